From an optimization exercise on the open Yosys and OpenROAD flow, aimed at a short achievable clock period and few clock cycles; shortcuts taken in it are not production practice. RTL that was checked went through simulation tests only; none was proved equivalent to the original. The runs stand in the order in which they began. Some may have run side by side, so a run need not build on the results above it, and the first need not be the original design. Some runs may be left out. An edit can pass the tests and still lose a function that they never use. For runs 5 to 8, 11 to 31, 33, 34, 37 to 39, 43, 44, 46 and 47, only the layout was checked, not whether the RTL still works. Power figures rest on the tool's default switching activity, not on a simulated workload.

File: config.mk
export PLATFORM = sky130hd
export DESIGN_NAME = cpu
export DESIGN_NICKNAME = cpu
export VERILOG_FILES = /design/flow/design.v
export SDC_FILE = /design/flow/constraint.sdc
export NUM_CORES = 4
export LEC_CHECK = 0
export CAP_MARGIN = 20
export CORE_MARGIN = 2
export CORE_UTILIZATION = 40
export PLACE_DENSITY = 0.6
export SLEW_MARGIN = 20
File: constraint.sdc
create_clock -name core_clock -period 13.0 [get_ports {clk}]
set_input_delay 2.6000 -clock core_clock [delete_from_list [all_inputs] [get_ports {clk}]]
set_output_delay 2.6000 -clock core_clock [all_outputs]
set_load 0.01 [all_outputs]
File: design.v
module alu(input	[15:0] a, b, 
		   input	[1:0]  alucont,
           output reg [15:0] result);
  always@(*)
    case(alucont[1:0])
      2'b00: result <= a + b;
      2'b01: result <= a & b;
      2'b10: result <= a - b; 
      default: result <= 16'b0000000000000000;
    endcase
endmodule
module regfile(input         clk, 
               input         RegWr, 
               input  [2:0]  Rs1, Rs2, Rd, 
               input  [15:0] WBus, 
               output reg [15:0] Bus1, Bus2);
	reg [15:0] rf[7:0];
	always @(negedge clk)
		if (RegWr && Rd != 0)
			rf[Rd] <= WBus ;
  	assign Bus1 = (Rs1 != 0) ? rf[Rs1] : 0 ;
  	assign Bus2 = (Rs2 != 0) ? rf[Rs2] : 0 ;
endmodule
module adder(input  [15:0] a, b,
             output [15:0] y);
  assign y = a + b;
endmodule
module subtractor(input  [15:0] a, b,
				output	Z, N, V, 
             	output [15:0] y);
	assign y = a - b;
	assign N = y[15];
	assign V = (a[15] ^ b[15]) & (a[15] ^ y[15]);
	assign Z = ~|y;
endmodule
module signext #(parameter WIDTH = 8)  
				(input  [WIDTH-1:0] a,
				input	extendcont,
				output [15:0] y);
  assign y = extendcont ? {{(16-WIDTH){a[WIDTH-1]}}, a} : {{(16-WIDTH){1'b0}}, a};
endmodule
module flopr #(parameter WIDTH = 16)  
              (input                  clk, reset,
               input      [WIDTH-1:0] d, 
               output reg [WIDTH-1:0] q);
  always @(posedge clk, posedge reset)
    if (reset) q <= 0;
    else       q <= d;
endmodule
module flopenr #(parameter WIDTH = 16)
                (input                  clk, reset,
                 input                  en,
                 input      [WIDTH-1:0] d, 
                 output reg [WIDTH-1:0] q);
  always @(posedge clk, posedge reset)
    if      (reset) q <= 0;
    else if (en)    q <= d;
endmodule
module mux2 #(parameter WIDTH = 16)
             (input  [WIDTH-1:0] d0, d1, 
              input              s, 
              output [WIDTH-1:0] y);
  assign y = s ? d1 : d0; 
endmodule
module mux4 #(parameter WIDTH = 16)
             (input  [WIDTH-1:0] d0, d1, d2, d3,
              input  [1:0]       s, 
              output [WIDTH-1:0] y);
  assign y = s[1] ? (s[0] ? d3 : d2) : (s[0] ? d1 : d0); 
endmodule
module controller(input        clk, reset,
                input  [3:0] opcode,
                input        M, N, V, Z, stall,
				output  [1:0] RegSrc1, RegSrc2, RegDest, MEMWBdata, EXALUOp, PCSrc,
				output sign_extend_imm, MEMMemRd, MEMMemWr, MEMSignExtendMemData, EXALUSrc, EXMemDataIn, 
    			output WBRegWr, EXRegWr, MEMRegWr, EXMemRd, EXMemWr, DMemWr, killF
				);
	wire  DRegWr, DALUSrc, DMemDataIn, DMemRd, DSignExtendMemData, selectedRegWr, selectedMemWr;
	wire  EXSignExtendMemData;
	wire [1:0] DALUOp, DWBdata, EXWBdata;
	mainControlUnit mcu(opcode, M,
	RegSrc1, RegSrc2, RegDest, DWBdata,
	sign_extend_imm, DRegWr, DALUSrc, DMemDataIn, DMemRd, DMemWr, DSignExtendMemData);
	alucontrol ac(opcode, DALUOp);
	pccontrol pc(opcode, Z, N, V, PCSrc, killF);
	mux2 #(2) ctrlSignalSelector({DRegWr, DMemWr}, 2'b00, stall, {selectedRegWr, selectedMemWr});
	flopr #(4) EX_IDEXBuffer(clk, reset, {DALUSrc, DALUOp, DMemDataIn}, {EXALUSrc, EXALUOp, EXMemDataIn});
	flopr #(5) MEM_IDEXBuffer(clk, reset, {DMemRd, selectedMemWr, DSignExtendMemData, DWBdata}, {EXMemRd, EXMemWr, EXSignExtendMemData, EXWBdata});
	flopr #(1) WB_IDEXBuffer(clk, reset, {selectedRegWr}, {EXRegWr}); 
	flopr #(5) MEM_EXMEMBuffer(clk, reset, {EXMemRd, EXMemWr, EXSignExtendMemData, EXWBdata}, {MEMMemRd, MEMMemWr, MEMSignExtendMemData, MEMWBdata});
	flopr #(1) WB_EXMEMBuffer(clk, reset, {EXRegWr}, {MEMRegWr});
	flopr #(1) WB_MEMWBBuffer(clk, reset, {MEMRegWr}, {WBRegWr});
endmodule
module mainControlUnit(input  [3:0] op, input mode,
               output       [1:0] RegSrc1, RegSrc2,
               output       [1:0] RegDest, WBdata,
               output       sign_extend_imm, RegWr,
               output       ALUsrc, MemDataIn,
               output 		MemRd, MemWr, 
			   output		Sign_Extend_Data);
  reg [14:0] controls;
  assign {RegSrc1, RegSrc2, RegDest,
          sign_extend_imm, RegWr,
          ALUsrc, MemDataIn, MemRd,
		  MemWr, Sign_Extend_Data, WBdata} = controls;
  always @(*)
    casez({op, mode})
      {4'b0000,   1'b?}: controls <= 15'b000000010000000;  
	  {4'b0001,   1'b?}: controls <= 15'b000000010000000;  
	  {4'b0010,   1'b?}: controls <= 15'b000000010000000;  
	  {4'b0011,  1'b?}: controls <= 15'b010101111000000;  
	  {4'b0100,  1'b?}: controls <= 15'b010101011000000;  
	  {4'b0101,    1'b?}: controls <= 15'b010101111010001;  
	  {4'b0110,   1'b0}: controls <= 15'b010101111010010;  
	  {4'b0110,   1'b1}: controls <= 15'b010101111010110;  
	  {4'b0111,    1'b?}: controls <= 15'b010100101001000;  
	  {4'b1000,   1'b0}: controls <= 15'b010100100000000;  
	  {4'b1000,  1'b1}: controls <= 15'b110100100000000;  
	  {4'b1001,   1'b0}: controls <= 15'b010100100000000;  
	  {4'b1001,  1'b1}: controls <= 15'b110100100000000;  
	  {4'b1010,   1'b0}: controls <= 15'b010100100000000;  
	  {4'b1010,  1'b1}: controls <= 15'b110100100000000;  
	  {4'b1011,   1'b0}: controls <= 15'b010100100000000;  
	  {4'b1011,  1'b1}: controls <= 15'b110100100000000;  
	  {4'b1100,   1'b?}: controls <= 15'b000000000000000;  
	  {4'b1101,  1'b?}: controls <= 15'b000010010000011;  
	  {4'b1110,   1'b?}: controls <= 15'b100000000000000;  
	  {4'b1111,   1'b?}: controls <= 15'b111100000101000;  
	  default: controls <= 15'b111111111111111;  
    endcase
endmodule
module alucontrol(input	[3:0] opcode,
				output reg	[1:0] ALUop);
  always @(*)
    case(opcode)
		4'b0000: ALUop <= 2'b01; 
     	4'b0001: ALUop <= 2'b00;
		4'b0010: ALUop <= 2'b10;
		4'b0011: ALUop <= 2'b00;
		4'b0100: ALUop <= 2'b01;
		4'b0101: ALUop <= 2'b00;
		4'b0110: ALUop <= 2'b00;
		4'b0111: ALUop <= 2'b00;
		4'b1000: ALUop <= 2'b00;
		4'b1001: ALUop <= 2'b00;
		4'b1010: ALUop <= 2'b00;
		4'b1011: ALUop <= 2'b00;
		4'b1100: ALUop <= 2'b00;
		4'b1101: ALUop <= 2'b00;
		4'b1110: ALUop <= 2'b00;
		4'b1111: ALUop <= 2'b00;
    endcase
endmodule
module pccontrol(input	[3:0] IDOpcode,
	input Z, N, V,
	output [1:0] PCsrc,
	output killF);
	reg branchTaken, jump, rtrn;
	assign branchTaken = ((IDOpcode == 4'b1000) && ((Z == 1) || (N != V))) ||
	((IDOpcode == 4'b1001) && (N == V)) ||
	((IDOpcode == 4'b1010) && (Z == 1)) ||
	((IDOpcode == 4'b1011) && (Z == 0));
	assign jump = (IDOpcode == 4'b1100) || (IDOpcode == 4'b1101);
	assign rtrn = IDOpcode == 4'b1110;
	assign PCsrc = branchTaken ? 2'b01 : 
	(jump ? 2'b10 : 
	(rtrn ?	2'b11 : 2'b00));
	assign killF = (IDOpcode[3:2] == 2'b10) || (IDOpcode == 4'b1100) || (IDOpcode == 4'b1101) || (IDOpcode == 4'b1110);
endmodule
module datapath(input         clk, reset,
				input  [1:0] RegSrc1, RegSrc2, RegDest, MEMWBdata, EXALUOp, PCSrc,
				input sign_extend_imm, MEMSignExtendMemData, EXALUSrc, EXMemDataIn,
    			input WBRegWr, EXRegWr, MEMRegWr, DMemWr, EXMemRd, EXMemWr, killF,
                output	Z, N, V, mode, stall,
                output [15:0] instrAddrF,
                input  [15:0] instrF,
                output [15:0] DataInM, ALUOutM,
                input  [15:0] DataOut, 
                output [3:0]  Opcode);
	wire [15:0] PCPlus2F, branchAddr, selectedInstruction;
	wire [15:0] untakenBranchPC;
	wire [15:0] PCNext;
	wire [1:0] ForwardBus1, ForwardBus2;
	wire ForwardME;
	wire [2:0] RegSrc1D, RegSrc2D, RegDestD;
	wire [15:0] Bus1D, Bus2D, SubOut, instrAddrD, PCPlus2D;
	wire [15:0] ForwardedData1, ForwardedData2, extendedImmediateD, extendedImmediateS, instrD;
	wire EXForwardME;
	wire [2:0] RegDestE;
	wire [15:0] ALUOutE, ALUIn2, SelectedDataIn, DataInE, extendedImmediateE, instrAddrE,
	Bus1E, Bus2E, PCPlus2E;
	wire [15:0] PCPlus2M, extendedDataOut, WrittenDataM;
	wire [2:0] RegDestM;
	wire [15:0] WrittenDataW;
	wire [2:0] RegDestW;
	hazard    h(RegDestE, RegDestM, RegSrc1D, RegSrc2D,
	EXRegWr, MEMRegWr, EXMemRd, DMemWr,
	ForwardME,
	ForwardBus1, ForwardBus2, 
	stall);
	mux2 #(16) untakenBranchMUX(PCPlus2F, instrAddrF, killF, untakenBranchPC);
	mux4 PCinput(untakenBranchPC, branchAddr, {instrAddrF[15:13], instrD[11:0], 1'b0}, ForwardedData1, PCSrc, PCNext);
	flopenr #(16) PC(clk, reset, ~stall, PCNext, instrAddrF);	 
	adder       pcadd1(instrAddrF, 16'b10, PCPlus2F);	 
	mux2 #(16) fetchedInstructionSelector(instrF, 16'b0000000000000000, killF, selectedInstruction);
	flopenr #(16) PCBufferF(clk, reset, ~stall, instrAddrF, instrAddrD);	 
	flopenr #(16) PCPlusBufferF(clk, reset, ~stall, PCPlus2F, PCPlus2D);	 
	flopenr #(16) FetchedInstrBufferF(clk, reset, ~stall, selectedInstruction, instrD);	 
	assign Opcode = instrD[15:12];
	assign mode = instrD[11];
	mux4 #(3) regSrc1Selector(instrD[8:6], instrD[7:5], 3'b111, 3'b000, RegSrc1, RegSrc1D);			
	mux4 #(3) regSrc2Selector(instrD[5:3], instrD[10:8], instrD[10:8], instrD[11:9], RegSrc2, RegSrc2D);
	mux4 #(3) regDestSelector(instrD[11:9], instrD[10:8], 3'b111, 3'b000, RegDest, RegDestD);
	regfile rf(clk, WBRegWr, RegSrc1D, RegSrc2D, RegDestW, WrittenDataW, Bus1D, Bus2D);
	mux4 #(16) ForwardBus1Selector(Bus1D, ALUOutE, WrittenDataM, WrittenDataW, ForwardBus1, ForwardedData1);
	mux4 #(16) ForwardBus2Selector(Bus2D, ALUOutE, WrittenDataM, WrittenDataW, ForwardBus2, ForwardedData2);
	signext #(5) itype_extender(instrD[4:0], sign_extend_imm, extendedImmediateD);
	adder branchAdder(extendedImmediateD, instrAddrD, branchAddr);
	subtractor sb(ForwardedData1, ForwardedData2, Z, N, V, SubOut);
	flopr #(16) ImmBufferE(clk, reset, extendedImmediateD, extendedImmediateE);
	flopr #(16) PCBufferE(clk, reset, instrAddrD, instrAddrE);
	flopr #(16) Bus1BufferE(clk, reset, ForwardedData1, Bus1E);
	flopr #(16) Bus2BufferE(clk, reset, ForwardedData2, Bus2E);
	flopr #(3) RdE(clk, reset, RegDestD, RegDestE);
	flopr #(16) PCPlusBufferE(clk, reset, PCPlus2D, PCPlus2E);
	flopr #(16) ExtendedSTypeImmediate(clk, reset, {{(7){instrD[8]}} ,instrD[8:0]}, extendedImmediateS);
	flopr #(1)  ForwardMEBuffer(clk, reset, ForwardME, EXForwardME);
	mux2 #(16) ALUInputSelector(Bus2E, extendedImmediateE, EXALUSrc, ALUIn2);
	alu ALU(Bus1E, ALUIn2, EXALUOp, ALUOutE);
	mux2 #(16) ForwardedMemDataSelector(Bus2E, DataOut, EXForwardME, DataInE);
	mux2 #(16) DataInSelector(DataInE, extendedImmediateS, EXMemDataIn, SelectedDataIn);
	flopr #(16) ALUOutBuffer(clk, reset, ALUOutE, ALUOutM);
	flopr #(16)	DataInBuffer(clk, reset, SelectedDataIn, DataInM);
	flopr #(16)	NextPCBuffer(clk, reset, PCPlus2E, PCPlus2M);
	flopr #(3)	RdMBuffer(clk, reset, RegDestE, RegDestM);
	signext #(8) MemDataExtender(DataOut[7:0], MEMSignExtendMemData, extendedDataOut);
	mux4 #(16) WBDataSelector(ALUOutM, DataOut, extendedDataOut, PCPlus2M, MEMWBdata, WrittenDataM);
	flopr #(16) WBDataBuffer(clk, reset, WrittenDataM, WrittenDataW);
	flopr #(3) RdWBuffer(clk, reset, RegDestM, RegDestW);	  
endmodule
module hazard(input [2:0] Rd2, Rd3, Rs1, Rs2, 
              input ExRegWr, MemRegWr, ExMemRd, DMemWr,
              output reg ForwardMemEx,
              output reg [1:0] ForwardBus1, ForwardBus2,
              output reg stall);
 	always @(*)
		begin
			ForwardBus1 = 2'b00; ForwardBus2 = 2'b00;
      		if (Rs1 != 0)
        		if (Rs1 == Rd2 & ExRegWr)
					ForwardBus1 = 2'b01 ;
        		else if (Rs1 == Rd3 & MemRegWr)
					ForwardBus1 = 2'b10 ;
      		if (Rs2 != 0)
        		if (Rs2 == Rd2 & ExRegWr)
					ForwardBus2 = 2'b01 ;
        		else if (Rs2 == Rd3 & MemRegWr)
					ForwardBus2 = 2'b10 ;
			ForwardMemEx = 1'b0 ;
			stall = ExMemRd && (ForwardBus1 == 1 || ForwardBus2 == 1) && !ForwardMemEx ;  
		end
endmodule
module cpu(input         clk, reset,
	input [15:0] dataout, instruction,
	output  MemRd, MemWr,
	output [15:0] datain, instrAddr, dataAddr);
  wire [3:0] opcode;
  wire M, Z, N, V, stall;
  wire [1:0] RegSrc1, RegSrc2, RegDest, MEMWBdata, EXALUOp, PCSrc;
  wire sign_extend_imm, MEMSignExtendMemData, EXALUSrc,
  WBRegWr, EXRegWr, MEMRegWr, EXMemRd, EXMemWr, killF, EXMemDataIn, DMemWr;
  controller c(clk, reset, opcode, M, N, V, Z, stall,
  RegSrc1, RegSrc2, RegDest, MEMWBdata, EXALUOp, PCSrc,
  sign_extend_imm, MemRd, MemWr, MEMSignExtendMemData, EXALUSrc, EXMemDataIn,
  WBRegWr, EXRegWr, MEMRegWr, EXMemRd, EXMemWr, DMemWr, killF);
  datapath dp(clk, reset, RegSrc1, RegSrc2, RegDest, MEMWBdata, EXALUOp, PCSrc,
  sign_extend_imm, MEMSignExtendMemData, EXALUSrc, EXMemDataIn,
  WBRegWr, EXRegWr, MEMRegWr, DMemWr, EXMemRd, EXMemWr, killF, Z, N, V, M, stall,
  instrAddr, instruction, datain, dataAddr, dataout, opcode);
endmodule
File: run.sh
#!/bin/bash
# synth_recipe.tcl (not shown) runs the flow's synth.tcl, then flattens the netlist and writes it again
# the make line also repeats each setting of config.mk as NAME=value (left out here)
make -C /OpenROAD-flow-scripts/flow DESIGN_CONFIG=/design/flow/config.mk WORK_HOME=/design/flow/orfs CLKGATE_MAP_FILE= SYNTH_SCRIPT=/design/flow/synth_recipe.tcl finish
==> flow_summary.json, run 1 <==
{
  "chipHeight_um": 215.4,
  "cts_tree": "yes",
  "cp.arrival_ps": 12970,
  "grt.met2_usage_pct": 39.32,
  "hpwl_um": 40150,
  "peakVddDrop_v": 0.0001390,
  "drive_gt1_share_pct": 10.81,
  "synth_ff_type": "dfrtp_1",
  "vias": 14620,
  "cts_sinks": 339,
  "grt_usage_pct": 24.43,
  "wl_um": 56960,
  "dp_cells": 2311,
  "netlist.area_leader.share_pct": 29.54,
  "synth.ff_latch_count": 339,
  "rows": 77,
  "synth_enable_flop_cells": 128,
  "rsz0062_at_grt": "false",
  "busiest_layer": "met2",
  "mappedNetlistArea_mm2": 0.01788,
  "crit_type": "reg2reg",
  "slew_violations": 0,
  "hold_class": "reg2reg",
  "ys_types": 91,
  "async_reset_ff_share_pct": 62.24,
  "overflow": 0,
  "status": "finished clean",
  "stdcell_area_mm2": 0.02147,
  "chipWidth_um": 215.4,
  "numCtsBuffers": 40,
  "core_area_mm2": 0.04412,
  "ant_nets": 0,
  "tightest_slew_ps": 1229,
  "place_congestion": 0.9514,
  "clk_latency_ps": 630,
  "areaGrowthSynthToFinish_pct": 20.08,
  "cp_max_fo": 5,
  "clkTransAtPathRegs_ps": 60,
  "dieArea_mm2": 0.04640,
  "synth_top_area_cell": "dfrtp_1",
  "synth_area_leaders": "dfrtp_1 (30%), edfxtp_1 (22%), mux2i_1 (4.9%)",
  "setup_tns_ps": 0,
  "slew_headroom_pct": 17.35,
  "avgSynthCellArea_um2": 10.67,
  "power.density_mw_per_mm2": 305.4,
  "place_area_mm2": 0.01945,
  "drt_iter0_drc": 1361,
  "fin_skew_ps": 65.02,
  "fillers": 4199,
  "syn_inst": 1676,
  "num-nets-final": 1978,
  "grt_antenna_before_repair": 0,
  "worst_setup_path_end_kind": "register",
  "yosys_warnings": 16,
  "grt_max_degree": 74,
  "met1_usage_pct": 33.32,
  "routed_via_density": 5.810,
  "pin_count": 84,
  "met3_usage_pct": 3.185,
  "n_antenna_cell": 0,
  "finalHoldViolCount": 0,
  "drc": 0,
  "crit_required_ps": 13460,
  "grt_pass1_vias": 14500,
  "power.leakage_uw": 0.009377,
  "max_cap_violations": 0,
  "setup_viol": 0,
  "cp-start-kind": "register",
  "yosysSeqAreaShare_pct": 51.04,
  "grt_first_pass_wirelength_um": 86420,
  "cts_max_level": 2,
  "initial_utilization_pct": 40.51,
  "wire_per_inst_um": 22.63,
  "finalNonFillerCells": 2517,
  "hold_buffers": 0,
  "drtPass1Iterations": 5,
  "cts_root_buf": "clkbuf_16",
  "cts_buffer_depth": 3,
  "io_buffers": 83
}
-- area by class of cell --
type	count	area (um^2)	share of cell area, %
flip-flops and latches	339	9124	42.50
multi-input cells	1201	8302	38.67
repair buffers	128	1172	5.461
clock buffers	49	1077	5.018
clock inverters	153	837.1	3.899
well taps	592	740.7	3.450
inverters	55	214.0	0.9967
-- worst max-delay path: stages, from the launching register on --
cell,delay (ps)
edfxtp_1,390
mux2_2,280
a222oi_1,250
mux2i_1,180
mux2i_1,330
a211oi_4,160
inv_1,100
ha_1,150
nand2b_1,140
a21oi_2,100
o41ai_4,430
o31ai_2,160
a21oi_1,170
nor2_1,50
o21ai_1,110
nand2b_1,80
fa_1,420
nand3b_1,160
a221o_1,270
nor4_2,130
o2111ai_1,130
and4bb_2,360
nand4_1,180
a21oi_4,230
buf_4,140
mux4_2,470
mux2_2,260
-- registers in the layout (all words and copies together), names as in the netlist, 6 cells and up --
| register | flops |
|---|---|
| dp.ImmBufferE.q | 6 |
| dp.PCPlusBufferF.q | 16 |
| dp.ALUOutBuffer.q | 16 |
| dp.Bus1BufferE.q | 16 |
| dp.PCPlusBufferE.q | 16 |
| dp.PC.q | 16 |
| dp.NextPCBuffer.q | 16 |
| dp.DataInBuffer.q | 16 |
| dp.WBDataBuffer.q | 16 |
| dp.FetchedInstrBufferF.q | 16 |
| dp.rf.rf | 128 |
| dp.PCBufferF.q | 15 |
| dp.Bus2BufferE.q | 16 |
-- synthesized netlist by cell type, drive strengths merged, types with 16 or more instances --
cell type and instances:
nand2 158, o22ai 21, o211ai 21, mux2i 87, buf 43, mux2 65
dfrtp 211, a211oi 44, edfxtp 128, a221oi 20, nor3 29, nand2b 25
nor2 134, o21ai 106, nand3 34, xor2 25, clkbuf 52, inv 56
nor2b 22, ha 48, a21oi 85, xnor2 36, and2 16
-- placed cells by master, fill, tap and decap left out, types with 24 or more instances in the layout --
cell / count
dfrtp_1: 211
inv_1: 184
nand2_1: 157
nor2_1: 134
edfxtp_1: 128
o21ai_0: 102
mux2i_1: 86
clkdlybuf4s50_1: 83
a21oi_1: 81
mux2_2: 65
ha_1: 48
buf_4: 44
clkbuf_16: 42
a211oi_1: 38
xnor2_1: 36
nand3_1: 33
nor3_1: 28
xor2_1: 25
nand2b_1: 24
-- report_power, final --
group,switching [uW],internal [uW],total [uW]
sequential,325,1530,1860
combinational,2020,1310,3330
clock,577,792,1370
total,2920,3630,6560
-- through the flow --
| step | hold slack [ps] | util (%) | total power, uW | worst slack (ps) |
|---|---|---|---|---|
| 2_1_floorplan | 331.2 | - | 3925 | 1062 |
| 3_3_place_gp | 334.1 | 44.09 | 5104 | 171.0 |
| 3_5_place_dp | 334.7 | 44.09 | 5127 | 44.68 |
| 4_1_cts | 347.8 | 48.43 | 6472 | 173.0 |
| 5_1_grt | 352.4 | 48.65 | 6958 | 48.24 |
| 6_report | 346.3 | 48.65 | 6556 | 487.5 |
-- cell families after synthesis --
group / after synthesis / synth area share, %
buffers and inverters: 151 / 3.478
other: 1 / 0.02098
AOI/OAI and AO/OA: 450 / 17.34
xor gates and xnor gates: 61 / 2.989
DFF: 339 / 51.04
adders and majority gates: 51 / 3.695
muxes: 153 / 9.092
and+or+nand+nor: 470 / 12.35
-- metal layers --
layer,share of wire (%),vias up
met3,6.7,115
li1,-,6634
met5,0,-
met4,3.8,0
met2,46,577
met1,43,7298
-- final timing paths --
kind / from / cells after the start / end / slack [ps]
worst max-delay path: dp.rf.rf[6][0]$_DFFE_NP_ / 26 / dp.PC.q[7]$_DFFE_PP0P_ / 490
worst min-delay path: dp.PCPlusBufferE.q[13]$_DFF_PP0_ / 0 / dp.NextPCBuffer.q[13]$_DFF_PP0_ / 350
worst max register to register: dp.rf.rf[6][0]$_DFFE_NP_ / 26 / dp.PC.q[7]$_DFFE_PP0P_ / 490
worst min register to register: dp.PCPlusBufferE.q[13]$_DFF_PP0_ / 0 / dp.NextPCBuffer.q[13]$_DFF_PP0_ / 350
max in group asynchronous: reset / 3 / dp.Bus1BufferE.q[6]$_DFF_PP0_ / 9160
min in group asynchronous: reset / 2 / dp.WBDataBuffer.q[4]$_DFF_PP0_ / 2490
-- what timing repair did --
item                                    CTS  global route
pin swaps                                 0             2
buffers inserted                          0             5
endpoints found under the setup margin    4            16
gates cloned                              0             0
gates resized for setup                   1            11
Testbench counts, summed over its fixed seeds: cycles 11,599.
--- run 2: outline of the changes from run 1 ---
design.v: 280 -> 143 lines; modules unchanged: 0
  cpu: edited, 18 -> 143 lines, shown in part
  removed: alu, regfile, adder, subtractor, signext, flopr, flopenr, mux2, mux4, controller, mainControlUnit, alucontrol, pccontrol, datapath, hazard
==> module cpu, changes in run 2, first 20 of 160 lines <==
@@ -1,18 +1,143 @@
 module cpu(input         clk, reset,
-	input [15:0] dataout, instruction,
-	output  MemRd, MemWr,
-	output [15:0] datain, instrAddr, dataAddr);
-  wire [3:0] opcode;
-  wire M, Z, N, V, stall;
-  wire [1:0] RegSrc1, RegSrc2, RegDest, MEMWBdata, EXALUOp, PCSrc;
-  wire sign_extend_imm, MEMSignExtendMemData, EXALUSrc,
-  WBRegWr, EXRegWr, MEMRegWr, EXMemRd, EXMemWr, killF, EXMemDataIn, DMemWr;
-  controller c(clk, reset, opcode, M, N, V, Z, stall,
-  RegSrc1, RegSrc2, RegDest, MEMWBdata, EXALUOp, PCSrc,
-  sign_extend_imm, MemRd, MemWr, MEMSignExtendMemData, EXALUSrc, EXMemDataIn,
-  WBRegWr, EXRegWr, MEMRegWr, EXMemRd, EXMemWr, DMemWr, killF);
-  datapath dp(clk, reset, RegSrc1, RegSrc2, RegDest, MEMWBdata, EXALUOp, PCSrc,
-  sign_extend_imm, MEMSignExtendMemData, EXALUSrc, EXMemDataIn,
-  WBRegWr, EXRegWr, MEMRegWr, DMemWr, EXMemRd, EXMemWr, killF, Z, N, V, M, stall,
-  instrAddr, instruction, datain, dataAddr, dataout, opcode);
+           input  [15:0] dataout, instruction,
+           output        MemRd, MemWr,
==> run 2 against run 1 <==
Against the previous run:
- clock power decreased by 42%
- sequential share of layout area decreased by 0.95 points
- clock skew decreased by 47 ps
- critical endpoint is now pc[5]$_DFFE_PP0P_
==> flow_summary.json, run 2 <==
{
  "initial_utilization_pct": 40.90,
  "timing.hold.ws_ps": 343.8,
  "finalHoldViolCount": 0,
  "slew_headroom_pct": 31.98,
  "grt_pass1_vias": 10870,
  "synth_top_family_by_area": "compound AO/OA/AOI/OAI gates",
  "drive_gt1_share_pct": 11.43,
  "cp.arrival_ps": 6030,
  "ys_top_cells_by_count": "edfxtp_1 (182), nand2_1 (107), nor2_1 (104)",
  "place_congestion": 0.9583,
  "cts_resized": 0,
  "ys_types": 86,
  "synth.mux.area_fraction_pct": 9.307,
  "status": "finished clean",
  "finalNonFillerCells": 1872,
  "cp_max_fo": 38,
  "drc": 0,
  "clk_latency_ps": 570,
  "final_common_cell": "edfxtp_1",
  "grt_max_degree": 59,
  "cp-start-kind": "register",
  "mappedNetlistArea_mm2": 0.01420,
  "setup_tns_ps": 0,
  "drt_iter0_drc": 1418,
  "cts_tree": "yes",
  "num-nets-final": 1469,
  "fin_skew_ps": 17.65,
  "routed_via_density": 6.048,
  "n_antenna_cell": 0,
  "crit_required_ps": 13440,
  "finalCriticalPeriod_ps": 5587,
  "core_area_mm2": 0.03471,
  "fmaxAchievable_mhz": 179.0,
  "dp_cells": 1822,
  "mostFrequentLayoutCells": "edfxtp_1 (182), nand2_1 (107), nor2_1 (103)",
  "async_reset_ff_share_pct": 8.230,
  "synth_fa_ha_area_share_pct": 3.543,
  "cts_root_buf": "clkbuf_16",
  "final.period_utilization_pct": 42.98,
  "synth_ff_type": "edfxtp_1",
  "chipWidth_um": 192.4,
  "hold_buffers": 0,
  "ant_nets": 0,
  "wire_per_inst_um": 24.52,
  "chipHeight_um": 192.4,
  "crit_type": "reg2reg",
  "synth_enable_flop_cells": 182,
  "worst_setup_path_end_kind": "register",
  "synth_area_leaders": "edfxtp_1 (38%), dfxtp_1 (5.8%), dfrtp_1 (3.5%)",
  "syn_inst": 1349,
  "cts_buffer_depth": 3,
  "yosysSeqAreaShare_pct": 47.81,
  "largest_register_ffs": 112,
  "cts_max_level": 1,
  "clkTransAtPathRegs_ps": 60,
  "overflow": 0,
  "pin_count": 84,
  "slew_violations": 0,
  "numCtsBuffers": 27,
  "vias": 11320,
  "yosysMostFrequentCell": "edfxtp_1",
  "tightest_slew_ps": 1013,
  "cts_sinks": 243,
  "hold_class": "reg2reg",
  "wl_um": 45900,
  "netlist.area_leader.share_pct": 38.50,
  "yosys_warnings": 1,
  "areaGrowthSynthToFinish_pct": 15.04,
  "fin_util_pct": 47.05,
  "top_register": "rf",
  "synth_xor_area_share_pct": 4.442,
  "hpwl_um": 33100,
  "power.leakage_uw": 0.005870,
  "dieArea_mm2": 0.03701,
  "power.density_mw_per_mm2": 196.8,
  "grt_antenna_before_repair": 4,
  "rsz0062_at_grt": "false",
  "setup_viol": 0,
  "synth_simple_gate_area_share_pct": 12.31,
  "max_cap_violations": 0,
  "io_buffers": 83,
  "rows": 68,
  "grt_first_pass_wirelength_um": 68800,
  "postCtsSetupBuffers": 0,
  "drtPass1Iterations": 6,
  "synth_top_area_cell": "edfxtp_1",
  "peakVddDrop_v": 0.00009871,
  "synth_compound_area_share_pct": 18.19,
  "avgSynthCellArea_um2": 10.52,
  "grt_usage_pct": 24.95,
  "fillers": 3228,
  "synth.ff_latch_count": 243
}
-- run 2: changes by cell type after synthesis, moves of 17 or more --
cell and delta:
nor2_1 -30, nand2_1 -51, mux2i_1 -51, dfrtp_1 -191
mux2_2 -23, dfxtp_1 +41, mux4_2 +18, buf_2 -18
edfxtp_1 +54, a211oi_1 -22, o21ai_0 -44, nand3_1 -17
-- run 2: per-stage QoR --
step           total power [uW]  cell area (um^2)  setup slack [ps]
6_report                   3214             16330              7413
5_1_grt                    3370             16330              7041
4_1_cts                    3202             16330              7551
3_5_place_dp               2402             15390              7138
3_3_place_gp               2399             15390              7140
2_1_floorplan              1916             14200              8067
-- run 2: power by group --
group / leakage (uW) / internal [uW] / switching [uW]
logic: 0.00308 / 495 / 673
clock network: 0.000467 / 473 / 324
registers: 0.00232 / 1030 / 216
total: 0.00587 / 2000 / 1210
-- run 2: final timing paths --
kind	cells after the start	slack [ps]	startpoint	to
setup / recovery	16	7410	xa[0]$_DFFE_PN_	pc[5]$_DFFE_PP0P_
hold reg to reg	0	340	xsx$_DFFE_PN_	msx$_DFF_P_
setup reg to reg	16	7410	xa[0]$_DFFE_PN_	pc[5]$_DFFE_PP0P_
max in group asynchronous	2	9860	reset	pc[15]$_DFFE_PP0P_
min in group asynchronous	2	2540	reset	mwr$_DFF_PP0_
hold / removal	0	340	xsx$_DFFE_PN_	msx$_DFF_P_
-- run 2: critical path, cell delays in order, from the launching register on --
cell,delay [ps]
edfxtp_1,330
buf_4,460
nor2b_1,710
a22oi_1,210
o21ai_1,210
a22o_1,380
ha_1,320
a21oi_1,160
a21oi_1,80
a2111oi_0,430
o211ai_1,240
a21o_1,200
a221oi_1,460
o21ai_1,230
a31oi_4,530
nor3_1,120
a311o_1,340
-- run 2: layout make-up --
cell class	count	area (um^2)	share of cell area (%)
clock buffers	40	847.1	5.187
flip-flops and latches	243	6787	41.55
well taps	455	569.3	3.486
clock inverters	10	96.34	0.5899
repair buffers	107	1011	6.190
inverters	61	229.0	1.402
multi-input cells	956	6793	41.59
-- run 2: per-layer routing --
layer  track usage [%]  part of all wire, %
met5                 0                0.028
met2             37.71                   43
met1             36.84                   46
met3             3.983                  8.4
met4             7.134                  2.7
Testbench counts for the RTL of run 2, summed over its fixed seeds: cycles 9,878.
==> run 3: changes to the inputs <==
--- a/config.mk
+++ b/config.mk
@@ -5,8 +5,10 @@
 export SDC_FILE = /design/flow/constraint.sdc
 export NUM_CORES = 4
 export LEC_CHECK = 0
+export ABC_CLOCK_PERIOD_IN_PS = 2000
 export CAP_MARGIN = 20
 export CORE_MARGIN = 2
-export CORE_UTILIZATION = 40
-export PLACE_DENSITY = 0.6
+export CORE_UTILIZATION = 60
+export PLACE_DENSITY = 0.75
+export SETUP_SLACK_MARGIN = 5
 export SLEW_MARGIN = 20
==> run 3 against run 2 <==
Against the previous run:
- worst hold slack improved by 11 ps
- via count rose by 1.2%
- sequential cell count did not move
- fmax decreased by 3.2%
- routed wire length decreased by 6.7%
- first-iteration DRC count rose by 5.5%
- non-clock buffer count down 3
- synthesized cell count is the same
- largest cell class unchanged
==> flow_summary.json, run 3 <==
{
  "status": "finished clean",
  "syn_inst": 1349,
  "ys_types": 86,
  "drtPass1Iterations": 6,
  "crit_family": "compound AO/OA/AOI/OAI gates",
  "fmaxAchievable_mhz": 173.3,
  "num-nets-final": 1466,
  "synth_area_leaders": "edfxtp_1 (38%), dfxtp_1 (5.8%), dfrtp_1 (3.5%)",
  "synth.ff_latch_count": 243,
  "synth_top_area_cell": "edfxtp_1",
  "power_uw": 3213,
  "mostFrequentLayoutCells": "edfxtp_1 (182), nand2_1 (107), nor2_1 (104)",
  "yosys_warnings": 1,
  "yosysSeqAreaShare_pct": 47.81,
  "avgSynthCellArea_um2": 10.52,
  "largest_register_ffs": 112,
  "fillers": 1762,
  "wire_per_inst_um": 24.70,
  "yosysMostFrequentCell": "edfxtp_1",
  "mappedNetlistArea_mm2": 0.01420,
  "cp.arrival_ps": 6220,
  "worst_setup_path_end_kind": "register",
  "rsz0062_at_grt": "false",
  "place_area_mm2": 0.01519,
  "hold_class": "reg2reg",
  "setup_tns_ps": 0,
  "cts_tree": "yes",
  "synth.mux.area_fraction_pct": 9.307,
  "cts_buffer_depth": 3,
  "place_congestion": 1.008,
  "stdcell_area_mm2": 0.01615,
  "rows": 56,
  "cts_resized": 0,
  "finalCriticalPeriod_ps": 5771,
  "overflow": 0,
  "drc": 0,
  "synth_fa_ha_area_share_pct": 3.543,
  "chipWidth_um": 157.8,
  "areaGrowthSynthToFinish_pct": 13.73,
  "wl_um": 42810,
  "power.leakage_uw": 0.005842,
  "async_reset_ff_share_pct": 8.230,
  "finalHoldViolCount": 0,
  "hpwl_um": 30610,
  "clk_latency_ps": 560,
  "synth_top_family_by_area": "compound AO/OA/AOI/OAI gates",
  "timing.hold.ws_ps": 354.6,
  "cp-start-kind": "register",
  "critical-path-max-stage-delay_ps": 950,
  "power.density_mw_per_mm2": 199.0,
  "cts_root_buf": "clkbuf_16",
  "tightest_slew_ps": 1158,
  "hold_buffers": 0,
  "final_common_cell": "edfxtp_1",
  "cts_max_level": 1,
  "path_buf_inv": 2,
  "crit_required_ps": 13450,
  "drive_gt1_share_pct": 11.53,
  "io_buffers": 83,
  "cts_sinks": 243,
  "core_area_mm2": 0.02333,
  "clkTransAtPathRegs_ps": 60,
  "crit_type": "reg2reg",
  "numCtsBuffers": 27,
  "routed_via_density": 6.613,
  "setup_viol": 0,
  "synth_xor_area_share_pct": 4.442,
  "crit_chain": "buf_4, nor3_1, or2_2, o21ai_0, inv_1, ha_1, a21oi_1, a21oi_1, a2111oi_0, o211ai_1, or2_2, o2111a_1, or3_4, a31oi_4, nor3_1, a311o_1",
  "max_cap_violations": 0,
  "vias": 11460,
  "drt_iter0_drc": 1496,
  "slowest_stage": "o21ai_0",
  "final.period_utilization_pct": 44.39,
  "fin_skew_ps": 19.08,
  "slew_violations": 0,
  "grt_max_degree": 58,
  "grt_antenna_before_repair": 1,
  "synth_simple_gate_area_share_pct": 12.31,
  "n_antenna_cell": 0,
  "dieArea_mm2": 0.02491,
  "fin_util_pct": 69.20,
  "synth_enable_flop_cells": 182,
  "peakVddDrop_v": 0.0001445,
  "chipHeight_um": 157.8,
  "synth_compound_area_share_pct": 18.19,
  "synth_ff_type": "edfxtp_1",
  "reg2reg_slack_ps": 7230,
  "ant_nets": 0,
  "postCtsSetupBuffers": 0,
  "cp_max_fo": 48,
  "ys_top_cells_by_count": "edfxtp_1 (182), nand2_1 (107), nor2_1 (104)",
  "grt_first_pass_wirelength_um": 64570,
  "pin_count": 84,
  "netlist.area_leader.share_pct": 38.50,
  "top_register": "rf",
  "grt_pass1_vias": 10820,
  "grt_usage_pct": 34.65,
  "initial_utilization_pct": 60.84,
  "slew_headroom_pct": 21.96
}
## run 3: cell counts after synthesis
No cell type changed its count.
## run 3: worst paths after layout
| check | start | end | depth (start not counted) |
|---|---|---|---|
| worst max-delay path | xb[1]$_DFFE_PN_ | pc[5]$_DFFE_PP0P_ | 16 |
| worst min-delay path | xbyte$_DFFE_PN_ | mbyte$_DFF_P_ | 0 |
| worst max register to register | xb[1]$_DFFE_PN_ | pc[5]$_DFFE_PP0P_ | 16 |
| worst min register to register | xbyte$_DFFE_PN_ | mbyte$_DFF_P_ | 0 |
| max in group asynchronous | reset | pc[6]$_DFFE_PP0P_ | 2 |
| min in group asynchronous | reset | xv$_DFFE_PP0P_ | 2 |
## run 3: cell type report
| type | instances | area (um^2) | share of cell area (%) |
|---|---|---|---|
| clock buffer | 29 | 703.2 | 4.355 |
| multi-input combinational | 956 | 6790 | 42.06 |
| inverter | 61 | 229.0 | 1.418 |
| timing repair buffer | 104 | 988.4 | 6.122 |
| sequential | 243 | 6787 | 42.03 |
| tap | 319 | 399.1 | 2.472 |
| clock inverter | 21 | 249.0 | 1.542 |
## run 3: stage by stage
step / worst slack (ps) / instances
after floorplan: 8067 / 1349
final: 7229 / 1733
after detailed placement: 7401 / 1683
after global routing: 6910 / 1733
after global placement: 7481 / 1683
after CTS: 7458 / 1733
## run 3: routing by layer
metal / GRT usage, % / up-vias / wire length [um]
li1: - / 5138 / -
met1: 50.37 / 5465 / 17520
met2: 51.95 / 747 / 18480
met3: 7.446 / 108 / 5331
met4: 11.26 / 2 / 1463
met5: 0 / - / 12
## run 3: cell families after synthesis
group                      Yosys count
DFF                                243
AOI/OAI and AO/OA                  380
and+or+nand+nor                    363
adders and majority gates           39
muxes                              102
buffers and inverters              150
xor gates and xnor gates            72
## run 3: worst register-to-register path, cell delays in order (launching register included)
cell	delay [ps]
edfxtp_1	320
buf_4	540
nor3_1	160
or2_2	440
o21ai_0	950
inv_1	110
ha_1	350
a21oi_1	160
a21oi_1	80
a2111oi_0	420
o211ai_1	260
or2_2	350
o2111a_1	140
or3_4	400
a31oi_4	500
nor3_1	140
a311o_1	350
## run 3: power by group
group	internal [uW]	switching, uW
clock	477	337
combinational	494	665
sequential	1030	208
==> run 4: changes to the inputs <==
--- a/config.mk
+++ b/config.mk
@@ -8,7 +8,6 @@
 export ABC_CLOCK_PERIOD_IN_PS = 2000
 export CAP_MARGIN = 20
 export CORE_MARGIN = 2
-export CORE_UTILIZATION = 60
-export PLACE_DENSITY = 0.75
-export SETUP_SLACK_MARGIN = 5
+export CORE_UTILIZATION = 40
+export PLACE_DENSITY = 0.6
 export SLEW_MARGIN = 20
==> run 4 against run 3 <==
Against the previous run:
- cell count rose by 8.0%
- critical path depth did not move
- worst setup slack improved by 180 ps
- sequential cell count did not move
- clock-buffer cell count rose by 11
- core utilization fell by 22 points
- first-iteration DRC count fell by 5.2%
- final area rose by 1.2%
- critical path type unchanged
- critical endpoint unchanged
==> flow_summary.json, run 4 <==
{
  "status": "finished clean",
  "drtPass1Iterations": 6,
  "grt_antenna_before_repair": 4,
  "cts_root_buf": "clkbuf_16",
  "final_common_cell": "edfxtp_1",
  "numCtsBuffers": 27,
  "clkTransAtPathRegs_ps": 60,
  "cp.arrival_ps": 6030,
  "finalCriticalPeriod_ps": 5587,
  "cp-start-kind": "register",
  "cts_sinks": 243,
  "grt_usage_pct": 24.95,
  "async_reset_ff_share_pct": 8.230,
  "power.density_mw_per_mm2": 196.8,
  "finalNonFillerCells": 1872,
  "postLayoutSetupSlackWorst_ps": 7413,
  "chipHeight_um": 192.4,
  "io_buffers": 83,
  "vias": 11320,
  "ys_types": 86,
  "dp_cells": 1822,
  "largest_register_ffs": 112,
  "fin_skew_ps": 17.65,
  "hpwl_um": 33100,
  "postCtsSetupBuffers": 0,
  "rsz0062_at_grt": "false",
  "grt_pass1_vias": 10870,
  "hold_buffers": 0,
  "hold_class": "reg2reg",
  "synth_area_leaders": "edfxtp_1 (38%), dfxtp_1 (5.8%), dfrtp_1 (3.5%)",
  "ys_top_cells_by_count": "edfxtp_1 (182), nand2_1 (107), nor2_1 (104)",
  "rows": 68,
  "setup_tns_ps": 0,
  "num-nets-final": 1469,
  "slowest_stage": "nor2b_1",
  "place_ws_ps": 7138,
  "yosysSeqAreaShare_pct": 47.81,
  "fillers": 3228,
  "overflow": 0,
  "critical-path-max-stage-delay_ps": 710,
  "yosysMostFrequentCell": "edfxtp_1",
  "drt_iter0_drc": 1418,
  "place_area_mm2": 0.01539,
  "syn_inst": 1349,
  "dieArea_mm2": 0.03701,
  "cts_tree": "yes",
  "timing.hold.ws_ps": 343.8,
  "max_cap_violations": 0,
  "synth_top_area_cell": "edfxtp_1",
  "cts_max_level": 1,
  "setup_viol": 0,
  "clk_latency_ps": 570,
  "n_antenna_cell": 0,
  "wire_per_inst_um": 24.52,
  "grt_max_degree": 59,
  "power.leakage_uw": 0.005870,
  "grt_first_pass_wirelength_um": 68800,
  "chipWidth_um": 192.4,
  "cts_buffer_depth": 3,
  "crit_family": "compound AO/OA/AOI/OAI gates",
  "final.period_utilization_pct": 42.98,
  "crit_required_ps": 13440,
  "stdcell_area_mm2": 0.01633,
  "path_buf_inv": 1,
  "drive_gt1_share_pct": 11.43,
  "fmaxAchievable_mhz": 179.0,
  "wl_um": 45900,
  "core_area_mm2": 0.03471,
  "slew_headroom_pct": 31.98,
  "slew_violations": 0,
  "cp_max_fo": 38,
  "synth_enable_flop_cells": 182,
  "netlist.area_leader.share_pct": 38.50,
  "crit_chain": "buf_4, nor2b_1, a22oi_1, o21ai_1, a22o_1, ha_1, a21oi_1, a21oi_1, a2111oi_0, o211ai_1, a21o_1, a221oi_1, o21ai_1, a31oi_4, nor3_1, a311o_1",
  "pin_count": 84,
  "areaGrowthSynthToFinish_pct": 15.04,
  "cts_resized": 0,
  "tightest_slew_ps": 1013,
  "finalHoldViolCount": 0,
  "worst_setup_path_end_kind": "register",
  "peakVddDrop_v": 0.00009871,
  "synth.ff_latch_count": 243,
  "place_congestion": 0.9583,
  "avgSynthCellArea_um2": 10.52,
  "synth_ff_type": "edfxtp_1",
  "routed_via_density": 6.048,
  "crit_type": "reg2reg",
  "yosys_warnings": 1,
  "mostFrequentLayoutCells": "edfxtp_1 (182), nand2_1 (107), nor2_1 (103)",
  "mappedNetlistArea_mm2": 0.01420,
  "drc": 0,
  "initial_utilization_pct": 40.90,
  "top_register": "rf",
  "ant_nets": 0,
  "reg2reg_slack_ps": 7410
}
[run 4: where the power goes]
group	switching (uW)	total [uW]	leakage, uW	internal [uW]
Combinational	673	1170	0.00308	495
Clock	324	797	0.000467	473
Sequential	216	1250	0.00232	1030
Total	1210	3210	0.00587	2000
[run 4: kinds of logic after synthesis]
kind of cell / Yosys count / share of synthesized area (%)
xor gates and xnor gates: 72 / 4.442
muxes: 102 / 9.307
DFF: 243 / 47.81
AOI/OAI and AO/OA: 380 / 18.19
buffers and inverters: 150 / 4.398
adders and majority gates: 39 / 3.543
and+or+nand+nor: 363 / 12.31
[run 4: final cells by class]
| cell class | count | area (um^2) | share of cell area [%] |
|---|---|---|---|
| timing repair buffer | 107 | 1011 | 6.190 |
| clock buffer | 40 | 847.1 | 5.187 |
| tap | 455 | 569.3 | 3.486 |
| inverter | 61 | 229.0 | 1.402 |
| clock inverter | 10 | 96.34 | 0.5899 |
| sequential | 243 | 6787 | 41.55 |
| multi-input combinational | 956 | 6793 | 41.59 |
[run 4: through the flow]
stage | total power [uW] | utilization (%)
after floorplan | 1916 | -
after global placement | 2399 | 44.32
after detailed placement | 2402 | 44.32
after CTS | 3202 | 47.04
after global routing | 3370 | 47.05
final | 3214 | 47.05
[run 4: final timing paths]
check / from / endpoint / cells past startpoint
max in group asynchronous: reset / pc[15]$_DFFE_PP0P_ / 2
min in group asynchronous: reset / mwr$_DFF_PP0_ / 2
setup / recovery: xa[0]$_DFFE_PN_ / pc[5]$_DFFE_PP0P_ / 16
setup reg to reg: xa[0]$_DFFE_PN_ / pc[5]$_DFFE_PP0P_ / 16
hold reg to reg: xsx$_DFFE_PN_ / msx$_DFF_P_ / 0
hold / removal: xsx$_DFFE_PN_ / msx$_DFF_P_ / 0
[run 4: per-layer routing]
| metal | track usage [%] | vias up | wire length (um) |
|---|---|---|---|
| li1 | - | 5156 | - |
| met5 | 0 | - | 13 |
| met2 | 37.71 | 543 | 19840 |
| met4 | 7.134 | 2 | 1234 |
| met1 | 36.84 | 5534 | 20960 |
| met3 | 3.983 | 87 | 3853 |
--- run 5: outline of the changes from run 4 ---
design.v: 143 -> 151 lines; modules unchanged: 0
  cpu: edited, 143 -> 151 lines, shown in part
==> module cpu, changes in run 5, first 29 of 180 lines <==
@@ -5,52 +5,38 @@
   reg [15:0] pc;           
   reg [15:0] ras;          
   reg        xv;           
-  reg [2:0]  xa, xb, xd;   
+  reg [7:1]  xao, xbo;     
+  reg [7:0]  xsa, xsb;     
+  reg [2:0]  xd;           
   reg        xwe;          
-  reg [1:0]  xop;          
+  reg        xand, xcall, xsub;  
   reg        ximm;         
   reg [15:0] xi;           
   reg        xld, xbyte, xsx, xst, xsv;
   reg [8:0]  xs9;          
-  reg        xbr, xpt, xret;
-  reg [1:0]  xbt;          
+  reg [2:0]  xm;           
+  reg        xret;
   reg [15:0] xalt;         
-  reg        xfa, xfb;     
   reg        xla, xlb;     
   reg [15:0] mres, mdata;
-  reg [2:0]  md;
-  reg        mwe, mld, mbyte, msx, mwr;
-  reg [15:0] rf [1:7];
-  reg [15:0] rfa, rfb;
-  always @(*) begin
-    case (xa)
--- a/config.mk
+++ b/config.mk
@@ -5,7 +5,6 @@
 export SDC_FILE = /design/flow/constraint.sdc
 export NUM_CORES = 4
 export LEC_CHECK = 0
-export ABC_CLOCK_PERIOD_IN_PS = 2000
 export CAP_MARGIN = 20
 export CORE_MARGIN = 2
 export CORE_UTILIZATION = 40
==> run 5 against run 4 <==
Against the previous run:
- clock power grew 13%
- core utilization shrank 0.069 points
- sequential power grew 7%
- via count shrank 1.3%
- non-clock buffer count shrank 10
- sequential share of layout area grew 3.9 points
- register-to-register slack gained 970 ps
- synthesized area shrank 0.67%
- clock-buffer cell count shrank 4
- highest routed layer is now met4
==> flow_summary.json, run 5 <==
{
  "status": "finished clean",
  "synth_area_leaders": "edfxtp_1 (40%), dfxtp_1 (7.4%), a22oi_1 (6.4%)",
  "cts_sinks": 268,
  "yosysSeqAreaShare_pct": 52.46,
  "rsz0062_at_grt": "false",
  "cp_common_cell": "nand3_1",
  "initial_utilization_pct": 40.72,
  "drc": 0,
  "synth.ff_latch_count": 268,
  "wl_met2_um": 19880,
  "chipHeight_um": 191.8,
  "num-nets-final": 1409,
  "worst_setup_path_end_kind": "register",
  "avgSynthCellArea_um2": 10.87,
  "vias": 11180,
  "mappedNetlistArea_mm2": 0.01410,
  "drt_iter0_drc": 1324,
  "met3_length_um": 3878,
  "cp.arrival_ps": 5870,
  "overflow": 0,
  "fin_skew_ps": 19.11,
  "syn_inst": 1297,
  "critical-path-max-stage-delay_ps": 610,
  "cts_tree": "yes",
  "finalHoldViolCount": 0,
  "crit_cells": 13,
  "slew_violations": 0,
  "r2r_end": "mres[14]$_DFF_P_",
  "crit_type": "in2reg",
  "synth_enable_flop_cells": 190,
  "wl_um": 45100,
  "slew_headroom_pct": 24.52,
  "drtPass1Iterations": 6,
  "pin_count": 84,
  "place_congestion": 0.8900,
  "crit_required_ps": 13430,
  "crit_family": "buffers and inverters",
  "hold_class": "reg2reg",
  "max_cap_violations": 0,
  "fmaxAchievable_mhz": 184.1,
  "cts_root_buf": "clkbuf_16",
  "crit_chain": "clkdlybuf4s50_1, inv_1, ha_1, nand3_1, buf_4, inv_1, a21oi_1, nand3_1, o21ai_1, xnor2_1, or4_1, nand3_1, o21ai_0",
  "grt_antenna_before_repair": 0,
  "grt_max_degree": 65,
  "synth_ff_type": "edfxtp_1",
  "reg2reg_slack_ps": 8380,
  "final.period_utilization_pct": 41.79,
  "finalCriticalPeriod_ps": 5433,
  "grt_first_pass_wirelength_um": 67210,
  "async_reset_ff_share_pct": 9.701,
  "areaGrowthSynthToFinish_pct": 15.37,
  "postLayoutSetupSlackWorst_ps": 7567,
  "min_delay_path_depth": 0,
  "power.leakage_uw": 0.005804,
  "hold_start": "xsx$_DFFE_PN_",
  "power.density_mw_per_mm2": 205.3,
  "routed_via_density": 6.160,
  "grt_usage_pct": 24.55,
  "wire_per_inst_um": 24.85,
  "clkTransAtPathRegs_ps": 60,
  "final_common_cell": "edfxtp_1",
  "ys_top_cells_by_count": "edfxtp_1 (190), a22oi_1 (121), nand2_1 (97)",
  "yosysMostFrequentCell": "edfxtp_1",
  "grt_pass1_vias": 10690,
  "setup_viol": 0,
  "chipWidth_um": 191.8,
  "cts_resized": 0,
  "ant_nets": 0,
  "drt-met1-wl_um": 19670,
  "timing.hold.ws_ps": 340.6,
  "cp_max_fo": 19,
  "yosys_warnings": 1,
  "cp-start-kind": "input pin",
  "dieArea_mm2": 0.03677,
  "n_antenna_cell": 0,
  "fillers": 3143,
  "path_buf_inv": 4,
  "cts_max_level": 1,
  "place_ws_ps": 7061,
  "clk_latency_ps": 570,
  "drive_gt1_share_pct": 9.412,
  "mostFrequentLayoutCells": "edfxtp_1 (190), a22oi_1 (121), nand2_1 (97)",
  "cts_buffer_depth": 3,
  "slowest_stage": "or4_1",
  "rows": 68,
  "tightest_slew_ps": 1132,
  "hpwl_um": 30760,
  "hold_buffers": 0,
  "top_layer_used": "met4",
  "hold-path-endpoint": "msx$_DFF_P_",
  "setup_tns_ps": 0,
  "timing.rr.start": "xsb[0]$_SDFF_PP0_",
  "peakVddDrop_v": 0.0001048,
  "postCtsSetupBuffers": 0,
  "r2r_cells": 16,
  "netlist.area_leader.share_pct": 40.46,
  "io_buffers": 83,
  "numCtsBuffers": 30,
  "synth_top_area_cell": "edfxtp_1",
  "ys_types": 79,
  "core_area_mm2": 0.03463
}
[run 5: cell count changes in the layout (fill, tap and decap cells not counted), moves of 17 or more]
cell      previous run  this run
nor2_1             103        83
a21oi_1             98        63
inv_1               58        41
a22oi_1             15       121
mux4_2              19         0
nand4_1              7        32
o211ai_1            14        31
mux2i_1             36        13
[run 5: per-stage QoR]
stage	total power, uW	utilization (%)	instances	area [um^2]
finish	3340	46.98	1815	16270
global route	3499	46.98	1815	16270
CTS	3330	46.98	1815	16270
detailed placement	2438	43.96	1759	15220
global placement	2421	43.96	1759	15220
floorplan	1993	-	1297	14100
[run 5: layout make-up]
cell class | instances | area (um^2) | area share, %
multi-input combinational | 894 | 6151 | 37.81
inverter | 45 | 170.2 | 1.046
clock inverter | 20 | 240.2 | 1.477
sequential | 268 | 7397 | 45.47
clock buffer | 36 | 804.5 | 4.945
timing repair buffer | 97 | 935.9 | 5.753
tap | 455 | 569.3 | 3.499
[run 5: cells by family (layout without fill, tap and decap cells)]
family,after synthesis,in the layout,share of synthesized area [%]
mux,52,52,4.037
fa+ha+maj,41,41,3.780
simple gates,333,333,11.62
buf+inv,135,198,3.957
flops,268,268,52.46
xor+xnor,86,86,5.342
compound gates,382,382,18.80
[run 5: per-layer routing]
metal,up-vias,track usage [%]
met4,0,8.757
met2,626,37.59
met3,108,3.252
met5,-,0
met1,5452,35.60
li1,4994,-
[run 5: worst max-delay path by stage]
stage | slack [ps] | endpoint | startpoint
finish | 7570 | xsa[3]$_DFF_P_ | instruction[12]
global route | 7350 | xsa[3]$_DFF_P_ | instruction[12]
CTS | 7640 | xsa[3]$_DFF_P_ | instruction[12]
detailed placement | 7060 | xsa[3]$_DFF_P_ | instruction[12]
global placement | 7180 | xsa[3]$_DFF_P_ | instruction[12]
floorplan | 8030 | xsa[2]$_DFF_P_ | instruction[12]
[run 5: power breakdown]
group	internal, uW	switching, uW	total [uW]	leakage [uW]
clock network	540	357	897	0.000504
registers	1120	223	1340	0.00261
logic	485	615	1100	0.00269
total	2150	1190	3340	0.00580
==> run 6: changes to the inputs <==
==> flow/run.sh (new file) <==
#!/bin/bash
# Own flow: the standard layout, with repair_timing aiming for more setup slack
# than the default (the clock period and constraints are unchanged).
set -euo pipefail
bash standard.sh SETUP_SLACK_MARGIN=9 finish > flow_standard.log 2>&1
==> standard.sh (new file) <==
#!/bin/bash
# synth_recipe.tcl (not shown) runs the flow's synth.tcl, then flattens the netlist and writes it again
# the make line also repeats each setting of config.mk as NAME=value (left out here)
make -C /OpenROAD-flow-scripts/flow DESIGN_CONFIG=/design/flow/config.mk WORK_HOME=/design/flow/orfs CLKGATE_MAP_FILE= SYNTH_SCRIPT=/design/flow/synth_recipe.tcl "${@:-finish}"
removed: run.sh
==> run 6 against run 5 <==
Against the previous run:
- still clean
- first-iteration DRC count increased by 6.4%
- sequential cell count unchanged
- total power increased by 3.3%
- final area increased by 7.8%
- synthesized area unchanged
- global-route usage increased by 0.49 points
- cell count increased by 3.7%
- clock power decreased by 8.4%
- fmax increased by 24%
- critical endpoint is now pc[10]$_DFFE_PP0P_
- largest cell class unchanged
==> flow_summary.json, run 6 <==
{
  "status": "finished clean",
  "crit_type": "in2reg",
  "cts_root_buf": "clkbuf_16",
  "cts_max_level": 1,
  "fillers": 3033,
  "slowest_stage": "o311a_1",
  "slew_violations": 0,
  "mappedNetlistArea_mm2": 0.01410,
  "chipHeight_um": 191.8,
  "setup_tns_ps": 0,
  "wl_um": 46830,
  "synth.ff_latch_count": 268,
  "chipWidth_um": 191.8,
  "place_congestion": 0.8778,
  "mostFrequentLayoutCells": "edfxtp_1 (190), a22oi_1 (119), nand2_1 (95)",
  "rsz0062_at_grt": "true",
  "synth_area_leaders": "edfxtp_1 (40%), dfxtp_1 (7.4%), a22oi_1 (6.4%)",
  "ff_latch_area_mm2": 0.007448,
  "power.density_mw_per_mm2": 196.9,
  "cp.arrival_ps": 4790,
  "slew_headroom_pct": 28.73,
  "numCtsBuffers": 29,
  "peakVddDrop_v": 0.0001030,
  "multiInputGateArea_mm2": 0.006853,
  "yosysMostFrequentCell": "edfxtp_1",
  "num-nets-final": 1477,
  "netlist.area_leader.share_pct": 40.46,
  "power.leakage_uw": 0.006404,
  "grt_usage_pct": 25.04,
  "final.period_utilization_pct": 33.58,
  "drtPass1Iterations": 8,
  "hold_buffers": 0,
  "pin_count": 84,
  "dieArea_mm2": 0.03677,
  "ys_types": 79,
  "cts_sinks": 268,
  "ant_nets": 0,
  "crit_required_ps": 13420,
  "core_area_mm2": 0.03463,
  "grt_max_degree": 66,
  "initial_utilization_pct": 40.72,
  "tightest_slew_ps": 1069,
  "avgSynthCellArea_um2": 10.87,
  "fmaxAchievable_mhz": 229.1,
  "hpwl_um": 30730,
  "areaGrowthSynthToFinish_pct": 24.31,
  "drive_gt1_share_pct": 24.46,
  "synth_ff_type": "edfxtp_1",
  "n_antenna_cell": 0,
  "crit_family": "compound AO/OA/AOI/OAI gates",
  "dp_cells": 1763,
  "drt_iter0_drc": 1409,
  "clkTransAtPathRegs_ps": 60,
  "synth_enable_flop_cells": 190,
  "async_reset_ff_share_pct": 9.701,
  "wire_per_inst_um": 24.88,
  "grt_antenna_before_repair": 0,
  "io_buffers": 83,
  "final_common_cell": "edfxtp_1",
  "cp_max_fo": 5,
  "finalNonFillerCells": 1882,
  "rows": 68,
  "grt_pass1_vias": 10960,
  "synth_top_area_cell": "edfxtp_1",
  "cts_buffer_depth": 3,
  "yosys_warnings": 1,
  "reg2reg_slack_ps": 9010,
  "clk_latency_ps": 570,
  "drc": 0,
  "cp-start-kind": "input pin",
  "routed_via_density": 6.113,
  "finalCriticalPeriod_ps": 4366,
  "worst_setup_path_end_kind": "register",
  "ys_top_cells_by_count": "edfxtp_1 (190), a22oi_1 (121), nand2_1 (97)",
  "cts_tree": "yes",
  "max_cap_violations": 0,
  "syn_inst": 1297,
  "overflow": 0,
  "hold_class": "reg2reg",
  "fin_skew_ps": 34.98,
  "vias": 11500,
  "path_buf_inv": 2,
  "crit_chain": "buf_2, ha_4, o21a_4, a21oi_2, buf_4, o2111ai_4, a21boi_4, nor2_2, o31ai_1, a31oi_1, o311a_1",
  "grt_first_pass_wirelength_um": 68590,
  "setup_viol": 0,
  "finalHoldViolCount": 0,
  "critical-path-max-stage-delay_ps": 320,
  "yosysSeqAreaShare_pct": 52.46
}
run 6: cell counts after synthesis:
No cell type changed its count.
run 6: final timing paths:
path,from,to,cells after the start
worst max-delay path,instruction[3],pc[10]$_DFFE_PP0P_,11
worst min-delay path,xsx$_DFFE_PN_,msx$_DFF_P_,0
worst max register to register,xsa[5]$_DFF_P_,pc[6]$_DFFE_PP0P_,12
worst min register to register,xsx$_DFFE_PN_,msx$_DFF_P_,0
max in group asynchronous,reset,pc[14]$_DFFE_PP0P_,3
min in group asynchronous,reset,mwe[7]$_DFF_PP0_,3
run 6: through the flow:
stage	hold WS (ps)	total power (uW)	area, um^2	setup WS (ps)	utilization, %
global placement	336.2	2460	15470	7163	44.68
finish	368.5	3451	17530	8634	50.62
floorplan	323.3	2020	14390	8246	-
detailed placement	336.9	2478	15470	7109	44.68
global route	376.2	3606	17530	8575	50.62
CTS	368.3	3392	17150	8673	49.53
run 6: repair_timing:
item / in CTS / in global routing
endpoints found under the setup margin: 143 / 89
gates cloned: 1 / 0
setup buffers: 47 / 17
resized for setup: 207 / 56
pin swaps: 57 / 44
run 6: metal layers:
| layer | wire [um] | global-route usage [%] | vias up |
|---|---|---|---|
| li1 | - | - | 5135 |
| met1 | 19880 | 35.86 | 5658 |
| met2 | 21190 | 38.96 | 622 |
| met3 | 4324 | 3.709 | 89 |
| met4 | 1428 | 8.166 | 0 |
| met5 | 0 | 0 | - |
run 6: power breakdown:
part | internal [uW] | switching [uW]
combinational | 567 | 781
sequential | 1130 | 149
clock | 476 | 346
run 6: kinds of logic after synthesis:
group	share of synthesized area, %
flops	52.46
xor+xnor	5.342
compound gates	18.80
mux	4.037
simple gates	11.62
buf+inv	3.957
fa+ha+maj	3.780
run 6: final cells by class:
cell class | instances | share of cell area, %
clock inverter | 14 | 0.6495
tap | 455 | 3.248
timing repair buffer | 166 | 8.594
clock buffer | 40 | 4.818
inverter | 45 | 1.106
multi-input combinational | 894 | 39.09
sequential | 268 | 42.49
==> run 7: changes to the inputs <==
==> flow/run.sh (replaced) <==
#!/bin/bash
# Own flow: the standard layout, with two changes to how it is made (the clock period
# and constraints are unchanged):
#  - the port buffers that buffer_ports inserts are plain buffers (buf_2), not whatever cell
#    it picks by default (a delay cell on this platform);
#  - repair_timing aims for more setup slack than the default.
set -euo pipefail
bash standard.sh SETUP_SLACK_MARGIN=9.2 'BUFFER_PORTS_ARGS=-buffer_cell sky130_fd_sc_hd__buf_2' finish > flow_standard.log 2>&1
==> run 7 against run 6 <==
Against the previous run:
- final area increased by 2.4%
- register-to-register slack improved by 100 ps
- via count increased by 2.0%
- still clean on timing, DRC and antenna
- synthesized area unchanged
- sequential share of layout area decreased by 1.0 points
- critical path type unchanged
==> flow_summary.json, run 7 <==
{
  "status": "finished clean",
  "grt_usage_pct": 25.21,
  "syn_inst": 1297,
  "grt_antenna_before_repair": 0,
  "fin_skew_ps": 46.30,
  "power_frac_clock_pct": 25.2,
  "synth.ff_latch_count": 268,
  "power.density_mw_per_mm2": 200.3,
  "fillers": 2999,
  "wire_per_inst_um": 24.78,
  "power_leader": "combinational logic",
  "wl_um": 47830,
  "timing.rr.start": "xsa[1]$_DFF_P_",
  "io_buffers": 83,
  "stdcell_area_mm2": 0.01795,
  "finalHoldViolCount": 0,
  "mappedNetlistArea_mm2": 0.01410,
  "power_uw": 3596,
  "core_area_mm2": 0.03463,
  "grt_first_pass_wirelength_um": 69140,
  "setup_viol": 0,
  "mostFrequentLayoutCells": "edfxtp_1 (190), a22oi_1 (114), buf_4 (99)",
  "drive_gt1_share_pct": 33.49,
  "r2r_end": "pc[6]$_DFFE_PP0P_",
  "place_area_mm2": 0.01504,
  "yosysMostFrequentCell": "edfxtp_1",
  "place_ws_ps": 7598,
  "p_switching_uw": 1325,
  "routed_via_density": 6.082,
  "synth_ff_type": "edfxtp_1",
  "drtPass1Iterations": 6,
  "tightest_slew_ps": 1035,
  "fmaxAchievable_mhz": 226.6,
  "num-nets-final": 1524,
  "dp_cells": 1761,
  "finalCriticalPeriod_ps": 4412,
  "postLayoutSetupSlackWorst_ps": 8588,
  "yosys_warnings": 1,
  "grt_max_degree": 73,
  "power.leakage_uw": 0.006625,
  "hold-path-endpoint": "msx$_DFF_P_",
  "numCtsBuffers": 30,
  "pin_count": 84,
  "hold_class": "reg2reg",
  "slowest_stage": "or4_4",
  "clk_latency_ps": 590,
  "seq_power_uw": 1280,
  "netlist.area_leader.share_pct": 40.46,
  "cts_buffer_depth": 3,
  "cts_sinks": 268,
  "place_congestion": 0.8749,
  "crit_required_ps": 13490,
  "grt_pass1_vias": 11000,
  "hpwl_um": 30730,
  "fin_util_pct": 51.85,
  "crit_type": "in2reg",
  "clkTransAtPathRegs_ps": 60,
  "cts_max_level": 1,
  "rsz0062_at_grt": "true",
  "dieArea_mm2": 0.03677,
  "final_common_cell": "edfxtp_1",
  "chipWidth_um": 191.8,
  "async_reset_ff_share_pct": 9.701,
  "crit_start": "instruction[13]",
  "reg2reg_slack_ps": 9110,
  "ys_top_cells_by_count": "edfxtp_1 (190), a22oi_1 (121), nand2_1 (97)",
  "setup_tns_ps": 0,
  "p_clk_uw": 907,
  "p_int_uw": 2271,
  "cts_root_buf": "clkbuf_16",
  "initial_utilization_pct": 40.72,
  "yosysSeqAreaShare_pct": 52.46,
  "timing.hold.ws_ps": 317.7,
  "min_delay_path_depth": 0,
  "drc": 0,
  "hold_buffers": 0,
  "cp-start-kind": "input pin",
  "ant_nets": 0,
  "synth_top_area_cell": "edfxtp_1",
  "slew_violations": 0,
  "r2r_cells": 13,
  "chipHeight_um": 191.8,
  "power_frac_seq_pct": 35.6,
  "finalNonFillerCells": 1930,
  "comb_power_share_pct": 39.2,
  "critical-path-max-stage-delay_ps": 600,
  "cp.arrival_ps": 4900,
  "crit_family": "simple AND/OR/NAND/NOR gates",
  "cp_common_cell": "buf_12",
  "hold_start": "xsx$_DFFE_PN_",
  "max_cap_violations": 0,
  "vias": 11740,
  "swShare_pct": 36.86,
  "rows": 68,
  "cts_tree": "yes",
  "path_buf_inv": 3,
  "met3_length_um": 4564,
  "avgSynthCellArea_um2": 10.87,
  "final.period_utilization_pct": 33.94,
  "top_layer_used": "met4",
  "n_antenna_cell": 0,
  "crit_chain": "buf_12, inv_12, ha_4, nor3_4, nor2_1, o21a_1, a221oi_2, a21oi_2, xor2_1, or4_4, buf_12, nand3_2, nand2_1",
  "powerComb_uw": 1410,
  "wl_met2_um": 21370,
  "peakVddDrop_v": 0.0001253,
  "worst_setup_path_end_kind": "register",
  "synth_area_leaders": "edfxtp_1 (40%), dfxtp_1 (7.4%), a22oi_1 (6.4%)",
  "cp_max_fo": 3,
  "areaGrowthSynthToFinish_pct": 27.33,
  "ys_types": 79,
  "overflow": 0,
  "slew_headroom_pct": 30.98,
  "synth_enable_flop_cells": 190,
  "drt_iter0_drc": 1329,
  "drt-met1-wl_um": 20320
}
==> run 7: cell count changes in the layout (fill, tap and decap cells not counted), moves of 5 or more <==
| cell | previous run | this run |
|---|---|---|
| buf_2 | 3 | 75 |
| dlygate4sd2_1 | 42 | 0 |
| buf_4 | 72 | 99 |
| clkdlybuf4s50_1 | 24 | 0 |
| o21ai_0 | 47 | 38 |
| buf_6 | 10 | 18 |
| nand2_1 | 95 | 88 |
| o21ai_1 | 8 | 15 |
| dlymetal6s2s_1 | 6 | 0 |
| nand2_2 | 2 | 8 |
| a22oi_1 | 119 | 114 |
| a22oi_2 | 6 | 11 |
| buf_8 | 1 | 6 |
| clkbuf_2 | 5 | 0 |
==> run 7: layout make-up <==
type	instances	area, um^2	area share (%)
Clock inverter	13	143.9	0.8014
Sequential cell	268	7443	41.46
Clock buffer	43	944.7	5.261
Tap cell	455	569.3	3.171
Timing Repair Buffer	208	1612	8.976
Multi-Input combinational cell	898	7047	39.25
Inverter	45	195.2	1.087
==> run 7: repair_timing <==
item	4_1_cts	5_1_grt
pin swaps	63	70
endpoints found under the setup margin	104	92
buffers inserted	60	48
gates cloned	1	4
resized for setup	128	104
==> run 7: how the worst max path moves through the flow <==
stage | end | slack, ps | depth (start not counted)
6_report | xsa[1]$_DFF_P_ | 8590 | 13
5_1_grt | xsa[3]$_DFF_P_ | 8520 | 12
4_1_cts | xsa[3]$_DFF_P_ | 8710 | 12
3_5_place_dp | xsa[2]$_DFF_P_ | 7600 | 11
3_3_place_gp | xsa[2]$_DFF_P_ | 7700 | 11
2_1_floorplan | xsb[2]$_DFF_P_ | 8250 | 11
==> run 7: worst register-to-register path, delay by kind of cell, from the launching register on <==
family / cells / cell delay, ps
multiplexers: 1 / 160
adder cells (fa/ha/maj): 1 / 430
AND/OR/NAND/NOR: 7 / 1770
AO/OA/AOI/OAI: 3 / 830
flip-flops: 1 / 300
buffers and inverters: 1 / 230
==> run 7: cell families after synthesis <==
group / after synthesis / share of synthesized area, %
muxes: 52 / 4.037
AOI/OAI and AO/OA: 382 / 18.80
adders and majority gates: 41 / 3.780
xor gates and xnor gates: 86 / 5.342
buffers and inverters: 135 / 3.957
and+or+nand+nor: 333 / 11.62
DFF: 268 / 52.46
==> run 7: metal layers <==
layer,up-vias,GRT usage (%)
li1,5236,-
met1,5710,36.51
met2,703,38.78
met3,89,3.691
met4,0,8.195
met5,-,0
==> run 8: changes to the inputs <==
--- a/design.v
+++ b/design.v
@@ -16,7 +16,8 @@
   reg [8:0]  xs9;          
   reg [2:0]  xm;           
   reg        xret;
-  reg [15:0] xalt;         
+  reg [15:0] xpc2, xbt;    
+  reg        xpt;          
   reg        xla, xlb;     
   reg [15:0] mres, mdata;
   reg [7:1]  mwe;          
@@ -32,12 +33,12 @@
   wire        go = xv & ~st;                   
   wire [15:0] bop = ximm ? xi : xsub ? ~bv : bv;
   wire [15:0] sum = av + bop + {15'd0, xsub};
-  wire [15:0] res = xcall ? xalt : xand ? (av & bop) : sum;
+  wire [15:0] res = xcall ? xpc2 : xand ? (av & bop) : sum;
   wire        eq = (av == bv);
   wire        lt = (av[15] ^ bv[15]) ? av[15] : (av[14:0] < bv[14:0]);   
   wire        mbr = eq ? xm[2] : lt ? xm[1] : xm[0];
   wire        mis = go & (mbr | (xret & (av != pc)));
-  wire [15:0] redir = xret ? av : xalt;
+  wire [15:0] redir = xret ? av : xpt ? xpc2 : xbt;
   wire [15:0] i   = instruction;
   wire [3:0]  op  = i[15:12];
   wire [15:0] pc2 = pc + 16'd2;
@@ -60,36 +61,31 @@
       2'd2: ftk = 3'b100;    
       default: ftk = 3'b011;  
     endcase
-  reg [2:0]  fa, fb, fd;
-  reg        fwe, fimm, fld, fst, fsv, fand, fsub;
-  reg [15:0] fi;
-  always @(*) begin
-    fa = i[7:5]; fb = 3'd0; fd = i[10:8]; fwe = 1'b0; fimm = 1'b1; fld = 1'b0;
-    fst = 1'b0; fsv = 1'b0; fand = 1'b0; fsub = 1'b0; fi = {{11{i[4]}}, i[4:0]};
-    case (op)
-      4'd0, 4'd1, 4'd2: begin
-        fa = i[8:6]; fb = i[5:3]; fd = i[11:9]; fwe = 1'b1; fimm = 1'b0;
-        fand = (op == 4'd0); fsub = (op == 4'd2);
-      end
-      4'd3: fwe = 1'b1;
-      4'd4: begin fwe = 1'b1; fand = 1'b1; fi = {11'd0, i[4:0]}; end
-      4'd5, 4'd6: begin fwe = 1'b1; fld = 1'b1; end
-      4'd7: begin fb = i[10:8]; fst = 1'b1; end
-      4'd8, 4'd9, 4'd10, 4'd11: begin
-        fa = i[11] ? 3'd0 : i[7:5]; fb = i[10:8];
-      end
-      4'd12: fa = 3'd0;
-      4'd13: begin fa = 3'd0; fd = 3'd7; fwe = 1'b1; end
-      4'd14: fa = 3'd7;
-      default: begin fa = i[11:9]; fst = 1'b1; fsv = 1'b1; fi = 16'd0; end
-    endcase
-    if (fd == 3'd0) fwe = 1'b0;
-  end
-  wire [7:0] fao = 8'd1 << fa;
-  wire [7:0] fbo = 8'd1 << fb;
+  wire fR   = ~op[3] & ~op[2] & ~(op[1] & op[0]);           
+  wire fA75 = (~op[3] & (op[2] | (op[1] & op[0]))) | (fbr & ~i[11]);
+  wire fA7  = fret;
+  wire fA119 = (op == 4'd15);
+  wire fB108 = (op == 4'd7) | fbr;
+  wire [7:0] d86  = 8'd1 << i[8:6];
+  wire [7:0] d75  = 8'd1 << i[7:5];
+  wire [7:0] d119 = 8'd1 << i[11:9];
+  wire [7:0] d53  = 8'd1 << i[5:3];
+  wire [7:0] d108 = 8'd1 << i[10:8];
+  wire [7:0] fao = ({8{fR}} & d86) | ({8{fA75}} & d75) | ({8{fA119}} & d119) | ({8{fA7}} & 8'h80);
+  wire [7:0] fbo = ({8{fR}} & d53) | ({8{fB108}} & d108);
+  wire [7:0] xdo = 8'd1 << xd;
   wire       xw  = xv & xwe;    
-  wire       ffa = xw & (fa == xd);
-  wire       ffb = xw & (fb == xd);
+  wire       ffa = xw & |(fao & xdo);
+  wire       ffb = xw & |(fbo & xdo);
+  wire [2:0] fd  = fR ? i[11:9] : (op == 4'd13) ? 3'd7 : i[10:8];
+  wire       fwe = (fR | (~op[3] & (op[2] ^ (op[1] & op[0]))) | (op == 4'd3) | (op == 4'd13)) & (fd != 3'd0);
+  wire       fimm = ~fR;
+  wire       fld  = (op == 4'd5) | (op == 4'd6);
+  wire       fst  = (op == 4'd7) | (op == 4'd15);
+  wire       fsv  = (op == 4'd15);
+  wire       fand = (op == 4'd0) | (op == 4'd4);
+  wire       fsub = (op == 4'd2);
+  wire [15:0] fi  = (op == 4'd15) ? 16'd0 : {{11{i[4] & (op != 4'd4)}}, i[4:0]};
   always @(posedge clk or posedge reset)
     if (reset) begin
       pc <= 16'd0;
@@ -117,9 +113,8 @@
       xs9 <= i[8:0];
       xm <= fbr ? (ftk ^ {3{fpt}}) : 3'b000;
       xret <= fret;
-      xalt <= (fbr & ~fpt) ? bt : pc2;
+      xpc2 <= pc2; xbt <= bt; xpt <= fpt;
     end
-  wire [7:0] xdo = 8'd1 << xd;
   always @(posedge clk or posedge reset)
     if (reset) begin
       mwe <= 7'd0; mld <= 1'b0; mwr <= 1'b0;
==> run 8 against run 7 <==
Against the previous run:
- die area grew 5.3%
- cell count increased by 1.4%
- first-iteration DRC count fell by 1.1%
- total power up 3.3%
- combinational power is 5% lower
- global-route usage grew 0.34 points
- synthesized area grew 5.4%
- sequential cell count rose by 17
- clock-buffer cell count increased by 5
- clock power rose by 4.4%
- critical endpoint is now pc[12]$_DFFE_PP0P_
- largest cell class unchanged
- highest routed layer unchanged
==> flow_summary.json, run 8 <==
{
  "rsz0062_at_grt": "true",
  "finalCriticalPeriod_ps": 4454,
  "synth_enable_flop_cells": 207,
  "grt_pass1_vias": 11600,
  "chipWidth_um": 196.8,
  "stdcell_area_mm2": 0.01834,
  "cts_buffer_depth": 3,
  "fillers": 3217,
  "synth_xor_area_share_pct": 4.637,
  "n_antenna_cell": 0,
  "grt_usage_pct": 25.55,
  "ys_top_cells_by_count": "edfxtp_1 (207), a22oi_1 (124), nor2_1 (108)",
  "num-nets-final": 1538,
  "clkTransAtPathRegs_ps": 60,
  "max_cap_violations": 0,
  "dp_cells": 1810,
  "crit_type": "in2reg",
  "power.density_mw_per_mm2": 202.7,
  "grt_first_pass_wirelength_um": 73860,
  "pin_count": 84,
  "place_ws_ps": 7480,
  "core_area_mm2": 0.03661,
  "hold_class": "reg2reg",
  "mappedNetlistArea_mm2": 0.01487,
  "dieArea_mm2": 0.03873,
  "synth_top_area_cell": "edfxtp_1",
  "final.period_utilization_pct": 34.26,
  "vias": 12010,
  "grt_max_degree": 84,
  "overflow": 0,
  "io_buffers": 83,
  "areaGrowthSynthToFinish_pct": 23.32,
  "grt_antenna_before_repair": 0,
  "status": "finished clean",
  "place_area_mm2": 0.01570,
  "synth_fa_ha_area_share_pct": 3.518,
  "hpwl_um": 32550,
  "synth_simple_gate_area_share_pct": 11.99,
  "cp_max_fo": 7,
  "cts_max_level": 2,
  "setup_viol": 0,
  "initial_utilization_pct": 40.61,
  "place_congestion": 0.9013,
  "postLayoutSetupSlackWorst_ps": 8546,
  "wl_um": 50280,
  "synth_area_leaders": "edfxtp_1 (42%), dfxtp_1 (7.0%), a22oi_1 (6.3%)",
  "finalNonFillerCells": 1957,
  "tightest_slew_ps": 1144,
  "chipHeight_um": 196.8,
  "synth_ff_type": "edfxtp_1",
  "ys_types": 82,
  "cp-start-kind": "input pin",
  "avgSynthCellArea_um2": 11.15,
  "routed_via_density": 6.138,
  "slew_headroom_pct": 23.74,
  "cts_root_buf": "clkbuf_16",
  "wire_per_inst_um": 25.69,
  "synth.mux.area_fraction_pct": 3.913,
  "synth_top_family_by_area": "compound AO/OA/AOI/OAI gates",
  "fmaxAchievable_mhz": 224.5,
  "drc": 0,
  "worst_setup_path_end_kind": "register",
  "min_delay_path_depth": 0,
  "cts_sinks": 285,
  "setup_tns_ps": 0,
  "power_uw": 3716,
  "power.leakage_uw": 0.006872,
  "final_common_cell": "edfxtp_1",
  "yosysMostFrequentCell": "edfxtp_1",
  "fin_skew_ps": 31.39,
  "peakVddDrop_v": 0.0001037,
  "synth_compound_area_share_pct": 17.66,
  "drtPass1Iterations": 5,
  "yosys_warnings": 1,
  "numCtsBuffers": 34,
  "rows": 70,
  "finalHoldViolCount": 0,
  "async_reset_ff_share_pct": 9.123,
  "ant_nets": 0,
  "drive_gt1_share_pct": 30.96,
  "drt_iter0_drc": 1315,
  "netlist.area_leader.share_pct": 41.81,
  "yosysSeqAreaShare_pct": 53.19,
  "crit_required_ps": 13410,
  "synth.ff_latch_count": 285,
  "syn_inst": 1333,
  "hold_buffers": 0,
  "slew_violations": 0,
  "clk_latency_ps": 520,
  "cts_tree": "yes",
  "r2r_cells": 13,
  "cp.arrival_ps": 4870,
  "mostFrequentLayoutCells": "edfxtp_1 (207), a22oi_1 (116), nor2_1 (101)"
}
==> run 8: worst max-delay path, cell delays in order <==
cell and delay (ps):
buf_8 100, ha_4 200, a21o_1 190, a2111oi_4 370, buf_6 160, and4b_4 310, buf_4 140, a31oi_4 90
xnor2_2 180, nor2_1 60, o21ai_1 150, a21oi_1 80, o31ai_1 220
==> run 8: timing repair <==
item	in CTS	in global routing
pin swaps	66	62
endpoints found under the setup margin	94	61
resized for setup	136	70
cloned	3	1
buffers inserted	52	30
==> run 8: path summary, 6_finish.rpt <==
check	start	to	slack, ps
setup reg to reg	xsb[5]$_DFF_P_	pc[15]$_DFFE_PP0P_	9240
hold / removal	xbyte$_DFFE_PN_	mbyte$_DFF_P_	360
max in group asynchronous	reset	pc[13]$_DFFE_PP0P_	10440
hold reg to reg	xbyte$_DFFE_PN_	mbyte$_DFF_P_	360
min in group asynchronous	reset	mwe[1]$_DFF_PP0_	2190
setup / recovery	instruction[1]	pc[12]$_DFFE_PP0P_	8550
==> run 8: logic make-up after synthesis <==
| kind of cell | count (synthesis) |
|---|---|
| AND/OR/NAND/NOR | 352 |
| multiplexers | 52 |
| adder cells (fa/ha/maj) | 40 |
| buffers and inverters | 143 |
| flip-flops | 285 |
| XOR/XNOR | 77 |
| AO/OA/AOI/OAI | 384 |
==> run 8: cell type report <==
cell class	count	area (um^2)	area share, %
multi-input combinational	907	7103	38.74
inverter	47	191.4	1.044
clock buffer	48	984.7	5.371
clock inverter	13	118.9	0.6483
sequential	285	7941	43.31
tap	468	585.6	3.194
timing repair buffer	189	1410	7.691
==> run 8: metal layers <==
layer	vias to the layer above	GRT usage (%)	wire, um
met1	5904	37.07	21750
li1	5292	-	-
met3	112	4.090	4834
met5	-	0	0
met2	704	38.31	21810
met4	0	9.942	1884
==> run 8: through the flow <==
step                util, %  hold WS [ps]
finish                50.08         357.0
global route          50.08         370.4
CTS                   48.54         363.7
detailed placement    42.89         343.0
global placement      42.89         365.6
floorplan                 -         323.3
==> run 8: report_power, final <==
| group | switching [uW] | internal [uW] |
|---|---|---|
| clock network | 379 | 568 |
| registers | 193 | 1240 |
| logic | 768 | 571 |
| total | 1340 | 2380 |
--- run 9: outline of the changes from run 8 ---
design.v: 146 -> 158 lines; modules unchanged: 0
  pcinc: new, 7 lines
  cpu: edited, 146 -> 151 lines, shown in part
==> module pcinc as of run 9 <==
module pcinc(input  [15:0] pc,
             output [15:0] pc2,
             output [10:0] hip, him);
  assign pc2 = pc + 16'd2;
  assign hip = pc[15:5] + 11'd1;
  assign him = pc[15:5] - 11'd1;
endmodule
==> module cpu, changes in run 9, first 23 of 105 lines <==
@@ -15,9 +15,9 @@
   reg        xld, xbyte, xsx, xst, xsv;
   reg [8:0]  xs9;          
   reg [2:0]  xm;           
-  reg        xret;
+  reg        xret, xpt;    
   reg [15:0] xpc2, xbt;    
-  reg        xpt;          
+  reg [15:0] xrt;          
   reg        xla, xlb;     
   reg [15:0] mres, mdata;
   reg [7:1]  mwe;          
@@ -37,22 +37,25 @@
   wire        eq = (av == bv);
   wire        lt = (av[15] ^ bv[15]) ? av[15] : (av[14:0] < bv[14:0]);   
   wire        mbr = eq ? xm[2] : lt ? xm[1] : xm[0];
-  wire        mis = go & (mbr | (xret & (av != pc)));
+  wire        mis = go & (mbr | (xret & (av != xrt)));
   wire [15:0] redir = xret ? av : xpt ? xpc2 : xbt;
-  wire [15:0] i   = instruction;
-  wire [3:0]  op  = i[15:12];
-  wire [15:0] pc2 = pc + 16'd2;
-  wire [5:0]  lo  = {1'b0, pc[4:0]} + {1'b0, i[4:0]};
==> run 9 against run 8 <==
Against the previous run:
- still clean
- sequential cell count rose by 16
- cell count increased by 3.5%
- critical path depth down 1
- final area up 4.1%
- clock power is 0.7% lower
- register-to-register slack worse by 200 ps
- clock skew rose by 4.9 ps
- first-iteration DRC count increased by 22%
- critical endpoint is now pc[15]$_DFFE_PP0P_
==> flow_summary.json, run 9 <==
{
  "peakVddDrop_v": 0.00007599,
  "grt_antenna_before_repair": 0,
  "overflow": 0,
  "drive_gt1_share_pct": 31.70,
  "crit_family": "compound AO/OA/AOI/OAI gates",
  "drtPass1Iterations": 6,
  "synth_compound_area_share_pct": 16.76,
  "max_cap_violations": 0,
  "drt_iter0_drc": 1601,
  "areaGrowthSynthToFinish_pct": 24.45,
  "cp.arrival_ps": 4710,
  "synth_xor_area_share_pct": 5.406,
  "routed_via_density": 5.998,
  "async_reset_ff_share_pct": 8.638,
  "core_area_mm2": 0.03776,
  "rows": 71,
  "setup_tns_ps": 0,
  "wire_per_inst_um": 25.43,
  "vias": 12150,
  "fin_skew_ps": 36.30,
  "cp_max_fo": 3,
  "mappedNetlistArea_mm2": 0.01534,
  "numCtsBuffers": 35,
  "clk_latency_ps": 550,
  "syn_inst": 1313,
  "crit_required_ps": 13350,
  "worst_setup_path_end_kind": "register",
  "finalHoldViolCount": 0,
  "synth_top_area_cell": "edfxtp_1",
  "io_buffers": 83,
  "power_uw": 3494,
  "hold_buffers": 0,
  "grt_pass1_vias": 11480,
  "ys_types": 86,
  "power.density_mw_per_mm2": 183.0,
  "tightest_slew_ps": 1076,
  "synth_area_leaders": "edfxtp_1 (44%), dfxtp_1 (6.8%), a22oi_1 (6.0%)",
  "synth_enable_flop_cells": 223,
  "avgSynthCellArea_um2": 11.69,
  "cts_sinks": 301,
  "synth_fa_ha_area_share_pct": 3.474,
  "chipWidth_um": 199.9,
  "grt_first_pass_wirelength_um": 74870,
  "place_congestion": 0.8855,
  "pin_count": 84,
  "fin_util_pct": 50.58,
  "postLayoutSetupSlackWorst_ps": 8644,
  "power.leakage_uw": 0.007192,
  "stdcell_area_mm2": 0.01910,
  "setup_viol": 0,
  "min_delay_path_depth": 0,
  "yosysSeqAreaShare_pct": 54.66,
  "rsz0062_at_grt": "true",
  "chipHeight_um": 199.9,
  "finalCriticalPeriod_ps": 4356,
  "clkTransAtPathRegs_ps": 60,
  "ys_top_cells_by_count": "edfxtp_1 (223), a22oi_1 (123), nor2_1 (92)",
  "crit_type": "in2reg",
  "slew_headroom_pct": 28.26,
  "initial_utilization_pct": 40.64,
  "yosys_warnings": 1,
  "final.period_utilization_pct": 33.51,
  "dieArea_mm2": 0.03994,
  "num-nets-final": 1561,
  "dp_cells": 1840,
  "wl_um": 51490,
  "cts_root_buf": "clkbuf_16",
  "hpwl_um": 32760,
  "hold_class": "reg2reg",
  "slowest_stage": "a222oi_1",
  "slew_violations": 0,
  "timing.hold.ws_ps": 344.6,
  "final_common_cell": "edfxtp_1",
  "synth.mux.area_fraction_pct": 3.669,
  "drc": 0,
  "r2r_cells": 18,
  "cts_buffer_depth": 3,
  "synth_top_family_by_area": "compound AO/OA/AOI/OAI gates",
  "synth.ff_latch_count": 301,
  "synth_ff_type": "edfxtp_1",
  "netlist.area_leader.share_pct": 43.64,
  "crit_chain": "buf_8, ha_4, a21o_1, a21oi_2, o21a_2, nor3_4, nor4b_4, buf_4, a32oi_4, xnor2_2, a222oi_1, a31oi_1",
  "crit_cells": 12,
  "synth_simple_gate_area_share_pct": 11.46,
  "grt_usage_pct": 25.52,
  "grt_max_degree": 75,
  "critical-path-max-stage-delay_ps": 330,
  "mostFrequentLayoutCells": "edfxtp_1 (223), buf_4 (125), a22oi_1 (117)",
  "status": "finished clean",
  "yosysMostFrequentCell": "edfxtp_1",
  "cp-start-kind": "input pin",
  "path_buf_inv": 2,
  "n_antenna_cell": 0,
  "cts_tree": "yes",
  "place_ws_ps": 7856,
  "ant_nets": 0,
  "place_area_mm2": 0.01626,
  "fmaxAchievable_mhz": 229.5,
  "finalNonFillerCells": 2025,
  "cts_max_level": 2
}
## run 9: cell count changes after synthesis, sizes merged, moves of 10 or more
cell	before	now
nand3	16	27
o31ai	16	5
edfxtp	207	223
nor2	108	93
nand2	87	77
a21oi	82	56
## run 9: final cells by class
| cell class | count | area (um^2) |
|---|---|---|
| fillers | 3276 | 18660 |
| inverters | 43 | 183.9 |
| repair buffers | 227 | 1737 |
| flip-flops and latches | 301 | 8427 |
| clock buffers | 44 | 959.7 |
| clock inverters | 20 | 140.1 |
| well taps | 511 | 639.4 |
| repair inverters | 1 | 7.507 |
| multi-input cells | 878 | 7002 |
## run 9: worst register-to-register path, cell delays in order, from the launching register on
cell and delay, ps:
dfxtp_2 330, buf_12 130, a22oi_2 190, nand4_1 110, buf_6 160, xnor2_4 160
o21ai_2 100, fa_2 400, fa_2 350, a21o_1 170, a21oi_2 200, o21bai_2 100
a211oi_2 330, o31ai_2 150, o41ai_2 290, buf_4 170, xor2_1 140, o21ai_1 70
mux2_4 290
## run 9: final timing paths
kind | from | to | slack (ps)
min in group asynchronous | reset | mwr$_DFF_PP0_ | 2140
max reg2reg | xsb[4]$_DFF_P_ | mres[12]$_DFF_P_ | 9040
min reg2reg | xsx$_DFFE_PN_ | msx$_DFF_P_ | 340
min | xsx$_DFFE_PN_ | msx$_DFF_P_ | 340
max in group asynchronous | reset | pc[15]$_DFFE_PP0P_ | 10520
max | instruction[1] | pc[15]$_DFFE_PP0P_ | 8640
## run 9: cells by family after synthesis
kind of cell	Yosys count
xor gates and xnor gates	93
muxes	52
adders and majority gates	41
AOI/OAI and AO/OA	358
DFF	301
and+or+nand+nor	334
buffers and inverters	134
## run 9: per-layer routing
| layer | GRT usage [%] | vias to the layer above | share of wire [%] |
|---|---|---|---|
| met3 | 3.663 | 109 | 9.1 |
| met4 | 9.246 | 0 | 3.5 |
| met2 | 39.70 | 687 | 45 |
| met1 | 36.42 | 5997 | 42 |
| li1 | - | 5352 | - |
| met5 | 0 | - | 0 |
## run 9: repair_timing
action,4_1_cts,5_1_grt
endpoints found under the setup margin,75,59
cloned,2,0
endpoints found under the hold margin,0,0
pin swaps,53,56
buffers inserted,73,46
resized for setup,125,69
## run 9: where the power goes
group	internal [uW]	leakage, uW	total (uW)	switching (uW)
clock network	529	0.000538	940	411
logic	490	0.00371	1110	623
registers	1270	0.00295	1440	168
Testbench counts for the RTL of run 9, summed over its fixed seeds: cycles 9,878.
==> run 10: changes to the inputs <==
--- a/config.mk
+++ b/config.mk
@@ -10,3 +10,4 @@
 export CORE_UTILIZATION = 40
 export PLACE_DENSITY = 0.6
 export SLEW_MARGIN = 20
+export SYNTH_HIERARCHICAL = 1
==> run 10 against run 9 <==
Against the previous run:
- still clean on timing, DRC and antenna
- global-route usage decreased by 1.5 points
- die area increased by 2.6%
- sequential power about the same
- synthesized cell count increased by 0.69%
- core utilization decreased by 1.0 points
- critical endpoint is now pc[7]$_DFFE_PP0P_
- largest power group unchanged
==> flow_summary.json, run 10 <==
{
  "wl_um": 50380,
  "setup_viol": 0,
  "synth_area_leaders": "edfxtp_1 (42%), dfxtp_1 (6.6%), a22oi_1 (4.6%)",
  "rows": 72,
  "wire_per_inst_um": 25.25,
  "grt_first_pass_wirelength_um": 74080,
  "chipWidth_um": 202.5,
  "areaGrowthSynthToFinish_pct": 21.79,
  "drtPass1Iterations": 8,
  "grt_max_degree": 61,
  "fin_util_pct": 49.55,
  "drt_iter0_drc": 1377,
  "crit_required_ps": 13470,
  "slew_violations": 0,
  "finalHoldViolCount": 0,
  "place_ws_ps": 7679,
  "synth_simple_gate_area_share_pct": 12.04,
  "fillers": 3440,
  "hpwl_um": 31740,
  "cts_tree": "yes",
  "synth_xor_area_share_pct": 5.780,
  "reg2reg_slack_ps": 9280,
  "numCtsBuffers": 35,
  "clkTransAtPathRegs_ps": 60,
  "overflow": 0,
  "synth.mux.area_fraction_pct": 3.882,
  "yosysMostFrequentCell": "edfxtp_1",
  "synth_top_area_cell": "edfxtp_1",
  "drc": 0,
  "place_congestion": 0.8520,
  "cts_root_buf": "clkbuf_16",
  "max_cap_violations": 0,
  "synth_ff_type": "edfxtp_1",
  "yosys_warnings": 7,
  "r2r_end": "pc[2]$_DFFE_PP0P_",
  "syn_inst": 1322,
  "finalCriticalPeriod_ps": 4019,
  "grt_pass1_vias": 11560,
  "n_antenna_cell": 0,
  "clk_latency_ps": 560,
  "cp_max_fo": 5,
  "fin_skew_ps": 24.27,
  "io_buffers": 83,
  "ant_nets": 0,
  "synth_top_family_by_area": "compound AO/OA/AOI/OAI gates",
  "netlist.area_leader.share_pct": 42.49,
  "fmaxAchievable_mhz": 248.8,
  "cp.arrival_ps": 4490,
  "drive_gt1_share_pct": 32.36,
  "hold_buffers": 0,
  "chipHeight_um": 202.5,
  "async_reset_ff_share_pct": 8.638,
  "power.density_mw_per_mm2": 188.6,
  "ys_types": 84,
  "power.leakage_uw": 0.007173,
  "slew_headroom_pct": 25.47,
  "cts_max_level": 2,
  "mappedNetlistArea_mm2": 0.01576,
  "mostFrequentLayoutCells": "edfxtp_1 (223), nand2_1 (96), a22oi_1 (88), buf_4 (88), buf_2 (73)",
  "timing.rr.start": "xsa[1]$_DFF_P_",
  "cts_buffer_depth": 3,
  "hold_class": "reg2reg",
  "critPathCapture": "pc[7]$_DFFE_PP0P_",
  "rsz0062_at_grt": "true",
  "crit_start": "instruction[1]",
  "synth_compound_area_share_pct": 16.79,
  "routed_via_density": 5.998,
  "initial_utilization_pct": 40.68,
  "final.period_utilization_pct": 30.92,
  "r2r_cells": 12,
  "num-nets-final": 1524,
  "synth.ff_latch_count": 301,
  "status": "finished clean",
  "worst_setup_path_end_kind": "register",
  "hold_start": "xsx$_DFFE_PN_",
  "postLayoutSetupSlackWorst_ps": 8981,
  "vias": 11970,
  "synth_fa_ha_area_share_pct": 3.390,
  "dieArea_mm2": 0.04100,
  "cp-start-kind": "input pin",
  "ys_top_cells_by_count": "edfxtp_1 (223), nand2_1 (101), a22oi_1 (96)",
  "cts_sinks": 301,
  "grt_antenna_before_repair": 0,
  "peakVddDrop_v": 0.0001505,
  "pin_count": 84,
  "avgSynthCellArea_um2": 11.92,
  "yosysSeqAreaShare_pct": 53.23,
  "tightest_slew_ps": 1118,
  "setup_tns_ps": 0,
  "final_common_cell": "edfxtp_1",
  "synth_enable_flop_cells": 223,
  "grt_usage_pct": 24.01,
  "core_area_mm2": 0.03874,
  "crit_type": "in2reg"
}
[run 10: cell types whose count changed after synthesis, sizes merged, moves of 7 or more]
cell	change
a21oi	+8
inv	-10
nand2	+26
nor2	-20
and4	+7
xor2	+11
a222oi	+7
buf	+8
a22o	+7
o21ai	-10
[run 10: stage by stage]
stage	std cells	hold WS, ps	instance area, um^2	total power, uW
final	1995	357.8	19190	3620
after global routing	1995	370.4	19190	3773
after CTS	1949	355.5	18480	3534
after detailed placement	1846	341.4	16520	2370
after global placement	1846	338.4	16520	2353
after floorplan	1322	323.3	16010	2071
[run 10: routing by layer]
layer | GRT usage [%] | part of all wire (%) | vias to the layer above
met2 | 38.15 | 46 | 612
li1 | - | - | 5309
met4 | 8.342 | 3.0 | 0
met1 | 33.41 | 43 | 5932
met5 | 0 | 0 | -
met3 | 3.852 | 8.2 | 113
[run 10: what timing repair did]
item / CTS / global route
pin swaps: 31 / 55
setup buffers: 34 / 45
endpoints found under the setup margin: 75 / 55
resized for setup: 120 / 75
hold endpoints to repair: 0 / 0
gates cloned: 5 / 1
[run 10: worst min path at each step]
stage / to / depth (start not counted)
final: msx$_DFF_P_ / 0
after global routing: msx$_DFF_P_ / 0
after CTS: msx$_DFF_P_ / 0
after detailed placement: msx$_DFF_P_ / 0
after global placement: msx$_DFF_P_ / 0
after floorplan: mbyte$_DFF_P_ / 0
[run 10: area by class of cell]
class	instances	area [um^2]	area share (%)
Clock buffer	42	933.4	4.863
Clock inverter	22	201.4	1.050
Inverter	34	147.6	0.7692
Multi-Input combinational cell	891	7323	38.16
Sequential cell	301	8442	43.98
Tap cell	518	648.1	3.377
Timing Repair Buffer	187	1498	7.803
[run 10: worst max-delay path: stages]
cell,delay [ps]
buf_12,100
ha_4,190
a21o_1,200
a21oi_4,170
o21ai_4,80
buf_6,140
buf_12,120
buf_16,130
o22ai_2,180
a21o_2,120
nand2_1,50
a221o_1,320
nand3_1,60
[run 10: modules after synthesis (local to each module, per instance)]
module / cell area, um^2 / flip-flops and latches / cells inside / times used
cpu: 15090 / 301 / 1233 / 1
pcinc: 668.1 / 0 / 89 / 1
[run 10: logic make-up after synthesis]
family | Yosys count
compound gates | 351
simple gates | 336
flops | 301
buf+inv | 132
xor+xnor | 104
mux | 57
fa+ha+maj | 41
[run 10: power by group]
part	switching [uW]	internal [uW]	total [uW]
logic	671	538	1210
registers	165	1270	1440
clock network	416	560	976
==> run 11: changes to the inputs <==
--- a/design.v
+++ b/design.v
@@ -4,6 +4,12 @@
   assign pc2 = pc + 16'd2;
   assign hip = pc[15:5] + 11'd1;
   assign him = pc[15:5] - 11'd1;
+endmodule
+module cmux #(parameter WIDTH = 11)
+             (input              s,
+              input  [WIDTH-1:0] d1, d0,
+              output [WIDTH-1:0] y);
+  assign y = s ? d1 : d0;
 endmodule
 module cpu(input         clk, reset,
            input  [15:0] dataout, instruction,
@@ -30,6 +36,7 @@
   reg [7:1]  mwe;          
   reg        mld, mbyte, msx, mwr;
   reg [15:0] r1, r2, r3, r4, r5, r6, r7;
+  wire [7:0]  xdo = 8'd1 << xd;
   wire [15:0] av = ({16{xsa[0]}} & mres) | ({16{xsa[1]}} & r1) | ({16{xsa[2]}} & r2) |
                    ({16{xsa[3]}} & r3)   | ({16{xsa[4]}} & r4) | ({16{xsa[5]}} & r5) |
                    ({16{xsa[6]}} & r6)   | ({16{xsa[7]}} & r7);
@@ -52,7 +59,7 @@
   wire [10:0] hip, him;
   pcinc pci(pc, pc2, hip, him);
   wire [5:0]  lo = {1'b0, pc[4:0]} + {1'b0, i[4:0]};
-  wire [15:0] bt = {i[4] ? (lo[5] ? pc[15:5] : him) : (lo[5] ? hip : pc[15:5]), lo[4:0]};
+  wire        c5 = lo[5];    
   wire [15:0] jt = {pc2[15:13], i[11:0], 1'b0};
   wire fbr  = (op[3:2] == 2'b10);
   wire fj   = (op[3:1] == 3'b110);
@@ -62,7 +69,19 @@
   wire sr   = fret;
   wire sb   = fbr & fpt;
   wire ss   = ~(sj | sr | sb);
-  wire [15:0] fnext = ({16{sj}} & jt) | ({16{sr}} & ras) | ({16{sb}} & bt) | ({16{ss}} & pc2);
+  wire [10:0] bt1 = i[4] ? pc[15:5] : hip;
+  wire [10:0] bt0 = i[4] ? him : pc[15:5];
+  wire [10:0] bth;
+  cmux #(11) btm(c5, bt1, bt0, bth);
+  wire [15:0] bt = {bth, lo[4:0]};
+  wire [15:0] keep = mis ? redir : pc;
+  wire        usek = mis | st;
+  wire [15:0] nb  = ({16{sj}} & jt) | ({16{sr}} & ras) | ({16{ss}} & pc2);
+  wire [15:0] n1  = usek ? keep : nb | {{11{sb}} & bt1, {5{sb}} & lo[4:0]};
+  wire [15:0] n0  = usek ? keep : nb | {{11{sb}} & bt0, {5{sb}} & lo[4:0]};
+  wire [15:0] pcd;
+  cmux #(11) pcm(c5, n1[15:5], n0[15:5], pcd[15:5]);
+  assign pcd[4:0] = n0[4:0];
   reg [2:0] ftk;
   always @(*)
     case (op[1:0])
@@ -83,11 +102,9 @@
   wire [7:0] d108 = 8'd1 << i[10:8];
   wire [7:0] fao = ({8{fR}} & d86) | ({8{fA75}} & d75) | ({8{fA119}} & d119) | ({8{fA7}} & 8'h80);
   wire [7:0] fbo = ({8{fR}} & d53) | ({8{fB108}} & d108);
-  wire       xw  = xv & xwe;    
-  wire       e86 = (i[8:6] == xd), e75 = (i[7:5] == xd), e119 = (i[11:9] == xd);
-  wire       e53 = (i[5:3] == xd), e108 = (i[10:8] == xd), e7 = (xd == 3'd7);
-  wire       ffa = xw & ((fR & e86) | (fA75 & e75) | (fA119 & e119) | (fA7 & e7));
-  wire       ffb = xw & ((fR & e53) | (fB108 & e108));
+  wire [7:1] xwd = {7{xv & xwe}} & xdo[7:1];
+  wire       ffa = |(fao[7:1] & xwd);
+  wire       ffb = |(fbo[7:1] & xwd);
   wire [2:0] fd  = fR ? i[11:9] : (op == 4'd13) ? 3'd7 : i[10:8];
   wire       fwe = (fR | (~op[3] & (op[2] ^ (op[1] & op[0]))) | (op == 4'd13)) & (fd != 3'd0);
   wire       fimm = ~fR;
@@ -101,12 +118,9 @@
     if (reset) begin
       pc <= 16'd0;
       xv <= 1'b0;
-    end else if (mis) begin
-      pc <= redir;
-      xv <= 1'b0;
-    end else if (!st) begin
-      pc <= fnext;
-      xv <= 1'b1;
+    end else begin
+      pc <= pcd;
+      xv <= ~mis;       
     end
   always @(posedge clk)
     if (!st && op == 4'd13) ras <= pc2;
@@ -115,8 +129,8 @@
       xsa <= {xao, 1'b0}; xsb <= {xbo, 1'b0}; xla <= 1'b0; xlb <= 1'b0;
     end else begin
       xao <= fao[7:1]; xbo <= fbo[7:1];
-      xsa <= {fao[7:1] & {7{~ffa}}, ffa};
-      xsb <= {fbo[7:1] & {7{~ffb}}, ffb};
+      xsa <= {fao[7:1] & ~xwd, ffa};
+      xsb <= {fbo[7:1] & ~xwd, ffb};
       xla <= ffa & xld; xlb <= ffb & xld;
       xd <= fd; xwe <= fwe; xand <= fand; xsub <= fsub; xcall <= (op == 4'd13);
       ximm <= fimm; xi <= fi;
@@ -126,7 +140,6 @@
       xret <= fret; xpt <= fpt;
       xpc2 <= pc2; xbt <= bt; xrt <= ras;
     end
-  wire [7:0] xdo = 8'd1 << xd;
   always @(posedge clk or posedge reset)
     if (reset) begin
       mwe <= 7'd0; mld <= 1'b0; mwr <= 1'b0;
==> run 11 against run 10 <==
Against the previous run:
- still clean
- clock-buffer cell count rose by 7
- final area rose by 0.98%
- total power rose by 2.6%
- clock power rose by 0.9%
- global-route usage rose by 0.92 points
- non-clock buffer count rose by 16
- clock skew fell by 9.1 ps
- fmax fell by 0.11%
- critical path depth fell by 3
- critical endpoint is now pc[5]$_DFF_PP0_
- largest cell class unchanged
- highest routed layer is now met5
==> flow_summary.json, run 11 <==
{
  "fillers": 3448,
  "netlist.area_leader.share_pct": 42.50,
  "max_cap_violations": 0,
  "num-nets-final": 1572,
  "grt_max_degree": 67,
  "vias": 12450,
  "fmaxAchievable_mhz": 248.5,
  "mostFrequentLayoutCells": "edfxtp_1 (223), a22oi_1 (121), buf_4 (103)",
  "avgSynthCellArea_um2": 11.72,
  "rows": 72,
  "final.period_utilization_pct": 30.95,
  "yosysMostFrequentCell": "edfxtp_1",
  "status": "finished clean",
  "drc": 0,
  "synth_ff_type": "edfxtp_1",
  "core_area_mm2": 0.03874,
  "overflow": 0,
  "routed_via_density": 6.101,
  "slew_violations": 0,
  "hpwl_um": 33830,
  "setup_tns_ps": 0,
  "grt_usage_pct": 24.94,
  "cp_max_fo": 8,
  "ant_nets": 0,
  "synth_area_leaders": "edfxtp_1 (42%), dfxtp_1 (6.6%), a22oi_1 (5.9%)",
  "fin_skew_ps": 15.16,
  "reg2reg_slack_ps": 9200,
  "drive_gt1_share_pct": 31.89,
  "busiest_layer": "met2",
  "peakVddDrop_v": 0.00009634,
  "wl_um": 52890,
  "slew_headroom_pct": 24.20,
  "io_buffers": 83,
  "ys_types": 77,
  "clkTransAtPathRegs_ps": 60,
  "place_congestion": 0.8773,
  "yosys_warnings": 7,
  "hold_buffers": 0,
  "numCtsBuffers": 35,
  "cts_root_buf": "clkbuf_16",
  "grt_antenna_before_repair": 1,
  "synth.ff_latch_count": 301,
  "power.leakage_uw": 0.007387,
  "critical-path-max-stage-delay_ps": 360,
  "chipHeight_um": 202.5,
  "dp_cells": 1867,
  "p_int_uw": 2438,
  "syn_inst": 1345,
  "worst_setup_path_end_kind": "register",
  "finalCriticalPeriod_ps": 4024,
  "grt_pass1_vias": 11830,
  "crit_chain": "buf_12, nor2b_4, or3_4, nor2b_4, nor3_4, buf_12, a222oi_1, a21boi_2, o221ai_1, mux2_4",
  "finalHoldViolCount": 0,
  "drt_iter0_drc": 1495,
  "cts_max_level": 2,
  "dieArea_mm2": 0.04100,
  "met3_usage_pct": 4.735,
  "finalNonFillerCells": 2040,
  "cp-start-kind": "input pin",
  "setup_viol": 0,
  "cp.arrival_ps": 4440,
  "async_reset_ff_share_pct": 8.638,
  "clk_latency_ps": 530,
  "chipWidth_um": 202.5,
  "wire_per_inst_um": 25.92,
  "drtPass1Iterations": 6,
  "ys_top_cells_by_count": "edfxtp_1 (223), a22oi_1 (124), nor2_1 (97)",
  "cts_sinks": 301,
  "hold_class": "reg2reg",
  "pin_count": 84,
  "crit_type": "in2reg",
  "grt_first_pass_wirelength_um": 76650,
  "yosysSeqAreaShare_pct": 53.23,
  "cts_tree": "yes",
  "tightest_slew_ps": 1137,
  "p_switching_uw": 1278,
  "grt.met2_usage_pct": 37.05,
  "hold_start": "xsx$_DFFE_PN_",
  "crit_start": "instruction[13]",
  "initial_utilization_pct": 40.68,
  "final_common_cell": "edfxtp_1",
  "cts_buffer_depth": 3,
  "slowest_stage": "a222oi_1",
  "timing.hold.ws_ps": 366.1,
  "areaGrowthSynthToFinish_pct": 23.00,
  "comb_power_share_pct": 34.7,
  "power.density_mw_per_mm2": 191.7,
  "synth_top_area_cell": "edfxtp_1",
  "met1_usage_pct": 36.03,
  "power_frac_clock_pct": 26.5,
  "power_frac_seq_pct": 38.8,
  "crit_required_ps": 13420,
  "synth_enable_flop_cells": 223,
  "rsz0062_at_grt": "true",
  "swShare_pct": 34.40,
  "mappedNetlistArea_mm2": 0.01576,
  "timing.rr.start": "xsb[5]$_DFF_P_"
}
## run 11: layout make-up
type / count / area (um^2) / area share, %
clock inverter: 15 / 175.2 / 0.9038
antenna: 1 / 2.502 / 0.01291
multi-input combinational: 908 / 7316 / 37.74
sequential: 301 / 8453 / 43.61
tap: 518 / 648.1 / 3.344
timing repair buffer: 203 / 1617 / 8.340
clock buffer: 49 / 989.7 / 5.106
inverter: 45 / 181.4 / 0.9360
## run 11: Yosys stat by module, one instance, submodules excluded, a selection
| module | flip-flops and latches | area [um^2] | copies in the design |
|---|---|---|---|
| cpu | 301 | 14740 | 1 |
| pcinc | 0 | 668.1 | 1 |
## run 11: per-layer routing
layer  vias to the layer above  share of wire, %
met5                         -             0.013
met4                         2               3.9
met3                       131                11
met2                       771                43
met1                      6078                42
li1                       5464                 -
## run 11: timing repair
action | CTS | global route
setup buffers | 56 | 45
resized for setup | 123 | 59
pin swaps | 40 | 55
cloned | 4 | 2
setup endpoints to repair | 89 | 65
hold endpoints to repair | 0 | 0
## run 11: cells by family after synthesis
| kind of cell | Yosys count | synth area share (%) |
|---|---|---|
| compound gates | 372 | 16.80 |
| simple gates | 316 | 10.62 |
| flops | 301 | 53.23 |
| buf+inv | 140 | 4.335 |
| mux | 89 | 6.694 |
| xor+xnor | 82 | 4.605 |
| fa+ha+maj | 45 | 3.708 |
## run 11: metrics by stage
stage,util (%),area [um^2],worst slack (ps),power (uW)
global placement,42.94,16630,7391,2502
detailed placement,42.94,16630,7263,2525
CTS,48.22,18680,8997,3598
floorplan,-,16060,8566,2183
global route,50.03,19380,8932,3862
finish,50.04,19380,8976,3716
## run 11: worst max-delay path: cells and delay by family
family	cells	cell delay, ps
AOI/OAI and AO/OA	3	720
and+or+nand+nor	4	570
muxes	1	280
buffers and inverters	2	260
## run 11: path summary, 6_finish.rpt
check	end	depth (start not counted)
worst max-delay path	pc[5]$_DFF_PP0_	10
worst min-delay path	msx$_DFF_P_	0
worst max register to register	pc[10]$_DFF_PP0_	17
worst min register to register	msx$_DFF_P_	0
max in group asynchronous	pc[9]$_DFF_PP0_	3
min in group asynchronous	mwr$_DFF_PP0_	3
## run 11: power groups by stage
stage / clock [uW] / combinational, uW / sequential (uW)
floorplan: 0 / 788 / 1390
global placement: 0 / 1010 / 1490
detailed placement: 0 / 1030 / 1490
CTS: 993 / 1160 / 1440
global route: 1030 / 1380 / 1450
finish: 985 / 1290 / 1440
==> run 12: changes to the inputs <==
--- a/flow/run.sh
+++ b/flow/run.sh
@@ -5,4 +5,4 @@
 #    it picks by default (a delay cell on this platform);
 #  - repair_timing aims for more setup slack than the default.
 set -euo pipefail
-bash standard.sh SETUP_SLACK_MARGIN=9.2 'BUFFER_PORTS_ARGS=-buffer_cell sky130_fd_sc_hd__buf_2' finish > flow_standard.log 2>&1
+bash standard.sh SETUP_SLACK_MARGIN=9.2 MATCH_CELL_FOOTPRINT=0 'BUFFER_PORTS_ARGS=-buffer_cell sky130_fd_sc_hd__buf_2' finish > flow_standard.log 2>&1
==> run 12 against run 11 <==
Against the previous run:
- synthesized cell count stayed put
- non-clock buffer count increased by 10
- combinational power is 6% higher
- die area stayed put
- final area increased by 0.69%
- sequential share of layout area is 0.33 points lower
- global-route usage is 0.20 points higher
- sequential cell count did not move
- total power grew 1.1%
- first-iteration DRC count increased by 1.3%
- still clean on timing, DRC and antenna
- fmax is essentially flat
- clock power fell by 5.3%
==> flow_summary.json, run 12 <==
{
  "netlist.area_leader.share_pct": 42.50,
  "power_frac_clock_pct": 24.8,
  "wire_per_inst_um": 26.21,
  "grt_first_pass_wirelength_um": 76800,
  "cts_sinks": 301,
  "chipHeight_um": 202.5,
  "multiInputGateArea_mm2": 0.007447,
  "postLayoutSetupSlackWorst_ps": 8979,
  "synth_area_leaders": "edfxtp_1 (42%), dfxtp_1 (6.6%), a22oi_1 (5.9%)",
  "yosys_warnings": 7,
  "drt_iter0_drc": 1515,
  "finalCriticalPeriod_ps": 4021,
  "swShare_pct": 35.26,
  "cts_buffer_depth": 3,
  "power.density_mw_per_mm2": 192.4,
  "crit_required_ps": 13470,
  "mostFrequentLayoutCells": "edfxtp_1 (223), a22oi_1 (118), buf_4 (107)",
  "final_common_cell": "edfxtp_1",
  "cp-start-kind": "input pin",
  "grt_pass1_vias": 11750,
  "ys_types": 77,
  "synth_ff_type": "edfxtp_1",
  "cp_max_fo": 5,
  "ys_top_cells_by_count": "edfxtp_1 (223), a22oi_1 (124), nor2_1 (97)",
  "fmaxAchievable_mhz": 248.7,
  "synth_simple_gate_area_share_pct": 10.62,
  "setup_tns_ps": 0,
  "grt_antenna_before_repair": 1,
  "timing.rr.start": "xsb[1]$_DFF_P_",
  "min_delay_path_depth": 0,
  "synth.mux.area_fraction_pct": 6.694,
  "crit_chain": "buf_12, ha_4, inv_4, ha_4, nor2b_4, or3b_4, o21ai_2, a21o_1, nor2b_1, a21oi_1, a31oi_2, and2_1",
  "slew_violations": 0,
  "crit_type": "in2reg",
  "fin_util_pct": 50.38,
  "hold_buffers": 0,
  "rsz0062_at_grt": "true",
  "timing.hold.ws_ps": 410.6,
  "n_antenna_cell": 0,
  "drc": 0,
  "r2r_cells": 17,
  "grt_max_degree": 59,
  "hold-path-endpoint": "msx$_DFF_P_",
  "place_congestion": 0.9105,
  "cts_root_buf": "clkbuf_16",
  "worst_setup_path_end_kind": "register",
  "hold_class": "reg2reg",
  "grt_usage_pct": 25.14,
  "areaGrowthSynthToFinish_pct": 23.85,
  "comb_power_share_pct": 36.5,
  "chipWidth_um": 202.5,
  "dieArea_mm2": 0.04100,
  "synth_xor_area_share_pct": 4.605,
  "status": "finished clean",
  "tightest_slew_ps": 1155,
  "yosysMostFrequentCell": "edfxtp_1",
  "finalNonFillerCells": 2047,
  "crit_family": "simple AND/OR/NAND/NOR gates",
  "synth.ff_latch_count": 301,
  "drtPass1Iterations": 6,
  "r2r_end": "pc[15]$_DFF_PP0_",
  "setup_viol": 0,
  "ant_nets": 0,
  "critical-path-max-stage-delay_ps": 410,
  "stdcell_area_mm2": 0.01952,
  "slowest_stage": "or3b_4",
  "syn_inst": 1345,
  "fillers": 3432,
  "initial_utilization_pct": 40.68,
  "synth_fa_ha_area_share_pct": 3.708,
  "io_buffers": 83,
  "ff_latch_area_mm2": 0.008447,
  "power_uw": 3756,
  "power.leakage_uw": 0.007469,
  "async_reset_ff_share_pct": 8.638,
  "pin_count": 84,
  "cts_max_level": 2,
  "cp_common_cell": "ha_4",
  "clkTransAtPathRegs_ps": 60,
  "mappedNetlistArea_mm2": 0.01576,
  "max_cap_violations": 0,
  "power_frac_seq_pct": 38.7,
  "hpwl_um": 33950,
  "fin_skew_ps": 30.60,
  "reg2reg_slack_ps": 9220,
  "rows": 72,
  "synth_top_family_by_area": "compound AO/OA/AOI/OAI gates",
  "clk_latency_ps": 540,
  "routed_via_density": 6.110,
  "yosysSeqAreaShare_pct": 53.23,
  "path_buf_inv": 2,
  "synth_enable_flop_cells": 223,
  "finalHoldViolCount": 0,
  "cp.arrival_ps": 4490,
  "synth_top_area_cell": "edfxtp_1",
  "vias": 12510,
  "num-nets-final": 1581,
  "synth_compound_area_share_pct": 16.80,
  "place_ws_ps": 7280,
  "place_area_mm2": 0.01659,
  "p_switching_uw": 1324,
  "dp_cells": 1867,
  "hold_start": "xsx$_DFFE_PN_",
  "peakVddDrop_v": 0.0001112,
  "p_int_uw": 2432,
  "cts_tree": "yes",
  "numCtsBuffers": 34,
  "drive_gt1_share_pct": 33.81,
  "overflow": 0,
  "avgSynthCellArea_um2": 11.72,
  "slew_headroom_pct": 22.99,
  "wl_um": 53660,
  "core_area_mm2": 0.03874,
  "final.period_utilization_pct": 30.93
}
run 12: cell counts after synthesis:
Identical to the previous run, type by type.
run 12: worst max path at each step:
stage	from	to	slack [ps]	cells after the start
detailed placement	instruction[4]	pc[9]$_DFF_PP0_	7280	8
global placement	instruction[4]	pc[5]$_DFF_PP0_	7460	8
CTS	instruction[13]	xla$_SDFF_PP0_	9030	12
finish	instruction[13]	xla$_SDFF_PP0_	8980	12
global route	instruction[13]	xla$_SDFF_PP0_	8940	12
floorplan	instruction[11]	pc[14]$_DFF_PP0_	8640	9
run 12: modules after synthesis (local to each module, per instance), a selection:
module  flops+latches  times used
cpu               301           1
pcinc               0           1
run 12: logic make-up (layout without fill, tap and decap cells):
| family | Yosys count | count (layout) |
|---|---|---|
| AOI/OAI and AO/OA | 372 | 372 |
| xor gates and xnor gates | 82 | 82 |
| adders and majority gates | 45 | 45 |
| buffers and inverters | 140 | 320 |
| DFF | 301 | 301 |
| muxes | 89 | 89 |
| and+or+nand+nor | 316 | 320 |
run 12: power groups by stage:
stage,clock (uW),sequential (uW),combinational (uW)
after CTS,938,1460,1190
after detailed placement,0,1490,1040
after floorplan,0,1390,781
after global routing,978,1460,1460
after global placement,0,1490,1020
final,933,1450,1370
run 12: what timing repair did:
item | in CTS | in global routing
buffers inserted | 40 | 70
pin swaps | 42 | 59
setup endpoints to repair | 85 | 66
resized for setup | 124 | 103
gates cloned | 7 | 1
run 12: worst register-to-register path: cells and delay by family, from the launching register on:
family / cells / cell delay, ps
and+or+nand+nor: 2 / 560
muxes: 1 / 300
AOI/OAI and AO/OA: 9 / 1580
DFF: 1 / 330
buffers and inverters: 4 / 630
adders and majority gates: 1 / 270
run 12: layout make-up:
class	count	share of cell area, %
sequential	301	43.28
multi-input combinational	908	38.16
timing repair buffer	213	8.834
clock buffer	40	4.578
tap	518	3.321
clock inverter	22	0.9232
inverter	45	0.9040
run 12: routing by layer:
| layer | track usage (%) | wire length (um) | up-vias |
|---|---|---|---|
| met5 | 0 | 0 | - |
| met4 | 7.873 | 1488 | 0 |
| met3 | 5.088 | 5694 | 105 |
| met2 | 37.37 | 24030 | 743 |
| met1 | 36.83 | 22440 | 6179 |
| li1 | - | - | 5480 |
==> run 13: changes to the inputs <==
--- a/flow/run.sh
+++ b/flow/run.sh
@@ -5,4 +5,4 @@
 #    it picks by default (a delay cell on this platform);
 #  - repair_timing aims for more setup slack than the default.
 set -euo pipefail
-bash standard.sh SETUP_SLACK_MARGIN=9.2 MATCH_CELL_FOOTPRINT=0 'BUFFER_PORTS_ARGS=-buffer_cell sky130_fd_sc_hd__buf_2' finish > flow_standard.log 2>&1
+bash standard.sh SETUP_SLACK_MARGIN=9.5 MATCH_CELL_FOOTPRINT=0 'BUFFER_PORTS_ARGS=-buffer_cell sky130_fd_sc_hd__buf_2' finish > flow_standard.log 2>&1
==> run 13 against run 12 <==
Against the previous run:
- still clean
- sequential share of layout area is 1.3 points lower
- final area is 3.8% higher
- clock-buffer cell count is 9 higher
- synthesized area stayed put
- synthesized cell count stayed put
- cell count is 2.2% higher
- fmax is 0.67% lower
- sequential cell count stayed put
- die area stayed put
==> flow_summary.json, run 13 <==
{
  "io_buffers": 83,
  "chipHeight_um": 202.5,
  "p_clk_uw": 940,
  "power_leader": "combinational logic",
  "rsz0062_at_grt": "true",
  "rows": 72,
  "cts_max_level": 2,
  "yosysMostFrequentCell": "edfxtp_1",
  "setup_tns_ps": 0,
  "cp-start-kind": "input pin",
  "power_frac_seq_pct": 37.1,
  "powerComb_uw": 1500,
  "overflow": 0,
  "syn_inst": 1345,
  "vias": 12830,
  "yosysSeqAreaShare_pct": 53.23,
  "hold_class": "reg2reg",
  "power.leakage_uw": 0.007745,
  "yosys_warnings": 7,
  "grt_antenna_before_repair": 1,
  "slowest_stage": "a222oi_1",
  "postCtsSetupBuffers": 114,
  "cp.arrival_ps": 4440,
  "power.density_mw_per_mm2": 191.3,
  "grt_usage_pct": 25.52,
  "avgSynthCellArea_um2": 11.72,
  "clk_latency_ps": 530,
  "wire_per_inst_um": 25.92,
  "final_common_cell": "edfxtp_1",
  "seq_power_uw": 1440,
  "crit_chain": "buf_12, nor2b_4, or3_4, nor2b_4, nor3_4, buf_6, a222oi_1, a21boi_2, o221ai_2, mux2_4",
  "slew_violations": 0,
  "ant_nets": 0,
  "place_congestion": 0.9093,
  "ys_types": 77,
  "cp_common_cell": "nor2b_4",
  "peakVddDrop_v": 0.0001364,
  "routed_via_density": 6.131,
  "wl_um": 54230,
  "power_frac_clock_pct": 24.2,
  "crit_required_ps": 13390,
  "numCtsBuffers": 35,
  "postLayoutSetupSlackWorst_ps": 8952,
  "cts_resized": 218,
  "chipWidth_um": 202.5,
  "mappedNetlistArea_mm2": 0.01576,
  "comb_power_share_pct": 38.7,
  "p_int_uw": 2542,
  "cts_tree": "yes",
  "synth_enable_flop_cells": 223,
  "cp_max_fo": 5,
  "worst_setup_path_end_kind": "register",
  "critical-path-max-stage-delay_ps": 340,
  "dieArea_mm2": 0.04100,
  "swShare_pct": 34.43,
  "fillers": 3337,
  "slew_headroom_pct": 24.49,
  "crit_type": "in2reg",
  "finalHoldViolCount": 0,
  "core_area_mm2": 0.03874,
  "tightest_slew_ps": 1133,
  "initial_utilization_pct": 40.68,
  "areaGrowthSynthToFinish_pct": 28.59,
  "place_ws_ps": 7330,
  "stdcell_area_mm2": 0.02026,
  "grt_first_pass_wirelength_um": 78010,
  "place_area_mm2": 0.01673,
  "mostFrequentLayoutCells": "edfxtp_1 (223), buf_4 (138), a22oi_1 (120)",
  "drt_iter0_drc": 1768,
  "cts_sinks": 301,
  "clkTransAtPathRegs_ps": 60,
  "synth_ff_type": "edfxtp_1",
  "async_reset_ff_share_pct": 8.638,
  "fin_util_pct": 52.31,
  "status": "finished clean",
  "cts_root_buf": "clkbuf_16",
  "num-nets-final": 1624,
  "synth_area_leaders": "edfxtp_1 (42%), dfxtp_1 (6.6%), a22oi_1 (5.9%)",
  "setup_viol": 0,
  "hpwl_um": 33890,
  "grt_max_degree": 61,
  "netlist.area_leader.share_pct": 42.50,
  "synth.ff_latch_count": 301,
  "drtPass1Iterations": 9,
  "cts_buffer_depth": 3,
  "synth_top_area_cell": "edfxtp_1",
  "max_cap_violations": 0,
  "drive_gt1_share_pct": 36.81,
  "drc": 0,
  "power_uw": 3876,
  "grt_pass1_vias": 11850,
  "fin_skew_ps": 25.31,
  "ys_top_cells_by_count": "edfxtp_1 (223), a22oi_1 (124), nor2_1 (97)",
  "final.period_utilization_pct": 31.14,
  "hold_buffers": 0,
  "fmaxAchievable_mhz": 247.1,
  "finalCriticalPeriod_ps": 4048,
  "p_switching_uw": 1335,
  "pin_count": 84
}
## run 13: stage by stage
step	cells	hold slack, ps
floorplan	1345	323.3
global placement	1867	380.8
detailed placement	1867	369.0
CTS	2051	378.7
global route	2092	388.1
finish	2092	375.8
## run 13: path summary, 6_finish.rpt
path / from / endpoint / slack [ps] / cells past startpoint
min in group asynchronous: reset / mwr$_DFF_PP0_ / 2150 / 3
worst min register to register: xsx$_DFFE_PN_ / msx$_DFF_P_ / 380 / 0
worst max-delay path: instruction[13] / pc[11]$_DFF_PP0_ / 8950 / 10
max in group asynchronous: reset / pc[4]$_DFFE_PP0P_ / 10490 / 3
worst min-delay path: xsx$_DFFE_PN_ / msx$_DFF_P_ / 380 / 0
worst max register to register: xsb[1]$_DFF_P_ / pc[10]$_DFF_PP0_ / 9250 / 13
## run 13: logic make-up (layout without fill, tap and decap cells)
group / after synthesis / in the layout / share of synthesized area, %
xor gates and xnor gates: 82 / 82 / 4.605
and+or+nand+nor: 316 / 322 / 10.62
adders and majority gates: 45 / 45 / 3.708
muxes: 89 / 89 / 6.694
buffers and inverters: 140 / 362 / 4.335
other: 0 / 1 / 0
DFF: 301 / 301 / 53.23
AOI/OAI and AO/OA: 372 / 372 / 16.80
## run 13: area by class of cell
| cell class | instances | area (um^2) | share of cell area, % |
|---|---|---|---|
| Sequential cell | 301 | 8507 | 41.98 |
| Clock buffer | 49 | 969.7 | 4.785 |
| Inverter | 45 | 186.4 | 0.9200 |
| Tap cell | 518 | 648.1 | 3.199 |
| Antenna cell | 1 | 2.502 | 0.01235 |
| Clock inverter | 15 | 125.1 | 0.6175 |
| Multi-Input combinational cell | 910 | 7512 | 37.07 |
| Timing Repair Buffer | 253 | 2312 | 11.41 |
## run 13: per-module statistics from Yosys (local to each module, per instance), excerpt
module  times used  cells  area, um^2
cpu              1   1232       14740
pcinc            1     89       668.1
## run 13: per-layer routing
layer	global-route usage, %	share of wire [%]	up-vias
li1	-	-	5570
met1	35.75	41	6308
met2	37.78	43	809
met3	6.244	11	140
met4	10.71	4.5	0
met5	0	0	-
## run 13: worst max-delay path, delay by kind of cell
family | cells | cell delay (ps)
and+or+nand+nor | 4 | 570
AOI/OAI and AO/OA | 3 | 760
buffers and inverters | 2 | 240
muxes | 1 | 280
==> run 14: changes to the inputs <==
--- a/design.v
+++ b/design.v
@@ -36,6 +36,10 @@
   reg [7:1]  mwe;          
   reg        mld, mbyte, msx, mwr;
   reg [15:0] r1, r2, r3, r4, r5, r6, r7;
+  reg [7:1]  zf, nf;       
+  reg [15:0] xni;          
+  reg        xaddi;        
+  reg        xzk;          
   wire [7:0]  xdo = 8'd1 << xd;
   wire [15:0] av = ({16{xsa[0]}} & mres) | ({16{xsa[1]}} & r1) | ({16{xsa[2]}} & r2) |
                    ({16{xsa[3]}} & r3)   | ({16{xsa[4]}} & r4) | ({16{xsa[5]}} & r5) |
@@ -53,6 +57,13 @@
   wire        mbr = eq ? xm[2] : lt ? xm[1] : xm[0];
   wire        mis = go & (mbr | (xret & (av != xrt)));
   wire [15:0] redir = xret ? av : xpt ? xpc2 : xbt;
+  wire        xz  = xaddi ? (av == xni) : xand ? ((av & bop) == 16'd0) : eq;
+  wire        mz  = (mres == 16'd0);
+  wire [7:1]  mw  = mwe & {7{~mld}};
+  wire [7:1]  ez  = (xwd & {7{xz}}) | (~xwd & mw & {7{mz}}) | (~xwd & ~mwe & zf);
+  wire [7:1]  en  = (~xwd & mw & {7{mres[15]}}) | (~xwd & ~mwe & nf);
+  wire [7:1]  ekz = (xwd & {7{xzk}}) | (~xwd & ~(mwe & {7{mld}}));    
+  wire [7:1]  ekn = ~xwd & ~(mwe & {7{mld}});                           
   wire [15:0] i  = instruction;
   wire [3:0]  op = i[15:12];
   wire [15:0] pc2;
@@ -64,7 +75,16 @@
   wire fbr  = (op[3:2] == 2'b10);
   wire fj   = (op[3:1] == 3'b110);
   wire fret = (op == 4'd14);
-  wire fpt  = i[4] | op[0] | (~op[1] & i[11]);    
+  wire fps  = i[4] | op[0] | (~op[1] & i[11]);    
+  wire [7:0] rdo = 8'd1 << i[10:8];
+  wire       rz  = rdo[0] | |(rdo[7:1] & ez);
+  wire       rn  = |(rdo[7:1] & en);
+  wire       rkz = rdo[0] | |(rdo[7:1] & ekz);
+  wire       rkn = rdo[0] | |(rdo[7:1] & ekn);
+  wire       fzc = i[11] | (i[7:5] == 3'd0);       
+  wire       rtk = op[1] ? (op[0] ^ rz) : op[0] ? (rn | rz) : ~rn;
+  wire       rkn2 = op[1] ? rkz : (rkz & rkn);
+  wire fpt  = (fzc & rkn2) ? rtk : fps;
   wire sj   = fj;
   wire sr   = fret;
   wire sb   = fbr & fpt;
@@ -138,6 +158,8 @@
       xs9 <= i[8:0];
       xm <= fbr ? (ftk ^ {3{fpt}}) : 3'b000;
       xret <= fret; xpt <= fpt;
+      xni <= 16'd0 - fi; xaddi <= (op == 4'd3);
+      xzk <= (op == 4'd3) | (op == 4'd2) | (op == 4'd0) | (op == 4'd4);
       xpc2 <= pc2; xbt <= bt; xrt <= ras;
     end
   always @(posedge clk or posedge reset)
@@ -163,6 +185,16 @@
     if (mwe[6]) r6 <= wv;
     if (mwe[7]) r7 <= wv;
   end
+  wire wz = (wv == 16'd0);
+  always @(posedge clk) begin
+    if (mwe[1]) begin zf[1] <= wz; nf[1] <= wv[15]; end
+    if (mwe[2]) begin zf[2] <= wz; nf[2] <= wv[15]; end
+    if (mwe[3]) begin zf[3] <= wz; nf[3] <= wv[15]; end
+    if (mwe[4]) begin zf[4] <= wz; nf[4] <= wv[15]; end
+    if (mwe[5]) begin zf[5] <= wz; nf[5] <= wv[15]; end
+    if (mwe[6]) begin zf[6] <= wz; nf[6] <= wv[15]; end
+    if (mwe[7]) begin zf[7] <= wz; nf[7] <= wv[15]; end
+  end
   assign instrAddr = pc;
   assign dataAddr  = mres;
   assign datain    = mdata;
--- a/flow/run.sh
+++ b/flow/run.sh
@@ -5,4 +5,4 @@
 #    it picks by default (a delay cell on this platform);
 #  - repair_timing aims for more setup slack than the default.
 set -euo pipefail
-bash standard.sh SETUP_SLACK_MARGIN=9.5 MATCH_CELL_FOOTPRINT=0 'BUFFER_PORTS_ARGS=-buffer_cell sky130_fd_sc_hd__buf_2' finish > flow_standard.log 2>&1
+bash standard.sh SETUP_SLACK_MARGIN=9.2 'BUFFER_PORTS_ARGS=-buffer_cell sky130_fd_sc_hd__buf_2' finish > flow_standard.log 2>&1
==> run 14 against run 13 <==
Against the previous run:
- routed wire length rose by 9.6%
- combinational power down 8%
- cell count increased by 11%
- final area is 5.1% higher
- first-iteration DRC count shrank 4.4%
- register-to-register slack worse by 830 ps
- critical path type unchanged
- critical endpoint is now pc[6]$_DFF_PP0_
==> flow_summary.json, run 14 <==
{
  "synth.ff_latch_count": 323,
  "grt_pass1_vias": 13290,
  "overflow": 0,
  "worst_setup_path_end_kind": "register",
  "vias": 13930,
  "power_uw": 3883,
  "rsz0062_at_grt": "true",
  "fmaxAchievable_mhz": 210.3,
  "slew_headroom_pct": 27.96,
  "finalCriticalPeriod_ps": 4755,
  "peakVddDrop_v": 0.00009738,
  "r2r_cells": 15,
  "finalNonFillerCells": 2312,
  "netlist.area_leader.share_pct": 42.28,
  "drive_gt1_share_pct": 29.49,
  "power.density_mw_per_mm2": 182.3,
  "avgSynthCellArea_um2": 11.23,
  "drtPass1Iterations": 6,
  "synth_ff_type": "edfxtp_1",
  "synth_area_leaders": "edfxtp_1 (42%), a22oi_1 (6.0%), dfxtp_1 (6.0%)",
  "timing.rr.start": "xsa[0]$_SDFF_PP0_",
  "async_reset_ff_share_pct": 8.050,
  "dp_cells": 2133,
  "final.period_utilization_pct": 36.58,
  "slew_violations": 0,
  "stdcell_area_mm2": 0.02129,
  "finalHoldViolCount": 0,
  "ant_nets": 0,
  "clk_latency_ps": 530,
  "mappedNetlistArea_mm2": 0.01740,
  "crit_type": "in2reg",
  "rows": 76,
  "fin_util_pct": 49.54,
  "grt_antenna_before_repair": 2,
  "fin_skew_ps": 17.53,
  "yosysSeqAreaShare_pct": 52.00,
  "core_area_mm2": 0.04298,
  "cp.arrival_ps": 5160,
  "numCtsBuffers": 34,
  "drc": 0,
  "min_delay_path_depth": 0,
  "hpwl_um": 39710,
  "initial_utilization_pct": 40.49,
  "crit_required_ps": 13400,
  "cts_sinks": 323,
  "fillers": 3865,
  "synth_enable_flop_cells": 245,
  "cts_root_buf": "clkbuf_16",
  "mostFrequentLayoutCells": "edfxtp_1 (245), a22oi_1 (139), buf_4 (111)",
  "hold_start": "xbyte$_DFFE_PN_",
  "wire_per_inst_um": 25.70,
  "cp_max_fo": 7,
  "crit_start": "instruction[10]",
  "grt_first_pass_wirelength_um": 86310,
  "areaGrowthSynthToFinish_pct": 22.36,
  "hold_class": "reg2reg",
  "grt_usage_pct": 25.89,
  "num-nets-final": 1786,
  "final_common_cell": "edfxtp_1",
  "clkTransAtPathRegs_ps": 60,
  "wl_um": 59410,
  "chipHeight_um": 212.6,
  "r2r_end": "pc[9]$_DFF_PP0_",
  "ys_top_cells_by_count": "edfxtp_1 (245), a22oi_1 (140), nor2_1 (105)",
  "pin_count": 84,
  "status": "finished clean",
  "yosysMostFrequentCell": "edfxtp_1",
  "grt_max_degree": 65,
  "place_congestion": 0.9155,
  "cts_max_level": 2,
  "hold_buffers": 0,
  "drt_iter0_drc": 1691,
  "chipWidth_um": 212.6,
  "setup_viol": 0,
  "synth_top_area_cell": "edfxtp_1",
  "place_area_mm2": 0.01843,
  "cts_tree": "yes",
  "cp-start-kind": "input pin",
  "yosys_warnings": 7,
  "io_buffers": 83,
  "routed_via_density": 6.025,
  "power.leakage_uw": 0.008161,
  "hold-path-endpoint": "mbyte$_DFF_P_",
  "max_cap_violations": 0,
  "reg2reg_slack_ps": 8420,
  "ys_types": 87,
  "setup_tns_ps": 0,
  "dieArea_mm2": 0.04519,
  "syn_inst": 1550,
  "cts_buffer_depth": 3,
  "tightest_slew_ps": 1081
}
run 14: stage by stage:
stage                     worst slack, ps  hold WS [ps]
after detailed placement             6722         328.6
after global routing                 8151         351.1
after global placement               6842         326.8
after CTS                            8268         342.8
after floorplan                      7834         323.3
final                                8245         342.8
run 14: cell families (layout without fill, tap and decap cells):
logic type               count (synthesis)  in the layout  share of synthesized area (%)
other                                    0              1                              0
buffers and inverters                  185            357                          4.501
AO/OA/AOI/OAI                          389            389                          15.77
XOR/XNOR                                97             97                          4.882
adder cells (fa/ha/maj)                 51             51                          3.796
AND/OR/NAND/NOR                        399            403                          12.15
flip-flops                             323            323                          52.00
multiplexers                           106            106                          6.903
run 14: worst max-delay path by stage:
stage | to | slack, ps | depth (start not counted)
3_3_place_gp | pc[13]$_DFF_PP0_ | 6840 | 11
4_1_cts | pc[8]$_DFF_PP0_ | 8270 | 13
3_5_place_dp | pc[13]$_DFF_PP0_ | 6720 | 11
2_1_floorplan | pc[14]$_DFF_PP0_ | 7830 | 13
6_report | pc[6]$_DFF_PP0_ | 8240 | 13
5_1_grt | pc[6]$_DFF_PP0_ | 8150 | 13
run 14: layout make-up:
class	instances	area [um^2]	share of cell area [%]
tap	585	732.0	3.438
timing repair buffer	212	1615	7.586
clock buffer	49	973.4	4.572
multi-input combinational	1046	8437	39.62
sequential	323	9133	42.89
inverter	84	336.6	1.581
antenna	1	2.502	0.01175
clock inverter	12	63.81	0.2997
run 14: repair_timing:
action | 4_1_cts | 5_1_grt
buffers inserted | 62 | 49
endpoints found under the setup margin | 102 | 67
cloned | 5 | 1
pin swaps | 52 | 50
endpoints found under the hold margin | 0 | 0
resized for setup | 168 | 75
run 14: modules after synthesis, one instance, submodules excluded, a selection:
module / times used / area (um^2)
pcinc: 1 / 680.7
cpu: 1 / 16380
run 14: per-layer routing:
metal	global-route usage [%]	vias up	part of all wire [%]
met3	3.456	150	6.9
li1	-	6202	-
met4	10.71	2	4.3
met5	0	-	0.012
met2	41.29	693	46
met1	35.59	6883	43
run 14: power by group:
group | internal, uW | switching, uW
Clock | 523 | 406
Combinational | 616 | 766
Sequential | 1360 | 212
run 14: worst max-delay path: stages:
cell and delay (ps):
buf_12 120, xnor2_4 120, nand4b_1 160, o311ai_4 130, a222oi_1 380, a41oi_2 230
and3_1 230, and3_4 190, o311ai_4 220, buf_6 190, nand2b_4 200, o211ai_1 110
mux2_4 280
==> run 15: changes to the inputs <==
--- a/design.v
+++ b/design.v
@@ -10,6 +10,12 @@
               input  [WIDTH-1:0] d1, d0,
               output [WIDTH-1:0] y);
   assign y = s ? d1 : d0;
+endmodule
+module nsel #(parameter WIDTH = 11)
+             (input              pt, c,
+              input  [WIDTH-1:0] t1, t0, n,
+              output [WIDTH-1:0] y);
+  assign y = pt ? (c ? t1 : t0) : n;
 endmodule
 module cpu(input         clk, reset,
            input  [15:0] dataout, instruction,
@@ -87,8 +93,6 @@
   wire fpt  = (fzc & rkn2) ? rtk : fps;
   wire sj   = fj;
   wire sr   = fret;
-  wire sb   = fbr & fpt;
-  wire ss   = ~(sj | sr | sb);
   wire [10:0] bt1 = i[4] ? pc[15:5] : hip;
   wire [10:0] bt0 = i[4] ? him : pc[15:5];
   wire [10:0] bth;
@@ -96,12 +100,12 @@
   wire [15:0] bt = {bth, lo[4:0]};
   wire [15:0] keep = mis ? redir : pc;
   wire        usek = mis | st;
-  wire [15:0] nb  = ({16{sj}} & jt) | ({16{sr}} & ras) | ({16{ss}} & pc2);
-  wire [15:0] n1  = usek ? keep : nb | {{11{sb}} & bt1, {5{sb}} & lo[4:0]};
-  wire [15:0] n0  = usek ? keep : nb | {{11{sb}} & bt0, {5{sb}} & lo[4:0]};
+  wire [15:0] nb  = ({16{sj}} & jt) | ({16{sr}} & ras) | ({16{~fbr & ~sj & ~sr}} & pc2);
+  wire [15:0] tn  = usek ? keep : nb | ({16{fbr}} & pc2);             
+  wire [15:0] t1  = usek ? keep : nb | ({16{fbr}} & {bt1, lo[4:0]});  
+  wire [15:0] t0  = usek ? keep : nb | ({16{fbr}} & {bt0, lo[4:0]});  
   wire [15:0] pcd;
-  cmux #(11) pcm(c5, n1[15:5], n0[15:5], pcd[15:5]);
-  assign pcd[4:0] = n0[4:0];
+  nsel #(16) pcm(fpt & fbr, c5, t1, t0, tn, pcd);
   reg [2:0] ftk;
   always @(*)
     case (op[1:0])
==> run 15 against run 14 <==
Against the previous run:
- sequential share of layout area down 1.1 points
- via count up 4.8%
- clock-buffer cell count up 6
- cell count up 3.2%
- synthesized area up 1.6%
- clock power up 11%
- sequential cell count unchanged
- routed wire length up 2.1%
- worst hold slack better by 28 ps
- first-iteration DRC count down 2.0%
- fmax up 7.4%
- critical path type unchanged
- largest power group unchanged
==> flow_summary.json, run 15 <==
{
  "n_antenna_cell": 0,
  "ys_top_cells_by_count": "edfxtp_1 (245), a22oi_1 (142), nor2_1 (135)",
  "max_cap_violations": 0,
  "async_reset_ff_share_pct": 8.050,
  "final.period_utilization_pct": 34.06,
  "ff_latch_area_mm2": 0.009125,
  "cp-start-kind": "input pin",
  "dp_cells": 2200,
  "wl_um": 60660,
  "avgSynthCellArea_um2": 10.98,
  "finalNonFillerCells": 2386,
  "grt.met2_usage_pct": 41.28,
  "yosysMostFrequentCell": "edfxtp_1",
  "grt_antenna_before_repair": 0,
  "power_frac_clock_pct": 24.8,
  "slowest_stage": "or2_4",
  "slew_violations": 0,
  "grt_usage_pct": 25.62,
  "overflow": 0,
  "peakVddDrop_v": 0.0001077,
  "syn_inst": 1611,
  "crit_chain": "buf_16, xor2_4, nor3_2, nor2_1, a211o_1, a41o_1, o31ai_1, o31ai_1, a41o_1, or2_4, and2_4, nor2_2, a21oi_2",
  "numCtsBuffers": 36,
  "chipWidth_um": 214.3,
  "drive_gt1_share_pct": 30.49,
  "synth.ff_latch_count": 323,
  "num-nets-final": 1854,
  "cp.arrival_ps": 4830,
  "hold-path-endpoint": "msx$_DFF_P_",
  "routed_via_density": 6.117,
  "hpwl_um": 39180,
  "grt_max_degree": 66,
  "synth_simple_gate_area_share_pct": 11.68,
  "synth_top_family_by_area": "compound AO/OA/AOI/OAI gates",
  "grt_first_pass_wirelength_um": 89630,
  "p_int_uw": 2657,
  "hold_buffers": 0,
  "grt_pass1_vias": 14380,
  "cts_max_level": 2,
  "fin_skew_ps": 21.28,
  "areaGrowthSynthToFinish_pct": 23.39,
  "fillers": 3931,
  "worst_setup_path_end_kind": "register",
  "timing.rr.start": "xsb[0]$_SDFF_PP0_",
  "r2r_end": "pc[15]$_DFF_PP0_",
  "setup_viol": 0,
  "clk_latency_ps": 530,
  "met3_usage_pct": 4.638,
  "critical-path-max-stage-delay_ps": 290,
  "crit_type": "in2reg",
  "drtPass1Iterations": 5,
  "cts_root_buf": "clkbuf_16",
  "synth_fa_ha_area_share_pct": 3.807,
  "synth_ff_type": "edfxtp_1",
  "mappedNetlistArea_mm2": 0.01768,
  "cp_max_fo": 8,
  "met1_usage_pct": 34.08,
  "wire_per_inst_um": 25.42,
  "finalCriticalPeriod_ps": 4428,
  "final_common_cell": "edfxtp_1",
  "drt_iter0_drc": 1658,
  "core_area_mm2": 0.04393,
  "vias": 14590,
  "setup_tns_ps": 0,
  "fmaxAchievable_mhz": 225.8,
  "rsz0062_at_grt": "true",
  "clkTransAtPathRegs_ps": 60,
  "synth.mux.area_fraction_pct": 6.836,
  "yosys_warnings": 7,
  "synth_xor_area_share_pct": 4.755,
  "initial_utilization_pct": 40.25,
  "r2r_cells": 17,
  "drc": 0,
  "synth_top_area_cell": "edfxtp_1",
  "hold_start": "xsx$_DFFE_PN_",
  "p_switching_uw": 1503,
  "swShare_pct": 36.12,
  "power_frac_seq_pct": 37.7,
  "comb_power_share_pct": 37.5,
  "multiInputGateArea_mm2": 0.008737,
  "chipHeight_um": 214.3,
  "netlist.area_leader.share_pct": 41.61,
  "cts_buffer_depth": 3,
  "dieArea_mm2": 0.04590,
  "ant_nets": 0,
  "status": "finished clean",
  "hold_class": "reg2reg",
  "cts_sinks": 323,
  "crit_required_ps": 13400,
  "tightest_slew_ps": 1066,
  "synth_enable_flop_cells": 245,
  "synth_compound_area_share_pct": 17.46,
  "io_buffers": 83,
  "mostFrequentLayoutCells": "edfxtp_1 (245), a22oi_1 (138), buf_4 (127)",
  "synth_area_leaders": "edfxtp_1 (42%), a22oi_1 (6.0%), dfxtp_1 (5.9%)",
  "timing.hold.ws_ps": 370.7,
  "cts_tree": "yes",
  "min_delay_path_depth": 0,
  "yosysSeqAreaShare_pct": 51.17,
  "slew_headroom_pct": 28.92,
  "power.density_mw_per_mm2": 190.7,
  "reg2reg_slack_ps": 8670,
  "ys_types": 72,
  "pin_count": 84,
  "place_congestion": 0.9144,
  "finalHoldViolCount": 0,
  "busiest_layer": "met2",
  "power.leakage_uw": 0.008156,
  "rows": 77
}
run 15: power groups by stage:
stage                     Sequential (uW)  Clock (uW)  Combinational [uW]
after global routing                 1580        1080                1680
after detailed placement             1620           0                1240
final                                1570        1030                1560
after CTS                            1570        1040                1440
after global placement               1610           0                1210
after floorplan                      1500           0                 949
run 15: critical path: cells and delay by family:
kind	cells	cell delay [ps]
xor+xnor	1	160
simple gates	5	960
compound gates	6	1000
buf+inv	1	110
run 15: stage by stage:
stage | util (%) | total power, uW | worst slack [ps] | area (um^2)
2_1_floorplan | - | 2448 | 8234 | 17960
3_3_place_gp | 42.49 | 2823 | 7744 | 18670
3_5_place_dp | 42.49 | 2855 | 7616 | 18670
4_1_cts | 48.37 | 4053 | 8659 | 21250
5_1_grt | 49.66 | 4345 | 8539 | 21820
6_report | 49.66 | 4160 | 8572 | 21820
run 15: metal layers:
metal	up-vias	share of wire [%]
li1	6452	-
met1	7093	40
met5	-	0
met3	184	9.2
met2	865	46
met4	0	4.4
run 15: worst max path at each step:
stage	slack (ps)	to	depth (start not counted)	startpoint
final	8570	pc[15]$_DFF_PP0_	13	instruction[8]
after global routing	8540	pc[15]$_DFF_PP0_	13	instruction[8]
after CTS	8660	pc[13]$_DFF_PP0_	13	instruction[8]
after detailed placement	7620	pc[11]$_DFF_PP0_	13	instruction[8]
after global placement	7740	pc[1]$_DFF_PP0_	12	instruction[8]
after floorplan	8230	pc[10]$_DFF_PP0_	14	instruction[8]
run 15: area by class of cell:
cell class | count | area share, %
inverter | 52 | 0.9806
tap | 592 | 3.395
multi-input combinational | 1128 | 40.04
clock buffer | 55 | 4.926
timing repair buffer | 227 | 8.327
sequential | 323 | 41.82
clock inverter | 9 | 0.5046
run 15: per-module statistics from Yosys (local to each module, per instance), a selection:
module,cell area [um^2],copies in the design,flops+latches
pcinc,680.7,1,0
cpu,16480,1,323
run 15: repair_timing:
item | in CTS | in global routing
setup endpoints to repair | 117 | 64
endpoints found under the hold margin | 0 | 0
gates resized for setup | 195 | 74
pin swaps | 49 | 35
cloned | 7 | 0
setup buffers | 79 | 36
run 15: logic make-up after synthesis:
group,Yosys count
muxes,109
adders and majority gates,52
DFF,323
AOI/OAI and AO/OA,456
xor gates and xnor gates,96
and+or+nand+nor,412
buffers and inverters,163
==> run 16: changes to the inputs <==
--- a/design.v
+++ b/design.v
@@ -127,8 +127,11 @@
   wire [7:0] fao = ({8{fR}} & d86) | ({8{fA75}} & d75) | ({8{fA119}} & d119) | ({8{fA7}} & 8'h80);
   wire [7:0] fbo = ({8{fR}} & d53) | ({8{fB108}} & d108);
   wire [7:1] xwd = {7{xv & xwe}} & xdo[7:1];
-  wire       ffa = |(fao[7:1] & xwd);
-  wire       ffb = |(fbo[7:1] & xwd);
+  wire       xw  = xv & xwe;
+  wire       e86 = (i[8:6] == xd), e75 = (i[7:5] == xd), e119 = (i[11:9] == xd);
+  wire       e53 = (i[5:3] == xd), e108 = (i[10:8] == xd), e7 = (xd == 3'd7);
+  wire       ffa = xw & ((fR & e86) | (fA75 & e75) | (fA119 & e119) | (fA7 & e7));
+  wire       ffb = xw & ((fR & e53) | (fB108 & e108));
   wire [2:0] fd  = fR ? i[11:9] : (op == 4'd13) ? 3'd7 : i[10:8];
   wire       fwe = (fR | (~op[3] & (op[2] ^ (op[1] & op[0]))) | (op == 4'd13)) & (fd != 3'd0);
   wire       fimm = ~fR;
==> run 16 against run 15 <==
Against the previous run:
- still clean
- core utilization up 0.39 points
- clock-buffer cell count down 2
- synthesized area about the same
- routed wire length down 0.34%
- cell count up 0.54%
- sequential cell count unchanged
- sequential power about the same
- via count down 0.12%
- critical endpoint is now xm[0]$_SDFFCE_PN0N_
- largest cell class unchanged
- largest power group is now combinational logic
==> flow_summary.json, run 16 <==
{
  "async_reset_ff_share_pct": 8.050,
  "grt_max_degree": 84,
  "synth.mux.area_fraction_pct": 6.839,
  "clk_latency_ps": 550,
  "power.density_mw_per_mm2": 194.7,
  "drive_gt1_share_pct": 31.14,
  "cts_sinks": 323,
  "synth_top_family_by_area": "compound AO/OA/AOI/OAI gates",
  "vias": 14580,
  "initial_utilization_pct": 40.23,
  "synth_xor_area_share_pct": 5.353,
  "crit_type": "in2reg",
  "grt_pass1_vias": 14210,
  "hpwl_um": 39310,
  "areaGrowthSynthToFinish_pct": 24.43,
  "fillers": 3852,
  "overflow": 0,
  "fin_skew_ps": 21.12,
  "drc": 0,
  "power_frac_seq_pct": 37.1,
  "cts_buffer_depth": 3,
  "grt_usage_pct": 25.59,
  "postLayoutSetupSlackWorst_ps": 8340,
  "grt_first_pass_wirelength_um": 89670,
  "power.leakage_uw": 0.008259,
  "worst_setup_path_end_kind": "register",
  "pin_count": 84,
  "avgSynthCellArea_um2": 10.84,
  "finalNonFillerCells": 2399,
  "slew_headroom_pct": 31.50,
  "num-nets-final": 1863,
  "mappedNetlistArea_mm2": 0.01767,
  "synth_enable_flop_cells": 245,
  "p_int_uw": 2727,
  "synth_compound_area_share_pct": 16.26,
  "cp_max_fo": 5,
  "wire_per_inst_um": 25.20,
  "p_switching_uw": 1555,
  "crit_required_ps": 13380,
  "hold_class": "reg2reg",
  "fmaxAchievable_mhz": 214.6,
  "status": "finished clean",
  "cts_tree": "yes",
  "core_area_mm2": 0.04393,
  "setup_viol": 0,
  "cp.arrival_ps": 5040,
  "finalHoldViolCount": 0,
  "rows": 77,
  "place_congestion": 0.9270,
  "mostFrequentLayoutCells": "edfxtp_1 (245), a22oi_1 (152), nor2_1 (109)",
  "numCtsBuffers": 36,
  "yosys_warnings": 7,
  "chipHeight_um": 214.2,
  "drtPass1Iterations": 8,
  "syn_inst": 1630,
  "ys_top_cells_by_count": "edfxtp_1 (245), a22oi_1 (153), a21oi_1 (122)",
  "final_common_cell": "edfxtp_1",
  "finalCriticalPeriod_ps": 4660,
  "synth_fa_ha_area_share_pct": 3.866,
  "postCtsSetupBuffers": 71,
  "power_uw": 4282,
  "routed_via_density": 6.076,
  "place_ws_ps": 7385,
  "swShare_pct": 36.32,
  "yosysSeqAreaShare_pct": 51.20,
  "stdcell_area_mm2": 0.02199,
  "setup_tns_ps": 0,
  "grt_antenna_before_repair": 3,
  "synth_area_leaders": "edfxtp_1 (42%), a22oi_1 (6.5%), dfxtp_1 (5.9%)",
  "power_frac_clock_pct": 25.1,
  "drt_iter0_drc": 1662,
  "slew_violations": 0,
  "final.period_utilization_pct": 35.85,
  "ys_types": 80,
  "wl_um": 60460,
  "hold_buffers": 0,
  "synth_simple_gate_area_share_pct": 12.13,
  "tightest_slew_ps": 1028,
  "cp-start-kind": "input pin",
  "cts_resized": 182,
  "max_cap_violations": 0,
  "rsz0062_at_grt": "true",
  "timing.hold.ws_ps": 361.7,
  "chipWidth_um": 214.2,
  "peakVddDrop_v": 0.0001127,
  "cts_root_buf": "clkbuf_16",
  "dp_cells": 2217,
  "fin_util_pct": 50.05,
  "yosysMostFrequentCell": "edfxtp_1",
  "io_buffers": 83,
  "comb_power_share_pct": 37.8,
  "clkTransAtPathRegs_ps": 60,
  "synth_ff_type": "edfxtp_1",
  "synth_top_area_cell": "edfxtp_1",
  "synth.ff_latch_count": 323,
  "dieArea_mm2": 0.04588,
  "ant_nets": 0,
  "cts_max_level": 2,
  "place_area_mm2": 0.01868,
  "netlist.area_leader.share_pct": 41.63
}
[run 16: cell types whose count changed after synthesis, sizes merged, moves of 11 or more]
cell,before,now
a22oi,142,153
buf,48,28
clkbuf,63,81
nor2,135,121
o21ai,54,105
o221ai,43,2
xor2,42,57
[run 16: cell families after synthesis]
| family | count (synthesis) |
|---|---|
| AO/OA/AOI/OAI | 455 |
| XOR/XNOR | 108 |
| adder cells (fa/ha/maj) | 53 |
| buffers and inverters | 163 |
| flip-flops | 323 |
| multiplexers | 108 |
| AND/OR/NAND/NOR | 420 |
[run 16: modules after synthesis, one instance, submodules excluded, a selection]
module | flip-flops and latches | area [um^2]
cpu | 323 | 16470
pcinc | 0 | 680.7
[run 16: final timing paths]
path,startpoint,endpoint,cells after the start,slack (ps)
min in group asynchronous,reset,mwe[3]$_DFF_PP0_,3,2140
max,instruction[13],xm[0]$_SDFFCE_PN0N_,10,8340
min reg2reg,xsx$_DFFE_PN_,msx$_DFF_P_,0,360
max reg2reg,xsa[3]$_DFF_P_,pc[7]$_DFF_PP0_,19,8480
min,xsx$_DFFE_PN_,msx$_DFF_P_,0,360
max in group asynchronous,reset,pc[8]$_DFF_PP0_,3,10500
[run 16: critical path, stage by stage]
cell and delay (ps):
buf_12 100, and2_4 140, mux2_4 260, a2111o_1 370, a2111o_1 430, o21ai_4 110, nor3b_2 70, mux2_4 310
or4_4 500, a21oi_4 150
[run 16: power groups by stage]
stage | sequential, uW | combinational, uW | clock [uW]
after floorplan | 1520 | 974 | 0
after global placement | 1650 | 1260 | 0
after detailed placement | 1650 | 1280 | 0
after CTS | 1580 | 1520 | 1090
after global routing | 1600 | 1750 | 1130
final | 1590 | 1620 | 1080
[run 16: cell type report]
type | instances | area (um^2) | area share (%)
well taps | 592 | 740.7 | 3.369
clock inverters | 13 | 181.4 | 0.8251
flip-flops and latches | 323 | 9144 | 41.58
repair buffers | 218 | 1848 | 8.404
multi-input cells | 1144 | 8782 | 39.94
diodes | 2 | 5.005 | 0.02276
clock buffers | 53 | 1067 | 4.854
inverters | 54 | 220.2 | 1.001
[run 16: layer usage]
layer	wire length, um	share of wire, %	up-vias	global-route usage [%]
li1	-	-	6405	-
met1	24530	41	7110	34.28
met2	27990	46	877	40.81
met3	5551	9.2	182	5.177
met4	2382	3.9	2	10.09
met5	13	0.022	-	0
==> run 17: changes to the inputs <==
--- a/design.v
+++ b/design.v
@@ -42,7 +42,7 @@
   reg [7:1]  mwe;          
   reg        mld, mbyte, msx, mwr;
   reg [15:0] r1, r2, r3, r4, r5, r6, r7;
-  reg [7:1]  zf, nf;       
+  reg [7:1]  zf;           
   reg [15:0] xni;          
   reg        xaddi;        
   reg        xzk;          
@@ -67,9 +67,7 @@
   wire        mz  = (mres == 16'd0);
   wire [7:1]  mw  = mwe & {7{~mld}};
   wire [7:1]  ez  = (xwd & {7{xz}}) | (~xwd & mw & {7{mz}}) | (~xwd & ~mwe & zf);
-  wire [7:1]  en  = (~xwd & mw & {7{mres[15]}}) | (~xwd & ~mwe & nf);
   wire [7:1]  ekz = (xwd & {7{xzk}}) | (~xwd & ~(mwe & {7{mld}}));    
-  wire [7:1]  ekn = ~xwd & ~(mwe & {7{mld}});                           
   wire [15:0] i  = instruction;
   wire [3:0]  op = i[15:12];
   wire [15:0] pc2;
@@ -82,15 +80,11 @@
   wire fj   = (op[3:1] == 3'b110);
   wire fret = (op == 4'd14);
   wire fps  = i[4] | op[0] | (~op[1] & i[11]);    
-  wire [7:0] rdo = 8'd1 << i[10:8];
-  wire       rz  = rdo[0] | |(rdo[7:1] & ez);
-  wire       rn  = |(rdo[7:1] & en);
-  wire       rkz = rdo[0] | |(rdo[7:1] & ekz);
-  wire       rkn = rdo[0] | |(rdo[7:1] & ekn);
+  wire [7:0] pne = {~(ekz & ez), 1'b0};                           
+  wire [7:0] peq = {(ekz & ez) | (~ekz & {7{i[4]}}), 1'b1};       
   wire       fzc = i[11] | (i[7:5] == 3'd0);       
-  wire       rtk = op[1] ? (op[0] ^ rz) : op[0] ? (rn | rz) : ~rn;
-  wire       rkn2 = op[1] ? rkz : (rkz & rkn);
-  wire fpt  = (fzc & rkn2) ? rtk : fps;
+  wire       rne = pne[i[10:8]], req = peq[i[10:8]];
+  wire fpt  = (op[1] & fzc) ? (op[0] ? rne : req) : fps;
   wire sj   = fj;
   wire sr   = fret;
   wire [10:0] bt1 = i[4] ? pc[15:5] : hip;
@@ -194,13 +188,13 @@
   end
   wire wz = (wv == 16'd0);
   always @(posedge clk) begin
-    if (mwe[1]) begin zf[1] <= wz; nf[1] <= wv[15]; end
-    if (mwe[2]) begin zf[2] <= wz; nf[2] <= wv[15]; end
-    if (mwe[3]) begin zf[3] <= wz; nf[3] <= wv[15]; end
-    if (mwe[4]) begin zf[4] <= wz; nf[4] <= wv[15]; end
-    if (mwe[5]) begin zf[5] <= wz; nf[5] <= wv[15]; end
-    if (mwe[6]) begin zf[6] <= wz; nf[6] <= wv[15]; end
-    if (mwe[7]) begin zf[7] <= wz; nf[7] <= wv[15]; end
+    if (mwe[1]) zf[1] <= wz;
+    if (mwe[2]) zf[2] <= wz;
+    if (mwe[3]) zf[3] <= wz;
+    if (mwe[4]) zf[4] <= wz;
+    if (mwe[5]) zf[5] <= wz;
+    if (mwe[6]) zf[6] <= wz;
+    if (mwe[7]) zf[7] <= wz;
   end
   assign instrAddr = pc;
   assign dataAddr  = mres;
==> run 17 against run 16 <==
Against the previous run:
- critical path depth increased by 5
- sequential share of layout area decreased by 2.1 points
- synthesized cell count rose by 2.1%
- clock power about the same
- first-iteration DRC count up 39%
- worst setup slack better by 420 ps
- routed wire length up 9.5%
- core utilization grew 2.1 points
- largest cell class is now multi-input gates
- worst hold slack worse by 7.2 ps
- register-to-register slack improved by 280 ps
- sequential power is essentially flat
- critical path type is now reg2reg
==> flow_summary.json, run 17 <==
{
  "cts_sinks": 323,
  "buffers": 265,
  "met3_length_um": 7159,
  "r2r_end": "xm[1]$_SDFFCE_PN0N_",
  "syn_inst": 1664,
  "hpwl_um": 40670,
  "cts_resized": 229,
  "busiest_layer": "met2",
  "setup_viol": 0,
  "top_layer_used": "met5",
  "synth_enable_flop_cells": 245,
  "chipWidth_um": 216.6,
  "cts_buffer_depth": 3,
  "fmaxAchievable_mhz": 235.9,
  "pin_count": 84,
  "finalHoldViolCount": 0,
  "setup_tns_ps": 0,
  "drc": 0,
  "ff_latch_area_mm2": 0.009131,
  "synth_area_leaders": "edfxtp_1 (41%), dfxtp_1 (5.8%), a22oi_1 (5.4%)",
  "core_area_mm2": 0.04441,
  "final_common_cell": "edfxtp_1",
  "slew_headroom_pct": 24.32,
  "cts_tree": "yes",
  "seq_area_share_pct": 39.45,
  "peakVddDrop_v": 0.0001148,
  "multi_input_gates": 1158,
  "timing.rr.start": "xsa[1]$_DFF_P_",
  "drt_iter0_drc": 2309,
  "place_congestion": 0.9164,
  "wl_met2_um": 29610,
  "hold_start": "xsx$_DFFE_PN_",
  "grt_max_degree": 87,
  "dieArea_mm2": 0.04694,
  "inv_count": 60,
  "largest_cell_class": "multi-input gates",
  "vias": 15410,
  "finalCriticalPeriod_ps": 4239,
  "yosysMostFrequentCell": "edfxtp_1",
  "grt.met2_usage_pct": 41.29,
  "drt-met1-wl_um": 26690,
  "synth_top_area_cell": "edfxtp_1",
  "wire_per_inst_um": 26.84,
  "crit_required_ps": 13400,
  "status": "finished clean",
  "overflow": 0,
  "hold-path-endpoint": "msx$_DFF_P_",
  "wl_um": 66210,
  "numCtsBuffers": 38,
  "clkbuf_count": 54,
  "grt_pass1_vias": 14630,
  "fillers": 3773,
  "async_reset_ff_share_pct": 8.050,
  "chipHeight_um": 216.6,
  "rsz0062_at_grt": "true",
  "crit_type": "reg2reg",
  "initial_utilization_pct": 40.72,
  "fin_skew_ps": 30.02,
  "drtPass1Iterations": 7,
  "nFlopsAndLatches": 323,
  "tightest_slew_ps": 1135,
  "num-nets-final": 1931,
  "power.leakage_uw": 0.008750,
  "avgSynthCellArea_um2": 10.87,
  "postLayoutSetupSlackWorst_ps": 8761,
  "hold_class": "reg2reg",
  "synth_ff_type": "edfxtp_1",
  "grt_antenna_before_repair": 3,
  "clk_latency_ps": 570,
  "ys_top_cells_by_count": "edfxtp_1 (245), a21oi_1 (140), nor2_1 (138)",
  "cp_max_fo": 16,
  "grt_usage_pct": 27.20,
  "hold_buffers": 0,
  "final-clk-cell-share_pct": 5.184,
  "multiInputGateArea_mm2": 0.009425,
  "cp-start-kind": "register",
  "power.density_mw_per_mm2": 186.1,
  "cts_max_level": 2,
  "r2r_cells": 15,
  "grt_first_pass_wirelength_um": 94840,
  "mappedNetlistArea_mm2": 0.01809,
  "met3_usage_pct": 7.972,
  "bufAreaShareNonClock_pct": 10.42,
  "ys_types": 75,
  "drive_gt1_share_pct": 34.63,
  "netlist.area_leader.share_pct": 40.68,
  "yosys_warnings": 7,
  "cp.arrival_ps": 4640,
  "nWellTaps": 592,
  "postCtsSetupBuffers": 112,
  "io_buffers": 83,
  "final.period_utilization_pct": 32.61,
  "reg2reg_slack_ps": 8760,
  "ant_nets": 0,
  "min_delay_path_depth": 0,
  "clkTransAtPathRegs_ps": 60,
  "multi_input_area_share_pct": 40.72,
  "slew_violations": 0,
  "n_antenna_cell": 1,
  "met1_usage_pct": 36.37,
  "rows": 77,
  "routed_via_density": 6.244,
  "place_ws_ps": 7700,
  "mostFrequentLayoutCells": "edfxtp_1 (245), buf_4 (134), a21oi_1 (116)",
  "synth.ff_latch_count": 323,
  "cts_root_buf": "clkbuf_16",
  "yosysSeqAreaShare_pct": 50.03,
  "worst_setup_path_end_kind": "register",
  "areaGrowthSynthToFinish_pct": 27.97,
  "max_cap_violations": 0
}
==> run 17: cell types whose count changed after synthesis, moves of 7 or more <==
| cell | delta |
|---|---|
| o21ai_1 | -40 |
| nand4_2 | +7 |
| xnor2_1 | -10 |
| o21a_1 | +9 |
| a22oi_1 | -22 |
| nor2_1 | +17 |
| o21ai_0 | -23 |
| and3_1 | -7 |
| buf_6 | +12 |
| a21oi_1 | +18 |
| o221ai_1 | +42 |
| clkbuf_1 | +11 |
==> run 17: per-module statistics from Yosys (local to each module, per instance), excerpt <==
module,copies in the design,cell area (um^2),cells
pcinc,1,620.6,92
cpu,1,16950,1507
==> run 17: worst max-delay path by stage <==
| stage | startpoint | slack [ps] | to |
|---|---|---|---|
| 2_1_floorplan | instruction[12] | 8790 | xni[11]$_DFFE_PN_ |
| 3_3_place_gp | instruction[12] | 7810 | pc[11]$_DFF_PP0_ |
| 3_5_place_dp | xsa[0]$_SDFF_PP0_ | 7700 | pc[14]$_DFF_PP0_ |
| 4_1_cts | r1[0]$_DFFE_PP_ | 8930 | pc[14]$_DFF_PP0_ |
| 5_1_grt | xsa[1]$_DFF_P_ | 8690 | pc[3]$_DFF_PP0_ |
| 6_report | xsa[1]$_DFF_P_ | 8760 | xm[1]$_SDFFCE_PN0N_ |
==> run 17: cell families after synthesis <==
group / after synthesis / synth area share (%)
multiplexers: 114 / 7.104
AO/OA/AOI/OAI: 464 / 17.74
adder cells (fa/ha/maj): 51 / 3.652
XOR/XNOR: 102 / 4.939
flip-flops: 323 / 50.03
AND/OR/NAND/NOR: 426 / 11.82
buffers and inverters: 184 / 4.725
==> run 17: through the flow <==
stage	power, uW	cells	hold slack, ps	area, um^2	util [%]
final	4307	2467	354.5	23150	52.11
after floorplan	2440	1664	323.3	18600	-
after CTS	4172	2426	359.2	22390	50.40
after global placement	2849	2237	335.5	19120	43.05
after global routing	4471	2466	367.7	23140	52.11
after detailed placement	2872	2237	347.1	19120	43.05
==> run 17: worst max-delay path, stage by stage, from the launching register on <==
cell	delay [ps]
dfxtp_1	330
buf_4	230
a22oi_1	260
nand4_1	290
ha_1	430
nand4_1	230
nor3_4	360
a41oi_4	160
buf_12	180
a2111oi_4	340
nor3b_2	110
o32a_1	410
buf_4	160
buf_6	110
o41a_1	370
o211ai_1	90
==> run 17: power breakdown <==
group,switching [uW],internal (uW)
Sequential,188,1370
Combinational,976,727
Clock,439,607
==> run 18: changes to the inputs <==
--- a/design.v
+++ b/design.v
@@ -16,6 +16,19 @@
               input  [WIDTH-1:0] t1, t0, n,
               output [WIDTH-1:0] y);
   assign y = pt ? (c ? t1 : t0) : n;
+endmodule
+module bpred(input  [3:0] op,
+             input        i11, i4,
+             input  [2:0] rs, rd,
+             input  [7:1] kz, kn,
+             output       ptb);
+  wire fps = i4 | op[0] | (~op[1] & i11);
+  wire fzc = i11 | (rs == 3'd0);
+  wire [7:0] z = {kz, 1'b1};
+  wire [7:0] n = {kn, 1'b0};
+  wire rne = ~z[rd];
+  wire req = z[rd] | (~n[rd] & i4);
+  assign ptb = (op[3:2] == 2'b10) & ((op[1] & fzc) ? (op[0] ? rne : req) : fps);
 endmodule
 module cpu(input         clk, reset,
            input  [15:0] dataout, instruction,
@@ -33,7 +46,8 @@
   reg [15:0] xi;           
   reg        xld, xbyte, xsx, xst, xsv;
   reg [8:0]  xs9;          
-  reg [2:0]  xm;           
+  reg [2:0]  xtk;          
+  reg        xbr;          
   reg        xret, xpt;    
   reg [15:0] xpc2, xbt;    
   reg [15:0] xrt;          
@@ -44,7 +58,6 @@
   reg [15:0] r1, r2, r3, r4, r5, r6, r7;
   reg [7:1]  zf;           
   reg [15:0] xni;          
-  reg        xaddi;        
   reg        xzk;          
   wire [7:0]  xdo = 8'd1 << xd;
   wire [15:0] av = ({16{xsa[0]}} & mres) | ({16{xsa[1]}} & r1) | ({16{xsa[2]}} & r2) |
@@ -60,10 +73,11 @@
   wire [15:0] res = xcall ? xpc2 : xand ? (av & bop) : sum;
   wire        eq = (av == bv);
   wire        lt = (av[15] ^ bv[15]) ? av[15] : (av[14:0] < bv[14:0]);   
+  wire [2:0]  xm  = {3{xbr}} & (xtk ^ {3{xpt}});    
   wire        mbr = eq ? xm[2] : lt ? xm[1] : xm[0];
   wire        mis = go & (mbr | (xret & (av != xrt)));
   wire [15:0] redir = xret ? av : xpt ? xpc2 : xbt;
-  wire        xz  = xaddi ? (av == xni) : xand ? ((av & bop) == 16'd0) : eq;
+  wire        xz  = (av == xni);
   wire        mz  = (mres == 16'd0);
   wire [7:1]  mw  = mwe & {7{~mld}};
   wire [7:1]  ez  = (xwd & {7{xz}}) | (~xwd & mw & {7{mz}}) | (~xwd & ~mwe & zf);
@@ -79,12 +93,8 @@
   wire fbr  = (op[3:2] == 2'b10);
   wire fj   = (op[3:1] == 3'b110);
   wire fret = (op == 4'd14);
-  wire fps  = i[4] | op[0] | (~op[1] & i[11]);    
-  wire [7:0] pne = {~(ekz & ez), 1'b0};                           
-  wire [7:0] peq = {(ekz & ez) | (~ekz & {7{i[4]}}), 1'b1};       
-  wire       fzc = i[11] | (i[7:5] == 3'd0);       
-  wire       rne = pne[i[10:8]], req = peq[i[10:8]];
-  wire fpt  = (op[1] & fzc) ? (op[0] ? rne : req) : fps;
+  wire fpt;
+  bpred bp(op, i[11], i[4], i[7:5], i[10:8], ekz & ez, ekz & ~ez, fpt);
   wire sj   = fj;
   wire sr   = fret;
   wire [10:0] bt1 = i[4] ? pc[15:5] : hip;
@@ -99,7 +109,7 @@
   wire [15:0] t1  = usek ? keep : nb | ({16{fbr}} & {bt1, lo[4:0]});  
   wire [15:0] t0  = usek ? keep : nb | ({16{fbr}} & {bt0, lo[4:0]});  
   wire [15:0] pcd;
-  nsel #(16) pcm(fpt & fbr, c5, t1, t0, tn, pcd);
+  nsel #(16) pcm(fpt, c5, t1, t0, tn, pcd);
   reg [2:0] ftk;
   always @(*)
     case (op[1:0])
@@ -157,10 +167,10 @@
       ximm <= fimm; xi <= fi;
       xld <= fld; xbyte <= (op == 4'd6); xsx <= i[11]; xst <= fst; xsv <= fsv;
       xs9 <= i[8:0];
-      xm <= fbr ? (ftk ^ {3{fpt}}) : 3'b000;
+      xtk <= ftk; xbr <= fbr;
       xret <= fret; xpt <= fpt;
-      xni <= 16'd0 - fi; xaddi <= (op == 4'd3);
-      xzk <= (op == 4'd3) | (op == 4'd2) | (op == 4'd0) | (op == 4'd4);
+      xni <= 16'd0 - fi;
+      xzk <= (op == 4'd3);
       xpc2 <= pc2; xbt <= bt; xrt <= ras;
     end
   always @(posedge clk or posedge reset)
==> run 18 against run 17 <==
Against the previous run:
- worst setup slack worse by 92 ps
- die area is 2.2% lower
- core utilization is 3.0 points lower
- critical path depth is 1 higher
- clock skew is 10 ps lower
- critical endpoint is now pc[10]$_DFF_PP0_
- largest cell class is now sequential cells
==> flow_summary.json, run 18 <==
{
  "wire_per_inst_um": 26.29,
  "yosys_warnings": 7,
  "cts_root_buf": "clkbuf_16",
  "core_area_mm2": 0.04393,
  "top_layer_used": "met5",
  "rows": 77,
  "synth.ff_latch_count": 323,
  "crit_type": "reg2reg",
  "final.period_utilization_pct": 33.32,
  "ys_top_cells_by_count": "edfxtp_1 (245), a22oi_1 (137), a21oi_1 (135)",
  "hpwl_um": 40200,
  "postLayoutSetupSlackWorst_ps": 8669,
  "fmaxAchievable_mhz": 230.9,
  "avgSynthCellArea_um2": 10.99,
  "p_int_uw": 2689,
  "busiest_layer": "met2",
  "worst_setup_path_end_kind": "register",
  "mostFrequentLayoutCells": "edfxtp_1 (245), a22oi_1 (123), a21oi_1 (122)",
  "yosysMostFrequentCell": "edfxtp_1",
  "num-nets-final": 1816,
  "grt_first_pass_wirelength_um": 89500,
  "chipHeight_um": 214.2,
  "numCtsBuffers": 37,
  "synth_xor_area_share_pct": 5.399,
  "cts_tree": "yes",
  "synth_enable_flop_cells": 245,
  "synth_top_family_by_area": "compound AO/OA/AOI/OAI gates",
  "met3_usage_pct": 5.603,
  "synth_compound_area_share_pct": 16.97,
  "p_clk_uw": 1070,
  "hold_class": "reg2reg",
  "crit_required_ps": 13460,
  "dp_cells": 2200,
  "areaGrowthSynthToFinish_pct": 22.02,
  "slew_violations": 0,
  "finalCriticalPeriod_ps": 4331,
  "drtPass1Iterations": 6,
  "clk_latency_ps": 540,
  "cts_max_level": 2,
  "initial_utilization_pct": 40.25,
  "met1_usage_pct": 36.14,
  "async_reset_ff_share_pct": 8.050,
  "critical-path-max-stage-delay_ps": 500,
  "chipWidth_um": 214.2,
  "status": "finished clean",
  "cts_sinks": 323,
  "cp-start-kind": "register",
  "synth_fa_ha_area_share_pct": 3.659,
  "grt_pass1_vias": 13660,
  "netlist.area_leader.share_pct": 41.61,
  "vias": 14570,
  "pin_count": 84,
  "drc": 0,
  "final_common_cell": "edfxtp_1",
  "swShare_pct": 36.24,
  "finalNonFillerCells": 2353,
  "grt_usage_pct": 25.84,
  "dieArea_mm2": 0.04590,
  "fin_util_pct": 49.11,
  "place_ws_ps": 7591,
  "hold_buffers": 0,
  "synth_ff_type": "edfxtp_1",
  "synth_area_leaders": "edfxtp_1 (42%), dfxtp_1 (5.9%), a22oi_1 (5.8%)",
  "max_cap_violations": 0,
  "wl_um": 61870,
  "grt_antenna_before_repair": 3,
  "place_congestion": 0.9297,
  "setup_viol": 0,
  "power_frac_clock_pct": 25.5,
  "drive_gt1_share_pct": 28.05,
  "powerComb_uw": 1550,
  "place_area_mm2": 0.01874,
  "power.leakage_uw": 0.008043,
  "synth_top_area_cell": "edfxtp_1",
  "wl_met2_um": 27700,
  "slowest_stage": "mux4_2",
  "cp.arrival_ps": 4790,
  "synth_simple_gate_area_share_pct": 11.35,
  "fin_skew_ps": 19.86,
  "peakVddDrop_v": 0.0001450,
  "tightest_slew_ps": 1102,
  "cts_buffer_depth": 3,
  "setup_tns_ps": 0,
  "finalHoldViolCount": 0,
  "rsz0062_at_grt": "true",
  "slew_headroom_pct": 26.52,
  "power.density_mw_per_mm2": 195.5,
  "drt-met1-wl_um": 25810,
  "grt_max_degree": 83,
  "fillers": 3984,
  "crit_family": "compound AO/OA/AOI/OAI gates",
  "overflow": 0,
  "power_frac_seq_pct": 37.7,
  "path_buf_inv": 3,
  "crit_chain": "buf_6, a22oi_2, nand4_1, or3_4, a2111oi_4, o21ai_4, mux2_4, o211a_1, mux4_2, a211oi_4, o21ai_4, a2111oi_4, buf_6, clkbuf_16, nor2_1, a21oi_1",
  "drt_iter0_drc": 1829,
  "clkTransAtPathRegs_ps": 60,
  "mappedNetlistArea_mm2": 0.01768,
  "stdcell_area_mm2": 0.02157,
  "io_buffers": 83,
  "met3_length_um": 6009,
  "ys_types": 75,
  "routed_via_density": 6.191,
  "power_leader": "sequential cells",
  "cp_max_fo": 8,
  "synth.mux.area_fraction_pct": 7.112,
  "syn_inst": 1609,
  "comb_power_share_pct": 36.8,
  "ant_nets": 0,
  "grt.met2_usage_pct": 39.31,
  "n_antenna_cell": 0,
  "seq_power_uw": 1590,
  "p_switching_uw": 1528,
  "yosysSeqAreaShare_pct": 51.18
}
==> run 18: timing repair <==
item / 4_1_cts / 5_1_grt
setup buffers: 52 / 28
pin swaps: 25 / 49
gates resized for setup: 132 / 103
gates cloned: 3 / 3
endpoints found under the setup margin: 110 / 67
endpoints found under the hold margin: 0 / 0
==> run 18: per-stage QoR <==
| stage | total power (uW) | hold slack (ps) |
|---|---|---|
| detailed placement | 2856 | 330.4 |
| global route | 4387 | 361.1 |
| global placement | 2833 | 325.3 |
| floorplan | 2419 | 323.3 |
| finish | 4217 | 347.1 |
| CTS | 4095 | 344.1 |
==> run 18: cell families (layout without fill, tap and decap cells) <==
logic type,Yosys count,in the layout
adders and majority gates,50,50
AOI/OAI and AO/OA,441,441
and+or+nand+nor,411,412
muxes,111,111
buffers and inverters,164,315
xor gates and xnor gates,109,109
DFF,323,323
==> run 18: cell type report <==
| type | count | area (um^2) | share of cell area (%) |
|---|---|---|---|
| clock buffer | 48 | 998.5 | 4.628 |
| clock inverter | 19 | 234.0 | 1.084 |
| inverter | 52 | 210.2 | 0.9743 |
| multi-input combinational | 1123 | 8587 | 39.80 |
| sequential | 323 | 9131 | 42.32 |
| tap | 592 | 740.7 | 3.433 |
| timing repair buffer | 196 | 1673 | 7.754 |
==> run 18: final timing paths <==
kind | start | to | slack, ps | cells after the start
setup / recovery | xsa[2]$_DFF_P_ | pc[10]$_DFF_PP0_ | 8670 | 16
hold / removal | xsx$_DFFE_PN_ | msx$_DFF_P_ | 350 | 0
setup reg to reg | xsa[2]$_DFF_P_ | pc[10]$_DFF_PP0_ | 8670 | 16
hold reg to reg | xsx$_DFFE_PN_ | msx$_DFF_P_ | 350 | 0
max in group asynchronous | reset | mwe[5]$_DFF_PP0_ | 10490 | 3
min in group asynchronous | reset | pc[12]$_DFF_PP0_ | 2160 | 3
==> run 18: worst reg2reg max path: stages, from the launching register on <==
cell       delay, ps
dfxtp_4          390
buf_6            150
a22oi_2          150
nand4_1          240
or3_4            480
a2111oi_4        430
o21ai_4          170
mux2_4           310
o211a_1          120
mux4_2           500
a211oi_4         300
o21ai_4          110
a2111oi_4        300
buf_6            210
clkbuf_16        200
nor2_1            50
a21oi_1          130
==> run 18: per-module statistics from Yosys, one instance, submodules excluded, excerpt <==
module / times used / cells
bpred: 1 / 20
cpu: 1 / 1432
pcinc: 1 / 92
==> run 19: changes to the inputs <==
--- a/flow/run.sh
+++ b/flow/run.sh
@@ -5,4 +5,4 @@
 #    it picks by default (a delay cell on this platform);
 #  - repair_timing aims for more setup slack than the default.
 set -euo pipefail
-bash standard.sh SETUP_SLACK_MARGIN=9.2 'BUFFER_PORTS_ARGS=-buffer_cell sky130_fd_sc_hd__buf_2' finish > flow_standard.log 2>&1
+bash standard.sh SETUP_SLACK_MARGIN=9.2 ADDER_MAP_FILE= 'BUFFER_PORTS_ARGS=-buffer_cell sky130_fd_sc_hd__buf_2' finish > flow_standard.log 2>&1
==> run 19 against run 18 <==
Against the previous run:
- via count rose by 1.9%
- total power fell by 6.3%
- clock power barely moved
- sequential cell count did not move
- synthesized cell count rose by 2.2%
- sequential power fell by 4%
- routed wire length rose by 2.0%
- critical endpoint is now pc[11]$_DFF_PP0_
- sequential share of layout area fell by 0.11 points
- cell count rose by 2.7%
- first-iteration DRC count rose by 5.2%
==> flow_summary.json, run 19 <==
{
  "cts_max_level": 2,
  "setup_viol": 0,
  "async_reset_ff_share_pct": 8.050,
  "chipHeight_um": 214.2,
  "synth.mux.area_fraction_pct": 6.642,
  "p_switching_uw": 1412,
  "netlist.area_leader.share_pct": 41.64,
  "drive_gt1_share_pct": 29.93,
  "fmaxAchievable_mhz": 232.4,
  "grt.met2_usage_pct": 39.73,
  "drc": 0,
  "met1_usage_pct": 37.34,
  "grt_usage_pct": 26.39,
  "clk_latency_ps": 570,
  "power_frac_clock_pct": 27.0,
  "cp_max_fo": 21,
  "wl_um": 63090,
  "mostFrequentLayoutCells": "edfxtp_1 (245), nor2_1 (132), a22oi_1 (130), buf_4 (130), a21oi_1 (103)",
  "vias": 14840,
  "final_common_cell": "edfxtp_1",
  "slew_violations": 0,
  "cts_tree": "yes",
  "wire_per_inst_um": 26.11,
  "ys_top_cells_by_count": "edfxtp_1 (245), a22oi_1 (152), nor2_1 (139)",
  "yosysMostFrequentCell": "edfxtp_1",
  "overflow": 0,
  "grt_pass1_vias": 13900,
  "timing.rr.start": "xsa[1]$_DFF_P_",
  "cts_sinks": 323,
  "synth_top_area_cell": "edfxtp_1",
  "hpwl_um": 39340,
  "drtPass1Iterations": 6,
  "fin_skew_ps": 28.40,
  "initial_utilization_pct": 40.22,
  "power.density_mw_per_mm2": 181.9,
  "synth_enable_flop_cells": 245,
  "pin_count": 84,
  "num-nets-final": 1829,
  "ant_nets": 0,
  "cp-start-kind": "register",
  "core_area_mm2": 0.04393,
  "synth_area_leaders": "edfxtp_1 (42%), a22oi_1 (6.5%), dfxtp_1 (5.9%)",
  "place_ws_ps": 7453,
  "met3_usage_pct": 5.135,
  "grt_antenna_before_repair": 1,
  "yosys_warnings": 7,
  "synth_simple_gate_area_share_pct": 12.09,
  "comb_power_share_pct": 34.4,
  "io_buffers": 83,
  "cts_root_buf": "clkbuf_16",
  "power.leakage_uw": 0.007895,
  "tightest_slew_ps": 1084,
  "grt_first_pass_wirelength_um": 91510,
  "routed_via_density": 6.143,
  "setup_tns_ps": 0,
  "areaGrowthSynthToFinish_pct": 22.98,
  "slew_headroom_pct": 27.73,
  "hold_start": "xbyte$_DFFE_PN_",
  "crit_required_ps": 13440,
  "postLayoutSetupSlackWorst_ps": 8697,
  "crit_start": "xsa[1]$_DFF_P_",
  "synth_xor_area_share_pct": 6.047,
  "synth_top_family_by_area": "compound AO/OA/AOI/OAI gates",
  "grt_max_degree": 84,
  "busiest_layer": "met2",
  "numCtsBuffers": 37,
  "swShare_pct": 35.74,
  "synth_fa_ha_area_share_pct": 1.239,
  "finalCriticalPeriod_ps": 4303,
  "peakVddDrop_v": 0.0001518,
  "critPathCapture": "pc[11]$_DFF_PP0_",
  "synth.ff_latch_count": 323,
  "hold_buffers": 0,
  "worst_setup_path_end_kind": "register",
  "synth_ff_type": "edfxtp_1",
  "r2r_cells": 18,
  "clkTransAtPathRegs_ps": 60,
  "chipWidth_um": 214.2,
  "r2r_end": "pc[11]$_DFF_PP0_",
  "rows": 77,
  "drt_iter0_drc": 1924,
  "rsz0062_at_grt": "true",
  "yosysSeqAreaShare_pct": 51.21,
  "syn_inst": 1644,
  "crit_type": "reg2reg",
  "place_congestion": 0.9041,
  "cp.arrival_ps": 4740,
  "ys_types": 84,
  "final.period_utilization_pct": 33.10,
  "synth_compound_area_share_pct": 18.08,
  "dp_cells": 2214,
  "finalHoldViolCount": 0,
  "hold_class": "reg2reg",
  "status": "finished clean",
  "power_frac_seq_pct": 38.6,
  "mappedNetlistArea_mm2": 0.01767,
  "stdcell_area_mm2": 0.02173,
  "reg2reg_slack_ps": 8700,
  "n_antenna_cell": 0,
  "place_area_mm2": 0.01852,
  "avgSynthCellArea_um2": 10.75,
  "max_cap_violations": 0,
  "dieArea_mm2": 0.04587,
  "finalNonFillerCells": 2416,
  "p_int_uw": 2540,
  "cts_buffer_depth": 3
}
## run 19: area by class of cell
class | count | area, um^2
Clock inverter | 20 | 215.2
Inverter | 37 | 145.1
Fill cell | 3974 | 22200
Clock buffer | 48 | 1017
Multi-Input combinational cell | 1161 | 8536
Timing Repair Buffer | 235 | 1903
Sequential cell | 323 | 9173
Tap cell | 592 | 740.7
## run 19: kinds of logic (layout without fill, tap and decap cells)
kind of cell	Yosys count	after routing
AO/OA/AOI/OAI	483	483
XOR/XNOR	122	122
adder cells (fa/ha/maj)	21	22
buffers and inverters	161	340
flip-flops	323	323
multiplexers	104	104
AND/OR/NAND/NOR	430	430
## run 19: what timing repair did
item                                    4_1_cts  5_1_grt
resized for setup                           162       66
endpoints found under the setup margin      125       63
buffers inserted                             90       38
pin swaps                                    30       26
gates cloned                                  4        2
## run 19: Yosys stat by module (local to each module, per instance), a selection
module / area (um^2) / copies in the design
cpu: 16350 / 1
pcinc: 614.3 / 1
bpred: 183.9 / 1
## run 19: critical path, cell delays in order, from the launching register on
cell and delay [ps]:
dfxtp_4 520, a22oi_1 140, nand4_1 210, buf_4 150, nand2b_1 70, maj3_1 360, maj3_1 390, maj3_2 330
o21ai_1 160, nor3_2 100, mux2i_1 170, mux2_1 340, o211ai_1 170, and3_4 230, or2_4 150, bufbuf_16 300
o21ai_1 110, mux2i_1 190, a21oi_1 90
## run 19: worst min-delay path by stage
stage	to	slack (ps)	cells past startpoint
2_1_floorplan	mbyte$_DFF_P_	320	0
3_5_place_dp	mbyte$_DFF_P_	340	0
3_3_place_gp	msx$_DFF_P_	330	0
5_1_grt	mbyte$_DFF_P_	350	0
6_report	mbyte$_DFF_P_	340	0
4_1_cts	mbyte$_DFF_P_	340	0
## run 19: power groups by stage
stage	Combinational, uW	Sequential (uW)	Clock [uW]
after global placement	1010	1580	0
after CTS	1260	1520	1080
after floorplan	805	1460	0
final	1360	1520	1070
after global routing	1450	1530	1120
after detailed placement	1030	1580	0
## run 19: metal layers
metal	vias up	routed length (um)
li1	6508	-
met4	2	2690
met2	930	27760
met5	-	13
met1	7249	25640
met3	153	6983
## run 19: metrics by stage
stage          utilization (%)  hold WS, ps  total power [uW]
5_1_grt                  49.46        353.4              4105
3_3_place_gp             42.15        329.5              2590
4_1_cts                  48.07        343.4              3861
2_1_floorplan                -        323.3              2263
6_report                 49.46        338.8              3952
3_5_place_dp             42.15        335.3              2613
==> run 20: changes to the inputs <==
--- a/design.v
+++ b/design.v
@@ -68,16 +68,19 @@
                    ({16{xsb[6]}} & r6)   | ({16{xsb[7]}} & r7);
   wire        st = xv & (xla | xlb);           
   wire        go = xv & ~st;                   
-  wire [15:0] bop = ximm ? xi : xsub ? ~bv : bv;
-  wire [15:0] sum = av + bop + {15'd0, xsub};
-  wire [15:0] res = xcall ? xpc2 : xand ? (av & bop) : sum;
+  wire [15:0] bop = ximm ? xi : bv;
+  wire [15:0] sum = av + bop;
+  wire [15:0] dif = av - bv;
+  wire [15:0] res = xcall ? xpc2 : xand ? (av & bop) : xsub ? dif : sum;
   wire        eq = (av == bv);
   wire        lt = (av[15] ^ bv[15]) ? av[15] : (av[14:0] < bv[14:0]);   
   wire [2:0]  xm  = {3{xbr}} & (xtk ^ {3{xpt}});    
   wire        mbr = eq ? xm[2] : lt ? xm[1] : xm[0];
   wire        mis = go & (mbr | (xret & (av != xrt)));
   wire [15:0] redir = xret ? av : xpt ? xpc2 : xbt;
-  wire        xz  = (av == xni);
+  wire [7:0]  xe  = {r7 == xni, r6 == xni, r5 == xni, r4 == xni, r3 == xni, r2 == xni, r1 == xni,
+                     mres == xni};
+  wire        xz  = |(xsa & xe);
   wire        mz  = (mres == 16'd0);
   wire [7:1]  mw  = mwe & {7{~mld}};
   wire [7:1]  ez  = (xwd & {7{xz}}) | (~xwd & mw & {7{mz}}) | (~xwd & ~mwe & zf);
--- a/flow/run.sh
+++ b/flow/run.sh
@@ -5,4 +5,4 @@
 #    it picks by default (a delay cell on this platform);
 #  - repair_timing aims for more setup slack than the default.
 set -euo pipefail
-bash standard.sh SETUP_SLACK_MARGIN=9.2 ADDER_MAP_FILE= 'BUFFER_PORTS_ARGS=-buffer_cell sky130_fd_sc_hd__buf_2' finish > flow_standard.log 2>&1
+bash standard.sh SETUP_SLACK_MARGIN=9.2 'BUFFER_PORTS_ARGS=-buffer_cell sky130_fd_sc_hd__buf_2' finish > flow_standard.log 2>&1
==> run 20 against run 19 <==
Against the previous run:
- critical path depth shrank 8
- cell count grew 12%
- worst setup slack gained 180 ps
- total power grew 13%
- highest routed layer is now met4
- fmax grew 4.4%
- synthesized area grew 9.9%
- sequential cell count is the same
- combinational power grew 34%
- non-clock buffer count grew 20
==> flow_summary.json, run 20 <==
{
  "status": "finished clean",
  "rows": 80,
  "hpwl_um": 49040,
  "clkTransAtPathRegs_ps": 60,
  "dp_cells": 2495,
  "synth_top_family_by_area": "compound AO/OA/AOI/OAI gates",
  "cts_max_level": 2,
  "finalHoldViolCount": 0,
  "cp_max_fo": 8,
  "ys_top_cells_by_count": "edfxtp_1 (245), a22oi_1 (150), nand2_1 (138)",
  "setup_viol": 0,
  "cp_common_cell": "buf_16",
  "yosysMostFrequentCell": "edfxtp_1",
  "grt_antenna_before_repair": 0,
  "routed_via_density": 6.264,
  "cp-start-kind": "input pin",
  "grt_usage_pct": 28.43,
  "cts_root_buf": "clkbuf_16",
  "place_congestion": 0.9532,
  "reg2reg_slack_ps": 8900,
  "areaGrowthSynthToFinish_pct": 24.03,
  "min_delay_path_depth": 0,
  "io_buffers": 83,
  "stdcell_area_mm2": 0.02408,
  "crit_chain": "buf_16, mux4_2, and2_4, or3_4, o21ai_4, a2111oi_4, buf_6, buf_16, nor2_2, a21oi_1",
  "crit_required_ps": 13440,
  "synth_simple_gate_area_share_pct": 13.42,
  "final_common_cell": "edfxtp_1",
  "grt_first_pass_wirelength_um": 106000,
  "finalNonFillerCells": 2697,
  "synth_fa_ha_area_share_pct": 3.029,
  "clk_latency_ps": 560,
  "cts_tree": "yes",
  "drc": 0,
  "synth_enable_flop_cells": 245,
  "slew_violations": 0,
  "synth_ff_type": "edfxtp_1",
  "cts_buffer_depth": 3,
  "cts_sinks": 323,
  "mostFrequentLayoutCells": "edfxtp_1 (245), a22oi_1 (139), nand2_1 (135)",
  "async_reset_ff_share_pct": 8.050,
  "power.density_mw_per_mm2": 184.8,
  "mappedNetlistArea_mm2": 0.01941,
  "met3_length_um": 7511,
  "hold-path-endpoint": "msx$_DFF_P_",
  "tightest_slew_ps": 921.9,
  "chipWidth_um": 224.3,
  "path_buf_inv": 3,
  "drt-met1-wl_um": 31060,
  "worst_setup_path_end_kind": "register",
  "synth_xor_area_share_pct": 8.881,
  "setup_tns_ps": 0,
  "power.leakage_uw": 0.009036,
  "synth_top_area_cell": "edfxtp_1",
  "crit_type": "in2reg",
  "top_layer_used": "met4",
  "core_area_mm2": 0.04785,
  "crit_family": "simple AND/OR/NAND/NOR gates",
  "timing.rr.start": "xni[1]$_DFFE_PN_",
  "yosysSeqAreaShare_pct": 46.61,
  "yosys_warnings": 7,
  "wl_met2_um": 31940,
  "synth.ff_latch_count": 323,
  "wire_per_inst_um": 27.40,
  "num-nets-final": 2131,
  "synth.mux.area_fraction_pct": 6.109,
  "ys_types": 83,
  "final.period_utilization_pct": 31.69,
  "r2r_end": "pc[8]$_DFF_PP0_",
  "fin_skew_ps": 16.38,
  "slew_headroom_pct": 38.54,
  "vias": 16890,
  "grt_max_degree": 88,
  "max_cap_violations": 0,
  "dieArea_mm2": 0.05032,
  "n_antenna_cell": 0,
  "wl_um": 73890,
  "critical-path-max-stage-delay_ps": 490,
  "r2r_cells": 18,
  "syn_inst": 1892,
  "peakVddDrop_v": 0.0001459,
  "grt_pass1_vias": 15900,
  "fmaxAchievable_mhz": 242.7,
  "cp.arrival_ps": 4560,
  "drt_iter0_drc": 2405,
  "synth_compound_area_share_pct": 17.43,
  "chipHeight_um": 224.3,
  "hold_start": "xsx$_DFFE_PN_",
  "numCtsBuffers": 38,
  "ant_nets": 0,
  "rsz0062_at_grt": "true",
  "pin_count": 84,
  "initial_utilization_pct": 40.58,
  "drive_gt1_share_pct": 28.00,
  "place_area_mm2": 0.02046,
  "avgSynthCellArea_um2": 10.26,
  "drtPass1Iterations": 8,
  "finalCriticalPeriod_ps": 4120,
  "netlist.area_leader.share_pct": 37.89,
  "synth_area_leaders": "edfxtp_1 (38%), a22oi_1 (5.8%), xnor2_1 (5.4%)",
  "hold_class": "reg2reg",
  "overflow": 0,
  "slowest_stage": "mux4_2"
}
==> run 20: layout make-up <==
| class | count | area, um^2 |
|---|---|---|
| multi-input combinational | 1377 | 10450 |
| sequential | 323 | 9133 |
| inverter | 57 | 220.2 |
| clock inverter | 21 | 167.7 |
| timing repair buffer | 255 | 2263 |
| fill | 4298 | 23770 |
| tap | 615 | 769.5 |
| clock buffer | 49 | 1075 |
==> run 20: repair_timing <==
| item | CTS | global route |
|---|---|---|
| gates cloned | 6 | 6 |
| gates resized for setup | 152 | 136 |
| pin swaps | 39 | 74 |
| setup endpoints to repair | 122 | 60 |
| hold buffers | 0 | 0 |
| buffers inserted | 80 | 40 |
==> run 20: routing by layer <==
layer | vias to the layer above | global-route usage (%)
met5 | - | 0
met1 | 8255 | 39.66
met2 | 1048 | 43.15
met4 | 0 | 11.69
met3 | 199 | 5.879
li1 | 7392 | -
==> run 20: report_power, final <==
group | switching [uW] | leakage (uW) | internal [uW] | total [uW]
logic | 1050 | 0.00526 | 769 | 1820
registers | 199 | 0.00316 | 1370 | 1570
clock network | 453 | 0.000612 | 610 | 1060
==> run 20: modules after synthesis (local to each module, per instance), excerpt <==
module / cells / flops+latches / times used
bpred: 20 / 0 / 1
cpu: 1715 / 323 / 1
pcinc: 92 / 0 / 1
==> run 20: worst max path at each step <==
stage	start	endpoint	slack, ps	cells past startpoint
global route	xsb[2]$_DFF_P_	pc[1]$_DFF_PP0_	8760	17
CTS	instruction[9]	xpt$_DFFE_PN_	8930	8
finish	instruction[9]	pc[8]$_DFF_PP0_	8880	10
global placement	instruction[12]	pc[5]$_DFF_PP0_	7860	12
detailed placement	instruction[12]	pc[6]$_DFF_PP0_	7850	12
floorplan	instruction[9]	pc[6]$_DFF_PP0_	8600	9
==> run 20: metrics by stage <==
step | hold WS [ps] | total power (uW) | util (%) | setup slack (ps)
after floorplan | 323.3 | 2530 | - | 8604
after global placement | 325.7 | 2975 | 42.76 | 7856
after detailed placement | 344.3 | 2997 | 42.76 | 7853
after CTS | 359.7 | 4297 | 48.19 | 8932
after global routing | 361.3 | 4631 | 50.33 | 8763
final | 355.4 | 4449 | 50.33 | 8880
==> run 20: logic make-up after synthesis <==
| family | Yosys count |
|---|---|
| DFF | 323 |
| buffers and inverters | 192 |
| and+or+nand+nor | 527 |
| muxes | 105 |
| AOI/OAI and AO/OA | 503 |
| xor gates and xnor gates | 196 |
| adders and majority gates | 46 |
==> run 21: changes to the inputs <==
--- a/design.v
+++ b/design.v
@@ -29,6 +29,19 @@
   wire rne = ~z[rd];
   wire req = z[rd] | (~n[rd] & i4);
   assign ptb = (op[3:2] == 2'b10) & ((op[1] & fzc) ? (op[0] ? rne : req) : fps);
+endmodule
+module ao4 #(parameter WIDTH = 16)
+            (input              s0, s1, s2, s3,
+             input  [WIDTH-1:0] d0, d1, d2, d3,
+             output [WIDTH-1:0] y);
+  assign y = ({WIDTH{s0}} & d0) | ({WIDTH{s1}} & d1) | ({WIDTH{s2}} & d2) | ({WIDTH{s3}} & d3);
+endmodule
+module fdec(input  [3:0] op,
+            output       sj, sr, sb, ss);
+  assign sj = op[3] & op[2] & ~op[1];
+  assign sr = op[3] & op[2] & op[1] & ~op[0];
+  assign sb = op[3] & ~op[2];
+  assign ss = ~op[3] | (op[3] & op[2] & op[1] & op[0]);
 endmodule
 module cpu(input         clk, reset,
            input  [15:0] dataout, instruction,
@@ -98,20 +111,22 @@
   wire fret = (op == 4'd14);
   wire fpt;
   bpred bp(op, i[11], i[4], i[7:5], i[10:8], ekz & ez, ekz & ~ez, fpt);
-  wire sj   = fj;
-  wire sr   = fret;
   wire [10:0] bt1 = i[4] ? pc[15:5] : hip;
   wire [10:0] bt0 = i[4] ? him : pc[15:5];
   wire [10:0] bth;
   cmux #(11) btm(c5, bt1, bt0, bth);
   wire [15:0] bt = {bth, lo[4:0]};
+  wire        sj, sr, sb, ss;
+  fdec fd0(op, sj, sr, sb, ss);
   wire [15:0] keep = mis ? redir : pc;
   wire        usek = mis | st;
-  wire [15:0] nb  = ({16{sj}} & jt) | ({16{sr}} & ras) | ({16{~fbr & ~sj & ~sr}} & pc2);
-  wire [15:0] tn  = usek ? keep : nb | ({16{fbr}} & pc2);             
-  wire [15:0] t1  = usek ? keep : nb | ({16{fbr}} & {bt1, lo[4:0]});  
-  wire [15:0] t0  = usek ? keep : nb | ({16{fbr}} & {bt0, lo[4:0]});  
-  wire [15:0] pcd;
+  wire [15:0] p1, p0, pn, t1, t0, tn, pcd;
+  ao4 #(16) a1(sj, sr, ss, sb, jt, ras, pc2, {bt1, lo[4:0]}, p1);    
+  ao4 #(16) a0(sj, sr, ss, sb, jt, ras, pc2, {bt0, lo[4:0]}, p0);    
+  ao4 #(16) an(sj, sr, ss, sb, jt, ras, pc2, pc2, pn);               
+  cmux #(16) k1(usek, keep, p1, t1);
+  cmux #(16) k0(usek, keep, p0, t0);
+  cmux #(16) kn(usek, keep, pn, tn);
   nsel #(16) pcm(fpt, c5, t1, t0, tn, pcd);
   reg [2:0] ftk;
   always @(*)
==> run 21 against run 20 <==
Against the previous run:
- register-to-register slack worse by 60 ps
- core utilization down 1.8 points
- still clean
- critical path type is now reg2reg
- clock-buffer cell count down 5
- non-clock buffer count down 25
==> flow_summary.json, run 21 <==
{
  "status": "finished clean",
  "pin_count": 84,
  "fin_util_pct": 48.52,
  "netlist.area_leader.share_pct": 35.15,
  "wire_per_inst_um": 27.95,
  "fin_skew_ps": 19.81,
  "avgSynthCellArea_um2": 10.55,
  "finalHoldViolCount": 0,
  "crit_chain": "buf_6, and3_1, o2111ai_4, nor4_2, nor4_1, nand4_1, buf_6, nor2_1, a21oi_2, nor2b_1, mux4_2, and2_4, or3_4, o21ai_2, a2111oi_4, buf_6, clkbuf_16, nor2_1, a21oi_1",
  "slowest_stage": "edfxtp_1",
  "wl_um": 79020,
  "grt_usage_pct": 28.48,
  "finalNonFillerCells": 2827,
  "routed_via_density": 6.399,
  "rsz0062_at_grt": "true",
  "drt_iter0_drc": 2677,
  "mappedNetlistArea_mm2": 0.02093,
  "min_delay_path_depth": 0,
  "ys_types": 89,
  "initial_utilization_pct": 40.64,
  "cts_root_buf": "clkbuf_16",
  "cts_buffer_depth": 3,
  "hpwl_um": 52010,
  "synth_area_leaders": "edfxtp_1 (35%), a22oi_1 (6.2%), xnor2_1 (5.0%)",
  "reg2reg_slack_ps": 8840,
  "num-nets-final": 2193,
  "crit_start": "xni[12]$_DFFE_PN_",
  "vias": 18090,
  "path_buf_inv": 4,
  "critical-path-max-stage-delay_ps": 570,
  "synth_enable_flop_cells": 245,
  "synth_ff_type": "edfxtp_1",
  "crit_type": "reg2reg",
  "tightest_slew_ps": 1193,
  "core_area_mm2": 0.05151,
  "r2r_cells": 19,
  "power.leakage_uw": 0.009393,
  "drtPass1Iterations": 7,
  "mostFrequentLayoutCells": "edfxtp_1 (245), a22oi_1 (172), nand2_1 (144), nor2_1 (144), xnor2_1 (117)",
  "ys_top_cells_by_count": "edfxtp_1 (245), a22oi_1 (173), nor2_1 (154)",
  "chipWidth_um": 232.8,
  "numCtsBuffers": 39,
  "overflow": 0,
  "setup_tns_ps": 0,
  "worst_setup_path_end_kind": "register",
  "syn_inst": 1984,
  "areaGrowthSynthToFinish_pct": 19.40,
  "crit_family": "simple AND/OR/NAND/NOR gates",
  "final.period_utilization_pct": 31.98,
  "slew_violations": 0,
  "cp.arrival_ps": 4600,
  "r2r_end": "pc[10]$_DFF_PP0_",
  "synth.ff_latch_count": 323,
  "max_cap_violations": 0,
  "peakVddDrop_v": 0.0001028,
  "postCtsSetupBuffers": 74,
  "crit_required_ps": 13440,
  "hold_class": "reg2reg",
  "fmaxAchievable_mhz": 240.6,
  "finalCriticalPeriod_ps": 4157,
  "timing.rr.start": "xni[12]$_DFFE_PN_",
  "rows": 83,
  "ant_nets": 0,
  "dp_cells": 2638,
  "hold_start": "xsx$_DFFE_PN_",
  "drive_gt1_share_pct": 30.48,
  "hold-path-endpoint": "msx$_DFF_P_",
  "grt_antenna_before_repair": 3,
  "cp_common_cell": "buf_6",
  "yosys_warnings": 7,
  "slew_headroom_pct": 20.49,
  "dieArea_mm2": 0.05417,
  "crit_cells": 19,
  "grt_pass1_vias": 16990,
  "clk_latency_ps": 580,
  "cp_max_fo": 8,
  "power.density_mw_per_mm2": 192.8,
  "place_congestion": 0.9620,
  "io_buffers": 83,
  "final_common_cell": "edfxtp_1",
  "cts_sinks": 323,
  "critPathCapture": "pc[10]$_DFF_PP0_",
  "cts_max_level": 2,
  "yosysMostFrequentCell": "edfxtp_1",
  "setup_viol": 0,
  "cts_tree": "yes",
  "yosysSeqAreaShare_pct": 43.23,
  "chipHeight_um": 232.8,
  "grt_first_pass_wirelength_um": 113800,
  "synth_top_area_cell": "edfxtp_1",
  "clkTransAtPathRegs_ps": 60,
  "drc": 0,
  "cp-start-kind": "register",
  "power_uw": 4817,
  "hold_buffers": 0,
  "cts_resized": 154,
  "async_reset_ff_share_pct": 8.050,
  "grt_max_degree": 77
}
-- run 21: cell types whose count changed in the layout (fill, tap and decap cells not counted), moves of 17 or more --
cell	delta
nor2_1	+21
a22oi_2	+32
a21oi_1	-35
mux2_4	+35
a22oi_1	+33
mux2_2	+28
buf_4	-17
o21ai_1	-39
-- run 21: per-stage QoR --
stage	cell area, um^2	hold WS [ps]	setup slack, ps
floorplan	21230	323.3	8590
global placement	21720	327.7	7846
detailed placement	21770	328.8	7827
CTS	24340	343.2	8917
global route	24990	365.4	8745
finish	24990	344.0	8843
-- run 21: layout make-up --
cell class | instances | area (um^2)
Sequential cell | 323 | 9149
Fill cell | 4638 | 26520
Antenna cell | 1 | 2.502
Multi-Input combinational cell | 1460 | 11510
Tap cell | 680 | 850.8
Clock inverter | 28 | 285.3
Inverter | 61 | 231.5
Timing Repair Buffer | 230 | 1958
Clock buffer | 44 | 1005
-- run 21: routing by layer --
| metal | global-route usage [%] | part of all wire, % | routed length, um | up-vias |
|---|---|---|---|---|
| li1 | - | - | - | 7678 |
| met1 | 40.51 | 41 | 32790 | 8850 |
| met2 | 41.89 | 42 | 33500 | 1292 |
| met3 | 5.355 | 11 | 8637 | 268 |
| met4 | 12.82 | 5.2 | 4086 | 2 |
| met5 | 0 | 0.016 | 13 | - |
-- run 21: worst register-to-register path, cell delays in order, from the launching register on --
cell	delay, ps
edfxtp_1	570
buf_6	210
and3_1	190
o2111ai_4	240
nor4_2	80
nor4_1	240
nand4_1	140
buf_6	180
nor2_1	150
a21oi_2	60
nor2b_1	150
mux4_2	470
and2_4	190
or3_4	360
o21ai_2	160
a2111oi_4	90
buf_6	190
clkbuf_16	190
nor2_1	110
a21oi_1	50
-- run 21: power breakdown --
group	internal [uW]	switching, uW	total, uW	leakage, uW
Combinational	937	1150	2090	0.00559
Sequential	1380	224	1610	0.00317
Clock	644	480	1120	0.000631
-- run 21: kinds of logic after synthesis --
group                    Yosys count  share of synthesized area (%)
AO/OA/AOI/OAI                    485                          16.92
AND/OR/NAND/NOR                  564                          13.38
multiplexers                     167                          9.690
other                              1                        0.01792
XOR/XNOR                         194                          8.243
adder cells (fa/ha/maj)           46                          2.804
flip-flops                       323                          43.23
buffers and inverters            204                          5.721
==> run 22: changes to the inputs <==
--- a/design.v
+++ b/design.v
@@ -42,6 +42,34 @@
   assign sr = op[3] & op[2] & op[1] & ~op[0];
   assign sb = op[3] & ~op[2];
   assign ss = ~op[3] | (op[3] & op[2] & op[1] & op[0]);
+endmodule
+module kslvl #(parameter WIDTH = 16, parameter DIST = 1)
+              (input  [WIDTH-1:0] gi, pi,
+               output [WIDTH-1:0] go, po);
+  genvar k;
+  generate
+    for (k = 0; k < WIDTH; k = k + 1) begin : bitk
+      if (k >= DIST) begin : comb
+        assign go[k] = gi[k] | (pi[k] & gi[k-DIST]);
+        assign po[k] = pi[k] & pi[k-DIST];
+      end else begin : pass
+        assign go[k] = gi[k];
+        assign po[k] = pi[k];
+      end
+    end
+  endgenerate
+endmodule
+module ksadd(input  [15:0] a, b,
+             input         cin,
+             output [15:0] s);
+  wire [15:0] p = a ^ b;
+  wire [15:0] g0 = (a & b) | {15'd0, p[0] & cin};
+  wire [15:0] g1, p1, g2, p2, g3, p3, g4, p4;
+  kslvl #(16, 1) l1(g0, p, g1, p1);
+  kslvl #(16, 2) l2(g1, p1, g2, p2);
+  kslvl #(16, 4) l3(g2, p2, g3, p3);
+  kslvl #(16, 8) l4(g3, p3, g4, p4);
+  assign s = p ^ {g4[14:0], cin};
 endmodule
 module cpu(input         clk, reset,
            input  [15:0] dataout, instruction,
@@ -82,11 +110,12 @@
   wire        st = xv & (xla | xlb);           
   wire        go = xv & ~st;                   
   wire [15:0] bop = ximm ? xi : bv;
-  wire [15:0] sum = av + bop;
-  wire [15:0] dif = av - bv;
+  wire [15:0] sum, dif;
+  ksadd adda(av, bop, 1'b0, sum);
+  ksadd adds(av, ~bv, 1'b1, dif);
   wire [15:0] res = xcall ? xpc2 : xand ? (av & bop) : xsub ? dif : sum;
   wire        eq = (av == bv);
-  wire        lt = (av[15] ^ bv[15]) ? av[15] : (av[14:0] < bv[14:0]);   
+  wire        lt = dif[15] ^ ((av[15] ^ bv[15]) & (av[15] ^ dif[15]));   
   wire [2:0]  xm  = {3{xbr}} & (xtk ^ {3{xpt}});    
   wire        mbr = eq ? xm[2] : lt ? xm[1] : xm[0];
   wire        mis = go & (mbr | (xret & (av != xrt)));
==> run 22 against run 21 <==
Against the previous run:
- largest cell class unchanged
- core utilization up 0.14 points
- cell count is 2.5% higher
- non-clock buffer count up 55
- first-iteration DRC count shrank 8.6%
- fmax is 6.0% lower
- synthesized cell count rose by 1.0%
- clock-buffer cell count rose by 3
- die area is 2.7% higher
- register-to-register slack got worse by 260 ps
- critical path depth increased by 2
- sequential power hardly changed
- combinational power increased by 7%
==> flow_summary.json, run 22 <==
{
  "overflow": 0,
  "vias": 17780,
  "busiest_layer": "met2",
  "cp.arrival_ps": 4860,
  "setup_viol": 0,
  "hold_class": "reg2reg",
  "power.leakage_uw": 0.01045,
  "grt_max_degree": 65,
  "n_antenna_cell": 0,
  "max_cap_violations": 0,
  "areaGrowthSynthToFinish_pct": 20.99,
  "met1_usage_pct": 39.76,
  "io_buffers": 83,
  "finalCriticalPeriod_ps": 4422,
  "cts_buffer_depth": 3,
  "cp-start-kind": "register",
  "dieArea_mm2": 0.05566,
  "grt_antenna_before_repair": 2,
  "wire_per_inst_um": 27.41,
  "cts_root_buf": "clkbuf_16",
  "cp_max_fo": 8,
  "mappedNetlistArea_mm2": 0.02151,
  "drt-met1-wl_um": 34700,
  "chipWidth_um": 235.9,
  "setup_tns_ps": 0,
  "cts_tree": "yes",
  "worst_setup_path_end_kind": "register",
  "path_buf_inv": 4,
  "mostFrequentLayoutCells": "edfxtp_1 (245), buf_4 (174), xor2_1 (156)",
  "drtPass1Iterations": 6,
  "initial_utilization_pct": 40.22,
  "grt_usage_pct": 27.94,
  "status": "finished clean",
  "place_congestion": 0.9750,
  "grt_pass1_vias": 16900,
  "yosys_warnings": 7,
  "chipHeight_um": 235.9,
  "numCtsBuffers": 39,
  "syn_inst": 2004,
  "wl_um": 79440,
  "rsz0062_at_grt": "true",
  "drc": 0,
  "avgSynthCellArea_um2": 10.74,
  "rows": 85,
  "grt_first_pass_wirelength_um": 116000,
  "hpwl_um": 53530,
  "crit_family": "multiplexers",
  "crit_required_ps": 13440,
  "routed_via_density": 6.134,
  "critical-path-max-stage-delay_ps": 390,
  "cts_sinks": 323,
  "wl_met2_um": 34790,
  "timing.hold.ws_ps": 486.1,
  "grt.met2_usage_pct": 42.42,
  "crit_chain": "buf_4, a22oi_1, nand4_1, inv_2, ha_1, and2_4, and2_4, a21o_1, a21o_1, xor2_1, maj3_2, mux2i_2, xnor2_1, nand3_1, a31oi_4, buf_12, buf_12, mux2_4, mux2_4, mux2i_1, a21oi_1",
  "final_common_cell": "edfxtp_1",
  "slew_headroom_pct": 26.16,
  "drive_gt1_share_pct": 32.61,
  "slowest_stage": "dfxtp_4",
  "ant_nets": 0,
  "tightest_slew_ps": 1108,
  "met3_usage_pct": 4.669,
  "slew_violations": 0,
  "fin_skew_ps": 21.55,
  "fmaxAchievable_mhz": 226.2,
  "final.period_utilization_pct": 34.01,
  "peakVddDrop_v": 0.0001207,
  "pin_count": 84,
  "met3_length_um": 6647,
  "fillers": 4846,
  "cts_max_level": 2,
  "top_layer_used": "met4",
  "drt_iter0_drc": 2448,
  "crit_type": "reg2reg",
  "clk_latency_ps": 570,
  "core_area_mm2": 0.05350,
  "num-nets-final": 2258,
  "finalHoldViolCount": 0,
  "clkTransAtPathRegs_ps": 60,
  "power.density_mw_per_mm2": 192.9
}
==> run 22: changes by cell type in the layout (fill, tap and decap cells not counted), sizes merged, moves of 9 or more <==
cell | previous run | this run
nand3 | 47 | 38
o21ai | 49 | 31
xor2 | 72 | 159
a311oi | 3 | 16
nand2 | 151 | 110
mux2i | 47 | 59
nor2 | 154 | 119
a21o | 11 | 94
xnor2 | 122 | 50
and2 | 7 | 69
buf | 222 | 281
==> run 22: stage by stage <==
stage	std cells	util, %	total power (uW)	setup slack [ps]	cell area, um^2
2_1_floorplan	2007	-	2921	8599	21830
3_3_place_gp	2641	41.19	3408	6981	22030
3_5_place_dp	2641	41.19	3423	6942	22030
4_1_cts	2854	47.61	4916	8685	25470
5_1_grt	2898	48.66	5230	8428	26030
6_report	2898	48.66	5021	8578	26030
==> run 22: cell type report <==
cell class	count	area, um^2	share of cell area [%]
inverter	65	256.5	0.9854
clock inverter	23	297.8	1.144
tap	696	870.8	3.346
multi-input combinational	1459	12010	46.14
timing repair buffer	285	2370	9.104
sequential	323	9189	35.30
clock buffer	47	1037	3.985
==> run 22: path summary, 6_finish.rpt <==
path                                      from                to  slack [ps]  cells past startpoint
worst min register to register   xsx$_DFFE_PN_       msx$_DFF_P_         490                      0
worst max register to register  xsb[6]$_DFF_P_   pc[4]$_DFF_PP0_        8580                     21
worst max-delay path            xsb[6]$_DFF_P_   pc[4]$_DFF_PP0_        8580                     21
worst min-delay path             xsx$_DFFE_PN_       msx$_DFF_P_         490                      0
min in group asynchronous                reset     mwr$_DFF_PP0_        2150                      3
max in group asynchronous                reset  pc[12]$_DFF_PP0_       10470                      3
==> run 22: timing repair <==
| action | CTS | global route |
|---|---|---|
| gates resized for setup | 209 | 50 |
| pin swaps | 65 | 27 |
| setup buffers | 136 | 43 |
| gates cloned | 7 | 0 |
| hold buffers | 0 | 0 |
| setup endpoints to repair | 86 | 54 |
==> run 22: report_power, final <==
part | total (uW) | internal [uW] | switching (uW)
Clock | 1170 | 709 | 456
Sequential | 1630 | 1380 | 246
Combinational | 2230 | 1040 | 1190
==> run 23: changes to the inputs <==
--- a/design.v
+++ b/design.v
@@ -20,15 +20,24 @@
 module bpred(input  [3:0] op,
              input        i11, i4,
              input  [2:0] rs, rd,
-             input  [7:1] kz, kn,
-             output       ptb);
+             input  [7:1] kz, kn, xw,
+             output       p1, p0, pm, hx);
+  wire fbr = (op[3:2] == 2'b10);
   wire fps = i4 | op[0] | (~op[1] & i11);
-  wire fzc = i11 | (rs == 3'd0);
+  wire zc  = op[1] & (i11 | (rs == 3'd0));       
   wire [7:0] z = {kz, 1'b1};
   wire [7:0] n = {kn, 1'b0};
+  wire [7:0] x = {xw, 1'b0};
   wire rne = ~z[rd];
   wire req = z[rd] | (~n[rd] & i4);
-  assign ptb = (op[3:2] == 2'b10) & ((op[1] & fzc) ? (op[0] ? rne : req) : fps);
+  assign pm = fbr & (zc ? (op[0] ? rne : req) : fps);
+  assign p1 = fbr & (zc ? ~op[0] : fps);
+  assign p0 = fbr & (zc ? op[0] : fps);
+  assign hx = zc & x[rd];
+endmodule
+module psel(input hx, xz, p1, p0, pm,
+            output y);
+  assign y = hx ? (xz ? p1 : p0) : pm;
 endmodule
 module ao4 #(parameter WIDTH = 16)
             (input              s0, s1, s2, s3,
@@ -125,8 +134,8 @@
   wire        xz  = |(xsa & xe);
   wire        mz  = (mres == 16'd0);
   wire [7:1]  mw  = mwe & {7{~mld}};
-  wire [7:1]  ez  = (xwd & {7{xz}}) | (~xwd & mw & {7{mz}}) | (~xwd & ~mwe & zf);
-  wire [7:1]  ekz = (xwd & {7{xzk}}) | (~xwd & ~(mwe & {7{mld}}));    
+  wire [7:1]  kzm = ~xwd & ((mw & {7{mz}}) | (~mwe & zf));
+  wire [7:1]  knm = ~xwd & ((mw & {7{~mz}}) | (~mwe & ~zf));
   wire [15:0] i  = instruction;
   wire [3:0]  op = i[15:12];
   wire [15:0] pc2;
@@ -138,8 +147,9 @@
   wire fbr  = (op[3:2] == 2'b10);
   wire fj   = (op[3:1] == 3'b110);
   wire fret = (op == 4'd14);
-  wire fpt;
-  bpred bp(op, i[11], i[4], i[7:5], i[10:8], ekz & ez, ekz & ~ez, fpt);
+  wire fpt, fp1, fp0, fpm, fhx;
+  bpred bp(op, i[11], i[4], i[7:5], i[10:8], kzm, knm, xwd & {7{xzk}}, fp1, fp0, fpm, fhx);
+  psel ps(fhx, xz, fp1, fp0, fpm, fpt);
   wire [10:0] bt1 = i[4] ? pc[15:5] : hip;
   wire [10:0] bt0 = i[4] ? him : pc[15:5];
   wire [10:0] bth;
@@ -216,7 +226,6 @@
       xs9 <= i[8:0];
       xtk <= ftk; xbr <= fbr;
       xret <= fret; xpt <= fpt;
-      xni <= 16'd0 - fi;
       xzk <= (op == 4'd3);
       xpc2 <= pc2; xbt <= bt; xrt <= ras;
     end
@@ -226,6 +235,8 @@
     end else begin
       mwe <= (go & xwe) ? xdo[7:1] : 7'd0; mld <= go & xld; mwr <= go & xst;
     end
+  always @(posedge clk)
+    xni <= 16'd0 - fi;
   always @(posedge clk) begin
     mres  <= res;
     mdata <= xsv ? {{7{xs9[8]}}, xs9} : bv;
==> run 23 against run 22 <==
Against the previous run:
- clock skew decreased by 2.9 ps
- sequential cell count increased by 1
- global-route usage decreased by 0.30 points
- fmax decreased by 1.9%
- clock power about the same
- critical path type unchanged
- total power decreased by 0.70%
- largest power group unchanged
- via count decreased by 0.13%
- critical path depth unchanged
- synthesized cell count decreased by 0.50%
- first-iteration DRC count decreased by 14%
- routed wire length increased by 0.63%
==> flow_summary.json, run 23 <==
{
  "status": "finished clean",
  "grt_usage_pct": 27.64,
  "wire_per_inst_um": 27.76,
  "stdcell_area_mm2": 0.02616,
  "pin_count": 84,
  "finalCriticalPeriod_ps": 4505,
  "cts_buffer_depth": 3,
  "cp-start-kind": "register",
  "drive_gt1_share_pct": 34.28,
  "cp.arrival_ps": 4940,
  "crit_required_ps": 13440,
  "tightest_slew_ps": 1128,
  "hold-path-endpoint": "msx$_DFF_P_",
  "final_common_cell": "edfxtp_1",
  "place_congestion": 0.9881,
  "syn_inst": 1994,
  "dieArea_mm2": 0.05565,
  "max_cap_violations": 0,
  "fmaxAchievable_mhz": 222.0,
  "cp_max_fo": 16,
  "finalHoldViolCount": 0,
  "avgSynthCellArea_um2": 10.79,
  "core_area_mm2": 0.05287,
  "initial_utilization_pct": 40.69,
  "drtPass1Iterations": 6,
  "areaGrowthSynthToFinish_pct": 21.62,
  "place_area_mm2": 0.02211,
  "crit_type": "reg2reg",
  "wl_met2_um": 35180,
  "routed_via_density": 6.164,
  "ant_nets": 0,
  "reg2reg_slack_ps": 8490,
  "cts_root_buf": "clkbuf_16",
  "numCtsBuffers": 38,
  "cts_sinks": 324,
  "rsz0062_at_grt": "true",
  "io_buffers": 83,
  "num-nets-final": 2248,
  "grt_first_pass_wirelength_um": 114800,
  "setup_viol": 0,
  "met3_length_um": 6673,
  "final.period_utilization_pct": 34.66,
  "fin_skew_ps": 18.61,
  "hold_start": "xsx$_DFFE_PN_",
  "drt-met1-wl_um": 34500,
  "setup_tns_ps": 0,
  "hpwl_um": 53100,
  "drt_iter0_drc": 2110,
  "cts_max_level": 2,
  "slew_violations": 0,
  "power.leakage_uw": 0.01040,
  "cts_tree": "yes",
  "min_delay_path_depth": 0,
  "peakVddDrop_v": 0.0001163,
  "r2r_cells": 21,
  "chipHeight_um": 235.9,
  "yosys_warnings": 7,
  "grt_antenna_before_repair": 1,
  "clk_latency_ps": 560,
  "timing.rr.start": "xsb[6]$_DFF_P_",
  "wl_um": 79940,
  "mappedNetlistArea_mm2": 0.02151,
  "crit_start": "xsb[6]$_DFF_P_",
  "slew_headroom_pct": 24.79,
  "rows": 84,
  "mostFrequentLayoutCells": "edfxtp_1 (232), buf_4 (169), a22oi_1 (129)",
  "top_layer_used": "met5",
  "worst_setup_path_end_kind": "register",
  "vias": 17750,
  "chipWidth_um": 235.9,
  "drc": 0,
  "power.density_mw_per_mm2": 190.6,
  "grt_pass1_vias": 16760,
  "hold_class": "reg2reg",
  "clkTransAtPathRegs_ps": 60,
  "overflow": 0,
  "r2r_end": "pc[9]$_DFF_PP0_",
  "grt_max_degree": 61
}
run 23: per-stage QoR:
stage                     utilization (%)  worst slack [ps]  power [uW]  hold WS, ps  instances
final                               49.49              8495        4986        347.5       2880
after global routing                49.48              8340        5188        351.5       2879
after CTS                           47.21              8537        4800        350.0       2789
after detailed placement            41.82              6930        3403        329.4       2626
after global placement              41.76              6953        3380        328.6       2625
after floorplan                         -              8580        2912        323.3       1997
run 23: how the worst max path moves through the flow:
stage | slack (ps) | cells after the start | endpoint
after floorplan | 8580 | 8 | pc[10]$_DFF_PP0_
after global placement | 6950 | 17 | pc[13]$_DFF_PP0_
after detailed placement | 6930 | 17 | pc[15]$_DFF_PP0_
after CTS | 8540 | 20 | pc[4]$_DFF_PP0_
after global routing | 8340 | 21 | pc[6]$_DFF_PP0_
final | 8490 | 21 | pc[9]$_DFF_PP0_
run 23: worst max-delay path, cell delays in order, from the launching register on:
cell and delay (ps):
dfxtp_4 440, a22oi_2 240, nand4_1 280, inv_2 150, ha_4 210, a21o_1 170, a21o_1 180, a21o_1 200
a21o_1 180, xor2_2 160, maj3_2 370, mux2i_2 210, xnor2_1 90, nand3_1 130, a31oi_4 100, buf_12 160
buf_4 140, or2_4 260, buf_12 160, mux2_4 300, mux2i_1 160, a21oi_2 70
run 23: area by class of cell:
| type | instances | area, um^2 |
|---|---|---|
| fill | 4737 | 26700 |
| multi-input combinational | 1448 | 12240 |
| sequential | 324 | 9079 |
| timing repair buffer | 285 | 2400 |
| clock buffer | 51 | 1031 |
| tap | 688 | 860.8 |
| clock inverter | 17 | 294.0 |
| inverter | 66 | 256.5 |
| antenna | 1 | 2.502 |
run 23: timing repair:
action,in CTS,in global routing
resized for setup,186,113
hold endpoints to repair,0,0
gates cloned,9,0
setup endpoints to repair,90,72
setup buffers,86,90
hold buffers,0,0
pin swaps,40,34
run 23: report_power, final:
group	switching, uW	internal (uW)
logic	1180	1030
registers	244	1370
clock network	442	716
total	1860	3120
run 23: routing by layer:
layer / global-route usage (%) / vias up
li1: - / 7731
met1: 38.28 / 8802
met2: 43.19 / 1005
met3: 4.810 / 212
met4: 10.33 / 2
met5: 0 / -
==> run 24: changes to the inputs <==
--- a/design.v
+++ b/design.v
@@ -157,16 +157,15 @@
   wire [15:0] bt = {bth, lo[4:0]};
   wire        sj, sr, sb, ss;
   fdec fd0(op, sj, sr, sb, ss);
-  wire [15:0] keep = mis ? redir : pc;
-  wire        usek = mis | st;
-  wire [15:0] p1, p0, pn, t1, t0, tn, pcd;
+  wire [15:0] p1, p0, pn, t1, t0, tn, fn, pcd;
   ao4 #(16) a1(sj, sr, ss, sb, jt, ras, pc2, {bt1, lo[4:0]}, p1);    
   ao4 #(16) a0(sj, sr, ss, sb, jt, ras, pc2, {bt0, lo[4:0]}, p0);    
   ao4 #(16) an(sj, sr, ss, sb, jt, ras, pc2, pc2, pn);               
-  cmux #(16) k1(usek, keep, p1, t1);
-  cmux #(16) k0(usek, keep, p0, t0);
-  cmux #(16) kn(usek, keep, pn, tn);
-  nsel #(16) pcm(fpt, c5, t1, t0, tn, pcd);
+  cmux #(16) k1(st, pc, p1, t1);
+  cmux #(16) k0(st, pc, p0, t0);
+  cmux #(16) kn(st, pc, pn, tn);
+  nsel #(16) pcm(fpt, c5, t1, t0, tn, fn);
+  cmux #(16) km(mis, redir, fn, pcd);
   reg [2:0] ftk;
   always @(*)
     case (op[1:0])
==> run 24 against run 23 <==
Against the previous run:
- synthesized cell count is 1.1% higher
- sequential cell count did not move
- worst setup slack better by 57 ps
- global-route usage shrank 0.62 points
- critical path type is now in2reg
==> flow_summary.json, run 24 <==
{
  "status": "finished clean",
  "worst_setup_path_end_kind": "register",
  "num-nets-final": 2202,
  "mostFrequentLayoutCells": "edfxtp_1 (232), a22oi_1 (156), nor2_1 (131)",
  "fmaxAchievable_mhz": 224.8,
  "max_cap_violations": 0,
  "overflow": 0,
  "reg2reg_slack_ps": 8600,
  "numCtsBuffers": 38,
  "setup_viol": 0,
  "finalCriticalPeriod_ps": 4448,
  "grt_first_pass_wirelength_um": 112900,
  "slew_headroom_pct": 35.94,
  "rows": 85,
  "cts_tree": "yes",
  "power.density_mw_per_mm2": 188.6,
  "r2r_cells": 14,
  "cts_max_level": 2,
  "ant_nets": 0,
  "crit_required_ps": 13440,
  "mappedNetlistArea_mm2": 0.02160,
  "place_congestion": 0.9946,
  "tightest_slew_ps": 960.9,
  "clk_latency_ps": 570,
  "drtPass1Iterations": 6,
  "drive_gt1_share_pct": 29.73,
  "dieArea_mm2": 0.05586,
  "grt_pass1_vias": 16940,
  "power.leakage_uw": 0.01008,
  "grt_usage_pct": 27.02,
  "syn_inst": 2015,
  "setup_tns_ps": 0,
  "hold_buffers": 0,
  "core_area_mm2": 0.05360,
  "drc": 0,
  "yosys_warnings": 7,
  "finalNonFillerCells": 2842,
  "fin_util_pct": 47.17,
  "drt_iter0_drc": 2039,
  "final_common_cell": "edfxtp_1",
  "clkTransAtPathRegs_ps": 60,
  "finalHoldViolCount": 0,
  "min_delay_path_depth": 0,
  "cts_sinks": 324,
  "avgSynthCellArea_um2": 10.72,
  "slew_violations": 0,
  "rsz0062_at_grt": "true",
  "timing.hold.ws_ps": 339.8,
  "routed_via_density": 6.154,
  "hpwl_um": 51110,
  "grt_max_degree": 68,
  "wire_per_inst_um": 27.51,
  "pin_count": 84,
  "grt_antenna_before_repair": 1,
  "cp_max_fo": 7,
  "hold_class": "reg2reg",
  "areaGrowthSynthToFinish_pct": 17.07,
  "peakVddDrop_v": 0.0001704,
  "cts_buffer_depth": 3,
  "n_antenna_cell": 0,
  "initial_utilization_pct": 40.29,
  "chipWidth_um": 236.4,
  "final.period_utilization_pct": 34.21,
  "chipHeight_um": 236.4,
  "crit_type": "in2reg",
  "cp.arrival_ps": 4890,
  "cts_root_buf": "clkbuf_16",
  "fin_skew_ps": 31.07,
  "dp_cells": 2657,
  "wl_um": 78190,
  "cp-start-kind": "input pin",
  "io_buffers": 83,
  "vias": 17490
}
-- run 24: cell count changes in the layout (fill, tap and decap cells not counted), sizes merged, moves of 4 or more --
cell,before,now
nand2,99,105
nor2,111,148
xor2,114,96
xnor2,98,112
inv,64,69
bufinv,8,3
buf,282,214
a21oi,102,83
nor3,32,36
-- run 24: repair_timing --
| item | CTS | global route |
|---|---|---|
| buffers inserted | 80 | 26 |
| endpoints found under the setup margin | 84 | 67 |
| gates resized for setup | 173 | 52 |
| pin swaps | 42 | 8 |
| gates cloned | 8 | 1 |
-- run 24: critical path, cell delays in order --
cell	delay, ps
buf_16	120
mux2_4	300
mux4_2	510
a2111oi_4	260
a311oi_4	70
nor2_4	250
a21oi_4	90
buf_12	180
buf_6	110
nor2_4	70
a21oi_2	40
mux2_4	270
-- run 24: path summary, 6_finish.rpt --
kind	to	startpoint
worst max register to register	pc[5]$_DFF_PP0_	xsb[0]$_SDFF_PP0_
worst min-delay path	msx$_DFF_P_	xsx$_DFFE_PN_
max in group asynchronous	pc[0]$_DFF_PP0_	reset
min in group asynchronous	mwe[2]$_DFF_PP0_	reset
worst max-delay path	pc[1]$_DFF_PP0_	instruction[10]
worst min register to register	msx$_DFF_P_	xsx$_DFFE_PN_
-- run 24: area by class of cell --
type                            count  area, um^2
Clock buffer                       50        1110
Clock inverter                     19       185.2
Fill cell                        4963       28320
Inverter                           66       250.2
Multi-Input combinational cell   1467       11970
Sequential cell                   324        9066
Tap cell                          696       870.8
Timing Repair Buffer              220        1834
-- run 24: where the power goes --
part / switching (uW) / total [uW] / internal (uW)
Combinational: 1120 / 2030 / 914
Sequential: 237 / 1610 / 1370
Clock: 460 / 1120 / 663
Total: 1820 / 4770 / 2950
-- run 24: metal layers --
metal	GRT usage [%]	routed length, um	vias to the layer above
met5	0	13	-
met4	12.72	4144	2
met3	4.962	7001	236
met2	42.42	34610	1005
met1	36.07	32420	8601
li1	-	-	7645
-- run 24: per-stage QoR --
stage | cell area (um^2) | setup WS (ps) | power (uW)
floorplan | 21950 | 8346 | 2848
global route | 25280 | 8506 | 4955
finish | 25280 | 8552 | 4767
detailed placement | 22100 | 7188 | 3335
CTS | 24780 | 8599 | 4666
global placement | 22100 | 7195 | 3313
==> run 25: changes to the inputs <==
--- a/design.v
+++ b/design.v
@@ -79,6 +79,22 @@
   kslvl #(16, 4) l3(g2, p2, g3, p3);
   kslvl #(16, 8) l4(g3, p3, g4, p4);
   assign s = p ^ {g4[14:0], cin};
+endmodule
+module kscarry(input  [15:0] a, b,
+               input         cin,
+               output        cout);
+  wire [15:0] p = a ^ b;
+  wire [15:0] g0 = (a & b) | {15'd0, p[0] & cin};
+  wire [15:0] g1, p1, g2, p2, g3, p3, g4, p4;
+  kslvl #(16, 1) l1(g0, p, g1, p1);
+  kslvl #(16, 2) l2(g1, p1, g2, p2);
+  kslvl #(16, 4) l3(g2, p2, g3, p3);
+  kslvl #(16, 8) l4(g3, p3, g4, p4);
+  assign cout = g4[15];
+endmodule
+module misl(input  eq, lt, m2, m1, m0, rw,
+            output mis);
+  assign mis = (eq & m2) | (~eq & (lt ? m1 : m0)) | rw;
 endmodule
 module cpu(input         clk, reset,
            input  [15:0] dataout, instruction,
@@ -124,10 +140,13 @@
   ksadd adds(av, ~bv, 1'b1, dif);
   wire [15:0] res = xcall ? xpc2 : xand ? (av & bop) : xsub ? dif : sum;
   wire        eq = (av == bv);
-  wire        lt = dif[15] ^ ((av[15] ^ bv[15]) & (av[15] ^ dif[15]));   
+  wire        nlt;
+  kscarry cmpc({~av[15], av[14:0]}, {bv[15], ~bv[14:0]}, 1'b1, nlt);
+  wire        lt = ~nlt;
   wire [2:0]  xm  = {3{xbr}} & (xtk ^ {3{xpt}});    
-  wire        mbr = eq ? xm[2] : lt ? xm[1] : xm[0];
-  wire        mis = go & (mbr | (xret & (av != xrt)));
+  wire [2:0]  gm  = {3{go}} & xm;
+  wire        mis;
+  misl ml(eq, lt, gm[2], gm[1], gm[0], go & xret & (av != xrt), mis);
   wire [15:0] redir = xret ? av : xpt ? xpc2 : xbt;
   wire [7:0]  xe  = {r7 == xni, r6 == xni, r5 == xni, r4 == xni, r3 == xni, r2 == xni, r1 == xni,
                      mres == xni};
--- a/flow/run.sh
+++ b/flow/run.sh
@@ -5,4 +5,4 @@
 #    it picks by default (a delay cell on this platform);
 #  - repair_timing aims for more setup slack than the default.
 set -euo pipefail
-bash standard.sh SETUP_SLACK_MARGIN=9.2 'BUFFER_PORTS_ARGS=-buffer_cell sky130_fd_sc_hd__buf_2' finish > flow_standard.log 2>&1
+bash standard.sh SETUP_SLACK_MARGIN=9.45 'BUFFER_PORTS_ARGS=-buffer_cell sky130_fd_sc_hd__buf_2' finish > flow_standard.log 2>&1
==> run 25 against run 24 <==
Against the previous run:
- still clean
- cell count grew 0.88%
- sequential share of layout area decreased by 0.86 points
- sequential cell count is the same
- clock skew is 9.4 ps lower
- largest power group unchanged
==> flow_summary.json, run 25 <==
{
  "grt_antenna_before_repair": 2,
  "initial_utilization_pct": 40.22,
  "fin_skew_ps": 21.71,
  "crit_required_ps": 13450,
  "fin_util_pct": 47.17,
  "hpwl_um": 52850,
  "ant_nets": 0,
  "drive_gt1_share_pct": 30.28,
  "drt_iter0_drc": 2075,
  "cts_max_level": 2,
  "peakVddDrop_v": 0.0001339,
  "clk_latency_ps": 580,
  "power.leakage_uw": 0.01021,
  "cts_tree": "yes",
  "drc": 0,
  "mappedNetlistArea_mm2": 0.02207,
  "final.period_utilization_pct": 33.74,
  "crit_type": "in2reg",
  "multiInputGateArea_mm2": 0.01254,
  "yosys_warnings": 7,
  "max_cap_violations": 0,
  "drtPass1Iterations": 7,
  "chipHeight_um": 238.9,
  "overflow": 0,
  "num-nets-final": 2235,
  "routed_via_density": 6.205,
  "dp_cells": 2694,
  "core_area_mm2": 0.05488,
  "cts_buffer_depth": 3,
  "slew_headroom_pct": 27.74,
  "clkTransAtPathRegs_ps": 60,
  "grt_max_degree": 62,
  "setup_viol": 0,
  "n_antenna_cell": 0,
  "tightest_slew_ps": 1084,
  "cp_max_fo": 9,
  "ff_latch_area_mm2": 0.009060,
  "wl_um": 78990,
  "hold_class": "reg2reg",
  "hold_buffers": 0,
  "finalCriticalPeriod_ps": 4386,
  "rows": 86,
  "place_congestion": 0.9592,
  "numCtsBuffers": 37,
  "areaGrowthSynthToFinish_pct": 17.28,
  "vias": 17790,
  "cp-start-kind": "input pin",
  "fillers": 5005,
  "fmaxAchievable_mhz": 228.0,
  "mostFrequentLayoutCells": "edfxtp_1 (232), a22oi_1 (155), xnor2_1 (137)",
  "cts_root_buf": "clkbuf_16",
  "syn_inst": 2039,
  "chipWidth_um": 238.9,
  "rsz0062_at_grt": "true",
  "slew_violations": 0,
  "finalNonFillerCells": 2867,
  "cp.arrival_ps": 4840,
  "power.density_mw_per_mm2": 184.8,
  "finalHoldViolCount": 0,
  "final_common_cell": "edfxtp_1",
  "dieArea_mm2": 0.05707,
  "pin_count": 84,
  "avgSynthCellArea_um2": 10.82,
  "grt_first_pass_wirelength_um": 114900,
  "cts_sinks": 324,
  "wire_per_inst_um": 27.55,
  "grt_usage_pct": 27.31,
  "grt_pass1_vias": 17160,
  "setup_tns_ps": 0,
  "timing.hold.ws_ps": 347.1,
  "worst_setup_path_end_kind": "register",
  "io_buffers": 83,
  "status": "finished clean"
}
## run 25: changes by cell type in the layout (fill, tap and decap cells not counted), sizes merged, moves of 5 or more
cell,change
a21o,+15
a21oi,-31
a22o,+10
a311oi,-16
a31oi,+16
and2,+18
clkbuf,-5
ha,+16
inv,-15
nand2,+8
nor2,-12
o21ai,+15
xnor2,+27
xor2,-24
## run 25: cell type report
type	instances	share of cell area, %
multi-input combinational	1504	48.44
sequential	324	35.00
timing repair buffer	215	7.628
clock buffer	49	3.954
tap	704	3.403
clock inverter	19	0.7976
inverter	52	0.7734
## run 25: final timing paths
path | slack, ps | start | end | cells past startpoint
max | 8610 | instruction[10] | pc[6]$_DFF_PP0_ | 11
min | 350 | xbyte$_DFFE_PN_ | mbyte$_DFF_P_ | 0
max reg2reg | 9220 | mres[1]$_DFF_P_ | pc[6]$_DFF_PP0_ | 16
min reg2reg | 350 | xbyte$_DFFE_PN_ | mbyte$_DFF_P_ | 0
max in group asynchronous | 10470 | reset | pc[14]$_DFF_PP0_ | 3
min in group asynchronous | 2140 | reset | pc[10]$_DFF_PP0_ | 3
## run 25: power by group
| part | switching (uW) | internal, uW |
|---|---|---|
| combinational | 1140 | 963 |
| sequential | 228 | 1370 |
| clock | 448 | 636 |
## run 25: timing repair
item	CTS	global route
pin swaps	27	34
buffers inserted	74	24
endpoints found under the hold margin	0	0
resized for setup	205	59
cloned	7	0
endpoints found under the setup margin	138	122
## run 25: metal layers
| metal | routed length, um | global-route usage (%) |
|---|---|---|
| met3 | 7247 | 4.861 |
| met2 | 34710 | 42.19 |
| met4 | 3971 | 11.78 |
| met1 | 33040 | 37.54 |
| met5 | 16 | 0 |
## run 25: worst max-delay path: stages
cell,delay (ps)
buf_16,120
mux2_4,290
mux4_2,520
a311oi_2,260
nor2_2,80
a21oi_4,180
buf_6,150
buf_4,120
buf_12,140
a21oi_1,80
mux2_4,270
## run 25: stage by stage
| step | cell area (um^2) | total power (uW) | setup slack, ps |
|---|---|---|---|
| 5_1_grt | 25880 | 4975 | 8546 |
| 4_1_cts | 25450 | 4708 | 8642 |
| 2_1_floorplan | 22520 | 2849 | 8346 |
| 6_report | 25880 | 4784 | 8614 |
| 3_5_place_dp | 22750 | 3329 | 7548 |
| 3_3_place_gp | 22750 | 3293 | 7598 |
==> run 26: changes to the inputs <==
--- a/flow/run.sh
+++ b/flow/run.sh
@@ -5,4 +5,4 @@
 #    it picks by default (a delay cell on this platform);
 #  - repair_timing aims for more setup slack than the default.
 set -euo pipefail
-bash standard.sh SETUP_SLACK_MARGIN=9.45 'BUFFER_PORTS_ARGS=-buffer_cell sky130_fd_sc_hd__buf_2' finish > flow_standard.log 2>&1
+bash standard.sh SETUP_SLACK_MARGIN=9.2 'BUFFER_PORTS_ARGS=-buffer_cell sky130_fd_sc_hd__buf_2' finish > flow_standard.log 2>&1
==> run 26 against run 25 <==
Against the previous run:
- sequential power is essentially flat
- critical endpoint unchanged
- combinational power is 7% lower
- still clean on timing, DRC and antenna
- total power is 2.8% lower
==> flow_summary.json, run 26 <==
{
  "wl_um": 77520,
  "status": "finished clean",
  "cts_root_buf": "clkbuf_16",
  "grt_pass1_vias": 16950,
  "finalCriticalPeriod_ps": 4414,
  "hpwl_um": 52370,
  "met3_length_um": 7336,
  "critical-path-max-stage-delay_ps": 520,
  "wire_per_inst_um": 27.47,
  "cts_sinks": 324,
  "cts_tree": "yes",
  "cp.arrival_ps": 4850,
  "timing.hold.ws_ps": 364.3,
  "cts_buffer_depth": 3,
  "place_congestion": 0.9621,
  "pin_count": 84,
  "vias": 17430,
  "hold_class": "reg2reg",
  "dp_cells": 2694,
  "crit_required_ps": 13440,
  "yosys_warnings": 7,
  "postLayoutSetupSlackWorst_ps": 8586,
  "grt_first_pass_wirelength_um": 113600,
  "areaGrowthSynthToFinish_pct": 13.19,
  "setup_viol": 0,
  "fmaxAchievable_mhz": 226.5,
  "top_layer_used": "met4",
  "mostFrequentLayoutCells": "edfxtp_1 (232), a22oi_1 (158), xnor2_1 (138)",
  "routed_via_density": 6.175,
  "peakVddDrop_v": 0.0001816,
  "drive_gt1_share_pct": 26.64,
  "cts_max_level": 2,
  "rsz0062_at_grt": "true",
  "chipWidth_um": 238.9,
  "path_buf_inv": 3,
  "dieArea_mm2": 0.05707,
  "slew_violations": 0,
  "grt_usage_pct": 26.86,
  "cp-start-kind": "input pin",
  "power.leakage_uw": 0.009852,
  "power.density_mw_per_mm2": 186.1,
  "place_ws_ps": 7531,
  "cp_max_fo": 8,
  "max_cap_violations": 0,
  "crit_type": "in2reg",
  "avgSynthCellArea_um2": 10.82,
  "fillers": 5072,
  "drc": 0,
  "clk_latency_ps": 580,
  "crit_chain": "buf_16, mux2_4, mux4_2, a2111oi_4, a311oi_2, nor2_2, a21oi_4, buf_12, buf_16, nor2_4, a21oi_2, mux2_4",
  "setup_tns_ps": 0,
  "worst_setup_path_end_kind": "register",
  "crit_family": "multiplexers",
  "fin_skew_ps": 32.79,
  "drt_iter0_drc": 2141,
  "wl_met2_um": 33630,
  "slowest_stage": "mux4_2",
  "num-nets-final": 2188,
  "final.period_utilization_pct": 33.96,
  "io_buffers": 83,
  "rows": 86,
  "ant_nets": 0,
  "finalHoldViolCount": 0,
  "mappedNetlistArea_mm2": 0.02207,
  "overflow": 0,
  "grt_max_degree": 59,
  "grt_antenna_before_repair": 3,
  "final_common_cell": "edfxtp_1",
  "syn_inst": 2039,
  "slew_headroom_pct": 29.91,
  "tightest_slew_ps": 1051,
  "initial_utilization_pct": 40.22,
  "core_area_mm2": 0.05488,
  "reg2reg_slack_ps": 9170,
  "finalNonFillerCells": 2822,
  "chipHeight_um": 238.9,
  "drt-met1-wl_um": 33000,
  "clkTransAtPathRegs_ps": 60,
  "numCtsBuffers": 39,
  "drtPass1Iterations": 6
}
run 26: report_power, final:
part | switching [uW] | internal, uW
registers | 236 | 1370
logic | 1080 | 873
clock network | 463 | 618
total | 1780 | 2860
run 26: through the flow:
| stage | cell area (um^2) | utilization (%) | power, uW |
|---|---|---|---|
| CTS | 24780 | 45.15 | 4587 |
| detailed placement | 22620 | 41.22 | 3317 |
| global placement | 22620 | 41.22 | 3287 |
| global route | 24980 | 45.52 | 4852 |
| finish | 24980 | 45.52 | 4648 |
| floorplan | 22370 | - | 2842 |
run 26: final timing paths:
| check | from | endpoint | depth (start not counted) |
|---|---|---|---|
| worst max register to register | xsa[1]$_DFF_P_ | pc[1]$_DFF_PP0_ | 13 |
| worst min register to register | xsx$_DFFE_PN_ | msx$_DFF_P_ | 0 |
| max in group asynchronous | reset | pc[9]$_DFF_PP0_ | 3 |
| min in group asynchronous | reset | mwe[1]$_DFF_PP0_ | 3 |
| worst max-delay path | instruction[10] | pc[6]$_DFF_PP0_ | 12 |
| worst min-delay path | xsx$_DFFE_PN_ | msx$_DFF_P_ | 0 |
run 26: what timing repair did:
item,in CTS,in global routing
hold buffers,0,0
cloned,6,0
pin swaps,18,15
resized for setup,145,28
setup buffers,38,12
setup endpoints to repair,90,57
run 26: area by class of cell:
class,count,area [um^2],area share [%]
repair buffers,167,1359,5.439
well taps,704,880.8,3.526
clock buffers,56,1102,4.412
clock inverters,15,140.1,0.5609
flip-flops and latches,324,9031,36.15
multi-input cells,1503,12270,49.11
inverters,52,197.7,0.7913
diodes,1,2.502,0.01002
run 26: metal layers:
layer	track usage, %	up-vias
met5	0	-
met4	11.74	0
met3	5.012	203
met2	40.58	1011
met1	37.48	8552
li1	-	7660
==> run 27: changes to the inputs <==
--- a/design.v
+++ b/design.v
@@ -19,21 +19,25 @@
 endmodule
 module bpred(input  [3:0] op,
              input        i11, i4,
-             input  [2:0] rs, rd,
+             input  [2:0] rs,
+             input  [7:0] rdo,
              input  [7:1] kz, kn, xw,
              output       p1, p0, pm, hx);
   wire fbr = (op[3:2] == 2'b10);
   wire fps = i4 | op[0] | (~op[1] & i11);
   wire zc  = op[1] & (i11 | (rs == 3'd0));       
-  wire [7:0] z = {kz, 1'b1};
-  wire [7:0] n = {kn, 1'b0};
-  wire [7:0] x = {xw, 1'b0};
-  wire rne = ~z[rd];
-  wire req = z[rd] | (~n[rd] & i4);
+  wire zr  = rdo[0] | |(rdo[7:1] & kz);          
+  wire nr  = |(rdo[7:1] & kn);                   
+  wire rne = ~zr;
+  wire req = zr | (~nr & i4);
   assign pm = fbr & (zc ? (op[0] ? rne : req) : fps);
   assign p1 = fbr & (zc ? ~op[0] : fps);
   assign p0 = fbr & (zc ? op[0] : fps);
-  assign hx = zc & x[rd];
+  assign hx = zc & |(rdo[7:1] & xw);
+endmodule
+module dec8(input  [2:0] a,
+            output [7:0] y);
+  assign y = 8'd1 << a;
 endmodule
 module psel(input hx, xz, p1, p0, pm,
             output y);
@@ -167,7 +171,9 @@
   wire fj   = (op[3:1] == 3'b110);
   wire fret = (op == 4'd14);
   wire fpt, fp1, fp0, fpm, fhx;
-  bpred bp(op, i[11], i[4], i[7:5], i[10:8], kzm, knm, xwd & {7{xzk}}, fp1, fp0, fpm, fhx);
+  wire [7:0] rdo;
+  dec8 rdd(i[10:8], rdo);
+  bpred bp(op, i[11], i[4], i[7:5], rdo, kzm, knm, xwd & {7{xzk}}, fp1, fp0, fpm, fhx);
   psel ps(fhx, xz, fp1, fp0, fpm, fpt);
   wire [10:0] bt1 = i[4] ? pc[15:5] : hip;
   wire [10:0] bt0 = i[4] ? him : pc[15:5];
==> run 27 against run 26 <==
Against the previous run:
- still clean
- worst setup slack improved by 80 ps
- routed wire length fell by 1.3%
- sequential cell count did not move
- first-iteration DRC count rose by 16%
- critical path depth rose by 2
- via count rose by 0.23%
- final area rose by 0.86%
- sequential share of layout area fell by 0.33 points
- clock power rose by 4%
- sequential power barely moved
- register-to-register slack got worse by 280 ps
- fmax rose by 1.9%
- critical path type unchanged
- largest cell class unchanged
==> flow_summary.json, run 27 <==
{
  "fillers": 5077,
  "fmaxAchievable_mhz": 230.7,
  "crit_start": "instruction[10]",
  "vias": 17470,
  "grt_antenna_before_repair": 0,
  "chipWidth_um": 238.8,
  "dieArea_mm2": 0.05704,
  "ff_latch_area_mm2": 0.009026,
  "crit_type": "in2reg",
  "fin_util_pct": 46.00,
  "cp_max_fo": 8,
  "power.leakage_uw": 0.009998,
  "clkTransAtPathRegs_ps": 60,
  "stdcell_area_mm2": 0.02520,
  "cts_max_level": 2,
  "mappedNetlistArea_mm2": 0.02206,
  "hpwl_um": 51700,
  "dp_cells": 2698,
  "grt_pass1_vias": 16760,
  "overflow": 0,
  "yosys_warnings": 7,
  "chipHeight_um": 238.8,
  "cp_common_cell": "buf_16",
  "drtPass1Iterations": 6,
  "cts_buffer_depth": 3,
  "setup_tns_ps": 0,
  "multiInputGateArea_mm2": 0.01224,
  "initial_utilization_pct": 40.28,
  "mostFrequentLayoutCells": "edfxtp_1 (232), a22oi_1 (161), xnor2_1 (135)",
  "grt.met2_usage_pct": 40.87,
  "hold_class": "reg2reg",
  "final.period_utilization_pct": 33.34,
  "syn_inst": 2040,
  "cts_tree": "yes",
  "place_area_mm2": 0.02266,
  "timing.rr.start": "xsa[5]$_DFF_P_",
  "final_common_cell": "edfxtp_1",
  "finalNonFillerCells": 2838,
  "met1_usage_pct": 36.45,
  "path_buf_inv": 3,
  "met3_usage_pct": 4.192,
  "hold_buffers": 0,
  "slew_headroom_pct": 28.07,
  "numCtsBuffers": 38,
  "pin_count": 84,
  "slowest_stage": "mux2_4",
  "slew_violations": 0,
  "rows": 86,
  "ant_nets": 0,
  "finalCriticalPeriod_ps": 4334,
  "drc": 0,
  "grt_max_degree": 66,
  "grt_first_pass_wirelength_um": 111400,
  "tightest_slew_ps": 1069,
  "wl_um": 76540,
  "critical-path-max-stage-delay_ps": 260,
  "drive_gt1_share_pct": 27.33,
  "crit_chain": "buf_16, and3b_2, a22o_1, a221oi_2, nand3_1, a2111oi_2, a311oi_1, nor2_1, a21oi_4, buf_12, buf_16, nor2_4, a21oi_2, mux2_4",
  "finalHoldViolCount": 0,
  "cp-start-kind": "input pin",
  "peakVddDrop_v": 0.0001260,
  "areaGrowthSynthToFinish_pct": 14.22,
  "place_ws_ps": 7569,
  "status": "finished clean",
  "crit_family": "compound AO/OA/AOI/OAI gates",
  "max_cap_violations": 0,
  "clk_latency_ps": 570,
  "cp.arrival_ps": 4780,
  "worst_setup_path_end_kind": "register",
  "cts_sinks": 324,
  "num-nets-final": 2204,
  "wire_per_inst_um": 26.97,
  "grt_usage_pct": 26.23,
  "routed_via_density": 6.154,
  "postLayoutSetupSlackWorst_ps": 8666,
  "core_area_mm2": 0.05477,
  "cts_root_buf": "clkbuf_16",
  "avgSynthCellArea_um2": 10.81,
  "busiest_layer": "met2",
  "crit_required_ps": 13450,
  "hold_start": "xsx$_DFFE_PN_",
  "rsz0062_at_grt": "true",
  "fin_skew_ps": 25.82,
  "power.density_mw_per_mm2": 185.2,
  "setup_viol": 0,
  "place_congestion": 0.9533,
  "io_buffers": 83,
  "drt_iter0_drc": 2493
}
-- run 27: final cells by class --
type,count,area share (%)
timing repair buffer,181,6.262
clock buffer,53,4.236
clock inverter,17,0.8243
inverter,52,0.7846
sequential,324,35.82
multi-input combinational,1506,48.56
tap,704,3.496
antenna,1,0.009931
-- run 27: final timing paths --
kind                                          to  slack (ps)  cells past startpoint
worst max-delay path            pc[10]$_DFF_PP0_        8670                     14
worst min-delay path                 msx$_DFF_P_         350                      0
worst max register to register  pc[12]$_DFF_PP0_        8890                     11
worst min register to register       msx$_DFF_P_         350                      0
max in group asynchronous       pc[14]$_DFF_PP0_       10510                      3
min in group asynchronous          mwr$_DFF_PP0_        2120                      3
-- run 27: what timing repair did --
action | CTS | global route
hold endpoints to repair | 0 | 0
cloned | 6 | 4
setup buffers | 39 | 20
gates resized for setup | 114 | 39
endpoints found under the setup margin | 80 | 64
pin swaps | 16 | 20
-- run 27: metal layers --
| layer | wire (um) | vias to the layer above |
|---|---|---|
| met5 | 0 | - |
| met4 | 3403 | 0 |
| met3 | 6628 | 197 |
| met2 | 33820 | 986 |
| met1 | 32690 | 8581 |
| li1 | - | 7702 |
-- run 27: through the flow --
step | total power (uW) | hold WS (ps)
floorplan | 2851 | 323.3
global placement | 3283 | 330.9
detailed placement | 3311 | 340.4
CTS | 4583 | 352.0
global route | 4872 | 366.1
finish | 4667 | 354.4
-- run 27: where the power goes --
part	internal (uW)	total (uW)	switching [uW]	leakage, uW
combinational	879	1950	1070	0.00619
sequential	1370	1600	226	0.00317
clock	659	1120	458	0.000630
==> run 28: changes to the inputs <==
--- a/design.v
+++ b/design.v
@@ -21,27 +21,14 @@
              input        i11, i4,
              input  [2:0] rs,
              input  [7:0] rdo,
-             input  [7:1] kz, kn, xw,
-             output       p1, p0, pm, hx);
+             input  [7:0] pne, eqz, equ,
+             output       pt);
   wire fbr = (op[3:2] == 2'b10);
   wire fps = i4 | op[0] | (~op[1] & i11);
   wire zc  = op[1] & (i11 | (rs == 3'd0));       
-  wire zr  = rdo[0] | |(rdo[7:1] & kz);          
-  wire nr  = |(rdo[7:1] & kn);                   
-  wire rne = ~zr;
-  wire req = zr | (~nr & i4);
-  assign pm = fbr & (zc ? (op[0] ? rne : req) : fps);
-  assign p1 = fbr & (zc ? ~op[0] : fps);
-  assign p0 = fbr & (zc ? op[0] : fps);
-  assign hx = zc & |(rdo[7:1] & xw);
-endmodule
-module dec8(input  [2:0] a,
-            output [7:0] y);
-  assign y = 8'd1 << a;
-endmodule
-module psel(input hx, xz, p1, p0, pm,
-            output y);
-  assign y = hx ? (xz ? p1 : p0) : pm;
+  wire rne = |(rdo & pne);
+  wire req = |(rdo & eqz) | (|(rdo & equ) & i4);
+  assign pt = fbr & (zc ? (op[0] ? rne : req) : fps);
 endmodule
 module ao4 #(parameter WIDTH = 16)
             (input              s0, s1, s2, s3,
@@ -99,6 +86,22 @@
 module misl(input  eq, lt, m2, m1, m0, rw,
             output mis);
   assign mis = (eq & m2) | (~eq & (lt ? m1 : m0)) | rw;
+endmodule
+module dec8(input  [2:0] a,
+            output [7:0] y);
+  assign y = 8'd1 << a;
+endmodule
+module ksadd5(input  [4:0] a, b,
+              output [4:0] s,
+              output       co);
+  wire [4:0] p = a ^ b;
+  wire [4:0] g0 = a & b;
+  wire [4:0] g1, p1, g2, p2, g3, p3;
+  kslvl #(5, 1) l1(g0, p, g1, p1);
+  kslvl #(5, 2) l2(g1, p1, g2, p2);
+  kslvl #(5, 4) l3(g2, p2, g3, p3);
+  assign s  = p ^ {g3[3:0], 1'b0};
+  assign co = g3[4];
 endmodule
 module cpu(input         clk, reset,
            input  [15:0] dataout, instruction,
@@ -164,17 +167,20 @@
   wire [15:0] pc2;
   wire [10:0] hip, him;
   pcinc pci(pc, pc2, hip, him);
-  wire [5:0]  lo = {1'b0, pc[4:0]} + {1'b0, i[4:0]};
+  wire [5:0]  lo;
+  ksadd5 loa(pc[4:0], i[4:0], lo[4:0], lo[5]);
   wire        c5 = lo[5];    
   wire [15:0] jt = {pc2[15:13], i[11:0], 1'b0};
   wire fbr  = (op[3:2] == 2'b10);
   wire fj   = (op[3:1] == 3'b110);
   wire fret = (op == 4'd14);
-  wire fpt, fp1, fp0, fpm, fhx;
+  wire [7:1] xk  = xwd & {7{xzk}};
+  wire [7:1] ekz = (xk & {7{xz}}) | kzm;           
+  wire [7:1] ekn = (xk & {7{~xz}}) | knm;          
+  wire fpt;
   wire [7:0] rdo;
   dec8 rdd(i[10:8], rdo);
-  bpred bp(op, i[11], i[4], i[7:5], rdo, kzm, knm, xwd & {7{xzk}}, fp1, fp0, fpm, fhx);
-  psel ps(fhx, xz, fp1, fp0, fpm, fpt);
+  bpred bp(op, i[11], i[4], i[7:5], rdo, {~ekz, 1'b0}, {ekz, 1'b1}, {~ekn, 1'b0}, fpt);
   wire [10:0] bt1 = i[4] ? pc[15:5] : hip;
   wire [10:0] bt0 = i[4] ? him : pc[15:5];
   wire [10:0] bth;
==> run 28 against run 27 <==
Against the previous run:
- critical endpoint is now pc[7]$_DFF_PP0_
- highest routed layer is now met5
- total power is 1.9% higher
- core utilization up 0.32 points
- routed wire length rose by 3.4%
- clock-buffer cell count fell by 2
- combinational power rose by 3%
- largest power group unchanged
==> flow_summary.json, run 28 <==
{
  "cp.arrival_ps": 4630,
  "ant_nets": 0,
  "finalNonFillerCells": 2889,
  "place_ws_ps": 7812,
  "cts_max_level": 2,
  "grt_antenna_before_repair": 1,
  "hold_class": "reg2reg",
  "avgSynthCellArea_um2": 10.55,
  "worst_setup_path_end_kind": "register",
  "p_switching_uw": 1799,
  "rows": 86,
  "final_common_cell": "edfxtp_1",
  "num-nets-final": 2256,
  "crit_type": "in2reg",
  "rsz0062_at_grt": "true",
  "grt_first_pass_wirelength_um": 114800,
  "peakVddDrop_v": 0.0001478,
  "postLayoutSetupSlackWorst_ps": 8817,
  "crit_required_ps": 13440,
  "cp-start-kind": "input pin",
  "routed_via_density": 6.233,
  "power.leakage_uw": 0.01028,
  "slew_violations": 0,
  "drtPass1Iterations": 9,
  "grt_usage_pct": 27.04,
  "clk_latency_ps": 570,
  "cts_buffer_depth": 3,
  "grt_pass1_vias": 17510,
  "slew_headroom_pct": 21.68,
  "drt_iter0_drc": 2267,
  "setup_viol": 0,
  "vias": 18010,
  "n_antenna_cell": 0,
  "wire_per_inst_um": 27.40,
  "yosys_warnings": 7,
  "power_uw": 4755,
  "pin_count": 84,
  "hold_buffers": 0,
  "place_congestion": 0.9615,
  "hpwl_um": 52280,
  "drc": 0,
  "p_int_uw": 2956,
  "finalHoldViolCount": 0,
  "status": "finished clean",
  "drive_gt1_share_pct": 25.86,
  "grt_max_degree": 73,
  "core_area_mm2": 0.05488,
  "fillers": 5068,
  "setup_tns_ps": 0,
  "numCtsBuffers": 37,
  "chipWidth_um": 239.0,
  "cts_sinks": 324,
  "comb_power_share_pct": 42.3,
  "overflow": 0,
  "stdcell_area_mm2": 0.02542,
  "dieArea_mm2": 0.05711,
  "mappedNetlistArea_mm2": 0.02209,
  "max_cap_violations": 0,
  "syn_inst": 2094,
  "power.density_mw_per_mm2": 187.0,
  "chipHeight_um": 239.0,
  "dp_cells": 2727,
  "areaGrowthSynthToFinish_pct": 15.11,
  "power_frac_seq_pct": 33.9,
  "cp_max_fo": 8,
  "cts_tree": "yes",
  "reg2reg_slack_ps": 8890,
  "cts_root_buf": "clkbuf_16",
  "finalCriticalPeriod_ps": 4183,
  "mostFrequentLayoutCells": "edfxtp_1 (232), a22oi_1 (193), xor2_1 (166)",
  "place_area_mm2": 0.02246,
  "power_frac_clock_pct": 23.8,
  "wl_um": 79170,
  "final.period_utilization_pct": 32.17,
  "fmaxAchievable_mhz": 239.1,
  "io_buffers": 83,
  "swShare_pct": 37.84,
  "tightest_slew_ps": 1175,
  "fin_skew_ps": 19.37,
  "clkTransAtPathRegs_ps": 60,
  "initial_utilization_pct": 40.25
}
-- run 28: cell count changes in the layout (fill, tap and decap cells not counted), moves of 14 or more --
cell / delta
xor2_1: +93
xnor2_1: -90
a22oi_1: +32
a21oi_1: +29
nand3_1: +29
or3_1: +18
a22oi_2: -17
a311oi_1: +15
a21oi_2: -14
and3_1: -14
-- run 28: path summary, 6_finish.rpt --
kind | end | cells past startpoint | start
setup / recovery | pc[7]$_DFF_PP0_ | 11 | instruction[9]
hold / removal | mbyte$_DFF_P_ | 0 | xbyte$_DFFE_PN_
setup reg to reg | pc[14]$_DFF_PP0_ | 15 | xni[9]$_DFF_P_
hold reg to reg | mbyte$_DFF_P_ | 0 | xbyte$_DFFE_PN_
max in group asynchronous | pc[1]$_DFF_PP0_ | 3 | reset
min in group asynchronous | pc[11]$_DFF_PP0_ | 3 | reset
-- run 28: metal layers --
metal / track usage [%] / part of all wire, % / up-vias
li1: - / - / 7876
met2: 41.82 / 44 / 1049
met5: 0 / 0.016 / -
met4: 11.04 / 4.4 / 2
met1: 37.10 / 43 / 8863
met3: 5.208 / 8.6 / 217
-- run 28: final cells by class --
cell class	instances	area, um^2	area share [%]
inverter	62	235.2	0.9252
tap	704	880.8	3.465
sequential	324	9032	35.53
multi-input combinational	1535	12190	47.94
clock inverter	17	252.7	0.9941
timing repair buffer	196	1763	6.934
clock buffer	51	1071	4.213
-- run 28: worst max-delay path, cell delays in order --
cell and delay (ps):
buf_16 120, buf_6 130, nor3b_2 280, a22oi_1 130
a41oi_2 230, a2111oi_4 80, o31ai_4 320, buf_6 210
buf_16 170, a21oi_2 60, mux2_4 280
-- run 28: timing repair --
action | CTS | global route
buffers inserted | 62 | 21
hold endpoints to repair | 0 | 0
cloned | 10 | 1
gates resized for setup | 151 | 47
pin swaps | 22 | 17
setup endpoints to repair | 90 | 62
-- run 28: through the flow --
stage | hold WS (ps) | utilization (%)
3_5_place_dp | 329.6 | 40.93
2_1_floorplan | 323.3 | -
3_3_place_gp | 327.2 | 40.93
5_1_grt | 350.8 | 46.33
6_report | 338.8 | 46.33
4_1_cts | 342.5 | 45.66
-- run 28: power groups by stage --
stage               combinational, uW  sequential [uW]  clock [uW]
floorplan                        1340             1520           0
global placement                 1620             1670           0
detailed placement               1650             1670           0
CTS                              1920             1600        1150
global route                     2140             1620        1190
finish                           2010             1610        1130
==> run 29: changes to the inputs <==
--- a/config.mk
+++ b/config.mk
@@ -7,7 +7,7 @@
 export LEC_CHECK = 0
 export CAP_MARGIN = 20
 export CORE_MARGIN = 2
-export CORE_UTILIZATION = 40
-export PLACE_DENSITY = 0.6
+export CORE_UTILIZATION = 55
+export PLACE_DENSITY = 0.7
 export SLEW_MARGIN = 20
 export SYNTH_HIERARCHICAL = 1
==> run 29 against run 28 <==
Against the previous run:
- register-to-register slack improved by 70 ps
- total power down 2.3%
- synthesized area stayed put
- core utilization up 17 points
- still clean on timing, DRC and antenna
- critical path depth unchanged
- highest routed layer unchanged
- final area fell by 1.8%
- global-route usage rose by 8.2 points
- worst setup slack improved by 32 ps
- die area is 27% lower
- via count increased by 0.41%
- clock power fell by 4%
==> flow_summary.json, run 29 <==
{
  "finalCriticalPeriod_ps": 4150,
  "cts_max_level": 2,
  "power.leakage_uw": 0.01019,
  "setup_tns_ps": 0,
  "drtPass1Iterations": 8,
  "hpwl_um": 48940,
  "slew_violations": 0,
  "cts_root_buf": "clkbuf_16",
  "max_cap_violations": 0,
  "r2r_cells": 14,
  "cp_max_fo": 8,
  "comb_power_share_pct": 42.3,
  "slowest_stage": "o31ai_4",
  "rows": 73,
  "final_common_cell": "edfxtp_1",
  "finalNonFillerCells": 2704,
  "final.period_utilization_pct": 31.93,
  "overflow": 0,
  "finalHoldViolCount": 0,
  "drc": 0,
  "p_switching_uw": 1773,
  "vias": 18080,
  "rsz0062_at_grt": "true",
  "hold_buffers": 0,
  "initial_utilization_pct": 55.72,
  "core_area_mm2": 0.03964,
  "critical-path-max-stage-delay_ps": 310,
  "min_delay_path_depth": 0,
  "postLayoutSetupSlackWorst_ps": 8850,
  "mappedNetlistArea_mm2": 0.02209,
  "routed_via_density": 6.687,
  "mostFrequentLayoutCells": "edfxtp_1 (232), a22oi_1 (193), xor2_1 (167)",
  "fin_skew_ps": 20.45,
  "power.density_mw_per_mm2": 186.2,
  "power_uw": 4647,
  "areaGrowthSynthToFinish_pct": 12.99,
  "crit_type": "in2reg",
  "peakVddDrop_v": 0.0001713,
  "grt_usage_pct": 35.27,
  "chipHeight_um": 204.4,
  "cp-start-kind": "input pin",
  "drive_gt1_share_pct": 24.93,
  "fmaxAchievable_mhz": 240.9,
  "status": "finished clean",
  "chipWidth_um": 204.4,
  "clkTransAtPathRegs_ps": 70,
  "power_frac_seq_pct": 34.4,
  "drt_iter0_drc": 2471,
  "grt_antenna_before_repair": 2,
  "numCtsBuffers": 37,
  "yosys_warnings": 7,
  "fillers": 3215,
  "ant_nets": 0,
  "place_ws_ps": 7831,
  "slew_headroom_pct": 22.68,
  "clk_latency_ps": 580,
  "dp_cells": 2553,
  "crit_chain": "buf_16, buf_4, nor3b_4, a22oi_2, a41oi_2, a2111oi_4, o31ai_4, buf_6, buf_16, a21oi_1, mux2_4",
  "swShare_pct": 38.16,
  "avgSynthCellArea_um2": 10.55,
  "tightest_slew_ps": 1160,
  "reg2reg_slack_ps": 8960,
  "grt_first_pass_wirelength_um": 109100,
  "num-nets-final": 2249,
  "power_frac_clock_pct": 23.3,
  "syn_inst": 2094,
  "crit_required_ps": 13450,
  "cts_buffer_depth": 3,
  "grt_pass1_vias": 17270,
  "wire_per_inst_um": 27.59,
  "cts_sinks": 324,
  "pin_count": 84,
  "cts_tree": "yes",
  "worst_setup_path_end_kind": "register",
  "ff_latch_area_mm2": 0.009042,
  "multiInputGateArea_mm2": 0.01212,
  "io_buffers": 83,
  "dieArea_mm2": 0.04178,
  "setup_viol": 0,
  "grt_max_degree": 68,
  "place_congestion": 0.9851,
  "hold_class": "reg2reg",
  "cp.arrival_ps": 4600,
  "p_int_uw": 2873,
  "cp_common_cell": "buf_16",
  "wl_um": 74610
}
## run 29: cell count changes in the layout (fill, tap and decap cells not counted), moves of 4 or more
| cell | delta |
|---|---|
| dfxtp_4 | +5 |
| clkinv_1 | +6 |
| clkbuf_8 | -5 |
| buf_6 | -4 |
| clkbuf_1 | -4 |
| dfxtp_2 | -6 |
| dfrtp_2 | -4 |
## run 29: worst max-delay path, delay by kind of cell
family          cells  cell delay [ps]
simple gates        1              250
compound gates      5              850
mux                 1              270
buf+inv             4              620
## run 29: per-layer routing
metal  vias up  global-route usage [%]  part of all wire (%)
li1       7860                       -                     -
met1      8810                   47.40                    40
met2      1202                   54.76                    44
met3       207                   8.115                    11
met4         2                   14.96                   4.5
met5         -                       0                0.0094
## run 29: area by class of cell
| type | count | area share (%) |
|---|---|---|
| antenna | 1 | 0.01003 |
| clock buffer | 41 | 3.855 |
| clock inverter | 27 | 1.138 |
| inverter | 62 | 0.9425 |
| multi-input combinational | 1535 | 48.55 |
| sequential | 324 | 36.23 |
| tap | 525 | 2.632 |
| timing repair buffer | 189 | 6.643 |
## run 29: worst paths after layout
kind,startpoint,endpoint
hold / removal,xsx$_DFFE_PN_,msx$_DFF_P_
hold reg to reg,xsx$_DFFE_PN_,msx$_DFF_P_
setup reg to reg,xsa[7]$_DFF_P_,pc[13]$_DFF_PP0_
min in group asynchronous,reset,mld$_DFF_PP0_
max in group asynchronous,reset,pc[7]$_DFF_PP0_
setup / recovery,instruction[9],pc[14]$_DFF_PP0_
## run 29: power by group through the flow
| stage | sequential [uW] | clock, uW | combinational [uW] |
|---|---|---|---|
| 2_1_floorplan | 1520 | 0 | 1340 |
| 3_3_place_gp | 1650 | 0 | 1610 |
| 3_5_place_dp | 1660 | 0 | 1640 |
| 4_1_cts | 1580 | 1090 | 1880 |
| 5_1_grt | 1600 | 1130 | 2090 |
| 6_report | 1600 | 1080 | 1970 |
## run 29: what timing repair did
action / CTS / global route
gates cloned: 9 / 2
gates resized for setup: 133 / 45
buffers inserted: 50 / 21
endpoints found under the setup margin: 86 / 59
pin swaps: 17 / 11
## run 29: stage by stage
step,instance area (um^2),utilization [%],hold WS (ps)
finish,24960,62.96,336.2
global route,24950,62.95,366.2
CTS,24600,62.05,350.7
detailed placement,22270,56.19,340.4
global placement,22270,56.19,327.0
floorplan,22400,-,323.3
--- run 30: outline of the changes from run 29 ---
design.v: 302 -> 301 lines; modules unchanged: 12
  cpu: edited, 197 -> 196 lines, shown in part
==> module cpu, changes in run 30, first 28 of 114 lines <==
@@ -21,10 +21,11 @@
   reg [15:0] xrt;          
   reg        xla, xlb;     
   reg [15:0] mres, mdata;
+  reg [15:0] maddr;        
   reg [7:1]  mwe;          
+  reg [7:1]  mwl;          
   reg        mld, mbyte, msx, mwr;
   reg [15:0] r1, r2, r3, r4, r5, r6, r7;
-  reg [7:1]  zf;           
   reg [15:0] xni;          
   reg        xzk;          
   wire [7:0]  xdo = 8'd1 << xd;
@@ -47,14 +48,18 @@
   wire        lt = ~nlt;
   wire [2:0]  xm  = {3{xbr}} & (xtk ^ {3{xpt}});    
   wire [2:0]  gm  = {3{go}} & xm;
-  wire        mis;
-  misl ml(eq, lt, gm[2], gm[1], gm[0], go & xret & (av != xrt), mis);
+  wire        mis, mis2;    
+  wire        rw = go & xret & (av != xrt);
+  misl ml(eq, lt, gm[2], gm[1], gm[0], rw, mis);
+  misl ml2(eq, lt, gm[2], gm[1], gm[0], rw, mis2);
   wire [15:0] redir = xret ? av : xpt ? xpc2 : xbt;
   wire [7:0]  xe  = {r7 == xni, r6 == xni, r5 == xni, r4 == xni, r3 == xni, r2 == xni, r1 == xni,
                      mres == xni};
   wire        xz  = |(xsa & xe);
   wire        mz  = (mres == 16'd0);
==> run 30 against run 29 <==
Against the previous run:
- critical path depth increased by 2
- sequential power increased by 7%
- core utilization decreased by 0.97 points
- sequential share of layout area decreased by 1.5 points
- global-route usage increased by 2.9 points
- largest power group unchanged
==> flow_summary.json, run 30 <==
{
  "stdcell_area_mm2": 0.02670,
  "crit_required_ps": 13440,
  "grt_antenna_before_repair": 2,
  "place_area_mm2": 0.02429,
  "grt_usage_pct": 38.21,
  "chipWidth_um": 212.7,
  "rsz0062_at_grt": "true",
  "wl_um": 86390,
  "worst_setup_path_end_kind": "register",
  "crit_type": "reg2reg",
  "tightest_slew_ps": 1086,
  "grt_pass1_vias": 19350,
  "drc": 0,
  "setup_tns_ps": 0,
  "p_switching_uw": 1858,
  "rows": 76,
  "slew_headroom_pct": 27.63,
  "power.leakage_uw": 0.01067,
  "clkTransAtPathRegs_ps": 60,
  "avgSynthCellArea_um2": 10.06,
  "cts_sinks": 340,
  "vias": 20420,
  "mostFrequentLayoutCells": "edfxtp_1 (225), nor2_1 (203), a22oi_1 (195)",
  "initial_utilization_pct": 55.63,
  "dieArea_mm2": 0.04526,
  "cts_root_buf": "clkbuf_16",
  "drt_iter0_drc": 2926,
  "power_uw": 4899,
  "p_int_uw": 3041,
  "io_buffers": 83,
  "final_common_cell": "edfxtp_1",
  "yosys_warnings": 7,
  "place_congestion": 0.9725,
  "numCtsBuffers": 39,
  "overflow": 0,
  "routed_via_density": 6.737,
  "drive_gt1_share_pct": 24.38,
  "max_cap_violations": 0,
  "grt_max_degree": 71,
  "hold_class": "reg2reg",
  "areaGrowthSynthToFinish_pct": 11.42,
  "hold_buffers": 0,
  "clk_latency_ps": 580,
  "cts_max_level": 2,
  "cts_buffer_depth": 3,
  "swShare_pct": 37.92,
  "power.density_mw_per_mm2": 183.5,
  "fmaxAchievable_mhz": 241.9,
  "wire_per_inst_um": 28.50,
  "status": "finished clean",
  "timing.hold.ws_ps": 338.6,
  "fin_skew_ps": 26.53,
  "mappedNetlistArea_mm2": 0.02396,
  "final.period_utilization_pct": 31.80,
  "finalCriticalPeriod_ps": 4134,
  "setup_viol": 0,
  "finalHoldViolCount": 0,
  "power_frac_clock_pct": 22.8,
  "drtPass1Iterations": 6,
  "hpwl_um": 58820,
  "peakVddDrop_v": 0.0001800,
  "syn_inst": 2381,
  "chipHeight_um": 212.7,
  "cp.arrival_ps": 4570,
  "cp-start-kind": "register",
  "cts_tree": "yes",
  "comb_power_share_pct": 42.2,
  "cp_max_fo": 8,
  "power_frac_seq_pct": 34.9,
  "slew_violations": 0,
  "core_area_mm2": 0.04308,
  "pin_count": 84,
  "ant_nets": 0,
  "num-nets-final": 2514,
  "grt_first_pass_wirelength_um": 127000
}
[run 30: metrics by stage]
stage | utilization [%] | cells | setup slack [ps]
6_report | 61.99 | 3031 | 8866
5_1_grt | 61.98 | 3030 | 8804
4_1_cts | 61.34 | 3009 | 8926
3_5_place_dp | 56.38 | 2886 | 7765
3_3_place_gp | 56.34 | 2885 | 7838
2_1_floorplan | - | 2391 | 8575
[run 30: metal layers]
metal	vias to the layer above	global-route usage [%]	share of wire [%]
met4	0	15.51	4.2
met2	1342	58.73	44
met1	10020	53.29	41
met3	223	7.016	11
met5	-	0	0
li1	8832	-	-
[run 30: worst max-delay path, stage by stage (launching register included)]
cell,delay (ps)
edfxtp_1,540
nor4_1,650
nand4_1,390
nor4_1,690
a31oi_1,90
nor2_1,180
a31oi_1,100
a221oi_2,310
and4_1,300
o31ai_4,120
buf_6,210
nor2_1,100
a21oi_1,50
mux2_4,270
[run 30: layout make-up]
| cell class | count | area, um^2 |
|---|---|---|
| fillers | 3465 | 16370 |
| multi-input cells | 1760 | 13480 |
| flip-flops and latches | 340 | 9275 |
| repair buffers | 200 | 1668 |
| clock buffers | 53 | 1132 |
| well taps | 585 | 732.0 |
| inverters | 73 | 276.5 |
| clock inverters | 19 | 140.1 |
| diodes | 1 | 2.502 |
[run 30: power groups by stage]
stage	sequential, uW	combinational (uW)	clock (uW)
after global placement	1790	1740	0
after CTS	1700	2000	1120
final	1710	2070	1120
after detailed placement	1790	1790	0
after global routing	1720	2220	1160
after floorplan	1580	1550	0
[run 30: repair_timing]
item,4_1_cts,5_1_grt
gates cloned,9,0
endpoints found under the setup margin,65,59
setup buffers,42,21
hold endpoints to repair,0,0
pin swaps,14,13
resized for setup,88,45
[run 30: path summary, 6_finish.rpt]
path | startpoint | to | slack [ps] | depth (start not counted)
hold / removal | xsx$_DFFE_PN_ | msx$_DFF_P_ | 340 | 0
hold reg to reg | xsx$_DFFE_PN_ | msx$_DFF_P_ | 340 | 0
setup / recovery | r4[3]$_DFFE_PP_ | pc[5]$_DFF_PP0_ | 8870 | 13
setup reg to reg | r4[3]$_DFFE_PP_ | pc[5]$_DFF_PP0_ | 8870 | 13
min in group asynchronous | reset | mwr$_DFF_PP0_ | 2160 | 3
max in group asynchronous | reset | pc[5]$_DFF_PP0_ | 10370 | 3
==> run 31: changes to the inputs <==
--- a/flow/run.sh
+++ b/flow/run.sh
@@ -5,4 +5,4 @@
 #    it picks by default (a delay cell on this platform);
 #  - repair_timing aims for more setup slack than the default.
 set -euo pipefail
-bash standard.sh SETUP_SLACK_MARGIN=9.2 'BUFFER_PORTS_ARGS=-buffer_cell sky130_fd_sc_hd__buf_2' finish > flow_standard.log 2>&1
+bash standard.sh SETUP_SLACK_MARGIN=9.5 'BUFFER_PORTS_ARGS=-buffer_cell sky130_fd_sc_hd__buf_2' finish > flow_standard.log 2>&1
==> run 31 against run 30 <==
Against the previous run:
- synthesized cell count did not move
- total power up 6.6%
- fmax fell by 0.81%
- sequential share of layout area fell by 2.0 points
- sequential cell count unchanged
- routed wire length grew 2.6%
==> flow_summary.json, run 31 <==
{
  "drc": 0,
  "cp-start-kind": "input pin",
  "fin_util_pct": 66.14,
  "critPathCapture": "pc[2]$_DFF_PP0_",
  "rows": 76,
  "path_buf_inv": 3,
  "crit_type": "in2reg",
  "chipWidth_um": 212.7,
  "multiInputGateArea_mm2": 0.01411,
  "clkTransAtPathRegs_ps": 60,
  "cts_buffer_depth": 3,
  "wire_per_inst_um": 28.51,
  "overflow": 0,
  "grt_antenna_before_repair": 1,
  "cp_max_fo": 14,
  "crit_cells": 11,
  "critical-path-max-stage-delay_ps": 280,
  "grt_first_pass_wirelength_um": 127600,
  "numCtsBuffers": 39,
  "io_buffers": 83,
  "peakVddDrop_v": 0.0002184,
  "routed_via_density": 6.679,
  "stdcell_area_mm2": 0.02849,
  "cts_root_buf": "clkbuf_16",
  "place_congestion": 0.9819,
  "crit_required_ps": 13450,
  "yosys_warnings": 7,
  "avgSynthCellArea_um2": 10.06,
  "chipHeight_um": 212.7,
  "crit_start": "instruction[9]",
  "fmaxAchievable_mhz": 239.9,
  "cts_sinks": 340,
  "fillers": 3278,
  "power.leakage_uw": 0.01133,
  "num-nets-final": 2591,
  "vias": 20760,
  "place_area_mm2": 0.02444,
  "worst_setup_path_end_kind": "register",
  "crit_family": "compound AO/OA/AOI/OAI gates",
  "final_common_cell": "edfxtp_1",
  "slowest_stage": "a2111oi_4",
  "timing.rr.start": "r2[4]$_DFFE_PP_",
  "fin_skew_ps": 17.72,
  "drtPass1Iterations": 7,
  "reg2reg_slack_ps": 8870,
  "grt_max_degree": 80,
  "hpwl_um": 58040,
  "drive_gt1_share_pct": 31.09,
  "wl_um": 88620,
  "cp.arrival_ps": 4620,
  "rsz0062_at_grt": "true",
  "slew_violations": 0,
  "setup_tns_ps": 0,
  "syn_inst": 2381,
  "grt_usage_pct": 38.39,
  "final.period_utilization_pct": 32.06,
  "pin_count": 84,
  "cts_tree": "yes",
  "slew_headroom_pct": 24.64,
  "timing.hold.ws_ps": 341.2,
  "ff_latch_area_mm2": 0.009324,
  "cts_max_level": 2,
  "power_uw": 5221,
  "power.density_mw_per_mm2": 183.3,
  "dieArea_mm2": 0.04526,
  "hold_class": "reg2reg",
  "r2r_end": "pc[11]$_DFF_PP0_",
  "initial_utilization_pct": 55.63,
  "finalHoldViolCount": 0,
  "hold_buffers": 0,
  "tightest_slew_ps": 1130,
  "finalCriticalPeriod_ps": 4168,
  "grt_pass1_vias": 19600,
  "areaGrowthSynthToFinish_pct": 18.88,
  "core_area_mm2": 0.04308,
  "status": "finished clean",
  "clk_latency_ps": 580,
  "max_cap_violations": 0,
  "setup_viol": 0,
  "mostFrequentLayoutCells": "edfxtp_1 (225), nor2_1 (199), a22oi_1 (193)",
  "mappedNetlistArea_mm2": 0.02396,
  "drt_iter0_drc": 2740,
  "r2r_cells": 12,
  "crit_chain": "buf_16, and3b_2, buf_4, a222oi_1, nand3_1, a2111oi_4, o31ai_2, buf_6, nor2_1, a21oi_1, mux2_4",
  "ant_nets": 0
}
[run 31: power by group]
group          leakage, uW  internal, uW  switching (uW)
clock             0.000693           744             493
sequential         0.00333          1440             290
combinational      0.00731          1100            1160
[run 31: repair_timing]
action,4_1_cts,5_1_grt
setup buffers,103,51
gates cloned,9,1
pin swaps,50,58
setup endpoints to repair,192,123
resized for setup,183,101
[run 31: cell type report]
type | instances | area share (%)
multi-input combinational | 1761 | 49.52
tap | 585 | 2.569
clock inverter | 24 | 1.173
timing repair buffer | 276 | 9.161
sequential | 340 | 32.73
clock buffer | 48 | 3.834
inverter | 73 | 1.006
antenna | 1 | 0.008783
[run 31: metrics by stage]
stage	instances	worst slack, ps
after global placement	2869	7847
final	3108	8832
after global routing	3107	8741
after floorplan	2391	8575
after detailed placement	2870	7798
after CTS	3054	8860
[run 31: worst min-delay path by stage]
stage	from	endpoint	slack [ps]	cells past startpoint
2_1_floorplan	xbyte$_DFFE_PN_	mbyte$_DFF_P_	320	0
3_3_place_gp	xbyte$_DFFE_PN_	mbyte$_DFF_P_	330	0
3_5_place_dp	xsx$_DFFE_PN_	msx$_DFF_P_	330	0
4_1_cts	xsx$_DFFE_PN_	msx$_DFF_P_	340	0
5_1_grt	xsx$_DFFE_PN_	msx$_DFF_P_	340	0
6_report	xsx$_DFFE_PN_	msx$_DFF_P_	340	0
[run 31: per-layer routing]
layer	track usage, %	wire length, um
met5	0	45
met2	58.50	39420
met1	52.42	35450
met3	7.575	9271
met4	18.64	4441
==> run 32: changes to the inputs <==
--- a/design.v
+++ b/design.v
@@ -153,10 +153,8 @@
   wire        lt = ~nlt;
   wire [2:0]  xm  = {3{xbr}} & (xtk ^ {3{xpt}});    
   wire [2:0]  gm  = {3{go}} & xm;
-  wire        mis, mis2;    
-  wire        rw = go & xret & (av != xrt);
-  misl ml(eq, lt, gm[2], gm[1], gm[0], rw, mis);
-  misl ml2(eq, lt, gm[2], gm[1], gm[0], rw, mis2);
+  wire        mis;
+  misl ml(eq, lt, gm[2], gm[1], gm[0], go & xret & (av != xrt), mis);
   wire [15:0] redir = xret ? av : xpt ? xpc2 : xbt;
   wire [7:0]  xe  = {r7 == xni, r6 == xni, r5 == xni, r4 == xni, r3 == xni, r2 == xni, r1 == xni,
                      mres == xni};
@@ -182,11 +180,10 @@
   wire [7:1] xk  = xwd & {7{xzk}};
   wire [7:1] ekz = (xk & {7{xz}}) | kzm;           
   wire [7:1] ekn = (xk & {7{~xz}}) | knm;          
-  wire fpt, fpt2;    
+  wire fpt;
   wire [7:0] rdo;
   dec8 rdd(i[10:8], rdo);
   bpred bp(op, i[11], i[4], i[7:5], rdo, {~ekz, 1'b0}, {ekz, 1'b1}, {~ekn, 1'b0}, fpt);
-  bpred bp2(op, i[11], i[4], i[7:5], rdo, {~ekz, 1'b0}, {ekz, 1'b1}, {~ekn, 1'b0}, fpt2);
   wire [10:0] bt1 = i[4] ? pc[15:5] : hip;
   wire [10:0] bt0 = i[4] ? him : pc[15:5];
   wire [10:0] bth;
@@ -201,10 +198,8 @@
   cmux #(16) k1(st, pc, p1, t1);
   cmux #(16) k0(st, pc, p0, t0);
   cmux #(16) kn(st, pc, pn, tn);
-  nsel #(8) pcmh(fpt, c5, t1[15:8], t0[15:8], tn[15:8], fn[15:8]);
-  nsel #(8) pcml(fpt2, c5, t1[7:0], t0[7:0], tn[7:0], fn[7:0]);
-  cmux #(8) kmh(mis, redir[15:8], fn[15:8], pcd[15:8]);
-  cmux #(8) kml(mis2, redir[7:0], fn[7:0], pcd[7:0]);
+  nsel #(16) pcm(fpt, c5, t1, t0, tn, fn);
+  cmux #(16) km(mis, redir, fn, pcd);
   reg [2:0] ftk;
   always @(*)
     case (op[1:0])
--- a/flow/run.sh
+++ b/flow/run.sh
@@ -5,4 +5,4 @@
 #    it picks by default (a delay cell on this platform);
 #  - repair_timing aims for more setup slack than the default.
 set -euo pipefail
-bash standard.sh SETUP_SLACK_MARGIN=9.5 'BUFFER_PORTS_ARGS=-buffer_cell sky130_fd_sc_hd__buf_2' finish > flow_standard.log 2>&1
+bash standard.sh SETUP_SLACK_MARGIN=9.2 'BUFFER_PORTS_ARGS=-buffer_cell sky130_fd_sc_hd__buf_2' finish > flow_standard.log 2>&1
--- a/config.mk
+++ b/config.mk
@@ -7,7 +7,7 @@
 export LEC_CHECK = 0
 export CAP_MARGIN = 20
 export CORE_MARGIN = 2
-export CORE_UTILIZATION = 55
-export PLACE_DENSITY = 0.7
+export CORE_UTILIZATION = 40
+export PLACE_DENSITY = 0.6
 export SLEW_MARGIN = 20
 export SYNTH_HIERARCHICAL = 1
==> run 32 against run 31 <==
Against the previous run:
- clock power barely moved
- cell count increased by 1.7%
- synthesized area shrank 0.98%
- largest cell class unchanged
==> flow_summary.json, run 32 <==
{
  "postLayoutSetupSlackWorst_ps": 8905,
  "numCtsBuffers": 42,
  "clk_latency_ps": 600,
  "drt-met1-wl_um": 37050,
  "fmaxAchievable_mhz": 244.2,
  "final_common_cell": "edfxtp_1",
  "crit_cells": 11,
  "worst_setup_path_end_kind": "register",
  "cts_root_buf": "clkbuf_16",
  "chipWidth_um": 247.6,
  "cts_max_level": 2,
  "critPathCapture": "pc[4]$_DFF_PP0_",
  "hold_class": "reg2reg",
  "crit_start": "instruction[0]",
  "power.leakage_uw": 0.01044,
  "clkTransAtPathRegs_ps": 60,
  "dieArea_mm2": 0.06129,
  "wire_per_inst_um": 27.53,
  "peakVddDrop_v": 0.0001320,
  "top_layer_used": "met4",
  "ant_nets": 0,
  "fin_skew_ps": 40.33,
  "crit_type": "in2reg",
  "overflow": 0,
  "initial_utilization_pct": 40.36,
  "wl_um": 87020,
  "slowest_stage": "ha_1",
  "max_cap_violations": 0,
  "timing.rr.start": "r3[4]$_DFFE_PP_",
  "slew_headroom_pct": 23.94,
  "finalHoldViolCount": 0,
  "wl_met2_um": 39410,
  "num-nets-final": 2453,
  "cp.arrival_ps": 4550,
  "grt_antenna_before_repair": 0,
  "vias": 19470,
  "rows": 89,
  "yosys_warnings": 7,
  "io_buffers": 83,
  "grt_usage_pct": 27.50,
  "r2r_cells": 13,
  "met3_length_um": 6655,
  "rsz0062_at_grt": "true",
  "hold_buffers": 0,
  "core_area_mm2": 0.05880,
  "min_delay_path_depth": 0,
  "cp_max_fo": 6,
  "drt_iter0_drc": 2198,
  "cp-start-kind": "input pin",
  "syn_inst": 2353,
  "grt_first_pass_wirelength_um": 125000,
  "critical-path-max-stage-delay_ps": 270,
  "chipHeight_um": 247.6,
  "cts_sinks": 340,
  "mappedNetlistArea_mm2": 0.02373,
  "routed_via_density": 6.161,
  "power.density_mw_per_mm2": 189.2,
  "cts_buffer_depth": 3,
  "hpwl_um": 60650,
  "avgSynthCellArea_um2": 10.08,
  "drive_gt1_share_pct": 23.08,
  "grt_max_degree": 69,
  "r2r_end": "pc[4]$_DFF_PP0_",
  "setup_tns_ps": 0,
  "cts_tree": "yes",
  "finalCriticalPeriod_ps": 4095,
  "crit_family": "multiplexers",
  "reg2reg_slack_ps": 8980,
  "setup_viol": 0,
  "grt_pass1_vias": 18390,
  "status": "finished clean",
  "crit_required_ps": 13460,
  "tightest_slew_ps": 1141,
  "drc": 0,
  "slew_violations": 0,
  "areaGrowthSynthToFinish_pct": 11.85,
  "final.period_utilization_pct": 31.50,
  "place_ws_ps": 7828,
  "place_congestion": 1.005,
  "crit_chain": "buf_2, ha_1, a21o_1, a21o_1, xor2_2, a22oi_2, nand2_1, mux2_4, mux2i_1, a21oi_1, mux2_4",
  "mostFrequentLayoutCells": "edfxtp_1 (225), nor2_1 (206), a22oi_1 (189)",
  "path_buf_inv": 1,
  "drtPass1Iterations": 6,
  "pin_count": 84
}
-- run 32: cell types whose count changed in the layout (fill, tap and decap cells not counted), sizes merged, moves of 3 or more --
cell / delta
buf: -115
bufbuf: -4
clkbuf: +18
a22oi: -7
conb: -3
-- run 32: power by group --
| group | total, uW | switching (uW) | internal, uW |
|---|---|---|---|
| sequential | 1730 | 291 | 1440 |
| combinational | 2030 | 1070 | 954 |
| clock | 1270 | 504 | 765 |
-- run 32: final cells by class --
cell class | count | area (um^2)
well taps | 773 | 967.2
inverters | 72 | 272.8
diodes | 1 | 2.502
clock buffers | 58 | 1191
clock inverters | 20 | 287.8
flip-flops and latches | 340 | 9283
fillers | 5525 | 32250
multi-input cells | 1732 | 13130
repair buffers | 165 | 1405
-- run 32: what timing repair did --
item | 4_1_cts | 5_1_grt
pin swaps | 13 | 4
buffers inserted | 33 | 9
cloned | 2 | 7
resized for setup | 75 | 47
endpoints found under the setup margin | 62 | 66
-- run 32: how the worst min path moves through the flow --
stage	startpoint	end	slack, ps
floorplan	xbyte$_DFFE_PN_	mbyte$_DFF_P_	320
global placement	xsx$_DFFE_PN_	msx$_DFF_P_	330
detailed placement	xsx$_DFFE_PN_	msx$_DFF_P_	340
CTS	xsx$_DFFE_PN_	msx$_DFF_P_	350
global route	xsx$_DFFE_PN_	msx$_DFF_P_	350
finish	xsx$_DFFE_PN_	msx$_DFF_P_	350
-- run 32: through the flow --
step	hold WS [ps]	power (uW)	area, um^2	util, %	instances
global placement	331.9	3537	24110	41.01	3029
finish	347.0	5022	26540	45.14	3161
global route	352.1	5251	26540	45.14	3160
CTS	353.4	4980	26140	44.45	3143
floorplan	323.3	3111	23980	-	2360
detailed placement	343.7	3575	24140	41.06	3030
-- run 32: worst reg2reg max path: stages, from the launching register on --
cell      delay [ps]
edfxtp_1         490
nor4_1           600
nand4_1          340
nor4_1           670
a31oi_1          150
nor2_1           170
a31oi_1           80
a222oi_1         340
and4_1           290
o31ai_4          100
buf_12           210
nor2_1           130
a21oi_1           50
mux2_4           260
-- run 32: per-layer routing --
metal,up-vias,global-route usage [%]
li1,8660,-
met1,9593,37.97
met2,998,43.95
met3,223,4.022
met4,0,9.598
met5,-,0
Testbench counts for the RTL of run 32, summed over its fixed seeds: cycles 9,497.
==> run 33: changes to the inputs <==
--- a/design.v
+++ b/design.v
@@ -21,14 +21,14 @@
              input        i11, i4,
              input  [2:0] rs,
              input  [7:0] rdo,
-             input  [7:0] pne, eqz, equ,
+             input  [7:1] xk,
+             input        xz,
              output       pt);
   wire fbr = (op[3:2] == 2'b10);
-  wire fps = i4 | op[0] | (~op[1] & i11);
-  wire zc  = op[1] & (i11 | (rs == 3'd0));       
-  wire rne = |(rdo & pne);
-  wire req = |(rdo & eqz) | (|(rdo & equ) & i4);
-  assign pt = fbr & (zc ? (op[0] ? rne : req) : fps);
+  wire fps = fbr & (i4 | op[0] | (~op[1] & i11));
+  wire zc  = fbr & op[1] & (i11 | (rs == 3'd0));
+  wire hx  = zc & |({xk, 1'b1} & rdo);           
+  assign pt = hx ? (op[0] ^ (xz | rdo[0])) : fps;
 endmodule
 module ao4 #(parameter WIDTH = 16)
             (input              s0, s1, s2, s3,
@@ -153,18 +153,14 @@
   wire        lt = ~nlt;
   wire [2:0]  xm  = {3{xbr}} & (xtk ^ {3{xpt}});    
   wire [2:0]  gm  = {3{go}} & xm;
-  wire        mis;
-  misl ml(eq, lt, gm[2], gm[1], gm[0], go & xret & (av != xrt), mis);
+  wire        mis, mis2;    
+  wire        rw = go & xret & (av != xrt);
+  misl ml(eq, lt, gm[2], gm[1], gm[0], rw, mis);
+  misl ml2(eq, lt, gm[2], gm[1], gm[0], rw, mis2);
   wire [15:0] redir = xret ? av : xpt ? xpc2 : xbt;
   wire [7:0]  xe  = {r7 == xni, r6 == xni, r5 == xni, r4 == xni, r3 == xni, r2 == xni, r1 == xni,
                      mres == xni};
   wire        xz  = |(xsa & xe);
-  wire        mz  = (mres == 16'd0);
-  wire [7:1]  mw  = mwe & ~mwl;
-  wire [7:1]  zf  = {r7 == 16'd0, r6 == 16'd0, r5 == 16'd0, r4 == 16'd0, r3 == 16'd0,
-                     r2 == 16'd0, r1 == 16'd0};
-  wire [7:1]  kzm = ~xwd & ((mw & {7{mz}}) | (~mwe & zf));
-  wire [7:1]  knm = ~xwd & ((mw & {7{~mz}}) | (~mwe & ~zf));
   wire [15:0] i  = instruction;
   wire [3:0]  op = i[15:12];
   wire [15:0] pc2;
@@ -177,13 +173,11 @@
   wire fbr  = (op[3:2] == 2'b10);
   wire fj   = (op[3:1] == 3'b110);
   wire fret = (op == 4'd14);
-  wire [7:1] xk  = xwd & {7{xzk}};
-  wire [7:1] ekz = (xk & {7{xz}}) | kzm;           
-  wire [7:1] ekn = (xk & {7{~xz}}) | knm;          
-  wire fpt;
+  wire fpt, fpt2;    
   wire [7:0] rdo;
   dec8 rdd(i[10:8], rdo);
-  bpred bp(op, i[11], i[4], i[7:5], rdo, {~ekz, 1'b0}, {ekz, 1'b1}, {~ekn, 1'b0}, fpt);
+  bpred bp(op, i[11], i[4], i[7:5], rdo, xwd & {7{xzk}}, xz, fpt);
+  bpred bp2(op, i[11], i[4], i[7:5], rdo, xwd & {7{xzk}}, xz, fpt2);
   wire [10:0] bt1 = i[4] ? pc[15:5] : hip;
   wire [10:0] bt0 = i[4] ? him : pc[15:5];
   wire [10:0] bth;
@@ -198,8 +192,10 @@
   cmux #(16) k1(st, pc, p1, t1);
   cmux #(16) k0(st, pc, p0, t0);
   cmux #(16) kn(st, pc, pn, tn);
-  nsel #(16) pcm(fpt, c5, t1, t0, tn, fn);
-  cmux #(16) km(mis, redir, fn, pcd);
+  nsel #(8) pcmh(fpt, c5, t1[15:8], t0[15:8], tn[15:8], fn[15:8]);
+  nsel #(8) pcml(fpt2, c5, t1[7:0], t0[7:0], tn[7:0], fn[7:0]);
+  cmux #(8) kmh(mis, redir[15:8], fn[15:8], pcd[15:8]);
+  cmux #(8) kml(mis2, redir[7:0], fn[7:0], pcd[7:0]);
   reg [2:0] ftk;
   always @(*)
     case (op[1:0])
--- a/config.mk
+++ b/config.mk
@@ -7,7 +7,7 @@
 export LEC_CHECK = 0
 export CAP_MARGIN = 20
 export CORE_MARGIN = 2
-export CORE_UTILIZATION = 40
-export PLACE_DENSITY = 0.6
+export CORE_UTILIZATION = 55
+export PLACE_DENSITY = 0.7
 export SLEW_MARGIN = 20
 export SYNTH_HIERARCHICAL = 1
==> run 33 against run 32 <==
Against the previous run:
- clock-buffer cell count rose by 2
- worst setup slack improved by 54 ps
- via count shrank 4.2%
- non-clock buffer count is 12 higher
- global-route usage grew 7.7 points
- largest power group unchanged
- combinational power is 5% higher
- synthesized cell count down 5.4%
- synthesized area down 1.5%
- final area decreased by 2.4%
- critical path type unchanged
- total power decreased by 1.0%
==> flow_summary.json, run 33 <==
{
  "slew_violations": 0,
  "crit_required_ps": 13460,
  "grt_first_pass_wirelength_um": 115700,
  "hold_start": "xbyte$_DFFE_PN_",
  "drc": 0,
  "areaGrowthSynthToFinish_pct": 10.83,
  "final.period_utilization_pct": 31.08,
  "power_frac_seq_pct": 34.0,
  "tightest_slew_ps": 1163,
  "routed_via_density": 6.647,
  "hpwl_um": 51580,
  "pin_count": 84,
  "chipHeight_um": 210.1,
  "fillers": 3391,
  "power_frac_clock_pct": 23.1,
  "mappedNetlistArea_mm2": 0.02337,
  "wire_per_inst_um": 28.32,
  "grt_antenna_before_repair": 1,
  "p_switching_uw": 1852,
  "cts_max_level": 2,
  "grt_pass1_vias": 18170,
  "num-nets-final": 2338,
  "drtPass1Iterations": 6,
  "cts_root_buf": "clkbuf_16",
  "io_buffers": 83,
  "ant_nets": 0,
  "vias": 18670,
  "initial_utilization_pct": 55.71,
  "drt_iter0_drc": 2500,
  "drive_gt1_share_pct": 25.21,
  "reg2reg_slack_ps": 9110,
  "comb_power_share_pct": 42.8,
  "hold_class": "reg2reg",
  "crit_type": "in2reg",
  "n_antenna_cell": 0,
  "avgSynthCellArea_um2": 10.50,
  "finalCriticalPeriod_ps": 4041,
  "fmaxAchievable_mhz": 247.5,
  "p_int_uw": 3118,
  "fin_util_pct": 61.74,
  "max_cap_violations": 0,
  "clk_latency_ps": 580,
  "finalHoldViolCount": 0,
  "cp.arrival_ps": 4500,
  "peakVddDrop_v": 0.0001354,
  "place_congestion": 1.014,
  "cp-start-kind": "input pin",
  "slew_headroom_pct": 22.49,
  "rsz0062_at_grt": "true",
  "rows": 75,
  "hold-path-endpoint": "mbyte$_DFF_P_",
  "overflow": 0,
  "setup_tns_ps": 0,
  "cp_max_fo": 9,
  "power.density_mw_per_mm2": 191.9,
  "min_delay_path_depth": 0,
  "timing.rr.start": "xsb[4]$_DFF_P_",
  "multiInputGateArea_mm2": 0.01285,
  "grt_max_degree": 57,
  "hold_buffers": 0,
  "power.leakage_uw": 0.01044,
  "wl_um": 79520,
  "mostFrequentLayoutCells": "edfxtp_1 (225), nor2_1 (178), a22oi_1 (160)",
  "fin_skew_ps": 28.77,
  "dieArea_mm2": 0.04415,
  "yosys_warnings": 7,
  "r2r_end": "pc[12]$_DFF_PP0_",
  "grt_usage_pct": 35.18,
  "setup_viol": 0,
  "clkTransAtPathRegs_ps": 60,
  "ff_latch_area_mm2": 0.009273,
  "final_common_cell": "edfxtp_1",
  "core_area_mm2": 0.04195,
  "numCtsBuffers": 40,
  "status": "finished clean",
  "worst_setup_path_end_kind": "register",
  "syn_inst": 2226,
  "swShare_pct": 37.26,
  "chipWidth_um": 210.1,
  "cts_buffer_depth": 3,
  "r2r_cells": 14,
  "cts_tree": "yes",
  "cts_sinks": 340
}
run 33: worst max-delay path by stage:
stage	start	end	slack, ps
2_1_floorplan	instruction[2]	pc[4]$_DFF_PP0_	8590
3_3_place_gp	instruction[4]	pc[15]$_DFF_PP0_	7810
3_5_place_dp	instruction[4]	pc[15]$_DFF_PP0_	7740
4_1_cts	instruction[2]	pc[3]$_DFF_PP0_	9000
5_1_grt	instruction[3]	pc[4]$_DFF_PP0_	8900
6_report	instruction[3]	pc[4]$_DFF_PP0_	8960
run 33: power groups by stage:
stage	Clock (uW)	Combinational, uW	Sequential (uW)
2_1_floorplan	0	1540	1580
3_5_place_dp	0	1780	1770
5_1_grt	1190	2270	1700
6_report	1150	2130	1690
3_3_place_gp	0	1730	1760
4_1_cts	1150	2030	1670
run 33: final cells by class:
type,instances,share of cell area (%)
sequential,340,35.80
clock buffer,60,4.469
clock inverter,13,0.6474
timing repair buffer,177,6.145
multi-input combinational,1631,49.64
inverter,48,0.6957
tap,539,2.604
run 33: layer usage:
metal	track usage, %	share of wire [%]	up-vias
met5	0	0.014	-
met4	20.32	6.6	2
li1	-	-	8157
met1	45.98	39	9010
met2	54.24	44	1192
met3	7.449	11	304
run 33: repair_timing:
action | 4_1_cts | 5_1_grt
setup endpoints to repair | 58 | 39
cloned | 7 | 3
pin swaps | 27 | 19
gates resized for setup | 113 | 27
setup buffers | 49 | 9
run 33: worst max-delay path, cell delays in order:
cell	delay, ps
buf_8	130
ha_4	250
a21o_1	170
a21o_1	180
xor2_2	170
a22oi_2	130
nand2_1	80
mux2_4	290
mux2i_4	160
a21oi_2	70
mux2_4	260
run 33: per-stage QoR:
stage | instances | hold WS [ps] | instance area (um^2) | total power (uW) | setup slack [ps]
after floorplan | 2230 | 323.3 | 23610 | 3117 | 8588
after global placement | 2666 | 328.0 | 23320 | 3486 | 7811
after detailed placement | 2667 | 348.7 | 23350 | 3548 | 7740
after CTS | 2796 | 362.9 | 25650 | 4861 | 9003
after global routing | 2808 | 381.0 | 25900 | 5172 | 8899
final | 2808 | 371.2 | 25900 | 4970 | 8959
==> run 34: changes to the inputs <==
--- a/config.mk
+++ b/config.mk
@@ -7,7 +7,7 @@
 export LEC_CHECK = 0
 export CAP_MARGIN = 20
 export CORE_MARGIN = 2
-export CORE_UTILIZATION = 55
-export PLACE_DENSITY = 0.7
+export CORE_UTILIZATION = 40
+export PLACE_DENSITY = 0.6
 export SLEW_MARGIN = 20
 export SYNTH_HIERARCHICAL = 1
==> run 34 against run 33 <==
Against the previous run:
- critical path type unchanged
- sequential share of layout area decreased by 0.58 points
- first-iteration DRC count down 13%
- still clean
- core utilization decreased by 16 points
==> flow_summary.json, run 34 <==
{
  "worst_setup_path_end_kind": "register",
  "areaGrowthSynthToFinish_pct": 12.45,
  "fin_skew_ps": 36.86,
  "ant_nets": 0,
  "overflow": 0,
  "dieArea_mm2": 0.06037,
  "grt_antenna_before_repair": 2,
  "status": "finished clean",
  "max_cap_violations": 0,
  "hold_class": "reg2reg",
  "slew_violations": 0,
  "crit_chain": "buf_12, ha_4, a21o_1, a21o_1, xor2_2, a22oi_1, nand2_1, mux2_4, mux2i_1, a21oi_1, mux2_4",
  "rsz0062_at_grt": "true",
  "slew_headroom_pct": 20.92,
  "drt_iter0_drc": 2182,
  "cts_buffer_depth": 3,
  "fmaxAchievable_mhz": 246.2,
  "syn_inst": 2226,
  "tightest_slew_ps": 1186,
  "cp-start-kind": "input pin",
  "core_area_mm2": 0.05770,
  "mostFrequentLayoutCells": "edfxtp_1 (225), nor2_1 (172), a22oi_1 (163)",
  "power_uw": 4978,
  "crit_required_ps": 13450,
  "pin_count": 84,
  "peakVddDrop_v": 0.0001352,
  "mappedNetlistArea_mm2": 0.02337,
  "yosys_warnings": 7,
  "grt_max_degree": 74,
  "grt_pass1_vias": 18210,
  "cts_sinks": 340,
  "chipHeight_um": 245.7,
  "num-nets-final": 2339,
  "power.leakage_uw": 0.01047,
  "setup_tns_ps": 0,
  "finalCriticalPeriod_ps": 4062,
  "routed_via_density": 6.072,
  "slowest_stage": "mux2_4",
  "cts_max_level": 2,
  "grt_first_pass_wirelength_um": 119500,
  "drc": 0,
  "grt_usage_pct": 26.57,
  "cp.arrival_ps": 4520,
  "wl_um": 82560,
  "finalHoldViolCount": 0,
  "min_delay_path_depth": 0,
  "cts_tree": "yes",
  "clkTransAtPathRegs_ps": 60,
  "hpwl_um": 54820,
  "cp_max_fo": 4,
  "r2r_cells": 14,
  "initial_utilization_pct": 40.50,
  "rows": 88,
  "timing.hold.ws_ps": 347.9,
  "clk_latency_ps": 590,
  "wire_per_inst_um": 27.20,
  "power.density_mw_per_mm2": 189.4,
  "avgSynthCellArea_um2": 10.50,
  "drive_gt1_share_pct": 25.35,
  "vias": 18430,
  "drtPass1Iterations": 7,
  "io_buffers": 83,
  "crit_type": "in2reg",
  "chipWidth_um": 245.7,
  "cts_root_buf": "clkbuf_16",
  "final_common_cell": "edfxtp_1",
  "critical-path-max-stage-delay_ps": 270,
  "place_congestion": 0.9507,
  "setup_viol": 0,
  "numCtsBuffers": 40,
  "final.period_utilization_pct": 31.25
}
run 34: final timing paths:
path / end / from / slack (ps)
min in group asynchronous: mld$_DFF_PP0_ / reset / 2160
max: pc[3]$_DFF_PP0_ / instruction[2] / 8940
min: mbyte$_DFF_P_ / xbyte$_DFFE_PN_ / 350
max in group asynchronous: pc[11]$_DFF_PP0_ / reset / 10410
min reg2reg: mbyte$_DFF_P_ / xbyte$_DFFE_PN_ / 350
max reg2reg: pc[8]$_DFF_PP0_ / xsb[6]$_DFF_P_ / 9130
run 34: cell type report:
type                            count  area [um^2]
Tap cell                          765        957.2
Clock buffer                       52         1151
Sequential cell                   340         9255
Multi-Input combinational cell   1632        12930
Antenna cell                        2        5.005
Inverter                           48        180.2
Clock inverter                     19        165.2
Fill cell                        5463        31420
Timing Repair Buffer              177         1638
run 34: per-stage QoR:
stage          instance area (um^2)  worst slack, ps  util, %  std cells
6_report                      26280             8938    45.55       3035
5_1_grt                       26280             8904    45.54       3034
4_1_cts                       25930             8984    44.95       3020
3_5_place_dp                  23690             7730    41.05       2899
3_3_place_gp                  23650             7809    41.00       2898
2_1_floorplan                 23610             8588        -       2230
run 34: metal layers:
layer  global-route usage (%)  part of all wire (%)  routed length [um]  up-vias
met2                    42.64                    46               37830      976
met5                        0                     0                   0        -
met3                    4.093                   8.1                6662      204
met4                    12.14                   4.9                4027        0
met1                    35.23                    41               34040     9094
li1                         -                     -                   -     8154
run 34: power by group:
part / internal [uW] / switching (uW)
clock: 667 / 476
sequential: 1430 / 251
combinational: 1030 / 1130
run 34: repair_timing:
item | 4_1_cts | 5_1_grt
hold buffers | 0 | 0
buffers inserted | 43 | 8
cloned | 7 | 5
setup endpoints to repair | 64 | 36
pin swaps | 30 | 18
gates resized for setup | 122 | 29
run 34: critical path: cells and delay by family:
kind	cells	cell delay [ps]
AO/OA/AOI/OAI	4	670
multiplexers	3	650
adder cells (fa/ha/maj)	1	220
XOR/XNOR	1	180
buffers and inverters	1	100
AND/OR/NAND/NOR	1	80
==> run 35: changes to the inputs <==
--- a/design.v
+++ b/design.v
@@ -168,6 +168,8 @@
   pcinc pci(pc, pc2, hip, him);
   wire [5:0]  lo;
   ksadd5 loa(pc[4:0], i[4:0], lo[4:0], lo[5]);
+  wire [5:0]  lob;    
+  ksadd5 lob5(pc[4:0], i[4:0], lob[4:0], lob[5]);
   wire        c5 = lo[5];    
   wire [15:0] jt = {pc2[15:13], i[11:0], 1'b0};
   wire fbr  = (op[3:2] == 2'b10);
@@ -181,8 +183,8 @@
   wire [10:0] bt1 = i[4] ? pc[15:5] : hip;
   wire [10:0] bt0 = i[4] ? him : pc[15:5];
   wire [10:0] bth;
-  cmux #(11) btm(c5, bt1, bt0, bth);
-  wire [15:0] bt = {bth, lo[4:0]};
+  cmux #(11) btm(lob[5], bt1, bt0, bth);
+  wire [15:0] bt = {bth, lob[4:0]};
   wire        sj, sr, sb, ss;
   fdec fd0(op, sj, sr, sb, ss);
   wire [15:0] p1, p0, pn, t1, t0, tn, fn, pcd;
--- a/config.mk
+++ b/config.mk
@@ -7,7 +7,7 @@
 export LEC_CHECK = 0
 export CAP_MARGIN = 20
 export CORE_MARGIN = 2
-export CORE_UTILIZATION = 40
-export PLACE_DENSITY = 0.6
+export CORE_UTILIZATION = 65
+export PLACE_DENSITY = 0.8
 export SLEW_MARGIN = 20
 export SYNTH_HIERARCHICAL = 1
==> run 35 against run 34 <==
Against the previous run:
- first-iteration DRC count up 21%
- highest routed layer is now met5
- largest cell class unchanged
- sequential power about the same
- synthesized cell count up 1.3%
- worst setup slack worse by 32 ps
- non-clock buffer count down 7
- global-route usage up 15 points
- fmax down 0.78%
- still clean on timing, DRC and antenna
- critical endpoint is now pc[4]$_DFF_PP0_
- clock-buffer cell count down 3
==> flow_summary.json, run 35 <==
{
  "ant_nets": 0,
  "peakVddDrop_v": 0.0001567,
  "cp.arrival_ps": 4540,
  "grt_antenna_before_repair": 2,
  "grt_max_degree": 58,
  "num-nets-final": 2357,
  "clkTransAtPathRegs_ps": 60,
  "mostFrequentLayoutCells": "edfxtp_1 (225), nor2_1 (172), a22oi_1 (164)",
  "cts_root_buf": "clkbuf_16",
  "grt_pass1_vias": 18730,
  "path_buf_inv": 1,
  "chipHeight_um": 194.6,
  "cts_max_level": 2,
  "place_ws_ps": 7398,
  "slowest_stage": "mux2_4",
  "cp_max_fo": 6,
  "vias": 19300,
  "setup_tns_ps": 0,
  "drive_gt1_share_pct": 25.00,
  "tightest_slew_ps": 1202,
  "final_common_cell": "edfxtp_1",
  "worst_setup_path_end_kind": "register",
  "clk_latency_ps": 580,
  "slew_headroom_pct": 19.89,
  "timing.hold.ws_ps": 349.6,
  "avgSynthCellArea_um2": 10.47,
  "rsz0062_at_grt": "true",
  "place_congestion": 1.026,
  "fillers": 2432,
  "yosys_warnings": 7,
  "hpwl_um": 51550,
  "fmaxAchievable_mhz": 244.3,
  "cts_tree": "yes",
  "overflow": 0,
  "crit_type": "in2reg",
  "routed_via_density": 7.042,
  "chipWidth_um": 194.6,
  "finalCriticalPeriod_ps": 4094,
  "core_area_mm2": 0.03566,
  "drt_iter0_drc": 2642,
  "mappedNetlistArea_mm2": 0.02361,
  "initial_utilization_pct": 66.22,
  "wire_per_inst_um": 29.23,
  "syn_inst": 2255,
  "hold_class": "reg2reg",
  "cp-start-kind": "input pin",
  "drtPass1Iterations": 8,
  "drc": 0,
  "power.density_mw_per_mm2": 192.0,
  "final.period_utilization_pct": 31.49,
  "numCtsBuffers": 38,
  "io_buffers": 83,
  "slew_violations": 0,
  "grt_first_pass_wirelength_um": 117500,
  "finalHoldViolCount": 0,
  "cts_sinks": 340,
  "critical-path-max-stage-delay_ps": 280,
  "pin_count": 84,
  "place_area_mm2": 0.02348,
  "wl_um": 80110,
  "ff_latch_area_mm2": 0.009275,
  "grt_usage_pct": 41.45,
  "n_antenna_cell": 0,
  "cts_buffer_depth": 3,
  "areaGrowthSynthToFinish_pct": 9.851,
  "crit_required_ps": 13450,
  "multiInputGateArea_mm2": 0.01310,
  "dieArea_mm2": 0.03787,
  "stdcell_area_mm2": 0.02594,
  "power.leakage_uw": 0.01052,
  "setup_viol": 0,
  "crit_family": "multiplexers",
  "status": "finished clean",
  "hold_buffers": 0,
  "postLayoutSetupSlackWorst_ps": 8906,
  "max_cap_violations": 0,
  "rows": 69,
  "crit_chain": "buf_12, ha_4, a21o_1, a21o_1, xor2_2, a22oi_2, nand2_1, mux2_4, mux2i_2, a21oi_2, mux2_4",
  "fin_skew_ps": 15.20
}
[run 35: path summary, 6_finish.rpt]
path	startpoint	endpoint	slack [ps]	depth (start not counted)
setup / recovery	instruction[3]	pc[4]$_DFF_PP0_	8910	11
hold / removal	xsx$_DFFE_PN_	msx$_DFF_P_	350	0
setup reg to reg	xsb[2]$_DFF_P_	pc[5]$_DFF_PP0_	9110	14
hold reg to reg	xsx$_DFFE_PN_	msx$_DFF_P_	350	0
max in group asynchronous	reset	pc[11]$_DFF_PP0_	10420	3
min in group asynchronous	reset	mld$_DFF_PP0_	2140	3
[run 35: stage by stage]
stage / util (%) / instances / total power, uW
6_report: 72.74 / 2741 / 4980
4_1_cts: 71.90 / 2723 / 4839
5_1_grt: 72.74 / 2741 / 5159
3_3_place_gp: 65.77 / 2610 / 3528
2_1_floorplan: - / 2259 / 3174
3_5_place_dp: 65.85 / 2611 / 3594
[run 35: layout make-up]
class | instances | area share (%)
clock buffers | 49 | 4.100
inverters | 48 | 0.6946
clock inverters | 19 | 0.8056
flip-flops and latches | 340 | 35.76
repair buffers | 170 | 5.909
multi-input cells | 1654 | 50.51
well taps | 461 | 2.224
[run 35: layer usage]
layer	vias to the layer above	GRT usage [%]	share of wire (%)
met5	-	0	0.027
met4	4	24.67	6.7
met3	369	9.353	12
met2	1487	64.09	44
met1	9233	53.48	37
li1	8210	-	-
[run 35: repair_timing]
action,4_1_cts,5_1_grt
pin swaps,15,19
gates resized for setup,107,30
buffers inserted,36,17
cloned,8,1
endpoints found under the setup margin,61,34
[run 35: report_power, final]
part	total (uW)	internal, uW	switching, uW
logic	2180	1020	1160
clock network	1110	658	455
registers	1690	1430	255
[run 35: worst reg2reg max path: stages, from the launching register on]
cell and delay [ps]:
dfxtp_2 690, a22oi_1 150, nand4_1 340, inv_1 150, ha_1 300, a21o_1 160
a21o_1 180, a21o_1 190, a21o_1 190, a21o_1 180, inv_1 270, mux2i_1 260
a22oi_1 110, buf_4 260, mux2_4 320
Testbench counts for the RTL of run 35, summed over its fixed seeds: cycles 9,516.
==> run 36: changes to the inputs <==
--- a/config.mk
+++ b/config.mk
@@ -7,7 +7,7 @@
 export LEC_CHECK = 0
 export CAP_MARGIN = 20
 export CORE_MARGIN = 2
-export CORE_UTILIZATION = 65
-export PLACE_DENSITY = 0.8
+export CORE_UTILIZATION = 55
+export PLACE_DENSITY = 0.7
 export SLEW_MARGIN = 20
 export SYNTH_HIERARCHICAL = 1
==> run 36 against run 35 <==
Against the previous run:
- combinational power is 2% lower
- critical path depth unchanged
- worst setup slack better by 78 ps
- sequential cell count unchanged
- synthesized area unchanged
- non-clock buffer count shrank 4
- highest routed layer unchanged
- routed wire length fell by 1.1%
- final area increased by 0.11%
- first-iteration DRC count decreased by 4.7%
==> flow_summary.json, run 36 <==
{
  "num-nets-final": 2351,
  "core_area_mm2": 0.04213,
  "setup_tns_ps": 0,
  "crit_required_ps": 13460,
  "power.density_mw_per_mm2": 190.6,
  "final.period_utilization_pct": 30.89,
  "place_ws_ps": 7349,
  "chipWidth_um": 211.2,
  "cts_buffer_depth": 3,
  "hold_buffers": 0,
  "chipHeight_um": 211.2,
  "fillers": 3423,
  "grt_first_pass_wirelength_um": 116600,
  "crit_type": "in2reg",
  "rows": 75,
  "fin_skew_ps": 22.13,
  "slowest_stage": "mux2_4",
  "hold_start": "xsx$_DFFE_PN_",
  "cts_sinks": 340,
  "syn_inst": 2255,
  "finalCriticalPeriod_ps": 4016,
  "drtPass1Iterations": 6,
  "tightest_slew_ps": 1173,
  "critical-path-max-stage-delay_ps": 260,
  "worst_setup_path_end_kind": "register",
  "io_buffers": 83,
  "multiInputGateArea_mm2": 0.01308,
  "grt_max_degree": 71,
  "cp_max_fo": 7,
  "routed_via_density": 6.669,
  "initial_utilization_pct": 56.04,
  "numCtsBuffers": 38,
  "vias": 18780,
  "dieArea_mm2": 0.04460,
  "crit_start": "instruction[0]",
  "drt_iter0_drc": 2517,
  "finalNonFillerCells": 2816,
  "areaGrowthSynthToFinish_pct": 9.968,
  "drc": 0,
  "dp_cells": 2691,
  "cp-start-kind": "input pin",
  "hold-path-endpoint": "msx$_DFF_P_",
  "finalHoldViolCount": 0,
  "min_delay_path_depth": 0,
  "slew_headroom_pct": 21.82,
  "ant_nets": 0,
  "fmaxAchievable_mhz": 249.0,
  "hpwl_um": 52330,
  "setup_viol": 0,
  "cp.arrival_ps": 4480,
  "yosys_warnings": 7,
  "overflow": 0,
  "status": "finished clean",
  "avgSynthCellArea_um2": 10.47,
  "wire_per_inst_um": 28.13,
  "cts_tree": "yes",
  "hold_class": "reg2reg",
  "pin_count": 84,
  "drive_gt1_share_pct": 24.74,
  "reg2reg_slack_ps": 9080,
  "timing.rr.start": "xsb[5]$_DFF_P_",
  "slew_violations": 0,
  "grt_usage_pct": 35.34,
  "mostFrequentLayoutCells": "edfxtp_1 (225), nor2_1 (172), a22oi_1 (164)",
  "peakVddDrop_v": 0.0001330,
  "cts_max_level": 2,
  "cts_root_buf": "clkbuf_16",
  "r2r_cells": 14,
  "wl_um": 79230,
  "ff_latch_area_mm2": 0.009280,
  "max_cap_violations": 0,
  "crit_chain": "buf_4, ha_4, a21o_1, a21o_1, xor2_2, a22oi_2, nand2_1, mux2_4, mux2i_1, a21oi_2, mux2_4",
  "r2r_end": "pc[9]$_DFF_PP0_",
  "place_congestion": 0.9923,
  "grt_pass1_vias": 17960,
  "clkTransAtPathRegs_ps": 60,
  "postLayoutSetupSlackWorst_ps": 8984,
  "grt_antenna_before_repair": 2,
  "final_common_cell": "edfxtp_1",
  "power.leakage_uw": 0.01051,
  "clk_latency_ps": 580,
  "mappedNetlistArea_mm2": 0.02361,
  "rsz0062_at_grt": "true",
  "power_uw": 4950
}
==> run 36: metal layers <==
metal	up-vias	GRT usage (%)	share of wire (%)
met5	-	0	0.014
met4	2	16.42	5.0
met3	233	4.758	9.9
met2	1154	55.32	45
met1	9167	48.73	40
li1	8224	-	-
==> run 36: power breakdown <==
part / leakage [uW] / internal [uW] / total [uW] / switching (uW)
Combinational: 0.00654 / 1000 / 2130 / 1130
Sequential: 0.00333 / 1430 / 1680 / 246
Clock: 0.000638 / 671 / 1140 / 470
Total: 0.0105 / 3110 / 4950 / 1840
==> run 36: critical path: cells and delay by family <==
family	cells	cell delay, ps
fa+ha+maj	1	180
simple gates	1	80
buf+inv	1	160
xor+xnor	1	160
compound gates	4	610
mux	3	680
==> run 36: area by class of cell <==
cell class / instances / share of cell area, %
timing repair buffer: 166 / 5.551
tap: 539 / 2.597
multi-input combinational: 1652 / 50.36
clock buffer: 55 / 4.351
inverter: 48 / 0.6939
antenna: 1 / 0.009638
sequential: 340 / 35.74
clock inverter: 15 / 0.6939
==> run 36: through the flow <==
stage	hold WS [ps]	utilization, %	area, um^2
after floorplan	323.3	-	23890
after global placement	329.6	55.93	23570
after detailed placement	332.0	55.93	23570
after CTS	350.6	61.12	25750
after global routing	367.8	61.62	25960
final	349.3	61.62	25960
==> run 36: how the worst max path moves through the flow <==
stage	end	cells after the start
after floorplan	pc[4]$_DFF_PP0_	11
after global placement	pc[12]$_DFF_PP0_	8
after detailed placement	pc[15]$_DFF_PP0_	8
after CTS	pc[13]$_DFF_PP0_	11
after global routing	pc[4]$_DFF_PP0_	11
final	pc[4]$_DFF_PP0_	11
==> run 36: timing repair <==
action                                  CTS  global route
gates resized for setup                 115            31
buffers inserted                         40             6
hold endpoints to repair                  0             0
endpoints found under the setup margin   62            37
gates cloned                              6             2
pin swaps                                20             4
==> run 37: changes to the inputs <==
--- a/design.v
+++ b/design.v
@@ -43,45 +43,53 @@
   assign sb = op[3] & ~op[2];
   assign ss = ~op[3] | (op[3] & op[2] & op[1] & op[0]);
 endmodule
-module kslvl #(parameter WIDTH = 16, parameter DIST = 1)
-              (input  [WIDTH-1:0] gi, pi,
-               output [WIDTH-1:0] go, po);
-  genvar k;
-  generate
-    for (k = 0; k < WIDTH; k = k + 1) begin : bitk
-      if (k >= DIST) begin : comb
-        assign go[k] = gi[k] | (pi[k] & gi[k-DIST]);
-        assign po[k] = pi[k] & pi[k-DIST];
-      end else begin : pass
-        assign go[k] = gi[k];
-        assign po[k] = pi[k];
-      end
-    end
-  endgenerate
-endmodule
 module ksadd(input  [15:0] a, b,
              input         cin,
              output [15:0] s);
   wire [15:0] p = a ^ b;
-  wire [15:0] g0 = (a & b) | {15'd0, p[0] & cin};
-  wire [15:0] g1, p1, g2, p2, g3, p3, g4, p4;
-  kslvl #(16, 1) l1(g0, p, g1, p1);
-  kslvl #(16, 2) l2(g1, p1, g2, p2);
-  kslvl #(16, 4) l3(g2, p2, g3, p3);
-  kslvl #(16, 8) l4(g3, p3, g4, p4);
-  assign s = p ^ {g4[14:0], cin};
+  wire [15:0] g [0:4];
+  wire [15:0] q [0:4];
+  assign g[0] = (a & b) | {15'd0, p[0] & cin};
+  assign q[0] = p;
+  genvar l, k;
+  generate
+    for (l = 0; l < 4; l = l + 1) begin : lvl
+      for (k = 0; k < 16; k = k + 1) begin : bitk
+        if (k >= (1 << l)) begin : comb
+          assign g[l+1][k] = g[l][k] | (q[l][k] & g[l][k - (1 << l)]);
+          assign q[l+1][k] = q[l][k] & q[l][k - (1 << l)];
+        end else begin : pass
+          assign g[l+1][k] = g[l][k];
+          assign q[l+1][k] = q[l][k];
+        end
+      end
+    end
+  endgenerate
+  assign s = p ^ {g[4][14:0], cin};
 endmodule
 module kscarry(input  [15:0] a, b,
                input         cin,
                output        cout);
   wire [15:0] p = a ^ b;
-  wire [15:0] g0 = (a & b) | {15'd0, p[0] & cin};
-  wire [15:0] g1, p1, g2, p2, g3, p3, g4, p4;
-  kslvl #(16, 1) l1(g0, p, g1, p1);
-  kslvl #(16, 2) l2(g1, p1, g2, p2);
-  kslvl #(16, 4) l3(g2, p2, g3, p3);
-  kslvl #(16, 8) l4(g3, p3, g4, p4);
-  assign cout = g4[15];
+  wire [15:0] g [0:4];
+  wire [15:0] q [0:4];
+  assign g[0] = (a & b) | {15'd0, p[0] & cin};
+  assign q[0] = p;
+  genvar l, k;
+  generate
+    for (l = 0; l < 4; l = l + 1) begin : lvl
+      for (k = 0; k < 16; k = k + 1) begin : bitk
+        if (k >= (1 << l)) begin : comb
+          assign g[l+1][k] = g[l][k] | (q[l][k] & g[l][k - (1 << l)]);
+          assign q[l+1][k] = q[l][k] & q[l][k - (1 << l)];
+        end else begin : pass
+          assign g[l+1][k] = g[l][k];
+          assign q[l+1][k] = q[l][k];
+        end
+      end
+    end
+  endgenerate
+  assign cout = g[4][15];
 endmodule
 module misl(input  eq, lt, m2, m1, m0, rw,
             output mis);
@@ -95,13 +103,26 @@
               output [4:0] s,
               output       co);
   wire [4:0] p = a ^ b;
-  wire [4:0] g0 = a & b;
-  wire [4:0] g1, p1, g2, p2, g3, p3;
-  kslvl #(5, 1) l1(g0, p, g1, p1);
-  kslvl #(5, 2) l2(g1, p1, g2, p2);
-  kslvl #(5, 4) l3(g2, p2, g3, p3);
-  assign s  = p ^ {g3[3:0], 1'b0};
-  assign co = g3[4];
+  wire [4:0] g [0:3];
+  wire [4:0] q [0:3];
+  assign g[0] = a & b;
+  assign q[0] = p;
+  genvar l, k;
+  generate
+    for (l = 0; l < 3; l = l + 1) begin : lvl
+      for (k = 0; k < 5; k = k + 1) begin : bitk
+        if (k >= (1 << l)) begin : comb
+          assign g[l+1][k] = g[l][k] | (q[l][k] & g[l][k - (1 << l)]);
+          assign q[l+1][k] = q[l][k] & q[l][k - (1 << l)];
+        end else begin : pass
+          assign g[l+1][k] = g[l][k];
+          assign q[l+1][k] = q[l][k];
+        end
+      end
+    end
+  endgenerate
+  assign s  = p ^ {g[3][3:0], 1'b0};
+  assign co = g[3][4];
 endmodule
 module cpu(input         clk, reset,
            input  [15:0] dataout, instruction,
==> run 37 against run 36 <==
Against the previous run:
- still clean
- clock-buffer cell count shrank 2
- sequential cell count unchanged
- synthesized area shrank 2.5%
- worst setup slack worse by 63 ps
- fmax shrank 1.5%
- final area about the same
- sequential power about the same
- combinational power about the same
- global-route usage down 0.85 points
- core utilization rose by 1.5 points
==> flow_summary.json, run 37 <==
{
  "met1_usage_pct": 45.63,
  "busiest_layer": "met2",
  "slowest_stage": "fa_2",
  "mappedNetlistArea_mm2": 0.02302,
  "place_congestion": 0.9720,
  "avgSynthCellArea_um2": 10.47,
  "clk_latency_ps": 580,
  "chipHeight_um": 208.6,
  "grt_first_pass_wirelength_um": 113200,
  "ys_top_cells_by_count": "edfxtp_1 (225), nor2_1 (205), a22oi_1 (167)",
  "worst_setup_path_end_kind": "register",
  "numCtsBuffers": 38,
  "hold_class": "reg2reg",
  "synth_area_leaders": "edfxtp_1 (29%), dfxtp_1 (7.1%), a22oi_1 (5.4%)",
  "crit_cells": 13,
  "final.period_utilization_pct": 31.38,
  "cts_max_level": 2,
  "fmaxAchievable_mhz": 245.2,
  "slew_violations": 0,
  "hpwl_um": 50580,
  "cts_tree": "yes",
  "crit_chain": "buf_12, ha_4, inv_2, fa_2, nand2b_4, a21oi_4, xor2_2, a22oi_2, nand2_1, mux2_4, mux2i_1, a21oi_2, mux2_4",
  "path_buf_inv": 2,
  "cp_common_cell": "mux2_4",
  "ys_types": 82,
  "cts_buffer_depth": 3,
  "wl_met2_um": 34930,
  "cp.arrival_ps": 4530,
  "wire_per_inst_um": 27.72,
  "drc": 0,
  "crit_type": "in2reg",
  "hold_buffers": 0,
  "grt.met2_usage_pct": 52.88,
  "critical-path-max-stage-delay_ps": 330,
  "tightest_slew_ps": 1199,
  "grt_max_degree": 65,
  "finalHoldViolCount": 0,
  "drt-met1-wl_um": 30110,
  "final_common_cell": "edfxtp_1",
  "grt_pass1_vias": 18010,
  "top_layer_used": "met4",
  "fin_util_pct": 63.14,
  "drtPass1Iterations": 6,
  "io_buffers": 83,
  "grt_usage_pct": 34.49,
  "wl_um": 78060,
  "yosysMostFrequentCell": "edfxtp_1",
  "yosys_warnings": 10,
  "netlist.area_leader.share_pct": 29.35,
  "rows": 74,
  "async_reset_ff_share_pct": 9.706,
  "syn_inst": 2198,
  "synth_enable_flop_cells": 225,
  "rsz0062_at_grt": "true",
  "clkTransAtPathRegs_ps": 60,
  "power.density_mw_per_mm2": 188.2,
  "status": "finished clean",
  "setup_tns_ps": 0,
  "finalCriticalPeriod_ps": 4079,
  "synth.ff_latch_count": 340,
  "grt_antenna_before_repair": 0,
  "chipWidth_um": 208.6,
  "max_cap_violations": 0,
  "synth_ff_type": "edfxtp_1",
  "yosysSeqAreaShare_pct": 40.07,
  "cts_root_buf": "clkbuf_16",
  "r2r_cells": 9,
  "crit_family": "multiplexers",
  "slew_headroom_pct": 20.06,
  "drive_gt1_share_pct": 27.41,
  "cp-start-kind": "input pin",
  "ff_latch_area_mm2": 0.009296,
  "mostFrequentLayoutCells": "edfxtp_1 (225), nor2_1 (191), a22oi_1 (163)",
  "cp_max_fo": 2,
  "peakVddDrop_v": 0.0001941,
  "ant_nets": 0,
  "n_antenna_cell": 0,
  "core_area_mm2": 0.04111,
  "synth_top_area_cell": "edfxtp_1",
  "drt_iter0_drc": 2382,
  "initial_utilization_pct": 55.99,
  "min_delay_path_depth": 0,
  "cts_sinks": 340,
  "reg2reg_slack_ps": 9190,
  "fin_skew_ps": 25.69,
  "crit_required_ps": 13450,
  "dieArea_mm2": 0.04350,
  "areaGrowthSynthToFinish_pct": 12.77,
  "fillers": 3290,
  "num-nets-final": 2361,
  "routed_via_density": 6.713,
  "setup_viol": 0,
  "met3_usage_pct": 6.162,
  "power.leakage_uw": 0.009853,
  "met3_length_um": 7969,
  "overflow": 0,
  "vias": 18910,
  "pin_count": 84,
  "multiInputGateArea_mm2": 0.01291
}
-- run 37: cell types whose count changed in the layout (fill, tap and decap cells not counted), sizes merged, moves of 7 or more --
cell   previous run  this run
nor2            184       205
inv              52        68
nor3             24        31
and2             89         8
nand2           116       135
a21o            122        12
xor2            122        95
buf             158       181
o21ai            35        46
xnor2           102       124
a21oi           100       136
-- run 37: power breakdown --
group          switching, uW  internal (uW)  total (uW)
Sequential               264           1430        1700
Clock                    469            600        1070
Combinational           1110           1000        2120
-- run 37: layout make-up --
class                   instances  share of cell area, %
flip-flops and latches        340                  35.81
well taps                     532                  2.564
repair buffers                188                  6.295
inverters                      64                 0.9255
multi-input cells            1622                  49.74
clock inverters                17                 0.5495
clock buffers                  53                  4.112
-- run 37: path summary, 6_finish.rpt --
kind	from	end
setup / recovery	instruction[0]	pc[4]$_DFF_PP0_
hold / removal	xsx$_DFFE_PN_	msx$_DFF_P_
setup reg to reg	mres[15]$_DFF_P_	pc[15]$_DFF_PP0_
hold reg to reg	xsx$_DFFE_PN_	msx$_DFF_P_
max in group asynchronous	reset	pc[8]$_DFF_PP0_
min in group asynchronous	reset	mwe[6]$_DFF_PP0_
-- run 37: stage by stage --
stage	setup slack (ps)	instances	hold WS [ps]	cell area (um^2)	total power [uW]
after floorplan	8481	2202	323.3	23270	3088
after global placement	7743	2664	325.8	23240	3511
after detailed placement	7730	2664	331.0	23250	3562
after CTS	8965	2781	340.1	25320	4766
after global routing	8862	2816	353.0	25960	5107
final	8921	2816	337.9	25960	4884
-- run 37: kinds of logic (layout without fill, tap and decap cells) --
kind of cell | count (synthesis) | in the layout | synth area share, %
compound gates | 536 | 536 | 17.18
xor+xnor | 219 | 219 | 8.333
fa+ha+maj | 73 | 73 | 4.164
buf+inv | 240 | 322 | 6.507
flops | 340 | 340 | 40.07
mux | 220 | 220 | 11.38
other cells | 2 | 6 | 0.03263
simple gates | 568 | 568 | 12.32
-- run 37: Yosys stat by module, one instance, submodules excluded, excerpt --
module   flops+latches  copies in the design
bpred                0                     2
ksadd5               0                     2
fdec                 0                     1
ksadd                0                     2
pcinc                0                     1
cpu                340                     1
dec8                 0                     1
misl                 0                     2
kscarry              0                     1
-- run 37: repair_timing --
item                       in CTS  in global routing
gates resized for setup       123                 72
setup buffers                  43                 30
hold endpoints to repair        0                  0
setup endpoints to repair      66                 52
pin swaps                      26                 33
cloned                          4                  4
==> run 38: changes to the inputs <==
--- a/design.v
+++ b/design.v
@@ -91,9 +91,10 @@
   endgenerate
   assign cout = g[4][15];
 endmodule
-module misl(input  eq, lt, m2, m1, m0, rw,
-            output mis);
+module misl(input  eq, lt, m2, m1, m0, rw, st,
+            output mis, sel);
   assign mis = (eq & m2) | (~eq & (lt ? m1 : m0)) | rw;
+  assign sel = (eq & m2) | (~eq & (lt ? m1 : m0)) | rw | st;
 endmodule
 module dec8(input  [2:0] a,
             output [7:0] y);
@@ -176,9 +177,10 @@
   wire [2:0]  gm  = {3{go}} & xm;
   wire        mis, mis2;    
   wire        rw = go & xret & (av != xrt);
-  misl ml(eq, lt, gm[2], gm[1], gm[0], rw, mis);
-  misl ml2(eq, lt, gm[2], gm[1], gm[0], rw, mis2);
-  wire [15:0] redir = xret ? av : xpt ? xpc2 : xbt;
+  wire        sel, sel2;
+  misl ml(eq, lt, gm[2], gm[1], gm[0], rw, st, mis, sel);
+  misl ml2(eq, lt, gm[2], gm[1], gm[0], rw, st, mis2, sel2);
+  wire [15:0] redir = st ? pc : xret ? av : xpt ? xpc2 : xbt;
   wire [7:0]  xe  = {r7 == xni, r6 == xni, r5 == xni, r4 == xni, r3 == xni, r2 == xni, r1 == xni,
                      mres == xni};
   wire        xz  = |(xsa & xe);
@@ -212,13 +214,13 @@
   ao4 #(16) a1(sj, sr, ss, sb, jt, ras, pc2, {bt1, lo[4:0]}, p1);    
   ao4 #(16) a0(sj, sr, ss, sb, jt, ras, pc2, {bt0, lo[4:0]}, p0);    
   ao4 #(16) an(sj, sr, ss, sb, jt, ras, pc2, pc2, pn);               
-  cmux #(16) k1(st, pc, p1, t1);
-  cmux #(16) k0(st, pc, p0, t0);
-  cmux #(16) kn(st, pc, pn, tn);
+  assign t1 = p1;
+  assign t0 = p0;
+  assign tn = pn;
   nsel #(8) pcmh(fpt, c5, t1[15:8], t0[15:8], tn[15:8], fn[15:8]);
   nsel #(8) pcml(fpt2, c5, t1[7:0], t0[7:0], tn[7:0], fn[7:0]);
-  cmux #(8) kmh(mis, redir[15:8], fn[15:8], pcd[15:8]);
-  cmux #(8) kml(mis2, redir[7:0], fn[7:0], pcd[7:0]);
+  cmux #(8) kmh(sel, redir[15:8], fn[15:8], pcd[15:8]);
+  cmux #(8) kml(sel2, redir[7:0], fn[7:0], pcd[7:0]);
   reg [2:0] ftk;
   always @(*)
     case (op[1:0])
==> run 38 against run 37 <==
Against the previous run:
- synthesized cell count down 0.41%
- core utilization up 0.094 points
- combinational power down 3%
- non-clock buffer count down 26
- sequential share of layout area up 0.90 points
- critical path type unchanged
- largest power group unchanged
==> flow_summary.json, run 38 <==
{
  "setup_tns_ps": 0,
  "setup_viol": 0,
  "grt_pass1_vias": 17870,
  "clk_latency_ps": 570,
  "cp-start-kind": "input pin",
  "worst_setup_path_end_kind": "register",
  "grt_max_degree": 58,
  "crit_type": "in2reg",
  "place_congestion": 0.9858,
  "wire_per_inst_um": 27.13,
  "power_uw": 4883,
  "cts_sinks": 340,
  "rows": 73,
  "hpwl_um": 49380,
  "io_buffers": 83,
  "core_area_mm2": 0.04001,
  "slowest_stage": "mux2_4",
  "avgSynthCellArea_um2": 10.23,
  "tightest_slew_ps": 1191,
  "areaGrowthSynthToFinish_pct": 12.94,
  "cts_buffer_depth": 3,
  "cp.arrival_ps": 4410,
  "power.leakage_uw": 0.009452,
  "finalCriticalPeriod_ps": 3962,
  "syn_inst": 2189,
  "crit_chain": "buf_16, and3b_2, a22o_1, a221oi_2, a31oi_1, mux2i_2, buf_4, buf_12, nor2_4, a21oi_2, mux2_4",
  "vias": 18660,
  "critical-path-max-stage-delay_ps": 260,
  "drive_gt1_share_pct": 24.34,
  "mappedNetlistArea_mm2": 0.02240,
  "slew_violations": 0,
  "hold_buffers": 0,
  "grt_antenna_before_repair": 1,
  "power.density_mw_per_mm2": 193.0,
  "overflow": 0,
  "final.period_utilization_pct": 30.48,
  "fillers": 3186,
  "mostFrequentLayoutCells": "edfxtp_1 (225), nor2_1 (208), a22oi_1 (167)",
  "numCtsBuffers": 39,
  "timing.hold.ws_ps": 343.7,
  "pin_count": 84,
  "cts_root_buf": "clkbuf_16",
  "drt_iter0_drc": 2552,
  "yosys_warnings": 10,
  "wl_um": 75450,
  "dieArea_mm2": 0.04236,
  "grt_usage_pct": 35.58,
  "num-nets-final": 2333,
  "drc": 0,
  "crit_family": "compound AO/OA/AOI/OAI gates",
  "peakVddDrop_v": 0.0001781,
  "path_buf_inv": 3,
  "ant_nets": 0,
  "cts_max_level": 2,
  "chipWidth_um": 205.8,
  "cts_tree": "yes",
  "fmaxAchievable_mhz": 252.4,
  "slew_headroom_pct": 20.58,
  "crit_required_ps": 13450,
  "finalHoldViolCount": 0,
  "rsz0062_at_grt": "true",
  "grt_first_pass_wirelength_um": 112100,
  "clkTransAtPathRegs_ps": 60,
  "status": "finished clean",
  "routed_via_density": 6.709,
  "chipHeight_um": 205.8,
  "fin_skew_ps": 22.89,
  "initial_utilization_pct": 55.99,
  "n_antenna_cell": 0,
  "final_common_cell": "edfxtp_1",
  "max_cap_violations": 0,
  "drtPass1Iterations": 6,
  "cp_max_fo": 8,
  "hold_class": "reg2reg"
}
==> run 38: per-stage QoR <==
stage	util, %	cells	worst slack (ps)	instance area (um^2)
4_1_cts	62.49	2769	9059	25000
6_report	63.24	2781	9038	25300
5_1_grt	63.24	2781	8981	25300
2_1_floorplan	-	2193	8739	22560
3_5_place_dp	56.68	2649	7695	22680
3_3_place_gp	56.61	2648	7728	22650
==> run 38: worst reg2reg max path: stages, from the launching register on <==
cell	delay (ps)
dfxtp_1	440
a22oi_1	240
nand4_1	370
mux2_2	440
ha_1	340
o211a_1	270
and3b_1	210
o31ai_1	270
o2bb2ai_1	160
xnor2_1	180
mux2i_1	110
nor2_1	130
a31oi_1	80
o21ai_0	430
==> run 38: worst paths after layout <==
kind,from,endpoint,cells after the start,slack (ps)
setup reg to reg,mres[2]$_DFF_P_,mres[13]$_DFF_P_,13,9160
hold reg to reg,xbyte$_DFFE_PN_,mbyte$_DFF_P_,0,340
setup / recovery,instruction[8],pc[2]$_DFF_PP0_,11,9040
max in group asynchronous,reset,pc[7]$_DFF_PP0_,3,10380
min in group asynchronous,reset,mld$_DFF_PP0_,3,2180
hold / removal,xbyte$_DFFE_PN_,mbyte$_DFF_P_,0,340
==> run 38: cell type report <==
| class | instances | area (um^2) | area share (%) |
|---|---|---|---|
| clock buffers | 56 | 1184 | 4.679 |
| inverters | 64 | 240.2 | 0.9496 |
| clock inverters | 15 | 167.7 | 0.6627 |
| multi-input cells | 1619 | 12350 | 48.82 |
| well taps | 525 | 656.9 | 2.597 |
| flip-flops and latches | 340 | 9288 | 36.71 |
| repair buffers | 162 | 1413 | 5.584 |
==> run 38: routing by layer <==
metal  vias up  routed length, um  global-route usage, %
met5         -                  0                      0
met4         0               4241                  18.60
met3       281               7919                  5.923
met2      1274              33720                  55.38
met1      8929              29570                  47.75
li1       8173                  -                      -
==> run 38: report_power, final <==
part | internal (uW) | switching, uW
clock network | 695 | 456
registers | 1430 | 251
logic | 922 | 1120
==> run 38: timing repair <==
action                     4_1_cts  5_1_grt
setup endpoints to repair       76       30
pin swaps                       20       12
setup buffers                   39       11
gates cloned                    10        0
gates resized for setup        120       38
==> run 39: changes to the inputs <==
--- a/design.v
+++ b/design.v
@@ -43,53 +43,45 @@
   assign sb = op[3] & ~op[2];
   assign ss = ~op[3] | (op[3] & op[2] & op[1] & op[0]);
 endmodule
-module ksadd(input  [15:0] a, b,
-             input         cin,
-             output [15:0] s);
-  wire [15:0] p = a ^ b;
-  wire [15:0] g [0:4];
-  wire [15:0] q [0:4];
-  assign g[0] = (a & b) | {15'd0, p[0] & cin};
-  assign q[0] = p;
-  genvar l, k;
+module kslvl #(parameter WIDTH = 16, parameter DIST = 1)
+              (input  [WIDTH-1:0] gi, pi,
+               output [WIDTH-1:0] go, po);
+  genvar k;
   generate
-    for (l = 0; l < 4; l = l + 1) begin : lvl
-      for (k = 0; k < 16; k = k + 1) begin : bitk
-        if (k >= (1 << l)) begin : comb
-          assign g[l+1][k] = g[l][k] | (q[l][k] & g[l][k - (1 << l)]);
-          assign q[l+1][k] = q[l][k] & q[l][k - (1 << l)];
-        end else begin : pass
-          assign g[l+1][k] = g[l][k];
-          assign q[l+1][k] = q[l][k];
-        end
+    for (k = 0; k < WIDTH; k = k + 1) begin : bitk
+      if (k >= DIST) begin : comb
+        assign go[k] = gi[k] | (pi[k] & gi[k-DIST]);
+        assign po[k] = pi[k] & pi[k-DIST];
+      end else begin : pass
+        assign go[k] = gi[k];
+        assign po[k] = pi[k];
       end
     end
   endgenerate
-  assign s = p ^ {g[4][14:0], cin};
+endmodule
+module ksadd(input  [15:0] a, b,
+             input         cin,
+             output [15:0] s);
+  wire [15:0] p = a ^ b;
+  wire [15:0] g0 = (a & b) | {15'd0, p[0] & cin};
+  wire [15:0] g1, p1, g2, p2, g3, p3, g4, p4;
+  kslvl #(16, 1) l1(g0, p, g1, p1);
+  kslvl #(16, 2) l2(g1, p1, g2, p2);
+  kslvl #(16, 4) l3(g2, p2, g3, p3);
+  kslvl #(16, 8) l4(g3, p3, g4, p4);
+  assign s = p ^ {g4[14:0], cin};
 endmodule
 module kscarry(input  [15:0] a, b,
                input         cin,
                output        cout);
   wire [15:0] p = a ^ b;
-  wire [15:0] g [0:4];
-  wire [15:0] q [0:4];
-  assign g[0] = (a & b) | {15'd0, p[0] & cin};
-  assign q[0] = p;
-  genvar l, k;
-  generate
-    for (l = 0; l < 4; l = l + 1) begin : lvl
-      for (k = 0; k < 16; k = k + 1) begin : bitk
-        if (k >= (1 << l)) begin : comb
-          assign g[l+1][k] = g[l][k] | (q[l][k] & g[l][k - (1 << l)]);
-          assign q[l+1][k] = q[l][k] & q[l][k - (1 << l)];
-        end else begin : pass
-          assign g[l+1][k] = g[l][k];
-          assign q[l+1][k] = q[l][k];
-        end
-      end
-    end
-  endgenerate
-  assign cout = g[4][15];
+  wire [15:0] g0 = (a & b) | {15'd0, p[0] & cin};
+  wire [15:0] g1, p1, g2, p2, g3, p3, g4, p4;
+  kslvl #(16, 1) l1(g0, p, g1, p1);
+  kslvl #(16, 2) l2(g1, p1, g2, p2);
+  kslvl #(16, 4) l3(g2, p2, g3, p3);
+  kslvl #(16, 8) l4(g3, p3, g4, p4);
+  assign cout = g4[15];
 endmodule
 module misl(input  eq, lt, m2, m1, m0, rw, st,
             output mis, sel);
@@ -104,26 +96,13 @@
               output [4:0] s,
               output       co);
   wire [4:0] p = a ^ b;
-  wire [4:0] g [0:3];
-  wire [4:0] q [0:3];
-  assign g[0] = a & b;
-  assign q[0] = p;
-  genvar l, k;
-  generate
-    for (l = 0; l < 3; l = l + 1) begin : lvl
-      for (k = 0; k < 5; k = k + 1) begin : bitk
-        if (k >= (1 << l)) begin : comb
-          assign g[l+1][k] = g[l][k] | (q[l][k] & g[l][k - (1 << l)]);
-          assign q[l+1][k] = q[l][k] & q[l][k - (1 << l)];
-        end else begin : pass
-          assign g[l+1][k] = g[l][k];
-          assign q[l+1][k] = q[l][k];
-        end
-      end
-    end
-  endgenerate
-  assign s  = p ^ {g[3][3:0], 1'b0};
-  assign co = g[3][4];
+  wire [4:0] g0 = a & b;
+  wire [4:0] g1, p1, g2, p2, g3, p3;
+  kslvl #(5, 1) l1(g0, p, g1, p1);
+  kslvl #(5, 2) l2(g1, p1, g2, p2);
+  kslvl #(5, 4) l3(g2, p2, g3, p3);
+  assign s  = p ^ {g3[3:0], 1'b0};
+  assign co = g3[4];
 endmodule
 module cpu(input         clk, reset,
            input  [15:0] dataout, instruction,
==> run 39 against run 38 <==
Against the previous run:
- via count is 1.0% lower
- non-clock buffer count is 10 higher
- combinational power is 2% lower
- synthesized area is 2.7% higher
- register-to-register slack better by 40 ps
- core utilization is 1.5 points lower
- clock-buffer cell count is 7 lower
- cell count is 1.1% higher
- clock skew is 2.1 ps higher
- global-route usage is 1.1 points lower
- routed wire length is 0.76% higher
- worst setup slack worse by 34 ps
- largest power group unchanged
- highest routed layer unchanged
==> flow_summary.json, run 39 <==
{
  "crit_family": "compound AO/OA/AOI/OAI gates",
  "avgSynthCellArea_um2": 10.24,
  "hpwl_um": 50490,
  "initial_utilization_pct": 56.06,
  "finalHoldViolCount": 0,
  "ant_nets": 0,
  "crit_required_ps": 13450,
  "setup_viol": 0,
  "max_cap_violations": 0,
  "fillers": 3342,
  "drc": 0,
  "power_frac_seq_pct": 35.2,
  "grt_first_pass_wirelength_um": 112600,
  "comb_power_share_pct": 41.9,
  "clkTransAtPathRegs_ps": 60,
  "cp.arrival_ps": 4440,
  "pin_count": 84,
  "slew_violations": 0,
  "reg2reg_slack_ps": 9200,
  "hold_class": "reg2reg",
  "wl_um": 76030,
  "final_common_cell": "edfxtp_1",
  "hold_buffers": 0,
  "place_area_mm2": 0.02301,
  "swShare_pct": 37.64,
  "dieArea_mm2": 0.04346,
  "n_antenna_cell": 0,
  "mappedNetlistArea_mm2": 0.02299,
  "cts_tree": "yes",
  "path_buf_inv": 3,
  "stdcell_area_mm2": 0.02532,
  "grt_antenna_before_repair": 0,
  "wire_per_inst_um": 27.04,
  "vias": 18470,
  "cts_buffer_depth": 3,
  "power_frac_clock_pct": 22.9,
  "final.period_utilization_pct": 30.74,
  "fin_skew_ps": 25.02,
  "areaGrowthSynthToFinish_pct": 10.10,
  "ff_latch_area_mm2": 0.009256,
  "peakVddDrop_v": 0.0001320,
  "multiInputGateArea_mm2": 0.01253,
  "cts_root_buf": "clkbuf_16",
  "p_switching_uw": 1804,
  "cts_sinks": 340,
  "crit_type": "in2reg",
  "chipHeight_um": 208.5,
  "critical-path-max-stage-delay_ps": 260,
  "numCtsBuffers": 39,
  "cp-start-kind": "input pin",
  "routed_via_density": 6.568,
  "rows": 74,
  "worst_setup_path_end_kind": "register",
  "yosys_warnings": 7,
  "cp_max_fo": 8,
  "chipWidth_um": 208.5,
  "fmaxAchievable_mhz": 250.2,
  "crit_chain": "buf_16, and3b_2, a22o_1, a221oi_2, a31oi_2, mux2i_4, buf_12, buf_6, nor2_4, a21oi_2, mux2_4",
  "clk_latency_ps": 580,
  "cts_max_level": 2,
  "drive_gt1_share_pct": 22.94,
  "grt_pass1_vias": 17990,
  "drtPass1Iterations": 6,
  "mostFrequentLayoutCells": "edfxtp_1 (225), nor2_1 (194), a22oi_1 (166)",
  "finalCriticalPeriod_ps": 3996,
  "grt_usage_pct": 34.45,
  "slew_headroom_pct": 27.08,
  "power.density_mw_per_mm2": 189.3,
  "setup_tns_ps": 0,
  "rsz0062_at_grt": "true",
  "power.leakage_uw": 0.01017,
  "grt_max_degree": 81,
  "num-nets-final": 2355,
  "status": "finished clean",
  "tightest_slew_ps": 1094,
  "slowest_stage": "mux2_4",
  "syn_inst": 2246,
  "overflow": 0,
  "place_congestion": 0.9837,
  "core_area_mm2": 0.04102,
  "io_buffers": 83,
  "drt_iter0_drc": 2247,
  "p_int_uw": 2989
}
run 39: metal layers:
layer / track usage (%) / vias up / wire, um
met3: 6.943 / 248 / 7450
met1: 44.92 / 8940 / 30050
li1: - / 8192 / -
met4: 17.04 / 0 / 3610
met5: 0 / - / 0
met2: 54.77 / 1089 / 34910
run 39: power by group through the flow:
stage	registers, uW	clock network (uW)	logic, uW
after floorplan	1570	0	1510
after global placement	1750	0	1700
after detailed placement	1760	0	1740
after CTS	1670	1110	1960
after global routing	1700	1140	2170
final	1690	1100	2010
run 39: cell type report:
type	count	area share, %
Multi-Input combinational cell	1649	49.49
Sequential cell	340	36.56
Timing Repair Buffer	172	5.624
Clock buffer	49	4.290
Tap cell	532	2.629
Inverter	48	0.7117
Clock inverter	22	0.6919
run 39: worst paths after layout:
path | startpoint | to | cells after the start
max reg2reg | xsa[1]$_DFF_P_ | pc[14]$_DFF_PP0_ | 13
max in group asynchronous | reset | mwl[3]$_DFF_PP0_ | 3
min reg2reg | xbyte$_DFFE_PN_ | mbyte$_DFF_P_ | 0
min | xbyte$_DFFE_PN_ | mbyte$_DFF_P_ | 0
min in group asynchronous | reset | mwr$_DFF_PP0_ | 3
max | instruction[8] | pc[4]$_DFF_PP0_ | 11
run 39: worst reg2reg max path, cell delays in order (launching register included):
cell	delay [ps]
dfxtp_1	300
buf_4	230
a22oi_1	280
nand4_2	540
ha_1	460
a21o_1	180
a21o_1	180
a21o_1	160
a21o_1	260
inv_1	150
mux2i_1	260
o211ai_1	120
buf_4	250
mux2_4	320
run 39: per-stage QoR:
stage                     total power (uW)  hold slack [ps]  util (%)  setup WS [ps]  cells
final                                 4793            347.2     61.72           9004   2812
after global routing                  5011            353.2     61.72           8949   2812
after CTS                             4736            348.8     61.38           9042   2800
after detailed placement              3504            335.3     56.10           7727   2673
after global placement                3457            326.7     56.08           7722   2673
after floorplan                       3083            323.3         -           8800   2250
run 39: repair_timing:
item / CTS / global route
pin swaps: 17 / 10
endpoints found under the setup margin: 82 / 45
setup buffers: 48 / 12
cloned: 8 / 0
gates resized for setup: 97 / 12
--- run 40: outline of the changes from run 39 ---
design.v: 296 -> 320 lines; modules unchanged: 7
  bpred: edited, 13 -> 12 lines, not shown
  ksadd: edited, 12 -> 24 lines, not shown
  kscarry: edited, 12 -> 24 lines, not shown
  ksadd5: edited, 12 -> 25 lines, not shown
  cpu: edited, 190 -> 194 lines, not shown
  removed: kslvl
--- a/flow/run.sh
+++ b/flow/run.sh
@@ -5,4 +5,4 @@
 #    it picks by default (a delay cell on this platform);
 #  - repair_timing aims for more setup slack than the default.
 set -euo pipefail
-bash standard.sh SETUP_SLACK_MARGIN=9.2 'BUFFER_PORTS_ARGS=-buffer_cell sky130_fd_sc_hd__buf_2' finish > flow_standard.log 2>&1
+bash standard.sh SETUP_SLACK_MARGIN=9.4 'BUFFER_PORTS_ARGS=-buffer_cell sky130_fd_sc_hd__buf_2' finish > flow_standard.log 2>&1
==> run 40 against run 39 <==
Against the previous run:
- still clean
- clock-buffer cell count up 5
- combinational power up about 10%
- worst setup slack better by 57 ps
- worst hold slack worse by 5.2 ps
- critical path depth up 1
- fmax up 1.4%
- total power up 5.9%
- clock power up 5%
- critical endpoint unchanged
- largest power group unchanged
==> flow_summary.json, run 40 <==
{
  "fin_util_pct": 64.32,
  "cts_root_buf": "clkbuf_16",
  "grt_max_degree": 74,
  "hold-path-endpoint": "msx$_DFF_P_",
  "overflow": 0,
  "dieArea_mm2": 0.04250,
  "p_switching_uw": 1926,
  "critical-path-max-stage-delay_ps": 330,
  "cp-start-kind": "input pin",
  "finalHoldViolCount": 0,
  "worst_setup_path_end_kind": "register",
  "drc": 0,
  "hold_start": "xsx$_DFFE_PN_",
  "comb_power_share_pct": 43.5,
  "place_congestion": 0.9561,
  "fmaxAchievable_mhz": 253.9,
  "grt_usage_pct": 35.59,
  "wl_um": 76670,
  "final_common_cell": "edfxtp_1",
  "max_cap_violations": 0,
  "chipHeight_um": 206.2,
  "grt_pass1_vias": 17770,
  "cp_max_fo": 2,
  "ff_latch_area_mm2": 0.009298,
  "crit_chain": "buf_12, ha_4, inv_2, fa_2, nand2b_4, a21oi_4, xor2_2, a22oi_2, nand2_1, mux2i_1, a21oi_1, mux2_4",
  "hold_buffers": 0,
  "grt_antenna_before_repair": 2,
  "num-nets-final": 2389,
  "clkTransAtPathRegs_ps": 60,
  "cts_max_level": 2,
  "tightest_slew_ps": 1163,
  "vias": 18810,
  "timing.rr.start": "xsa[1]$_DFF_P_",
  "setup_viol": 0,
  "cts_buffer_depth": 3,
  "finalCriticalPeriod_ps": 3939,
  "cts_sinks": 340,
  "yosys_warnings": 10,
  "avgSynthCellArea_um2": 10.22,
  "wire_per_inst_um": 26.96,
  "rows": 74,
  "status": "finished clean",
  "drt_iter0_drc": 2722,
  "power_frac_clock_pct": 22.8,
  "power.leakage_uw": 0.009858,
  "slowest_stage": "fa_2",
  "drtPass1Iterations": 6,
  "reg2reg_slack_ps": 9280,
  "mappedNetlistArea_mm2": 0.02248,
  "slew_violations": 0,
  "drive_gt1_share_pct": 27.47,
  "routed_via_density": 6.613,
  "r2r_cells": 13,
  "numCtsBuffers": 39,
  "ant_nets": 0,
  "swShare_pct": 37.95,
  "hpwl_um": 50530,
  "fin_skew_ps": 20.59,
  "power_frac_seq_pct": 33.8,
  "r2r_end": "pc[8]$_DFF_PP0_",
  "initial_utilization_pct": 55.43,
  "cts_tree": "yes",
  "final.period_utilization_pct": 30.30,
  "crit_required_ps": 13440,
  "hold_class": "reg2reg",
  "slew_headroom_pct": 22.45,
  "crit_type": "in2reg",
  "syn_inst": 2199,
  "mostFrequentLayoutCells": "edfxtp_1 (225), nor2_1 (209), a22oi_1 (158)",
  "io_buffers": 83,
  "grt_first_pass_wirelength_um": 112400,
  "pin_count": 84,
  "rsz0062_at_grt": "true",
  "peakVddDrop_v": 0.0001670,
  "setup_tns_ps": 0,
  "clk_latency_ps": 570,
  "fillers": 3128,
  "p_int_uw": 3150,
  "min_delay_path_depth": 0,
  "multiInputGateArea_mm2": 0.01267,
  "core_area_mm2": 0.04055,
  "power.density_mw_per_mm2": 194.6,
  "n_antenna_cell": 0,
  "cp.arrival_ps": 4370,
  "areaGrowthSynthToFinish_pct": 16.04,
  "chipWidth_um": 206.2
}
==> run 40: what timing repair did <==
action | CTS | global route
resized for setup | 120 | 90
setup buffers | 43 | 53
pin swaps | 19 | 44
endpoints found under the setup margin | 136 | 124
gates cloned | 1 | 2
==> run 40: layout make-up <==
cell class	instances	area share, %
inverters	63	0.9354
clock buffers	54	4.317
well taps	532	2.552
multi-input cells	1626	48.59
flip-flops and latches	340	35.65
clock inverters	17	0.7771
repair buffers	212	7.186
==> run 40: power by group through the flow <==
stage	clock network, uW	logic (uW)	registers [uW]
floorplan	0	1510	1580
global placement	0	1780	1780
detailed placement	0	1830	1790
CTS	1160	2060	1700
global route	1200	2380	1730
finish	1160	2210	1710
==> run 40: metal layers <==
layer	GRT usage, %	vias to the layer above	wire length (um)
met5	0	-	0
met4	16.71	0	3689
met3	6.386	245	8816
met2	54.53	1268	34210
met1	48.97	9007	29960
li1	-	8288	-
==> run 40: through the flow <==
stage,std cells,worst slack (ps),cell area (um^2),power (uW),hold WS (ps)
4_1_cts,2789,9175,25150,4916,343.3
2_1_floorplan,2203,8762,22770,3097,323.3
5_1_grt,2844,9035,26080,5309,347.7
3_5_place_dp,2674,7782,23040,3612,330.4
3_3_place_gp,2673,7805,23020,3554,326.0
6_report,2844,9061,26080,5076,342.0
==> run 40: critical path, delay by kind of cell <==
| kind | cells | cell delay, ps |
|---|---|---|
| compound gates | 3 | 370 |
| buf+inv | 2 | 120 |
| xor+xnor | 1 | 100 |
| fa+ha+maj | 2 | 460 |
| mux | 2 | 470 |
| simple gates | 2 | 250 |
==> run 40: worst max-delay path by stage <==
stage	start	end	slack (ps)	cells after the start
2_1_floorplan	instruction[0]	pc[4]$_DFF_PP0_	8760	11
3_3_place_gp	instruction[4]	xbt[13]$_DFFE_PN_	7800	5
3_5_place_dp	instruction[4]	xbt[13]$_DFFE_PN_	7780	5
4_1_cts	instruction[0]	pc[4]$_DFF_PP0_	9180	12
5_1_grt	instruction[0]	pc[4]$_DFF_PP0_	9040	12
6_report	instruction[0]	pc[4]$_DFF_PP0_	9060	12
Testbench counts for the RTL of run 40, summed over its fixed seeds: cycles 9,516.
==> run 41: changes to the inputs <==
--- a/flow/run.sh
+++ b/flow/run.sh
@@ -5,4 +5,4 @@
 #    it picks by default (a delay cell on this platform);
 #  - repair_timing aims for more setup slack than the default.
 set -euo pipefail
-bash standard.sh SETUP_SLACK_MARGIN=9.4 'BUFFER_PORTS_ARGS=-buffer_cell sky130_fd_sc_hd__buf_2' finish > flow_standard.log 2>&1
+bash standard.sh SETUP_SLACK_MARGIN=9.2 'BUFFER_PORTS_ARGS=-buffer_cell sky130_fd_sc_hd__buf_2' finish > flow_standard.log 2>&1
==> run 41 against run 40 <==
Against the previous run:
- clock power is 5% lower
- cell count decreased by 1.5%
- critical path type unchanged
- sequential power barely moved
- clock skew is 7.2 ps higher
- combinational power down 4%
- non-clock buffer count is 45 lower
- core utilization is 2.5 points lower
- register-to-register slack got worse by 80 ps
- routed wire length decreased by 2.1%
- critical path depth stayed put
- worst hold slack got worse by 23 ps
- highest routed layer is now met5
==> flow_summary.json, run 41 <==
{
  "finalNonFillerCells": 2801,
  "mostFrequentLayoutCells": "edfxtp_1 (225), nor2_1 (213), a22oi_1 (163)",
  "met1_usage_pct": 47.48,
  "place_congestion": 0.9841,
  "crit_type": "in2reg",
  "drtPass1Iterations": 8,
  "cts_sinks": 340,
  "finalHoldViolCount": 0,
  "chipWidth_um": 206.2,
  "dieArea_mm2": 0.04250,
  "grt_usage_pct": 35.28,
  "rsz0062_at_grt": "true",
  "initial_utilization_pct": 55.43,
  "crit_family": "adder cells",
  "grt_max_degree": 75,
  "grt_first_pass_wirelength_um": 111400,
  "rows": 74,
  "fin_skew_ps": 27.77,
  "dp_cells": 2668,
  "cts_root_buf": "clkbuf_16",
  "final_common_cell": "edfxtp_1",
  "cp_max_fo": 2,
  "core_area_mm2": 0.04055,
  "drc": 0,
  "met3_usage_pct": 6.701,
  "mappedNetlistArea_mm2": 0.02248,
  "power.leakage_uw": 0.009445,
  "num-nets-final": 2346,
  "power_frac_seq_pct": 34.5,
  "final.period_utilization_pct": 29.82,
  "power_frac_clock_pct": 22.4,
  "status": "finished clean",
  "busiest_layer": "met2",
  "slew_violations": 0,
  "grt_pass1_vias": 17780,
  "grt_antenna_before_repair": 4,
  "hpwl_um": 50410,
  "cts_max_level": 2,
  "clk_latency_ps": 570,
  "hold_class": "reg2reg",
  "vias": 18600,
  "crit_chain": "buf_12, ha_4, inv_2, fa_2, nand2b_4, a21oi_4, xor2_4, a22oi_2, nand2_1, mux2i_1, a21oi_1, mux2_4",
  "comb_power_share_pct": 43.0,
  "pin_count": 84,
  "numCtsBuffers": 39,
  "wire_per_inst_um": 26.80,
  "max_cap_violations": 0,
  "avgSynthCellArea_um2": 10.22,
  "yosys_warnings": 10,
  "fmaxAchievable_mhz": 257.9,
  "cp.arrival_ps": 4330,
  "wl_um": 75060,
  "peakVddDrop_v": 0.0001493,
  "hold_buffers": 0,
  "grt.met2_usage_pct": 53.78,
  "slowest_stage": "fa_2",
  "io_buffers": 83,
  "overflow": 0,
  "setup_viol": 0,
  "crit_required_ps": 13460,
  "p_int_uw": 3034,
  "cp-start-kind": "input pin",
  "clkTransAtPathRegs_ps": 60,
  "path_buf_inv": 2,
  "routed_via_density": 6.639,
  "fin_util_pct": 61.79,
  "drt_iter0_drc": 2218,
  "swShare_pct": 38.33,
  "cts_tree": "yes",
  "power.density_mw_per_mm2": 196.3,
  "drive_gt1_share_pct": 23.15,
  "slew_headroom_pct": 21.41,
  "finalCriticalPeriod_ps": 3877,
  "ant_nets": 0,
  "syn_inst": 2199,
  "cts_buffer_depth": 3,
  "areaGrowthSynthToFinish_pct": 11.47,
  "chipHeight_um": 206.2,
  "critical-path-max-stage-delay_ps": 350,
  "worst_setup_path_end_kind": "register",
  "p_switching_uw": 1885,
  "tightest_slew_ps": 1179,
  "setup_tns_ps": 0
}
[run 41: changes by cell type in the layout (fill, tap and decap cells not counted), moves of 11 or more]
cell | before | now
dfxtp_1 | 60 | 71
buf_6 | 38 | 10
buf_2 | 40 | 67
dfxtp_2 | 14 | 3
buf_4 | 114 | 78
[run 41: area by class of cell]
cell class	instances	area, um^2
Fill cell	3288	15500
Tap cell	532	665.6
Antenna cell	1	2.502
Multi-Input combinational cell	1628	12340
Inverter	63	239.0
Timing Repair Buffer	167	1256
Sequential cell	340	9285
Clock buffer	55	1129
Clock inverter	15	136.4
[run 41: path summary, 6_finish.rpt]
| check | from | to | slack [ps] | cells after the start |
|---|---|---|---|---|
| worst max-delay path | instruction[0] | pc[4]$_DFF_PP0_ | 9120 | 12 |
| worst min register to register | xbyte$_DFFE_PN_ | mbyte$_DFF_P_ | 320 | 0 |
| worst max register to register | mres[12]$_DFF_P_ | pc[14]$_DFF_PP0_ | 9200 | 12 |
| worst min-delay path | xbyte$_DFFE_PN_ | mbyte$_DFF_P_ | 320 | 0 |
| max in group asynchronous | reset | pc[9]$_DFF_PP0_ | 10430 | 3 |
| min in group asynchronous | reset | mwe[6]$_DFF_PP0_ | 2160 | 3 |
[run 41: routing by layer]
layer  vias up  part of all wire, %
li1       8194                    -
met2      1185                   44
met4         2                  5.3
met5         -                0.017
met3       247                   11
met1      8969                   40
[run 41: what timing repair did]
item	in CTS	in global routing
cloned	4	0
pin swaps	14	14
setup buffers	23	33
resized for setup	87	24
setup endpoints to repair	88	60
[run 41: metrics by stage]
stage / instance area [um^2] / hold WS (ps) / total power, uW / worst slack, ps
after global routing: 25060 / 333.2 / 5158 / 9044
after detailed placement: 22870 / 327.8 / 3607 / 7865
after global placement: 22870 / 325.3 / 3553 / 7937
final: 25060 / 319.3 / 4919 / 9123
after CTS: 24670 / 327.3 / 4840 / 9145
after floorplan: 22660 / 323.3 / 3089 / 8762
[run 41: power by group through the flow]
stage / sequential, uW / clock (uW) / combinational, uW
3_5_place_dp: 1790 / 0 / 1820
4_1_cts: 1690 / 1110 / 2040
3_3_place_gp: 1780 / 0 / 1770
6_report: 1700 / 1100 / 2120
2_1_floorplan: 1580 / 0 / 1510
5_1_grt: 1710 / 1150 / 2290
==> run 42: changes to the inputs <==
--- a/flow/run.sh
+++ b/flow/run.sh
@@ -5,4 +5,4 @@
 #    it picks by default (a delay cell on this platform);
 #  - repair_timing aims for more setup slack than the default.
 set -euo pipefail
-bash standard.sh SETUP_SLACK_MARGIN=9.2 'BUFFER_PORTS_ARGS=-buffer_cell sky130_fd_sc_hd__buf_2' finish > flow_standard.log 2>&1
+bash standard.sh SETUP_SLACK_MARGIN=9.2 ADDER_MAP_FILE= 'BUFFER_PORTS_ARGS=-buffer_cell sky130_fd_sc_hd__buf_2' finish > flow_standard.log 2>&1
==> run 42 against run 41 <==
Against the previous run:
- still clean on timing, DRC and antenna
- global-route usage fell by 0.54 points
- sequential cell count did not move
- cell count rose by 0.75%
- core utilization fell by 0.84 points
- critical path type unchanged
- critical endpoint is now pc[6]$_DFF_PP0_
==> flow_summary.json, run 42 <==
{
  "cp.arrival_ps": 4460,
  "routed_via_density": 6.683,
  "cts_sinks": 340,
  "worst_setup_path_end_kind": "register",
  "finalHoldViolCount": 0,
  "areaGrowthSynthToFinish_pct": 10.07,
  "hold_class": "reg2reg",
  "finalNonFillerCells": 2822,
  "crit_required_ps": 13450,
  "wire_per_inst_um": 26.46,
  "grt_pass1_vias": 17700,
  "vias": 18860,
  "setup_viol": 0,
  "setup_tns_ps": 0,
  "grt_antenna_before_repair": 1,
  "power_frac_seq_pct": 35.3,
  "dp_cells": 2685,
  "slew_headroom_pct": 22.38,
  "hpwl_um": 48430,
  "rows": 74,
  "fin_util_pct": 60.95,
  "wl_um": 74670,
  "power.leakage_uw": 0.008941,
  "cts_max_level": 2,
  "swShare_pct": 38.18,
  "grt_usage_pct": 34.74,
  "fin_skew_ps": 28.55,
  "grt.met2_usage_pct": 55.41,
  "crit_type": "in2reg",
  "met1_usage_pct": 45.43,
  "busiest_layer": "met2",
  "num-nets-final": 2292,
  "grt_first_pass_wirelength_um": 110300,
  "place_ws_ps": 8039,
  "yosys_warnings": 10,
  "final_common_cell": "edfxtp_1",
  "pin_count": 84,
  "status": "finished clean",
  "hold_buffers": 0,
  "p_switching_uw": 1845,
  "max_cap_violations": 0,
  "chipWidth_um": 206.3,
  "initial_utilization_pct": 55.37,
  "place_congestion": 0.9866,
  "tightest_slew_ps": 1164,
  "power_frac_clock_pct": 23.1,
  "met3_usage_pct": 5.676,
  "hold_start": "xsx$_DFFE_PN_",
  "place_area_mm2": 0.02260,
  "syn_inst": 2240,
  "cts_buffer_depth": 3,
  "drt_iter0_drc": 2344,
  "cts_root_buf": "clkbuf_16",
  "dieArea_mm2": 0.04256,
  "ant_nets": 0,
  "drc": 0,
  "grt_max_degree": 77,
  "clkTransAtPathRegs_ps": 60,
  "chipHeight_um": 206.3,
  "rsz0062_at_grt": "true",
  "drive_gt1_share_pct": 23.02,
  "core_area_mm2": 0.04065,
  "overflow": 0,
  "fmaxAchievable_mhz": 249.7,
  "avgSynthCellArea_um2": 10.05,
  "mappedNetlistArea_mm2": 0.02251,
  "cts_tree": "yes",
  "p_int_uw": 2987,
  "cp_max_fo": 8,
  "final.period_utilization_pct": 30.80,
  "comb_power_share_pct": 41.6,
  "drtPass1Iterations": 18,
  "io_buffers": 83,
  "crit_start": "instruction[1]",
  "peakVddDrop_v": 0.0001335,
  "clk_latency_ps": 570,
  "finalCriticalPeriod_ps": 4004,
  "cp-start-kind": "input pin",
  "fillers": 3349,
  "slew_violations": 0,
  "power.density_mw_per_mm2": 195.0,
  "numCtsBuffers": 39,
  "mostFrequentLayoutCells": "edfxtp_1 (225), nor2_1 (214), xnor2_1 (187)",
  "postLayoutSetupSlackWorst_ps": 8996,
  "timing.rr.start": "mres[14]$_DFF_P_",
  "stdcell_area_mm2": 0.02477
}
[run 42: cell types whose count changed in the layout (fill, tap and decap cells not counted), sizes merged, moves of 8 or more]
| cell | before | now |
|---|---|---|
| xnor2 | 150 | 187 |
| a31oi | 22 | 38 |
| inv | 64 | 44 |
| nor3 | 41 | 50 |
| maj3 | 0 | 17 |
| a21oi | 152 | 144 |
| a21o | 14 | 6 |
| nand2 | 137 | 147 |
| ha | 67 | 0 |
| o21ai | 50 | 58 |
| xor2 | 77 | 91 |
[run 42: metrics by stage]
step                hold slack (ps)  power, uW
detailed placement            335.1       3511
CTS                           349.5       4740
finish                        344.6       4832
global route                  346.1       5061
floorplan                     323.3       3074
global placement              325.6       3459
[run 42: routing by layer]
metal  wire, um  part of all wire, %
met3       7167                  9.6
met5          0                    0
met2      33770                   45
met4       4570                  6.1
met1      29170                   39
[run 42: critical path, cell delays in order]
cell and delay, ps:
buf_12 110, o211ai_4 210, a31oi_4 120, maj3_2 380
maj3_4 450, mux2i_1 200, a21oi_1 90, mux2_4 290
[run 42: layout make-up]
| cell class | instances | area (um^2) | area share (%) |
|---|---|---|---|
| repair buffers | 164 | 1156 | 4.667 |
| well taps | 532 | 665.6 | 2.687 |
| inverters | 43 | 161.4 | 0.6515 |
| clock buffers | 52 | 1077 | 4.348 |
| clock inverters | 20 | 195.2 | 0.7879 |
| diodes | 1 | 2.502 | 0.01010 |
| multi-input cells | 1670 | 12220 | 49.32 |
| flip-flops and latches | 340 | 9296 | 37.53 |
[run 42: path summary, 6_finish.rpt]
check                                   endpoint  depth (start not counted)  slack [ps]
worst min-delay path                 msx$_DFF_P_                          0         340
min in group asynchronous       mwl[1]$_DFF_PP0_                          3        2150
max in group asynchronous        pc[0]$_DFF_PP0_                          3       10460
worst max-delay path             pc[6]$_DFF_PP0_                          8        9000
worst min register to register       msx$_DFF_P_                          0         340
worst max register to register  pc[11]$_DFF_PP0_                         12        9160
[run 42: power groups by stage]
stage	logic [uW]	clock network (uW)	registers (uW)
global route	2180	1160	1720
floorplan	1490	0	1590
finish	2010	1120	1710
CTS	1930	1120	1690
detailed placement	1730	0	1780
global placement	1690	0	1770
[run 42: repair_timing]
action                                  in CTS  in global routing
setup buffers                               44                 15
endpoints found under the setup margin      70                 71
pin swaps                                   17                 13
cloned                                       4                  0
resized for setup                           67                 44
==> run 43: changes to the inputs <==
--- a/design.v
+++ b/design.v
@@ -143,7 +143,7 @@
   reg [2:0]  xtk;          
   reg        xbr;          
   reg        xret, xpt;    
-  reg [15:0] xpc2, xbt;    
+  reg [15:0] xpc2, xpcb;   
   reg [15:0] xrt;          
   reg        xla, xlb;     
   reg [15:0] mres, mdata;
@@ -179,6 +179,8 @@
   wire        sel, sel2;
   misl ml(eq, lt, gm[2], gm[1], gm[0], rw, st, mis, sel);
   misl ml2(eq, lt, gm[2], gm[1], gm[0], rw, st, mis2, sel2);
+  wire [15:0] xbt;          
+  ksadd btx(xpcb, xi, 1'b0, xbt);
   wire [15:0] redir = st ? pc : xret ? av : xpt ? xpc2 : xbt;
   wire [7:0]  xe  = {r7 == xni, r6 == xni, r5 == xni, r4 == xni, r3 == xni, r2 == xni, r1 == xni,
                      mres == xni};
@@ -190,8 +192,6 @@
   pcinc pci(pc, pc2, hip, him);
   wire [5:0]  lo;
   ksadd5 loa(pc[4:0], i[4:0], lo[4:0], lo[5]);
-  wire [5:0]  lob;    
-  ksadd5 lob5(pc[4:0], i[4:0], lob[4:0], lob[5]);
   wire        c5 = lo[5];    
   wire [15:0] jt = {pc2[15:13], i[11:0], 1'b0};
   wire fbr  = (op[3:2] == 2'b10);
@@ -206,9 +206,6 @@
   wire       fpt = fpq[0];
   wire [10:0] bt1 = i[4] ? pc[15:5] : hip;
   wire [10:0] bt0 = i[4] ? him : pc[15:5];
-  wire [10:0] bth;
-  cmux #(11) btm(lob[5], bt1, bt0, bth);
-  wire [15:0] bt = {bth, lob[4:0]};
   wire        sj, sr, sb, ss;
   fdec fd0(op, sj, sr, sb, ss);
   wire [15:0] p1, p0, pn, t1, t0, tn, fn, pcd;
@@ -284,7 +281,7 @@
       xtk <= ftk; xbr <= fbr;
       xret <= fret; xpt <= fpt;
       xzk <= (op == 4'd3);
-      xpc2 <= pc2; xbt <= bt; xrt <= ras;
+      xpc2 <= pc2; xpcb <= pc; xrt <= ras;
     end
   always @(posedge clk or posedge reset)
     if (reset) begin
--- a/flow/run.sh
+++ b/flow/run.sh
@@ -5,4 +5,4 @@
 #    it picks by default (a delay cell on this platform);
 #  - repair_timing aims for more setup slack than the default.
 set -euo pipefail
-bash standard.sh SETUP_SLACK_MARGIN=9.2 ADDER_MAP_FILE= 'BUFFER_PORTS_ARGS=-buffer_cell sky130_fd_sc_hd__buf_2' finish > flow_standard.log 2>&1
+bash standard.sh SETUP_SLACK_MARGIN=9.2 'BUFFER_PORTS_ARGS=-buffer_cell sky130_fd_sc_hd__buf_2' finish > flow_standard.log 2>&1
==> run 43 against run 42 <==
Against the previous run:
- still clean
- total power is 6.6% higher
- clock-buffer cell count is 6 lower
- cell count increased by 1.3%
- core utilization increased by 1.3 points
- critical path type unchanged
- critical endpoint is now pc[4]$_DFF_PP0_
- largest cell class unchanged
- largest power group unchanged
==> flow_summary.json, run 43 <==
{
  "n_antenna_cell": 0,
  "wire_per_inst_um": 27.21,
  "cts_root_buf": "clkbuf_16",
  "timing.rr.start": "mres[9]$_DFF_P_",
  "setup_tns_ps": 0,
  "chipHeight_um": 207.9,
  "crit_start": "instruction[0]",
  "drc": 0,
  "drt_iter0_drc": 2589,
  "routed_via_density": 6.728,
  "mappedNetlistArea_mm2": 0.02287,
  "grt_first_pass_wirelength_um": 115700,
  "grt_antenna_before_repair": 4,
  "pin_count": 84,
  "clkTransAtPathRegs_ps": 60,
  "areaGrowthSynthToFinish_pct": 11.33,
  "grt_pass1_vias": 18270,
  "hold_buffers": 0,
  "chipWidth_um": 207.9,
  "multiInputGateArea_mm2": 0.01277,
  "dieArea_mm2": 0.04324,
  "ant_nets": 0,
  "cp_max_fo": 2,
  "drtPass1Iterations": 8,
  "cp-start-kind": "input pin",
  "fin_util_pct": 62.23,
  "fillers": 3312,
  "syn_inst": 2261,
  "fin_skew_ps": 34.15,
  "cts_max_level": 2,
  "comb_power_share_pct": 45.0,
  "peakVddDrop_v": 0.0001212,
  "p_switching_uw": 2075,
  "cts_tree": "yes",
  "io_buffers": 83,
  "avgSynthCellArea_um2": 10.12,
  "slew_headroom_pct": 19.01,
  "final_common_cell": "edfxtp_1",
  "final.period_utilization_pct": 29.63,
  "core_area_mm2": 0.04092,
  "power_frac_clock_pct": 21.9,
  "grt_usage_pct": 35.07,
  "slew_violations": 0,
  "num-nets-final": 2414,
  "clk_latency_ps": 600,
  "max_cap_violations": 0,
  "grt_max_degree": 82,
  "finalCriticalPeriod_ps": 3852,
  "finalHoldViolCount": 0,
  "overflow": 0,
  "rows": 74,
  "drive_gt1_share_pct": 21.95,
  "worst_setup_path_end_kind": "register",
  "p_int_uw": 3077,
  "vias": 19240,
  "status": "finished clean",
  "rsz0062_at_grt": "true",
  "tightest_slew_ps": 1215,
  "mostFrequentLayoutCells": "edfxtp_1 (225), nor2_1 (214), a22oi_1 (160)",
  "power.density_mw_per_mm2": 202.3,
  "numCtsBuffers": 39,
  "fmaxAchievable_mhz": 259.6,
  "hold_start": "xsx$_DFFE_PN_",
  "cp.arrival_ps": 4300,
  "hold_class": "reg2reg",
  "swShare_pct": 40.28,
  "cts_sinks": 340,
  "place_congestion": 1.002,
  "power.leakage_uw": 0.009634,
  "crit_required_ps": 13450,
  "wl_um": 77810,
  "power_frac_seq_pct": 33.1,
  "initial_utilization_pct": 55.89,
  "setup_viol": 0,
  "crit_type": "in2reg",
  "yosys_warnings": 10,
  "cts_buffer_depth": 3,
  "hpwl_um": 52650,
  "ff_latch_area_mm2": 0.009279
}
==> run 43: metrics by stage <==
stage | instance area [um^2] | cells | setup slack (ps) | power [uW] | hold slack [ps]
2_1_floorplan | 23030 | 2266 | 8762 | 3196 | 323.3
3_5_place_dp | 23290 | 2737 | 8121 | 3791 | 330.2
6_report | 25470 | 2860 | 9148 | 5152 | 341.8
4_1_cts | 25150 | 2840 | 9109 | 5058 | 343.7
3_3_place_gp | 23290 | 2737 | 8157 | 3743 | 328.0
5_1_grt | 25470 | 2860 | 9095 | 5401 | 375.6
==> run 43: final cells by class <==
type,instances,area share [%]
Inverter,63,0.9384
Clock inverter,26,1.140
Clock buffer,46,4.014
Sequential cell,340,36.44
Timing Repair Buffer,160,4.722
Tap cell,532,2.614
Multi-Input combinational cell,1693,50.13
==> run 43: worst paths after layout <==
check | to | slack [ps] | cells after the start
max | pc[4]$_DFF_PP0_ | 9150 | 12
min reg2reg | msx$_DFF_P_ | 340 | 0
max reg2reg | pc[13]$_DFF_PP0_ | 9250 | 13
min in group asynchronous | mwl[4]$_DFF_PP0_ | 2100 | 3
min | msx$_DFF_P_ | 340 | 0
max in group asynchronous | pc[9]$_DFF_PP0_ | 10480 | 3
==> run 43: timing repair <==
action	4_1_cts	5_1_grt
buffers inserted	27	20
pin swaps	16	18
resized for setup	83	39
endpoints found under the setup margin	73	40
cloned	4	0
==> run 43: power groups by stage <==
stage / registers [uW] / clock network, uW / logic, uW
floorplan: 1580 / 0 / 1610
CTS: 1690 / 1140 / 2230
global placement: 1770 / 0 / 1970
detailed placement: 1780 / 0 / 2010
global route: 1720 / 1180 / 2500
finish: 1700 / 1130 / 2320
==> run 43: routing by layer <==
layer / up-vias / wire length, um / track usage [%]
li1: 8463 / - / -
met1: 9217 / 31230 / 48.87
met2: 1302 / 34210 / 53.11
met3: 254 / 8681 / 7.064
met4: 6 / 3652 / 15.31
met5: - / 34 / 0
==> run 43: worst max-delay path, stage by stage <==
cell and delay [ps]:
buf_12 70, ha_4 120, inv_2 30, fa_2 340, nand2b_4 160, a21oi_4 140
xor2_2 120, a22oi_2 130, nand2_1 70, mux2i_1 130, a21oi_1 90, mux2_4 290
==> run 44: changes to the inputs <==
--- a/design.v
+++ b/design.v
@@ -99,30 +99,27 @@
             output [7:0] y);
   assign y = 8'd1 << a;
 endmodule
+module pg5(input  [4:0] a, b,
+           output [4:0] p, g);
+  assign p = a ^ b;
+  assign g = a & b;
+endmodule
+module pfx5(input  [4:0] p, g,
+            output [4:0] c);
+  wire [4:0] g1 = g  | (p  & {g[3:0],  1'b0});
+  wire [4:0] p1 = p  & {p[3:0],  1'b0};
+  wire [4:0] g2 = g1 | (p1 & {g1[2:0], 2'b0});
+  wire [4:0] p2 = p1 & {p1[2:0], 2'b0};
+  assign c = g2 | (p2 & {g2[0], 4'b0});
+endmodule
 module ksadd5(input  [4:0] a, b,
               output [4:0] s,
               output       co);
-  wire [4:0] p = a ^ b;
-  wire [4:0] g [0:3];
-  wire [4:0] q [0:3];
-  assign g[0] = a & b;
-  assign q[0] = p;
-  genvar l, k;
-  generate
-    for (l = 0; l < 3; l = l + 1) begin : lvl
-      for (k = 0; k < 5; k = k + 1) begin : bitk
-        if (k >= (1 << l)) begin : comb
-          assign g[l+1][k] = g[l][k] | (q[l][k] & g[l][k - (1 << l)]);
-          assign q[l+1][k] = q[l][k] & q[l][k - (1 << l)];
-        end else begin : pass
-          assign g[l+1][k] = g[l][k];
-          assign q[l+1][k] = q[l][k];
-        end
-      end
-    end
-  endgenerate
-  assign s  = p ^ {g[3][3:0], 1'b0};
-  assign co = g[3][4];
+  wire [4:0] p, g, c;
+  pg5 u_pg(a, b, p, g);
+  pfx5 u_c(p, g, c);
+  assign s  = p ^ {c[3:0], 1'b0};
+  assign co = c[4];
 endmodule
 module cpu(input         clk, reset,
            input  [15:0] dataout, instruction,
@@ -146,6 +143,7 @@
   reg [15:0] xpc2, xpcb;   
   reg [15:0] xrt;          
   reg        xla, xlb;     
+  reg        xls;          
   reg [15:0] mres, mdata;
   reg [15:0] maddr;        
   reg [7:1]  mwe;          
@@ -154,6 +152,7 @@
   reg [15:0] r1, r2, r3, r4, r5, r6, r7;
   reg [15:0] xni;          
   reg        xzk;          
+  wire [15:0] ldv = mbyte ? {{8{msx & dataout[7]}}, dataout[7:0]} : dataout;
   wire [7:0]  xdo = 8'd1 << xd;
   wire [15:0] av = ({16{xsa[0]}} & mres) | ({16{xsa[1]}} & r1) | ({16{xsa[2]}} & r2) |
                    ({16{xsa[3]}} & r3)   | ({16{xsa[4]}} & r4) | ({16{xsa[5]}} & r5) |
@@ -268,12 +267,12 @@
     if (!st && op == 4'd13) ras <= pc2;
   always @(posedge clk)
     if (st) begin
-      xsa <= {xao, 1'b0}; xsb <= {xbo, 1'b0}; xla <= 1'b0; xlb <= 1'b0;
+      xsa <= {xao, 1'b0}; xsb <= {xbo, 1'b0}; xla <= 1'b0; xlb <= 1'b0; xls <= 1'b0;
     end else begin
       xao <= fao[7:1]; xbo <= fbo[7:1];
       xsa <= {fao[7:1] & ~xwd, ffa};
       xsb <= {fbo[7:1] & ~xwd, ffb};
-      xla <= ffa & xld; xlb <= ffb & xld;
+      xla <= ffa & xld; xlb <= ffb & xld & (op != 4'd7); xls <= ffb & xld & (op == 4'd7);
       xd <= fd; xwe <= fwe; xand <= fand; xsub <= fsub; xcall <= (op == 4'd13);
       ximm <= fimm; xi <= fi;
       xld <= fld; xbyte <= (op == 4'd6); xsx <= i[11]; xst <= fst; xsv <= fsv;
@@ -295,11 +294,10 @@
   always @(posedge clk) begin
     mres  <= res;
     maddr <= sum;
-    mdata <= xsv ? {{7{xs9[8]}}, xs9} : bv;
+    mdata <= xsv ? {{7{xs9[8]}}, xs9} : xls ? ldv : bv;
     mbyte <= xbyte;
     msx   <= xsx;
   end
-  wire [15:0] ldv = mbyte ? {{8{msx & dataout[7]}}, dataout[7:0]} : dataout;
   always @(posedge clk) begin
     if (mwe[1]) r1 <= mwl[1] ? ldv : mres;
     if (mwe[2]) r2 <= mwl[2] ? ldv : mres;
==> run 44 against run 43 <==
Against the previous run:
- via count grew 1.2%
- clock skew is 21 ps lower
- largest cell class unchanged
- sequential cell count is 1 higher
- global-route usage decreased by 0.18 points
- largest power group unchanged
==> flow_summary.json, run 44 <==
{
  "status": "finished clean",
  "n_antenna_cell": 0,
  "drt_iter0_drc": 2886,
  "drtPass1Iterations": 8,
  "wire_per_inst_um": 26.82,
  "cp-start-kind": "input pin",
  "rows": 74,
  "syn_inst": 2280,
  "worst_setup_path_end_kind": "register",
  "overflow": 0,
  "grt.met2_usage_pct": 52.34,
  "cp_max_fo": 2,
  "setup_tns_ps": 0,
  "cts_root_buf": "clkbuf_16",
  "fin_skew_ps": 12.67,
  "mappedNetlistArea_mm2": 0.02283,
  "hold_buffers": 0,
  "routed_via_density": 6.727,
  "finalHoldViolCount": 0,
  "drc": 0,
  "grt_antenna_before_repair": 2,
  "avgSynthCellArea_um2": 10.01,
  "place_congestion": 0.9961,
  "cts_sinks": 341,
  "busiest_layer": "met2",
  "hpwl_um": 52900,
  "final_common_cell": "edfxtp_1",
  "dp_cells": 2756,
  "cts_max_level": 2,
  "pin_count": 84,
  "cp.arrival_ps": 4290,
  "chipHeight_um": 207.7,
  "grt_first_pass_wirelength_um": 114400,
  "fin_util_pct": 62.35,
  "numCtsBuffers": 39,
  "setup_viol": 0,
  "clk_latency_ps": 570,
  "slew_headroom_pct": 20.44,
  "cts_tree": "yes",
  "final.period_utilization_pct": 29.57,
  "crit_type": "in2reg",
  "initial_utilization_pct": 55.78,
  "yosys_warnings": 9,
  "tightest_slew_ps": 1193,
  "crit_required_ps": 13450,
  "fmaxAchievable_mhz": 260.2,
  "power.density_mw_per_mm2": 194.3,
  "hold_class": "reg2reg",
  "ant_nets": 0,
  "grt_pass1_vias": 18090,
  "met3_usage_pct": 6.929,
  "grt_usage_pct": 34.90,
  "areaGrowthSynthToFinish_pct": 11.77,
  "chipWidth_um": 207.7,
  "cts_buffer_depth": 3,
  "mostFrequentLayoutCells": "edfxtp_1 (225), nor2_1 (202), a22oi_1 (173)",
  "peakVddDrop_v": 0.0001207,
  "rsz0062_at_grt": "true",
  "clkTransAtPathRegs_ps": 60,
  "fillers": 3314,
  "max_cap_violations": 0,
  "grt_max_degree": 82,
  "slew_violations": 0,
  "finalCriticalPeriod_ps": 3844,
  "multiInputGateArea_mm2": 0.01274,
  "ff_latch_area_mm2": 0.009281,
  "num-nets-final": 2448,
  "dieArea_mm2": 0.04315,
  "drive_gt1_share_pct": 20.91,
  "finalNonFillerCells": 2895,
  "power.leakage_uw": 0.009687,
  "met1_usage_pct": 49.24,
  "wl_um": 77660,
  "io_buffers": 83,
  "vias": 19470,
  "core_area_mm2": 0.04092
}
## run 44: power breakdown
| group | switching (uW) | total [uW] | internal (uW) |
|---|---|---|---|
| clock network | 485 | 1150 | 663 |
| logic | 1220 | 2140 | 921 |
| registers | 244 | 1670 | 1430 |
| total | 1950 | 4960 | 3010 |
## run 44: final timing paths
kind                                         end       startpoint  depth (start not counted)  slack [ps]
worst max-delay path             pc[4]$_DFF_PP0_   instruction[1]                         11        9160
worst min-delay path               mbyte$_DFF_P_  xbyte$_DFFE_PN_                          0         340
worst max register to register  mres[10]$_DFF_P_   xsb[6]$_DFF_P_                         17        9310
worst min register to register     mbyte$_DFF_P_  xbyte$_DFFE_PN_                          0         340
max in group asynchronous        pc[8]$_DFF_PP0_            reset                          3       10460
min in group asynchronous       mwe[6]$_DFF_PP0_            reset                          3        2140
## run 44: layer usage
layer	vias to the layer above	share of wire (%)
met5	-	0.017
met4	2	5.0
met3	253	12
met2	1311	43
met1	9342	40
li1	8566	-
## run 44: critical path, stage by stage
cell     delay, ps
buf_8          100
ha_4           200
a21o_1         170
a21o_1         190
a21o_1         190
xor2_2         160
a22oi_2        120
nand2_1         70
mux2i_1        150
a21oi_1         80
mux2_4         270
## run 44: timing repair
item | in CTS | in global routing
pin swaps | 17 | 19
gates resized for setup | 67 | 42
buffers inserted | 36 | 26
endpoints found under the setup margin | 72 | 36
gates cloned | 3 | 0
## run 44: through the flow
step           worst slack, ps  hold WS [ps]  power, uW  area (um^2)
2_1_floorplan             8783         323.3       3056        22970
3_3_place_gp              7767         330.4       3542        23240
3_5_place_dp              7715         328.6       3593        23240
4_1_cts                   9103         342.5       4859        25110
5_1_grt                   9096         348.9       5180        25510
6_report                  9156         341.2       4957        25510
## run 44: cell type report
| type | instances | share of cell area, % |
|---|---|---|
| Tap cell | 532 | 2.609 |
| Clock buffer | 50 | 4.276 |
| Multi-Input combinational cell | 1714 | 49.95 |
| Timing Repair Buffer | 177 | 5.017 |
| Inverter | 59 | 0.8680 |
| Clock inverter | 22 | 0.9072 |
| Sequential cell | 341 | 36.38 |
==> run 45: changes to the inputs <==
--- a/design.v
+++ b/design.v
@@ -99,27 +99,30 @@
             output [7:0] y);
   assign y = 8'd1 << a;
 endmodule
-module pg5(input  [4:0] a, b,
-           output [4:0] p, g);
-  assign p = a ^ b;
-  assign g = a & b;
-endmodule
-module pfx5(input  [4:0] p, g,
-            output [4:0] c);
-  wire [4:0] g1 = g  | (p  & {g[3:0],  1'b0});
-  wire [4:0] p1 = p  & {p[3:0],  1'b0};
-  wire [4:0] g2 = g1 | (p1 & {g1[2:0], 2'b0});
-  wire [4:0] p2 = p1 & {p1[2:0], 2'b0};
-  assign c = g2 | (p2 & {g2[0], 4'b0});
-endmodule
 module ksadd5(input  [4:0] a, b,
               output [4:0] s,
               output       co);
-  wire [4:0] p, g, c;
-  pg5 u_pg(a, b, p, g);
-  pfx5 u_c(p, g, c);
-  assign s  = p ^ {c[3:0], 1'b0};
-  assign co = c[4];
+  wire [4:0] p = a ^ b;
+  wire [4:0] g [0:3];
+  wire [4:0] q [0:3];
+  assign g[0] = a & b;
+  assign q[0] = p;
+  genvar l, k;
+  generate
+    for (l = 0; l < 3; l = l + 1) begin : lvl
+      for (k = 0; k < 5; k = k + 1) begin : bitk
+        if (k >= (1 << l)) begin : comb
+          assign g[l+1][k] = g[l][k] | (q[l][k] & g[l][k - (1 << l)]);
+          assign q[l+1][k] = q[l][k] & q[l][k - (1 << l)];
+        end else begin : pass
+          assign g[l+1][k] = g[l][k];
+          assign q[l+1][k] = q[l][k];
+        end
+      end
+    end
+  endgenerate
+  assign s  = p ^ {g[3][3:0], 1'b0};
+  assign co = g[3][4];
 endmodule
 module cpu(input         clk, reset,
            input  [15:0] dataout, instruction,
==> run 45 against run 44 <==
Against the previous run:
- largest cell class unchanged
- highest routed layer unchanged
- sequential power is essentially flat
- worst setup slack gained 5.1 ps
- first-iteration DRC count shrank 4.0%
- worst hold slack is essentially flat
- die area grew 0.35%
==> flow_summary.json, run 45 <==
{
  "grt_usage_pct": 34.83,
  "overflow": 0,
  "io_buffers": 83,
  "critical-path-max-stage-delay_ps": 340,
  "yosys_warnings": 10,
  "grt_first_pass_wirelength_um": 114100,
  "r2r_end": "mres[11]$_DFF_P_",
  "slew_headroom_pct": 21.86,
  "place_congestion": 1.018,
  "hold_start": "xbyte$_DFFE_PN_",
  "rows": 74,
  "final_common_cell": "edfxtp_1",
  "cp-start-kind": "input pin",
  "pin_count": 84,
  "power_uw": 4995,
  "slowest_stage": "ha_1",
  "syn_inst": 2284,
  "drtPass1Iterations": 8,
  "fmaxAchievable_mhz": 260.5,
  "grt_max_degree": 69,
  "ant_nets": 0,
  "timing.rr.start": "xsb[2]$_DFF_P_",
  "numCtsBuffers": 38,
  "worst_setup_path_end_kind": "register",
  "initial_utilization_pct": 55.86,
  "power.density_mw_per_mm2": 193.6,
  "cts_root_buf": "clkbuf_16",
  "mappedNetlistArea_mm2": 0.02291,
  "top_layer_used": "met5",
  "power_frac_seq_pct": 33.7,
  "swShare_pct": 38.72,
  "r2r_cells": 14,
  "grt_antenna_before_repair": 1,
  "reg2reg_slack_ps": 9330,
  "rsz0062_at_grt": "true",
  "hold-path-endpoint": "mbyte$_DFF_P_",
  "drt_iter0_drc": 2770,
  "cts_max_level": 2,
  "tightest_slew_ps": 1172,
  "chipWidth_um": 208.1,
  "crit_type": "in2reg",
  "crit_required_ps": 13440,
  "mostFrequentLayoutCells": "edfxtp_1 (225), nor2_1 (205), a22oi_1 (175)",
  "hold_class": "reg2reg",
  "wl_met2_um": 34480,
  "cts_sinks": 341,
  "power_frac_clock_pct": 23.6,
  "finalHoldViolCount": 0,
  "p_int_uw": 3061,
  "p_switching_uw": 1934,
  "status": "finished clean",
  "setup_tns_ps": 0,
  "areaGrowthSynthToFinish_pct": 12.64,
  "path_buf_inv": 2,
  "core_area_mm2": 0.04102,
  "min_delay_path_depth": 0,
  "crit_chain": "buf_4, ha_1, o211ai_1, a21oi_2, buf_12, mux2i_1, a21oi_1, mux2_4",
  "avgSynthCellArea_um2": 10.03,
  "power.leakage_uw": 0.009785,
  "dieArea_mm2": 0.04330,
  "met3_length_um": 8671,
  "cts_tree": "yes",
  "vias": 19390,
  "drc": 0,
  "drt-met1-wl_um": 31700,
  "chipHeight_um": 208.1,
  "cts_buffer_depth": 3,
  "wl_um": 77800,
  "slew_violations": 0,
  "drive_gt1_share_pct": 22.52,
  "max_cap_violations": 0,
  "routed_via_density": 6.657,
  "finalNonFillerCells": 2913,
  "cp.arrival_ps": 4280,
  "hpwl_um": 53040,
  "comb_power_share_pct": 42.7,
  "finalCriticalPeriod_ps": 3839,
  "num-nets-final": 2468,
  "cp_max_fo": 16,
  "setup_viol": 0,
  "dp_cells": 2745,
  "final.period_utilization_pct": 29.53,
  "clkTransAtPathRegs_ps": 60,
  "grt_pass1_vias": 18030,
  "wire_per_inst_um": 26.71,
  "fin_skew_ps": 20.26,
  "peakVddDrop_v": 0.0001920,
  "crit_family": "multiplexers",
  "clk_latency_ps": 570
}
==> run 45: per-layer routing <==
metal  global-route usage [%]  vias up
met2                    52.95     1269
met4                    15.16        2
met3                    7.004      211
met1                    48.37     9291
li1                         -     8619
met5                        0        -
==> run 45: how the worst max path moves through the flow <==
stage	slack, ps	startpoint	end	cells past startpoint
after floorplan	8760	instruction[0]	pc[4]$_DFF_PP0_	11
after global placement	8170	instruction[9]	pc[12]$_DFF_PP0_	7
after detailed placement	8100	instruction[15]	pc[9]$_DFF_PP0_	8
after CTS	9120	r5[0]$_DFFE_PP_	mres[14]$_DFF_P_	16
after global routing	9090	instruction[0]	pc[4]$_DFF_PP0_	12
final	9160	instruction[3]	pc[7]$_DFF_PP0_	8
==> run 45: stage by stage <==
step	worst slack [ps]	area [um^2]	hold WS, ps	utilization, %
after floorplan	8762	23060	323.3	-
after global placement	8166	23220	326.4	56.60
after detailed placement	8102	23240	329.4	56.67
after CTS	9124	25200	343.5	61.43
after global routing	9091	25800	350.5	62.91
final	9161	25810	341.5	62.92
==> run 45: cell type report <==
cell class / instances / area [um^2]
Timing Repair Buffer: 191 / 1399
Tap cell: 532 / 665.6
Inverter: 64 / 242.7
Fill cell: 3340 / 15210
Sequential cell: 341 / 9328
Clock inverter: 18 / 240.2
Antenna cell: 1 / 2.502
Multi-Input combinational cell: 1715 / 12810
Clock buffer: 51 / 1122
==> run 45: power groups by stage <==
stage	registers (uW)	clock network [uW]	logic (uW)
2_1_floorplan	1570	0	1500
3_3_place_gp	1770	0	1790
3_5_place_dp	1770	0	1830
4_1_cts	1680	1180	2030
5_1_grt	1700	1220	2310
6_report	1680	1180	2130
==> run 45: what timing repair did <==
| item | CTS | global route |
|---|---|---|
| pin swaps | 14 | 12 |
| setup endpoints to repair | 80 | 36 |
| buffers inserted | 40 | 53 |
| gates resized for setup | 84 | 42 |
| gates cloned | 3 | 1 |
| hold buffers | 0 | 0 |
Testbench counts for the RTL of run 45, summed over its fixed seeds: cycles 9,499.
==> run 46: changes to the inputs <==
--- a/design.v
+++ b/design.v
@@ -99,30 +99,27 @@
             output [7:0] y);
   assign y = 8'd1 << a;
 endmodule
+module pg5(input  [4:0] a, b,
+           output [4:0] p, g);
+  assign p = a ^ b;
+  assign g = a & b;
+endmodule
+module pfx5(input  [4:0] p, g,
+            output [4:0] c);
+  wire [4:0] g1 = g  | (p  & {g[3:0],  1'b0});
+  wire [4:0] p1 = p  & {p[3:0],  1'b0};
+  wire [4:0] g2 = g1 | (p1 & {g1[2:0], 2'b0});
+  wire [4:0] p2 = p1 & {p1[2:0], 2'b0};
+  assign c = g2 | (p2 & {g2[0], 4'b0});
+endmodule
 module ksadd5(input  [4:0] a, b,
               output [4:0] s,
               output       co);
-  wire [4:0] p = a ^ b;
-  wire [4:0] g [0:3];
-  wire [4:0] q [0:3];
-  assign g[0] = a & b;
-  assign q[0] = p;
-  genvar l, k;
-  generate
-    for (l = 0; l < 3; l = l + 1) begin : lvl
-      for (k = 0; k < 5; k = k + 1) begin : bitk
-        if (k >= (1 << l)) begin : comb
-          assign g[l+1][k] = g[l][k] | (q[l][k] & g[l][k - (1 << l)]);
-          assign q[l+1][k] = q[l][k] & q[l][k - (1 << l)];
-        end else begin : pass
-          assign g[l+1][k] = g[l][k];
-          assign q[l+1][k] = q[l][k];
-        end
-      end
-    end
-  endgenerate
-  assign s  = p ^ {g[3][3:0], 1'b0};
-  assign co = g[3][4];
+  wire [4:0] p, g, c;
+  pg5 u_pg(a, b, p, g);
+  pfx5 u_c(p, g, c);
+  assign s  = p ^ {c[3:0], 1'b0};
+  assign co = c[4];
 endmodule
 module cpu(input         clk, reset,
            input  [15:0] dataout, instruction,
@@ -194,6 +191,10 @@
   pcinc pci(pc, pc2, hip, him);
   wire [5:0]  lo;
   ksadd5 loa(pc[4:0], i[4:0], lo[4:0], lo[5]);
+  wire [4:0]  lod1, lod2;
+  wire        c5b, c5c;
+  ksadd5 loa1(pc[4:0], i[4:0], lod1, c5b);
+  ksadd5 loa2(pc[4:0], i[4:0], lod2, c5c);
   wire        c5 = lo[5];    
   wire [15:0] jt = {pc2[15:13], i[11:0], 1'b0};
   wire fbr  = (op[3:2] == 2'b10);
@@ -218,8 +219,8 @@
   assign t0 = p0;
   assign tn = pn;
   nsel #(4) pcm3(fpq[3], c5, t1[15:12], t0[15:12], tn[15:12], fn[15:12]);
-  nsel #(4) pcm2(fpq[2], c5, t1[11:8], t0[11:8], tn[11:8], fn[11:8]);
-  nsel #(4) pcm1(fpq[1], c5, t1[7:4], t0[7:4], tn[7:4], fn[7:4]);
+  nsel #(4) pcm2(fpq[2], c5b, t1[11:8], t0[11:8], tn[11:8], fn[11:8]);
+  nsel #(4) pcm1(fpq[1], c5c, t1[7:4], t0[7:4], tn[7:4], fn[7:4]);
   nsel #(4) pcm0(fpq[0], c5, t1[3:0], t0[3:0], tn[3:0], fn[3:0]);
   cmux #(8) kmh(sel, redir[15:8], fn[15:8], pcd[15:8]);
   cmux #(8) kml(sel2, redir[7:0], fn[7:0], pcd[7:0]);
==> run 46 against run 45 <==
Against the previous run:
- fmax fell by 2.3%
- combinational power up 2%
- synthesized area grew 0.46%
- via count rose by 1.9%
- clock power down 6%
- highest routed layer unchanged
- non-clock buffer count fell by 3
- critical endpoint is now pc[3]$_DFF_PP0_
- still clean on timing, DRC and antenna
==> flow_summary.json, run 46 <==
{
  "status": "finished clean",
  "fin_skew_ps": 24.08,
  "dieArea_mm2": 0.04350,
  "cts_max_level": 2,
  "rows": 74,
  "clk_latency_ps": 590,
  "numCtsBuffers": 40,
  "power_frac_seq_pct": 33.9,
  "io_buffers": 83,
  "fmaxAchievable_mhz": 254.5,
  "cts_buffer_depth": 3,
  "drive_gt1_share_pct": 21.14,
  "wire_per_inst_um": 27.56,
  "grt_antenna_before_repair": 2,
  "chipWidth_um": 208.6,
  "vias": 19770,
  "crit_type": "in2reg",
  "p_switching_uw": 1988,
  "mostFrequentLayoutCells": "edfxtp_1 (225), nor2_1 (203), a22oi_1 (173)",
  "tightest_slew_ps": 1200,
  "crit_required_ps": 13470,
  "overflow": 0,
  "areaGrowthSynthToFinish_pct": 12.07,
  "grt_max_degree": 62,
  "drt_iter0_drc": 2743,
  "setup_tns_ps": 0,
  "pin_count": 84,
  "dp_cells": 2776,
  "swShare_pct": 39.98,
  "rsz0062_at_grt": "true",
  "worst_setup_path_end_kind": "register",
  "max_cap_violations": 0,
  "power.leakage_uw": 0.009881,
  "hold_class": "reg2reg",
  "slowest_stage": "mux2_4",
  "comb_power_share_pct": 43.8,
  "power_uw": 4971,
  "drc": 0,
  "grt_usage_pct": 36.27,
  "setup_viol": 0,
  "routed_via_density": 6.754,
  "final.period_utilization_pct": 30.22,
  "mappedNetlistArea_mm2": 0.02302,
  "finalHoldViolCount": 0,
  "cp_max_fo": 4,
  "hpwl_um": 53940,
  "finalCriticalPeriod_ps": 3929,
  "slew_headroom_pct": 19.99,
  "num-nets-final": 2488,
  "final_common_cell": "edfxtp_1",
  "power.density_mw_per_mm2": 192.7,
  "grt_first_pass_wirelength_um": 118500,
  "place_congestion": 0.9806,
  "cp-start-kind": "input pin",
  "chipHeight_um": 208.6,
  "initial_utilization_pct": 55.99,
  "slew_violations": 0,
  "cts_tree": "yes",
  "clkTransAtPathRegs_ps": 60,
  "grt_pass1_vias": 18540,
  "wl_um": 80670,
  "crit_chain": "buf_12, ha_4, a21o_1, a21o_1, buf_6, xor2_4, a22oi_1, nand2_1, mux2i_1, a21oi_1, mux2_4",
  "critical-path-max-stage-delay_ps": 280,
  "cts_root_buf": "clkbuf_16",
  "avgSynthCellArea_um2": 10.02,
  "timing.hold.ws_ps": 339.3,
  "power_frac_clock_pct": 22.3,
  "core_area_mm2": 0.04111,
  "finalNonFillerCells": 2927,
  "p_int_uw": 2983,
  "cp_common_cell": "a21o_1",
  "ant_nets": 0,
  "fin_util_pct": 62.75,
  "drtPass1Iterations": 8,
  "syn_inst": 2298,
  "yosys_warnings": 9,
  "peakVddDrop_v": 0.0001288,
  "cts_sinks": 341,
  "cp.arrival_ps": 4400
}
[run 46: power by group through the flow]
stage / clock network [uW] / registers (uW) / logic [uW]
finish: 1110 / 1680 / 2180
global route: 1160 / 1700 / 2340
CTS: 1120 / 1680 / 2060
detailed placement: 0 / 1760 / 1870
global placement: 0 / 1760 / 1830
floorplan: 0 / 1570 / 1510
[run 46: final timing paths]
kind | start | end | slack (ps) | depth (start not counted)
hold reg to reg | xbyte$_DFFE_PN_ | mbyte$_DFF_P_ | 340 | 0
hold / removal | xbyte$_DFFE_PN_ | mbyte$_DFF_P_ | 340 | 0
setup / recovery | instruction[1] | pc[3]$_DFF_PP0_ | 9070 | 11
setup reg to reg | xsb[1]$_DFF_P_ | mres[10]$_DFF_P_ | 9250 | 15
max in group asynchronous | reset | pc[9]$_DFF_PP0_ | 10480 | 3
min in group asynchronous | reset | mld$_DFF_PP0_ | 2120 | 3
[run 46: per-stage QoR]
step / instance area, um^2 / setup WS, ps
2_1_floorplan: 23200 / 8783
3_3_place_gp: 23470 / 8181
3_5_place_dp: 23470 / 8136
4_1_cts: 25280 / 9142
5_1_grt: 25790 / 9023
6_report: 25790 / 9071
[run 46: worst max-delay path, delay by kind of cell]
kind	cells	cell delay, ps
adder cells (fa/ha/maj)	1	230
AO/OA/AOI/OAI	4	630
multiplexers	2	430
AND/OR/NAND/NOR	1	80
XOR/XNOR	1	180
buffers and inverters	2	250
[run 46: final cells by class]
type / count / area [um^2]
diodes: 1 / 2.502
fillers: 3328 / 15310
multi-input cells: 1732 / 12930
clock inverters: 19 / 190.2
inverters: 59 / 221.5
well taps: 532 / 665.6
flip-flops and latches: 341 / 9296
repair buffers: 188 / 1403
clock buffers: 55 / 1087
[run 46: metal layers]
layer	vias up	global-route usage (%)	wire length, um
met5	-	0	27
met1	9571	49.83	32220
met3	247	6.868	8917
li1	8660	-	-
met4	4	16.43	3744
met2	1286	55.77	35760
[run 46: what timing repair did]
action	4_1_cts	5_1_grt
buffers inserted	29	42
gates cloned	4	0
endpoints found under the hold margin	0	0
pin swaps	7	26
hold buffers	0	0
endpoints found under the setup margin	66	35
gates resized for setup	81	38
==> run 47: changes to the inputs <==
--- a/flow/run.sh
+++ b/flow/run.sh
@@ -5,4 +5,4 @@
 #    it picks by default (a delay cell on this platform);
 #  - repair_timing aims for more setup slack than the default.
 set -euo pipefail
-bash standard.sh SETUP_SLACK_MARGIN=9.2 'BUFFER_PORTS_ARGS=-buffer_cell sky130_fd_sc_hd__buf_2' finish > flow_standard.log 2>&1
+bash standard.sh SETUP_SLACK_MARGIN=9.3 'BUFFER_PORTS_ARGS=-buffer_cell sky130_fd_sc_hd__buf_2' finish > flow_standard.log 2>&1
==> run 47 against run 46 <==
Against the previous run:
- global-route usage is 1.3 points lower
- clock skew is 11 ps lower
- sequential power hardly changed
- via count is 0.25% lower
- critical path depth stayed put
- worst hold slack better by 19 ps
- critical endpoint is now pc[4]$_DFF_PP0_
- highest routed layer is now met4
==> flow_summary.json, run 47 <==
{
  "peakVddDrop_v": 0.0001096,
  "fmaxAchievable_mhz": 257.9,
  "status": "finished clean",
  "yosys_warnings": 9,
  "fin_skew_ps": 13.19,
  "cp_max_fo": 3,
  "drc": 0,
  "pin_count": 84,
  "mostFrequentLayoutCells": "edfxtp_1 (225), nor2_1 (200), a22oi_1 (174)",
  "cts_tree": "yes",
  "drtPass1Iterations": 6,
  "cp-start-kind": "input pin",
  "hold_class": "reg2reg",
  "hold_buffers": 0,
  "grt_usage_pct": 35.01,
  "place_congestion": 0.9990,
  "dp_cells": 2778,
  "critical-path-max-stage-delay_ps": 270,
  "reg2reg_slack_ps": 9200,
  "rsz0062_at_grt": "true",
  "slew_violations": 0,
  "crit_type": "in2reg",
  "cp_common_cell": "a21o_1",
  "core_area_mm2": 0.04111,
  "slowest_stage": "mux2_4",
  "setup_viol": 0,
  "cts_root_buf": "clkbuf_16",
  "drt_iter0_drc": 2520,
  "cts_sinks": 341,
  "grt_max_degree": 79,
  "final.period_utilization_pct": 29.83,
  "max_cap_violations": 0,
  "tightest_slew_ps": 1160,
  "crit_required_ps": 13450,
  "initial_utilization_pct": 55.99,
  "r2r_end": "mres[15]$_DFF_P_",
  "power.density_mw_per_mm2": 192.3,
  "finalHoldViolCount": 0,
  "finalCriticalPeriod_ps": 3877,
  "stdcell_area_mm2": 0.02630,
  "worst_setup_path_end_kind": "register",
  "mappedNetlistArea_mm2": 0.02302,
  "postLayoutSetupSlackWorst_ps": 9123,
  "fillers": 3339,
  "overflow": 0,
  "vias": 19720,
  "place_area_mm2": 0.02354,
  "ant_nets": 0,
  "hpwl_um": 52630,
  "timing.rr.start": "r2[0]$_DFFE_PP_",
  "grt_first_pass_wirelength_um": 115300,
  "min_delay_path_depth": 0,
  "num-nets-final": 2510,
  "crit_chain": "buf_12, ha_4, a21o_1, a21o_1, a21o_1, xor2_2, a22oi_2, nand2_1, mux2i_1, a21oi_1, mux2_4",
  "final_common_cell": "edfxtp_1",
  "hold-path-endpoint": "mbyte$_DFF_P_",
  "syn_inst": 2298,
  "fin_util_pct": 63.98,
  "place_ws_ps": 7940,
  "avgSynthCellArea_um2": 10.02,
  "chipWidth_um": 208.6,
  "dieArea_mm2": 0.04350,
  "rows": 74,
  "grt_antenna_before_repair": 0,
  "grt_pass1_vias": 18280,
  "routed_via_density": 6.687,
  "hold_start": "xbyte$_DFFE_PN_",
  "drive_gt1_share_pct": 23.01,
  "clkTransAtPathRegs_ps": 60,
  "wl_um": 78370,
  "finalNonFillerCells": 2949,
  "setup_tns_ps": 0,
  "chipHeight_um": 208.6,
  "cts_max_level": 2,
  "areaGrowthSynthToFinish_pct": 14.28,
  "r2r_cells": 15,
  "power.leakage_uw": 0.01006,
  "slew_headroom_pct": 22.65,
  "cts_buffer_depth": 3,
  "wire_per_inst_um": 26.57,
  "numCtsBuffers": 40,
  "io_buffers": 83,
  "clk_latency_ps": 580,
  "cp.arrival_ps": 4330
}
==> run 47: cell type report <==
cell class	instances	area [um^2]	share of cell area, %
clock buffer	50	1059	4.025
multi-input combinational	1734	13100	49.81
sequential	341	9296	35.35
tap	532	665.6	2.531
clock inverter	24	270.3	1.028
inverter	59	229.0	0.8706
timing repair buffer	208	1679	6.384
antenna	1	2.502	0.009514
==> run 47: how the worst max path moves through the flow <==
stage / from / endpoint / slack (ps)
6_report: instruction[1] / pc[4]$_DFF_PP0_ / 9120
5_1_grt: instruction[1] / pc[4]$_DFF_PP0_ / 9000
4_1_cts: pc[7]$_DFF_PP0_ / instrAddr[7] / 9160
3_5_place_dp: instruction[4] / pc[2]$_DFF_PP0_ / 7940
3_3_place_gp: instruction[4] / pc[3]$_DFF_PP0_ / 8020
2_1_floorplan: instruction[1] / pc[4]$_DFF_PP0_ / 8780
==> run 47: through the flow <==
| stage | total power [uW] | hold slack (ps) |
|---|---|---|
| after global placement | 3595 | 325.4 |
| after global routing | 5290 | 357.5 |
| after CTS | 4948 | 348.1 |
| final | 5057 | 358.6 |
| after floorplan | 3085 | 323.3 |
| after detailed placement | 3638 | 334.5 |
==> run 47: report_power, final <==
| part | internal, uW | leakage [uW] | switching, uW |
|---|---|---|---|
| clock | 667 | 0.000643 | 491 |
| combinational | 971 | 0.00608 | 1250 |
| sequential | 1430 | 0.00334 | 249 |
| total | 3060 | 0.0101 | 1990 |
==> run 47: what timing repair did <==
action,4_1_cts,5_1_grt
gates resized for setup,118,50
gates cloned,4,1
setup endpoints to repair,66,61
setup buffers,48,43
pin swaps,15,32
==> run 47: critical path, delay by kind of cell <==
family	cells	cell delay [ps]
XOR/XNOR	1	160
multiplexers	2	400
AND/OR/NAND/NOR	1	70
AO/OA/AOI/OAI	5	780
adder cells (fa/ha/maj)	1	210
buffers and inverters	1	110
==> run 47: per-layer routing <==
layer / global-route usage [%] / routed length (um)
met2: 53.14 / 33850
met1: 49.29 / 32210
met4: 13.20 / 3238
met3: 7.336 / 9070
met5: 0 / 0
==> run 48: changes to the inputs <==
--- a/design.v
+++ b/design.v
@@ -99,27 +99,30 @@
             output [7:0] y);
   assign y = 8'd1 << a;
 endmodule
-module pg5(input  [4:0] a, b,
-           output [4:0] p, g);
-  assign p = a ^ b;
-  assign g = a & b;
-endmodule
-module pfx5(input  [4:0] p, g,
-            output [4:0] c);
-  wire [4:0] g1 = g  | (p  & {g[3:0],  1'b0});
-  wire [4:0] p1 = p  & {p[3:0],  1'b0};
-  wire [4:0] g2 = g1 | (p1 & {g1[2:0], 2'b0});
-  wire [4:0] p2 = p1 & {p1[2:0], 2'b0};
-  assign c = g2 | (p2 & {g2[0], 4'b0});
-endmodule
 module ksadd5(input  [4:0] a, b,
               output [4:0] s,
               output       co);
-  wire [4:0] p, g, c;
-  pg5 u_pg(a, b, p, g);
-  pfx5 u_c(p, g, c);
-  assign s  = p ^ {c[3:0], 1'b0};
-  assign co = c[4];
+  wire [4:0] p = a ^ b;
+  wire [4:0] g [0:3];
+  wire [4:0] q [0:3];
+  assign g[0] = a & b;
+  assign q[0] = p;
+  genvar l, k;
+  generate
+    for (l = 0; l < 3; l = l + 1) begin : lvl
+      for (k = 0; k < 5; k = k + 1) begin : bitk
+        if (k >= (1 << l)) begin : comb
+          assign g[l+1][k] = g[l][k] | (q[l][k] & g[l][k - (1 << l)]);
+          assign q[l+1][k] = q[l][k] & q[l][k - (1 << l)];
+        end else begin : pass
+          assign g[l+1][k] = g[l][k];
+          assign q[l+1][k] = q[l][k];
+        end
+      end
+    end
+  endgenerate
+  assign s  = p ^ {g[3][3:0], 1'b0};
+  assign co = g[3][4];
 endmodule
 module cpu(input         clk, reset,
            input  [15:0] dataout, instruction,
@@ -191,10 +194,6 @@
   pcinc pci(pc, pc2, hip, him);
   wire [5:0]  lo;
   ksadd5 loa(pc[4:0], i[4:0], lo[4:0], lo[5]);
-  wire [4:0]  lod1, lod2;
-  wire        c5b, c5c;
-  ksadd5 loa1(pc[4:0], i[4:0], lod1, c5b);
-  ksadd5 loa2(pc[4:0], i[4:0], lod2, c5c);
   wire        c5 = lo[5];    
   wire [15:0] jt = {pc2[15:13], i[11:0], 1'b0};
   wire fbr  = (op[3:2] == 2'b10);
@@ -211,16 +210,14 @@
   wire [10:0] bt0 = i[4] ? him : pc[15:5];
   wire        sj, sr, sb, ss;
   fdec fd0(op, sj, sr, sb, ss);
-  wire [15:0] p1, p0, pn, t1, t0, tn, fn, pcd;
-  ao4 #(16) a1(sj, sr, ss, sb, jt, ras, pc2, {bt1, lo[4:0]}, p1);    
-  ao4 #(16) a0(sj, sr, ss, sb, jt, ras, pc2, {bt0, lo[4:0]}, p0);    
-  ao4 #(16) an(sj, sr, ss, sb, jt, ras, pc2, pc2, pn);               
-  assign t1 = p1;
-  assign t0 = p0;
+  wire [15:0] pn, t1, t0, tn, fn, pcd;
+  ao4 #(16) an(sj, sr, ss, sb, jt, ras, pc2, pc2, pn);
+  assign t1 = {bt1, lo[4:0]};    
+  assign t0 = {bt0, lo[4:0]};    
   assign tn = pn;
   nsel #(4) pcm3(fpq[3], c5, t1[15:12], t0[15:12], tn[15:12], fn[15:12]);
-  nsel #(4) pcm2(fpq[2], c5b, t1[11:8], t0[11:8], tn[11:8], fn[11:8]);
-  nsel #(4) pcm1(fpq[1], c5c, t1[7:4], t0[7:4], tn[7:4], fn[7:4]);
+  nsel #(4) pcm2(fpq[2], c5, t1[11:8], t0[11:8], tn[11:8], fn[11:8]);
+  nsel #(4) pcm1(fpq[1], c5, t1[7:4], t0[7:4], tn[7:4], fn[7:4]);
   nsel #(4) pcm0(fpq[0], c5, t1[3:0], t0[3:0], tn[3:0], fn[3:0]);
   cmux #(8) kmh(sel, redir[15:8], fn[15:8], pcd[15:8]);
   cmux #(8) kml(sel2, redir[7:0], fn[7:0], pcd[7:0]);
==> run 48 against run 47 <==
Against the previous run:
- still clean
- core utilization is 0.064 points lower
- combinational power is 7% lower
- total power is 3.6% lower
- clock power is 3% lower
- synthesized cell count is 5.5% lower
- non-clock buffer count stayed put
- final area is 3.9% lower
- worst hold slack worse by 14 ps
- worst setup slack better by 18 ps
==> flow_summary.json, run 48 <==
{
  "status": "finished clean",
  "comb_power_share_pct": 42.5,
  "rows": 73,
  "fin_skew_ps": 19.51,
  "dp_cells": 2646,
  "mostFrequentLayoutCells": "edfxtp_1 (225), nor2_1 (202), xnor2_1 (155)",
  "crit_start": "instruction[1]",
  "clk_latency_ps": 570,
  "cts_sinks": 341,
  "initial_utilization_pct": 55.58,
  "areaGrowthSynthToFinish_pct": 14.99,
  "reg2reg_slack_ps": 9350,
  "p_switching_uw": 1861,
  "worst_setup_path_end_kind": "register",
  "slowest_stage": "a211o_1",
  "finalCriticalPeriod_ps": 3859,
  "timing.rr.start": "xsa[5]$_DFF_P_",
  "numCtsBuffers": 39,
  "place_congestion": 1.011,
  "drive_gt1_share_pct": 23.29,
  "hold_start": "xsx$_DFFE_PN_",
  "crit_required_ps": 13450,
  "peakVddDrop_v": 0.0001327,
  "io_buffers": 83,
  "place_ws_ps": 8035,
  "power_frac_seq_pct": 34.5,
  "grt_antenna_before_repair": 0,
  "finalNonFillerCells": 2822,
  "wire_per_inst_um": 26.56,
  "grt_usage_pct": 35.24,
  "final.period_utilization_pct": 29.68,
  "n_antenna_cell": 0,
  "num-nets-final": 2385,
  "p_int_uw": 3011,
  "cts_buffer_depth": 3,
  "critical-path-max-stage-delay_ps": 310,
  "hpwl_um": 51170,
  "drtPass1Iterations": 8,
  "power.leakage_uw": 0.009608,
  "cp.arrival_ps": 4310,
  "finalHoldViolCount": 0,
  "clkTransAtPathRegs_ps": 60,
  "wl_um": 74960,
  "crit_family": "compound AO/OA/AOI/OAI gates",
  "slew_headroom_pct": 22.62,
  "grt_first_pass_wirelength_um": 109600,
  "chipWidth_um": 203.9,
  "drc": 0,
  "cts_tree": "yes",
  "cts_max_level": 2,
  "grt_max_degree": 80,
  "power.density_mw_per_mm2": 192.7,
  "setup_tns_ps": 0,
  "avgSynthCellArea_um2": 10.12,
  "grt_pass1_vias": 17430,
  "cts_root_buf": "clkbuf_16",
  "rsz0062_at_grt": "true",
  "drt_iter0_drc": 2497,
  "final_common_cell": "edfxtp_1",
  "cp_max_fo": 6,
  "swShare_pct": 38.20,
  "routed_via_density": 6.652,
  "tightest_slew_ps": 1161,
  "mappedNetlistArea_mm2": 0.02198,
  "stdcell_area_mm2": 0.02528,
  "fmaxAchievable_mhz": 259.1,
  "cp-start-kind": "input pin",
  "syn_inst": 2172,
  "crit_type": "in2reg",
  "chipHeight_um": 203.9,
  "path_buf_inv": 3,
  "vias": 18770,
  "setup_viol": 0,
  "yosys_warnings": 10,
  "crit_chain": "buf_8, ha_4, a211o_1, o211ai_1, a21oi_4, buf_6, buf_12, mux2i_1, a21oi_1, mux2_4",
  "hold_buffers": 0,
  "fin_util_pct": 63.92,
  "overflow": 0,
  "ant_nets": 0,
  "core_area_mm2": 0.03955,
  "hold_class": "reg2reg",
  "power_frac_clock_pct": 22.9,
  "postLayoutSetupSlackWorst_ps": 9141,
  "dieArea_mm2": 0.04158,
  "pin_count": 84,
  "slew_violations": 0,
  "max_cap_violations": 0,
  "place_area_mm2": 0.02253
}
-- run 48: area by class of cell --
type	count	area (um^2)
clock buffers	52	1086
clock inverters	18	205.2
fillers	3110	14270
inverters	64	247.7
multi-input cells	1613	12150
flip-flops and latches	341	9304
well taps	525	656.9
repair buffers	208	1625
repair inverters	1	7.507
-- run 48: final timing paths --
path	endpoint	cells after the start
max	pc[15]$_DFF_PP0_	10
min reg2reg	msx$_DFF_P_	0
min in group asynchronous	mld$_DFF_PP0_	3
min	msx$_DFF_P_	0
max in group asynchronous	pc[9]$_DFF_PP0_	3
max reg2reg	pc[14]$_DFF_PP0_	13
-- run 48: per-layer routing --
metal	track usage (%)	wire (um)	vias to the layer above
li1	-	-	8237
met1	48.31	30110	9058
met2	53.36	32900	1220
met3	6.075	7669	256
met4	18.80	4275	0
met5	0	0	-
-- run 48: power groups by stage --
| stage | sequential (uW) | clock [uW] | combinational [uW] |
|---|---|---|---|
| 3_5_place_dp | 1770 | 0 | 1710 |
| 6_report | 1680 | 1120 | 2070 |
| 3_3_place_gp | 1760 | 0 | 1670 |
| 2_1_floorplan | 1570 | 0 | 1400 |
| 5_1_grt | 1700 | 1170 | 2230 |
| 4_1_cts | 1680 | 1130 | 1960 |
-- run 48: per-stage QoR --
stage / power (uW) / hold slack [ps]
floorplan: 2969 / 323.3
global route: 5093 / 348.1
CTS: 4760 / 347.1
detailed placement: 3475 / 333.8
finish: 4872 / 344.8
global placement: 3426 / 325.4
-- run 48: timing repair --
action                     CTS  global route
setup buffers               47            55
gates resized for setup     99            55
pin swaps                   15            31
gates cloned                 1             1
setup endpoints to repair   62            78
Testbench counts for the RTL of run 48, summed over its fixed seeds: cycles 9,499.
==> run 49: changes to the inputs <==
--- a/flow/run.sh
+++ b/flow/run.sh
@@ -5,4 +5,4 @@
 #    it picks by default (a delay cell on this platform);
 #  - repair_timing aims for more setup slack than the default.
 set -euo pipefail
-bash standard.sh SETUP_SLACK_MARGIN=9.3 'BUFFER_PORTS_ARGS=-buffer_cell sky130_fd_sc_hd__buf_2' finish > flow_standard.log 2>&1
+bash standard.sh SETUP_SLACK_MARGIN=9.2 'BUFFER_PORTS_ARGS=-buffer_cell sky130_fd_sc_hd__buf_2' finish > flow_standard.log 2>&1
==> run 49 against run 48 <==
Against the previous run:
- largest power group unchanged
- total power rose by 0.44%
- still clean
- combinational power fell by 3%
- via count fell by 1.8%
- cell count fell by 1.1%
- largest cell class unchanged
- fmax rose by 0.79%
==> flow_summary.json, run 49 <==
{
  "cts_buffer_depth": 3,
  "fin_skew_ps": 32.92,
  "power_frac_clock_pct": 24.7,
  "final_common_cell": "edfxtp_1",
  "overflow": 0,
  "finalHoldViolCount": 0,
  "final.period_utilization_pct": 29.45,
  "rows": 73,
  "power_uw": 4894,
  "crit_family": "compound AO/OA/AOI/OAI gates",
  "vias": 18430,
  "n_antenna_cell": 0,
  "pin_count": 84,
  "cts_sinks": 341,
  "timing.rr.start": "xsa[3]$_DFF_P_",
  "slew_headroom_pct": 17.10,
  "ant_nets": 0,
  "numCtsBuffers": 38,
  "power_frac_seq_pct": 34.4,
  "setup_viol": 0,
  "cts_max_level": 2,
  "power.leakage_uw": 0.009438,
  "power.density_mw_per_mm2": 197.1,
  "cp.arrival_ps": 4270,
  "avgSynthCellArea_um2": 10.12,
  "drt_iter0_drc": 2344,
  "hpwl_um": 50610,
  "routed_via_density": 6.602,
  "chipHeight_um": 203.9,
  "slowest_stage": "mux2_4",
  "drtPass1Iterations": 6,
  "cts_root_buf": "clkbuf_16",
  "timing.hold.ws_ps": 345.4,
  "clk_latency_ps": 580,
  "finalNonFillerCells": 2792,
  "crit_chain": "buf_8, ha_4, a211o_1, o211ai_1, a21oi_4, buf_12, mux2i_2, a21oi_1, mux2_4",
  "cts_tree": "yes",
  "areaGrowthSynthToFinish_pct": 12.97,
  "core_area_mm2": 0.03955,
  "dp_cells": 2647,
  "grt_antenna_before_repair": 2,
  "fin_util_pct": 62.79,
  "swShare_pct": 37.61,
  "cp-start-kind": "input pin",
  "fmaxAchievable_mhz": 261.2,
  "peakVddDrop_v": 0.0001550,
  "finalCriticalPeriod_ps": 3829,
  "p_switching_uw": 1841,
  "chipWidth_um": 203.9,
  "drive_gt1_share_pct": 21.09,
  "drc": 0,
  "hold_class": "reg2reg",
  "crit_start": "instruction[1]",
  "num-nets-final": 2355,
  "tightest_slew_ps": 1244,
  "cp_max_fo": 8,
  "critical-path-max-stage-delay_ps": 270,
  "syn_inst": 2172,
  "initial_utilization_pct": 55.58,
  "yosys_warnings": 10,
  "io_buffers": 83,
  "wl_um": 74180,
  "path_buf_inv": 2,
  "hold_buffers": 0,
  "slew_violations": 0,
  "clkTransAtPathRegs_ps": 60,
  "reg2reg_slack_ps": 9220,
  "p_int_uw": 3053,
  "rsz0062_at_grt": "true",
  "wire_per_inst_um": 26.57,
  "max_cap_violations": 0,
  "grt_pass1_vias": 17450,
  "mappedNetlistArea_mm2": 0.02198,
  "place_congestion": 0.9611,
  "hold_start": "xbyte$_DFFE_PN_",
  "crit_required_ps": 13440,
  "crit_type": "in2reg",
  "comb_power_share_pct": 40.9,
  "grt_first_pass_wirelength_um": 108800,
  "status": "finished clean",
  "grt_max_degree": 78,
  "dieArea_mm2": 0.04158,
  "worst_setup_path_end_kind": "register",
  "grt_usage_pct": 35.02,
  "mostFrequentLayoutCells": "edfxtp_1 (225), nor2_1 (204), a21oi_1 (157)",
  "setup_tns_ps": 0
}
-- run 49: what timing repair did --
| item | CTS | global route |
|---|---|---|
| resized for setup | 58 | 41 |
| setup endpoints to repair | 69 | 59 |
| gates cloned | 0 | 1 |
| pin swaps | 4 | 22 |
| setup buffers | 27 | 48 |
-- run 49: power by group through the flow --
stage | registers (uW) | logic (uW) | clock network (uW)
6_report | 1680 | 2000 | 1210
5_1_grt | 1700 | 2160 | 1250
4_1_cts | 1670 | 1890 | 1210
3_5_place_dp | 1770 | 1710 | 0
3_3_place_gp | 1760 | 1670 | 0
2_1_floorplan | 1570 | 1400 | 0
-- run 49: final timing paths --
| path | to | cells after the start |
|---|---|---|
| worst min-delay path | mbyte$_DFF_P_ | 0 |
| max in group asynchronous | pc[9]$_DFF_PP0_ | 3 |
| worst max register to register | pc[12]$_DFF_PP0_ | 12 |
| worst min register to register | mbyte$_DFF_P_ | 0 |
| min in group asynchronous | mld$_DFF_PP0_ | 3 |
| worst max-delay path | pc[3]$_DFF_PP0_ | 9 |
-- run 49: per-layer routing --
metal  routed length [um]  vias to the layer above  GRT usage [%]  share of wire (%)
met4                 3967                        4          17.49                5.3
met2                32320                     1198          53.49                 44
met5                   23                        -              0              0.031
met3                 7773                      236          5.820                 10
met1                30090                     8839          48.27                 41
li1                     -                     8156              -                  -
-- run 49: layout make-up --
type | count | area [um^2]
Clock buffer | 48 | 1041
Clock inverter | 21 | 344.1
Fill cell | 3204 | 14720
Inverter | 64 | 242.7
Multi-Input combinational cell | 1613 | 11960
Sequential cell | 341 | 9305
Tap cell | 525 | 656.9
Timing Repair Buffer | 180 | 1285
-- run 49: metrics by stage --
stage,setup slack [ps],instance area (um^2)
3_3_place_gp,7742,22470
5_1_grt,9104,24830
4_1_cts,9080,24260
2_1_floorplan,8934,22080
6_report,9171,24830
3_5_place_dp,8008,22480
==> run 50: changes to the inputs <==
--- a/design.v
+++ b/design.v
@@ -124,6 +124,13 @@
   assign s  = p ^ {g[3][3:0], 1'b0};
   assign co = g[3][4];
 endmodule
+module carry5(input  [4:0] a, b,
+              output       c);
+  wire [4:0] g = a & b;
+  wire [4:0] t = a | b;
+  assign c = g[4] | (t[4] & g[3]) | (t[4] & t[3] & g[2]) | (t[4] & t[3] & t[2] & g[1]) |
+             (t[4] & t[3] & t[2] & t[1] & g[0]);
+endmodule
 module cpu(input         clk, reset,
            input  [15:0] dataout, instruction,
            output        MemRd, MemWr,
@@ -193,7 +200,9 @@
   wire [10:0] hip, him;
   pcinc pci(pc, pc2, hip, him);
   wire [5:0]  lo;
-  ksadd5 loa(pc[4:0], i[4:0], lo[4:0], lo[5]);
+  wire        lo5n;    
+  ksadd5 loa(pc[4:0], i[4:0], lo[4:0], lo5n);
+  carry5 lca(pc[4:0], i[4:0], lo[5]);
   wire        c5 = lo[5];    
   wire [15:0] jt = {pc2[15:13], i[11:0], 1'b0};
   wire fbr  = (op[3:2] == 2'b10);
--- a/flow/run.sh
+++ b/flow/run.sh
@@ -5,4 +5,4 @@
 #    it picks by default (a delay cell on this platform);
 #  - repair_timing aims for more setup slack than the default.
 set -euo pipefail
-bash standard.sh SETUP_SLACK_MARGIN=9.2 'BUFFER_PORTS_ARGS=-buffer_cell sky130_fd_sc_hd__buf_2' finish > flow_standard.log 2>&1
+bash standard.sh SETUP_SLACK_MARGIN=9.3 'BUFFER_PORTS_ARGS=-buffer_cell sky130_fd_sc_hd__buf_2' finish > flow_standard.log 2>&1
==> run 50 against run 49 <==
Against the previous run:
- sequential power is essentially flat
- critical path type is now reg2out
- synthesized area down 0.12%
- non-clock buffer count is 34 higher
- worst setup slack lost 8.6 ps
- highest routed layer is now met4
- clock skew increased by 9.5 ps
- worst hold slack gained 8.4 ps
- first-iteration DRC count grew 10%
- clock-buffer cell count rose by 7
- largest cell class unchanged
- sequential cell count unchanged
- sequential share of layout area is 1.3 points lower
- routed wire length up 5.8%
- cell count grew 1.5%
- critical endpoint is now instrAddr[7]
==> flow_summary.json, run 50 <==
{
  "finalHoldViolCount": 0,
  "wl_um": 78510,
  "chipHeight_um": 203.8,
  "place_congestion": 0.9825,
  "routed_via_density": 6.712,
  "fillers": 3133,
  "hpwl_um": 52160,
  "core_area_mm2": 0.03955,
  "swShare_pct": 38.71,
  "syn_inst": 2175,
  "ant_nets": 0,
  "hold_class": "reg2reg",
  "crit_type": "reg2out",
  "status": "finished clean",
  "max_cap_violations": 0,
  "peakVddDrop_v": 0.0001457,
  "multiInputGateArea_mm2": 0.01234,
  "cp-start-kind": "register",
  "timing.rr.start": "xsb[3]$_DFF_P_",
  "drt_iter0_drc": 2582,
  "drtPass1Iterations": 7,
  "power.density_mw_per_mm2": 195.8,
  "place_ws_ps": 8188,
  "hold_start": "xsx$_DFFE_PN_",
  "slew_violations": 0,
  "min_delay_path_depth": 0,
  "mostFrequentLayoutCells": "edfxtp_1 (225), nor2_1 (193), a21oi_1 (152)",
  "fmaxAchievable_mhz": 260.6,
  "final_common_cell": "edfxtp_1",
  "numCtsBuffers": 40,
  "rsz0062_at_grt": "true",
  "finalCriticalPeriod_ps": 3837,
  "initial_utilization_pct": 55.52,
  "p_int_uw": 3090,
  "final.period_utilization_pct": 29.52,
  "cts_root_buf": "clkbuf_16",
  "wire_per_inst_um": 27.71,
  "chipWidth_um": 203.8,
  "io_buffers": 83,
  "overflow": 0,
  "grt_antenna_before_repair": 1,
  "finalNonFillerCells": 2833,
  "power_frac_clock_pct": 24.0,
  "postLayoutSetupSlackWorst_ps": 9163,
  "p_switching_uw": 1952,
  "slew_headroom_pct": 21.22,
  "r2r_cells": 14,
  "dieArea_mm2": 0.04153,
  "power.leakage_uw": 0.009813,
  "comb_power_share_pct": 42.5,
  "clkTransAtPathRegs_ps": 70,
  "cts_buffer_depth": 3,
  "reg2reg_slack_ps": 9170,
  "avgSynthCellArea_um2": 10.09,
  "pin_count": 84,
  "num-nets-final": 2394,
  "grt_pass1_vias": 17550,
  "cp_max_fo": 2,
  "timing.hold.ws_ps": 353.8,
  "drc": 0,
  "power_frac_seq_pct": 33.5,
  "cts_max_level": 2,
  "cts_sinks": 341,
  "hold-path-endpoint": "msx$_DFF_P_",
  "yosys_warnings": 10,
  "slowest_stage": "dfrtp_1",
  "drive_gt1_share_pct": 24.70,
  "grt_usage_pct": 36.49,
  "cts_tree": "yes",
  "tightest_slew_ps": 1182,
  "fin_skew_ps": 42.39,
  "vias": 19020,
  "cp.arrival_ps": 1240,
  "areaGrowthSynthToFinish_pct": 17.27,
  "mappedNetlistArea_mm2": 0.02196,
  "crit_required_ps": 10400,
  "clk_latency_ps": 600,
  "ff_latch_area_mm2": 0.009305,
  "setup_tns_ps": 0,
  "grt_first_pass_wirelength_um": 113200,
  "setup_viol": 0,
  "grt_max_degree": 80,
  "fin_util_pct": 65.10,
  "rows": 73,
  "dp_cells": 2656,
  "critical-path-max-stage-delay_ps": 410,
  "n_antenna_cell": 0,
  "r2r_end": "mres[10]$_DFF_P_",
  "crit_chain": "buf_12, buf_6",
  "worst_setup_path_end_kind": "output pin"
}
## run 50: per-layer routing
metal,GRT usage (%),share of wire (%),vias to the layer above
met5,0,0,-
met4,16.24,5.3,0
met3,6.727,12,292
met2,54.60,43,1433
met1,51.60,39,9027
li1,-,-,8263
## run 50: worst max path at each step
stage / cells past startpoint / slack, ps / start / to
after floorplan: 9 / 8970 / instruction[0] / pc[4]$_DFF_PP0_
after global placement: 8 / 8300 / instruction[14] / pc[10]$_DFF_PP0_
after detailed placement: 5 / 8190 / instruction[4] / pc[11]$_DFF_PP0_
after CTS: 2 / 9160 / pc[7]$_DFF_PP0_ / instrAddr[7]
after global routing: 14 / 9070 / xsb[3]$_DFF_P_ / mres[10]$_DFF_P_
final: 2 / 9160 / pc[7]$_DFF_PP0_ / instrAddr[7]
## run 50: metrics by stage
step	area (um^2)	total power [uW]
floorplan	22160	2959
global placement	22550	3436
detailed placement	22570	3485
CTS	24690	4839
global route	25750	5261
finish	25750	5042
## run 50: layout make-up
cell class,instances,area share [%]
Inverter,64,0.9524
Timing Repair Buffer,214,6.915
Clock inverter,18,0.9038
Multi-Input combinational cell,1616,47.91
Sequential cell,341,36.14
Clock buffer,55,4.626
Tap cell,525,2.551
## run 50: timing repair
| item | CTS | global route |
|---|---|---|
| endpoints found under the setup margin | 58 | 72 |
| hold buffers | 0 | 0 |
| buffers inserted | 48 | 54 |
| resized for setup | 87 | 118 |
| gates cloned | 1 | 1 |
| pin swaps | 15 | 44 |
## run 50: power groups by stage
stage | logic [uW] | registers (uW) | clock network, uW
4_1_cts | 1950 | 1680 | 1210
3_5_place_dp | 1730 | 1760 | 0
6_report | 2140 | 1690 | 1210
2_1_floorplan | 1390 | 1570 | 0
5_1_grt | 2300 | 1700 | 1260
3_3_place_gp | 1680 | 1750 | 0
## run 50: worst max-delay path, delay by kind of cell (launching register included)
kind     cells  cell delay, ps
buf+inv      2             250
flops        1             410
Testbench counts for the RTL of run 50, summed over its fixed seeds: cycles 9,499.
==> run 51: changes to the inputs <==
--- a/flow/run.sh
+++ b/flow/run.sh
@@ -5,4 +5,4 @@
 #    it picks by default (a delay cell on this platform);
 #  - repair_timing aims for more setup slack than the default.
 set -euo pipefail
-bash standard.sh SETUP_SLACK_MARGIN=9.3 'BUFFER_PORTS_ARGS=-buffer_cell sky130_fd_sc_hd__buf_2' finish > flow_standard.log 2>&1
+bash standard.sh SETUP_SLACK_MARGIN=9.2 'BUFFER_PORTS_ARGS=-buffer_cell sky130_fd_sc_hd__buf_2' finish > flow_standard.log 2>&1
==> run 51 against run 50 <==
Against the previous run:
- synthesized cell count unchanged
- routed wire length down 5.0%
- clock power down 12%
- worst hold slack lost 5.8 ps
- core utilization is 3.0 points lower
- final area down 4.6%
- die area is the same
- largest power group unchanged
- still clean on timing, DRC and antenna
- register-to-register slack improved by 100 ps
- critical endpoint unchanged
- fmax grew 1.0%
- synthesized area unchanged
- clock skew decreased by 13 ps
==> flow_summary.json, run 51 <==
{
  "comb_power_share_pct": 41.9,
  "grt_usage_pct": 35.20,
  "wire_per_inst_um": 26.73,
  "overflow": 0,
  "cp_max_fo": 2,
  "drive_gt1_share_pct": 20.54,
  "drc": 0,
  "core_area_mm2": 0.03955,
  "status": "finished clean",
  "num-nets-final": 2353,
  "ant_nets": 0,
  "power_frac_seq_pct": 35.6,
  "busiest_layer": "met2",
  "setup_viol": 0,
  "power_frac_clock_pct": 22.5,
  "hold_class": "reg2reg",
  "power.leakage_uw": 0.009355,
  "grt_first_pass_wirelength_um": 109400,
  "final_common_cell": "edfxtp_1",
  "cts_sinks": 341,
  "numCtsBuffers": 37,
  "setup_tns_ps": 0,
  "place_area_mm2": 0.02246,
  "io_buffers": 83,
  "fillers": 3238,
  "finalCriticalPeriod_ps": 3799,
  "initial_utilization_pct": 55.52,
  "final.period_utilization_pct": 29.22,
  "grt.met2_usage_pct": 52.68,
  "vias": 18380,
  "peakVddDrop_v": 0.0001194,
  "p_int_uw": 2895,
  "drt_iter0_drc": 2447,
  "fin_skew_ps": 29.46,
  "multiInputGateArea_mm2": 0.01194,
  "cp.arrival_ps": 1200,
  "grt_antenna_before_repair": 1,
  "mostFrequentLayoutCells": "edfxtp_1 (225), nor2_1 (199), a21oi_1 (156)",
  "slew_violations": 0,
  "areaGrowthSynthToFinish_pct": 11.93,
  "crit_family": "flip-flops",
  "p_switching_uw": 1827,
  "cts_max_level": 2,
  "cts_buffer_depth": 3,
  "power.density_mw_per_mm2": 192.2,
  "wl_um": 74550,
  "rows": 73,
  "chipHeight_um": 203.8,
  "crit_required_ps": 10400,
  "fmaxAchievable_mhz": 263.3,
  "clk_latency_ps": 580,
  "tightest_slew_ps": 1185,
  "path_buf_inv": 1,
  "pin_count": 84,
  "mappedNetlistArea_mm2": 0.02196,
  "crit_type": "reg2out",
  "slowest_stage": "dfrtp_4",
  "drtPass1Iterations": 7,
  "met1_usage_pct": 50.06,
  "avgSynthCellArea_um2": 10.09,
  "met3_usage_pct": 6.312,
  "ff_latch_area_mm2": 0.009305,
  "worst_setup_path_end_kind": "output pin",
  "max_cap_violations": 0,
  "grt_max_degree": 76,
  "crit_chain": "buf_6",
  "slew_headroom_pct": 21.01,
  "critical-path-max-stage-delay_ps": 510,
  "yosys_warnings": 10,
  "routed_via_density": 6.589,
  "n_antenna_cell": 0,
  "finalHoldViolCount": 0,
  "grt_pass1_vias": 17150,
  "dieArea_mm2": 0.04153,
  "swShare_pct": 38.70,
  "place_congestion": 0.9738,
  "clkTransAtPathRegs_ps": 60,
  "rsz0062_at_grt": "true",
  "chipWidth_um": 203.8,
  "stdcell_area_mm2": 0.02457,
  "syn_inst": 2175,
  "cp-start-kind": "register",
  "cts_tree": "yes",
  "hpwl_um": 51840,
  "cts_root_buf": "clkbuf_16"
}
==> run 51: path summary, 6_finish.rpt <==
check | depth (start not counted) | endpoint | slack (ps) | from
worst min register to register | 0 | msx$_DFF_P_ | 350 | xsx$_DFFE_PN_
max in group asynchronous | 3 | pc[9]$_DFF_PP0_ | 10470 | reset
min in group asynchronous | 3 | mwl[6]$_DFF_PP0_ | 2140 | reset
worst max-delay path | 1 | instrAddr[7] | 9200 | pc[7]$_DFF_PP0_
worst max register to register | 13 | mres[13]$_DFF_P_ | 9270 | xsb[6]$_DFF_P_
worst min-delay path | 0 | msx$_DFF_P_ | 350 | xsx$_DFFE_PN_
==> run 51: stage by stage <==
step	utilization (%)	hold WS (ps)	cells	worst slack (ps)	power (uW)
after floorplan	-	323.3	2178	8974	2951
after global placement	56.76	330.4	2648	8302	3436
after detailed placement	56.78	331.3	2649	8224	3482
after CTS	60.79	348.0	2749	9147	4628
after global routing	62.14	367.8	2789	9088	4942
final	62.14	348.0	2789	9201	4722
==> run 51: power by group through the flow <==
stage	registers, uW	clock network [uW]	logic [uW]
floorplan	1570	0	1380
global placement	1760	0	1670
detailed placement	1770	0	1710
CTS	1670	1070	1890
global route	1690	1110	2140
finish	1680	1060	1980
==> run 51: final cells by class <==
cell class	instances	area share [%]
multi-input combinational	1615	48.58
sequential	341	37.86
timing repair buffer	177	5.091
clock buffer	46	3.905
tap	525	2.673
inverter	64	0.9775
clock inverter	21	0.9063
==> run 51: repair_timing <==
action / CTS / global route
pin swaps: 9 / 21
resized for setup: 57 / 38
setup endpoints to repair: 69 / 64
hold endpoints to repair: 0 / 0
setup buffers: 33 / 38
hold buffers: 0 / 0
==> run 51: routing by layer <==
metal | routed length, um | part of all wire (%) | vias to the layer above
met5 | 13 | 0.017 | -
met4 | 3627 | 4.9 | 2
met3 | 8179 | 11 | 232
met2 | 32160 | 43 | 1190
met1 | 30570 | 41 | 8784
li1 | - | - | 8168

[afterwards: timing with drivers on the ports]
No port has a modelled driver above. Below, the same layouts with a new extraction and two added sets of constraints.
Step 1 sets driving cells, clkbuf_16 on the clock port and buf_2 on the other inputs (assumed; they add their load-dependent delay and slew).
Step 2 moves the port delays by t, midway between the first and last clock arrival at a register: inputs arrive t later, outputs are due t later. That takes back most of the time a late clock gives input paths.
a / b / c = ideal / step 1 / step 2; a / b = the first two.
run | t, ns | setup slack, ns | worst setup path at the end
run 2 | 0.608 | 7.413 / 7.413 / 7.085 | input to register
run 3 | 0.607 | 7.229 / 7.229 / 7.229 | register to register
run 4 | 0.608 | 7.413 / 7.413 / 7.085 | input to register
run 5 | 0.611 | 7.567 / 7.596 / 6.984 | input to register
run 6 | 0.605 | 8.634 / 8.647 / 8.043 | input to register
run 7 | 0.623 | 8.588 / 8.574 / 7.950 | input to register
run 8 | 0.562 | 8.546 / 8.484 / 7.922 | input to register
run 9 | 0.586 | 8.644 / 8.658 / 8.072 | input to register
run 10 | 0.595 | 8.981 / 8.935 / 8.340 | input to register
run 11 | 0.577 | 8.976 / 8.961 / 8.384 | input to register
run 12 | 0.583 | 8.979 / 8.972 / 8.389 | input to register
run 13 | 0.575 | 8.952 / 8.940 / 8.364 | input to register
run 14 | 0.569 | 8.245 / 8.213 / 7.644 | input to register
run 15 | 0.579 | 8.572 / 8.537 / 7.959 | input to register
run 16 | 0.601 | 8.340 / 8.332 / 7.731 | input to register
run 17 | 0.611 | 8.761 / 8.761 / 8.222 | input to register
run 18 | 0.589 | 8.669 / 8.669 / 8.256 | input to register
run 19 | 0.613 | 8.697 / 8.697 / 8.149 | input to register
run 20 | 0.615 | 8.880 / 8.847 / 8.232 | input to register
run 21 | 0.623 | 8.843 / 8.843 / 8.231 | input to register
run 22 | 0.619 | 8.578 / 8.578 / 8.191 | input to register
run 23 | 0.605 | 8.495 / 8.495 / 8.202 | input to register
run 24 | 0.612 | 8.552 / 8.433 / 7.821 | input to register
run 25 | 0.626 | 8.614 / 8.512 / 7.886 | input to register
run 26 | 0.626 | 8.586 / 8.465 / 7.839 | input to register
run 27 | 0.621 | 8.666 / 8.498 / 7.877 | input to register
run 28 | 0.617 | 8.817 / 8.722 / 8.105 | input to register
run 29 | 0.615 | 8.850 / 8.732 / 8.116 | input to register
run 30 | 0.631 | 8.866 / 8.702 / 8.071 | input to register
run 31 | 0.635 | 8.832 / 8.710 / 8.075 | input to register
run 32 | 0.644 | 8.905 / 8.825 / 8.181 | input to register
run 33 | 0.629 | 8.959 / 8.866 / 8.237 | input to register
run 34 | 0.631 | 8.938 / 8.924 / 8.292 | input to register
run 35 | 0.627 | 8.906 / 8.878 / 8.250 | input to register
run 36 | 0.631 | 8.984 / 8.921 / 8.290 | input to register
run 37 | 0.625 | 8.921 / 8.894 / 8.269 | input to register
run 38 | 0.611 | 9.038 / 8.937 / 8.325 | input to register
run 39 | 0.619 | 9.004 / 8.949 / 8.330 | input to register
run 40 | 0.617 | 9.061 / 9.057 / 8.439 | input to register
run 41 | 0.620 | 9.123 / 9.117 / 8.497 | input to register
run 42 | 0.623 | 8.996 / 9.013 / 8.390 | input to register
run 43 | 0.633 | 9.148 / 9.138 / 8.510 | input to register
run 44 | 0.625 | 9.156 / 9.129 / 8.547 | input to register
run 45 | 0.613 | 9.161 / 9.137 / 8.540 | input to register
run 46 | 0.635 | 9.071 / 9.076 / 8.441 | input to register
run 47 | 0.633 | 9.123 / 9.121 / 8.502 | input to register
run 48 | 0.613 | 9.141 / 9.136 / 8.543 | input to register
run 49 | 0.615 | 9.171 / 9.147 / 8.568 | input to register
run 50 | 0.636 | 9.163 / 9.105 / 8.566 | input to register
run 51 | 0.623 | 9.201 / 9.143 / 8.641 | input to register
After both steps every run listed still meets setup and hold. The setup slack of run 30, which loses most, moves by -0.164 ns with the drivers and by -0.795 ns with both steps.
